From an optimization exercise on the open Yosys and OpenROAD flow, aimed at small area, a short achievable clock period and few clock cycles; shortcuts taken in it are not production practice. At most, simulation tests tie the RTL to the original design; equivalence was not proved. The runs stand in the order in which they began. Some may have run side by side, so a run need not build on the results above it, and the first need not be the original design. Not every run is shown, and edits may drop behaviour that the tests do not exercise. No functional check of the RTL was part of runs 1 to 10, 17, 18, 25 and 26. The clock cells of runs 20 to 22 come from the design's own scripts or RTL, not from TritonCTS. The clock input has no modelled driver; a real chip could not lean on it and would need a root buffer or a full tree. Power and IR drop assume default switching activity.

===== flow/config.mk =====
export PLATFORM = sky130hd
export DESIGN_NAME = systol_new1
export DESIGN_NICKNAME = systol_new1
export VERILOG_FILES = /design/flow/design.v
export SDC_FILE = /design/flow/constraint.sdc
export NUM_CORES = 4
export LEC_CHECK = 0
export CAP_MARGIN = 20
export CORE_MARGIN = 2
export CORE_UTILIZATION = 40
export SLEW_MARGIN = 20

===== flow/constraint.sdc =====
create_clock -name core_clock -period 7.0 [get_ports {clk}]
set_input_delay 1.4000 -clock core_clock [delete_from_list [all_inputs] [get_ports {clk}]]
set_output_delay 1.4000 -clock core_clock [all_outputs]
set_load 0.01 [all_outputs]

===== flow/design.v =====
`timescale 1ns / 1ns
module systol_new1(read_select, result, finish, start, read_data, clk, rst, we, ws);
input start, clk, rst;
input [7:0] read_data;
output reg [13:0] read_select;
output [7:0] result;
output finish;
output we;
output [13:0] ws;
localparam IDLE = 2'd0, CONV = 2'd1, BORD = 2'd2, DRAIN = 2'd3;
reg [1:0] state;
reg [13:0] base;                  
reg [5:0] pr, pc;                 
reg [1:0] dr, dc;                 
reg [5:0] br, bc;                 
reg [13:0] baddr;                 
reg v0, b0, last0;
reg [1:0] dr0, dc0;
reg [13:0] pa0;
reg v1, b1, last1;
reg [1:0] dr1, dc1;
reg [13:0] pa1, a1;
reg [7:0] d1, d2, d3;
reg cd;
reg [1:0] cdc;
reg [13:0] pa2;
reg [7:0] bd;
reg bw, blast2;
reg [13:0] ba2;
reg [7:0] w1, w2, w3, w4, w5, w6, w7, w8, w9;
reg [13:0] result_1;
reg [7:0] result_r;
reg [13:0] ws_r;
reg we_r, finish_r;
wire [13:0] l = base + {12'd0, dc};
wire [13:0] j = l + 14'd50;
wire [13:0] k = l + 14'd100;
always @(posedge clk)
begin
	if (rst)
	begin
		state <= IDLE;
		read_select <= 0;
		v0 <= 0;
		b0 <= 0;
		last0 <= 0;
		base <= 0;
		pr <= 1;
		pc <= 1;
		dr <= 0;
		dc <= 0;
		br <= 0;
		bc <= 0;
		baddr <= 0;
	end
	else
	begin
		v0 <= 0;
		b0 <= 0;
		last0 <= 0;
		case (state)
		IDLE:
			if (start)
			begin
				state <= CONV;
				base <= 0;
				pr <= 1;
				pc <= 1;
				dr <= 0;
				dc <= 0;
				br <= 0;
				bc <= 0;
				baddr <= 0;
			end
		CONV:
		begin
			read_select <= (dr == 2'd0) ? l : (dr == 2'd1) ? j : k;
			v0 <= 1;
			dr0 <= dr;
			dc0 <= dc;
			pa0 <= base + 14'd51;
			if (dr == 2'd2)
			begin
				dr <= 0;
				if (dc == 2'd2)
				begin
					dc <= 0;
					if (pc == 6'd48)
					begin
						pc <= 1;
						base <= base + 14'd3;
						if (pr == 6'd48)
							state <= BORD;
						else
							pr <= pr + 1'b1;
					end
					else
					begin
						pc <= pc + 1'b1;
						base <= base + 1'b1;
					end
				end
				else
					dc <= dc + 1'b1;
			end
			else
				dr <= dr + 1'b1;
		end
		BORD:
		begin
			read_select <= baddr;
			v0 <= 1;
			b0 <= 1;
			if (br == 6'd0 || br == 6'd49)
			begin
				if (bc == 6'd49)
				begin
					bc <= 0;
					br <= br + 1'b1;
					baddr <= baddr + 1'b1;
					if (br == 6'd49)
					begin
						last0 <= 1;
						state <= DRAIN;
					end
				end
				else
				begin
					bc <= bc + 1'b1;
					baddr <= baddr + 1'b1;
				end
			end
			else if (bc == 6'd0)
			begin
				bc <= 6'd49;
				baddr <= baddr + 14'd49;
			end
			else
			begin
				bc <= 0;
				br <= br + 1'b1;
				baddr <= baddr + 1'b1;
			end
		end
		DRAIN:
			if (bw && blast2)
				state <= IDLE;
		endcase
	end
end
always @(posedge clk)
begin
	if (rst)
	begin
		v1 <= 0;
		b1 <= 0;
		last1 <= 0;
	end
	else
	begin
		v1 <= v0;
		b1 <= b0;
		last1 <= last0;
	end
	dr1 <= dr0;
	dc1 <= dc0;
	pa1 <= pa0;
	a1 <= read_select;
end
always @(posedge clk)
begin
	if (rst)
	begin
		cd <= 0;
		bw <= 0;
		blast2 <= 0;
	end
	else
	begin
		cd <= 0;
		bw <= 0;
		blast2 <= 0;
		if (v1 && b1)
		begin
			bd <= read_data;
			bw <= 1;
			ba2 <= a1;
			blast2 <= last1;
		end
		else if (v1)
		begin
			if (dr1 == 2'd0)
				d1 <= read_data;
			else if (dr1 == 2'd1)
				d2 <= read_data;
			else
			begin
				d3 <= read_data;
				cd <= 1;
				cdc <= dc1;
				pa2 <= pa1;
			end
		end
	end
end
wire [7:0] wa = (cdc == 2'd0) ? w1 : (cdc == 2'd1) ? w2 : w3;
wire [7:0] wb = (cdc == 2'd0) ? w4 : (cdc == 2'd1) ? w5 : w6;
wire [7:0] wc = (cdc == 2'd0) ? w7 : (cdc == 2'd1) ? w8 : w9;
wire [15:0] mac = ((cdc == 2'd0) ? 16'd0 : {2'd0, result_1}) + wa*d1 + wb*d2 + wc*d3;
always @(posedge clk)
begin
	if (rst)
	begin
		w1 <= 1;
		w2 <= 2;
		w3 <= 1;
		w4 <= 2;
		w5 <= 4;
		w6 <= 2;
		w7 <= 1;
		w8 <= 2;
		w9 <= 1;
		result_1 <= 0;
		we_r <= 0;
		finish_r <= 0;
	end
	else
	begin
		we_r <= 0;
		finish_r <= 0;
		if (bw)
		begin
			result_r <= bd;
			ws_r <= ba2;
			we_r <= 1;
			finish_r <= blast2;
		end
		else if (cd)
		begin
			result_1 <= mac[13:0];
			if (cdc == 2'd2)
			begin
				result_r <= mac[11:4];
				ws_r <= pa2;
				we_r <= 1;
			end
		end
	end
end
assign result = result_r;
assign ws = ws_r;
assign we = we_r;
assign finish = finish_r;
endmodule

===== flow/run.sh =====
#!/bin/bash
# synth_recipe.tcl (not shown) runs the flow's synth.tcl, then flattens the netlist and writes it again
# the make line also repeats each setting of config.mk as NAME=value (left out here)
make -C /OpenROAD-flow-scripts/flow DESIGN_CONFIG=/design/flow/config.mk WORK_HOME=/design/flow/orfs CLKGATE_MAP_FILE= SYNTH_SCRIPT=/design/flow/synth_recipe.tcl finish

==> impl_results.md, run 1 <==
- Hold_sp: pa0[3]
- Initial Util: between 40% and 50%
- Power, Total: around 3.7 mW
- Largest cells by area after synthesis: edfxtp_1, dfxtp_1, fa_1, ha_1, nand2_1
- Synth Instances: roughly 1100
- R2r setup slk: between 1.5 and 2 ns
- R2r worst-path depth: 16
- Row count: slightly above 60
- Antenna-violating nets left: 0
- Via count: 7300
- Dpl cells: approximately 1400
- Drt first pass iters: 5
- Hold Slack: approximately 0.32 ns
- H-Tree Depth: 1
- Final Net Count: roughly 1200
- Dpl hpwl: roughly 16 mm
- Avg Inst Size Synth: ~11 µm²
- R2R Path End: result_r[5]
- GP Congestion: ~0.78
- Post-layout minimum cycle time: roughly 5.4 ns
- Worst Tran Pin Value: ~0.9 ns
- Cell Pwr Density: between 200 and 300 nW/µm²
- Residual DRC: 0
- First-pass GRT wire length: 37.6 mm
- CTS tree: built
- Die width: roughly 170 µm
- Status: complete, no violations
- Hold path endpoint: pa1[3]
- IO Pins: a little under 50
- Post-synth top flop: dfxtp_1
- Worst hold path class: flip-flop to flip-flop
- CP arrival: 5.65 ns
- Max cap viols: 0
- Post-synth EDFFs: about 100
- Synth warnings: 1
- FF-to-FF Start: cdc[1]
- Cts bufs inserted: 25
- Seq/Total Area, Yosys: between 50% and 60%
- Top cell type's share of synthesized area: about 28%
- Core Util, Final: between 40% and 50%
- Setup WS pre-CTS: roughly 1.6 ns
- Crit path kind: flip-flop to flip-flop
- FF+latch area: between 5000 and 6000 µm²
- CP required: around 7.3 ns
- Max-slew violations: 0
- Most common cell after layout, fill and taps aside: dfxtp_1
- Share of layout cells above drive strength 1: 7.37%
- Worst setup SP type: flip-flop
- Max VDD drop: 0.176 mV
- Library cells used by synthesis: 60
- Total grt overflow: 0
- Cell Area, Synth: approximately 11000 µm²
- Reg clk slew, reported paths: roughly 0.06 ns
- Postcts setup bufs: 0
- Sink Count: 229
- Largest net degree at the start of global routing: 60
- Initial antenna violation count: 0
- Fin crit share: approximately three quarters
- Core footprint: ~28000 µm²
- Clock root cell: clkbuf_16
- Overall Global Routing Usage: between 15 and 20%
- Slew headroom: 40.7%
- Synth area leader: edfxtp_1
- Final Worst Setup Slack: ~1.6 ns
- Dpl cell area: approximately 12000 µm²
- Die area: 29200 µm²
- Final instance area: ~13000 µm²
- Hold-critical path depth: 0
- Top cell by count, worst path: fa_1
- I/O Buffers: between 40 and 50
- Crit Path Max Fanout: 24
- Vias per cell: between 4 and 5
- Most frequent cells in the layout: dfxtp_1, edfxtp_1, nand2_1
- Ys async rst share: 0%
- Hold Fails Final Rpt: 0
- Clock Skew: around 0.031 ns
- Number of synthesized register bits: between 200 and 250
- Vias in the first global route: 7272
- DRT Wirelength: 22.6 mm
- Worst path slowest cell: nand2b_1
- Lkg Pwr: roughly 4.8 nW
- Area grow syn2layout: 15.8%
- Setup TNS: 0 ns
- Final setup violating endpoints: 0
- CP Launch Point: cdc[1]
- Clock Latency Late Sink: about 0.54 ns
- Crit-path cells: nand2b_1 -> and2_1 -> fa_1 -> fa_1 -> fa_1 -> inv_1 -> fa_1 -> inv_1 -> ha_1 -> a21o_1 -> a21oi_1 -> nor2b_1 -> o21ai_0 -> a21oi_1 -> xor2_1 -> mux2_2
- Fmax: between 0.15 and 0.2 GHz
- CP Capture Type: flip-flop
- Wire length per cell: roughly 15 µm
- Die Span Y: 171 µm
- Crit path largest cell delay: between 0.5 and 0.6 ns
- Cts repair resizes: 0
- Iteration-0 DRC Markers: roughly 480
- RSZ-0062 raised after global routing: no
- Multi-input gate area: ~5100 µm²
- Fin cells: about 1500
- Fill cells: between 2000 and 3000
- Maximum buffer depth of the clock tree: 3
- ANT cells: 0
- Hold Buf Count CTS: 0
[metal layers]
layer,track usage [%],share of wire [%]
met1,21.6,47
met2,27.1,47
met3,2.50,4.0
met4,4.20,2.1
met5,0,0
[critical path, delay by kind of cell (launching register included)]
family / cells / cell delay [ns]
adder cells (fa/ha/maj): 5 / 2.36
XOR/XNOR: 1 / 0.17
flip-flops: 1 / 0.41
AO/OA/AOI/OAI: 4 / 0.80
buffers and inverters: 2 / 0.12
multiplexers: 1 / 0.27
AND/OR/NAND/NOR: 3 / 0.99
[worst max path at each step]
stage	end	slack, ns	cells after the start
floorplan	result_r[6]	2.14	16
global placement	result_r[5]	1.64	16
detailed placement	result_r[5]	1.59	16
CTS	result_r[5]	1.58	16
global route	result_1[10]	1.22	17
finish	result_r[5]	1.61	16
[registers in the layout, indices dropped and copies added (netlist names), 8 cells and up]
signal       count
a1              14
ba2             14
baddr           14
base            14
bd               8
d1               8
d2               8
d3               8
pa0             14
pa1             14
pa2             14
read_select     14
result_1        12
result_r         8
ws_r            14
[cell type report]
type | count | share of cell area [%]
multi-input cells | 703 | 39.6
repair buffers | 59 | 4.33
flip-flops and latches | 229 | 43.5
clock buffers | 30 | 5.17
well taps | 378 | 3.67
inverters | 75 | 2.19
clock inverters | 16 | 1.54
[cell usage after synthesis, types with 34 or more instances]
library cell and number:
fa_1 40, nor2_1 90, inv_1 74, o21ai_0 47, nand2_1 92, xor2_1 34, a21oi_1 44, dfxtp_1 127
ha_1 49, xnor2_1 35, edfxtp_1 102, and2_1 46, clkbuf_1 35
[cell families after synthesis]
group	share of synthesized area, %
AND/OR/NAND/NOR	16.2
flip-flops	50.4
AO/OA/AOI/OAI	8.58
buffers and inverters	4.00
adder cells (fa/ha/maj)	12.7
XOR/XNOR	5.43
multiplexers	2.72
[where the power goes]
part | switching, mW | internal (mW) | total (mW)
combinational | 0.453 | 0.272 | 0.725
sequential | 0.0584 | 1.51 | 1.56
clock | 0.545 | 0.831 | 1.38
total | 1.06 | 2.61 | 3.67
==> run 2: changes to the inputs <==
==> flow/design.v (replaced) <==
`timescale 1ns / 1ns
module systol_new1(read_select, result, finish, start, read_data, clk, rst, we, ws);
input start, clk, rst;
input [7:0] read_data;
output reg [13:0] read_select;
output [7:0] result;
output finish;
output we;
output [13:0] ws;
localparam H  = 4;                
localparam D  = H + 2;            
localparam NS = 48 / H;           
localparam L  = 2 * D + 1;        
reg busy;
reg [2:0] k;                      
reg [5:0] c;                      
reg [3:0] s;                      
reg [7:0] sr [0:L-1];
reg [9:0] h0, h1, h2;
reg [7:0] result_r;
reg [13:0] ws_r;
reg we_r, finish_r;
wire last_k = (k == D - 1);
wire last_s = (s == NS - 1);
wire xstrip  = last_k && (c == 6'd49) && !last_s;
wire fin   = busy && (k == 3'd2) && (c == 6'd51);
always @(posedge clk)
begin
	if (rst)
	begin
		busy <= 0;
		k <= 0;
		c <= 0;
		s <= 0;
		read_select <= 0;
	end
	else if (fin)
	begin
		busy <= 0;
		k <= 0;
		c <= 0;
		s <= 0;
		read_select <= 0;
	end
	else if (busy || start)
	begin
		busy <= 1;
		if (last_k)
		begin
			k <= 0;
			if (xstrip)
			begin
				c <= 0;
				s <= s + 1'b1;
				read_select <= read_select - 14'd99;
			end
			else
			begin
				c <= c + 1'b1;
				read_select <= read_select - 14'd50 * (D - 1) + 14'd1;
			end
		end
		else
		begin
			k <= k + 1'b1;
			read_select <= read_select + 14'd50;
		end
	end
end
integer i;
always @(posedge clk)
begin
	sr[0] <= read_data;
	for (i = 1; i < L; i = i + 1)
		sr[i] <= sr[i-1];
	h0 <= {2'd0, sr[0]} + {1'b0, sr[D], 1'b0} + {2'd0, sr[2*D]};
	h1 <= h0;
	h2 <= h1;
end
wire [11:0] vsum = {2'd0, h2} + {1'b0, h1, 1'b0} + {2'd0, h0};
wire same_col = (k >= 3'd5);
wire c0 = (c == 6'd0);
wire c1 = (c == 6'd1);
wire c2 = (c == 6'd2);
wire s0 = (s == 4'd0);
wire cx0  = same_col ? c0 : c1;
wire cx1  = same_col ? c1 : c2;
wire cx50 = same_col ? (c == 6'd50) : (c == 6'd51);
wire copy = cx0 | cx1 | cx50;
wire slot_a = (k == 3'd3);
wire slot_b = (k == 3'd4);
wire wr_a = slot_a && s0 && (c <= 6'd49);
wire wr_b = slot_b && last_s && !c0 && (c <= 6'd50);
wire wr_i = !slot_a && !slot_b && (same_col ? !(c0 && s0) : !(s0 && (c0 || c1)));
reg [13:0] off;
always @*
begin
	if (slot_a)
		off = -14'd150;
	else if (slot_b)
		off = 14'd50 * (D - 5) - 14'd1;
	else if (same_col)
		off = cx0 ? -14'd201 + 14'd50 - 14'd50 * H : -14'd201;
	else if (c0)
		off = -14'd52;
	else
		off = cx0 ? 14'd50 * (D - 4) - 14'd2 + 14'd50 - 14'd50 * H : 14'd50 * (D - 4) - 14'd2;
end
always @(posedge clk)
begin
	if (rst)
	begin
		we_r <= 0;
		finish_r <= 0;
	end
	else
	begin
		we_r <= busy && (wr_a || wr_b || wr_i);
		finish_r <= fin;
	end
	ws_r <= read_select + off;
	if (slot_a)
		result_r <= sr[1];
	else if (slot_b)
		result_r <= sr[3];
	else if (copy)
		result_r <= sr[D+2];
	else
		result_r <= vsum[11:4];
end
assign result = result_r;
assign ws = ws_r;
assign we = we_r;
assign finish = finish_r;
endmodule
==> run 2 against run 1 <==
  * Largest power group unchanged
  * Sequential cell count down 43
  * Non-clock buffer count fell by 10
  * Design area fell by 36%
  * Register-to-register slack improved by 2.2 ns
  * Clock skew is 0.023 ns lower
==> impl_results.md, run 2 <==
- Worst hold path class: flip-flop to flip-flop (unchanged)
- Post-synth top flop: dfxtp_1 (unchanged)
- Synth area leader: dfxtp_1 (was edfxtp_1)
- Seq pwr share: 38.8% (was 42.7%)
- Number of synthesized register bits: 186 (was 229)
- Reg clk slew, reported paths: 0.07 ns (was 0.06 ns)
- Clock root cell: clkbuf_16 (unchanged)
- Setup TNS: 0 ns (unchanged)
- Clock power share: 28.2% (was 37.5%)
- Share of layout cells above drive strength 1: 6.55% (was 7.37%)
- Largest net degree at the start of global routing: 24 (was 60)
- Max VDD drop: 0.213 mV (was 0.176 mV)
- Crit path largest cell delay: 0.75 ns (was 0.54 ns)
- Initial antenna violation count: 0 (unchanged)
- Fmax: 0.309 GHz (was 0.186 GHz)
- CP Capture Type: flip-flop (unchanged)
- Wire length per cell: 14.6 µm (was 15.1 µm)
- Final instance area: 8210 µm² (was 12900 µm²)
- Worst Tran Pin Value: 0.981 ns (was 0.886 ns)
- Top reg by flops: sr
- Overall Global Routing Usage: 15.8% (was 16.1%)
- Max-slew violations: 0 (unchanged)
- Cell Pwr Density: 413 nW/µm² (was 285 nW/µm²)
- ANT cells: 0 (unchanged)
- CP arrival: 3.56 ns (was 5.65 ns)
- Final Net Count: 764 (was 1193)
- Hold Buf Count CTS: 0 (unchanged)
- Cts bufs inserted: 17 (was 25)
- Cell Area, Synth: 6940 µm² (was 11100 µm²)
- Avg Inst Size Synth: 10.9 µm² (was 10.6 µm²)
- Total grt overflow: 0 (unchanged)
- Fin cells: 927 (was 1490)
- Iteration-0 DRC Markers: 220 (was 478)
- Antenna-violating nets left: 0 (unchanged)
- Synth Instances: 639 (was 1050)
- Worst path slowest cell: nor2_1 (was nand2b_1)
- Buf/Inv on CP: 0 (was 2)
- Die Span Y: 136 µm (was 171 µm)
- Crit-path cells: or2_2 -> nor2_1 -> a21oi_1 -> or2_2 -> ha_1 -> o21ai_0 -> nor2_1 -> a211o_1 -> xor2_1 (was nand2b_1 -> and2_1 -> fa_1 -> fa_1 -> fa_1 -> inv_1 -> fa_1 -> inv_1 -> ha_1 -> a21o_1 -> a21oi_1 -> nor2b_1 -> o21ai_0 -> a21oi_1 -> xor2_1 -> mux2_2)
- First-pass GRT wire length: 22.7 mm (was 37.6 mm)
- Fin crit share: 46.2% (was 77.0%)
- I/O Buffers: 48 (unchanged)
- Dpl hpwl: 9.83 mm (was 16.1 mm)
- Worst setup SP type: flip-flop (unchanged)
- Core Util, Final: 48.0% (was 46.8%)
- Via count: 4631 (was 7300)
- CTS tree: built (unchanged)
- Int Power: 2.31 mW (was 2.61 mW)
- Synth cell count leaders: dfxtp_1, nor2_1, ha_1, a21oi_1, nand2_1 (was dfxtp_1, edfxtp_1, nand2_1, nor2_1, inv_1)
- Most frequent cells in the layout: dfxtp_1, nor2_1, clkdlybuf4s50_1 (was dfxtp_1, edfxtp_1, nand2_1)
- Max cap viols: 0 (unchanged)
- Largest cells by area after synthesis: dfxtp_1, ha_1, fa_1, nor2_1, xnor2_1 (was edfxtp_1, dfxtp_1, fa_1, ha_1, nand2_1)
- CP required: 7.32 ns (was 7.27 ns)
- Dpl cell area: 7620 µm² (was 12000 µm²)
- Crit path kind: flip-flop to flip-flop (unchanged)
- Initial Util: 40.5% (was 40.4%)
- Die width: 136 µm (was 171 µm)
- Largest regs: sr x104, read_select x14, ws_r x14
- Maximum buffer depth of the clock tree: 2 (was 3)
- Met3 Usage GRT: 3.89% (was 2.50%)
- Post-synth EDFFs: 0 (was 102)
- Worst path top cell family by delay: simple AND/OR/NAND/NOR gates (was adder cells)
- Synth warnings: 2 (was 1)
- GP Congestion: 0.860 (was 0.778)
- H-Tree Depth: 4 (was 1)
- Drt first pass iters: 4 (was 5)
- Comb pwr share: 33.0% (was 19.8%)
- Status: complete, no violations (unchanged)
- Dpl cells: 896 (was 1444)
- Most common cell after layout, fill and taps aside: dfxtp_1 (unchanged)
- Library cells used by synthesis: 63 (was 60)
- Crit Path Max Fanout: 11 (was 24)
- IO Pins: 49 (unchanged)
- Clock Skew: 0.00783 ns (was 0.0311 ns)
- DRT Wirelength: 13.5 mm (was 22.6 mm)
- Vias per cell: 5.00 (was 4.90)
- Final setup violating endpoints: 0 (unchanged)
- Core footprint: 17100 µm² (was 27600 µm²)
- Sw Pwr: 1.08 mW (was 1.06 mW)
- Grt met2 use: 25.4% (was 27.1%)
- Top-count cell post-synth: dfxtp_1 (unchanged)
- Postcts setup bufs: 0 (unchanged)
- Residual DRC: 0 (unchanged)
- Area grow syn2layout: 18.4% (was 15.8%)
- Fill cells: 1558 (was 2599)
- Seq/Total Area, Yosys: 53.7% (was 50.4%)
- Vias in the first global route: 4710 (was 7272)
- RSZ-0062 raised after global routing: no (unchanged)
- Top cell type's share of synthesized area: 53.7% (was 27.5%)
- Lkg Pwr: 3.38 nW (was 4.79 nW)
- Clock Latency Late Sink: 0.43 ns (was 0.54 ns)
- Ys async rst share: 0% (unchanged)
- Cts repair resizes: 0 (unchanged)
- Post-layout minimum cycle time: 3.24 ns (was 5.39 ns)
- Sink Count: 186 (was 229)
- Sw Share: 31.7% (was 28.8%)
- Die area: 18400 µm² (was 29200 µm²)
- Grt peak-use layer: met2 (unchanged)
- Hold Fails Final Rpt: 0 (unchanged)
- Max FFs per register: between 100 and 150
- Slew headroom: 34.4% (was 40.7%)
- M1 GR Usage: 20.0% (was 21.6%)
- Row count: 48 (was 61)
-- run 2: power groups by stage --
stage / registers [mW] / logic [mW] / clock network, mW
after floorplan: 1.34 / 0.752 / 0
after global placement: 1.34 / 1.11 / 0
after detailed placement: 1.34 / 1.12 / 0
after CTS: 1.32 / 1.14 / 0.982
after global routing: 1.34 / 1.25 / 1.02
final: 1.31 / 1.12 / 0.958
-- run 2: per-layer routing --
metal | part of all wire (%) | vias to the layer above
met4 | 2.3 | 0
met1 | 47 | 2202
li1 | - | 2327
met5 | 0 | -
met2 | 48 | 72
met3 | 3.4 | 30
-- run 2: worst reg2reg max path, stage by stage (launching register included) --
cell and delay, ns:
dfxtp_1 0.38, or2_2 0.35, nor2_1 0.75, a21oi_1 0.08, or2_2 0.38, ha_1 0.34, o21ai_0 0.31, nor2_1 0.09
a211o_1 0.31, xor2_1 0.14
-- run 2: area by class of cell --
class	instances	area (µm²)	share of cell area [%]
Sequential cell	186	3720	45.3
Multi-Input combinational cell	410	3030	36.9
Timing Repair Buffer	49	488	5.94
Clock buffer	18	429	5.23
Tap cell	225	282	3.43
Clock inverter	13	163	1.98
Inverter	26	97.6	1.19
-- run 2: path summary, 6_finish.rpt --
kind / start / end / slack (ns) / cells after the start
setup / recovery: k[0] / ws_r[12] / 3.76 / 9
hold / removal: sr[9][7] / sr[10][7] / 0.32 / 0
setup reg to reg: k[0] / ws_r[12] / 3.76 / 9
hold reg to reg: sr[9][7] / sr[10][7] / 0.32 / 0
-- run 2: through the flow --
stage | setup slack [ns] | hold slack (ns) | total power, mW
detailed placement | 3.48 | 0.312 | 2.46
floorplan | 4.28 | 0.310 | 2.10
finish | 3.76 | 0.322 | 3.39
global route | 3.51 | 0.322 | 3.61
CTS | 3.74 | 0.322 | 3.44
global placement | 3.53 | 0.310 | 2.45
-- run 2: kinds of logic (layout without fill, tap and decap cells) --
group	after synthesis	in the layout	share of synthesized area, %
mux	8	8	1.17
simple gates	173	173	12.6
buf+inv	43	106	2.62
compound gates	125	125	11.5
flops	186	186	53.7
xor+xnor	41	41	5.18
fa+ha+maj	63	63	13.3
==> run 3: changes to the inputs <==
--- a/flow/config.mk
+++ b/flow/config.mk
@@ -10,2 +10,3 @@
 export CORE_UTILIZATION = 40
+export CTS_BUF_LIST = sky130_fd_sc_hd__clkbuf_4 sky130_fd_sc_hd__clkbuf_8
 export SLEW_MARGIN = 20
==> run 3 against run 2 <==
  * Still clean
  * Design area is 2.3% lower
  * Clock skew is 0.0027 ns higher
  * Count of clock-buffer cells in the layout stayed put
  * Non-clock buffer count stayed put
  * Combinational power hardly changed
  * Routed wire length is 0.55% lower
  * Die area stayed put
  * Register-to-register slack worse by 0.04 ns
  * First-iteration DRC count is 16% higher
  * Sequential cell count stayed put
==> impl_results.md, run 3 <==
- Via count: 4610 (was 4631)
- Worst Tran Pin Value: 0.981 ns (about the same)
- Multi-input gate area: 3030 µm² (unchanged)
- Most common cell after layout, fill and taps aside: dfxtp_1 (unchanged)
- Sink Count: 186 (unchanged)
- Final setup violating endpoints: 0 (unchanged)
- Synth cell count leaders: dfxtp_1, nor2_1, ha_1, a21oi_1, nand2_1 (unchanged)
- Synth warnings: 2 (unchanged)
- First-pass GRT wire length: 22.7 mm (about the same)
- GP Congestion: 0.860 (unchanged)
- Iteration-0 DRC Markers: 255 (was 220)
- Clock power share: 23.0% (was 28.2%)
- Fin crit share: 46.7% (was 46.2%)
- Initial antenna violation count: 0 (unchanged)
- Reg clk slew, reported paths: 0.09 ns (was 0.07 ns)
- Setup TNS: 0 ns (unchanged)
- Largest net degree at the start of global routing: 24 (unchanged)
- Hold_sp: sr[7][6] (was sr[9][7])
- Seq pwr share: 41.6% (was 38.8%)
- Cell Pwr Density: 393 nW/µm² (was 413 nW/µm²)
- Top cell type's share of synthesized area: 53.7% (unchanged)
- Postcts setup bufs: 0 (unchanged)
- Fmax: 0.306 GHz (was 0.309 GHz)
- Largest regs: sr x104, read_select x14, ws_r x14 (unchanged)
- CP arrival: 3.63 ns (was 3.56 ns)
- Initial Util: 40.5% (unchanged)
- Wire length per cell: 14.5 µm (was 14.6 µm)
- Sw Share: 33.2% (was 31.7%)
- Top reg by flops: sr (unchanged)
- Die width: 136 µm (unchanged)
- Die Span Y: 136 µm (unchanged)
- Antenna-violating nets left: 0 (unchanged)
- Library cells used by synthesis: 63 (unchanged)
- Overall Global Routing Usage: 15.8% (about the same)
- RSZ-0062 raised after global routing: no (unchanged)
- Post-synth EDFFs: 0 (unchanged)
- CP required: 7.36 ns (was 7.32 ns)
- Vias in the first global route: 4699 (was 4710)
- Total grt overflow: 0 (unchanged)
- CTS tree: built (unchanged)
- Clock Skew: 0.0105 ns (was 0.00783 ns)
- Hold Buf Count CTS: 0 (unchanged)
- Max cap viols: 0 (unchanged)
- Dpl hpwl: 9.83 mm (unchanged)
- DRT Wirelength: 13.4 mm (was 13.5 mm)
- Die area: 18400 µm² (unchanged)
- I/O Buffers: 48 (unchanged)
- Vias per cell: 4.97 (was 5.00)
- ANT cells: 0 (unchanged)
- FF+latch area: 3720 µm² (unchanged)
- Slew headroom: 34.3% (was 34.4%)
- H-Tree Depth: 4 (unchanged)
- Crit path kind: flip-flop to flip-flop (unchanged)
- CP Launch Point: k[0] (unchanged)
- Share of layout cells above drive strength 1: 6.70% (was 6.55%)
- Synth Instances: 639 (unchanged)
- Cts bufs inserted: 17 (unchanged)
- Comb pwr share: 35.4% (was 33.0%)
- Lkg Pwr: 3.29 nW (was 3.38 nW)
- Post-synth top flop: dfxtp_1 (unchanged)
- Number of synthesized register bits: 186 (unchanged)
- Hold Fails Final Rpt: 0 (unchanged)
- Cell Area, Synth: 6940 µm² (unchanged)
- Most frequent cells in the layout: dfxtp_1, nor2_1, clkdlybuf4s50_1 (unchanged)
- Core footprint: 17100 µm² (unchanged)
- FF-to-FF Start: k[0] (unchanged)
- Clock Latency Late Sink: 0.46 ns (was 0.43 ns)
- Worst setup SP type: flip-flop (unchanged)
- Post-layout minimum cycle time: 3.27 ns (was 3.24 ns)
- Avg Inst Size Synth: 10.9 µm² (unchanged)
- Max-slew violations: 0 (unchanged)
- Synth area leader: dfxtp_1 (unchanged)
- Status: complete, no violations (unchanged)
- Fill cells: 1572 (was 1558)
- CP Capture Type: flip-flop (unchanged)
- Maximum buffer depth of the clock tree: 2 (unchanged)
- Worst hold path class: flip-flop to flip-flop (unchanged)
- Power, Total: 3.16 mW (was 3.39 mW)
- Top-count cell post-synth: dfxtp_1 (unchanged)
- Dpl cells: 896 (unchanged)
- Crit Path Max Fanout: 11 (unchanged)
- Int Power: 2.11 mW (was 2.31 mW)
- Largest cells by area after synthesis: dfxtp_1, ha_1, fa_1, nor2_1, xnor2_1 (unchanged)
- Residual DRC: 0 (unchanged)
- Max VDD drop: 0.166 mV (was 0.213 mV)
- Seq/Total Area, Yosys: 53.7% (unchanged)
- Drt first pass iters: 4 (unchanged)
- Ys async rst share: 0% (unchanged)
- Sw Pwr: 1.05 mW (was 1.08 mW)
- Area grow syn2layout: 15.7% (was 18.4%)
- Clock root cell: clkbuf_8 (was clkbuf_16)
- Max FFs per register: 104 (unchanged)
- Cts repair resizes: 0 (unchanged)
- Fin cells: 927 (unchanged)
- Row count: 48 (unchanged)
- Final Net Count: 764 (unchanged)
- IO Pins: 49 (unchanged)
-- run 3: power by group through the flow --
stage / logic, mW / clock network (mW) / registers [mW]
after floorplan: 0.752 / 0 / 1.34
after global placement: 1.11 / 0 / 1.34
after detailed placement: 1.12 / 0 / 1.34
after CTS: 1.14 / 0.745 / 1.32
after global routing: 1.25 / 0.790 / 1.34
final: 1.12 / 0.725 / 1.31
-- run 3: routing by layer --
layer | wire (µm) | vias to the layer above | track usage (%)
met1 | 6290 | 2178 | 20.1
met2 | 6400 | 79 | 25.1
li1 | - | 2325 | -
met3 | 482 | 28 | 4.60
met5 | 0 | - | 0
met4 | 250 | 0 | 6.60
-- run 3: kinds of logic after synthesis --
kind of cell / count (synthesis) / share of synthesized area (%)
DFF: 186 / 53.7
and+or+nand+nor: 173 / 12.6
AOI/OAI and AO/OA: 125 / 11.5
adders and majority gates: 63 / 13.3
buffers and inverters: 43 / 2.62
xor gates and xnor gates: 41 / 5.18
muxes: 8 / 1.17
-- run 3: through the flow --
step	cell area (µm²)	setup slack (ns)	util (%)	hold slack, ns
after floorplan	6940	4.28	-	0.310
after global placement	7620	3.53	44.5	0.310
after detailed placement	7620	3.48	44.5	0.312
after CTS	8030	3.70	46.9	0.325
after global routing	8030	3.50	46.9	0.324
final	8030	3.73	46.9	0.324
-- run 3: worst paths after layout --
check	end	cells after the start	slack (ns)
setup / recovery	ws_r[12]	9	3.73
hold / removal	sr[8][6]	0	0.32
setup reg to reg	ws_r[12]	9	3.73
hold reg to reg	sr[8][6]	0	0.32
-- run 3: area by class of cell --
class	count	area share (%)
Multi-Input combinational cell	410	37.8
Inverter	26	1.22
Sequential cell	186	46.4
Timing Repair Buffer	49	6.08
Tap cell	225	3.51
Clock inverter	13	2.03
Clock buffer	18	3.01
-- run 3: worst max-delay path, stage by stage, from the launching register on --
cell and delay, ns:
dfxtp_1 0.39, or2_2 0.35, nor2_1 0.75, a21oi_1 0.10, or2_2 0.38, ha_1 0.34
o21ai_0 0.31, nor2_1 0.09, a211o_1 0.31, xor2_1 0.14
==> run 4: changes to the inputs <==
--- a/flow/config.mk
+++ b/flow/config.mk
@@ -11,2 +11,3 @@
 export CTS_BUF_LIST = sky130_fd_sc_hd__clkbuf_4 sky130_fd_sc_hd__clkbuf_8
+export SETUP_SLACK_MARGIN = 4.3
 export SLEW_MARGIN = 20
==> run 4 against run 3 <==
  * Critical path depth is 2 higher
  * Synthesized cell count stayed put
  * Highest routed layer unchanged
  * Via count is 3.1% higher
  * Global-route usage is 0.14 points higher
  * Power is 0.32% higher
  * Cell count is 1.7% higher
  * Maximum frequency is 23% higher
  * Sequential cell count stayed put
  * Hold slack hardly changed
  * Design area is 3.6% higher
  * Die area stayed put
  * Still clean
==> impl_results.md, run 4 <==
- Avg Inst Size Synth: 10.9 µm² (unchanged)
- Vias per cell: 5.04 (was 4.97)
- Core Util, Final: 48.6% (was 46.9%)
- Synth area leader: dfxtp_1 (unchanged)
- CTS tree: built (unchanged)
- Hold Fails Final Rpt: 0 (unchanged)
- RSZ-0062 raised after global routing: yes (was no)
- Residual DRC: 0 (unchanged)
- Max FFs per register: 104 (unchanged)
- Dpl hpwl: 9.78 mm (was 9.83 mm)
- Hold-critical path depth: 0 (unchanged)
- Clock Skew: 0.0163 ns (was 0.0105 ns)
- Total grt overflow: 0 (unchanged)
- Iteration-0 DRC Markers: 227 (was 255)
- Initial antenna violation count: 0 (unchanged)
- Post-synth top flop: dfxtp_1 (unchanged)
- Wire length per cell: 14.9 µm (was 14.5 µm)
- GP Congestion: 0.864 (was 0.860)
- Critical path depth: 11 (was 9)
- Worst hold path class: flip-flop to flip-flop (unchanged)
- Final Worst Setup Slack: 4.34 ns (was 3.73 ns)
- Slew headroom: 50.1% (was 34.3%)
- Worst path slowest cell: dfxtp_2 (was nor2_1)
- Top cell type's share of synthesized area: 53.7% (unchanged)
- Max VDD drop: 0.197 mV (was 0.166 mV)
- DRT Wirelength: 14.1 mm (was 13.4 mm)
- Hold_sp: sr[5][2] (was sr[7][6])
- Vias in the first global route: 4713 (was 4699)
- Cell Pwr Density: 381 nW/µm² (was 393 nW/µm²)
- I/O Buffers: 48 (unchanged)
- Via count: 4752 (was 4610)
- Ys async rst share: 0% (unchanged)
- Crit-path cells: or2_2 -> or2_4 -> a21o_1 -> inv_1 -> fa_2 -> nor2b_2 -> o31a_1 -> nor3_2 -> o21ai_2 -> a211o_1 -> xor2_1 (was or2_2 -> nor2_1 -> a21oi_1 -> or2_2 -> ha_1 -> o21ai_0 -> nor2_1 -> a211o_1 -> xor2_1)
- Most common cell after layout, fill and taps aside: dfxtp_1 (unchanged)
- Synth cell count leaders: dfxtp_1, nor2_1, ha_1, a21oi_1, nand2_1 (unchanged)
- Max-slew violations: 0 (unchanged)
- Multi-input gate area: 3190 µm² (was 3030 µm²)
- Setup WS pre-CTS: 3.47 ns (was 3.48 ns)
- Status: complete, no violations (unchanged)
- First-pass GRT wire length: 22.7 mm (about the same)
- Power, Total: 3.17 mW (was 3.16 mW)
- Core footprint: 17100 µm² (unchanged)
- Final setup violating endpoints: 0 (unchanged)
- Max cap viols: 0 (unchanged)
- Antenna-violating nets left: 0 (unchanged)
- Top reg by flops: sr (unchanged)
- Most frequent cells in the layout: dfxtp_1, nor2_1, ha_1 (was dfxtp_1, nor2_1, clkdlybuf4s50_1)
- Worst setup SP type: flip-flop (unchanged)
- Fmax: 0.376 GHz (was 0.306 GHz)
- Clock root cell: clkbuf_8 (unchanged)
- FF+latch area: 3790 µm² (was 3720 µm²)
- Hold Buf Count CTS: 0 (unchanged)
- Synth Instances: 639 (unchanged)
- Clock Latency Late Sink: 0.47 ns (was 0.46 ns)
- Crit path kind: flip-flop to flip-flop (unchanged)
- Crit Path Max Fanout: 12 (was 11)
- H-Tree Depth: 4 (unchanged)
- Drt first pass iters: 5 (was 4)
- Post-synth EDFFs: 0 (unchanged)
- Die Span Y: 136 µm (unchanged)
- Worst Tran Pin Value: 0.748 ns (was 0.981 ns)
- Row count: 48 (unchanged)
- CP arrival: 3.02 ns (was 3.63 ns)
- Reg clk slew, reported paths: 0.10 ns (was 0.09 ns)
- R2r worst-path depth: 11 (was 9)
- Cell Area, Synth: 6940 µm² (unchanged)
- Cts bufs inserted: 17 (unchanged)
- Maximum buffer depth of the clock tree: 2 (unchanged)
- Share of layout cells above drive strength 1: 15.9% (was 6.70%)
- Number of synthesized register bits: 186 (unchanged)
- Top-count cell post-synth: dfxtp_1 (unchanged)
- Seq/Total Area, Yosys: 53.7% (unchanged)
- Hold Slack: 0.323 ns (was 0.324 ns)
- Largest net degree at the start of global routing: 24 (unchanged)
- Sink Count: 186 (unchanged)
- FF-to-FF Start: k[0] (unchanged)
- ANT cells: 0 (unchanged)
- Final Net Count: 779 (was 764)
- Fill cells: 1529 (was 1572)
- Initial Util: 40.5% (unchanged)
- Overall Global Routing Usage: 15.9% (was 15.8%)
- Hold path endpoint: sr[6][2] (was sr[8][6])
- Crit path largest cell delay: 0.37 ns (was 0.75 ns)
- Largest cells by area after synthesis: dfxtp_1, ha_1, fa_1, nor2_1, xnor2_1 (unchanged)
- IO Pins: 49 (unchanged)
- Largest regs: sr x104, read_select x14, ws_r x14 (unchanged)
- Worst path top cell family by delay: simple AND/OR/NAND/NOR gates (unchanged)
- R2R Path End: ws_r[12] (unchanged)
- CP Capture Type: flip-flop (unchanged)
- Fin crit share: 37.9% (was 46.7%)
- R2r setup slk: 4.34 ns (was 3.73 ns)
- Area grow syn2layout: 19.9% (was 15.7%)
- Post-layout minimum cycle time: 2.66 ns (was 3.27 ns)
- CP required: 7.36 ns (about the same)
- Die width: 136 µm (unchanged)
- Library cells used by synthesis: 63 (unchanged)
- Buf/Inv on CP: 1 (was 0)
- Synth warnings: 2 (unchanged)
- Die area: 18400 µm² (unchanged)
- Lkg Pwr: 3.49 nW (was 3.29 nW)
- Setup TNS: 0 ns (unchanged)
-- run 4: how the worst max path moves through the flow --
stage / startpoint / endpoint
after detailed placement: start / read_select[5]
after CTS: c[4] / ws_r[12]
after global routing: c[5] / ws_r[12]
after floorplan: k[2] / ws_r[12]
after global placement: start / read_select[5]
final: k[0] / ws_r[12]
-- run 4: final cells by class --
| cell class | count | share of cell area, % |
|---|---|---|
| Clock buffer | 18 | 2.98 |
| Clock inverter | 14 | 1.84 |
| Inverter | 26 | 1.22 |
| Multi-Input combinational cell | 410 | 38.4 |
| Sequential cell | 186 | 45.5 |
| Tap cell | 225 | 3.38 |
| Timing Repair Buffer | 64 | 6.69 |
-- run 4: logic make-up (layout without fill, tap and decap cells) --
family,Yosys count,after routing,synth area share [%]
AOI/OAI and AO/OA,125,125,11.5
xor gates and xnor gates,41,41,5.18
adders and majority gates,63,63,13.3
buffers and inverters,43,122,2.62
DFF,186,186,53.7
muxes,8,8,1.17
and+or+nand+nor,173,173,12.6
-- run 4: stage by stage --
stage,instance area (µm²),cells
6_report,8320,943
5_1_grt,8320,943
4_1_cts,8180,937
3_5_place_dp,7630,896
3_3_place_gp,7630,896
2_1_floorplan,6950,639
-- run 4: per-layer routing --
metal | vias to the layer above | global-route usage [%] | part of all wire, %
met5 | - | 0 | 0
met4 | 0 | 5.84 | 1.8
met3 | 25 | 4.94 | 3.7
met2 | 92 | 25.7 | 48
met1 | 2281 | 20.1 | 46
li1 | 2354 | - | -
-- run 4: where the power goes --
group          internal [mW]  switching [mW]  total [mW]
Clock                  0.277           0.416       0.693
Combinational          0.547           0.617        1.16
Sequential              1.23          0.0826        1.31
Total                   2.05            1.12        3.17
-- run 4: timing repair --
item,CTS,global route
setup buffers,9,6
setup endpoints to repair,54,14
pin swaps,3,11
resized for setup,90,25
==> run 5: changes to the inputs <==
==> flow/design.v (replaced) <==
`timescale 1ns / 1ns
module systol_new1(read_select, result, finish, start, read_data, clk, rst, we, ws);
input start, clk, rst;
input [7:0] read_data;
output [13:0] read_select;
output [7:0] result;
output finish;
output we;
output [13:0] ws;
localparam H  = 6;                
localparam D  = H + 2;            
localparam NS = 48 / H;           
localparam L  = 2 * D + 1;        
localparam [11:0] OFF_ROW0 = -12'd150;                        
localparam [11:0] OFF_ROW49 = 12'd50 * (D - 5) - 12'd1;       
localparam [11:0] OFF_SAME = -12'd201;                        
localparam [11:0] OFF_NEXT = 12'd50 * (D - 4) - 12'd2;        
localparam [11:0] OFF_XS = -12'd52;                           
localparam [11:0] OFF_SAME49 = -12'd201 + 12'd50 - 12'd50 * H;  
reg busy;
reg [2:0] k;                      
reg [5:0] c;                      
reg [3:0] s;                      
reg [11:0] ra;                    
reg [7:0] sr [0:L-1];
reg [9:0] h0, h1;
reg [11:0] u;
reg [7:0] result_r;
reg [11:0] ws_r;
reg we_r, finish_r;
wire last_k = (k == D - 1);
wire last_s = (s == NS - 1);
wire fin    = busy && (k == 3'd2) && (c == 6'd51);
reg busy_nx;
reg [2:0] k_nx;
reg [5:0] c_nx;
reg [3:0] s_nx;
reg [11:0] ra_nx;
always @*
begin
	busy_nx = 0;
	k_nx = 0;
	c_nx = 0;
	s_nx = 0;
	ra_nx = 0;
	if (busy && !fin)
	begin
		busy_nx = 1;
		s_nx = s;
		if (last_k)
		begin
			if ((c == 6'd49) && !last_s)
			begin
				s_nx = s + 1'b1;
				ra_nx = ra - 12'd99;
			end
			else
			begin
				c_nx = c + 1'b1;
				ra_nx = ra - 12'd50 * (D - 1) + 12'd1;
			end
		end
		else
		begin
			k_nx = k + 1'b1;
			c_nx = c;
			ra_nx = ra + 12'd50;
		end
	end
	else if (!busy && start)
	begin
		busy_nx = 1;
		k_nx = 1;
		ra_nx = 12'd50;
	end
end
always @(posedge clk)
begin
	if (rst)
	begin
		busy <= 0;
		k <= 0;
		c <= 0;
		s <= 0;
		ra <= 0;
	end
	else
	begin
		busy <= busy_nx;
		k <= k_nx;
		c <= c_nx;
		s <= s_nx;
		ra <= ra_nx;
	end
end
wire same_col = (k_nx >= 3'd5);
wire nc0 = (c_nx == 6'd0);
wire nc1 = (c_nx == 6'd1);
wire ns0 = (s_nx == 4'd0);
wire cx0  = same_col ? nc0 : nc1;
wire cx1  = same_col ? nc1 : (c_nx == 6'd2);
wire cx50 = same_col ? (c_nx == 6'd50) : (c_nx == 6'd51);
wire slot_a = (k_nx == 3'd3);
wire slot_b = (k_nx == 3'd4);
wire wr_a = slot_a && ns0 && (c_nx <= 6'd49);
wire wr_b = slot_b && (s_nx == NS - 1) && !nc0 && (c_nx <= 6'd50);
wire wr_i = !slot_a && !slot_b && (same_col ? !(nc0 && ns0) : !(ns0 && (nc0 || nc1)));
reg wen_q, fin_q;
reg [1:0] rsel_q;                 
reg [2:0] osel_q;
always @(posedge clk)
begin
	if (rst)
	begin
		wen_q <= 0;
		fin_q <= 0;
	end
	else
	begin
		wen_q <= busy_nx && (wr_a || wr_b || wr_i);
		fin_q <= busy_nx && (k_nx == 3'd2) && (c_nx == 6'd51);
	end
	rsel_q <= slot_a ? 2'd1 : slot_b ? 2'd2 : (cx0 | cx1 | cx50) ? 2'd3 : 2'd0;
	osel_q <= slot_a ? 3'd0 : slot_b ? 3'd1 :
	          same_col ? (cx0 ? 3'd2 : 3'd3) :
	          nc0 ? 3'd4 : cx0 ? 3'd4 : 3'd5;
end
reg [11:0] off;
always @*
	case (osel_q)
	3'd0: off = OFF_ROW0;
	3'd1: off = OFF_ROW49;
	3'd2: off = OFF_SAME49;
	3'd3: off = OFF_SAME;
	3'd4: off = OFF_XS;
	default: off = OFF_NEXT;
	endcase
integer i;
always @(posedge clk)
begin
	sr[0] <= read_data;
	for (i = 1; i < L; i = i + 1)
		sr[i] <= sr[i-1];
	h0 <= {2'd0, sr[0]} + {1'b0, sr[D], 1'b0} + {2'd0, sr[2*D]};
	h1 <= h0;
	u <= {2'b0, h1} + {1'b0, h0, 1'b0};
end
wire [11:0] vsum = u + {2'd0, h0};
always @(posedge clk)
begin
	if (rst)
	begin
		we_r <= 0;
		finish_r <= 0;
	end
	else
	begin
		we_r <= wen_q;
		finish_r <= fin_q;
	end
	ws_r <= ra + off;
	case (rsel_q)
	2'd0: result_r <= vsum[11:4];
	2'd1: result_r <= sr[1];
	2'd2: result_r <= sr[3];
	default: result_r <= sr[D+2];
	endcase
end
assign read_select = {2'b00, ra};
assign result = result_r;
assign ws = {2'b00, ws_r};
assign we = we_r;
assign finish = finish_r;
endmodule
--- a/flow/config.mk
+++ b/flow/config.mk
@@ -11,3 +11,3 @@
 export CTS_BUF_LIST = sky130_fd_sc_hd__clkbuf_4 sky130_fd_sc_hd__clkbuf_8
-export SETUP_SLACK_MARGIN = 4.3
+export SETUP_SLACK_MARGIN = 4.7
 export SLEW_MARGIN = 20
==> run 5 against run 4 <==
  * Clock skew is 0.0085 ns higher
  * Maximum frequency is 9.8% higher
  * Critical endpoint is now ws_r[11]
  * Largest cell class unchanged
  * Die area is 12% higher
  * Still clean on timing, DRC and antenna
  * Via count is 9.1% higher
  * Sequential cell count is 37 higher
  * Routed wire length is 13% higher
  * First-iteration DRC count is 2.6% higher
  * Area after synthesis is 13% higher
  * Power is 11% higher
  * Highest routed layer unchanged
==> impl_results.md, run 5 <==
- IO Pins: 49 (unchanged)
- Lkg Pwr: 4.13 nW (was 3.49 nW)
- Synth area leader: dfxtp_1 (unchanged)
- Cts bufs inserted: 37 (was 17)
- Ys async rst share: 0% (unchanged)
- GP Congestion: 0.835 (was 0.864)
- Post-layout minimum cycle time: 2.42 ns (was 2.66 ns)
- Max VDD drop: 0.131 mV (was 0.197 mV)
- Library cells used by synthesis: 71 (was 63)
- Power, Total: 3.52 mW (was 3.17 mW)
- H-Tree Depth: 2 (was 4)
- Final Worst Setup Slack: 4.58 ns (was 4.34 ns)
- Top cell type's share of synthesized area: 57.2% (was 53.7%)
- Sw Pwr: 0.976 mW (was 1.12 mW)
- Die Span Y: 144 µm (was 136 µm)
- Core footprint: 19300 µm² (was 17100 µm²)
- Max-slew violations: 0 (unchanged)
- Crit path largest cell delay: 0.37 ns (about the same)
- Via count: 5186 (was 4752)
- Final Net Count: 868 (was 779)
- Met1 WL: 7.08 mm (was 6.50 mm)
- Clock root cell: clkbuf_8 (unchanged)
- Vias per cell: 4.78 (was 5.04)
- Number of synthesized register bits: 223 (was 186)
- Sw Share: 27.7% (was 35.3%)
- Wire length per cell: 14.6 µm (was 14.9 µm)
- Worst Tran Pin Value: 0.829 ns (was 0.748 ns)
- Status: complete, no violations (unchanged)
- Fin crit share: 34.6% (was 37.9%)
- Slew headroom: 44.6% (was 50.1%)
- Initial Util: 40.4% (was 40.5%)
- Worst setup SP type: flip-flop (unchanged)
- Max cap viols: 0 (unchanged)
- Most common cell after layout, fill and taps aside: dfxtp_1 (unchanged)
- Post-synth EDFFs: 0 (unchanged)
- CTS tree: built (unchanged)
- Dpl hpwl: 9.79 mm (was 9.78 mm)
- Row count: 51 (was 48)
- Worst hold path class: flip-flop to flip-flop (unchanged)
- Crit-path cells: xor2_1 -> o21ai_2 -> ha_1 -> a21oi_2 -> o211ai_1 -> a31oi_1 -> nor2b_1 -> o21a_1 -> o41ai_2 -> xnor2_1 (was or2_2 -> or2_4 -> a21o_1 -> inv_1 -> fa_2 -> nor2b_2 -> o31a_1 -> nor3_2 -> o21ai_2 -> a211o_1 -> xor2_1)
- Iteration-0 DRC Markers: 233 (was 227)
- Area grow syn2layout: 29.1% (was 19.9%)
- Final setup violating endpoints: 0 (unchanged)
- Vias in the first global route: 5277 (was 4713)
- Maximum buffer depth of the clock tree: 3 (was 2)
- RSZ-0062 raised after global routing: yes (unchanged)
- Worst path top cell family by delay: compound AO/OA/AOI/OAI gates (was simple AND/OR/NAND/NOR gates)
- First-pass GRT wire length: 25.4 mm (was 22.7 mm)
- DRT Wirelength: 15.9 mm (was 14.1 mm)
- Cell Area, Synth: 7810 µm² (was 6940 µm²)
- CP Capture Type: flip-flop (unchanged)
- Hold Fails Final Rpt: 0 (unchanged)
- Comb pwr share: 24.7% (was 36.8%)
- Most frequent cells in the layout: dfxtp_1, nor2_1, buf_4 (was dfxtp_1, nor2_1, ha_1)
- Antenna-violating nets left: 0 (unchanged)
- CP arrival: 2.86 ns (was 3.02 ns)
- Cell Pwr Density: 349 nW/µm² (was 381 nW/µm²)
- Synth cell count leaders: dfxtp_1, nor2_1, ha_1, a21oi_1, inv_1 (was dfxtp_1, nor2_1, ha_1, a21oi_1, nand2_1)
- Die width: 144 µm (was 136 µm)
- Int Power: 2.55 mW (was 2.05 mW)
- Top reg by flops: sr (unchanged)
- Reg clk slew, reported paths: 0.06 ns (was 0.10 ns)
- Core Util, Final: 52.1% (was 48.6%)
- Avg Inst Size Synth: 11.5 µm² (was 10.9 µm²)
- Top-count cell post-synth: dfxtp_1 (unchanged)
- Largest net degree at the start of global routing: 15 (was 24)
- Hold Buf Count CTS: 0 (unchanged)
- Clock power share: 32.4% (was 21.9%)
- Buf/Inv on CP: 0 (was 1)
- Max FFs per register: 136 (was 104)
- Post-synth top flop: dfxtp_1 (unchanged)
- ANT cells: 0 (unchanged)
- Crit path kind: flip-flop to flip-flop (unchanged)
- WL met3: 688 µm (was 519 µm)
- Total length of routed met2 wires: 7.78 mm (was 6.81 mm)
- Share of layout cells above drive strength 1: 31.6% (was 15.9%)
- Fmax: 0.413 GHz (was 0.376 GHz)
- Largest cells by area after synthesis: dfxtp_1, ha_1, xnor2_1, nor2_1, fa_1 (was dfxtp_1, ha_1, fa_1, nor2_1, xnor2_1)
- Die area: 20700 µm² (was 18400 µm²)
- Setup TNS: 0 ns (unchanged)
- Initial antenna violation count: 0 (unchanged)
- Clock Latency Late Sink: 0.52 ns (was 0.47 ns)
- Overall Global Routing Usage: 15.5% (was 15.9%)
- Sink Count: 223 (was 186)
- Total grt overflow: 0 (unchanged)
- Drt first pass iters: 4 (was 5)
- Setup WS pre-CTS: 3.71 ns (was 3.47 ns)
- Worst path slowest cell: dfxtp_4 (was dfxtp_2)
- Top layer in use: met4 (unchanged)
- Seq/Total Area, Yosys: 57.2% (was 53.7%)
- CP required: 7.44 ns (was 7.36 ns)
- Seq pwr share: 42.9% (was 41.3%)
- Synth warnings: 2 (unchanged)
- Clock Skew: 0.0248 ns (was 0.0163 ns)
- Synth Instances: 681 (was 639)
- I/O Buffers: 44 (was 48)
- Residual DRC: 0 (unchanged)
- Crit Path Max Fanout: 8 (was 12)
## run 5: cell types whose count changed in the layout (fill, tap and decap cells not counted), moves of 9 or more
cell,delta
dlygate4sd2_1,-36
buf_4,+33
clkbuf_8,+26
dfxtp_1,+22
buf_6,+19
buf_2,+14
dfxtp_2,+12
fa_1,-9
## run 5: worst paths after layout
kind                  start         to  slack [ns]  cells past startpoint
setup reg to reg  osel_q[2]   ws_r[11]        4.58                     10
hold reg to reg   sr[11][3]  sr[12][3]        0.31                      0
hold / removal    sr[11][3]  sr[12][3]        0.31                      0
setup / recovery  osel_q[2]   ws_r[11]        4.58                     10
## run 5: per-layer routing
| metal | GRT usage (%) | vias up |
|---|---|---|
| met4 | 5.31 | 0 |
| met2 | 26.0 | 90 |
| met5 | 0 | - |
| met1 | 19.2 | 2494 |
| li1 | - | 2578 |
| met3 | 4.37 | 24 |
## run 5: what timing repair did
action	in CTS	in global routing
buffers inserted	38	10
cloned	1	1
endpoints found under the setup margin	54	52
pin swaps	15	20
resized for setup	225	67
## run 5: cell type report
cell class | count | area, µm²
well taps | 265 | 332
clock inverters | 9 | 82.6
fillers | 1724 | 9260
flip-flops and latches | 223 | 4550
inverters | 33 | 130
clock buffers | 52 | 666
repair buffers | 95 | 831
multi-input cells | 408 | 3480
## run 5: power groups by stage
stage	Sequential (mW)	Clock (mW)	Combinational, mW
after global routing	1.53	1.25	0.968
after global placement	1.53	0	0.747
after CTS	1.51	1.18	0.843
after detailed placement	1.53	0	0.761
final	1.51	1.14	0.871
after floorplan	1.52	0	0.558
## run 5: cell families (layout without fill, tap and decap cells)
kind of cell    Yosys count  after routing  synth area share, %
buf+inv                  53            189                 2.82
fa+ha+maj                59             59                 10.4
flops                   223            223                 57.2
xor+xnor                 49             49                 5.50
mux                      14             14                 2.93
compound gates          120            120                 10.1
simple gates            162            162                 11.0
other cells               1              4               0.0480
## run 5: through the flow
stage | std cells | instance area [µm²] | hold slack [ns]
global placement | 974 | 8520 | 0.310
detailed placement | 974 | 8520 | 0.312
floorplan | 684 | 7840 | 0.310
CTS | 1074 | 9740 | 0.301
finish | 1085 | 10100 | 0.306
global route | 1085 | 10100 | 0.318
## run 5: worst register-to-register path, delay by kind of cell, from the launching register on
family          cells  cell delay [ns]
flops               1             0.37
xor+xnor            2             0.34
compound gates      6             1.29
simple gates        1             0.07
fa+ha+maj           1             0.27
==> run 6: changes to the inputs <==
--- a/flow/config.mk
+++ b/flow/config.mk
@@ -11,3 +11,3 @@
 export CTS_BUF_LIST = sky130_fd_sc_hd__clkbuf_4 sky130_fd_sc_hd__clkbuf_8
-export SETUP_SLACK_MARGIN = 4.7
+export SETUP_SLACK_MARGIN = 4.4
 export SLEW_MARGIN = 20
==> run 6 against run 5 <==
  * Register-to-register slack got worse by 0.12 ns
  * Highest routed layer unchanged
  * Hold slack improved by 0.0045 ns
  * Core utilization decreased by 2.5 points
  * Design area decreased by 4.8%
  * Sequential power about the same
  * Critical path type is now flip-flop to output port
  * Count of clock-buffer cells in the layout increased by 4
  * Die area unchanged
  * Clock skew decreased by 0.0091 ns
  * Maximum frequency decreased by 5.7%
  * First-iteration DRC count increased by 14%
  * Routed wire length decreased by 7.7%
  * Power decreased by 0.11%
==> impl_results.md, run 6 <==
- Worst path top cell family by delay: flip-flops (was compound AO/OA/AOI/OAI gates)
- Vias in the first global route: 5016 (was 5277)
- Library cells used by synthesis: 71 (unchanged)
- Comb pwr share: 21.6% (was 24.7%)
- IO Pins: 49 (unchanged)
- Critical path depth: 1 (was 10)
- Seq/Total Area, Yosys: 57.2% (unchanged)
- Setup TNS: 0 ns (unchanged)
- Max cap viols: 0 (unchanged)
- Wire length per cell: 13.9 µm (was 14.6 µm)
- H-Tree Depth: 2 (unchanged)
- Dpl hpwl: 9.59 mm (was 9.79 mm)
- RSZ-0062 raised after global routing: yes (unchanged)
- Largest cells by area after synthesis: dfxtp_1, ha_1, xnor2_1, nor2_1, fa_1 (unchanged)
- CP arrival: 1.16 ns (was 2.86 ns)
- Max FFs per register: 136 (unchanged)
- Sw Pwr: 0.949 mW (was 0.976 mW)
- Crit path largest cell delay: 0.35 ns (was 0.37 ns)
- Worst Setup EP: read_select[0] (was ws_r[11])
- Reg clk slew, reported paths: 0.06 ns (about the same)
- Int Power: 2.57 mW (was 2.55 mW)
- Die area: 20700 µm² (unchanged)
- Slew headroom: 47.5% (was 44.6%)
- Most frequent cells in the layout: dfxtp_1, nor2_1, ha_1 (was dfxtp_1, nor2_1, buf_4)
- Clock Skew: 0.0156 ns (was 0.0248 ns)
- Drt first pass iters: 4 (unchanged)
- Largest net degree at the start of global routing: 28 (was 15)
- Synth area leader: dfxtp_1 (unchanged)
- Synth cell count leaders: dfxtp_1, nor2_1, ha_1, a21oi_1, inv_1 (unchanged)
- Final setup violating endpoints: 0 (unchanged)
- Clock power share: 35.9% (was 32.4%)
- Hold_sp: sr[7][2] (was sr[11][3])
- Hold Buf Count CTS: 0 (unchanged)
- DRT Wirelength: 14.6 mm (was 15.9 mm)
- Top-count cell post-synth: dfxtp_1 (unchanged)
- Vias per cell: 4.76 (was 4.78)
- Buf/Inv on CP: 1 (was 0)
- GP Congestion: 0.829 (was 0.835)
- Die Span Y: 144 µm (unchanged)
- Multi-input gate area: 3240 µm² (was 3480 µm²)
- Via count: 5025 (was 5186)
- Number of synthesized register bits: 223 (unchanged)
- Maximum buffer depth of the clock tree: 3 (unchanged)
- Share of layout cells above drive strength 1: 18.2% (was 31.6%)
- R2r setup slk: 4.46 ns (was 4.58 ns)
- Worst Tran Pin Value: 0.787 ns (was 0.829 ns)
- Lkg Pwr: 3.98 nW (was 4.13 nW)
- Fill cells: 1731 (was 1724)
- Most common cell after layout, fill and taps aside: dfxtp_1 (unchanged)
- First-pass GRT wire length: 24.4 mm (was 25.4 mm)
- Synth warnings: 2 (unchanged)
- Setup WS pre-CTS: 3.74 ns (was 3.71 ns)
- Crit path kind: flip-flop to output port (was flip-flop to flip-flop)
- Max-slew violations: 0 (unchanged)
- Clock root cell: clkbuf_8 (unchanged)
- Worst setup SP type: flip-flop (unchanged)
- Post-synth top flop: dfxtp_1 (unchanged)
- Seq pwr share: 42.5% (was 42.9%)
- Iteration-0 DRC Markers: 265 (was 233)
- Cell Pwr Density: 367 nW/µm² (was 349 nW/µm²)
- Antenna-violating nets left: 0 (unchanged)
- Top cell type's share of synthesized area: 57.2% (unchanged)
- Total grt overflow: 0 (unchanged)
- Post-layout minimum cycle time: 2.56 ns (was 2.42 ns)
- Avg Inst Size Synth: 11.5 µm² (unchanged)
- CP Capture Type: output port (was flip-flop)
- Hold-critical path depth: 0 (unchanged)
- Top reg by flops: sr (unchanged)
- FF+latch area: 4520 µm² (was 4550 µm²)
- Initial Util: 40.4% (unchanged)
- Fin crit share: 36.6% (was 34.6%)
- Crit-path cells: dlygate4sd2_1 (was xor2_1 -> o21ai_2 -> ha_1 -> a21oi_2 -> o211ai_1 -> a31oi_1 -> nor2b_1 -> o21a_1 -> o41ai_2 -> xnor2_1)
- CP required: 5.60 ns (was 7.44 ns)
- Die width: 144 µm (unchanged)
- Overall Global Routing Usage: 14.7% (was 15.5%)
- Status: complete, no violations (unchanged)
- Area grow syn2layout: 23.0% (was 29.1%)
- Clock Latency Late Sink: 0.54 ns (was 0.52 ns)
- CTS tree: built (unchanged)
- Fmax: 0.390 GHz (was 0.413 GHz)
- CP Launch Point: ra[0] (was osel_q[2])
- R2r worst-path depth: 12 (was 10)
- FF-to-FF Start: osel_q[0] (was osel_q[2])
- Final Net Count: 834 (was 868)
- Initial antenna violation count: 0 (unchanged)
- ANT cells: 0 (unchanged)
- Sw Share: 27.0% (was 27.7%)
- Ys async rst share: 0% (unchanged)
- Cell Area, Synth: 7810 µm² (unchanged)
- Hold Slack: 0.310 ns (was 0.306 ns)
- Sink Count: 223 (unchanged)
- R2R Path End: ws_r[10] (was ws_r[11])
- Worst path slowest cell: dfxtp_4 (unchanged)
- Max VDD drop: 0.228 mV (was 0.131 mV)
- Synth Instances: 681 (unchanged)
- Hold Fails Final Rpt: 0 (unchanged)
- Post-synth EDFFs: 0 (unchanged)
- Worst hold path class: flip-flop to flip-flop (unchanged)
- Core footprint: 19300 µm² (unchanged)
- Cts bufs inserted: 37 (unchanged)
- Crit Path Max Fanout: 3 (was 8)
- Row count: 51 (unchanged)
- Final Worst Setup Slack: 4.44 ns (was 4.58 ns)
- I/O Buffers: 44 (unchanged)
- Residual DRC: 0 (unchanged)
## run 6: cell counts after synthesis
Identical to the previous run, type by type.
## run 6: layer usage
layer  GRT usage (%)  vias to the layer above  share of wire (%)
met5               0                        -                  0
li1                -                     2520                  -
met2            23.3                      108                 46
met4            6.09                        0                2.8
met3            3.87                       39                5.0
met1            19.1                     2358                 46
## run 6: logic make-up (layout without fill, tap and decap cells)
kind of cell             after synthesis  after routing  synth area share [%]
buffers and inverters                 53            159                  2.82
AND/OR/NAND/NOR                      162            162                  11.0
adder cells (fa/ha/maj)               59             59                  10.4
XOR/XNOR                              49             49                  5.50
flip-flops                           223            223                  57.2
other                                  1              4                0.0480
multiplexers                          14             14                  2.93
AO/OA/AOI/OAI                        120            120                  10.1
## run 6: area by class of cell
| cell class | count | area share (%) |
|---|---|---|
| Sequential cell | 223 | 47.0 |
| Multi-Input combinational cell | 408 | 33.7 |
| Clock buffer | 56 | 7.31 |
| Timing Repair Buffer | 61 | 5.72 |
| Tap cell | 265 | 3.45 |
| Clock inverter | 9 | 1.47 |
| Inverter | 33 | 1.30 |
## run 6: worst min path at each step
stage	to	slack, ns
global route	sr[8][2]	0.31
finish	sr[8][2]	0.31
detailed placement	sr[5][6]	0.31
global placement	sr[12][5]	0.31
CTS	sr[8][2]	0.30
floorplan	sr[10][0]	0.31
## run 6: repair_timing
| item | 4_1_cts | 5_1_grt |
|---|---|---|
| pin swaps | 2 | 9 |
| buffers inserted | 7 | 10 |
| gates resized for setup | 85 | 23 |
| cloned | 0 | 0 |
| endpoints found under the setup margin | 44 | 17 |
## run 6: power groups by stage
stage	clock network, mW	logic (mW)	registers [mW]
after floorplan	0	0.558	1.52
after global placement	0	0.751	1.53
after detailed placement	0	0.766	1.53
after CTS	1.31	0.760	1.50
final	1.26	0.760	1.49
after global routing	1.37	0.847	1.51
## run 6: per-stage QoR
step / utilization (%) / total power [mW] / cell area (µm²) / std cells
3_3_place_gp: 44.0 / 2.28 / 8500 / 973
5_1_grt: 49.7 / 3.73 / 9600 / 1055
6_report: 49.7 / 3.52 / 9600 / 1055
2_1_floorplan: - / 2.08 / 7830 / 684
3_5_place_dp: 44.0 / 2.30 / 8500 / 973
4_1_cts: 48.8 / 3.57 / 9440 / 1045
==> run 7: changes to the inputs <==
--- a/flow/config.mk
+++ b/flow/config.mk
@@ -10,3 +10,5 @@
 export CORE_UTILIZATION = 40
-export CTS_BUF_LIST = sky130_fd_sc_hd__clkbuf_4 sky130_fd_sc_hd__clkbuf_8
+export CTS_BUF_LIST = sky130_fd_sc_hd__clkbuf_8
+export CTS_CLUSTER_DIAMETER = 300
+export CTS_CLUSTER_SIZE = 18
 export SETUP_SLACK_MARGIN = 4.4
==> run 7 against run 6 <==
  * Sequential cell count stayed put
  * Setup slack better by 0.023 ns
  * Sequential power hardly changed
==> impl_results.md, run 7 <==
- Worst path top cell family by delay: flip-flops (unchanged)
- R2r worst-path depth: 12 (unchanged)
- Fin crit share: 36.3% (was 36.6%)
- Worst path slowest cell: dfxtp_4 (unchanged)
- Seq/Total Area, Yosys: 57.2% (unchanged)
- Number of synthesized register bits: 223 (unchanged)
- Synth cell count leaders: dfxtp_1, nor2_1, ha_1, a21oi_1, inv_1 (unchanged)
- Max-slew violations: 0 (unchanged)
- Setup TNS: 0 ns (unchanged)
- Row count: 51 (unchanged)
- Die area: 20700 µm² (unchanged)
- Ys async rst share: 0% (unchanged)
- Worst Tran Pin Value: 0.788 ns (was 0.787 ns)
- Total grt overflow: 0 (unchanged)
- Critical path depth: 1 (unchanged)
- Slew headroom: 47.4% (was 47.5%)
- Synth warnings: 2 (unchanged)
- Cts bufs inserted: 16 (was 37)
- Residual DRC: 0 (unchanged)
- Initial Util: 40.4% (unchanged)
- Hold-critical path depth: 0 (unchanged)
- Most common cell after layout, fill and taps aside: dfxtp_1 (unchanged)
- IO Pins: 49 (unchanged)
- CTS tree: built (unchanged)
- RSZ-0062 raised after global routing: yes (unchanged)
- Crit-path cells: clkdlybuf4s15_1 (was dlygate4sd2_1)
- Largest cells by area after synthesis: dfxtp_1, ha_1, xnor2_1, nor2_1, fa_1 (unchanged)
- Core footprint: 19300 µm² (unchanged)
- H-Tree Depth: 1 (was 2)
- Cell Area, Synth: 7810 µm² (unchanged)
- Hold Fails Final Rpt: 0 (unchanged)
- Max FFs per register: 136 (unchanged)
- CP Capture Type: output port (unchanged)
- Final Net Count: 817 (was 834)
- Hold_sp: sr[13][5] (was sr[7][2])
- Top-count cell post-synth: dfxtp_1 (unchanged)
- Die Span Y: 144 µm (unchanged)
- Fmax: 0.393 GHz (was 0.390 GHz)
- First-pass GRT wire length: 23.0 mm (was 24.4 mm)
- Clock Skew: 0.0128 ns (was 0.0156 ns)
- FF+latch area: 4520 µm² (unchanged)
- Wire length per cell: 13.8 µm (was 13.9 µm)
- Vias per cell: 4.82 (was 4.76)
- Post-synth EDFFs: 0 (unchanged)
- Sink Count: 223 (unchanged)
- CP required: 5.60 ns (about the same)
- Dpl hpwl: 9.59 mm (unchanged)
- Worst setup SP type: flip-flop (unchanged)
- Reg clk slew, reported paths: 0.11 ns (was 0.06 ns)
- Crit Path Max Fanout: 7 (was 3)
- Largest net degree at the start of global routing: 28 (unchanged)
- Hold Buf Count CTS: 0 (unchanged)
- Top cell type's share of synthesized area: 57.2% (unchanged)
- ANT cells: 0 (unchanged)
- Core Util, Final: 46.5% (was 49.7%)
- Final setup violating endpoints: 0 (unchanged)
- Most frequent cells in the layout: dfxtp_1, nor2_1, ha_1 (unchanged)
- CP arrival: 1.14 ns (was 1.16 ns)
- Area grow syn2layout: 15.1% (was 23.0%)
- Avg Inst Size Synth: 11.5 µm² (unchanged)
- Cell Pwr Density: 317 nW/µm² (was 367 nW/µm²)
- Crit path largest cell delay: 0.40 ns (was 0.35 ns)
- Maximum buffer depth of the clock tree: 3 (unchanged)
- Post-layout minimum cycle time: 2.54 ns (was 2.56 ns)
- Vias in the first global route: 4718 (was 5016)
- Initial antenna violation count: 0 (unchanged)
- DRT Wirelength: 14.0 mm (was 14.6 mm)
- Die width: 144 µm (unchanged)
- Worst hold path class: flip-flop to flip-flop (unchanged)
- Library cells used by synthesis: 71 (unchanged)
- Via count: 4882 (was 5025)
- Crit path kind: flip-flop to output port (unchanged)
- Clock Latency Late Sink: 0.49 ns (was 0.54 ns)
- R2r setup slk: 4.47 ns (was 4.46 ns)
- Multi-input gate area: 3210 µm² (was 3240 µm²)
- FF-to-FF Start: osel_q[0] (unchanged)
- GP Congestion: 0.829 (unchanged)
- Fill cells: 1786 (was 1731)
- Drt first pass iters: 5 (was 4)
- Synth area leader: dfxtp_1 (unchanged)
- Overall Global Routing Usage: 13.7% (was 14.7%)
- Synth Instances: 681 (unchanged)
- Antenna-violating nets left: 0 (unchanged)
- Lkg Pwr: 3.72 nW (was 3.98 nW)
- R2R Path End: ws_r[10] (unchanged)
- Post-synth top flop: dfxtp_1 (unchanged)
- Max VDD drop: 0.148 mV (was 0.228 mV)
- Hold path endpoint: sr[14][5] (was sr[8][2])
- Top reg by flops: sr (unchanged)
- Share of layout cells above drive strength 1: 12.3% (was 18.2%)
- Iteration-0 DRC Markers: 287 (was 265)
- I/O Buffers: 44 (unchanged)
- Clock root cell: clkbuf_8 (unchanged)
- Dpl cell area: 8500 µm² (unchanged)
- Buf/Inv on CP: 1 (unchanged)
- Max cap viols: 0 (unchanged)
- Final instance area: 8990 µm² (was 9600 µm²)
- Status: complete, no violations (unchanged)
- Hold Slack: 0.333 ns (was 0.310 ns)
-- run 7: cell count changes in the layout (fill, tap and decap cells not counted), sizes merged --
cell,previous run,this run
dlygate4sd2,23,28
clkdlybuf4s15,10,3
bufinv,3,0
inv,34,32
dlymetal6s2s,0,1
clkbuf,56,20
clkinv,5,2
buf,18,20
-- run 7: worst max path at each step --
stage	start	end	slack (ns)
detailed placement	rst	wen_q	3.74
floorplan	osel_q[1]	ws_r[10]	4.41
CTS	ra[0]	read_select[0]	4.18
global placement	rst	wen_q	3.83
finish	ra[9]	read_select[9]	4.46
global route	osel_q[2]	ws_r[11]	4.19
-- run 7: layer usage --
metal / GRT usage, % / routed length, µm / vias up
met1: 18.9 / 6830 / 2307
li1: - / - / 2464
met3: 2.30 / 528 / 18
met2: 22.4 / 6470 / 93
met5: 0 / 0 / -
met4: 3.15 / 173 / 0
-- run 7: metrics by stage --
step / power (mW) / worst slack, ns / instances
2_1_floorplan: 2.08 / 4.41 / 684
3_3_place_gp: 2.28 / 3.83 / 973
3_5_place_dp: 2.30 / 3.74 / 973
4_1_cts: 2.88 / 4.18 / 996
5_1_grt: 3.03 / 4.19 / 1012
6_report: 2.85 / 4.46 / 1012
-- run 7: cells by family after synthesis --
family	share of synthesized area, %
buffers and inverters	2.82
multiplexers	2.93
adder cells (fa/ha/maj)	10.4
AO/OA/AOI/OAI	10.1
flip-flops	57.2
other	0.0480
XOR/XNOR	5.50
AND/OR/NAND/NOR	11.0
-- run 7: final cells by class --
cell class	instances	share of cell area, %
Clock inverter	1	0.181
Sequential cell	223	50.2
Tap cell	265	3.69
Clock buffer	17	2.60
Inverter	33	1.39
Multi-Input combinational cell	408	35.7
Timing Repair Buffer	65	6.18
-- run 7: power breakdown --
group	leakage, nW	total (mW)	internal [mW]	switching, mW
Combinational	1.71	0.759	0.385	0.375
Clock	0.129	0.598	0.224	0.374
Sequential	1.88	1.49	1.42	0.0673
Total	3.72	2.85	2.03	0.816
-- run 7: what timing repair did --
| item | CTS | global route |
|---|---|---|
| setup endpoints to repair | 45 | 18 |
| pin swaps | 2 | 8 |
| setup buffers | 5 | 16 |
| gates resized for setup | 73 | 17 |
| gates cloned | 0 | 0 |
==> run 8: changes to the inputs <==
--- a/flow/config.mk
+++ b/flow/config.mk
@@ -10,5 +10,5 @@
 export CORE_UTILIZATION = 40
-export CTS_BUF_LIST = sky130_fd_sc_hd__clkbuf_8
+export CTS_BUF_LIST = sky130_fd_sc_hd__clkbuf_16
 export CTS_CLUSTER_DIAMETER = 300
-export CTS_CLUSTER_SIZE = 18
+export CTS_CLUSTER_SIZE = 28
 export SETUP_SLACK_MARGIN = 4.4
==> run 8 against run 7 <==
  * First-iteration DRC count increased by 1.7%
  * Power increased by 1.6%
  * Sequential cell count unchanged
  * Sequential power about the same
  * Routed wire length decreased by 1.4%
  * Maximum frequency decreased by 0.27%
  * Combinational power decreased by 0.8%
  * Global-route usage increased by 0.056 points
  * Die area unchanged
==> impl_results.md, run 8 <==
- Status: complete, no violations (unchanged)
- Clock Skew: 0.0145 ns (was 0.0128 ns)
- R2R Path End: ws_r[10] (unchanged)
- Iteration-0 DRC Markers: 292 (was 287)
- Final setup violating endpoints: 0 (unchanged)
- Power, Total: 2.90 mW (was 2.85 mW)
- RSZ-0062 raised after global routing: yes (unchanged)
- CP arrival: 1.15 ns (was 1.14 ns)
- Overall Global Routing Usage: 13.7% (about the same)
- Most frequent cells in the layout: dfxtp_1, nor2_1, ha_1 (unchanged)
- Fmax: 0.392 GHz (was 0.393 GHz)
- Antenna-violating nets left: 0 (unchanged)
- Largest net degree at the start of global routing: 29 (was 28)
- Slew headroom: 46.8% (was 47.4%)
- Comb pwr share: 26.0% (was 26.6%)
- Most common cell after layout, fill and taps aside: dfxtp_1 (unchanged)
- Clock power share: 22.4% (was 21.0%)
- First-pass GRT wire length: 23.0 mm (about the same)
- Ys async rst share: 0% (unchanged)
- Buf/Inv on CP: 1 (unchanged)
- Worst Tran Pin Value: 0.796 ns (was 0.788 ns)
- Hold-critical path depth: 0 (unchanged)
- Die area: 20700 µm² (unchanged)
- R2r setup slk: 4.49 ns (was 4.47 ns)
- Hold_sp: sr[4][3] (was sr[13][5])
- Seq/Total Area, Yosys: 57.2% (unchanged)
- Clock Latency Late Sink: 0.46 ns (was 0.49 ns)
- Hold Fails Final Rpt: 0 (unchanged)
- Via count: 4849 (was 4882)
- WL met3: 516 µm (was 528 µm)
- Vias per cell: 4.86 (was 4.82)
- Synth area leader: dfxtp_1 (unchanged)
- Cell Pwr Density: 323 nW/µm² (was 317 nW/µm²)
- Hold path endpoint: sr[5][3] (was sr[14][5])
- Max FFs per register: 136 (unchanged)
- Post-layout minimum cycle time: 2.55 ns (was 2.54 ns)
- ANT cells: 0 (unchanged)
- Crit path largest cell delay: 0.41 ns (was 0.40 ns)
- Wire length per cell: 13.8 µm (about the same)
- FF+latch area: 4520 µm² (unchanged)
- Crit path kind: flip-flop to output port (unchanged)
- Maximum buffer depth of the clock tree: 3 (unchanged)
- Synth Instances: 681 (unchanged)
- Drt first pass iters: 5 (unchanged)
- Top layer in use: met4 (unchanged)
- Setup TNS: 0 ns (unchanged)
- IO Pins: 49 (unchanged)
- Met1 WL: 6.71 mm (was 6.83 mm)
- Avg Inst Size Synth: 11.5 µm² (unchanged)
- Worst hold path class: flip-flop to flip-flop (unchanged)
- Share of layout cells above drive strength 1: 10.5% (was 12.3%)
- Sink Count: 223 (unchanged)
- Largest cells by area after synthesis: dfxtp_1, ha_1, xnor2_1, nor2_1, fa_1 (unchanged)
- I/O Buffers: 44 (unchanged)
- Worst setup SP type: flip-flop (unchanged)
- Final Net Count: 804 (was 817)
- Dpl cells: 973 (unchanged)
- Dpl hpwl: 9.59 mm (unchanged)
- Library cells used by synthesis: 71 (unchanged)
- Int Power: 2.09 mW (was 2.03 mW)
- Row count: 51 (unchanged)
- Seq pwr share: 51.6% (was 52.4%)
- Core footprint: 19300 µm² (unchanged)
- Post-synth EDFFs: 0 (unchanged)
- Multi-input gate area: 3220 µm² (was 3210 µm²)
- Initial antenna violation count: 0 (unchanged)
- Worst path slowest cell: dfxtp_4 (unchanged)
- Reg clk slew, reported paths: 0.11 ns (about the same)
- Cts bufs inserted: 11 (was 16)
- Synth cell count leaders: dfxtp_1, nor2_1, ha_1, a21oi_1, inv_1 (unchanged)
- Die width: 144 µm (unchanged)
- Max-slew violations: 0 (unchanged)
- Max cap viols: 0 (unchanged)
- Sw Share: 27.8% (was 28.6%)
- FF-to-FF Start: osel_q[0] (unchanged)
- Number of synthesized register bits: 223 (unchanged)
- Max VDD drop: 0.149 mV (was 0.148 mV)
- Lkg Pwr: 3.68 nW (was 3.72 nW)
- Residual DRC: 0 (unchanged)
- Worst path top cell family by delay: flip-flops (unchanged)
- Top-count cell post-synth: dfxtp_1 (unchanged)
- Cell Area, Synth: 7810 µm² (unchanged)
- Total length of routed met2 wires: 6.37 mm (was 6.47 mm)
- Synth warnings: 2 (unchanged)
- R2r worst-path depth: 12 (unchanged)
- Initial Util: 40.4% (unchanged)
- Top cell type's share of synthesized area: 57.2% (unchanged)
- Clock root cell: clkbuf_16 (was clkbuf_8)
- Crit Path Max Fanout: 9 (was 7)
- Fill cells: 1790 (was 1786)
- Post-synth top flop: dfxtp_1 (unchanged)
- Sw Pwr: 0.805 mW (was 0.816 mW)
- Fin cells: 998 (was 1012)
- H-Tree Depth: 1 (unchanged)
- GP Congestion: 0.829 (unchanged)
- Total grt overflow: 0 (unchanged)
- CP Capture Type: output port (unchanged)
- Die Span Y: 144 µm (unchanged)
- Fin crit share: 36.4% (was 36.3%)
- Crit-path cells: dlygate4sd2_1 (was clkdlybuf4s15_1)
- Vias in the first global route: 4723 (was 4718)
- DRT Wirelength: 13.8 mm (was 14.0 mm)
- Top reg by flops: sr (unchanged)
- Hold Buf Count CTS: 0 (unchanged)
- CP required: 5.60 ns (about the same)
- Area grow syn2layout: 14.8% (was 15.1%)
- CTS tree: built (unchanged)
[run 8: cell families after synthesis]
family                   count (synthesis)  synth area share [%]
flip-flops                             223                  57.2
AND/OR/NAND/NOR                        162                  11.0
AO/OA/AOI/OAI                          120                  10.1
adder cells (fa/ha/maj)                 59                  10.4
buffers and inverters                   53                  2.82
XOR/XNOR                                49                  5.50
multiplexers                            14                  2.93
other                                    1                0.0480
[run 8: worst max-delay path by stage]
stage | start | endpoint | slack [ns] | cells past startpoint
4_1_cts | ra[8] | read_select[8] | 4.40 | 1
5_1_grt | osel_q[2] | ws_r[11] | 4.28 | 10
6_report | ra[6] | read_select[6] | 4.45 | 1
2_1_floorplan | osel_q[1] | ws_r[10] | 4.41 | 13
3_5_place_dp | rst | wen_q | 3.74 | 6
3_3_place_gp | rst | wen_q | 3.83 | 6
[run 8: cell type report]
type | instances | area share [%]
clock buffers | 11 | 3.07
well taps | 265 | 3.70
clock inverters | 1 | 0.0419
flip-flops and latches | 223 | 50.4
multi-input cells | 408 | 35.9
inverters | 33 | 1.40
repair buffers | 57 | 5.51
[run 8: power by group through the flow]
| stage | clock (mW) | combinational, mW | sequential [mW] |
|---|---|---|---|
| 2_1_floorplan | 0 | 0.558 | 1.52 |
| 3_3_place_gp | 0 | 0.751 | 1.53 |
| 3_5_place_dp | 0 | 0.766 | 1.53 |
| 4_1_cts | 0.678 | 0.753 | 1.50 |
| 5_1_grt | 0.729 | 0.842 | 1.51 |
| 6_report | 0.649 | 0.753 | 1.49 |
[run 8: metrics by stage]
stage                     hold WS (ns)  utilization (%)  setup WS, ns  area [µm²]
after detailed placement         0.312             44.0          3.74        8500
final                            0.332             46.4          4.45        8960
after floorplan                  0.310                -          4.41        7830
after global routing             0.339             46.4          4.28        8960
after CTS                        0.334             45.6          4.40        8820
after global placement           0.311             44.0          3.83        8500
[run 8: routing by layer]
| layer | global-route usage [%] | up-vias |
|---|---|---|
| met2 | 22.6 | 89 |
| met1 | 18.9 | 2300 |
| li1 | - | 2439 |
| met4 | 3.15 | 0 |
| met3 | 2.27 | 21 |
| met5 | 0 | - |
[run 8: what timing repair did]
item                                    CTS  global route
endpoints found under the setup margin   45            16
pin swaps                                 2             8
gates resized for setup                  68            20
cloned                                    0             0
buffers inserted                          2            11
==> run 9: changes to the inputs <==
--- a/flow/design.v
+++ b/flow/design.v
@@ -19,2 +19,5 @@
 localparam [11:0] OFF_SAME49 = -12'd201 + 12'd50 - 12'd50 * H;  
+localparam [11:0] K_ROW = 12'd50;                             
+localparam [11:0] K_COL = -12'd50 * (D - 1) + 12'd1;          
+localparam [11:0] K_STRIP = -12'd99;                          
 reg busy;
@@ -22,3 +25,3 @@
 reg [5:0] c;                      
-reg [3:0] s;                      
+reg [2:0] s;                      
 reg [11:0] ra;                    
@@ -30,5 +33,80 @@
 reg we_r, finish_r;
-wire last_k = (k == D - 1);
-wire last_s = (s == NS - 1);
-wire fin    = busy && (k == 3'd2) && (c == 6'd51);
+reg last_k;                       
+reg strip_end;                    
+reg fin_q;                        
+wire fin = fin_q;
+wire [11:0] kra = !last_k ? K_ROW : strip_end ? K_STRIP : K_COL;
+	wire ar_p0 = ra[0] ^ kra[0];
+	wire ar_g0 = ra[0] & kra[0];
+	wire ar_p1 = ra[1] ^ kra[1];
+	wire ar_g1 = ra[1] & kra[1];
+	wire ar_p2 = ra[2] ^ kra[2];
+	wire ar_g2 = ra[2] & kra[2];
+	wire ar_p3 = ra[3] ^ kra[3];
+	wire ar_g3 = ra[3] & kra[3];
+	wire ar_p4 = ra[4] ^ kra[4];
+	wire ar_g4 = ra[4] & kra[4];
+	wire ar_p5 = ra[5] ^ kra[5];
+	wire ar_g5 = ra[5] & kra[5];
+	wire ar_p6 = ra[6] ^ kra[6];
+	wire ar_g6 = ra[6] & kra[6];
+	wire ar_p7 = ra[7] ^ kra[7];
+	wire ar_g7 = ra[7] & kra[7];
+	wire ar_p8 = ra[8] ^ kra[8];
+	wire ar_g8 = ra[8] & kra[8];
+	wire ar_p9 = ra[9] ^ kra[9];
+	wire ar_g9 = ra[9] & kra[9];
+	wire ar_p10 = ra[10] ^ kra[10];
+	wire ar_g10 = ra[10] & kra[10];
+	wire ar_p11 = ra[11] ^ kra[11];
+	wire ar_g11 = ra[11] & kra[11];
+	wire ar_G0 = ar_g1 | (ar_p1 & ar_g0);
+	wire ar_P0 = ar_p1 & ar_p0;
+	wire ar_G1 = ar_g3 | (ar_p3 & ar_g2);
+	wire ar_P1 = ar_p3 & ar_p2;
+	wire ar_G2 = ar_g5 | (ar_p5 & ar_g4);
+	wire ar_P2 = ar_p5 & ar_p4;
+	wire ar_G3 = ar_g7 | (ar_p7 & ar_g6);
+	wire ar_P3 = ar_p7 & ar_p6;
+	wire ar_G4 = ar_g9 | (ar_p9 & ar_g8);
+	wire ar_P4 = ar_p9 & ar_p8;
+	wire ar_G5 = ar_g11 | (ar_p11 & ar_g10);
+	wire ar_P5 = ar_p11 & ar_p10;
+	wire ar_G6 = ar_G1 | (ar_P1 & ar_G0);
+	wire ar_P6 = ar_P1 & ar_P0;
+	wire ar_G7 = ar_G3 | (ar_P3 & ar_G2);
+	wire ar_P7 = ar_P3 & ar_P2;
+	wire ar_G8 = ar_G5 | (ar_P5 & ar_G4);
+	wire ar_P8 = ar_P5 & ar_P4;
+	wire ar_G9 = ar_G7 | (ar_P7 & ar_G6);
+	wire ar_P9 = ar_P7 & ar_P6;
+	wire ar_G10 = ar_G8 | (ar_P8 & ar_G9);
+	wire ar_P10 = ar_P8 & ar_P9;
+	wire ar_G11 = ar_G2 | (ar_P2 & ar_G6);
+	wire ar_P11 = ar_P2 & ar_P6;
+	wire ar_G12 = ar_G4 | (ar_P4 & ar_G9);
+	wire ar_P12 = ar_P4 & ar_P9;
+	wire ar_G13 = ar_g2 | (ar_p2 & ar_G0);
+	wire ar_P13 = ar_p2 & ar_P0;
+	wire ar_G14 = ar_g4 | (ar_p4 & ar_G6);
+	wire ar_P14 = ar_p4 & ar_P6;
+	wire ar_G15 = ar_g6 | (ar_p6 & ar_G11);
+	wire ar_P15 = ar_p6 & ar_P11;
+	wire ar_G16 = ar_g8 | (ar_p8 & ar_G9);
+	wire ar_P16 = ar_p8 & ar_P9;
+	wire ar_G17 = ar_g10 | (ar_p10 & ar_G12);
+	wire ar_P17 = ar_p10 & ar_P12;
+	wire [11:0] ra_sum;
+	assign ra_sum[0] = ar_p0;
+	assign ra_sum[1] = ar_p1 ^ ar_g0;
+	assign ra_sum[2] = ar_p2 ^ ar_G0;
+	assign ra_sum[3] = ar_p3 ^ ar_G13;
+	assign ra_sum[4] = ar_p4 ^ ar_G6;
+	assign ra_sum[5] = ar_p5 ^ ar_G14;
+	assign ra_sum[6] = ar_p6 ^ ar_G11;
+	assign ra_sum[7] = ar_p7 ^ ar_G15;
+	assign ra_sum[8] = ar_p8 ^ ar_G9;
+	assign ra_sum[9] = ar_p9 ^ ar_G16;
+	assign ra_sum[10] = ar_p10 ^ ar_G12;
+	assign ra_sum[11] = ar_p11 ^ ar_G17;
 reg busy_nx;
@@ -36,3 +114,3 @@
 reg [5:0] c_nx;
-reg [3:0] s_nx;
+reg [2:0] s_nx;
 reg [11:0] ra_nx;
@@ -49,14 +127,9 @@
 		s_nx = s;
+		ra_nx = ra_sum;
 		if (last_k)
 		begin
-			if ((c == 6'd49) && !last_s)
-			begin
+			if (strip_end)
 				s_nx = s + 1'b1;
-				ra_nx = ra - 12'd99;
-			end
 			else
-			begin
 				c_nx = c + 1'b1;
-				ra_nx = ra - 12'd50 * (D - 1) + 12'd1;
-			end
 		end
@@ -66,3 +139,2 @@
 			c_nx = c;
-			ra_nx = ra + 12'd50;
 		end
@@ -73,3 +145,3 @@
 		k_nx = 1;
-		ra_nx = 12'd50;
+		ra_nx = K_ROW;
 	end
@@ -98,3 +170,3 @@
 wire nc1 = (c_nx == 6'd1);
-wire ns0 = (s_nx == 4'd0);
+wire ns0 = (s_nx == 3'd0);
 wire cx0  = same_col ? nc0 : nc1;
@@ -107,3 +179,3 @@
 wire wr_i = !slot_a && !slot_b && (same_col ? !(nc0 && ns0) : !(ns0 && (nc0 || nc1)));
-reg wen_q, fin_q;
+reg wen_q;
 reg [1:0] rsel_q;                 
@@ -116,2 +188,4 @@
 		fin_q <= 0;
+		last_k <= 0;
+		strip_end <= 0;
 	end
@@ -121,2 +195,4 @@
 		fin_q <= busy_nx && (k_nx == 3'd2) && (c_nx == 6'd51);
+		last_k <= (k_nx == D - 1);
+		strip_end <= (k_nx == D - 1) && (c_nx == 6'd49) && (s_nx != NS - 1);
 	end
@@ -137,2 +213,285 @@
 	endcase
+	wire aw_p0 = ra[0] ^ off[0];
+	wire aw_g0 = ra[0] & off[0];
+	wire aw_p1 = ra[1] ^ off[1];
+	wire aw_g1 = ra[1] & off[1];
+	wire aw_p2 = ra[2] ^ off[2];
+	wire aw_g2 = ra[2] & off[2];
+	wire aw_p3 = ra[3] ^ off[3];
+	wire aw_g3 = ra[3] & off[3];
+	wire aw_p4 = ra[4] ^ off[4];
+	wire aw_g4 = ra[4] & off[4];
+	wire aw_p5 = ra[5] ^ off[5];
+	wire aw_g5 = ra[5] & off[5];
+	wire aw_p6 = ra[6] ^ off[6];
+	wire aw_g6 = ra[6] & off[6];
+	wire aw_p7 = ra[7] ^ off[7];
+	wire aw_g7 = ra[7] & off[7];
+	wire aw_p8 = ra[8] ^ off[8];
+	wire aw_g8 = ra[8] & off[8];
+	wire aw_p9 = ra[9] ^ off[9];
+	wire aw_g9 = ra[9] & off[9];
+	wire aw_p10 = ra[10] ^ off[10];
+	wire aw_g10 = ra[10] & off[10];
+	wire aw_p11 = ra[11] ^ off[11];
+	wire aw_g11 = ra[11] & off[11];
+	wire aw_G0 = aw_g1 | (aw_p1 & aw_g0);
+	wire aw_P0 = aw_p1 & aw_p0;
+	wire aw_G1 = aw_g3 | (aw_p3 & aw_g2);
+	wire aw_P1 = aw_p3 & aw_p2;
+	wire aw_G2 = aw_g5 | (aw_p5 & aw_g4);
+	wire aw_P2 = aw_p5 & aw_p4;
+	wire aw_G3 = aw_g7 | (aw_p7 & aw_g6);
+	wire aw_P3 = aw_p7 & aw_p6;
+	wire aw_G4 = aw_g9 | (aw_p9 & aw_g8);
+	wire aw_P4 = aw_p9 & aw_p8;
+	wire aw_G5 = aw_g11 | (aw_p11 & aw_g10);
+	wire aw_P5 = aw_p11 & aw_p10;
+	wire aw_G6 = aw_G1 | (aw_P1 & aw_G0);
+	wire aw_P6 = aw_P1 & aw_P0;
+	wire aw_G7 = aw_G3 | (aw_P3 & aw_G2);
+	wire aw_P7 = aw_P3 & aw_P2;
+	wire aw_G8 = aw_G5 | (aw_P5 & aw_G4);
+	wire aw_P8 = aw_P5 & aw_P4;
+	wire aw_G9 = aw_G7 | (aw_P7 & aw_G6);
+	wire aw_P9 = aw_P7 & aw_P6;
+	wire aw_G10 = aw_G8 | (aw_P8 & aw_G9);
+	wire aw_P10 = aw_P8 & aw_P9;
+	wire aw_G11 = aw_G2 | (aw_P2 & aw_G6);
+	wire aw_P11 = aw_P2 & aw_P6;
+	wire aw_G12 = aw_G4 | (aw_P4 & aw_G9);
+	wire aw_P12 = aw_P4 & aw_P9;
+	wire aw_G13 = aw_g2 | (aw_p2 & aw_G0);
+	wire aw_P13 = aw_p2 & aw_P0;
+	wire aw_G14 = aw_g4 | (aw_p4 & aw_G6);
+	wire aw_P14 = aw_p4 & aw_P6;
+	wire aw_G15 = aw_g6 | (aw_p6 & aw_G11);
+	wire aw_P15 = aw_p6 & aw_P11;
+	wire aw_G16 = aw_g8 | (aw_p8 & aw_G9);
+	wire aw_P16 = aw_p8 & aw_P9;
+	wire aw_G17 = aw_g10 | (aw_p10 & aw_G12);
+	wire aw_P17 = aw_p10 & aw_P12;
+	wire [11:0] ws_sum;
+	assign ws_sum[0] = aw_p0;
+	assign ws_sum[1] = aw_p1 ^ aw_g0;
+	assign ws_sum[2] = aw_p2 ^ aw_G0;
+	assign ws_sum[3] = aw_p3 ^ aw_G13;
+	assign ws_sum[4] = aw_p4 ^ aw_G6;
+	assign ws_sum[5] = aw_p5 ^ aw_G14;
+	assign ws_sum[6] = aw_p6 ^ aw_G11;
+	assign ws_sum[7] = aw_p7 ^ aw_G15;
+	assign ws_sum[8] = aw_p8 ^ aw_G9;
+	assign ws_sum[9] = aw_p9 ^ aw_G16;
+	assign ws_sum[10] = aw_p10 ^ aw_G12;
+	assign ws_sum[11] = aw_p11 ^ aw_G17;
+wire [7:0] hp = sr[0];
+wire [7:0] hq = sr[D];
+wire [7:0] hr = sr[2*D];
+wire [8:0] hs = {hq[7], hp[7:1] ^ hq[6:0] ^ hr[7:1], hp[0] ^ hr[0]};
+wire [7:0] hc = {(hp[7:1] & hq[6:0]) | (hp[7:1] & hr[7:1]) | (hq[6:0] & hr[7:1]), hp[0] & hr[0]};
+	wire ah_p0 = hs[0] ^ 1'b0;
+	wire ah_g0 = hs[0] & 1'b0;
+	wire ah_p1 = hs[1] ^ hc[0];
+	wire ah_g1 = hs[1] & hc[0];
+	wire ah_p2 = hs[2] ^ hc[1];
+	wire ah_g2 = hs[2] & hc[1];
+	wire ah_p3 = hs[3] ^ hc[2];
+	wire ah_g3 = hs[3] & hc[2];
+	wire ah_p4 = hs[4] ^ hc[3];
+	wire ah_g4 = hs[4] & hc[3];
+	wire ah_p5 = hs[5] ^ hc[4];
+	wire ah_g5 = hs[5] & hc[4];
+	wire ah_p6 = hs[6] ^ hc[5];
+	wire ah_g6 = hs[6] & hc[5];
+	wire ah_p7 = hs[7] ^ hc[6];
+	wire ah_g7 = hs[7] & hc[6];
+	wire ah_p8 = hs[8] ^ hc[7];
+	wire ah_g8 = hs[8] & hc[7];
+	wire ah_p9 = 1'b0 ^ 1'b0;
+	wire ah_g9 = 1'b0 & 1'b0;
+	wire ah_G0 = ah_g1 | (ah_p1 & ah_g0);
+	wire ah_P0 = ah_p1 & ah_p0;
+	wire ah_G1 = ah_g3 | (ah_p3 & ah_g2);
+	wire ah_P1 = ah_p3 & ah_p2;
+	wire ah_G2 = ah_g5 | (ah_p5 & ah_g4);
+	wire ah_P2 = ah_p5 & ah_p4;
+	wire ah_G3 = ah_g7 | (ah_p7 & ah_g6);
+	wire ah_P3 = ah_p7 & ah_p6;
+	wire ah_G4 = ah_g9 | (ah_p9 & ah_g8);
+	wire ah_P4 = ah_p9 & ah_p8;
+	wire ah_G5 = ah_G1 | (ah_P1 & ah_G0);
+	wire ah_P5 = ah_P1 & ah_P0;
+	wire ah_G6 = ah_G3 | (ah_P3 & ah_G2);
+	wire ah_P6 = ah_P3 & ah_P2;
+	wire ah_G7 = ah_G6 | (ah_P6 & ah_G5);
+	wire ah_P7 = ah_P6 & ah_P5;
+	wire ah_G8 = ah_G2 | (ah_P2 & ah_G5);
+	wire ah_P8 = ah_P2 & ah_P5;
+	wire ah_G9 = ah_G4 | (ah_P4 & ah_G7);
+	wire ah_P9 = ah_P4 & ah_P7;
+	wire ah_G10 = ah_g2 | (ah_p2 & ah_G0);
+	wire ah_P10 = ah_p2 & ah_P0;
+	wire ah_G11 = ah_g4 | (ah_p4 & ah_G5);
+	wire ah_P11 = ah_p4 & ah_P5;
+	wire ah_G12 = ah_g6 | (ah_p6 & ah_G8);
+	wire ah_P12 = ah_p6 & ah_P8;
+	wire ah_G13 = ah_g8 | (ah_p8 & ah_G7);
+	wire ah_P13 = ah_p8 & ah_P7;
+	wire [9:0] h_sum;
+	assign h_sum[0] = ah_p0;
+	assign h_sum[1] = ah_p1 ^ ah_g0;
+	assign h_sum[2] = ah_p2 ^ ah_G0;
+	assign h_sum[3] = ah_p3 ^ ah_G10;
+	assign h_sum[4] = ah_p4 ^ ah_G5;
+	assign h_sum[5] = ah_p5 ^ ah_G11;
+	assign h_sum[6] = ah_p6 ^ ah_G8;
+	assign h_sum[7] = ah_p7 ^ ah_G12;
+	assign h_sum[8] = ah_p8 ^ ah_G7;
+	assign h_sum[9] = ah_p9 ^ ah_G13;
+	wire au_p0 = h1[0] ^ 1'b0;
+	wire au_g0 = h1[0] & 1'b0;
+	wire au_p1 = h1[1] ^ h0[0];
+	wire au_g1 = h1[1] & h0[0];
+	wire au_p2 = h1[2] ^ h0[1];
+	wire au_g2 = h1[2] & h0[1];
+	wire au_p3 = h1[3] ^ h0[2];
+	wire au_g3 = h1[3] & h0[2];
+	wire au_p4 = h1[4] ^ h0[3];
+	wire au_g4 = h1[4] & h0[3];
+	wire au_p5 = h1[5] ^ h0[4];
+	wire au_g5 = h1[5] & h0[4];
+	wire au_p6 = h1[6] ^ h0[5];
+	wire au_g6 = h1[6] & h0[5];
+	wire au_p7 = h1[7] ^ h0[6];
+	wire au_g7 = h1[7] & h0[6];
+	wire au_p8 = h1[8] ^ h0[7];
+	wire au_g8 = h1[8] & h0[7];
+	wire au_p9 = h1[9] ^ h0[8];
+	wire au_g9 = h1[9] & h0[8];
+	wire au_p10 = 1'b0 ^ h0[9];
+	wire au_g10 = 1'b0 & h0[9];
+	wire au_p11 = 1'b0 ^ 1'b0;
+	wire au_g11 = 1'b0 & 1'b0;
+	wire au_G0 = au_g1 | (au_p1 & au_g0);
+	wire au_P0 = au_p1 & au_p0;
+	wire au_G1 = au_g3 | (au_p3 & au_g2);
+	wire au_P1 = au_p3 & au_p2;
+	wire au_G2 = au_g5 | (au_p5 & au_g4);
+	wire au_P2 = au_p5 & au_p4;
+	wire au_G3 = au_g7 | (au_p7 & au_g6);
+	wire au_P3 = au_p7 & au_p6;
+	wire au_G4 = au_g9 | (au_p9 & au_g8);
+	wire au_P4 = au_p9 & au_p8;
+	wire au_G5 = au_g11 | (au_p11 & au_g10);
+	wire au_P5 = au_p11 & au_p10;
+	wire au_G6 = au_G1 | (au_P1 & au_G0);
+	wire au_P6 = au_P1 & au_P0;
+	wire au_G7 = au_G3 | (au_P3 & au_G2);
+	wire au_P7 = au_P3 & au_P2;
+	wire au_G8 = au_G5 | (au_P5 & au_G4);
+	wire au_P8 = au_P5 & au_P4;
+	wire au_G9 = au_G7 | (au_P7 & au_G6);
+	wire au_P9 = au_P7 & au_P6;
+	wire au_G10 = au_G8 | (au_P8 & au_G9);
+	wire au_P10 = au_P8 & au_P9;
+	wire au_G11 = au_G2 | (au_P2 & au_G6);
+	wire au_P11 = au_P2 & au_P6;
+	wire au_G12 = au_G4 | (au_P4 & au_G9);
+	wire au_P12 = au_P4 & au_P9;
+	wire au_G13 = au_g2 | (au_p2 & au_G0);
+	wire au_P13 = au_p2 & au_P0;
+	wire au_G14 = au_g4 | (au_p4 & au_G6);
+	wire au_P14 = au_p4 & au_P6;
+	wire au_G15 = au_g6 | (au_p6 & au_G11);
+	wire au_P15 = au_p6 & au_P11;
+	wire au_G16 = au_g8 | (au_p8 & au_G9);
+	wire au_P16 = au_p8 & au_P9;
+	wire au_G17 = au_g10 | (au_p10 & au_G12);
+	wire au_P17 = au_p10 & au_P12;
+	wire [11:0] u_sum;
+	assign u_sum[0] = au_p0;
+	assign u_sum[1] = au_p1 ^ au_g0;
+	assign u_sum[2] = au_p2 ^ au_G0;
+	assign u_sum[3] = au_p3 ^ au_G13;
+	assign u_sum[4] = au_p4 ^ au_G6;
+	assign u_sum[5] = au_p5 ^ au_G14;
+	assign u_sum[6] = au_p6 ^ au_G11;
+	assign u_sum[7] = au_p7 ^ au_G15;
+	assign u_sum[8] = au_p8 ^ au_G9;
+	assign u_sum[9] = au_p9 ^ au_G16;
+	assign u_sum[10] = au_p10 ^ au_G12;
+	assign u_sum[11] = au_p11 ^ au_G17;
+	wire av_p0 = u[0] ^ h0[0];
+	wire av_g0 = u[0] & h0[0];
+	wire av_p1 = u[1] ^ h0[1];
+	wire av_g1 = u[1] & h0[1];
+	wire av_p2 = u[2] ^ h0[2];
+	wire av_g2 = u[2] & h0[2];
+	wire av_p3 = u[3] ^ h0[3];
+	wire av_g3 = u[3] & h0[3];
+	wire av_p4 = u[4] ^ h0[4];
+	wire av_g4 = u[4] & h0[4];
+	wire av_p5 = u[5] ^ h0[5];
+	wire av_g5 = u[5] & h0[5];
+	wire av_p6 = u[6] ^ h0[6];
+	wire av_g6 = u[6] & h0[6];
+	wire av_p7 = u[7] ^ h0[7];
+	wire av_g7 = u[7] & h0[7];
+	wire av_p8 = u[8] ^ h0[8];
+	wire av_g8 = u[8] & h0[8];
+	wire av_p9 = u[9] ^ h0[9];
+	wire av_g9 = u[9] & h0[9];
+	wire av_p10 = u[10] ^ 1'b0;
+	wire av_g10 = u[10] & 1'b0;
+	wire av_p11 = u[11] ^ 1'b0;
+	wire av_g11 = u[11] & 1'b0;
+	wire av_G0 = av_g1 | (av_p1 & av_g0);
+	wire av_P0 = av_p1 & av_p0;
+	wire av_G1 = av_g3 | (av_p3 & av_g2);
+	wire av_P1 = av_p3 & av_p2;
+	wire av_G2 = av_g5 | (av_p5 & av_g4);
+	wire av_P2 = av_p5 & av_p4;
+	wire av_G3 = av_g7 | (av_p7 & av_g6);
+	wire av_P3 = av_p7 & av_p6;
+	wire av_G4 = av_g9 | (av_p9 & av_g8);
+	wire av_P4 = av_p9 & av_p8;
+	wire av_G5 = av_g11 | (av_p11 & av_g10);
+	wire av_P5 = av_p11 & av_p10;
+	wire av_G6 = av_G1 | (av_P1 & av_G0);
+	wire av_P6 = av_P1 & av_P0;
+	wire av_G7 = av_G3 | (av_P3 & av_G2);
+	wire av_P7 = av_P3 & av_P2;
+	wire av_G8 = av_G5 | (av_P5 & av_G4);
+	wire av_P8 = av_P5 & av_P4;
+	wire av_G9 = av_G7 | (av_P7 & av_G6);
+	wire av_P9 = av_P7 & av_P6;
+	wire av_G10 = av_G8 | (av_P8 & av_G9);
+	wire av_P10 = av_P8 & av_P9;
+	wire av_G11 = av_G2 | (av_P2 & av_G6);
+	wire av_P11 = av_P2 & av_P6;
+	wire av_G12 = av_G4 | (av_P4 & av_G9);
+	wire av_P12 = av_P4 & av_P9;
+	wire av_G13 = av_g2 | (av_p2 & av_G0);
+	wire av_P13 = av_p2 & av_P0;
+	wire av_G14 = av_g4 | (av_p4 & av_G6);
+	wire av_P14 = av_p4 & av_P6;
+	wire av_G15 = av_g6 | (av_p6 & av_G11);
+	wire av_P15 = av_p6 & av_P11;
+	wire av_G16 = av_g8 | (av_p8 & av_G9);
+	wire av_P16 = av_p8 & av_P9;
+	wire av_G17 = av_g10 | (av_p10 & av_G12);
+	wire av_P17 = av_p10 & av_P12;
+	wire [11:0] vsum;
+	assign vsum[0] = av_p0;
+	assign vsum[1] = av_p1 ^ av_g0;
+	assign vsum[2] = av_p2 ^ av_G0;
+	assign vsum[3] = av_p3 ^ av_G13;
+	assign vsum[4] = av_p4 ^ av_G6;
+	assign vsum[5] = av_p5 ^ av_G14;
+	assign vsum[6] = av_p6 ^ av_G11;
+	assign vsum[7] = av_p7 ^ av_G15;
+	assign vsum[8] = av_p8 ^ av_G9;
+	assign vsum[9] = av_p9 ^ av_G16;
+	assign vsum[10] = av_p10 ^ av_G12;
+	assign vsum[11] = av_p11 ^ av_G17;
 integer i;
@@ -143,7 +502,6 @@
 		sr[i] <= sr[i-1];
-	h0 <= {2'd0, sr[0]} + {1'b0, sr[D], 1'b0} + {2'd0, sr[2*D]};
+	h0 <= h_sum;
 	h1 <= h0;
-	u <= {2'b0, h1} + {1'b0, h0, 1'b0};
+	u <= u_sum;
 end
-wire [11:0] vsum = u + {2'd0, h0};
 always @(posedge clk)
@@ -160,3 +518,3 @@
 	end
-	ws_r <= ra + off;
+	ws_r <= ws_sum;
 	case (rsel_q)
==> run 9 against run 8 <==
  * Still clean
  * Die area is 5.1% lower
  * Critical path depth is 11 higher
  * Routed wire length is 10% lower
  * Power fell by 2.5%
  * Global-route usage decreased by 0.72 points
  * Synthesized cell count is 18% lower
  * Design area shrank 2.9%
  * Area after synthesis is 5.2% lower
  * Clock skew rose by 0.0090 ns
  * Maximum frequency shrank 9.9%
  * Count of clock-buffer cells in the layout unchanged
  * Clock power up 0.8%
  * Critical path type is now flip-flop to flip-flop
  * Critical endpoint is now ra[11]
  * Highest routed layer unchanged
==> impl_results.md, run 9 <==
- GP Congestion: 0.782 (was 0.829)
- Final instance area: 8700 µm² (was 8960 µm²)
- Seq/Total Area, Yosys: 60.6% (was 57.2%)
- CP Launch Point: last_k (was ra[6])
- Crit path kind: flip-flop to flip-flop (was flip-flop to output port)
- Multiplexer area fraction after synthesis: 2.57% (was 2.93%)
- DRT Wirelength: 12.4 mm (was 13.8 mm)
- Clock Latency Late Sink: 0.47 ns (was 0.46 ns)
- Die area: 19600 µm² (was 20700 µm²)
- Vias per cell: 4.71 (was 4.86)
- Xor and xnor area share after synthesis: 3.91% (was 5.50%)
- Synth area leader: dfxtp_1 (unchanged)
- CP required: 7.36 ns (was 5.60 ns)
- Vias in the first global route: 4161 (was 4723)
- First-pass GRT wire length: 21.0 mm (was 23.0 mm)
- Max FFs per register: 136 (unchanged)
- Fin crit share: 40.4% (was 36.4%)
- Final Worst Setup Slack: 4.17 ns (was 4.45 ns)
- Comb pwr share: 23.0% (was 26.0%)
- Clock power share: 23.2% (was 22.4%)
- Initial Util: 40.9% (was 40.4%)
- Avg Inst Size Synth: 13.2 µm² (was 11.5 µm²)
- Worst path slowest cell: dfxtp_4 (unchanged)
- Worst hold path class: flip-flop to flip-flop (unchanged)
- Max VDD drop: 0.176 mV (was 0.149 mV)
- CTS tree: built (unchanged)
- Die Span Y: 140 µm (was 144 µm)
- Core footprint: 18100 µm² (was 19300 µm²)
- Post-layout minimum cycle time: 2.83 ns (was 2.55 ns)
- Cts bufs inserted: 11 (unchanged)
- Synth Instances: 560 (was 681)
- Largest cells by area after synthesis: dfxtp_1, ha_1, fa_1, mux4_2, xor2_1 (was dfxtp_1, ha_1, xnor2_1, nor2_1, fa_1)
- Hold Fails Final Rpt: 0 (unchanged)
- Residual DRC: 0 (unchanged)
- Synth warnings: 2 (unchanged)
- Clock Skew: 0.0234 ns (was 0.0145 ns)
- Multi-input gate area: 2920 µm² (was 3220 µm²)
- Power, Total: 2.82 mW (was 2.90 mW)
- CP arrival: 3.19 ns (was 1.15 ns)
- Post-synth top flop: dfxtp_1 (unchanged)
- Crit Path Max Fanout: 4 (was 9)
- FF-to-FF Start: last_k (was osel_q[0])
- Dpl hpwl: 8.74 mm (was 9.59 mm)
- Share of layout cells above drive strength 1: 16.9% (was 10.5%)
- Top reg by flops: sr (unchanged)
- Reg clk slew, reported paths: 0.12 ns (was 0.11 ns)
- Worst Tran Pin Value: 0.647 ns (was 0.796 ns)
- Fmax: 0.353 GHz (was 0.392 GHz)
- Fill cells: 1591 (was 1790)
- Antenna-violating nets left: 0 (unchanged)
- Sink Count: 224 (was 223)
- Seq pwr share: 53.8% (was 51.6%)
- Final Net Count: 718 (was 804)
- Overall Global Routing Usage: 13.0% (was 13.7%)
- CP Capture Type: flip-flop (was output port)
- Largest net degree at the start of global routing: 30 (was 29)
- I/O Buffers: 44 (unchanged)
- Crit-path cells: ha_2 -> fa_2 -> a21o_1 -> a21oi_2 -> nor2b_2 -> o41a_1 -> a21o_1 -> a21o_1 -> fa_2 -> xor2_1 -> xnor2_1 -> nor2_1 (was dlygate4sd2_1)
- H-Tree Depth: 1 (unchanged)
- Wire length per cell: 14.5 µm (was 13.8 µm)
- Top cell by count, worst path: a21o_1
- Top-count cell post-synth: dfxtp_1 (unchanged)
- Slew headroom: 56.8% (was 46.8%)
- Core Util, Final: 48.1% (was 46.4%)
- Total grt overflow: 0 (unchanged)
- Synth cell count leaders: dfxtp_1, ha_1, inv_1, fa_1, nor2_1 (was dfxtp_1, nor2_1, ha_1, a21oi_1, inv_1)
- Worst setup SP type: flip-flop (unchanged)
- Die width: 140 µm (was 144 µm)
- Hold Buf Count CTS: 0 (unchanged)
- Sw Share: 26.7% (was 27.8%)
- Post-synthesis adder-cell area fraction: 16.1% (was 10.4%)
- IO Pins: 49 (unchanged)
- Dpl cell area: 8130 µm² (was 8500 µm²)
- Maximum buffer depth of the clock tree: 3 (unchanged)
- FF+latch area: 4530 µm² (was 4520 µm²)
- Lkg Pwr: 3.83 nW (was 3.68 nW)
- ANT cells: 0 (unchanged)
- Crit path largest cell delay: 0.39 ns (was 0.41 ns)
- Drt first pass iters: 6 (was 5)
- Iteration-0 DRC Markers: 171 (was 292)
- Setup WS pre-CTS: 3.89 ns (was 3.74 ns)
- Row count: 49 (was 51)
- Clock root cell: clkbuf_16 (unchanged)
- Int Power: 2.07 mW (was 2.09 mW)
- Initial antenna violation count: 0 (unchanged)
- Post-synthesis simple-gate area fraction: 7.73% (was 11.0%)
- Ys async rst share: 0% (unchanged)
- RSZ-0062 raised after global routing: yes (unchanged)
- Most common cell after layout, fill and taps aside: dfxtp_1 (unchanged)
- Setup TNS: 0 ns (unchanged)
- Via count: 4040 (was 4849)
- Cell Area, Synth: 7400 µm² (was 7810 µm²)
- Largest family of logic cells by synthesized area: adder cells (was simple AND/OR/NAND/NOR gates)
- Status: complete, no violations (unchanged)
- Max cap viols: 0 (unchanged)
- Number of synthesized register bits: 224 (was 223)
- Top cell type's share of synthesized area: 60.6% (was 57.2%)
- Area grow syn2layout: 17.6% (was 14.8%)
- Final setup violating endpoints: 0 (unchanged)
- Post-synth EDFFs: 0 (unchanged)
- Post-synthesis compound-gate area fraction: 6.54% (was 10.1%)
- Library cells used by synthesis: 55 (was 71)
- Most frequent cells in the layout: dfxtp_1, ha_1, dlygate4sd2_1 (was dfxtp_1, nor2_1, ha_1)
- Cell Pwr Density: 324 nW/µm² (was 323 nW/µm²)
- Hold_sp: sr[5][5] (was sr[4][3])
- Max-slew violations: 0 (unchanged)
- Sw Pwr: 0.755 mW (was 0.805 mW)
[run 9: changes by cell type in the layout (fill, tap and decap cells not counted), moves of 7 or more]
cell     delta
dfxtp_2     +9
nand3_1    -11
nor2_1     -34
nand2_1    -16
fa_1       +14
xnor2_1    -15
a21oi_1    -23
o21ai_0    -12
and2_1      +9
buf_4       +7
a31oi_1     -9
a21o_1      +8
[run 9: cells by family after synthesis]
family,after synthesis
adders and majority gates,78
DFF,224
muxes,9
other,1
and+or+nand+nor,104
buffers and inverters,42
AOI/OAI and AO/OA,69
xor gates and xnor gates,33
[run 9: final cells by class]
cell class | count | area share (%)
sequential | 224 | 52.1
multi-input combinational | 297 | 33.5
timing repair buffer | 65 | 6.51
tap | 229 | 3.29
clock buffer | 11 | 3.16
inverter | 30 | 1.32
clock inverter | 2 | 0.0863
[run 9: path summary, 6_finish.rpt]
kind              endpoint  slack (ns)  cells past startpoint
hold reg to reg   sr[6][5]        0.33                      0
hold / removal    sr[6][5]        0.33                      0
setup reg to reg    ra[11]        4.17                     12
setup / recovery    ra[11]        4.17                     12
[run 9: layer usage]
metal  up-vias  GRT usage (%)  routed length, µm
li1       2000              -                  -
met4         0           2.71                193
met3        16           2.19                313
met1      1980           18.2               6000
met2        44           21.4               5890
met5         -              0                  0
[run 9: worst max-delay path, delay by kind of cell (launching register included)]
kind	cells	cell delay (ns)
compound gates	5	1.06
xor+xnor	2	0.30
fa+ha+maj	3	0.86
flops	1	0.39
simple gates	2	0.12
[run 9: repair_timing]
action | in CTS | in global routing
gates resized for setup | 63 | 24
pin swaps | 17 | 20
endpoints found under the setup margin | 47 | 18
setup buffers | 11 | 10
[run 9: power groups by stage]
| stage | clock, mW | combinational [mW] | sequential (mW) |
|---|---|---|---|
| CTS | 0.683 | 0.643 | 1.52 |
| finish | 0.654 | 0.650 | 1.52 |
| global route | 0.728 | 0.745 | 1.54 |
| floorplan | 0 | 0.432 | 1.54 |
| detailed placement | 0 | 0.641 | 1.55 |
| global placement | 0 | 0.622 | 1.55 |
[run 9: through the flow]
step | std cells | hold WS [ns]
global route | 858 | 0.333
global placement | 824 | 0.310
floorplan | 563 | 0.310
CTS | 848 | 0.325
finish | 858 | 0.328
detailed placement | 824 | 0.312
==> run 10: changes to the inputs <==
==> flow/design.v: back to that of run 5 <==
==> flow/flow/run.sh (new file) <==
#!/bin/bash
# Layout flow: the standard flow (standard synthesis unchanged), with
#  - port buffers made from buf_1 cells instead of the default delay buffers,
#  - clock tree from clkbuf_16 in clusters of up to 28 sinks, without
#    dummy loads.
# Each tool's full output stays in the ORFS logs folder; the make output is
# kept in flow_make.log here.
set -euo pipefail
bash standard.sh \
  "BUFFER_PORTS_ARGS=-buffer_cell sky130_fd_sc_hd__buf_1" \
  "CTS_ARGS=-sink_clustering_enable -repair_clock_nets -buf_list sky130_fd_sc_hd__clkbuf_16 -sink_clustering_size 28 -sink_clustering_max_diameter 300 -dont_use_dummy_load" \
  finish > flow_make.log 2>&1
==> flow/standard.sh (new file) <==
#!/bin/bash
# synth_recipe.tcl (not shown) runs the flow's synth.tcl, then flattens the netlist and writes it again
# the make line also repeats each setting of config.mk as NAME=value (left out here)
make -C /OpenROAD-flow-scripts/flow DESIGN_CONFIG=/design/flow/config.mk WORK_HOME=/design/flow/orfs CLKGATE_MAP_FILE= SYNTH_SCRIPT=/design/flow/synth_recipe.tcl "${@:-finish}"
--- a/flow/config.mk
+++ b/flow/config.mk
@@ -10,5 +10,2 @@
 export CORE_UTILIZATION = 40
-export CTS_BUF_LIST = sky130_fd_sc_hd__clkbuf_16
-export CTS_CLUSTER_DIAMETER = 300
-export CTS_CLUSTER_SIZE = 28
 export SETUP_SLACK_MARGIN = 4.4
removed: flow/run.sh
==> run 10 against run 9 <==
  * Sequential power about the same
  * Sequential share of layout area fell by 0.47 points
  * Critical path type unchanged
  * Critical endpoint is now ws_r[8]
  * Count of clock-buffer cells in the layout unchanged
==> impl_results.md, run 10 <==
- CTS tree: built (unchanged)
- I/O Buffers: 44 (unchanged)
- Crit path largest cell delay: 0.39 ns (about the same)
- CP required: 7.36 ns (about the same)
- Fin crit share: 36.8% (was 40.4%)
- Largest family of logic cells by synthesized area: simple AND/OR/NAND/NOR gates (was adder cells)
- Total grt overflow: 0 (unchanged)
- Multiplexer area fraction after synthesis: 2.93% (was 2.57%)
- Worst Tran Pin Value: 0.762 ns (was 0.647 ns)
- Antenna-violating nets left: 0 (unchanged)
- Max cap viols: 0 (unchanged)
- Crit-path cells: nor2_4 -> or2_4 -> inv_4 -> ha_4 -> fa_2 -> a21o_1 -> a21oi_2 -> o21bai_2 -> a2111oi_4 -> buf_4 -> buf_6 -> nor2_2 -> xnor2_1 (was ha_2 -> fa_2 -> a21o_1 -> a21oi_2 -> nor2b_2 -> o41a_1 -> a21o_1 -> a21o_1 -> fa_2 -> xor2_1 -> xnor2_1 -> nor2_1)
- Largest net degree at the start of global routing: 29 (was 30)
- GP Congestion: 0.857 (was 0.782)
- Hold-critical path depth: 0 (unchanged)
- Lkg Pwr: 3.47 nW (was 3.83 nW)
- DRT Wirelength: 13.9 mm (was 12.4 mm)
- IO Pins: 49 (unchanged)
- Largest cells by area after synthesis: dfxtp_1, ha_1, xnor2_1, nor2_1, fa_1 (was dfxtp_1, ha_1, fa_1, mux4_2, xor2_1)
- Initial Util: 40.4% (was 40.9%)
- Setup WS pre-CTS: 3.88 ns (was 3.89 ns)
- Hold Buf Count CTS: 0 (unchanged)
- Residual DRC: 0 (unchanged)
- Synth cell count leaders: dfxtp_1, nor2_1, ha_1, a21oi_1, inv_1 (was dfxtp_1, ha_1, inv_1, fa_1, nor2_1)
- ANT cells: 0 (unchanged)
- Hold Fails Final Rpt: 0 (unchanged)
- Iteration-0 DRC Markers: 249 (was 171)
- Wire length per cell: 14.0 µm (was 14.5 µm)
- Crit path kind: flip-flop to flip-flop (unchanged)
- Vias per cell: 4.86 (was 4.71)
- H-Tree Depth: 1 (unchanged)
- Core footprint: 19300 µm² (was 18100 µm²)
- Worst hold path class: flip-flop to flip-flop (unchanged)
- Max VDD drop: 0.163 mV (was 0.176 mV)
- Post-synth top flop: dfxtp_1 (unchanged)
- Top cell type's share of synthesized area: 57.2% (was 60.6%)
- RSZ-0062 raised after global routing: yes (unchanged)
- Area grow syn2layout: 11.3% (was 17.6%)
- Final Worst Setup Slack: 4.42 ns (was 4.17 ns)
- Clock root cell: clkbuf_16 (unchanged)
- Synth warnings: 2 (unchanged)
- Core Util, Final: 44.9% (was 48.1%)
- Final Net Count: 799 (was 718)
- Die width: 144 µm (was 140 µm)
- Clock Skew: 0.0195 ns (was 0.0234 ns)
- Fmax: 0.388 GHz (was 0.353 GHz)
- CP Capture Type: flip-flop (unchanged)
- Status: complete, no violations (unchanged)
- Drt first pass iters: 4 (was 6)
- Cell Area, Synth: 7810 µm² (was 7400 µm²)
- Avg Inst Size Synth: 11.5 µm² (was 13.2 µm²)
- Initial antenna violation count: 0 (unchanged)
- Worst path slowest cell: dfxtp_4 (unchanged)
- R2r worst-path depth: 13 (was 12)
- Buf/Inv on CP: 3 (was 0)
- Synth area leader: dfxtp_1 (unchanged)
- CP arrival: 2.94 ns (was 3.19 ns)
- Worst path top cell family by delay: compound AO/OA/AOI/OAI gates (unchanged)
- Die Span Y: 144 µm (was 140 µm)
- Vias in the first global route: 4673 (was 4161)
- Post-synth EDFFs: 0 (unchanged)
- Ys async rst share: 0% (unchanged)
- Xor and xnor area share after synthesis: 5.50% (was 3.91%)
- Most common cell after layout, fill and taps aside: dfxtp_1 (unchanged)
- Cell Pwr Density: 329 nW/µm² (was 324 nW/µm²)
- Power, Total: 2.86 mW (was 2.82 mW)
- Via count: 4820 (was 4040)
- Post-synthesis adder-cell area fraction: 10.4% (was 16.1%)
- Worst setup SP type: flip-flop (unchanged)
- First-pass GRT wire length: 22.6 mm (was 21.0 mm)
- Cts bufs inserted: 11 (unchanged)
- Row count: 51 (was 49)
- Top-count cell post-synth: dfxtp_1 (unchanged)
- Most frequent cells in the layout: dfxtp_1, nor2_1, ha_1 (was dfxtp_1, ha_1, dlygate4sd2_1)
- Post-layout minimum cycle time: 2.58 ns (was 2.83 ns)
- Clock Latency Late Sink: 0.46 ns (was 0.47 ns)
- Setup TNS: 0 ns (unchanged)
- Die area: 20700 µm² (was 19600 µm²)
- Synth Instances: 681 (was 560)
- Crit Path Max Fanout: 8 (was 4)
- Dpl hpwl: 9.68 mm (was 8.74 mm)
- Overall Global Routing Usage: 13.6% (was 13.0%)
- Reg clk slew, reported paths: 0.11 ns (was 0.12 ns)
- Max FFs per register: 136 (unchanged)
- Hold Slack: 0.328 ns (about the same)
- Post-synthesis compound-gate area fraction: 10.1% (was 6.54%)
- Share of layout cells above drive strength 1: 9.90% (was 16.9%)
- Post-synthesis simple-gate area fraction: 11.0% (was 7.73%)
- Slew headroom: 49.1% (was 56.8%)
- Critical path depth: 13 (was 12)
- Number of synthesized register bits: 223 (was 224)
- Maximum buffer depth of the clock tree: 3 (unchanged)
- Seq/Total Area, Yosys: 57.2% (was 60.6%)
- Library cells used by synthesis: 71 (was 55)
- Final setup violating endpoints: 0 (unchanged)
- Sink Count: 223 (was 224)
- Top reg by flops: sr (unchanged)
- Max-slew violations: 0 (unchanged)
## run 10: cell types whose count changed in the layout (fill, tap and decap cells not counted), moves of 15 or more
cell	change
a21oi_1	+23
buf_1	+44
dlygate4sd2_1	-33
fa_1	-15
nand2_1	+16
nor2_1	+33
xnor2_1	+15
## run 10: where the power goes
| part | total (mW) | internal, mW | switching, mW |
|---|---|---|---|
| Clock | 0.643 | 0.284 | 0.359 |
| Sequential | 1.50 | 1.43 | 0.0708 |
| Combinational | 0.721 | 0.359 | 0.361 |
## run 10: metrics by stage
step | instances | cell area [µm²]
after floorplan | 684 | 7830
after global placement | 973 | 8230
after detailed placement | 973 | 8230
after CTS | 985 | 8560
after global routing | 992 | 8690
final | 992 | 8690
## run 10: cells by family after synthesis
group,Yosys count
adder cells (fa/ha/maj),59
multiplexers,14
AO/OA/AOI/OAI,120
flip-flops,223
other,1
buffers and inverters,53
XOR/XNOR,49
AND/OR/NAND/NOR,162
## run 10: final timing paths
kind / start / end / slack, ns
min reg2reg: sr[14][0] / sr[15][0] / 0.33
max: osel_q[0] / ws_r[8] / 4.42
max reg2reg: osel_q[0] / ws_r[8] / 4.42
min: sr[14][0] / sr[15][0] / 0.33
## run 10: timing repair
item,CTS,global route
endpoints found under the setup margin,20,14
pin swaps,2,11
gates resized for setup,19,24
setup buffers,1,7
## run 10: worst register-to-register path, cell delays in order (launching register included)
cell and delay, ns:
dfxtp_4 0.39, nor2_4 0.08, or2_4 0.13, inv_4 0.04
ha_4 0.15, fa_2 0.36, a21o_1 0.20, a21oi_2 0.19
o21bai_2 0.13, a2111oi_4 0.39, buf_4 0.17, buf_6 0.08
nor2_2 0.03, xnor2_1 0.12
## run 10: metal layers
metal  global-route usage, %  share of wire, %  vias to the layer above
met4                    3.82               1.7                        0
met5                       0                 0                        -
li1                        -                 -                     2424
met2                    22.7                47                       79
met3                    2.20               3.7                       17
met1                    18.3                47                     2300
## run 10: area by class of cell
type	count	area [µm²]
Sequential cell	223	4490
Fill cell	1832	10600
Timing Repair Buffer	52	238
Inverter	33	128
Tap cell	265	332
Clock buffer	11	275
Multi-Input combinational cell	408	3230
==> run 11: changes to the inputs <==
--- a/flow/design.v
+++ b/flow/design.v
@@ -19,2 +19,5 @@
 localparam [11:0] OFF_SAME49 = -12'd201 + 12'd50 - 12'd50 * H;  
+localparam [11:0] K_ROW = 12'd50;                             
+localparam [11:0] K_COL = -12'd50 * (D - 1) + 12'd1;          
+localparam [11:0] K_STRIP = -12'd99;                          
 reg busy;
@@ -22,3 +25,3 @@
 reg [5:0] c;                      
-reg [3:0] s;                      
+reg [2:0] s;                      
 reg [11:0] ra;                    
@@ -30,5 +33,110 @@
 reg we_r, finish_r;
-wire last_k = (k == D - 1);
-wire last_s = (s == NS - 1);
-wire fin    = busy && (k == 3'd2) && (c == 6'd51);
+reg last_k;                       
+reg strip_end;                    
+reg fin_q;                        
+wire fin = fin_q;
+wire [11:0] kra = !last_k ? K_ROW : strip_end ? K_STRIP : K_COL;
+	wire ar_p0 = ra[0] ^ kra[0];
+	wire ar_g0 = ra[0] & kra[0];
+	wire ar_p1 = ra[1] ^ kra[1];
+	wire ar_g1 = ra[1] & kra[1];
+	wire ar_p2 = ra[2] ^ kra[2];
+	wire ar_g2 = ra[2] & kra[2];
+	wire ar_p3 = ra[3] ^ kra[3];
+	wire ar_g3 = ra[3] & kra[3];
+	wire ar_p4 = ra[4] ^ kra[4];
+	wire ar_g4 = ra[4] & kra[4];
+	wire ar_p5 = ra[5] ^ kra[5];
+	wire ar_g5 = ra[5] & kra[5];
+	wire ar_p6 = ra[6] ^ kra[6];
+	wire ar_g6 = ra[6] & kra[6];
+	wire ar_p7 = ra[7] ^ kra[7];
+	wire ar_g7 = ra[7] & kra[7];
+	wire ar_p8 = ra[8] ^ kra[8];
+	wire ar_g8 = ra[8] & kra[8];
+	wire ar_p9 = ra[9] ^ kra[9];
+	wire ar_g9 = ra[9] & kra[9];
+	wire ar_p10 = ra[10] ^ kra[10];
+	wire ar_g10 = ra[10] & kra[10];
+	wire ar_p11 = ra[11] ^ kra[11];
+	wire ar_g11 = ra[11] & kra[11];
+	wire ar_G0 = ar_g1 | (ar_p1 & ar_g0);
+	wire ar_P0 = ar_p1 & ar_p0;
+	wire ar_G1 = ar_g2 | (ar_p2 & ar_g1);
+	wire ar_P1 = ar_p2 & ar_p1;
+	wire ar_G2 = ar_g3 | (ar_p3 & ar_g2);
+	wire ar_P2 = ar_p3 & ar_p2;
+	wire ar_G3 = ar_g4 | (ar_p4 & ar_g3);
+	wire ar_P3 = ar_p4 & ar_p3;
+	wire ar_G4 = ar_g5 | (ar_p5 & ar_g4);
+	wire ar_P4 = ar_p5 & ar_p4;
+	wire ar_G5 = ar_g6 | (ar_p6 & ar_g5);
+	wire ar_P5 = ar_p6 & ar_p5;
+	wire ar_G6 = ar_g7 | (ar_p7 & ar_g6);
+	wire ar_P6 = ar_p7 & ar_p6;
+	wire ar_G7 = ar_g8 | (ar_p8 & ar_g7);
+	wire ar_P7 = ar_p8 & ar_p7;
+	wire ar_G8 = ar_g9 | (ar_p9 & ar_g8);
+	wire ar_P8 = ar_p9 & ar_p8;
+	wire ar_G9 = ar_g10 | (ar_p10 & ar_g9);
+	wire ar_P9 = ar_p10 & ar_p9;
+	wire ar_G10 = ar_g11 | (ar_p11 & ar_g10);
+	wire ar_P10 = ar_p11 & ar_p10;
+	wire ar_G11 = ar_G1 | (ar_P1 & ar_g0);
+	wire ar_P11 = ar_P1 & ar_p0;
+	wire ar_G12 = ar_G2 | (ar_P2 & ar_G0);
+	wire ar_P12 = ar_P2 & ar_P0;
+	wire ar_G13 = ar_G3 | (ar_P3 & ar_G1);
+	wire ar_P13 = ar_P3 & ar_P1;
+	wire ar_G14 = ar_G4 | (ar_P4 & ar_G2);
+	wire ar_P14 = ar_P4 & ar_P2;
+	wire ar_G15 = ar_G5 | (ar_P5 & ar_G3);
+	wire ar_P15 = ar_P5 & ar_P3;
+	wire ar_G16 = ar_G6 | (ar_P6 & ar_G4);
+	wire ar_P16 = ar_P6 & ar_P4;
+	wire ar_G17 = ar_G7 | (ar_P7 & ar_G5);
+	wire ar_P17 = ar_P7 & ar_P5;
+	wire ar_G18 = ar_G8 | (ar_P8 & ar_G6);
+	wire ar_P18 = ar_P8 & ar_P6;
+	wire ar_G19 = ar_G9 | (ar_P9 & ar_G7);
+	wire ar_P19 = ar_P9 & ar_P7;
+	wire ar_G20 = ar_G10 | (ar_P10 & ar_G8);
+	wire ar_P20 = ar_P10 & ar_P8;
+	wire ar_G21 = ar_G13 | (ar_P13 & ar_g0);
+	wire ar_P21 = ar_P13 & ar_p0;
+	wire ar_G22 = ar_G14 | (ar_P14 & ar_G0);
+	wire ar_P22 = ar_P14 & ar_P0;
+	wire ar_G23 = ar_G15 | (ar_P15 & ar_G11);
+	wire ar_P23 = ar_P15 & ar_P11;
+	wire ar_G24 = ar_G16 | (ar_P16 & ar_G12);
+	wire ar_P24 = ar_P16 & ar_P12;
+	wire ar_G25 = ar_G17 | (ar_P17 & ar_G13);
+	wire ar_P25 = ar_P17 & ar_P13;
+	wire ar_G26 = ar_G18 | (ar_P18 & ar_G14);
+	wire ar_P26 = ar_P18 & ar_P14;
+	wire ar_G27 = ar_G19 | (ar_P19 & ar_G15);
+	wire ar_P27 = ar_P19 & ar_P15;
+	wire ar_G28 = ar_G20 | (ar_P20 & ar_G16);
+	wire ar_P28 = ar_P20 & ar_P16;
+	wire ar_G29 = ar_G25 | (ar_P25 & ar_g0);
+	wire ar_P29 = ar_P25 & ar_p0;
+	wire ar_G30 = ar_G26 | (ar_P26 & ar_G0);
+	wire ar_P30 = ar_P26 & ar_P0;
+	wire ar_G31 = ar_G27 | (ar_P27 & ar_G11);
+	wire ar_P31 = ar_P27 & ar_P11;
+	wire ar_G32 = ar_G28 | (ar_P28 & ar_G12);
+	wire ar_P32 = ar_P28 & ar_P12;
+	wire [11:0] ra_sum;
+	assign ra_sum[0] = ar_p0;
+	assign ra_sum[1] = ar_p1 ^ ar_g0;
+	assign ra_sum[2] = ar_p2 ^ ar_G0;
+	assign ra_sum[3] = ar_p3 ^ ar_G11;
+	assign ra_sum[4] = ar_p4 ^ ar_G12;
+	assign ra_sum[5] = ar_p5 ^ ar_G21;
+	assign ra_sum[6] = ar_p6 ^ ar_G22;
+	assign ra_sum[7] = ar_p7 ^ ar_G23;
+	assign ra_sum[8] = ar_p8 ^ ar_G24;
+	assign ra_sum[9] = ar_p9 ^ ar_G29;
+	assign ra_sum[10] = ar_p10 ^ ar_G30;
+	assign ra_sum[11] = ar_p11 ^ ar_G31;
 reg busy_nx;
@@ -36,3 +144,3 @@
 reg [5:0] c_nx;
-reg [3:0] s_nx;
+reg [2:0] s_nx;
 reg [11:0] ra_nx;
@@ -49,14 +157,9 @@
 		s_nx = s;
+		ra_nx = ra_sum;
 		if (last_k)
 		begin
-			if ((c == 6'd49) && !last_s)
-			begin
+			if (strip_end)
 				s_nx = s + 1'b1;
-				ra_nx = ra - 12'd99;
-			end
 			else
-			begin
 				c_nx = c + 1'b1;
-				ra_nx = ra - 12'd50 * (D - 1) + 12'd1;
-			end
 		end
@@ -66,3 +169,2 @@
 			c_nx = c;
-			ra_nx = ra + 12'd50;
 		end
@@ -73,3 +175,3 @@
 		k_nx = 1;
-		ra_nx = 12'd50;
+		ra_nx = K_ROW;
 	end
@@ -98,3 +200,3 @@
 wire nc1 = (c_nx == 6'd1);
-wire ns0 = (s_nx == 4'd0);
+wire ns0 = (s_nx == 3'd0);
 wire cx0  = same_col ? nc0 : nc1;
@@ -107,3 +209,3 @@
 wire wr_i = !slot_a && !slot_b && (same_col ? !(nc0 && ns0) : !(ns0 && (nc0 || nc1)));
-reg wen_q, fin_q;
+reg wen_q;
 reg [1:0] rsel_q;                 
@@ -116,2 +218,4 @@
 		fin_q <= 0;
+		last_k <= 0;
+		strip_end <= 0;
 	end
@@ -121,2 +225,4 @@
 		fin_q <= busy_nx && (k_nx == 3'd2) && (c_nx == 6'd51);
+		last_k <= (k_nx == D - 1);
+		strip_end <= (k_nx == D - 1) && (c_nx == 6'd49) && (s_nx != NS - 1);
 	end
@@ -137,2 +243,315 @@
 	endcase
+	wire aw_p0 = ra[0] ^ off[0];
+	wire aw_g0 = ra[0] & off[0];
+	wire aw_p1 = ra[1] ^ off[1];
+	wire aw_g1 = ra[1] & off[1];
+	wire aw_p2 = ra[2] ^ off[2];
+	wire aw_g2 = ra[2] & off[2];
+	wire aw_p3 = ra[3] ^ off[3];
+	wire aw_g3 = ra[3] & off[3];
+	wire aw_p4 = ra[4] ^ off[4];
+	wire aw_g4 = ra[4] & off[4];
+	wire aw_p5 = ra[5] ^ off[5];
+	wire aw_g5 = ra[5] & off[5];
+	wire aw_p6 = ra[6] ^ off[6];
+	wire aw_g6 = ra[6] & off[6];
+	wire aw_p7 = ra[7] ^ off[7];
+	wire aw_g7 = ra[7] & off[7];
+	wire aw_p8 = ra[8] ^ off[8];
+	wire aw_g8 = ra[8] & off[8];
+	wire aw_p9 = ra[9] ^ off[9];
+	wire aw_g9 = ra[9] & off[9];
+	wire aw_p10 = ra[10] ^ off[10];
+	wire aw_g10 = ra[10] & off[10];
+	wire aw_p11 = ra[11] ^ off[11];
+	wire aw_g11 = ra[11] & off[11];
+	wire aw_G0 = aw_g1 | (aw_p1 & aw_g0);
+	wire aw_P0 = aw_p1 & aw_p0;
+	wire aw_G1 = aw_g2 | (aw_p2 & aw_g1);
+	wire aw_P1 = aw_p2 & aw_p1;
+	wire aw_G2 = aw_g3 | (aw_p3 & aw_g2);
+	wire aw_P2 = aw_p3 & aw_p2;
+	wire aw_G3 = aw_g4 | (aw_p4 & aw_g3);
+	wire aw_P3 = aw_p4 & aw_p3;
+	wire aw_G4 = aw_g5 | (aw_p5 & aw_g4);
+	wire aw_P4 = aw_p5 & aw_p4;
+	wire aw_G5 = aw_g6 | (aw_p6 & aw_g5);
+	wire aw_P5 = aw_p6 & aw_p5;
+	wire aw_G6 = aw_g7 | (aw_p7 & aw_g6);
+	wire aw_P6 = aw_p7 & aw_p6;
+	wire aw_G7 = aw_g8 | (aw_p8 & aw_g7);
+	wire aw_P7 = aw_p8 & aw_p7;
+	wire aw_G8 = aw_g9 | (aw_p9 & aw_g8);
+	wire aw_P8 = aw_p9 & aw_p8;
+	wire aw_G9 = aw_g10 | (aw_p10 & aw_g9);
+	wire aw_P9 = aw_p10 & aw_p9;
+	wire aw_G10 = aw_g11 | (aw_p11 & aw_g10);
+	wire aw_P10 = aw_p11 & aw_p10;
+	wire aw_G11 = aw_G1 | (aw_P1 & aw_g0);
+	wire aw_P11 = aw_P1 & aw_p0;
+	wire aw_G12 = aw_G2 | (aw_P2 & aw_G0);
+	wire aw_P12 = aw_P2 & aw_P0;
+	wire aw_G13 = aw_G3 | (aw_P3 & aw_G1);
+	wire aw_P13 = aw_P3 & aw_P1;
+	wire aw_G14 = aw_G4 | (aw_P4 & aw_G2);
+	wire aw_P14 = aw_P4 & aw_P2;
+	wire aw_G15 = aw_G5 | (aw_P5 & aw_G3);
+	wire aw_P15 = aw_P5 & aw_P3;
+	wire aw_G16 = aw_G6 | (aw_P6 & aw_G4);
+	wire aw_P16 = aw_P6 & aw_P4;
+	wire aw_G17 = aw_G7 | (aw_P7 & aw_G5);
+	wire aw_P17 = aw_P7 & aw_P5;
+	wire aw_G18 = aw_G8 | (aw_P8 & aw_G6);
+	wire aw_P18 = aw_P8 & aw_P6;
+	wire aw_G19 = aw_G9 | (aw_P9 & aw_G7);
+	wire aw_P19 = aw_P9 & aw_P7;
+	wire aw_G20 = aw_G10 | (aw_P10 & aw_G8);
+	wire aw_P20 = aw_P10 & aw_P8;
+	wire aw_G21 = aw_G13 | (aw_P13 & aw_g0);
+	wire aw_P21 = aw_P13 & aw_p0;
+	wire aw_G22 = aw_G14 | (aw_P14 & aw_G0);
+	wire aw_P22 = aw_P14 & aw_P0;
+	wire aw_G23 = aw_G15 | (aw_P15 & aw_G11);
+	wire aw_P23 = aw_P15 & aw_P11;
+	wire aw_G24 = aw_G16 | (aw_P16 & aw_G12);
+	wire aw_P24 = aw_P16 & aw_P12;
+	wire aw_G25 = aw_G17 | (aw_P17 & aw_G13);
+	wire aw_P25 = aw_P17 & aw_P13;
+	wire aw_G26 = aw_G18 | (aw_P18 & aw_G14);
+	wire aw_P26 = aw_P18 & aw_P14;
+	wire aw_G27 = aw_G19 | (aw_P19 & aw_G15);
+	wire aw_P27 = aw_P19 & aw_P15;
+	wire aw_G28 = aw_G20 | (aw_P20 & aw_G16);
+	wire aw_P28 = aw_P20 & aw_P16;
+	wire aw_G29 = aw_G25 | (aw_P25 & aw_g0);
+	wire aw_P29 = aw_P25 & aw_p0;
+	wire aw_G30 = aw_G26 | (aw_P26 & aw_G0);
+	wire aw_P30 = aw_P26 & aw_P0;
+	wire aw_G31 = aw_G27 | (aw_P27 & aw_G11);
+	wire aw_P31 = aw_P27 & aw_P11;
+	wire aw_G32 = aw_G28 | (aw_P28 & aw_G12);
+	wire aw_P32 = aw_P28 & aw_P12;
+	wire [11:0] ws_sum;
+	assign ws_sum[0] = aw_p0;
+	assign ws_sum[1] = aw_p1 ^ aw_g0;
+	assign ws_sum[2] = aw_p2 ^ aw_G0;
+	assign ws_sum[3] = aw_p3 ^ aw_G11;
+	assign ws_sum[4] = aw_p4 ^ aw_G12;
+	assign ws_sum[5] = aw_p5 ^ aw_G21;
+	assign ws_sum[6] = aw_p6 ^ aw_G22;
+	assign ws_sum[7] = aw_p7 ^ aw_G23;
+	assign ws_sum[8] = aw_p8 ^ aw_G24;
+	assign ws_sum[9] = aw_p9 ^ aw_G29;
+	assign ws_sum[10] = aw_p10 ^ aw_G30;
+	assign ws_sum[11] = aw_p11 ^ aw_G31;
+wire [7:0] hp = sr[0];
+wire [7:0] hq = sr[D];
+wire [7:0] hr = sr[2*D];
+wire [8:0] hs = {hq[7], hp[7:1] ^ hq[6:0] ^ hr[7:1], hp[0] ^ hr[0]};
+wire [7:0] hc = {(hp[7:1] & hq[6:0]) | (hp[7:1] & hr[7:1]) | (hq[6:0] & hr[7:1]), hp[0] & hr[0]};
+	wire ah_p0 = hs[0] ^ 1'b0;
+	wire ah_g0 = hs[0] & 1'b0;
+	wire ah_p1 = hs[1] ^ hc[0];
+	wire ah_g1 = hs[1] & hc[0];
+	wire ah_p2 = hs[2] ^ hc[1];
+	wire ah_g2 = hs[2] & hc[1];
+	wire ah_p3 = hs[3] ^ hc[2];
+	wire ah_g3 = hs[3] & hc[2];
+	wire ah_p4 = hs[4] ^ hc[3];
+	wire ah_g4 = hs[4] & hc[3];
+	wire ah_p5 = hs[5] ^ hc[4];
+	wire ah_g5 = hs[5] & hc[4];
+	wire ah_p6 = hs[6] ^ hc[5];
+	wire ah_g6 = hs[6] & hc[5];
+	wire ah_p7 = hs[7] ^ hc[6];
+	wire ah_g7 = hs[7] & hc[6];
+	wire ah_p8 = hs[8] ^ hc[7];
+	wire ah_g8 = hs[8] & hc[7];
+	wire ah_p9 = 1'b0 ^ 1'b0;
+	wire ah_g9 = 1'b0 & 1'b0;
+	wire ah_G0 = ah_g1 | (ah_p1 & ah_g0);
+	wire ah_P0 = ah_p1 & ah_p0;
+	wire ah_G1 = ah_g3 | (ah_p3 & ah_g2);
+	wire ah_P1 = ah_p3 & ah_p2;
+	wire ah_G2 = ah_g5 | (ah_p5 & ah_g4);
+	wire ah_P2 = ah_p5 & ah_p4;
+	wire ah_G3 = ah_g7 | (ah_p7 & ah_g6);
+	wire ah_P3 = ah_p7 & ah_p6;
+	wire ah_G4 = ah_g9 | (ah_p9 & ah_g8);
+	wire ah_P4 = ah_p9 & ah_p8;
+	wire ah_G5 = ah_G1 | (ah_P1 & ah_G0);
+	wire ah_P5 = ah_P1 & ah_P0;
+	wire ah_G6 = ah_G3 | (ah_P3 & ah_G2);
+	wire ah_P6 = ah_P3 & ah_P2;
+	wire ah_G7 = ah_G6 | (ah_P6 & ah_G5);
+	wire ah_P7 = ah_P6 & ah_P5;
+	wire ah_G8 = ah_G2 | (ah_P2 & ah_G5);
+	wire ah_P8 = ah_P2 & ah_P5;
+	wire ah_G9 = ah_G4 | (ah_P4 & ah_G7);
+	wire ah_P9 = ah_P4 & ah_P7;
+	wire ah_G10 = ah_g2 | (ah_p2 & ah_G0);
+	wire ah_P10 = ah_p2 & ah_P0;
+	wire ah_G11 = ah_g4 | (ah_p4 & ah_G5);
+	wire ah_P11 = ah_p4 & ah_P5;
+	wire ah_G12 = ah_g6 | (ah_p6 & ah_G8);
+	wire ah_P12 = ah_p6 & ah_P8;
+	wire ah_G13 = ah_g8 | (ah_p8 & ah_G7);
+	wire ah_P13 = ah_p8 & ah_P7;
+	wire [9:0] h_sum;
+	assign h_sum[0] = ah_p0;
+	assign h_sum[1] = ah_p1 ^ ah_g0;
+	assign h_sum[2] = ah_p2 ^ ah_G0;
+	assign h_sum[3] = ah_p3 ^ ah_G10;
+	assign h_sum[4] = ah_p4 ^ ah_G5;
+	assign h_sum[5] = ah_p5 ^ ah_G11;
+	assign h_sum[6] = ah_p6 ^ ah_G8;
+	assign h_sum[7] = ah_p7 ^ ah_G12;
+	assign h_sum[8] = ah_p8 ^ ah_G7;
+	assign h_sum[9] = ah_p9 ^ ah_G13;
+	wire au_p0 = h1[0] ^ 1'b0;
+	wire au_g0 = h1[0] & 1'b0;
+	wire au_p1 = h1[1] ^ h0[0];
+	wire au_g1 = h1[1] & h0[0];
+	wire au_p2 = h1[2] ^ h0[1];
+	wire au_g2 = h1[2] & h0[1];
+	wire au_p3 = h1[3] ^ h0[2];
+	wire au_g3 = h1[3] & h0[2];
+	wire au_p4 = h1[4] ^ h0[3];
+	wire au_g4 = h1[4] & h0[3];
+	wire au_p5 = h1[5] ^ h0[4];
+	wire au_g5 = h1[5] & h0[4];
+	wire au_p6 = h1[6] ^ h0[5];
+	wire au_g6 = h1[6] & h0[5];
+	wire au_p7 = h1[7] ^ h0[6];
+	wire au_g7 = h1[7] & h0[6];
+	wire au_p8 = h1[8] ^ h0[7];
+	wire au_g8 = h1[8] & h0[7];
+	wire au_p9 = h1[9] ^ h0[8];
+	wire au_g9 = h1[9] & h0[8];
+	wire au_p10 = 1'b0 ^ h0[9];
+	wire au_g10 = 1'b0 & h0[9];
+	wire au_p11 = 1'b0 ^ 1'b0;
+	wire au_g11 = 1'b0 & 1'b0;
+	wire au_G0 = au_g1 | (au_p1 & au_g0);
+	wire au_P0 = au_p1 & au_p0;
+	wire au_G1 = au_g3 | (au_p3 & au_g2);
+	wire au_P1 = au_p3 & au_p2;
+	wire au_G2 = au_g5 | (au_p5 & au_g4);
+	wire au_P2 = au_p5 & au_p4;
+	wire au_G3 = au_g7 | (au_p7 & au_g6);
+	wire au_P3 = au_p7 & au_p6;
+	wire au_G4 = au_g9 | (au_p9 & au_g8);
+	wire au_P4 = au_p9 & au_p8;
+	wire au_G5 = au_g11 | (au_p11 & au_g10);
+	wire au_P5 = au_p11 & au_p10;
+	wire au_G6 = au_G1 | (au_P1 & au_G0);
+	wire au_P6 = au_P1 & au_P0;
+	wire au_G7 = au_G3 | (au_P3 & au_G2);
+	wire au_P7 = au_P3 & au_P2;
+	wire au_G8 = au_G5 | (au_P5 & au_G4);
+	wire au_P8 = au_P5 & au_P4;
+	wire au_G9 = au_G7 | (au_P7 & au_G6);
+	wire au_P9 = au_P7 & au_P6;
+	wire au_G10 = au_G8 | (au_P8 & au_G9);
+	wire au_P10 = au_P8 & au_P9;
+	wire au_G11 = au_G2 | (au_P2 & au_G6);
+	wire au_P11 = au_P2 & au_P6;
+	wire au_G12 = au_G4 | (au_P4 & au_G9);
+	wire au_P12 = au_P4 & au_P9;
+	wire au_G13 = au_g2 | (au_p2 & au_G0);
+	wire au_P13 = au_p2 & au_P0;
+	wire au_G14 = au_g4 | (au_p4 & au_G6);
+	wire au_P14 = au_p4 & au_P6;
+	wire au_G15 = au_g6 | (au_p6 & au_G11);
+	wire au_P15 = au_p6 & au_P11;
+	wire au_G16 = au_g8 | (au_p8 & au_G9);
+	wire au_P16 = au_p8 & au_P9;
+	wire au_G17 = au_g10 | (au_p10 & au_G12);
+	wire au_P17 = au_p10 & au_P12;
+	wire [11:0] u_sum;
+	assign u_sum[0] = au_p0;
+	assign u_sum[1] = au_p1 ^ au_g0;
+	assign u_sum[2] = au_p2 ^ au_G0;
+	assign u_sum[3] = au_p3 ^ au_G13;
+	assign u_sum[4] = au_p4 ^ au_G6;
+	assign u_sum[5] = au_p5 ^ au_G14;
+	assign u_sum[6] = au_p6 ^ au_G11;
+	assign u_sum[7] = au_p7 ^ au_G15;
+	assign u_sum[8] = au_p8 ^ au_G9;
+	assign u_sum[9] = au_p9 ^ au_G16;
+	assign u_sum[10] = au_p10 ^ au_G12;
+	assign u_sum[11] = au_p11 ^ au_G17;
+	wire av_p0 = u[0] ^ h0[0];
+	wire av_g0 = u[0] & h0[0];
+	wire av_p1 = u[1] ^ h0[1];
+	wire av_g1 = u[1] & h0[1];
+	wire av_p2 = u[2] ^ h0[2];
+	wire av_g2 = u[2] & h0[2];
+	wire av_p3 = u[3] ^ h0[3];
+	wire av_g3 = u[3] & h0[3];
+	wire av_p4 = u[4] ^ h0[4];
+	wire av_g4 = u[4] & h0[4];
+	wire av_p5 = u[5] ^ h0[5];
+	wire av_g5 = u[5] & h0[5];
+	wire av_p6 = u[6] ^ h0[6];
+	wire av_g6 = u[6] & h0[6];
+	wire av_p7 = u[7] ^ h0[7];
+	wire av_g7 = u[7] & h0[7];
+	wire av_p8 = u[8] ^ h0[8];
+	wire av_g8 = u[8] & h0[8];
+	wire av_p9 = u[9] ^ h0[9];
+	wire av_g9 = u[9] & h0[9];
+	wire av_p10 = u[10] ^ 1'b0;
+	wire av_g10 = u[10] & 1'b0;
+	wire av_p11 = u[11] ^ 1'b0;
+	wire av_g11 = u[11] & 1'b0;
+	wire av_G0 = av_g1 | (av_p1 & av_g0);
+	wire av_P0 = av_p1 & av_p0;
+	wire av_G1 = av_g3 | (av_p3 & av_g2);
+	wire av_P1 = av_p3 & av_p2;
+	wire av_G2 = av_g5 | (av_p5 & av_g4);
+	wire av_P2 = av_p5 & av_p4;
+	wire av_G3 = av_g7 | (av_p7 & av_g6);
+	wire av_P3 = av_p7 & av_p6;
+	wire av_G4 = av_g9 | (av_p9 & av_g8);
+	wire av_P4 = av_p9 & av_p8;
+	wire av_G5 = av_g11 | (av_p11 & av_g10);
+	wire av_P5 = av_p11 & av_p10;
+	wire av_G6 = av_G1 | (av_P1 & av_G0);
+	wire av_P6 = av_P1 & av_P0;
+	wire av_G7 = av_G3 | (av_P3 & av_G2);
+	wire av_P7 = av_P3 & av_P2;
+	wire av_G8 = av_G5 | (av_P5 & av_G4);
+	wire av_P8 = av_P5 & av_P4;
+	wire av_G9 = av_G7 | (av_P7 & av_G6);
+	wire av_P9 = av_P7 & av_P6;
+	wire av_G10 = av_G8 | (av_P8 & av_G9);
+	wire av_P10 = av_P8 & av_P9;
+	wire av_G11 = av_G2 | (av_P2 & av_G6);
+	wire av_P11 = av_P2 & av_P6;
+	wire av_G12 = av_G4 | (av_P4 & av_G9);
+	wire av_P12 = av_P4 & av_P9;
+	wire av_G13 = av_g2 | (av_p2 & av_G0);
+	wire av_P13 = av_p2 & av_P0;
+	wire av_G14 = av_g4 | (av_p4 & av_G6);
+	wire av_P14 = av_p4 & av_P6;
+	wire av_G15 = av_g6 | (av_p6 & av_G11);
+	wire av_P15 = av_p6 & av_P11;
+	wire av_G16 = av_g8 | (av_p8 & av_G9);
+	wire av_P16 = av_p8 & av_P9;
+	wire av_G17 = av_g10 | (av_p10 & av_G12);
+	wire av_P17 = av_p10 & av_P12;
+	wire [11:0] vsum;
+	assign vsum[0] = av_p0;
+	assign vsum[1] = av_p1 ^ av_g0;
+	assign vsum[2] = av_p2 ^ av_G0;
+	assign vsum[3] = av_p3 ^ av_G13;
+	assign vsum[4] = av_p4 ^ av_G6;
+	assign vsum[5] = av_p5 ^ av_G14;
+	assign vsum[6] = av_p6 ^ av_G11;
+	assign vsum[7] = av_p7 ^ av_G15;
+	assign vsum[8] = av_p8 ^ av_G9;
+	assign vsum[9] = av_p9 ^ av_G16;
+	assign vsum[10] = av_p10 ^ av_G12;
+	assign vsum[11] = av_p11 ^ av_G17;
 integer i;
@@ -143,7 +562,6 @@
 		sr[i] <= sr[i-1];
-	h0 <= {2'd0, sr[0]} + {1'b0, sr[D], 1'b0} + {2'd0, sr[2*D]};
+	h0 <= h_sum;
 	h1 <= h0;
-	u <= {2'b0, h1} + {1'b0, h0, 1'b0};
+	u <= u_sum;
 end
-wire [11:0] vsum = u + {2'd0, h0};
 always @(posedge clk)
@@ -160,3 +578,3 @@
 	end
-	ws_r <= ra + off;
+	ws_r <= ws_sum;
 	case (rsel_q)
==> flow/run.sh (new file) <==
#!/bin/bash
# synth_recipe.tcl (not shown) runs the flow's synth.tcl, then flattens the netlist and writes it again
# the make line also repeats each setting of config.mk as NAME=value (left out here)
make -C /OpenROAD-flow-scripts/flow DESIGN_CONFIG=/design/flow/config.mk WORK_HOME=/design/flow/orfs CLKGATE_MAP_FILE= SYNTH_SCRIPT=/design/flow/synth_recipe.tcl finish
--- a/flow/config.mk
+++ b/flow/config.mk
@@ -10,2 +10,5 @@
 export CORE_UTILIZATION = 40
+export CTS_BUF_LIST = sky130_fd_sc_hd__clkbuf_16
+export CTS_CLUSTER_DIAMETER = 300
+export CTS_CLUSTER_SIZE = 28
 export SETUP_SLACK_MARGIN = 4.4
removed: flow/flow/run.sh
removed: flow/standard.sh
==> run 11 against run 10 <==
  * Still clean
  * Hold slack improved by 0.0032 ns
  * Core utilization rose by 2.2 points
  * Non-clock buffer count rose by 9
  * Die area fell by 3.0%
  * Critical path type unchanged
  * Largest power group unchanged
==> impl_results.md, run 11 <==
- Area grow syn2layout: 16.0% (was 11.3%)
- Residual DRC: 0 (unchanged)
- Drt first pass iters: 4 (unchanged)
- Cell Area, Synth: 7570 µm² (was 7810 µm²)
- First-pass GRT wire length: 21.7 mm (was 22.6 mm)
- Dpl hpwl: 9.31 mm (was 9.68 mm)
- Final instance area: 8780 µm² (was 8690 µm²)
- ANT cells: 0 (unchanged)
- Worst hold path class: flip-flop to flip-flop (unchanged)
- Hold Fails Final Rpt: 0 (unchanged)
- R2R Path End: ws_r[11] (was ws_r[8])
- Initial Util: 40.6% (was 40.4%)
- Setup WS pre-CTS: 3.58 ns (was 3.88 ns)
- Fin crit share: 36.6% (was 36.8%)
- Clock Skew: 0.0197 ns (was 0.0195 ns)
- Hold Slack: 0.331 ns (was 0.328 ns)
- Clock root cell: clkbuf_16 (unchanged)
- Die width: 142 µm (was 144 µm)
- Max-slew violations: 0 (unchanged)
- FF-to-FF Start: osel_q[1] (was osel_q[0])
- Dpl cell area: 8250 µm² (was 8230 µm²)
- Synth cell count leaders: dfxtp_1, ha_1, nand2_1, nor2_1, inv_1 (was dfxtp_1, nor2_1, ha_1, a21oi_1, inv_1)
- Post-synth top flop: dfxtp_1 (unchanged)
- I/O Buffers: 44 (unchanged)
- Most frequent cells in the layout: dfxtp_1, ha_1, dlygate4sd2_1 (was dfxtp_1, nor2_1, ha_1)
- Hold-critical path depth: 0 (unchanged)
- Number of synthesized register bits: 224 (was 223)
- Status: complete, no violations (unchanged)
- IO Pins: 49 (unchanged)
- Via count: 4419 (was 4820)
- Most common cell after layout, fill and taps aside: dfxtp_1 (unchanged)
- Crit path kind: flip-flop to flip-flop (unchanged)
- Synth Instances: 605 (was 681)
- Avg Inst Size Synth: 12.5 µm² (was 11.5 µm²)
- Lkg Pwr: 3.75 nW (was 3.47 nW)
- Vias in the first global route: 4467 (was 4673)
- CP arrival: 2.93 ns (was 2.94 ns)
- Vias per cell: 4.89 (was 4.86)
- Iteration-0 DRC Markers: 240 (was 249)
- Hold_sp: sr[4][0] (was sr[14][0])
- Die Span Y: 142 µm (was 144 µm)
- Antenna-violating nets left: 0 (unchanged)
- Largest cells by area after synthesis: dfxtp_1, ha_1, fa_1, mux4_2, xnor2_1 (was dfxtp_1, ha_1, xnor2_1, nor2_1, fa_1)
- Hold Buf Count CTS: 0 (unchanged)
- CTS tree: built (unchanged)
- Sink Count: 224 (was 223)
- Max cap viols: 0 (unchanged)
- Maximum buffer depth of the clock tree: 3 (unchanged)
- CP required: 7.37 ns (was 7.36 ns)
- Initial antenna violation count: 0 (unchanged)
- Wire length per cell: 14.7 µm (was 14.0 µm)
- Library cells used by synthesis: 58 (was 71)
- Dpl cells: 875 (was 973)
- Setup TNS: 0 ns (unchanged)
- Die area: 20000 µm² (was 20700 µm²)
- Reg clk slew, reported paths: 0.11 ns (about the same)
- Fmax: 0.390 GHz (was 0.388 GHz)
- Final setup violating endpoints: 0 (unchanged)
- Crit Path Max Fanout: 6 (was 8)
- Power, Total: 2.84 mW (was 2.86 mW)
- Share of layout cells above drive strength 1: 13.6% (was 9.90%)
- Slew headroom: 53.4% (was 49.1%)
- Cts bufs inserted: 11 (unchanged)
- GP Congestion: 0.845 (was 0.857)
- Overall Global Routing Usage: 13.3% (was 13.6%)
- Cell Pwr Density: 324 nW/µm² (was 329 nW/µm²)
- DRT Wirelength: 13.2 mm (was 13.9 mm)
- Max VDD drop: 0.135 mV (was 0.163 mV)
- R2r setup slk: 4.44 ns (was 4.42 ns)
- Seq/Total Area, Yosys: 59.3% (was 57.2%)
- Final Worst Setup Slack: 4.44 ns (was 4.42 ns)
- Post-synth EDFFs: 0 (unchanged)
- Synth area leader: dfxtp_1 (unchanged)
- Largest net degree at the start of global routing: 29 (unchanged)
- Final Net Count: 754 (was 799)
- Top-count cell post-synth: dfxtp_1 (unchanged)
- Core footprint: 18600 µm² (was 19300 µm²)
- Post-layout minimum cycle time: 2.56 ns (was 2.58 ns)
- Top reg by flops: sr (unchanged)
- Hold path endpoint: sr[5][0] (was sr[15][0])
- Clock Latency Late Sink: 0.46 ns (about the same)
- RSZ-0062 raised after global routing: yes (unchanged)
- Synth warnings: 2 (unchanged)
- R2r worst-path depth: 10 (was 13)
- Ys async rst share: 0% (unchanged)
- Max FFs per register: 136 (unchanged)
- H-Tree Depth: 1 (unchanged)
- Worst Tran Pin Value: 0.699 ns (was 0.762 ns)
- Core Util, Final: 47.1% (was 44.9%)
- Row count: 50 (was 51)
- Total grt overflow: 0 (unchanged)
- Top cell type's share of synthesized area: 59.3% (was 57.2%)
- CP Capture Type: flip-flop (unchanged)
- Fin cells: 903 (was 992)
- Worst setup SP type: flip-flop (unchanged)
run 11: worst max-delay path by stage:
| stage | from | end | slack (ns) | cells past startpoint |
|---|---|---|---|---|
| after floorplan | start | rsel_q[0] | 4.34 | 5 |
| after global placement | rst | ra[11] | 3.61 | 6 |
| after detailed placement | rst | ra[11] | 3.58 | 6 |
| after CTS | osel_q[1] | ws_r[10] | 4.40 | 11 |
| after global routing | osel_q[1] | ws_r[11] | 4.34 | 10 |
| final | osel_q[1] | ws_r[11] | 4.44 | 10 |
run 11: per-layer routing:
layer  global-route usage (%)  share of wire [%]  wire length [µm]
met3                     2.23                3.1               412
met2                     22.0                 47              6220
met5                        0                  0                 0
met4                     2.79                1.9               251
met1                     18.6                 48              6360
run 11: what timing repair did:
| action | CTS | global route |
|---|---|---|
| hold endpoints to repair | 0 | 0 |
| buffers inserted | 9 | 8 |
| pin swaps | 19 | 19 |
| resized for setup | 81 | 14 |
| endpoints found under the setup margin | 56 | 13 |
| cloned | 0 | 0 |
run 11: layout make-up:
| cell class | instances | area [µm²] |
|---|---|---|
| Clock buffer | 11 | 275 |
| Fill cell | 1709 | 9860 |
| Inverter | 26 | 97.6 |
| Multi-Input combinational cell | 347 | 3070 |
| Sequential cell | 224 | 4530 |
| Tap cell | 234 | 293 |
| Timing Repair Buffer | 61 | 519 |
run 11: critical path, stage by stage, from the launching register on:
cell and delay (ns):
dfxtp_4 0.35, buf_4 0.15, xor2_1 0.16, o21ai_2 0.18
ha_4 0.24, a211oi_4 0.26, nor2_2 0.07, or4_4 0.55
a211oi_4 0.29, a21oi_2 0.10, xnor2_1 0.12
run 11: cells by family after synthesis:
logic type      count (synthesis)  share of synthesized area, %
compound gates                 96                          8.67
xor+xnor                       36                          4.17
fa+ha+maj                      72                          13.9
buf+inv                        37                          2.20
flops                         224                          59.3
mux                            12                          2.96
other cells                     1                        0.0496
simple gates                  127                          8.80
run 11: where the power goes:
| group | internal [mW] | switching (mW) |
|---|---|---|
| registers | 1.44 | 0.0845 |
| logic | 0.368 | 0.302 |
| clock network | 0.284 | 0.368 |
| total | 2.09 | 0.755 |
Testbench counts for the RTL of run 11, summed over its fixed seeds: cycles 77,088.
==> run 12: changes to the inputs <==
==> flow/flow/run.sh (new file) <==
#!/bin/bash
# Layout flow: the standard flow (standard synthesis unchanged), with
#  - port buffers made from buf_1 cells instead of the default delay buffers,
#  - clock tree from clkbuf_16 in clusters of up to 28 sinks, without
#    dummy loads.
# Each tool's full output stays in the ORFS logs folder; the make output is
# kept in flow_make.log here.
set -euo pipefail
bash standard.sh \
  "BUFFER_PORTS_ARGS=-buffer_cell sky130_fd_sc_hd__buf_1" \
  "CTS_ARGS=-sink_clustering_enable -repair_clock_nets -buf_list sky130_fd_sc_hd__clkbuf_16 -sink_clustering_size 28 -sink_clustering_max_diameter 300 -dont_use_dummy_load" \
  finish > flow_make.log 2>&1
==> flow/standard.sh (new file) <==
#!/bin/bash
# synth_recipe.tcl (not shown) runs the flow's synth.tcl, then flattens the netlist and writes it again
# the make line also repeats each setting of config.mk as NAME=value (left out here)
make -C /OpenROAD-flow-scripts/flow DESIGN_CONFIG=/design/flow/config.mk WORK_HOME=/design/flow/orfs CLKGATE_MAP_FILE= SYNTH_SCRIPT=/design/flow/synth_recipe.tcl "${@:-finish}"
--- a/flow/config.mk
+++ b/flow/config.mk
@@ -10,5 +10,2 @@
 export CORE_UTILIZATION = 40
-export CTS_BUF_LIST = sky130_fd_sc_hd__clkbuf_16
-export CTS_CLUSTER_DIAMETER = 300
-export CTS_CLUSTER_SIZE = 28
 export SETUP_SLACK_MARGIN = 4.4
removed: flow/run.sh
==> run 12 against run 11 <==
  * Register-to-register slack barely moved
  * Die area unchanged
  * Critical path depth shrank 1
  * Core utilization is 1.6 points lower
  * Hold slack worse by 0.0091 ns
  * Combinational power is 3.4% lower
  * Maximum frequency is 0.23% lower
  * Global-route usage is 0.22 points lower
  * Non-clock buffer count fell by 4
  * Synthesized cell count did not move
  * Sequential cell count unchanged
  * Sequential share of layout area up 1.5 points
  * Highest routed layer unchanged
==> impl_results.md, run 12 <==
- Status: complete, no violations (unchanged)
- Cell Pwr Density: 332 nW/µm² (was 324 nW/µm²)
- GP Congestion: 0.860 (was 0.845)
- WL met3: 476 µm (was 412 µm)
- Crit-path cells: buf_4 -> or3_1 -> ha_1 -> o21ai_1 -> nor2_2 -> or4_4 -> a211oi_4 -> buf_4 -> xnor2_1 (was buf_4 -> xor2_1 -> o21ai_2 -> ha_4 -> a211oi_4 -> nor2_2 -> or4_4 -> a211oi_4 -> a21oi_2 -> xnor2_1)
- IO Pins: 49 (unchanged)
- Most frequent cells in the layout: dfxtp_1, ha_1, buf_1 (was dfxtp_1, ha_1, dlygate4sd2_1)
- Synth warnings: 2 (unchanged)
- Initial antenna violation count: 0 (unchanged)
- Largest net degree at the start of global routing: 29 (unchanged)
- Lkg Pwr: 3.53 nW (was 3.75 nW)
- Post-layout minimum cycle time: 2.57 ns (was 2.56 ns)
- Top-count cell post-synth: dfxtp_1 (unchanged)
- Crit Path Max Fanout: 5 (was 6)
- Hold Fails Final Rpt: 0 (unchanged)
- DRT Wirelength: 13.1 mm (was 13.2 mm)
- Crit path largest cell delay: 0.45 ns (was 0.55 ns)
- H-Tree Depth: 1 (unchanged)
- Synth area leader: dfxtp_1 (unchanged)
- Die area: 20000 µm² (unchanged)
- Ys async rst share: 0% (unchanged)
- Setup TNS: 0 ns (unchanged)
- Total length of routed met2 wires: 6.01 mm (was 6.22 mm)
- Cts bufs inserted: 11 (unchanged)
- Antenna-violating nets left: 0 (unchanged)
- Fin cells: 899 (was 903)
- Top cell by count, worst path: buf_4 (was a211oi_4)
- Fin crit share: 36.7% (was 36.6%)
- Iteration-0 DRC Markers: 209 (was 240)
- CP Capture Type: flip-flop (unchanged)
- CTS tree: built (unchanged)
- Multi-input gate area: 3050 µm² (was 3070 µm²)
- Vias per cell: 4.87 (was 4.89)
- Initial Util: 40.6% (unchanged)
- Share of layout cells above drive strength 1: 11.0% (was 13.6%)
- Fmax: 0.389 GHz (was 0.390 GHz)
- Worst setup SP type: flip-flop (unchanged)
- Max cap viols: 0 (unchanged)
- Clock Skew: 0.0156 ns (was 0.0197 ns)
- Seq/Total Area, Yosys: 59.3% (unchanged)
- Largest cells by area after synthesis: dfxtp_1, ha_1, fa_1, mux4_2, xnor2_1 (unchanged)
- Dpl cells: 875 (unchanged)
- Via count: 4378 (was 4419)
- RSZ-0062 raised after global routing: yes (unchanged)
- Wire length per cell: 14.6 µm (was 14.7 µm)
- Final Net Count: 750 (was 754)
- I/O Buffers: 44 (unchanged)
- Residual DRC: 0 (unchanged)
- Met1 WL: 6.43 mm (was 6.36 mm)
- Reg clk slew, reported paths: 0.11 ns (about the same)
- Clock root cell: clkbuf_16 (unchanged)
- Library cells used by synthesis: 58 (unchanged)
- Max VDD drop: 0.150 mV (was 0.135 mV)
- CP required: 7.39 ns (was 7.37 ns)
- Slew headroom: 53.2% (was 53.4%)
- Sink Count: 224 (unchanged)
- Fill cells: 1712 (was 1709)
- Avg Inst Size Synth: 12.5 µm² (unchanged)
- First-pass GRT wire length: 21.5 mm (was 21.7 mm)
- Overall Global Routing Usage: 13.1% (was 13.3%)
- Worst hold path class: flip-flop to flip-flop (unchanged)
- Vias in the first global route: 4456 (was 4467)
- Total grt overflow: 0 (unchanged)
- Worst path slowest cell: or4_4 (unchanged)
- Post-synth EDFFs: 0 (unchanged)
- Synth cell count leaders: dfxtp_1, ha_1, nand2_1, nor2_1, inv_1 (unchanged)
- Synth Instances: 605 (unchanged)
- CP arrival: 2.96 ns (was 2.93 ns)
- Most common cell after layout, fill and taps aside: dfxtp_1 (unchanged)
- Cell Area, Synth: 7570 µm² (unchanged)
- Row count: 50 (unchanged)
- Worst Tran Pin Value: 0.701 ns (was 0.699 ns)
- Max-slew violations: 0 (unchanged)
- FF+latch area: 4500 µm² (was 4530 µm²)
- Core footprint: 18600 µm² (unchanged)
- Die width: 142 µm (unchanged)
- Post-synth top flop: dfxtp_1 (unchanged)
- Top reg by flops: sr (unchanged)
- Maximum buffer depth of the clock tree: 3 (unchanged)
- Area grow syn2layout: 12.1% (was 16.0%)
- Final setup violating endpoints: 0 (unchanged)
- Number of synthesized register bits: 224 (unchanged)
- Top cell type's share of synthesized area: 59.3% (unchanged)
- Crit path kind: flip-flop to flip-flop (unchanged)
- Clock Latency Late Sink: 0.46 ns (about the same)
- Dpl hpwl: 9.25 mm (was 9.31 mm)
- Max FFs per register: 136 (unchanged)
- R2r setup slk: 4.43 ns (was 4.44 ns)
- Top layer in use: met4 (unchanged)
- Die Span Y: 142 µm (unchanged)
- Drt first pass iters: 6 (was 4)
- ANT cells: 0 (unchanged)
==> run 12: changes by cell type in the layout (fill, tap and decap cells not counted), moves of 3 or more <==
cell	before	now
buf_1	0	43
dlygate4sd2_1	35	0
dfxtp_1	206	215
clkdlybuf4s50_1	8	0
dfxtp_4	9	2
buf_4	17	13
o21ai_1	0	3
o21ai_2	4	1
==> run 12: routing by layer <==
layer / GRT usage (%) / up-vias
met1: 18.2 / 2106
met4: 3.21 / 0
met2: 21.5 / 70
met5: 0 / -
met3: 2.29 / 19
li1: - / 2183
==> run 12: kinds of logic (layout without fill, tap and decap cells) <==
family / Yosys count / after routing / share of synthesized area, %
AOI/OAI and AO/OA: 96 / 96 / 8.67
xor gates and xnor gates: 36 / 36 / 4.17
adders and majority gates: 72 / 72 / 13.9
buffers and inverters: 37 / 94 / 2.20
DFF: 224 / 224 / 59.3
muxes: 12 / 12 / 2.96
other: 1 / 4 / 0.0496
and+or+nand+nor: 127 / 127 / 8.80
==> run 12: path summary, 6_finish.rpt <==
| kind | endpoint | start | cells after the start |
|---|---|---|---|
| max | ws_r[9] | osel_q[1] | 9 |
| min | sr[6][1] | sr[5][1] | 0 |
| max reg2reg | ws_r[9] | osel_q[1] | 9 |
| min reg2reg | sr[6][1] | sr[5][1] | 0 |
==> run 12: stage by stage <==
| step | util (%) | area [µm²] | setup slack (ns) | total power [mW] | hold WS, ns |
|---|---|---|---|---|---|
| 2_1_floorplan | - | 7590 | 4.34 | 1.99 | 0.310 |
| 3_3_place_gp | 42.8 | 7980 | 4.01 | 2.14 | 0.310 |
| 3_5_place_dp | 42.8 | 7980 | 3.84 | 2.17 | 0.312 |
| 4_1_cts | 44.8 | 8360 | 4.36 | 2.85 | 0.325 |
| 5_1_grt | 45.5 | 8480 | 4.36 | 3.00 | 0.329 |
| 6_report | 45.5 | 8480 | 4.43 | 2.82 | 0.322 |
==> run 12: critical path: cells and delay by family, from the launching register on <==
| kind | cells | cell delay (ns) |
|---|---|---|
| simple gates | 3 | 0.87 |
| compound gates | 2 | 0.51 |
| flops | 1 | 0.36 |
| fa+ha+maj | 1 | 0.35 |
| buf+inv | 2 | 0.30 |
| xor+xnor | 1 | 0.11 |
==> run 12: power by group <==
| group | total (mW) | leakage (nW) | internal [mW] | switching [mW] |
|---|---|---|---|---|
| combinational | 0.647 | 1.51 | 0.341 | 0.305 |
| sequential | 1.52 | 1.88 | 1.44 | 0.0846 |
| clock | 0.650 | 0.136 | 0.284 | 0.366 |
==> run 12: final cells by class <==
class	instances	area share [%]
clock buffer	11	3.25
tap	234	3.45
timing repair buffer	57	3.11
sequential	224	53.1
multi-input combinational	347	36.0
inverter	26	1.15
==> run 12: repair_timing <==
action | CTS | global route
resized for setup | 20 | 19
hold buffers | 0 | 0
gates cloned | 0 | 0
endpoints found under the setup margin | 20 | 11
endpoints found under the hold margin | 0 | 0
buffers inserted | 6 | 7
pin swaps | 13 | 16
==> run 13: changes to the inputs <==
--- a/flow/design.v
+++ b/flow/design.v
@@ -141,39 +141,11 @@
 	assign ra_sum[11] = ar_p11 ^ ar_G31;
-reg busy_nx;
-reg [2:0] k_nx;
-reg [5:0] c_nx;
-reg [2:0] s_nx;
-reg [11:0] ra_nx;
-always @*
-begin
-	busy_nx = 0;
-	k_nx = 0;
-	c_nx = 0;
-	s_nx = 0;
-	ra_nx = 0;
-	if (busy && !fin)
-	begin
-		busy_nx = 1;
-		s_nx = s;
-		ra_nx = ra_sum;
-		if (last_k)
-		begin
-			if (strip_end)
-				s_nx = s + 1'b1;
-			else
-				c_nx = c + 1'b1;
-		end
-		else
-		begin
-			k_nx = k + 1'b1;
-			c_nx = c;
-		end
-	end
-	else if (!busy && start)
-	begin
-		busy_nx = 1;
-		k_nx = 1;
-		ra_nx = K_ROW;
-	end
-end
+wire run = (busy || start) && !fin;
+wire [2:0] k_adv = last_k ? 3'd0 : k + 1'b1;
+wire [5:0] c_adv = !last_k ? c : strip_end ? 6'd0 : c + 1'b1;
+wire [2:0] s_adv = strip_end ? s + 1'b1 : s;
+wire busy_nx = run;
+wire [2:0] k_nx = run ? k_adv : 3'd0;
+wire [5:0] c_nx = run ? c_adv : 6'd0;
+wire [2:0] s_nx = run ? s_adv : 3'd0;
+wire [11:0] ra_nx = run ? ra_sum : 12'd0;
 always @(posedge clk)
@@ -197,13 +169,13 @@
 end
-wire same_col = (k_nx >= 3'd5);
-wire nc0 = (c_nx == 6'd0);
-wire nc1 = (c_nx == 6'd1);
-wire ns0 = (s_nx == 3'd0);
+wire same_col = (k_adv >= 3'd5);
+wire nc0 = (c_adv == 6'd0);
+wire nc1 = (c_adv == 6'd1);
+wire ns0 = (s_adv == 3'd0);
 wire cx0  = same_col ? nc0 : nc1;
-wire cx1  = same_col ? nc1 : (c_nx == 6'd2);
-wire cx50 = same_col ? (c_nx == 6'd50) : (c_nx == 6'd51);
-wire slot_a = (k_nx == 3'd3);
-wire slot_b = (k_nx == 3'd4);
-wire wr_a = slot_a && ns0 && (c_nx <= 6'd49);
-wire wr_b = slot_b && (s_nx == NS - 1) && !nc0 && (c_nx <= 6'd50);
+wire cx1  = same_col ? nc1 : (c_adv == 6'd2);
+wire cx50 = same_col ? (c_adv == 6'd50) : (c_adv == 6'd51);
+wire slot_a = (k_adv == 3'd3);
+wire slot_b = (k_adv == 3'd4);
+wire wr_a = slot_a && ns0 && (c_adv <= 6'd49);
+wire wr_b = slot_b && (s_adv == NS - 1) && !nc0 && (c_adv <= 6'd50);
 wire wr_i = !slot_a && !slot_b && (same_col ? !(nc0 && ns0) : !(ns0 && (nc0 || nc1)));
@@ -223,6 +195,6 @@
 	begin
-		wen_q <= busy_nx && (wr_a || wr_b || wr_i);
-		fin_q <= busy_nx && (k_nx == 3'd2) && (c_nx == 6'd51);
-		last_k <= (k_nx == D - 1);
-		strip_end <= (k_nx == D - 1) && (c_nx == 6'd49) && (s_nx != NS - 1);
+		wen_q <= busy && !fin && (wr_a || wr_b || wr_i);
+		fin_q <= busy && !fin && (k_adv == 3'd2) && (c_adv == 6'd51);
+		last_k <= run && (k_adv == D - 1);
+		strip_end <= run && (k_adv == D - 1) && (c_adv == 6'd49) && (s_adv != NS - 1);
 	end
@@ -556,2 +528,3 @@
 	assign vsum[11] = av_p11 ^ av_G17;
+wire [7:0] pix = (rsel_q == 2'd1) ? sr[1] : (rsel_q == 2'd2) ? sr[3] : sr[D+2];
 integer i;
@@ -579,8 +552,3 @@
 	ws_r <= ws_sum;
-	case (rsel_q)
-	2'd0: result_r <= vsum[11:4];
-	2'd1: result_r <= sr[1];
-	2'd2: result_r <= sr[3];
-	default: result_r <= sr[D+2];
-	endcase
+	result_r <= (rsel_q == 2'd0) ? vsum[11:4] : pix;
 end
--- a/flow/config.mk
+++ b/flow/config.mk
@@ -10,3 +10,3 @@
 export CORE_UTILIZATION = 40
-export SETUP_SLACK_MARGIN = 4.4
+export SETUP_SLACK_MARGIN = 4.6
 export SLEW_MARGIN = 20
==> run 13 against run 12 <==
  * Sequential share of layout area is 0.74 points lower
  * Non-clock buffer count up 11
  * Synthesized cell count rose by 0.17%
  * Design area rose by 2.2%
  * Clock power is essentially flat
  * Largest power group unchanged
==> impl_results.md, run 13 <==
- Initial Util: 40.4% (was 40.6%)
- CP required: 7.33 ns (was 7.39 ns)
- Iteration-0 DRC Markers: 207 (was 209)
- Die Span Y: 141 µm (was 142 µm)
- Ys async rst share: 0% (unchanged)
- R2R Path End: result_r[7] (was ws_r[9])
- Top cell type's share of synthesized area: 59.8% (was 59.3%)
- CP arrival: 2.84 ns (was 2.96 ns)
- Final setup violating endpoints: 0 (unchanged)
- Hold path endpoint: sr[5][7] (was sr[6][1])
- Via count: 4421 (was 4378)
- Top-count cell post-synth: dfxtp_1 (unchanged)
- Wire length per cell: 14.5 µm (was 14.6 µm)
- R2r worst-path depth: 10 (was 9)
- Crit Path Max Fanout: 2 (was 5)
- Fill cells: 1672 (was 1712)
- Most frequent cells in the layout: dfxtp_1, ha_1, nor2_1 (was dfxtp_1, ha_1, buf_1)
- DRT Wirelength: 13.2 mm (was 13.1 mm)
- Post-synth top flop: dfxtp_1 (unchanged)
- FF+latch area: 4530 µm² (was 4500 µm²)
- Setup WS pre-CTS: 4.16 ns (was 3.84 ns)
- Cell Area, Synth: 7500 µm² (was 7570 µm²)
- IO Pins: 49 (unchanged)
- Post-synth EDFFs: 0 (unchanged)
- Dpl hpwl: 9.25 mm (about the same)
- Post-layout minimum cycle time: 2.51 ns (was 2.57 ns)
- Hold Fails Final Rpt: 0 (unchanged)
- ANT cells: 0 (unchanged)
- Max VDD drop: 0.122 mV (was 0.150 mV)
- Library cells used by synthesis: 53 (was 58)
- Grt peak-use layer: met2 (unchanged)
- Number of synthesized register bits: 224 (unchanged)
- Reg clk slew, reported paths: 0.11 ns (about the same)
- Status: complete, no violations (unchanged)
- Slew headroom: 57.4% (was 53.2%)
- Clock Latency Late Sink: 0.46 ns (about the same)
- Top reg by flops: sr (unchanged)
- Total grt overflow: 0 (unchanged)
- Crit path kind: flip-flop to flip-flop (unchanged)
- Worst setup SP type: flip-flop (unchanged)
- Avg Inst Size Synth: 12.4 µm² (was 12.5 µm²)
- Sink Count: 224 (unchanged)
- Die area: 19900 µm² (was 20000 µm²)
- Met3 Usage GRT: 2.31% (was 2.29%)
- Area grow syn2layout: 15.5% (was 12.1%)
- Most common cell after layout, fill and taps aside: dfxtp_1 (unchanged)
- R2r setup slk: 4.49 ns (was 4.43 ns)
- Worst hold path class: flip-flop to flip-flop (unchanged)
- Hold-critical path depth: 0 (unchanged)
- Maximum buffer depth of the clock tree: 3 (unchanged)
- Largest cells by area after synthesis: dfxtp_1, ha_1, fa_1, mux4_2, xor2_1 (was dfxtp_1, ha_1, fa_1, mux4_2, xnor2_1)
- CTS tree: built (unchanged)
- Residual DRC: 0 (unchanged)
- I/O Buffers: 44 (unchanged)
- Max cap viols: 0 (unchanged)
- Drt first pass iters: 4 (was 6)
- Max FFs per register: 136 (unchanged)
- Worst Tran Pin Value: 0.635 ns (was 0.701 ns)
- Multi-input gate area: 3080 µm² (was 3050 µm²)
- Hold_sp: sr[4][7] (was sr[5][1])
- Final Net Count: 760 (was 750)
- CP Capture Type: flip-flop (unchanged)
- Lkg Pwr: 3.67 nW (was 3.53 nW)
- Vias per cell: 4.86 (was 4.87)
- Synth area leader: dfxtp_1 (unchanged)
- Share of layout cells above drive strength 1: 19.3% (was 11.0%)
- Cell Pwr Density: 342 nW/µm² (was 332 nW/µm²)
- Synth warnings: 2 (unchanged)
- Final Worst Setup Slack: 4.49 ns (was 4.43 ns)
- Grt met2 use: 21.7% (was 21.5%)
- Clock root cell: clkbuf_16 (unchanged)
- Antenna-violating nets left: 0 (unchanged)
- Setup TNS: 0 ns (unchanged)
- GP Congestion: 0.849 (was 0.860)
- Max-slew violations: 0 (unchanged)
- RSZ-0062 raised after global routing: yes (unchanged)
- Fmax: 0.399 GHz (was 0.389 GHz)
- Initial antenna violation count: 0 (unchanged)
- Synth Instances: 606 (was 605)
- Cts bufs inserted: 11 (unchanged)
- Core footprint: 18600 µm² (about the same)
- Largest net degree at the start of global routing: 29 (unchanged)
- H-Tree Depth: 1 (unchanged)
- Overall Global Routing Usage: 13.1% (about the same)
- Vias in the first global route: 4373 (was 4456)
- Row count: 50 (unchanged)
- Synth cell count leaders: dfxtp_1, ha_1, nor2_1, inv_1, a21oi_1 (was dfxtp_1, ha_1, nand2_1, nor2_1, inv_1)
- Power, Total: 2.96 mW (was 2.82 mW)
- Core Util, Final: 46.6% (was 45.5%)
- Hold Buf Count CTS: 0 (unchanged)
- M1 GR Usage: 17.7% (was 18.2%)
- First-pass GRT wire length: 21.3 mm (was 21.5 mm)
- Die width: 141 µm (was 142 µm)
- Seq/Total Area, Yosys: 59.8% (was 59.3%)
- Fin crit share: 35.8% (was 36.7%)
- FF-to-FF Start: u[1] (was osel_q[1])
- Clock Skew: 0.0171 ns (was 0.0156 ns)
[run 13: cell types whose count changed in the layout (fill, tap and decap cells not counted), sizes merged, moves of 4 or more]
| cell | before | now |
|---|---|---|
| nor2b | 12 | 7 |
| nor2 | 28 | 35 |
| buf | 56 | 66 |
| nand2 | 29 | 18 |
| a31oi | 6 | 2 |
| nor4 | 3 | 7 |
| nor3 | 9 | 20 |
| inv | 26 | 30 |
| a211oi | 8 | 4 |
| o21ai | 11 | 19 |
| nand2b | 9 | 4 |
[run 13: where the power goes]
group | total, mW | switching, mW | internal [mW] | leakage [nW]
clock network | 0.653 | 0.368 | 0.285 | 0.136
registers | 1.55 | 0.0995 | 1.45 | 1.89
logic | 0.757 | 0.362 | 0.395 | 1.64
total | 2.96 | 0.829 | 2.13 | 3.67
[run 13: logic make-up after synthesis]
logic type               share of synthesized area, %
flip-flops                                       59.8
multiplexers                                     2.55
AO/OA/AOI/OAI                                    8.06
AND/OR/NAND/NOR                                  8.91
other                                          0.0500
XOR/XNOR                                         4.09
buffers and inverters                            2.57
adder cells (fa/ha/maj)                          14.0
[run 13: cell type report]
cell class	count	area share, %
Clock buffer	11	3.18
Multi-Input combinational cell	342	35.5
Sequential cell	224	52.3
Timing Repair Buffer	68	4.22
Tap cell	234	3.38
Inverter	30	1.33
[run 13: metal layers]
layer  up-vias  wire length, µm
li1       2212                -
met1      2118             6130
met2        68             6300
met3        23              481
met4         0              265
met5         -                0
[run 13: worst max path at each step]
stage / start / to / slack, ns
2_1_floorplan: h0[1] / result_r[7] / 4.55
3_3_place_gp: last_k / ra[10] / 4.22
3_5_place_dp: last_k / ra[10] / 4.16
4_1_cts: u[1] / result_r[7] / 4.46
5_1_grt: u[1] / result_r[7] / 4.38
6_report: u[1] / result_r[7] / 4.49
[run 13: critical path, stage by stage (launching register included)]
cell	delay (ns)
dfxtp_2	0.34
ha_4	0.23
a31o_4	0.24
a21oi_4	0.13
o21ai_2	0.08
nor4_2	0.25
nor3_2	0.09
a31o_2	0.26
ha_4	0.16
xor2_2	0.14
mux4_2	0.45
[run 13: stage by stage]
step	hold slack, ns	area [µm²]	std cells
finish	0.320	8660	909
global route	0.332	8660	909
CTS	0.314	8420	900
detailed placement	0.312	7910	875
global placement	0.310	7910	875
floorplan	0.310	7520	609
[run 13: what timing repair did]
item,4_1_cts,5_1_grt
resized for setup,56,41
setup buffers,14,9
pin swaps,15,23
endpoints found under the setup margin,37,29
Testbench counts for the RTL of run 13, summed over its fixed seeds: cycles 77,088.
==> run 14: changes to the inputs <==
--- a/flow/config.mk
+++ b/flow/config.mk
@@ -10,3 +10,3 @@
 export CORE_UTILIZATION = 40
-export SETUP_SLACK_MARGIN = 4.6
+export SETUP_SLACK_MARGIN = 4.8
 export SLEW_MARGIN = 20
==> run 14 against run 13 <==
  * Still clean on timing, DRC and antenna
  * Sequential share of layout area down 2.4 points
  * Die area unchanged
  * Combinational power up 7.7%
  * Clock skew down 0.0048 ns
  * Area after synthesis unchanged
  * Clock power down 1%
  * Cell count up 2.1%
  * Sequential power about the same
  * Critical path type unchanged
==> impl_results.md, run 14 <==
- Residual DRC: 0 (unchanged)
- I/O Buffers: 44 (unchanged)
- Largest family of logic cells by synthesized area: adder cells (unchanged)
- Fin crit share: 35.0% (was 35.8%)
- First-pass GRT wire length: 22.1 mm (was 21.3 mm)
- Status: complete, no violations (unchanged)
- Core footprint: 18600 µm² (unchanged)
- Power, Total: 3.02 mW (was 2.96 mW)
- Clock root cell: clkbuf_16 (unchanged)
- Post-layout minimum cycle time: 2.45 ns (was 2.51 ns)
- Most frequent cells in the layout: dfxtp_1, ha_1, buf_4 (was dfxtp_1, ha_1, nor2_1)
- Die Span Y: 141 µm (unchanged)
- Crit-path cells: fa_1 -> ha_1 -> a21o_1 -> a21oi_2 -> o21bai_1 -> a21o_1 -> nand3_1 -> nand2_1 -> fa_1 (was ha_4 -> a31o_4 -> a21oi_4 -> o21ai_2 -> nor4_2 -> nor3_2 -> a31o_2 -> ha_4 -> xor2_2 -> mux4_2)
- Top-count cell post-synth: dfxtp_1 (unchanged)
- Lkg Pwr: 3.85 nW (was 3.67 nW)
- Max VDD drop: 0.143 mV (was 0.122 mV)
- Hold Fails Final Rpt: 0 (unchanged)
- Clock Latency Late Sink: 0.45 ns (was 0.46 ns)
- Setup TNS: 0 ns (unchanged)
- Final setup violating endpoints: 0 (unchanged)
- Seq pwr share: 51.7% (was 52.4%)
- Number of synthesized register bits: 224 (unchanged)
- Area grow syn2layout: 21.7% (was 15.5%)
- Die width: 141 µm (unchanged)
- CTS tree: built (unchanged)
- Post-synthesis adder-cell area fraction: 14.0% (unchanged)
- Clock Skew: 0.0123 ns (was 0.0171 ns)
- Reg clk slew, reported paths: 0.10 ns (was 0.11 ns)
- Hold Slack: 0.329 ns (was 0.320 ns)
- Multiplexer area fraction after synthesis: 2.55% (unchanged)
- Seq/Total Area, Yosys: 59.8% (unchanged)
- Crit Path Max Fanout: 2 (unchanged)
- Overall Global Routing Usage: 13.7% (was 13.1%)
- Max-slew violations: 0 (unchanged)
- Initial Util: 40.4% (unchanged)
- Comb pwr share: 27.0% (was 25.6%)
- Synth warnings: 2 (unchanged)
- Worst Tran Pin Value: 0.734 ns (was 0.635 ns)
- Top cell type's share of synthesized area: 59.8% (unchanged)
- Post-synthesis compound-gate area fraction: 8.06% (unchanged)
- Largest cells by area after synthesis: dfxtp_1, ha_1, fa_1, mux4_2, xor2_1 (unchanged)
- Post-synthesis simple-gate area fraction: 8.91% (unchanged)
- Iteration-0 DRC Markers: 133 (was 207)
- CP arrival: 2.78 ns (was 2.84 ns)
- Hold Buf Count CTS: 0 (unchanged)
- Core Util, Final: 49.1% (was 46.6%)
- Vias per cell: 4.81 (was 4.86)
- Vias in the first global route: 4595 (was 4373)
- Cell Pwr Density: 331 nW/µm² (was 342 nW/µm²)
- Sw Share: 27.6% (was 28.0%)
- Fmax: 0.408 GHz (was 0.399 GHz)
- Maximum buffer depth of the clock tree: 3 (unchanged)
- IO Pins: 49 (unchanged)
- Worst hold path class: flip-flop to flip-flop (unchanged)
- Max cap viols: 0 (unchanged)
- Setup WS pre-CTS: 4.16 ns (about the same)
- Buf/Inv on CP: 0 (unchanged)
- Xor and xnor area share after synthesis: 4.09% (unchanged)
- Post-synth EDFFs: 0 (unchanged)
- Synth area leader: dfxtp_1 (unchanged)
- Sink Count: 224 (unchanged)
- ANT cells: 0 (unchanged)
- Sw Pwr: 0.832 mW (was 0.829 mW)
- Crit path largest cell delay: 0.55 ns (was 0.45 ns)
- Library cells used by synthesis: 53 (unchanged)
- Max FFs per register: 136 (unchanged)
- GP Congestion: 0.866 (was 0.849)
- Int Power: 2.19 mW (was 2.13 mW)
- Largest net degree at the start of global routing: 29 (unchanged)
- Synth cell count leaders: dfxtp_1, ha_1, nor2_1, inv_1, a21oi_1 (unchanged)
- DRT Wirelength: 13.7 mm (was 13.2 mm)
- Worst setup SP type: flip-flop (unchanged)
- Synth Instances: 606 (unchanged)
- Via count: 4465 (was 4421)
- Worst path top cell family by delay: adder cells (was compound AO/OA/AOI/OAI gates)
- CP Capture Type: flip-flop (unchanged)
- Cts bufs inserted: 11 (unchanged)
- Cell Area, Synth: 7500 µm² (unchanged)
- Wire length per cell: 14.8 µm (was 14.5 µm)
- Most common cell after layout, fill and taps aside: dfxtp_1 (unchanged)
- Die area: 19900 µm² (unchanged)
- Crit path kind: flip-flop to flip-flop (unchanged)
- Post-synth top flop: dfxtp_1 (unchanged)
- Worst path slowest cell: fa_1 (was mux4_2)
- Ys async rst share: 0% (unchanged)
- Antenna-violating nets left: 0 (unchanged)
- Drt first pass iters: 4 (unchanged)
- Total grt overflow: 0 (unchanged)
- Top reg by flops: sr (unchanged)
- RSZ-0062 raised after global routing: yes (unchanged)
- Fill cells: 1611 (was 1672)
- Final Worst Setup Slack: 4.55 ns (was 4.49 ns)
- Row count: 50 (unchanged)
- Slew headroom: 50.7% (was 57.4%)
- Initial antenna violation count: 0 (unchanged)
- H-Tree Depth: 1 (unchanged)
- Final Net Count: 779 (was 760)
- Dpl hpwl: 9.16 mm (was 9.25 mm)
- Avg Inst Size Synth: 12.4 µm² (unchanged)
- Clock power share: 21.3% (was 22.0%)
- Share of layout cells above drive strength 1: 28.8% (was 19.3%)
- CP required: 7.33 ns (about the same)
==> run 14: cell counts after synthesis <==
Identical to the previous run, type by type.
==> run 14: metrics by stage <==
stage | instance area [µm²] | std cells
after global routing | 9130 | 928
after detailed placement | 8000 | 874
after CTS | 8810 | 911
after floorplan | 7620 | 609
after global placement | 8000 | 874
final | 9130 | 928
==> run 14: worst paths after layout <==
check	cells after the start	end	slack, ns	startpoint
min reg2reg	0	sr[10][3]	0.33	sr[9][3]
max	9	h0[8]	4.55	sr[0][2]
max reg2reg	9	h0[8]	4.55	sr[0][2]
min	0	sr[10][3]	0.33	sr[9][3]
==> run 14: routing by layer <==
layer	GRT usage (%)	part of all wire, %
met1	17.5	45
met3	1.87	2.5
met5	0	0
met2	24.4	51
met4	3.53	1.6
==> run 14: worst register-to-register path, cell delays in order (launching register included) <==
cell      delay [ns]
dfxtp_2         0.34
fa_1            0.55
ha_1            0.23
a21o_1          0.16
a21oi_2         0.17
o21bai_1        0.09
a21o_1          0.20
nand3_1         0.09
nand2_1         0.06
fa_1            0.43
==> run 14: layout make-up <==
cell class                      count  area (µm²)  share of cell area, %
Clock buffer                       11         275                   3.02
Sequential cell                   224        4560                   49.9
Multi-Input combinational cell    343        3220                   35.3
Tap cell                          234         293                   3.21
Timing Repair Buffer               86         671                   7.35
Inverter                           30         115                   1.26
==> run 14: what timing repair did <==
action                                 4_1_cts  5_1_grt
gates resized for setup                    118       43
setup endpoints to repair                   63       65
buffers inserted                            25       17
endpoints found under the hold margin        0        0
gates cloned                                 1        0
pin swaps                                   19       23
==> run 14: cell families (layout without fill, tap and decap cells) <==
group	Yosys count	after routing
AO/OA/AOI/OAI	92	93
XOR/XNOR	35	35
adder cells (fa/ha/maj)	72	72
buffers and inverters	43	127
flip-flops	224	224
multiplexers	9	9
other	1	4
AND/OR/NAND/NOR	130	130
==> run 14: power groups by stage <==
| stage | registers [mW] | logic [mW] | clock network, mW |
|---|---|---|---|
| finish | 1.56 | 0.815 | 0.644 |
| global route | 1.58 | 0.909 | 0.716 |
| CTS | 1.56 | 0.787 | 0.677 |
| detailed placement | 1.59 | 0.677 | 0 |
| global placement | 1.58 | 0.662 | 0 |
| floorplan | 1.57 | 0.502 | 0 |
==> run 15: changes to the inputs <==
--- a/flow/config.mk
+++ b/flow/config.mk
@@ -10,3 +10,3 @@
 export CORE_UTILIZATION = 40
-export SETUP_SLACK_MARGIN = 4.8
+export SETUP_SLACK_MARGIN = 4.0
 export SLEW_MARGIN = 20
==> run 15 against run 14 <==
  * Sequential share of layout area grew 5.0 points
  * Largest power group unchanged
  * Non-clock buffer count shrank 41
  * Count of clock-buffer cells in the layout is the same
==> impl_results.md, run 15 <==
- Status: complete, no violations (unchanged)
- Sw Share: 27.2% (was 27.6%)
- Area grow syn2layout: 8.97% (was 21.7%)
- CP arrival: 3.02 ns (was 2.78 ns)
- CP required: 7.34 ns (was 7.33 ns)
- Initial Util: 40.4% (unchanged)
- Int Power: 2.07 mW (was 2.19 mW)
- Synth cell count leaders: dfxtp_1, ha_1, nor2_1, inv_1, a21oi_1 (unchanged)
- Dpl hpwl: 9.02 mm (was 9.16 mm)
- Max FFs per register: 136 (unchanged)
- Final setup violating endpoints: 0 (unchanged)
- Top reg by flops: sr (unchanged)
- Post-layout minimum cycle time: 2.69 ns (was 2.45 ns)
- Sink Count: 224 (unchanged)
- Crit Path Max Fanout: 4 (was 2)
- Sw Pwr: 0.771 mW (was 0.832 mW)
- Worst Tran Pin Value: 0.653 ns (was 0.734 ns)
- Clock root cell: clkbuf_16 (unchanged)
- Top cell type's share of synthesized area: 59.8% (unchanged)
- CTS tree: built (unchanged)
- Via count: 4241 (was 4465)
- Comb pwr share: 22.7% (was 27.0%)
- Crit path kind: flip-flop to flip-flop (unchanged)
- R2r worst-path depth: 10 (was 9)
- Antenna-violating nets left: 0 (unchanged)
- Top-count cell post-synth: dfxtp_1 (unchanged)
- Slew headroom: 56.1% (was 50.7%)
- Die Span Y: 141 µm (unchanged)
- Max VDD drop: 0.128 mV (was 0.143 mV)
- Worst path slowest cell: mux4_2 (was fa_1)
- Number of synthesized register bits: 224 (unchanged)
- Avg Inst Size Synth: 12.4 µm² (unchanged)
- Worst setup SP type: flip-flop (unchanged)
- Synth Instances: 606 (unchanged)
- Hold-critical path depth: 0 (unchanged)
- Cts repair resizes: 0 (was 118)
- I/O Buffers: 44 (unchanged)
- Most frequent cells in the layout: dfxtp_1, ha_1, buf_1 (was dfxtp_1, ha_1, buf_4)
- Post-synth EDFFs: 0 (unchanged)
- Cts bufs inserted: 11 (unchanged)
- Max-slew violations: 0 (unchanged)
- Reg clk slew, reported paths: 0.10 ns (about the same)
- Worst hold path class: flip-flop to flip-flop (unchanged)
- Hold Fails Final Rpt: 0 (unchanged)
- Max cap viols: 0 (unchanged)
- Clock power share: 23.0% (was 21.3%)
- Cell Pwr Density: 348 nW/µm² (was 331 nW/µm²)
- Drt first pass iters: 4 (unchanged)
- FF-to-FF Start: h0[1] (was sr[0][2])
- Crit path largest cell delay: 0.44 ns (was 0.55 ns)
- Worst path top cell family by delay: compound AO/OA/AOI/OAI gates (was adder cells)
- Residual DRC: 0 (unchanged)
- Fin cells: 886 (was 928)
- R2R Path End: result_r[7] (was h0[8])
- Initial antenna violation count: 0 (unchanged)
- Maximum buffer depth of the clock tree: 3 (unchanged)
- First-pass GRT wire length: 20.5 mm (was 22.1 mm)
- Hold_sp: sr[7][7] (was sr[9][3])
- Seq/Total Area, Yosys: 59.8% (unchanged)
- Final Net Count: 737 (was 779)
- Fmax: 0.372 GHz (was 0.408 GHz)
- Clock Latency Late Sink: 0.45 ns (about the same)
- Row count: 50 (unchanged)
- Die area: 19900 µm² (unchanged)
- ANT cells: 0 (unchanged)
- Final instance area: 8180 µm² (was 9130 µm²)
- Share of layout cells above drive strength 1: 4.91% (was 28.8%)
- Die width: 141 µm (unchanged)
- CP Capture Type: flip-flop (unchanged)
- Overall Global Routing Usage: 12.6% (was 13.7%)
- Setup TNS: 0 ns (unchanged)
- Buf/Inv on CP: 0 (unchanged)
- Most common cell after layout, fill and taps aside: dfxtp_1 (unchanged)
- Crit-path cells: ha_1 -> a31o_2 -> a21oi_1 -> o21ai_0 -> nor4_1 -> nor3_1 -> a31o_2 -> ha_1 -> xor2_1 -> mux4_2 (was fa_1 -> ha_1 -> a21o_1 -> a21oi_2 -> o21bai_1 -> a21o_1 -> nand3_1 -> nand2_1 -> fa_1)
- Cell Area, Synth: 7500 µm² (unchanged)
- Fin crit share: 38.4% (was 35.0%)
- Postcts setup bufs: 0 (was 25)
- Wire length per cell: 13.9 µm (was 14.8 µm)
- DRT Wirelength: 12.3 mm (was 13.7 mm)
- H-Tree Depth: 1 (unchanged)
- Dpl cells: 875 (was 874)
- Vias in the first global route: 4264 (was 4595)
- GP Congestion: 0.870 (was 0.866)
- Lkg Pwr: 3.44 nW (was 3.85 nW)
- RSZ-0062 raised after global routing: no (was yes)
- Post-synth top flop: dfxtp_1 (unchanged)
- R2r setup slk: 4.31 ns (was 4.55 ns)
- Clock Skew: 0.0118 ns (was 0.0123 ns)
- Seq pwr share: 54.3% (was 51.7%)
- Ys async rst share: 0% (unchanged)
- Synth area leader: dfxtp_1 (unchanged)
- Hold path endpoint: sr[8][7] (was sr[10][3])
- Largest net degree at the start of global routing: 29 (unchanged)
- IO Pins: 49 (unchanged)
- Dpl cell area: 7900 µm² (was 8000 µm²)
- Iteration-0 DRC Markers: 170 (was 133)
- Core footprint: 18600 µm² (unchanged)
- Total grt overflow: 0 (unchanged)
- Library cells used by synthesis: 53 (unchanged)
- Hold Buf Count CTS: 0 (unchanged)
- Synth warnings: 2 (unchanged)
- Vias per cell: 4.79 (was 4.81)
- Largest cells by area after synthesis: dfxtp_1, ha_1, fa_1, mux4_2, xor2_1 (unchanged)
-- run 15: cell types whose count changed in the layout (fill, tap and decap cells not counted), moves of 10 or more --
| cell | change |
|---|---|
| buf_1 | +34 |
| buf_2 | -13 |
| buf_4 | -39 |
| buf_6 | -22 |
| dfxtp_1 | +32 |
| dfxtp_2 | -20 |
| dfxtp_4 | -12 |
| ha_1 | +10 |
-- run 15: layout make-up --
type,count,area (µm²)
Fill cell,1660,10400
Sequential cell,224,4490
Multi-Input combinational cell,342,2840
Tap cell,234,293
Clock buffer,11,275
Timing Repair Buffer,45,173
Inverter,30,113
-- run 15: cells by family (layout without fill, tap and decap cells) --
family / after synthesis / count (layout) / share of synthesized area [%]
XOR/XNOR: 35 / 35 / 4.09
multiplexers: 9 / 9 / 2.55
adder cells (fa/ha/maj): 72 / 72 / 14.0
flip-flops: 224 / 224 / 59.8
AND/OR/NAND/NOR: 130 / 130 / 8.91
other: 1 / 4 / 0.0500
AO/OA/AOI/OAI: 92 / 92 / 8.06
buffers and inverters: 43 / 86 / 2.57
-- run 15: how the worst max path moves through the flow --
| stage | start | endpoint | slack, ns | cells after the start |
|---|---|---|---|---|
| floorplan | h0[1] | result_r[7] | 4.50 | 10 |
| global placement | rst | ra[11] | 4.22 | 9 |
| detailed placement | last_k | ra[10] | 4.14 | 8 |
| CTS | last_k | ra[10] | 4.13 | 8 |
| global route | h0[1] | result_r[7] | 4.08 | 10 |
| finish | h0[1] | result_r[7] | 4.31 | 10 |
-- run 15: routing by layer --
layer / part of all wire (%) / wire (µm) / global-route usage [%]
met1: 48 / 5910 / 17.3
met2: 46 / 5690 / 21.1
met3: 4.5 / 552 / 2.34
met4: 1.1 / 130 / 2.58
met5: 0 / 0 / 0
-- run 15: through the flow --
step           worst slack [ns]  util, %  power, mW  hold WS (ns)
2_1_floorplan              4.50        -       2.05         0.310
3_3_place_gp               4.22     42.5       2.21         0.310
3_5_place_dp               4.14     42.5       2.23         0.312
4_1_cts                    4.13     44.0       2.89         0.327
5_1_grt                    4.08     44.0       3.04         0.332
6_report                   4.31     44.0       2.84         0.327
-- run 15: power by group through the flow --
stage / clock network (mW) / logic [mW] / registers (mW)
floorplan: 0 / 0.486 / 1.57
global placement: 0 / 0.637 / 1.57
detailed placement: 0 / 0.656 / 1.58
CTS: 0.678 / 0.659 / 1.55
global route: 0.723 / 0.749 / 1.57
finish: 0.652 / 0.645 / 1.54
==> run 16: changes to the inputs <==
--- a/flow/config.mk
+++ b/flow/config.mk
@@ -10,3 +10,3 @@
 export CORE_UTILIZATION = 40
-export SETUP_SLACK_MARGIN = 4.0
+export SETUP_SLACK_MARGIN = 4.2
 export SLEW_MARGIN = 20
==> run 16 against run 15 <==
  * Still clean on timing, DRC and antenna
  * Combinational power up 0.9%
  * Setup slack better by 0.029 ns
  * Maximum frequency up 1.1%
  * Sequential power about the same
  * Hold slack better by 0.0015 ns
  * Critical path type unchanged
  * Largest power group unchanged
  * Highest routed layer unchanged
==> impl_results.md, run 16 <==
- Final Net Count: 737 (unchanged)
- First-pass GRT wire length: 20.5 mm (unchanged)
- Avg Inst Size Synth: 12.4 µm² (unchanged)
- Status: complete, no violations (unchanged)
- RSZ-0062 raised after global routing: yes (was no)
- Cell Area, Synth: 7500 µm² (unchanged)
- Synth cell count leaders: dfxtp_1, ha_1, nor2_1, inv_1, a21oi_1 (unchanged)
- Post-layout minimum cycle time: 2.66 ns (was 2.69 ns)
- Share of layout cells above drive strength 1: 5.52% (was 4.91%)
- Wire length per cell: 14.0 µm (was 13.9 µm)
- Via count: 4274 (was 4241)
- ANT cells: 0 (unchanged)
- Grt met2 use: 21.1% (unchanged)
- Cell Pwr Density: 348 nW/µm² (about the same)
- Overall Global Routing Usage: 12.6% (unchanged)
- Clock root cell: clkbuf_16 (unchanged)
- IO Pins: 49 (unchanged)
- Iteration-0 DRC Markers: 157 (was 170)
- Top reg by flops: sr (unchanged)
- CTS tree: built (unchanged)
- I/O Buffers: 44 (unchanged)
- Largest cells by area after synthesis: dfxtp_1, ha_1, fa_1, mux4_2, xor2_1 (unchanged)
- Most frequent cells in the layout: dfxtp_1, ha_1, buf_1 (unchanged)
- Final setup violating endpoints: 0 (unchanged)
- Cts repair resizes: 1 (was 0)
- Worst path slowest cell: mux4_2 (unchanged)
- Post-synth top flop: dfxtp_1 (unchanged)
- Total grt overflow: 0 (unchanged)
- DRT Wirelength: 12.4 mm (was 12.3 mm)
- Slew headroom: 56.4% (was 56.1%)
- Number of synthesized register bits: 224 (unchanged)
- Top-count cell post-synth: dfxtp_1 (unchanged)
- Grt peak-use layer: met2 (unchanged)
- M1 GR Usage: 17.3% (unchanged)
- Most common cell after layout, fill and taps aside: dfxtp_1 (unchanged)
- Cts bufs inserted: 11 (unchanged)
- Clock Skew: 0.0126 ns (was 0.0118 ns)
- Met3 Usage GRT: 2.34% (unchanged)
- Crit Path Max Fanout: 4 (unchanged)
- Worst Tran Pin Value: 0.649 ns (was 0.653 ns)
- Crit path kind: flip-flop to flip-flop (unchanged)
- Synth area leader: dfxtp_1 (unchanged)
- Vias in the first global route: 4264 (unchanged)
- Worst path top cell family by delay: compound AO/OA/AOI/OAI gates (unchanged)
- Reg clk slew, reported paths: 0.10 ns (about the same)
- Core footprint: 18600 µm² (unchanged)
- Initial antenna violation count: 0 (unchanged)
- Die area: 19900 µm² (unchanged)
- Dpl hpwl: 9.02 mm (unchanged)
- Post-synth EDFFs: 0 (unchanged)
- Crit path largest cell delay: 0.44 ns (about the same)
- Hold Fails Final Rpt: 0 (unchanged)
- Clock Latency Late Sink: 0.45 ns (about the same)
- Initial Util: 40.4% (unchanged)
- Sink Count: 224 (unchanged)
- Dpl cells: 875 (unchanged)
- Buf/Inv on CP: 0 (unchanged)
- Maximum buffer depth of the clock tree: 3 (unchanged)
- CP Capture Type: flip-flop (unchanged)
- Max FFs per register: 136 (unchanged)
- Largest net degree at the start of global routing: 29 (unchanged)
- Row count: 50 (unchanged)
- Lkg Pwr: 3.44 nW (about the same)
- Max cap viols: 0 (unchanged)
- Fmax: 0.376 GHz (was 0.372 GHz)
- Max-slew violations: 0 (unchanged)
- Fill cells: 1661 (was 1660)
- Vias per cell: 4.82 (was 4.79)
- Seq/Total Area, Yosys: 59.8% (unchanged)
- Library cells used by synthesis: 53 (unchanged)
- Core Util, Final: 44.1% (was 44.0%)
- Top cell type's share of synthesized area: 59.8% (unchanged)
- Setup TNS: 0 ns (unchanged)
- CP arrival: 2.99 ns (was 3.02 ns)
- Dpl cell area: 7900 µm² (unchanged)
- Die Span Y: 141 µm (unchanged)
- Hold Buf Count CTS: 0 (unchanged)
- GP Congestion: 0.870 (unchanged)
- H-Tree Depth: 1 (unchanged)
- Synth warnings: 2 (unchanged)
- Area grow syn2layout: 9.14% (was 8.97%)
- Residual DRC: 0 (unchanged)
- Max VDD drop: 0.129 mV (was 0.128 mV)
- Synth Instances: 606 (unchanged)
- Postcts setup bufs: 0 (unchanged)
- Fin cells: 886 (unchanged)
- Worst setup SP type: flip-flop (unchanged)
- Antenna-violating nets left: 0 (unchanged)
- Die width: 141 µm (unchanged)
- Ys async rst share: 0% (unchanged)
- CP required: 7.33 ns (was 7.34 ns)
- Drt first pass iters: 4 (unchanged)
- Worst hold path class: flip-flop to flip-flop (unchanged)
- Fin crit share: 38.0% (was 38.4%)
- Final instance area: 8190 µm² (was 8180 µm²)
- Crit-path cells: ha_1 -> a31o_2 -> a21oi_2 -> o21ai_0 -> nor4_1 -> nor3_1 -> a31o_2 -> ha_1 -> xor2_1 -> mux4_2 (was ha_1 -> a31o_2 -> a21oi_1 -> o21ai_0 -> nor4_1 -> nor3_1 -> a31o_2 -> ha_1 -> xor2_1 -> mux4_2)
[run 16: cell counts after synthesis]
No cell type changed its count.
[run 16: worst paths after layout]
check | startpoint | to | slack (ns) | cells after the start
min | sr[5][0] | sr[6][0] | 0.33 | 0
max reg2reg | h0[1] | result_r[7] | 4.34 | 10
max | h0[1] | result_r[7] | 4.34 | 10
min reg2reg | sr[5][0] | sr[6][0] | 0.33 | 0
[run 16: kinds of logic after synthesis]
family / after synthesis / synth area share (%)
adders and majority gates: 72 / 14.0
and+or+nand+nor: 130 / 8.91
muxes: 9 / 2.55
buffers and inverters: 43 / 2.57
DFF: 224 / 59.8
xor gates and xnor gates: 35 / 4.09
other: 1 / 0.0500
AOI/OAI and AO/OA: 92 / 8.06
[run 16: final cells by class]
cell class	count	area (µm²)	share of cell area, %
multi-input combinational	342	2850	34.8
clock buffer	11	275	3.36
inverter	30	113	1.38
tap	234	293	3.58
timing repair buffer	45	173	2.11
sequential	224	4490	54.8
[run 16: metrics by stage]
step | setup WS [ns] | power (mW) | hold WS, ns
CTS | 4.28 | 2.89 | 0.327
global placement | 4.22 | 2.21 | 0.310
floorplan | 4.50 | 2.05 | 0.310
detailed placement | 4.14 | 2.23 | 0.312
global route | 4.19 | 3.04 | 0.332
finish | 4.34 | 2.85 | 0.328
[run 16: worst register-to-register path: cells and delay by family (launching register included)]
kind	cells	cell delay (ns)
flip-flops	1	0.35
AO/OA/AOI/OAI	4	0.84
adder cells (fa/ha/maj)	2	0.48
AND/OR/NAND/NOR	2	0.31
XOR/XNOR	1	0.16
multiplexers	1	0.44
[run 16: per-layer routing]
layer,routed length (µm),vias to the layer above,share of wire (%)
met2,5720,89,46
li1,-,2160,-
met3,583,12,4.7
met4,130,0,1.1
met1,5930,2013,48
met5,0,-,0
[run 16: where the power goes]
part           switching [mW]  total [mW]  internal, mW  leakage [nW]
Combinational           0.313       0.651         0.338          1.43
Sequential             0.0939        1.54          1.45          1.88
Clock                   0.369       0.653         0.285         0.136
Total                   0.776        2.85          2.07          3.44
==> run 17: changes to the inputs <==
--- a/flow/design.v
+++ b/flow/design.v
@@ -33,3 +33,3 @@
 reg we_r, finish_r;
-reg last_k;                       
+wire last_k = (k == D - 1);
 reg strip_end;                    
@@ -190,3 +190,2 @@
 		fin_q <= 0;
-		last_k <= 0;
 		strip_end <= 0;
@@ -197,3 +196,2 @@
 		fin_q <= busy && !fin && (k_adv == 3'd2) && (c_adv == 6'd51);
-		last_k <= run && (k_adv == D - 1);
 		strip_end <= run && (k_adv == D - 1) && (c_adv == 6'd49) && (s_adv != NS - 1);
--- a/flow/config.mk
+++ b/flow/config.mk
@@ -10,3 +10,3 @@
 export CORE_UTILIZATION = 40
-export SETUP_SLACK_MARGIN = 4.2
+export SETUP_SLACK_MARGIN = 4.4
 export SLEW_MARGIN = 20
==> run 17 against run 16 <==
  * Routed wire length grew 6.2%
  * Design area increased by 3.5%
  * Maximum frequency up 1.7%
  * Hold slack better by 0.0055 ns
  * Setup slack improved by 0.043 ns
  * Critical endpoint is now h0[8]
  * Largest power group unchanged
  * Clock skew decreased by 0.0010 ns
  * Still clean on timing, DRC and antenna
==> impl_results.md, run 17 <==
- Status: complete, no violations (unchanged)
- Largest cells by area after synthesis: dfxtp_1, ha_1, fa_1, mux4_2, xor2_1 (unchanged)
- First-pass GRT wire length: 21.9 mm (was 20.5 mm)
- Worst hold path class: flip-flop to flip-flop (unchanged)
- Final setup violating endpoints: 0 (unchanged)
- Wire length per cell: 14.5 µm (was 14.0 µm)
- Dpl cell area: 7940 µm² (was 7900 µm²)
- Synth warnings: 2 (unchanged)
- Synth cell count leaders: dfxtp_1, ha_1, inv_1, nor2_1, a21oi_1 (was dfxtp_1, ha_1, nor2_1, inv_1, a21oi_1)
- Vias per cell: 4.94 (was 4.82)
- Residual DRC: 0 (unchanged)
- Post-layout minimum cycle time: 2.61 ns (was 2.66 ns)
- Die area: 20000 µm² (was 19900 µm²)
- Crit path kind: flip-flop to flip-flop (unchanged)
- Row count: 50 (unchanged)
- Hold Buf Count CTS: 0 (unchanged)
- Setup WS pre-CTS: 3.59 ns (was 4.14 ns)
- Drt first pass iters: 4 (unchanged)
- Clock root cell: clkbuf_16 (unchanged)
- Post-synthesis simple-gate area fraction: 8.76% (was 8.91%)
- Initial Util: 40.6% (was 40.4%)
- Final Worst Setup Slack: 4.39 ns (was 4.34 ns)
- Lkg Pwr: 3.57 nW (was 3.44 nW)
- GP Congestion: 0.879 (was 0.870)
- Cts bufs inserted: 11 (unchanged)
- Die Span Y: 141 µm (about the same)
- Core footprint: 18600 µm² (unchanged)
- Antenna-violating nets left: 0 (unchanged)
- CP Capture Type: flip-flop (unchanged)
- Top-count cell post-synth: dfxtp_1 (unchanged)
- Post-synth top flop: dfxtp_1 (unchanged)
- Xor and xnor area share after synthesis: 3.14% (was 4.09%)
- Clock power share: 22.6% (was 22.9%)
- Number of synthesized register bits: 223 (was 224)
- H-Tree Depth: 1 (unchanged)
- Iteration-0 DRC Markers: 196 (was 157)
- Top reg by flops: sr (unchanged)
- Sw Pwr: 0.776 mW (about the same)
- Sw Share: 27.2% (about the same)
- Slew headroom: 52.7% (was 56.4%)
- Sink Count: 223 (was 224)
- Max-slew violations: 0 (unchanged)
- Maximum buffer depth of the clock tree: 3 (unchanged)
- RSZ-0062 raised after global routing: yes (unchanged)
- Dpl hpwl: 9.45 mm (was 9.02 mm)
- Final Net Count: 759 (was 737)
- Vias in the first global route: 4555 (was 4264)
- Max cap viols: 0 (unchanged)
- Reg clk slew, reported paths: 0.10 ns (about the same)
- Cell Pwr Density: 336 nW/µm² (was 348 nW/µm²)
- Avg Inst Size Synth: 12.3 µm² (was 12.4 µm²)
- Max FFs per register: 136 (unchanged)
- CP required: 7.33 ns (about the same)
- Setup TNS: 0 ns (unchanged)
- Worst setup SP type: flip-flop (unchanged)
- Share of layout cells above drive strength 1: 11.3% (was 5.52%)
- Clock Skew: 0.0116 ns (was 0.0126 ns)
- Most common cell after layout, fill and taps aside: dfxtp_1 (unchanged)
- Largest net degree at the start of global routing: 29 (unchanged)
- Clock Latency Late Sink: 0.46 ns (was 0.45 ns)
- Via count: 4477 (was 4274)
- Final instance area: 8470 µm² (was 8190 µm²)
- Most frequent cells in the layout: dfxtp_1, ha_1, buf_1 (unchanged)
- Comb pwr share: 23.6% (was 22.9%)
- Largest family of logic cells by synthesized area: adder cells (unchanged)
- Hold Slack: 0.334 ns (was 0.328 ns)
- DRT Wirelength: 13.1 mm (was 12.4 mm)
- Synth Instances: 612 (was 606)
- Fin crit share: 37.4% (was 38.0%)
- Die width: 141 µm (about the same)
- ANT cells: 0 (unchanged)
- Worst Tran Pin Value: 0.709 ns (was 0.649 ns)
- Top cell type's share of synthesized area: 59.2% (was 59.8%)
- Post-synth EDFFs: 0 (unchanged)
- Multiplexer area fraction after synthesis: 2.66% (was 2.55%)
- Post-synthesis adder-cell area fraction: 14.1% (was 14.0%)
- Library cells used by synthesis: 61 (was 53)
- Overall Global Routing Usage: 13.4% (was 12.6%)
- Crit Path Max Fanout: 2 (was 4)
- Hold Fails Final Rpt: 0 (unchanged)
- Ys async rst share: 0% (unchanged)
- CP arrival: 2.95 ns (was 2.99 ns)
- Int Power: 2.08 mW (was 2.07 mW)
- Cell Area, Synth: 7540 µm² (was 7500 µm²)
- I/O Buffers: 44 (unchanged)
- Area grow syn2layout: 12.4% (was 9.14%)
- Seq pwr share: 53.8% (was 54.2%)
- Post-synthesis compound-gate area fraction: 9.38% (was 8.06%)
- Fmax: 0.382 GHz (was 0.376 GHz)
- CTS tree: built (unchanged)
- Synth area leader: dfxtp_1 (unchanged)
- Total grt overflow: 0 (unchanged)
- Max VDD drop: 0.147 mV (was 0.129 mV)
- Initial antenna violation count: 0 (unchanged)
- IO Pins: 49 (unchanged)
- Seq/Total Area, Yosys: 59.2% (was 59.8%)
run 17: changes by cell type in the layout (fill, tap and decap cells not counted), moves of 6 or more:
cell     delta
dfxtp_1     -8
buf_4      +17
xnor2_1     -8
nor3_1      -6
run 17: critical path: stages (launching register included):
cell      delay [ns]
dfxtp_2         0.34
fa_1            0.56
ha_1            0.23
a21o_1          0.17
a21oi_2         0.18
o21bai_1        0.08
a21o_1          0.20
a21o_1          0.16
a21o_1          0.16
fa_1            0.42
run 17: layout make-up:
type                    count  area (µm²)
inverters                  32         123
fillers                  1655       10100
multi-input cells         345        3000
clock buffers              11         275
well taps                 234         293
repair buffers             62         300
flip-flops and latches    223        4480
run 17: per-stage QoR:
stage                     power [mW]  instances  utilization (%)
after floorplan                 2.00        615                -
after global placement          2.16        879             42.7
after detailed placement        2.19        879             42.7
after CTS                       2.88        896             44.7
after global routing            3.04        907             45.6
final                           2.85        907             45.6
run 17: final timing paths:
path / startpoint / end / slack (ns) / cells after the start
max: sr[8][1] / h0[8] / 4.39 / 9
min: sr[14][5] / sr[15][5] / 0.33 / 0
min reg2reg: sr[14][5] / sr[15][5] / 0.33 / 0
max reg2reg: sr[8][1] / h0[8] / 4.39 / 9
run 17: cell families after synthesis:
logic type      count (synthesis)
mux                            10
fa+ha+maj                      73
flops                         223
other cells                     1
buf+inv                        47
compound gates                105
xor+xnor                       27
simple gates                  126
run 17: what timing repair did:
item	CTS	global route
pin swaps	16	23
setup endpoints to repair	26	20
setup buffers	6	11
cloned	0	0
resized for setup	19	26
run 17: power groups by stage:
stage / clock (mW) / combinational, mW / sequential, mW
final: 0.646 / 0.673 / 1.53
after global routing: 0.720 / 0.771 / 1.55
after CTS: 0.678 / 0.661 / 1.54
after detailed placement: 0 / 0.626 / 1.57
after global placement: 0 / 0.598 / 1.56
after floorplan: 0 / 0.450 / 1.55
run 17: routing by layer:
metal	GRT usage, %	up-vias	wire [µm]
li1	-	2221	-
met1	18.0	2161	6120
met2	22.6	69	6240
met3	2.26	26	471
met4	3.68	0	297
met5	0	-	0
==> run 18: changes to the inputs <==
--- a/flow/config.mk
+++ b/flow/config.mk
@@ -9,3 +9,3 @@
 export CORE_MARGIN = 2
-export CORE_UTILIZATION = 40
+export CORE_UTILIZATION = 55
 export SETUP_SLACK_MARGIN = 4.4
==> run 18 against run 17 <==
  * Still clean on timing, DRC and antenna
  * Setup slack better by 0.023 ns
  * Die area down 27%
  * Clock skew rose by 0.0017 ns
  * Cell count is 6.1% lower
  * Core utilization grew 18 points
  * Maximum frequency is 0.88% higher
==> impl_results.md, run 18 <==
- Status: complete, no violations (unchanged)
- Top-count cell post-synth: dfxtp_1 (unchanged)
- Residual DRC: 0 (unchanged)
- Clock root cell: clkbuf_16 (unchanged)
- First-pass GRT wire length: 20.6 mm (was 21.9 mm)
- Hold_sp: sr[9][2] (was sr[14][5])
- Dpl cell area: 7860 µm² (was 7940 µm²)
- ANT cells: 0 (unchanged)
- Slew headroom: 58.0% (was 52.7%)
- Most frequent cells in the layout: dfxtp_1, ha_1, buf_1 (unchanged)
- Worst path slowest cell: fa_1 (unchanged)
- Hold Fails Final Rpt: 0 (unchanged)
- Clock Latency Late Sink: 0.45 ns (was 0.46 ns)
- Cell Area, Synth: 7540 µm² (unchanged)
- Library cells used by synthesis: 61 (unchanged)
- Setup TNS: 0 ns (unchanged)
- Hold Slack: 0.325 ns (was 0.334 ns)
- Post-layout minimum cycle time: 2.59 ns (was 2.61 ns)
- Largest net degree at the start of global routing: 29 (unchanged)
- Vias in the first global route: 4220 (was 4555)
- Max VDD drop: 0.151 mV (was 0.147 mV)
- Top cell type's share of synthesized area: 59.2% (unchanged)
- Area grow syn2layout: 11.5% (was 12.4%)
- I/O Buffers: 44 (unchanged)
- Dpl hpwl: 8.88 mm (was 9.45 mm)
- CTS tree: built (unchanged)
- Share of layout cells above drive strength 1: 11.4% (was 11.3%)
- CP Capture Type: flip-flop (unchanged)
- Final setup violating endpoints: 0 (unchanged)
- Overall Global Routing Usage: 17.5% (was 13.4%)
- Initial antenna violation count: 0 (unchanged)
- Avg Inst Size Synth: 12.3 µm² (unchanged)
- Final instance area: 8400 µm² (was 8470 µm²)
- Worst setup SP type: flip-flop (unchanged)
- R2r worst-path depth: 9 (unchanged)
- CP required: 7.33 ns (about the same)
- Hold-critical path depth: 0 (unchanged)
- FF-to-FF Start: sr[16][2] (was sr[8][1])
- Die width: 121 µm (was 141 µm)
- Cts bufs inserted: 11 (unchanged)
- Clock Skew: 0.0133 ns (was 0.0116 ns)
- Worst Tran Pin Value: 0.629 ns (was 0.709 ns)
- Maximum buffer depth of the clock tree: 3 (unchanged)
- Post-synth EDFFs: 0 (unchanged)
- Worst hold path class: flip-flop to flip-flop (unchanged)
- Most common cell after layout, fill and taps aside: dfxtp_1 (unchanged)
- Iteration-0 DRC Markers: 201 (was 196)
- Seq/Total Area, Yosys: 59.2% (unchanged)
- Number of synthesized register bits: 223 (unchanged)
- Vias per cell: 5.17 (was 4.94)
- Drt first pass iters: 5 (was 4)
- CP arrival: 2.92 ns (was 2.95 ns)
- Synth cell count leaders: dfxtp_1, ha_1, inv_1, nor2_1, a21oi_1 (unchanged)
- Final Net Count: 762 (was 759)
- DRT Wirelength: 12.5 mm (was 13.1 mm)
- IO Pins: 49 (unchanged)
- Max cap viols: 0 (unchanged)
- Initial Util: 56.7% (was 40.6%)
- Top cell by count, worst path: a21o_1 (unchanged)
- Synth Instances: 612 (unchanged)
- Fin crit share: 37.0% (was 37.4%)
- H-Tree Depth: 1 (unchanged)
- Post-synth top flop: dfxtp_1 (unchanged)
- Via count: 4405 (was 4477)
- Critical path depth: 9 (unchanged)
- CP Launch Point: sr[16][2] (was sr[8][1])
- Worst path top cell family by delay: adder cells (unchanged)
- Crit Path Max Fanout: 2 (unchanged)
- Max FFs per register: 136 (unchanged)
- Core footprint: 13300 µm² (was 18600 µm²)
- Buf/Inv on CP: 0 (unchanged)
- RSZ-0062 raised after global routing: yes (unchanged)
- Fmax: 0.386 GHz (was 0.382 GHz)
- Largest cells by area after synthesis: dfxtp_1, ha_1, fa_1, mux4_2, xor2_1 (unchanged)
- Ys async rst share: 0% (unchanged)
- Die area: 14700 µm² (was 20000 µm²)
- Crit path largest cell delay: 0.56 ns (about the same)
- Synth warnings: 2 (unchanged)
- Sink Count: 223 (unchanged)
- Max-slew violations: 0 (unchanged)
- Crit path kind: flip-flop to flip-flop (unchanged)
- Antenna-violating nets left: 0 (unchanged)
- Reg clk slew, reported paths: 0.10 ns (about the same)
- Top reg by flops: sr (unchanged)
- Crit-path cells: fa_1 -> ha_1 -> a21o_1 -> a21oi_2 -> o21bai_1 -> a21o_1 -> a21o_1 -> a21o_1 -> fa_1 (unchanged)
- Wire length per cell: 14.7 µm (was 14.5 µm)
- GP Congestion: 0.934 (was 0.879)
- Die Span Y: 121 µm (was 141 µm)
- Total grt overflow: 0 (unchanged)
- Cell Pwr Density: 338 nW/µm² (was 336 nW/µm²)
- Row count: 42 (was 50)
- Lkg Pwr: 3.58 nW (was 3.57 nW)
- Hold Buf Count CTS: 0 (unchanged)
- Synth area leader: dfxtp_1 (unchanged)
==> run 18: cell type report <==
class	count	area (µm²)
tap	176	220
fill	1065	4890
sequential	223	4480
multi-input combinational	345	2990
inverter	32	120
clock buffer	11	275
timing repair buffer	65	323
==> run 18: timing repair <==
action,in CTS,in global routing
buffers inserted,12,8
resized for setup,21,19
setup endpoints to repair,27,16
cloned,0,0
pin swaps,20,11
==> run 18: kinds of logic after synthesis <==
logic type,after synthesis,share of synthesized area [%]
DFF,223,59.2
AOI/OAI and AO/OA,105,9.38
other,1,0.0498
buffers and inverters,47,2.67
adders and majority gates,73,14.1
and+or+nand+nor,126,8.77
muxes,10,2.66
xor gates and xnor gates,27,3.14
==> run 18: final timing paths <==
path	end	slack (ns)
worst max-delay path	h0[8]	4.41
worst max register to register	h0[8]	4.41
worst min-delay path	sr[10][2]	0.33
worst min register to register	sr[10][2]	0.33
==> run 18: worst register-to-register path, cell delays in order, from the launching register on <==
cell	delay [ns]
dfxtp_2	0.33
fa_1	0.56
ha_1	0.24
a21o_1	0.17
a21oi_2	0.15
o21bai_1	0.10
a21o_1	0.18
a21o_1	0.17
a21o_1	0.17
fa_1	0.42
==> run 18: power breakdown <==
part	switching [mW]	leakage [nW]	total, mW	internal, mW
Sequential	0.0917	1.87	1.53	1.44
Clock	0.354	0.136	0.638	0.284
Combinational	0.317	1.58	0.675	0.358
Total	0.763	3.58	2.84	2.08
==> run 18: per-stage QoR <==
| step | instances | setup WS [ns] | power (mW) | util, % |
|---|---|---|---|---|
| after floorplan | 615 | 4.40 | 2.00 | - |
| after global placement | 821 | 3.74 | 2.15 | 59.1 |
| after detailed placement | 821 | 3.61 | 2.18 | 59.1 |
| after CTS | 844 | 4.39 | 2.87 | 62.4 |
| after global routing | 852 | 4.32 | 3.04 | 63.2 |
| final | 852 | 4.41 | 2.84 | 63.2 |
==> run 18: per-layer routing <==
| layer | up-vias | global-route usage (%) | routed length, µm |
|---|---|---|---|
| met5 | - | 0 | 0 |
| met2 | 61 | 30.5 | 6250 |
| li1 | 2226 | - | - |
| met3 | 13 | 2.58 | 364 |
| met4 | 0 | 3.34 | 136 |
| met1 | 2105 | 23.4 | 5770 |
==> run 19: changes to the inputs <==
--- a/flow/design.v
+++ b/flow/design.v
@@ -33,3 +33,3 @@
 reg we_r, finish_r;
-wire last_k = (k == D - 1);
+reg last_k;                       
 reg strip_end;                    
@@ -190,2 +190,3 @@
 		fin_q <= 0;
+		last_k <= 0;
 		strip_end <= 0;
@@ -196,2 +197,3 @@
 		fin_q <= busy && !fin && (k_adv == 3'd2) && (c_adv == 6'd51);
+		last_k <= run && (k_adv == D - 1);
 		strip_end <= run && (k_adv == D - 1) && (c_adv == 6'd49) && (s_adv != NS - 1);
--- a/flow/config.mk
+++ b/flow/config.mk
@@ -9,3 +9,3 @@
 export CORE_MARGIN = 2
-export CORE_UTILIZATION = 55
+export CORE_UTILIZATION = 40
 export SETUP_SLACK_MARGIN = 4.4
==> run 19 against run 18 <==
  * Still clean on timing, DRC and antenna
  * Sequential share of layout area up 0.97 points
  * Clock skew down 0.0030 ns
  * Power up 1.3%
  * Die area up 36%
  * Core utilization down 19 points
  * Design area down 1.3%
  * Synthesized cell count down 0.98%
  * Routed wire length about the same
  * Critical endpoint is now read_select[11]
==> impl_results.md, run 19 <==
- Status: complete, no violations (unchanged)
- H-Tree Depth: 1 (unchanged)
- RSZ-0062 raised after global routing: yes (unchanged)
- First-pass GRT wire length: 20.6 mm (about the same)
- Top cell type's share of synthesized area: 59.8% (was 59.2%)
- I/O Buffers: 44 (unchanged)
- Top-count cell post-synth: dfxtp_1 (unchanged)
- R2R Path End: result_r[7] (was h0[8])
- Fmax: 0.405 GHz (was 0.386 GHz)
- Post-synth EDFFs: 0 (unchanged)
- Clock Latency Late Sink: 0.46 ns (was 0.45 ns)
- CP Capture Type: output port (was flip-flop)
- CP required: 5.60 ns (was 7.33 ns)
- Seq/Total Area, Yosys: 59.8% (was 59.2%)
- Worst path slowest cell: dfxtp_1 (was fa_1)
- Sink Count: 224 (was 223)
- Die width: 141 µm (was 121 µm)
- Worst setup SP type: flip-flop (unchanged)
- Setup TNS: 0 ns (unchanged)
- Max FFs per register: 136 (unchanged)
- Wire length per cell: 14.1 µm (was 14.7 µm)
- Cell Area, Synth: 7500 µm² (was 7540 µm²)
- CP Launch Point: ra[11] (was sr[16][2])
- Worst Tran Pin Value: 0.641 ns (was 0.629 ns)
- Hold_sp: sr[5][0] (was sr[9][2])
- FF-to-FF Start: h0[1] (was sr[16][2])
- GP Congestion: 0.870 (was 0.934)
- Number of synthesized register bits: 224 (was 223)
- Fin cells: 889 (was 852)
- Worst hold path class: flip-flop to flip-flop (unchanged)
- Crit-path cells: buf_1 (was fa_1 -> ha_1 -> a21o_1 -> a21oi_2 -> o21bai_1 -> a21o_1 -> a21o_1 -> a21o_1 -> fa_1)
- Overall Global Routing Usage: 12.7% (was 17.5%)
- Avg Inst Size Synth: 12.4 µm² (was 12.3 µm²)
- Final setup violating endpoints: 0 (unchanged)
- Maximum buffer depth of the clock tree: 3 (unchanged)
- Synth Instances: 606 (was 612)
- Vias in the first global route: 4291 (was 4220)
- Fin crit share: 35.3% (was 37.0%)
- Hold Slack: 0.330 ns (was 0.325 ns)
- Post-layout minimum cycle time: 2.47 ns (was 2.59 ns)
- Ys async rst share: 0% (unchanged)
- Most frequent cells in the layout: dfxtp_1, ha_1, buf_1 (unchanged)
- Setup WS pre-CTS: 4.14 ns (was 3.61 ns)
- ANT cells: 0 (unchanged)
- Final Net Count: 740 (was 762)
- Via count: 4292 (was 4405)
- Reg clk slew, reported paths: 0.11 ns (was 0.10 ns)
- Iteration-0 DRC Markers: 159 (was 201)
- Area grow syn2layout: 10.6% (was 11.5%)
- Slew headroom: 57.0% (was 58.0%)
- Total length of routed met2 wires: 5.91 mm (was 6.25 mm)
- R2r setup slk: 4.54 ns (was 4.41 ns)
- Clock Skew: 0.0103 ns (was 0.0133 ns)
- Initial antenna violation count: 0 (unchanged)
- Largest cells by area after synthesis: dfxtp_1, ha_1, fa_1, mux4_2, xor2_1 (unchanged)
- IO Pins: 49 (unchanged)
- Buf/Inv on CP: 1 (was 0)
- Row count: 50 (was 42)
- Synth warnings: 2 (unchanged)
- Post-synth top flop: dfxtp_1 (unchanged)
- Largest net degree at the start of global routing: 29 (unchanged)
- Antenna-violating nets left: 0 (unchanged)
- Hold Fails Final Rpt: 0 (unchanged)
- Max cap viols: 0 (unchanged)
- Hold Buf Count CTS: 0 (unchanged)
- Synth area leader: dfxtp_1 (unchanged)
- Final Worst Setup Slack: 4.53 ns (was 4.41 ns)
- Total grt overflow: 0 (unchanged)
- Library cells used by synthesis: 53 (was 61)
- Dpl hpwl: 9.02 mm (was 8.88 mm)
- Crit path kind: flip-flop to output port (was flip-flop to flip-flop)
- Die area: 19900 µm² (was 14700 µm²)
- Max VDD drop: 0.122 mV (was 0.151 mV)
- Dpl cells: 875 (was 821)
- Lkg Pwr: 3.47 nW (was 3.58 nW)
- Die Span Y: 141 µm (was 121 µm)
- Hold-critical path depth: 0 (unchanged)
- Synth cell count leaders: dfxtp_1, ha_1, nor2_1, inv_1, a21oi_1 (was dfxtp_1, ha_1, inv_1, nor2_1, a21oi_1)
- Hold path endpoint: sr[6][0] (was sr[10][2])
- Clock root cell: clkbuf_16 (unchanged)
- Top reg by flops: sr (unchanged)
- CTS tree: built (unchanged)
- Worst path top cell family by delay: flip-flops (was adder cells)
- DRT Wirelength: 12.5 mm (about the same)
- CP arrival: 1.07 ns (was 2.92 ns)
- Top layer in use: met4 (unchanged)
- Initial Util: 40.4% (was 56.7%)
- Cell Pwr Density: 347 nW/µm² (was 338 nW/µm²)
- Cts bufs inserted: 11 (unchanged)
- Crit path largest cell delay: 0.43 ns (was 0.56 ns)
- Met1 WL: 5.91 mm (was 5.77 mm)
- Share of layout cells above drive strength 1: 8.24% (was 11.4%)
- WL met3: 580 µm (was 364 µm)
- Core footprint: 18600 µm² (was 13300 µm²)
- Vias per cell: 4.83 (was 5.17)
- Max-slew violations: 0 (unchanged)
- Residual DRC: 0 (unchanged)
- Drt first pass iters: 4 (was 5)
- R2r worst-path depth: 10 (was 9)
- Crit Path Max Fanout: 3 (was 2)
- Most common cell after layout, fill and taps aside: dfxtp_1 (unchanged)
run 19: metrics by stage:
step | util [%] | power [mW] | cell area [µm²]
final | 44.7 | 2.88 | 8300
after global routing | 44.7 | 3.08 | 8300
after detailed placement | 42.5 | 2.23 | 7900
after floorplan | - | 2.05 | 7510
after global placement | 42.5 | 2.21 | 7900
after CTS | 44.2 | 2.91 | 8210
run 19: how the worst max path moves through the flow:
| stage | to | slack [ns] | depth (start not counted) |
|---|---|---|---|
| after global placement | ra[11] | 4.22 | 9 |
| final | read_select[11] | 4.53 | 1 |
| after detailed placement | ra[10] | 4.14 | 8 |
| after floorplan | result_r[7] | 4.50 | 10 |
| after global routing | ws_r[10] | 4.37 | 12 |
| after CTS | result_r[7] | 4.41 | 10 |
run 19: cells by family after synthesis:
kind of cell,after synthesis,share of synthesized area (%)
DFF,224,59.8
and+or+nand+nor,130,8.91
AOI/OAI and AO/OA,92,8.06
adders and majority gates,72,14.0
buffers and inverters,43,2.57
xor gates and xnor gates,35,4.09
muxes,9,2.55
other,1,0.0500
run 19: layer usage:
layer  GRT usage [%]  vias to the layer above
li1                -                     2166
met1            17.3                     2030
met2            21.3                       84
met3            2.34                       12
met4            2.58                        0
met5               0                        -
run 19: cell type report:
class	instances	area, µm²
Fill cell	1652	10300
Sequential cell	224	4500
Multi-Input combinational cell	342	2920
Tap cell	234	293
Clock buffer	11	275
Timing Repair Buffer	48	195
Inverter	30	113
run 19: report_power, final:
part	total (mW)	internal, mW	switching [mW]	leakage (nW)
logic	0.688	0.357	0.331	1.45
clock network	0.648	0.284	0.363	0.136
registers	1.55	1.45	0.0954	1.88
run 19: repair_timing:
| item | in CTS | in global routing |
|---|---|---|
| pin swaps | 5 | 12 |
| resized for setup | 10 | 18 |
| buffers inserted | 1 | 2 |
| endpoints found under the setup margin | 15 | 15 |
run 19: worst reg2reg max path, delay by kind of cell (launching register included):
| family | cells | cell delay [ns] |
|---|---|---|
| AO/OA/AOI/OAI | 4 | 0.74 |
| XOR/XNOR | 1 | 0.15 |
| adder cells (fa/ha/maj) | 2 | 0.40 |
| flip-flops | 1 | 0.35 |
| multiplexers | 1 | 0.44 |
| AND/OR/NAND/NOR | 2 | 0.27 |
Testbench counts for the RTL of run 19, summed over its fixed seeds: cycles 77,088.
==> run 20: changes to the inputs <==
--- a/flow/flow/run.sh
+++ b/flow/flow/run.sh
@@ -3,4 +3,6 @@
 #  - port buffers made from buf_1 cells instead of the default delay buffers,
-#  - clock tree from clkbuf_16 in clusters of up to 28 sinks, without
-#    dummy loads.
+#  - the clock tree rebuilt after CTS (flow/manual_cts.tcl, run as ORFS's
+#    POST_CTS_TCL hook) as two balanced levels: the clock port drives four
+#    clkbuf_16, each driving three clkbuf_8 leaf buffers, each driving a
+#    compact group of flip-flops.
 # Each tool's full output stays in the ORFS logs folder; the make output is
@@ -11,2 +13,3 @@
   "CTS_ARGS=-sink_clustering_enable -repair_clock_nets -buf_list sky130_fd_sc_hd__clkbuf_16 -sink_clustering_size 28 -sink_clustering_max_diameter 300 -dont_use_dummy_load" \
+  "POST_CTS_TCL=$(pwd)/flow/manual_cts.tcl" \
   finish > flow_make.log 2>&1
==> flow/flow/manual_cts.tcl (new file) <==
# Two-level clock tree: the clock port drives NTOP clkbuf_16 buffers; each
# drives the leaf clkbuf buffers of its region; each leaf buffer drives a
# compact group of flip-flops.  Groups come from balanced k-means on the
# flip-flop positions; buffers sit at their group's centroid.
proc kmeans_groups { pts nb } {
  # pts: list of {id x y}; returns list of groups (lists of indices) and centres
  set n [llength $pts]
  set xs {}; set ys {}
  foreach s $pts { lappend xs [lindex $s 1]; lappend ys [lindex $s 2] }
  set xs [lsort -integer $xs]; set ys [lsort -integer $ys]
  set g [expr {int(ceil(sqrt($nb)))}]
  set gy [expr {int(ceil(double($nb) / $g))}]
  set cx {}; set cy {}
  for {set i 0} {$i < $nb} {incr i} {
    set ix [expr {$i % $g}]; set iy [expr {$i / $g}]
    lappend cx [lindex $xs [expr {int(($ix + 0.5) * $n / $g)}]]
    lappend cy [lindex $ys [expr {min($n - 1, int(($iy + 0.5) * $n / $gy))}]]
  }
  set cap [expr {int(ceil(double($n) / $nb))}]
  for {set round 0} {$round < 12} {incr round} {
    set pairs {}
    for {set i 0} {$i < $n} {incr i} {
      set s [lindex $pts $i]
      for {set c 0} {$c < $nb} {incr c} {
        set d [expr {abs([lindex $s 1] - [lindex $cx $c]) + abs([lindex $s 2] - [lindex $cy $c])}]
        lappend pairs [list $d $i $c]
      }
    }
    set pairs [lsort -integer -index 0 $pairs]
    array unset asg; array unset cnt
    for {set c 0} {$c < $nb} {incr c} { set cnt($c) 0; set sx($c) 0; set sy($c) 0 }
    foreach p $pairs {
      lassign $p d i c
      if {[info exists asg($i)] || $cnt($c) >= $cap} continue
      set asg($i) $c; incr cnt($c)
    }
    for {set i 0} {$i < $n} {incr i} {
      set c $asg($i); set s [lindex $pts $i]
      set sx($c) [expr {$sx($c) + [lindex $s 1]}]; set sy($c) [expr {$sy($c) + [lindex $s 2]}]
    }
    set ncx {}; set ncy {}
    for {set c 0} {$c < $nb} {incr c} {
      lappend ncx [expr {$cnt($c) ? $sx($c) / $cnt($c) : [lindex $cx $c]}]
      lappend ncy [expr {$cnt($c) ? $sy($c) / $cnt($c) : [lindex $cy $c]}]
    }
    set cx $ncx; set cy $ncy
  }
  set groups {}
  for {set c 0} {$c < $nb} {incr c} { set grp($c) {} }
  for {set i 0} {$i < $n} {incr i} { lappend grp($asg($i)) $i }
  for {set c 0} {$c < $nb} {incr c} { lappend groups [list $grp($c) [lindex $cx $c] [lindex $cy $c]] }
  return $groups
}

proc add_buf { block master name in_net x y } {
  set inst [odb::dbInst_create $block $master $name]
  set net [odb::dbNet_create $block "${name}_net"]
  $net setSigType CLOCK
  [$inst findITerm A] connect $in_net
  [$inst findITerm X] connect $net
  $inst setLocation [expr {int($x)}] [expr {int($y)}]
  $inst setPlacementStatus PLACED
  return $net
}

proc manual_clock_tree2 { ntop nleaf leafcell } {
  set block [ord::get_db_block]
  set clk_net [$block findNet clk]
  set topm [[ord::get_db] findMaster sky130_fd_sc_hd__clkbuf_16]
  set leafm [[ord::get_db] findMaster $leafcell]
  set pts {}
  set its {}
  set i 0
  foreach it [$clk_net getITerms] {
    lassign [[$it getInst] getLocation] x y
    lappend pts [list $i $x $y]; lappend its $it; incr i
  }
  # leaf groups
  set leaves [kmeans_groups $pts $nleaf]
  set lpts {}
  set li 0
  foreach l $leaves { lappend lpts [list $li [lindex $l 1] [lindex $l 2]]; incr li }
  set tops [kmeans_groups $lpts $ntop]
  set ti 0
  foreach t $tops {
    lassign $t members tx ty
    set tnet [add_buf $block $topm "clkbuf_top_$ti" $clk_net $tx $ty]
    foreach m $members {
      lassign [lindex $leaves $m] sinks lx ly
      set lnet [add_buf $block $leafm "clkbuf_leaf_$m" $tnet $lx $ly]
      foreach s $sinks {
        set it [lindex $its $s]
        $it disconnect
        $it connect $lnet
      }
      puts "manual clock tree: top $ti leaf $m drives [llength $sinks] sinks"
    }
    incr ti
  }
}

# ---- replace the tree clock_tree_synthesis built ----
proc rebuild_clock_tree { ntop nleaf leafcell } {
  set block [ord::get_db_block]
  set clk_net [$block findNet clk]
  # walk the clock network from the port, collecting buffers and sinks
  set bufs {}
  set sinks {}
  set todo [list $clk_net]
  while {[llength $todo]} {
    set net [lindex $todo 0]; set todo [lrange $todo 1 end]
    foreach it [$net getITerms] {
      if {![$it isInputSignal]} continue
      set inst [$it getInst]
      set m [[$inst getMaster] getName]
      if {[string match "sky130_fd_sc_hd__clkbuf_*" $m]} {
        lappend bufs $inst
        lappend todo [[$inst findITerm X] getNet]
      } else {
        lappend sinks $it
      }
    }
  }
  puts "rebuild_clock_tree: removing [llength $bufs] clock buffers, [llength $sinks] sinks"
  foreach it $sinks { $it disconnect; $it connect $clk_net }
  foreach inst $bufs {
    set onet [[$inst findITerm X] getNet]
    odb::dbInst_destroy $inst
    if {$onet ne "NULL" && $onet ne ""} { odb::dbNet_destroy $onet }
  }
  manual_clock_tree2 $ntop $nleaf $leafcell
}
rebuild_clock_tree 4 12 sky130_fd_sc_hd__clkbuf_8
detailed_placement
check_placement -verbose
estimate_parasitics -placement
report_clock_skew
==> run 20 against run 19 <==
  * Routed wire length grew 1.1%
  * Critical path depth increased by 9
  * Sequential cell count unchanged
  * Hold slack got worse by 0.025 ns
  * Core utilization about the same
  * Still clean on timing, DRC and antenna
  * Register-to-register slack lost 0.03 ns
  * Clock skew is 0.024 ns higher
  * Sequential power about the same
  * Sequential share of layout area down 0.094 points
  * Area after synthesis is the same
  * Via count is 1.1% higher
  * Design area about the same
==> impl_results.md, run 20 <==
- Die area: 19900 µm² (unchanged)
- Avg Inst Size Synth: 12.4 µm² (unchanged)
- I/O Buffers: 44 (unchanged)
- Slew headroom: 52.0% (was 57.0%)
- Final Net Count: 745 (was 740)
- Iteration-0 DRC Markers: 155 (was 159)
- R2r setup slk: 4.51 ns (was 4.54 ns)
- Hold-critical path depth: 0 (unchanged)
- Die Span Y: 141 µm (unchanged)
- Reg clk slew, reported paths: 0.12 ns (was 0.11 ns)
- Final Worst Setup Slack: 4.51 ns (was 4.53 ns)
- Core footprint: 18600 µm² (unchanged)
- CP Launch Point: h0[1] (was ra[11])
- IO Pins: 49 (unchanged)
- Dpl hpwl: 9.02 mm (unchanged)
- Ys async rst share: 0% (unchanged)
- Max cap viols: 0 (unchanged)
- Fmax: 0.402 GHz (was 0.405 GHz)
- Crit Path Max Fanout: 2 (was 3)
- First-pass GRT wire length: 20.8 mm (was 20.6 mm)
- Area grow syn2layout: 10.7% (was 10.6%)
- Dpl cells: 875 (unchanged)
- FF-to-FF Start: h0[1] (unchanged)
- Hold path endpoint: sr[10][1] (was sr[6][0])
- Overall Global Routing Usage: 13.0% (was 12.7%)
- Antenna-violating nets left: 0 (unchanged)
- Max-slew violations: 0 (unchanged)
- Seq/Total Area, Yosys: 59.8% (unchanged)
- DRT Wirelength: 12.7 mm (was 12.5 mm)
- Core Util, Final: 44.7% (about the same)
- Setup TNS: 0 ns (unchanged)
- R2R Path End: result_r[7] (unchanged)
- GP Congestion: 0.870 (unchanged)
- Synth cell count leaders: dfxtp_1, ha_1, nor2_1, inv_1, a21oi_1 (unchanged)
- Max FFs per register: 136 (unchanged)
- Die width: 141 µm (unchanged)
- Library cells used by synthesis: 53 (unchanged)
- Top-count cell post-synth: dfxtp_1 (unchanged)
- Cell Area, Synth: 7500 µm² (unchanged)
- Final setup violating endpoints: 0 (unchanged)
- Number of synthesized register bits: 224 (unchanged)
- Status: complete, no violations (unchanged)
- Via count: 4339 (was 4292)
- Worst setup SP type: flip-flop (unchanged)
- Largest net degree at the start of global routing: 25 (was 29)
- Vias per cell: 4.85 (was 4.83)
- Synth Instances: 606 (unchanged)
- Top reg by flops: sr (unchanged)
- Total grt overflow: 0 (unchanged)
- Initial Util: 40.4% (unchanged)
- Worst hold path class: flip-flop to flip-flop (unchanged)
- Vias in the first global route: 4315 (was 4291)
- Fin cells: 894 (was 889)
- Cell Pwr Density: 344 nW/µm² (was 347 nW/µm²)
- Most frequent cells in the layout: dfxtp_1, ha_1, buf_1 (unchanged)
- CP arrival: 2.65 ns (was 1.07 ns)
- Synth area leader: dfxtp_1 (unchanged)
- Worst Tran Pin Value: 0.715 ns (was 0.641 ns)
- Setup WS pre-CTS: 4.14 ns (unchanged)
- Crit path kind: flip-flop to flip-flop (was flip-flop to output port)
- Synth warnings: 2 (unchanged)
- R2r worst-path depth: 10 (unchanged)
- Post-layout minimum cycle time: 2.49 ns (was 2.47 ns)
- Post-synth EDFFs: 0 (unchanged)
- Residual DRC: 0 (unchanged)
- Post-synth top flop: dfxtp_1 (unchanged)
- Most common cell after layout, fill and taps aside: dfxtp_1 (unchanged)
- Hold_sp: sr[9][1] (was sr[5][0])
- CP Capture Type: flip-flop (was output port)
- RSZ-0062 raised after global routing: yes (unchanged)
- Wire length per cell: 14.2 µm (was 14.1 µm)
- Lkg Pwr: 3.47 nW (about the same)
- Max VDD drop: 0.153 mV (was 0.122 mV)
- Hold Fails Final Rpt: 0 (unchanged)
- Clock Skew: 0.0343 ns (was 0.0103 ns)
- ANT cells: 0 (unchanged)
- CP required: 7.17 ns (was 5.60 ns)
- Top cell type's share of synthesized area: 59.8% (unchanged)
- Fin crit share: 35.5% (was 35.3%)
- Sink Count: 224 (unchanged)
- Largest cells by area after synthesis: dfxtp_1, ha_1, fa_1, mux4_2, xor2_1 (unchanged)
- Share of layout cells above drive strength 1: 9.09% (was 8.24%)
- Clock Latency Late Sink: 0.31 ns (was 0.46 ns)
- Drt first pass iters: 4 (unchanged)
- Row count: 50 (unchanged)
- Initial antenna violation count: 0 (unchanged)
run 20: cell counts after synthesis:
Identical to the previous run, type by type.
run 20: power by group:
part           leakage, nW  internal, mW  switching [mW]
clock                0.136         0.259           0.353
sequential            1.88          1.45          0.0968
combinational         1.45         0.361           0.336
total                 3.47          2.07           0.786
run 20: worst max path at each step:
stage	to
2_1_floorplan	result_r[7]
3_3_place_gp	ra[11]
3_5_place_dp	ra[10]
5_1_grt	ws_r[10]
6_report	result_r[7]
run 20: cell type report:
cell class	count	area [µm²]
Fill cell	1658	10300
Sequential cell	224	4500
Multi-Input combinational cell	342	2940
Tap cell	234	293
Buffer	16	265
Timing Repair Buffer	48	199
Inverter	30	113
run 20: critical path, stage by stage (launching register included):
cell and delay (ns):
dfxtp_2 0.38, ha_4 0.20, a31o_4 0.22, a21oi_4 0.16
o21ai_2 0.09, nor4_2 0.17, nor3_2 0.11, a31o_2 0.28
ha_4 0.16, xor2_1 0.15, mux4_2 0.44
run 20: cell families (layout without fill, tap and decap cells):
family          after synthesis  after routing  synth area share, %
compound gates               92             92                 8.06
xor+xnor                     35             35                 4.09
flops                       224            224                 59.8
fa+ha+maj                    72             72                 14.0
mux                           9              9                 2.55
buf+inv                      43             94                 2.57
other cells                   1              4               0.0500
simple gates                130            130                 8.91
run 20: per-layer routing:
metal	wire [µm]	share of wire, %	vias up	GRT usage [%]
met5	0	0	-	0
met3	538	4.2	21	3.13
met2	5920	47	83	21.2
li1	-	-	2177	-
met4	261	2.1	0	3.89
met1	5940	47	2058	17.3
run 20: through the flow:
step                instance area [µm²]  hold slack, ns  total power, mW
global route                       8310           0.310             3.05
global placement                   7900           0.310             2.21
floorplan                          7510           0.310             2.05
detailed placement                 7900           0.312             2.23
finish                             8310           0.304             2.86
==> run 21: changes to the inputs <==
--- a/flow/config.mk
+++ b/flow/config.mk
@@ -10,3 +10,3 @@
 export CORE_UTILIZATION = 40
-export SETUP_SLACK_MARGIN = 4.4
+export SETUP_SLACK_MARGIN = 4.6
 export SLEW_MARGIN = 20
==> run 21 against run 20 <==
  * Global-route usage up 0.28 points
  * Power up 2.3%
  * First-iteration DRC count is 3.2% higher
  * Clock skew barely moved
  * Hold slack gained 0.019 ns
  * Synthesized cell count stayed put
  * Maximum frequency decreased by 1.6%
  * Design area increased by 4.0%
==> impl_results.md, run 21 <==
- Max VDD drop: 0.124 mV (was 0.153 mV)
- Core footprint: 18600 µm² (unchanged)
- Vias in the first global route: 4402 (was 4315)
- Lkg Pwr: 3.65 nW (was 3.47 nW)
- Max FFs per register: 136 (unchanged)
- R2r worst-path depth: 10 (unchanged)
- Worst Setup EP: result_r[7] (unchanged)
- Crit path kind: flip-flop to flip-flop (unchanged)
- Worst Tran Pin Value: 0.653 ns (was 0.715 ns)
- Synth area leader: dfxtp_1 (unchanged)
- Drt first pass iters: 4 (unchanged)
- RSZ-0062 raised after global routing: yes (unchanged)
- Die area: 19900 µm² (unchanged)
- Fin crit share: 36.1% (was 35.5%)
- Final Worst Setup Slack: 4.47 ns (was 4.51 ns)
- Hold Fails Final Rpt: 0 (unchanged)
- Xor and xnor area share after synthesis: 4.09% (unchanged)
- Share of layout cells above drive strength 1: 19.6% (was 9.09%)
- Library cells used by synthesis: 53 (unchanged)
- Int Power: 2.10 mW (was 2.07 mW)
- ANT cells: 0 (unchanged)
- Comb pwr share: 26.0% (was 24.4%)
- GP Congestion: 0.849 (was 0.870)
- Largest family of logic cells by synthesized area: adder cells (unchanged)
- Clock Skew: 0.0345 ns (was 0.0343 ns)
- Max-slew violations: 0 (unchanged)
- Initial Util: 40.4% (unchanged)
- Fin cells: 911 (was 894)
- Residual DRC: 0 (unchanged)
- Seq pwr share: 53.1% (was 54.2%)
- Crit Path Max Fanout: 2 (unchanged)
- Area grow syn2layout: 15.2% (was 10.7%)
- Final setup violating endpoints: 0 (unchanged)
- Die width: 141 µm (unchanged)
- Cell Pwr Density: 338 nW/µm² (was 344 nW/µm²)
- Synth cell count leaders: dfxtp_1, ha_1, nor2_1, inv_1, a21oi_1 (unchanged)
- Worst path slowest cell: mux4_2 (unchanged)
- FF-to-FF Start: u[1] (was h0[1])
- Post-synthesis compound-gate area fraction: 8.06% (unchanged)
- Fmax: 0.395 GHz (was 0.402 GHz)
- Dpl hpwl: 9.25 mm (was 9.02 mm)
- CP Launch Point: u[1] (was h0[1])
- Largest net degree at the start of global routing: 24 (was 25)
- Multiplexer area fraction after synthesis: 2.55% (unchanged)
- Largest cells by area after synthesis: dfxtp_1, ha_1, fa_1, mux4_2, xor2_1 (unchanged)
- Hold Slack: 0.323 ns (was 0.304 ns)
- Core Util, Final: 46.5% (was 44.7%)
- Row count: 50 (unchanged)
- Via count: 4417 (was 4339)
- Buf/Inv on CP: 0 (unchanged)
- Worst path top cell family by delay: compound AO/OA/AOI/OAI gates (unchanged)
- Post-synth EDFFs: 0 (unchanged)
- R2r setup slk: 4.47 ns (was 4.51 ns)
- Vias per cell: 4.85 (about the same)
- Final instance area: 8640 µm² (was 8310 µm²)
- Clock power share: 20.8% (was 21.4%)
- Total grt overflow: 0 (unchanged)
- Worst hold path class: flip-flop to flip-flop (unchanged)
- Sw Pwr: 0.815 mW (was 0.786 mW)
- Most frequent cells in the layout: dfxtp_1, ha_1, nor2_1 (was dfxtp_1, ha_1, buf_1)
- Ys async rst share: 0% (unchanged)
- Post-synthesis adder-cell area fraction: 14.0% (unchanged)
- Post-layout minimum cycle time: 2.53 ns (was 2.49 ns)
- R2R Path End: result_r[7] (unchanged)
- Status: complete, no violations (unchanged)
- Cell Area, Synth: 7500 µm² (unchanged)
- Critical path depth: 10 (unchanged)
- Setup WS pre-CTS: 4.16 ns (was 4.14 ns)
- CP arrival: 2.69 ns (was 2.65 ns)
- Seq/Total Area, Yosys: 59.8% (unchanged)
- CP required: 7.16 ns (was 7.17 ns)
- Sw Share: 27.9% (was 27.5%)
- First-pass GRT wire length: 21.3 mm (was 20.8 mm)
- Fill cells: 1669 (was 1658)
- Dpl cell area: 7910 µm² (was 7900 µm²)
- Clock Latency Late Sink: 0.31 ns (about the same)
- Number of synthesized register bits: 224 (unchanged)
- Post-synth top flop: dfxtp_1 (unchanged)
- Final Net Count: 762 (was 745)
- Top-count cell post-synth: dfxtp_1 (unchanged)
- Worst setup SP type: flip-flop (unchanged)
- Iteration-0 DRC Markers: 160 (was 155)
- Power, Total: 2.92 mW (was 2.86 mW)
- Sink Count: 224 (unchanged)
- Synth warnings: 2 (unchanged)
- Crit path largest cell delay: 0.45 ns (was 0.44 ns)
- Max cap viols: 0 (unchanged)
- Dpl cells: 875 (unchanged)
- Most common cell after layout, fill and taps aside: dfxtp_1 (unchanged)
- CP Capture Type: flip-flop (unchanged)
- Top reg by flops: sr (unchanged)
- Initial antenna violation count: 0 (unchanged)
- Top cell by count, worst path: ha_4 (unchanged)
- Reg clk slew, reported paths: 0.11 ns (was 0.12 ns)
- Crit-path cells: ha_4 -> a31o_4 -> a21oi_4 -> o21ai_2 -> nor4_2 -> nor3_2 -> a31o_2 -> ha_4 -> xor2_2 -> mux4_2 (was ha_4 -> a31o_4 -> a21oi_4 -> o21ai_2 -> nor4_2 -> nor3_2 -> a31o_2 -> ha_4 -> xor2_1 -> mux4_2)
- Slew headroom: 56.4% (was 52.0%)
- Overall Global Routing Usage: 13.3% (was 13.0%)
- DRT Wirelength: 13.2 mm (was 12.7 mm)
- Wire length per cell: 14.5 µm (was 14.2 µm)
- Die Span Y: 141 µm (unchanged)
- Post-synthesis simple-gate area fraction: 8.91% (unchanged)
- I/O Buffers: 44 (unchanged)
- Avg Inst Size Synth: 12.4 µm² (unchanged)
- Setup TNS: 0 ns (unchanged)
- Top cell type's share of synthesized area: 59.8% (unchanged)
- Antenna-violating nets left: 0 (unchanged)
- IO Pins: 49 (unchanged)
- Synth Instances: 606 (unchanged)
## run 21: cell counts after synthesis
No cell type changed its count.
## run 21: how the worst min path moves through the flow
stage               cells after the start  slack, ns   endpoint      start
finish                                  0       0.32  sr[13][4]  sr[12][4]
global route                            0       0.33  sr[13][6]  sr[12][6]
detailed placement                      0       0.31  sr[13][7]  sr[12][7]
global placement                        0       0.31  sr[13][6]  sr[12][6]
floorplan                               0       0.31  sr[10][0]   sr[9][0]
## run 21: area by class of cell
class | instances | area (µm²) | share of cell area [%]
inverter | 30 | 115 | 1.33
tap | 234 | 293 | 3.39
timing repair buffer | 65 | 340 | 3.94
buffer | 16 | 265 | 3.07
sequential | 224 | 4530 | 52.5
multi-input combinational | 342 | 3090 | 35.8
## run 21: cell families after synthesis
logic type / after synthesis
flops: 224
simple gates: 130
compound gates: 92
fa+ha+maj: 72
buf+inv: 43
xor+xnor: 35
mux: 9
other cells: 1
## run 21: power groups by stage
| stage | sequential, mW | clock (mW) | combinational [mW] |
|---|---|---|---|
| 2_1_floorplan | 1.57 | 0 | 0.492 |
| 3_3_place_gp | 1.57 | 0 | 0.654 |
| 3_5_place_dp | 1.58 | 0 | 0.688 |
| 5_1_grt | 1.57 | 0.682 | 0.858 |
| 6_report | 1.55 | 0.608 | 0.761 |
## run 21: metal layers
metal / part of all wire, % / vias up / global-route usage [%] / wire length (µm)
met5: 0 / - / 0 / 0
met4: 2.4 / 0 / 4.26 / 318
met2: 48 / 57 / 21.6 / 6300
met3: 3.7 / 27 / 3.53 / 496
li1: - / 2215 / - / -
met1: 46 / 2118 / 17.4 / 6120
==> run 22: changes to the inputs <==
--- a/flow/config.mk
+++ b/flow/config.mk
@@ -10,3 +10,3 @@
 export CORE_UTILIZATION = 40
-export SETUP_SLACK_MARGIN = 4.6
+export SETUP_SLACK_MARGIN = 4.7
 export SLEW_MARGIN = 20
==> run 22 against run 21 <==
  * Hold slack worse by 0.00094 ns
  * Register-to-register slack better by 0.08 ns
  * Via count up 1.4%
  * Synthesized cell count unchanged
  * First-iteration DRC count up 30%
  * Die area unchanged
  * Area after synthesis unchanged
  * Critical endpoint is now h0[8]
==> impl_results.md, run 22 <==
- Xor and xnor area share after synthesis: 4.09% (unchanged)
- Max VDD drop: 0.140 mV (was 0.124 mV)
- Largest net degree at the start of global routing: 22 (was 24)
- Die Span Y: 141 µm (unchanged)
- Cell Pwr Density: 332 nW/µm² (was 338 nW/µm²)
- Worst path top cell family by delay: adder cells (was compound AO/OA/AOI/OAI gates)
- Library cells used by synthesis: 53 (unchanged)
- Top cell type's share of synthesized area: 59.8% (unchanged)
- Max cap viols: 0 (unchanged)
- Most common cell after layout, fill and taps aside: dfxtp_1 (unchanged)
- Slew headroom: 56.4% (about the same)
- R2R Path End: h0[8] (was result_r[7])
- Via count: 4478 (was 4417)
- Die width: 141 µm (unchanged)
- Residual DRC: 0 (unchanged)
- RSZ-0062 raised after global routing: yes (unchanged)
- Max FFs per register: 136 (unchanged)
- Post-synth EDFFs: 0 (unchanged)
- Die area: 19900 µm² (unchanged)
- First-pass GRT wire length: 22.0 mm (was 21.3 mm)
- Top-count cell post-synth: dfxtp_1 (unchanged)
- IO Pins: 49 (unchanged)
- Final setup violating endpoints: 0 (unchanged)
- CP required: 7.24 ns (was 7.16 ns)
- Hold-critical path depth: 0 (unchanged)
- Post-synthesis compound-gate area fraction: 8.06% (unchanged)
- Dpl hpwl: 9.29 mm (was 9.25 mm)
- Post-synth top flop: dfxtp_1 (unchanged)
- Total grt overflow: 0 (unchanged)
- Cell Area, Synth: 7500 µm² (unchanged)
- Largest family of logic cells by synthesized area: adder cells (unchanged)
- Crit-path cells: fa_1 -> ha_1 -> a21o_1 -> a21oi_2 -> o21bai_1 -> a21o_1 -> nand3_2 -> nand2_2 -> fa_2 (was ha_4 -> a31o_4 -> a21oi_4 -> o21ai_2 -> nor4_2 -> nor3_2 -> a31o_2 -> ha_4 -> xor2_2 -> mux4_2)
- R2r setup slk: 4.55 ns (was 4.47 ns)
- Antenna-violating nets left: 0 (unchanged)
- Synth area leader: dfxtp_1 (unchanged)
- Synth cell count leaders: dfxtp_1, ha_1, nor2_1, inv_1, a21oi_1 (unchanged)
- Lkg Pwr: 3.78 nW (was 3.65 nW)
- Fill cells: 1614 (was 1669)
- ANT cells: 0 (unchanged)
- Post-layout minimum cycle time: 2.45 ns (was 2.53 ns)
- I/O Buffers: 44 (unchanged)
- Vias per cell: 4.85 (about the same)
- Worst Tran Pin Value: 0.654 ns (was 0.653 ns)
- Fmax: 0.409 GHz (was 0.395 GHz)
- Crit path kind: flip-flop to flip-flop (unchanged)
- Vias in the first global route: 4501 (was 4402)
- Top reg by flops: sr (unchanged)
- Multi-input gate area: 3140 µm² (was 3090 µm²)
- Post-synthesis adder-cell area fraction: 14.0% (unchanged)
- Hold path endpoint: sr[8][2] (was sr[13][4])
- Core footprint: 18600 µm² (unchanged)
- Initial Util: 40.4% (unchanged)
- Worst setup SP type: flip-flop (unchanged)
- Reg clk slew, reported paths: 0.11 ns (about the same)
- Row count: 50 (unchanged)
- Worst hold path class: flip-flop to flip-flop (unchanged)
- DRT Wirelength: 13.7 mm (was 13.2 mm)
- Max-slew violations: 0 (unchanged)
- Clock Skew: 0.0230 ns (was 0.0345 ns)
- Crit path largest cell delay: 0.55 ns (was 0.45 ns)
- Buf/Inv on CP: 0 (unchanged)
- CP Capture Type: flip-flop (unchanged)
- Most frequent cells in the layout: dfxtp_1, ha_1, nor2_1 (unchanged)
- Largest cells by area after synthesis: dfxtp_1, ha_1, fa_1, mux4_2, xor2_1 (unchanged)
- Iteration-0 DRC Markers: 208 (was 160)
- Ys async rst share: 0% (unchanged)
- Critical path depth: 9 (was 10)
- Post-synthesis simple-gate area fraction: 8.91% (unchanged)
- Number of synthesized register bits: 224 (unchanged)
- Fin crit share: 35.0% (was 36.1%)
- Area grow syn2layout: 19.3% (was 15.2%)
- Worst path slowest cell: fa_1 (was mux4_2)
- Top cell by count, worst path: a21o_1 (was ha_4)
- Wire length per cell: 14.9 µm (was 14.5 µm)
- FF+latch area: 4550 µm² (was 4530 µm²)
- Crit Path Max Fanout: 2 (unchanged)
- FF-to-FF Start: sr[16][2] (was u[1])
- CP arrival: 2.69 ns (about the same)
- Drt first pass iters: 4 (unchanged)
- Final Net Count: 774 (was 762)
- Multiplexer area fraction after synthesis: 2.55% (unchanged)
- R2r worst-path depth: 9 (was 10)
- Hold_sp: sr[7][2] (was sr[12][4])
- Clock Latency Late Sink: 0.30 ns (was 0.31 ns)
- Power, Total: 2.97 mW (was 2.92 mW)
- Synth Instances: 606 (unchanged)
- Setup TNS: 0 ns (unchanged)
- Seq/Total Area, Yosys: 59.8% (unchanged)
- Initial antenna violation count: 0 (unchanged)
- Synth warnings: 2 (unchanged)
- Share of layout cells above drive strength 1: 26.6% (was 19.6%)
- GP Congestion: 0.808 (was 0.849)
- Sink Count: 224 (unchanged)
- Overall Global Routing Usage: 13.8% (was 13.3%)
- Hold Fails Final Rpt: 0 (unchanged)
- Avg Inst Size Synth: 12.4 µm² (unchanged)
- Status: complete, no violations (unchanged)
==> run 22: cell counts after synthesis <==
No cell type changed its count.
==> run 22: cell type report <==
type / instances / share of cell area, %
Sequential cell: 224 / 50.8
Multi-Input combinational cell: 343 / 35.1
Timing Repair Buffer: 76 / 6.54
Tap cell: 234 / 3.27
Buffer: 16 / 2.96
Inverter: 30 / 1.29
==> run 22: worst register-to-register path, delay by kind of cell (launching register included) <==
kind            cells  cell delay, ns
flops               1            0.33
fa+ha+maj           3            1.29
compound gates      4            0.66
simple gates        2            0.14
==> run 22: metrics by stage <==
step | instances | hold WS (ns) | worst slack (ns) | util (%) | area [µm²]
global placement | 874 | 0.310 | 4.15 | 42.8 | 7960
floorplan | 609 | 0.310 | 4.66 | - | 7580
global route | 923 | 0.337 | 4.42 | 48.2 | 8950
finish | 923 | 0.322 | 4.55 | 48.2 | 8950
detailed placement | 874 | 0.312 | 4.09 | 42.8 | 7960
==> run 22: worst max-delay path by stage <==
stage,from,endpoint,slack [ns]
after floorplan,u[1],result_r[7],4.66
after global placement,start,ra[11],4.15
after detailed placement,start,ra[11],4.09
after global routing,h0[1],result_r[7],4.42
final,sr[16][2],h0[8],4.55
==> run 22: kinds of logic after synthesis <==
group,after synthesis
AOI/OAI and AO/OA,92
adders and majority gates,72
xor gates and xnor gates,35
other,1
buffers and inverters,43
and+or+nand+nor,130
DFF,224
muxes,9
==> run 22: where the power goes <==
| part | leakage [nW] | switching [mW] | internal [mW] |
|---|---|---|---|
| clock | 0.136 | 0.344 | 0.258 |
| sequential | 1.89 | 0.104 | 1.45 |
| combinational | 1.76 | 0.376 | 0.437 |
==> run 22: metal layers <==
metal / wire length (µm) / GRT usage (%)
met1: 6210 / 17.4
met2: 6860 / 23.9
met3: 480 / 2.82
met4: 203 / 4.74
met5: 0 / 0
==> run 23: changes to the inputs <==
==> flow/flow/run.sh (replaced) <==
#!/bin/bash
# Layout flow: the standard flow (standard synthesis unchanged), with
#  - port buffers made from buf_1 cells instead of the default delay buffers,
#  - clock tree from clkbuf_8 in clusters of up to 20 sinks, without
#    dummy loads.
# Each tool's full output stays in the ORFS logs folder; the make output is
# kept in flow_make.log here.
set -euo pipefail
bash standard.sh \
  "BUFFER_PORTS_ARGS=-buffer_cell sky130_fd_sc_hd__buf_1" \
  "CTS_ARGS=-sink_clustering_enable -repair_clock_nets -buf_list sky130_fd_sc_hd__clkbuf_8 -sink_clustering_size 20 -sink_clustering_max_diameter 300 -dont_use_dummy_load" \
  finish > flow_make.log 2>&1
--- a/flow/config.mk
+++ b/flow/config.mk
@@ -10,3 +10,3 @@
 export CORE_UTILIZATION = 40
-export SETUP_SLACK_MARGIN = 4.7
+export SETUP_SLACK_MARGIN = 4.4
 export SLEW_MARGIN = 20
removed: flow/flow/manual_cts.tcl
==> run 23 against run 22 <==
  * Setup slack lost 0.039 ns
  * Sequential share of layout area increased by 4.0 points
  * Largest cell class unchanged
  * Combinational power down 15%
  * Sequential cell count did not move
  * Maximum frequency down 1.6%
  * Clock skew rose by 0.051 ns
  * Die area unchanged
  * Clock power down 7.5%
  * Area after synthesis stayed put
==> impl_results.md, run 23 <==
- Residual DRC: 0 (unchanged)
- Top cell type's share of synthesized area: 59.8% (unchanged)
- CP Capture Type: output port (was flip-flop)
- Core footprint: 18600 µm² (unchanged)
- Max-slew violations: 0 (unchanged)
- Post-synth EDFFs: 0 (unchanged)
- Die width: 141 µm (unchanged)
- Sw Pwr: 0.787 mW (was 0.824 mW)
- Post-synthesis simple-gate area fraction: 8.91% (unchanged)
- Critical path depth: 1 (was 9)
- Most frequent cells in the layout: dfxtp_1, ha_1, buf_1 (was dfxtp_1, ha_1, nor2_1)
- Cell Pwr Density: 340 nW/µm² (was 332 nW/µm²)
- Setup TNS: 0 ns (unchanged)
- Ys async rst share: 0% (unchanged)
- Clock root cell: clkbuf_8
- Final setup violating endpoints: 0 (unchanged)
- Clock power share: 20.0% (was 20.3%)
- Total grt overflow: 0 (unchanged)
- Sw Share: 28.2% (was 27.7%)
- Crit path largest cell delay: 0.43 ns (was 0.55 ns)
- Int Power: 2.00 mW (was 2.15 mW)
- Fmax: 0.402 GHz (was 0.409 GHz)
- Vias per cell: 4.85 (about the same)
- Dpl hpwl: 9.02 mm (was 9.29 mm)
- Comb pwr share: 24.6% (was 27.3%)
- R2r worst-path depth: 8 (was 9)
- Post-synthesis adder-cell area fraction: 14.0% (unchanged)
- Hold-critical path depth: 0 (unchanged)
- Maximum buffer depth of the clock tree: 3
- Library cells used by synthesis: 53 (unchanged)
- H-Tree Depth: 1
- Synth cell count leaders: dfxtp_1, ha_1, nor2_1, inv_1, a21oi_1 (unchanged)
- Share of layout cells above drive strength 1: 8.51% (was 26.6%)
- Seq/Total Area, Yosys: 59.8% (unchanged)
- Lkg Pwr: 3.44 nW (was 3.78 nW)
- Antenna-violating nets left: 0 (unchanged)
- Drt first pass iters: 4 (unchanged)
- Overall Global Routing Usage: 12.8% (was 13.8%)
- Row count: 50 (unchanged)
- Worst path slowest cell: dfxtp_1 (was fa_1)
- Seq pwr share: 55.4% (was 52.4%)
- Crit-path cells: buf_1 (was fa_1 -> ha_1 -> a21o_1 -> a21oi_2 -> o21bai_1 -> a21o_1 -> nand3_2 -> nand2_2 -> fa_2)
- Reg clk slew, reported paths: 0.12 ns (was 0.11 ns)
- GP Congestion: 0.870 (was 0.808)
- CTS tree: built
- Synth area leader: dfxtp_1 (unchanged)
- Max VDD drop: 0.125 mV (was 0.140 mV)
- Die area: 19900 µm² (unchanged)
- Top reg by flops: sr (unchanged)
- DRT Wirelength: 12.5 mm (was 13.7 mm)
- Status: complete, no violations (unchanged)
- Buf/Inv on CP: 1 (was 0)
- Hold Fails Final Rpt: 0 (unchanged)
- Max cap viols: 0 (unchanged)
- Most common cell after layout, fill and taps aside: dfxtp_1 (unchanged)
- Worst path top cell family by delay: flip-flops (was adder cells)
- Worst setup SP type: flip-flop (unchanged)
- Cell Area, Synth: 7500 µm² (unchanged)
- Crit path kind: flip-flop to output port (was flip-flop to flip-flop)
- Sink Count: 224 (unchanged)
- I/O Buffers: 44 (unchanged)
- Top-count cell post-synth: dfxtp_1 (unchanged)
- CP arrival: 1.09 ns (was 2.69 ns)
- Xor and xnor area share after synthesis: 4.09% (unchanged)
- Clock Skew: 0.0742 ns (was 0.0230 ns)
- Worst Tran Pin Value: 0.652 ns (was 0.654 ns)
- RSZ-0062 raised after global routing: yes (unchanged)
- Largest cells by area after synthesis: dfxtp_1, ha_1, fa_1, mux4_2, xor2_1 (unchanged)
- Initial Util: 40.4% (unchanged)
- Largest net degree at the start of global routing: 25 (was 22)
- Worst hold path class: flip-flop to flip-flop (unchanged)
- Cts bufs inserted: 15
- Clock Latency Late Sink: 0.49 ns (was 0.30 ns)
- Max FFs per register: 136 (unchanged)
- Multiplexer area fraction after synthesis: 2.55% (unchanged)
- CP required: 5.60 ns (was 7.24 ns)
- Initial antenna violation count: 0 (unchanged)
- Slew headroom: 56.2% (was 56.4%)
- Number of synthesized register bits: 224 (unchanged)
- Post-synth top flop: dfxtp_1 (unchanged)
- IO Pins: 49 (unchanged)
- Hold Buf Count CTS: 0
- Post-layout minimum cycle time: 2.49 ns (was 2.45 ns)
- Synth Instances: 606 (unchanged)
- Vias in the first global route: 4297 (was 4501)
- Crit Path Max Fanout: 3 (was 2)
- Fin crit share: 35.5% (was 35.0%)
- Final Net Count: 743 (was 774)
- Avg Inst Size Synth: 12.4 µm² (unchanged)
- Wire length per cell: 14.0 µm (was 14.9 µm)
- Area grow syn2layout: 9.42% (was 19.3%)
- Via count: 4325 (was 4478)
- Iteration-0 DRC Markers: 189 (was 208)
- First-pass GRT wire length: 20.8 mm (was 22.0 mm)
- Synth warnings: 2 (unchanged)
- Largest family of logic cells by synthesized area: adder cells (unchanged)
- Die Span Y: 141 µm (unchanged)
- ANT cells: 0 (unchanged)
- Post-synthesis compound-gate area fraction: 8.06% (unchanged)
- Power, Total: 2.79 mW (was 2.97 mW)
==> run 23: cell counts after synthesis <==
No cell type changed its count.
==> run 23: metrics by stage <==
| step | hold slack [ns] | std cells | utilization [%] | worst slack (ns) | instance area, µm² |
|---|---|---|---|---|---|
| 2_1_floorplan | 0.310 | 609 | - | 4.50 | 7510 |
| 3_3_place_gp | 0.310 | 875 | 42.5 | 4.22 | 7900 |
| 3_5_place_dp | 0.312 | 875 | 42.5 | 4.14 | 7900 |
| 4_1_cts | 0.320 | 891 | 43.8 | 4.40 | 8140 |
| 5_1_grt | 0.323 | 892 | 44.2 | 4.39 | 8210 |
| 6_report | 0.312 | 892 | 44.2 | 4.51 | 8210 |
==> run 23: area by class of cell <==
type | count | area, µm²
multi-input cells | 342 | 2910
clock buffers | 15 | 206
flip-flops and latches | 224 | 4500
inverters | 30 | 113
repair buffers | 47 | 188
fillers | 1665 | 10400
well taps | 234 | 293
==> run 23: power groups by stage <==
stage               clock network, mW  registers [mW]  logic (mW)
global route                    0.636            1.57       0.787
global placement                    0            1.57       0.637
detailed placement                  0            1.58       0.656
floorplan                           0            1.57       0.486
CTS                             0.588            1.55       0.681
finish                          0.557            1.55       0.687
==> run 23: final timing paths <==
kind | startpoint | to | slack (ns)
worst min register to register | sr[15][6] | sr[16][6] | 0.31
worst min-delay path | sr[15][6] | sr[16][6] | 0.31
worst max register to register | h0[1] | result_r[3] | 4.52
worst max-delay path | ra[9] | read_select[9] | 4.51
==> run 23: kinds of logic (layout without fill, tap and decap cells) <==
group	count (synthesis)	count (layout)
multiplexers	9	9
adder cells (fa/ha/maj)	72	72
AND/OR/NAND/NOR	130	130
flip-flops	224	224
AO/OA/AOI/OAI	92	92
other	1	4
XOR/XNOR	35	35
buffers and inverters	43	92
==> run 23: metal layers <==
metal / GRT usage [%] / part of all wire [%] / routed length [µm]
met5: 0 / 0 / 0
met2: 21.0 / 46 / 5780
met1: 17.5 / 48 / 5950
met4: 3.16 / 1.9 / 231
met3: 2.65 / 4.1 / 505
==> run 23: repair_timing <==
action	4_1_cts	5_1_grt
endpoints found under the setup margin	15	15
pin swaps	4	11
resized for setup	10	14
buffers inserted	1	1
==> run 24: changes to the inputs <==
--- a/flow/config.mk
+++ b/flow/config.mk
@@ -10,2 +10,3 @@
 export CORE_UTILIZATION = 40
+export PLACE_DENSITY = 0.8
 export SETUP_SLACK_MARGIN = 4.4
==> run 24 against run 23 <==
  * Routed wire length is 0.29% higher
  * Hold slack better by 0.017 ns
  * Count of clock-buffer cells in the layout stayed put
  * Global-route usage is 0.054 points higher
  * Sequential cell count stayed put
  * Design area is 0.23% higher
  * Largest cell class unchanged
  * Highest routed layer unchanged
==> impl_results.md, run 24 <==
- Fmax: 0.402 GHz (about the same)
- Die area: 19900 µm² (unchanged)
- Setup TNS: 0 ns (unchanged)
- Core footprint: 18600 µm² (unchanged)
- Largest cells by area after synthesis: dfxtp_1, ha_1, fa_1, mux4_2, xor2_1 (unchanged)
- Synth Instances: 606 (unchanged)
- Wire length per cell: 14.0 µm (about the same)
- Comb pwr share: 25.2% (was 24.6%)
- Die Span Y: 141 µm (unchanged)
- Residual DRC: 0 (unchanged)
- R2r worst-path depth: 9 (was 8)
- R2R Path End: h0[8] (was result_r[3])
- Top reg by flops: sr (unchanged)
- Dpl cells: 875 (unchanged)
- Synth warnings: 2 (unchanged)
- Clock Latency Late Sink: 0.50 ns (was 0.49 ns)
- Largest net degree at the start of global routing: 25 (unchanged)
- Top-count cell post-synth: dfxtp_1 (unchanged)
- Row count: 50 (unchanged)
- Clock root cell: clkbuf_8 (unchanged)
- Worst path slowest cell: dfxtp_1 (unchanged)
- Hold Slack: 0.329 ns (was 0.312 ns)
- Cts bufs inserted: 15 (unchanged)
- FF-to-FF Start: sr[16][2] (was h0[1])
- FF+latch area: 4500 µm² (about the same)
- Sink Count: 224 (unchanged)
- Int Power: 2.01 mW (was 2.00 mW)
- Crit path kind: flip-flop to output port (unchanged)
- Post-layout minimum cycle time: 2.49 ns (about the same)
- Worst hold path class: flip-flop to flip-flop (unchanged)
- Max VDD drop: 0.132 mV (was 0.125 mV)
- Setup WS pre-CTS: 4.17 ns (was 4.14 ns)
- Max cap viols: 0 (unchanged)
- Initial Util: 40.4% (unchanged)
- Final Worst Setup Slack: 4.51 ns (about the same)
- Vias per cell: 4.88 (was 4.85)
- Crit-path cells: buf_1 (unchanged)
- IO Pins: 49 (unchanged)
- CP Capture Type: output port (unchanged)
- Final Net Count: 744 (was 743)
- H-Tree Depth: 1 (unchanged)
- Fill cells: 1668 (was 1665)
- Drt first pass iters: 4 (unchanged)
- Avg Inst Size Synth: 12.4 µm² (unchanged)
- Status: complete, no violations (unchanged)
- Hold Buf Count CTS: 0 (unchanged)
- First-pass GRT wire length: 21.0 mm (was 20.8 mm)
- Maximum buffer depth of the clock tree: 3 (unchanged)
- Post-synth top flop: dfxtp_1 (unchanged)
- Slew headroom: 52.1% (was 56.2%)
- Seq pwr share: 55.0% (was 55.4%)
- Multi-input gate area: 2920 µm² (was 2910 µm²)
- Antenna-violating nets left: 0 (unchanged)
- Die width: 141 µm (unchanged)
- CP arrival: 1.09 ns (about the same)
- Reg clk slew, reported paths: 0.12 ns (about the same)
- Fin cells: 893 (was 892)
- Hold-critical path depth: 0 (unchanged)
- Max FFs per register: 136 (unchanged)
- Synth area leader: dfxtp_1 (unchanged)
- RSZ-0062 raised after global routing: yes (unchanged)
- I/O Buffers: 44 (unchanged)
- Post-synth EDFFs: 0 (unchanged)
- Seq/Total Area, Yosys: 59.8% (unchanged)
- GP Congestion: 0.858 (was 0.870)
- Worst setup SP type: flip-flop (unchanged)
- Crit Path Max Fanout: 3 (unchanged)
- Area grow syn2layout: 9.67% (was 9.42%)
- Sw Share: 28.6% (was 28.2%)
- Top cell type's share of synthesized area: 59.8% (unchanged)
- Ys async rst share: 0% (unchanged)
- Hold_sp: sr[14][3] (was sr[15][6])
- Crit path largest cell delay: 0.44 ns (was 0.43 ns)
- Via count: 4362 (was 4325)
- Vias in the first global route: 4315 (was 4297)
- Final setup violating endpoints: 0 (unchanged)
- Buf/Inv on CP: 1 (unchanged)
- Most common cell after layout, fill and taps aside: dfxtp_1 (unchanged)
- Library cells used by synthesis: 53 (unchanged)
- Worst Tran Pin Value: 0.719 ns (was 0.652 ns)
- Share of layout cells above drive strength 1: 8.80% (was 8.51%)
- Clock power share: 19.8% (was 20.0%)
- Hold path endpoint: sr[15][3] (was sr[16][6])
- Clock Skew: 0.0903 ns (was 0.0742 ns)
- Initial antenna violation count: 0 (unchanged)
- Overall Global Routing Usage: 12.9% (was 12.8%)
- Worst path top cell family by delay: flip-flops (unchanged)
- CTS tree: built (unchanged)
- Cell Pwr Density: 342 nW/µm² (was 340 nW/µm²)
- Fin crit share: 35.6% (was 35.5%)
- Number of synthesized register bits: 224 (unchanged)
- Max-slew violations: 0 (unchanged)
- Synth cell count leaders: dfxtp_1, ha_1, nor2_1, inv_1, a21oi_1 (unchanged)
- Most frequent cells in the layout: dfxtp_1, ha_1, buf_1 (unchanged)
- Total grt overflow: 0 (unchanged)
- ANT cells: 0 (unchanged)
- Core Util, Final: 44.3% (was 44.2%)
- Iteration-0 DRC Markers: 201 (was 189)
- Cell Area, Synth: 7500 µm² (unchanged)
- CP required: 5.60 ns (about the same)
- Lkg Pwr: 3.44 nW (about the same)
- DRT Wirelength: 12.5 mm (about the same)
- R2r setup slk: 4.52 ns (about the same)
- Hold Fails Final Rpt: 0 (unchanged)
- Sw Pwr: 0.805 mW (was 0.787 mW)
- Dpl hpwl: 8.75 mm (was 9.02 mm)
==> run 24: cell count changes in the layout (fill, tap and decap cells not counted) <==
cell / previous run / this run
dfxtp_1: 213 / 216
ha_2: 0 / 2
dfxtp_2: 10 / 6
a211oi_1: 4 / 3
a211oi_2: 0 / 1
fa_2: 0 / 1
o21ai_1: 2 / 3
ha_1: 51 / 49
fa_1: 20 / 19
clkbuf_4: 0 / 1
dfxtp_4: 1 / 2
o21ai_0: 16 / 15
==> run 24: cells by family (layout without fill, tap and decap cells) <==
family                     after synthesis  in the layout  synth area share, %
AOI/OAI and AO/OA                       92             92                 8.06
xor gates and xnor gates                35             35                 4.09
adders and majority gates               72             72                 14.0
buffers and inverters                   43             93                 2.57
DFF                                    224            224                 59.8
muxes                                    9              9                 2.55
other                                    1              4               0.0500
and+or+nand+nor                        130            130                 8.91
==> run 24: timing repair <==
item | CTS | global route
buffers inserted | 1 | 2
pin swaps | 4 | 7
resized for setup | 9 | 18
endpoints found under the setup margin | 12 | 16
==> run 24: per-stage QoR <==
step / power, mW / instance area [µm²]
final: 2.82 / 8230
after global routing: 3.01 / 8230
after CTS: 2.83 / 8140
after detailed placement: 2.23 / 7900
after global placement: 2.20 / 7900
after floorplan: 2.05 / 7510
==> run 24: power groups by stage <==
stage | Combinational [mW] | Clock (mW) | Sequential (mW)
after floorplan | 0.486 | 0 | 1.57
after global placement | 0.628 | 0 | 1.57
after detailed placement | 0.655 | 0 | 1.58
after CTS | 0.700 | 0.581 | 1.55
after global routing | 0.802 | 0.632 | 1.57
final | 0.710 | 0.557 | 1.55
==> run 24: final cells by class <==
| cell class | instances | share of cell area, % |
|---|---|---|
| Sequential cell | 224 | 54.7 |
| Multi-Input combinational cell | 342 | 35.5 |
| Tap cell | 234 | 3.56 |
| Clock buffer | 15 | 2.51 |
| Timing Repair Buffer | 48 | 2.37 |
| Inverter | 30 | 1.37 |
==> run 24: how the worst max path moves through the flow <==
stage / startpoint / to / slack [ns] / cells after the start
after floorplan: h0[1] / result_r[7] / 4.50 / 10
after global placement: rst / ra[11] / 4.20 / 9
after detailed placement: rst / ra[11] / 4.17 / 9
after CTS: h0[1] / result_r[7] / 4.40 / 10
after global routing: osel_q[0] / ws_r[11] / 4.37 / 10
final: ra[11] / read_select[11] / 4.51 / 1
==> run 24: metal layers <==
layer  vias to the layer above  global-route usage (%)  part of all wire, %
met1                      2081                    17.5                   46
met4                         0                    3.26                  1.6
met3                        21                    2.31                  4.6
met5                         -                       0                    0
li1                       2177                       -                    -
met2                        83                    21.5                   48
==> run 25: changes to the inputs <==
--- a/flow/design.v
+++ b/flow/design.v
@@ -13,4 +13,4 @@
 localparam L  = 2 * D + 1;        
-localparam [11:0] OFF_ROW0 = -12'd150;                        
-localparam [11:0] OFF_ROW49 = 12'd50 * (D - 5) - 12'd1;       
+localparam [11:0] OFF_ROW0 = -12'd200;                        
+localparam [11:0] OFF_ROW49 = 12'd50 * (D - 4) - 12'd1;       
 localparam [11:0] OFF_SAME = -12'd201;                        
@@ -176,6 +176,6 @@
 wire cx50 = same_col ? (c_adv == 6'd50) : (c_adv == 6'd51);
-wire slot_a = (k_adv == 3'd3);
-wire slot_b = (k_adv == 3'd4);
-wire wr_a = slot_a && ns0 && (c_adv <= 6'd49);
-wire wr_b = slot_b && (s_adv == NS - 1) && !nc0 && (c_adv <= 6'd50);
+wire slot_a = (k_adv == 3'd4);   
+wire slot_b = (k_adv == 3'd3);   
+wire wr_a = slot_a && ns0;
+wire wr_b = slot_b && (s_adv == NS - 1) && !nc0;
 wire wr_i = !slot_a && !slot_b && (same_col ? !(nc0 && ns0) : !(ns0 && (nc0 || nc1)));
@@ -200,3 +200,3 @@
 	end
-	rsel_q <= slot_a ? 2'd1 : slot_b ? 2'd2 : (cx0 | cx1 | cx50) ? 2'd3 : 2'd0;
+	rsel_q <= (slot_a | slot_b) ? 2'd1 : (cx0 | cx1 | cx50) ? 2'd3 : 2'd0;
 	osel_q <= slot_a ? 3'd0 : slot_b ? 3'd1 :
@@ -528,3 +528,3 @@
 	assign vsum[11] = av_p11 ^ av_G17;
-wire [7:0] pix = (rsel_q == 2'd1) ? sr[1] : (rsel_q == 2'd2) ? sr[3] : sr[D+2];
+wire [7:0] pix = rsel_q[1] ? sr[D+2] : sr[2];
 integer i;
--- a/flow/config.mk
+++ b/flow/config.mk
@@ -10,3 +10,2 @@
 export CORE_UTILIZATION = 40
-export PLACE_DENSITY = 0.8
 export SETUP_SLACK_MARGIN = 4.4
==> run 25 against run 24 <==
  * Still clean
  * Sequential share of layout area up 0.11 points
  * Clock skew grew 0.0068 ns
  * Design area shrank 0.30%
  * Via count increased by 2.2%
  * Global-route usage increased by 0.21 points
  * Register-to-register slack worse by 0.07 ns
  * Largest power group unchanged
  * Highest routed layer unchanged
==> impl_results.md, run 25 <==
- Share of layout cells above drive strength 1: 6.77% (was 8.80%)
- Library cells used by synthesis: 66 (was 53)
- Fin crit share: 36.4% (was 35.6%)
- DRT Wirelength: 13.0 mm (was 12.5 mm)
- CTS tree: built (unchanged)
- Clock Skew: 0.0971 ns (was 0.0903 ns)
- Core footprint: 18600 µm² (about the same)
- Vias in the first global route: 4467 (was 4315)
- Antenna-violating nets left: 0 (unchanged)
- Dpl cells: 896 (was 875)
- Met3 Usage GRT: 2.43% (was 2.31%)
- Grt peak-use layer: met2 (unchanged)
- I/O Buffers: 44 (unchanged)
- FF+latch area: 4490 µm² (was 4500 µm²)
- Clock power share: 19.3% (was 19.8%)
- Seq pwr share: 54.5% (was 55.0%)
- Core Util, Final: 44.0% (was 44.3%)
- Multi-input gate area: 2930 µm² (was 2920 µm²)
- Sw Pwr: 0.870 mW (was 0.805 mW)
- Clock root cell: clkbuf_8 (unchanged)
- Die Span Y: 141 µm (about the same)
- Via count: 4460 (was 4362)
- Wire length per cell: 14.2 µm (was 14.0 µm)
- Clock Latency Late Sink: 0.51 ns (was 0.50 ns)
- Die area: 20000 µm² (was 19900 µm²)
- Largest cells by area after synthesis: dfxtp_1, ha_1, fa_1, xnor2_1, a21oi_1 (was dfxtp_1, ha_1, fa_1, mux4_2, xor2_1)
- Post-synth EDFFs: 0 (unchanged)
- Vias per cell: 4.88 (about the same)
- Worst path slowest cell: o41ai_1 (was dfxtp_1)
- Sink Count: 224 (unchanged)
- Buf/Inv on CP: 0 (was 1)
- Drt first pass iters: 5 (was 4)
- Initial Util: 40.5% (was 40.4%)
- Top cell type's share of synthesized area: 59.3% (was 59.8%)
- Final Net Count: 762 (was 744)
- Number of synthesized register bits: 224 (unchanged)
- Total grt overflow: 0 (unchanged)
- Sw Share: 30.3% (was 28.6%)
- Lkg Pwr: 3.36 nW (was 3.44 nW)
- Fill cells: 1729 (was 1668)
- Worst hold path class: flip-flop to flip-flop (unchanged)
- Comb pwr share: 26.2% (was 25.2%)
- Cell Area, Synth: 7560 µm² (was 7500 µm²)
- Synth warnings: 2 (unchanged)
- Ys async rst share: 0% (unchanged)
- Top-count cell post-synth: dfxtp_1 (unchanged)
- Fmax: 0.392 GHz (was 0.402 GHz)
- Largest net degree at the start of global routing: 25 (unchanged)
- Post-layout minimum cycle time: 2.55 ns (was 2.49 ns)
- Cell Pwr Density: 350 nW/µm² (was 342 nW/µm²)
- Crit Path Max Fanout: 7 (was 3)
- M1 GR Usage: 17.3% (was 17.5%)
- Iteration-0 DRC Markers: 186 (was 201)
- Worst setup SP type: flip-flop (unchanged)
- Slew headroom: 59.5% (was 52.1%)
- Reg clk slew, reported paths: 0.12 ns (about the same)
- CP Capture Type: flip-flop (was output port)
- Most frequent cells in the layout: dfxtp_1, ha_1, buf_1 (unchanged)
- Maximum buffer depth of the clock tree: 3 (unchanged)
- GP Congestion: 0.833 (was 0.858)
- Worst path top cell family by delay: compound AO/OA/AOI/OAI gates (was flip-flops)
- H-Tree Depth: 1 (unchanged)
- Hold Fails Final Rpt: 0 (unchanged)
- Max FFs per register: 136 (unchanged)
- Power, Total: 2.87 mW (was 2.82 mW)
- Hold Buf Count CTS: 0 (unchanged)
- Top reg by flops: sr (unchanged)
- Crit-path cells: nor2b_2 -> or2_2 -> ha_1 -> nand2_1 -> o41ai_1 -> a311oi_1 -> o21bai_1 -> xor2_1 (was buf_1)
- Row count: 50 (unchanged)
- Area grow syn2layout: 8.53% (was 9.67%)
- Synth area leader: dfxtp_1 (unchanged)
- Max-slew violations: 0 (unchanged)
- CP required: 7.40 ns (was 5.60 ns)
- Initial antenna violation count: 0 (unchanged)
- Synth Instances: 630 (was 606)
- Post-synth top flop: dfxtp_1 (unchanged)
- First-pass GRT wire length: 21.3 mm (was 21.0 mm)
- Die width: 141 µm (about the same)
- Final setup violating endpoints: 0 (unchanged)
- Grt met2 use: 21.8% (was 21.5%)
- Overall Global Routing Usage: 13.1% (was 12.9%)
- Max VDD drop: 0.137 mV (was 0.132 mV)
- Max cap viols: 0 (unchanged)
- Avg Inst Size Synth: 12.0 µm² (was 12.4 µm²)
- ANT cells: 0 (unchanged)
- Setup TNS: 0 ns (unchanged)
- Fin cells: 913 (was 893)
- Int Power: 2.00 mW (was 2.01 mW)
- Synth cell count leaders: dfxtp_1, ha_1, nor2_1, a21oi_1, nand2_1 (was dfxtp_1, ha_1, nor2_1, inv_1, a21oi_1)
- Status: complete, no violations (unchanged)
- Crit path largest cell delay: 0.49 ns (was 0.44 ns)
- Most common cell after layout, fill and taps aside: dfxtp_1 (unchanged)
- Seq/Total Area, Yosys: 59.3% (was 59.8%)
- IO Pins: 49 (unchanged)
- CP arrival: 2.95 ns (was 1.09 ns)
- Cts bufs inserted: 15 (unchanged)
- Dpl hpwl: 9.29 mm (was 8.75 mm)
- Worst Tran Pin Value: 0.607 ns (was 0.719 ns)
- Residual DRC: 0 (unchanged)
- Crit path kind: flip-flop to flip-flop (was flip-flop to output port)
- RSZ-0062 raised after global routing: yes (unchanged)
run 25: changes by cell type in the layout (fill, tap and decap cells not counted), sizes merged, moves of 5 or more:
cell    before  now
nand2       18   28
mux4         8    0
o21ai       19   27
a211oi       4   11
xor2        18   11
nand2b       4   10
and3         5    0
inv         30   25
mux2i        0    5
o21a         4    9
run 25: cell families (layout without fill, tap and decap cells):
family                   after synthesis  in the layout  share of synthesized area, %
AO/OA/AOI/OAI                        116            116                          10.5
multiplexers                           7              7                         0.960
flip-flops                           224            224                          59.3
AND/OR/NAND/NOR                      142            142                          9.63
other                                  1              4                        0.0496
XOR/XNOR                              29             29                          3.46
buffers and inverters                 41             87                          2.47
adder cells (fa/ha/maj)               70             70                          13.6
run 25: area by class of cell:
type,instances,area share [%]
sequential,224,54.8
multi-input combinational,368,35.7
tap,234,3.57
clock buffer,15,2.52
timing repair buffer,47,2.29
inverter,25,1.14
run 25: path summary, 6_finish.rpt:
check | startpoint | end | slack (ns) | cells after the start
setup reg to reg | osel_q[1] | ws_r[9] | 4.45 | 8
setup / recovery | osel_q[1] | ws_r[9] | 4.45 | 8
hold reg to reg | sr[15][7] | sr[16][7] | 0.30 | 0
hold / removal | sr[15][7] | sr[16][7] | 0.30 | 0
run 25: metrics by stage:
stage	hold WS (ns)	instance area, µm²	setup slack (ns)
after floorplan	0.310	7570	4.53
after global placement	0.310	7940	4.22
after detailed placement	0.312	7940	4.21
after CTS	0.306	8160	4.41
after global routing	0.304	8200	4.33
final	0.301	8200	4.45
run 25: per-layer routing:
layer / vias to the layer above / wire, µm
met5: - / 0
met4: 0 / 329
met3: 24 / 417
met2: 57 / 5910
met1: 2119 / 6300
li1: 2260 / -
run 25: power groups by stage:
stage | sequential, mW | combinational [mW] | clock [mW]
6_report | 1.57 | 0.752 | 0.556
5_1_grt | 1.59 | 0.865 | 0.629
3_3_place_gp | 1.59 | 0.709 | 0
3_5_place_dp | 1.60 | 0.737 | 0
2_1_floorplan | 1.59 | 0.526 | 0
4_1_cts | 1.57 | 0.747 | 0.583
run 25: worst register-to-register path, delay by kind of cell (launching register included):
family	cells	cell delay, ns
xor gates and xnor gates	1	0.23
and+or+nand+nor	3	0.55
DFF	1	0.48
AOI/OAI and AO/OA	3	0.80
adders and majority gates	1	0.41
run 25: timing repair:
item,4_1_cts,5_1_grt
gates resized for setup,6,11
endpoints found under the setup margin,10,11
cloned,0,0
buffers inserted,0,2
pin swaps,0,4
==> run 26: changes to the inputs <==
--- a/flow/design.v
+++ b/flow/design.v
@@ -13,4 +13,4 @@
 localparam L  = 2 * D + 1;        
-localparam [11:0] OFF_ROW0 = -12'd200;                        
-localparam [11:0] OFF_ROW49 = 12'd50 * (D - 4) - 12'd1;       
+localparam [11:0] OFF_ROW0 = -12'd150;                        
+localparam [11:0] OFF_ROW49 = 12'd50 * (D - 5) - 12'd1;       
 localparam [11:0] OFF_SAME = -12'd201;                        
@@ -176,6 +176,6 @@
 wire cx50 = same_col ? (c_adv == 6'd50) : (c_adv == 6'd51);
-wire slot_a = (k_adv == 3'd4);   
-wire slot_b = (k_adv == 3'd3);   
-wire wr_a = slot_a && ns0;
-wire wr_b = slot_b && (s_adv == NS - 1) && !nc0;
+wire slot_a = (k_adv == 3'd3);
+wire slot_b = (k_adv == 3'd4);
+wire wr_a = slot_a && ns0 && (c_adv <= 6'd49);
+wire wr_b = slot_b && (s_adv == NS - 1) && !nc0 && (c_adv <= 6'd50);
 wire wr_i = !slot_a && !slot_b && (same_col ? !(nc0 && ns0) : !(ns0 && (nc0 || nc1)));
@@ -200,3 +200,3 @@
 	end
-	rsel_q <= (slot_a | slot_b) ? 2'd1 : (cx0 | cx1 | cx50) ? 2'd3 : 2'd0;
+	rsel_q <= slot_a ? 2'd1 : slot_b ? 2'd2 : (cx0 | cx1 | cx50) ? 2'd3 : 2'd0;
 	osel_q <= slot_a ? 3'd0 : slot_b ? 3'd1 :
@@ -345,28 +345,50 @@
 	wire ah_P0 = ah_p1 & ah_p0;
-	wire ah_G1 = ah_g3 | (ah_p3 & ah_g2);
-	wire ah_P1 = ah_p3 & ah_p2;
-	wire ah_G2 = ah_g5 | (ah_p5 & ah_g4);
-	wire ah_P2 = ah_p5 & ah_p4;
-	wire ah_G3 = ah_g7 | (ah_p7 & ah_g6);
-	wire ah_P3 = ah_p7 & ah_p6;
-	wire ah_G4 = ah_g9 | (ah_p9 & ah_g8);
-	wire ah_P4 = ah_p9 & ah_p8;
-	wire ah_G5 = ah_G1 | (ah_P1 & ah_G0);
-	wire ah_P5 = ah_P1 & ah_P0;
-	wire ah_G6 = ah_G3 | (ah_P3 & ah_G2);
-	wire ah_P6 = ah_P3 & ah_P2;
-	wire ah_G7 = ah_G6 | (ah_P6 & ah_G5);
-	wire ah_P7 = ah_P6 & ah_P5;
-	wire ah_G8 = ah_G2 | (ah_P2 & ah_G5);
-	wire ah_P8 = ah_P2 & ah_P5;
-	wire ah_G9 = ah_G4 | (ah_P4 & ah_G7);
-	wire ah_P9 = ah_P4 & ah_P7;
-	wire ah_G10 = ah_g2 | (ah_p2 & ah_G0);
-	wire ah_P10 = ah_p2 & ah_P0;
-	wire ah_G11 = ah_g4 | (ah_p4 & ah_G5);
-	wire ah_P11 = ah_p4 & ah_P5;
-	wire ah_G12 = ah_g6 | (ah_p6 & ah_G8);
-	wire ah_P12 = ah_p6 & ah_P8;
-	wire ah_G13 = ah_g8 | (ah_p8 & ah_G7);
-	wire ah_P13 = ah_p8 & ah_P7;
+	wire ah_G1 = ah_g2 | (ah_p2 & ah_g1);
+	wire ah_P1 = ah_p2 & ah_p1;
+	wire ah_G2 = ah_g3 | (ah_p3 & ah_g2);
+	wire ah_P2 = ah_p3 & ah_p2;
+	wire ah_G3 = ah_g4 | (ah_p4 & ah_g3);
+	wire ah_P3 = ah_p4 & ah_p3;
+	wire ah_G4 = ah_g5 | (ah_p5 & ah_g4);
+	wire ah_P4 = ah_p5 & ah_p4;
+	wire ah_G5 = ah_g6 | (ah_p6 & ah_g5);
+	wire ah_P5 = ah_p6 & ah_p5;
+	wire ah_G6 = ah_g7 | (ah_p7 & ah_g6);
+	wire ah_P6 = ah_p7 & ah_p6;
+	wire ah_G7 = ah_g8 | (ah_p8 & ah_g7);
+	wire ah_P7 = ah_p8 & ah_p7;
+	wire ah_G8 = ah_g9 | (ah_p9 & ah_g8);
+	wire ah_P8 = ah_p9 & ah_p8;
+	wire ah_G9 = ah_G1 | (ah_P1 & ah_g0);
+	wire ah_P9 = ah_P1 & ah_p0;
+	wire ah_G10 = ah_G2 | (ah_P2 & ah_G0);
+	wire ah_P10 = ah_P2 & ah_P0;
+	wire ah_G11 = ah_G3 | (ah_P3 & ah_G1);
+	wire ah_P11 = ah_P3 & ah_P1;
+	wire ah_G12 = ah_G4 | (ah_P4 & ah_G2);
+	wire ah_P12 = ah_P4 & ah_P2;
+	wire ah_G13 = ah_G5 | (ah_P5 & ah_G3);
+	wire ah_P13 = ah_P5 & ah_P3;
+	wire ah_G14 = ah_G6 | (ah_P6 & ah_G4);
+	wire ah_P14 = ah_P6 & ah_P4;
+	wire ah_G15 = ah_G7 | (ah_P7 & ah_G5);
+	wire ah_P15 = ah_P7 & ah_P5;
+	wire ah_G16 = ah_G8 | (ah_P8 & ah_G6);
+	wire ah_P16 = ah_P8 & ah_P6;
+	wire ah_G17 = ah_G11 | (ah_P11 & ah_g0);
+	wire ah_P17 = ah_P11 & ah_p0;
+	wire ah_G18 = ah_G12 | (ah_P12 & ah_G0);
+	wire ah_P18 = ah_P12 & ah_P0;
+	wire ah_G19 = ah_G13 | (ah_P13 & ah_G9);
+	wire ah_P19 = ah_P13 & ah_P9;
+	wire ah_G20 = ah_G14 | (ah_P14 & ah_G10);
+	wire ah_P20 = ah_P14 & ah_P10;
+	wire ah_G21 = ah_G15 | (ah_P15 & ah_G11);
+	wire ah_P21 = ah_P15 & ah_P11;
+	wire ah_G22 = ah_G16 | (ah_P16 & ah_G12);
+	wire ah_P22 = ah_P16 & ah_P12;
+	wire ah_G23 = ah_G21 | (ah_P21 & ah_g0);
+	wire ah_P23 = ah_P21 & ah_p0;
+	wire ah_G24 = ah_G22 | (ah_P22 & ah_G0);
+	wire ah_P24 = ah_P22 & ah_P0;
 	wire [9:0] h_sum;
@@ -375,9 +397,9 @@
 	assign h_sum[2] = ah_p2 ^ ah_G0;
-	assign h_sum[3] = ah_p3 ^ ah_G10;
-	assign h_sum[4] = ah_p4 ^ ah_G5;
-	assign h_sum[5] = ah_p5 ^ ah_G11;
-	assign h_sum[6] = ah_p6 ^ ah_G8;
-	assign h_sum[7] = ah_p7 ^ ah_G12;
-	assign h_sum[8] = ah_p8 ^ ah_G7;
-	assign h_sum[9] = ah_p9 ^ ah_G13;
+	assign h_sum[3] = ah_p3 ^ ah_G9;
+	assign h_sum[4] = ah_p4 ^ ah_G10;
+	assign h_sum[5] = ah_p5 ^ ah_G17;
+	assign h_sum[6] = ah_p6 ^ ah_G18;
+	assign h_sum[7] = ah_p7 ^ ah_G19;
+	assign h_sum[8] = ah_p8 ^ ah_G20;
+	assign h_sum[9] = ah_p9 ^ ah_G23;
 	wire au_p0 = h1[0] ^ 1'b0;
@@ -408,36 +430,66 @@
 	wire au_P0 = au_p1 & au_p0;
-	wire au_G1 = au_g3 | (au_p3 & au_g2);
-	wire au_P1 = au_p3 & au_p2;
-	wire au_G2 = au_g5 | (au_p5 & au_g4);
-	wire au_P2 = au_p5 & au_p4;
-	wire au_G3 = au_g7 | (au_p7 & au_g6);
-	wire au_P3 = au_p7 & au_p6;
-	wire au_G4 = au_g9 | (au_p9 & au_g8);
-	wire au_P4 = au_p9 & au_p8;
-	wire au_G5 = au_g11 | (au_p11 & au_g10);
-	wire au_P5 = au_p11 & au_p10;
-	wire au_G6 = au_G1 | (au_P1 & au_G0);
-	wire au_P6 = au_P1 & au_P0;
-	wire au_G7 = au_G3 | (au_P3 & au_G2);
-	wire au_P7 = au_P3 & au_P2;
-	wire au_G8 = au_G5 | (au_P5 & au_G4);
-	wire au_P8 = au_P5 & au_P4;
-	wire au_G9 = au_G7 | (au_P7 & au_G6);
-	wire au_P9 = au_P7 & au_P6;
-	wire au_G10 = au_G8 | (au_P8 & au_G9);
-	wire au_P10 = au_P8 & au_P9;
-	wire au_G11 = au_G2 | (au_P2 & au_G6);
-	wire au_P11 = au_P2 & au_P6;
-	wire au_G12 = au_G4 | (au_P4 & au_G9);
-	wire au_P12 = au_P4 & au_P9;
-	wire au_G13 = au_g2 | (au_p2 & au_G0);
-	wire au_P13 = au_p2 & au_P0;
-	wire au_G14 = au_g4 | (au_p4 & au_G6);
-	wire au_P14 = au_p4 & au_P6;
-	wire au_G15 = au_g6 | (au_p6 & au_G11);
-	wire au_P15 = au_p6 & au_P11;
-	wire au_G16 = au_g8 | (au_p8 & au_G9);
-	wire au_P16 = au_p8 & au_P9;
-	wire au_G17 = au_g10 | (au_p10 & au_G12);
-	wire au_P17 = au_p10 & au_P12;
+	wire au_G1 = au_g2 | (au_p2 & au_g1);
+	wire au_P1 = au_p2 & au_p1;
+	wire au_G2 = au_g3 | (au_p3 & au_g2);
+	wire au_P2 = au_p3 & au_p2;
+	wire au_G3 = au_g4 | (au_p4 & au_g3);
+	wire au_P3 = au_p4 & au_p3;
+	wire au_G4 = au_g5 | (au_p5 & au_g4);
+	wire au_P4 = au_p5 & au_p4;
+	wire au_G5 = au_g6 | (au_p6 & au_g5);
+	wire au_P5 = au_p6 & au_p5;
+	wire au_G6 = au_g7 | (au_p7 & au_g6);
+	wire au_P6 = au_p7 & au_p6;
+	wire au_G7 = au_g8 | (au_p8 & au_g7);
+	wire au_P7 = au_p8 & au_p7;
+	wire au_G8 = au_g9 | (au_p9 & au_g8);
+	wire au_P8 = au_p9 & au_p8;
+	wire au_G9 = au_g10 | (au_p10 & au_g9);
+	wire au_P9 = au_p10 & au_p9;
+	wire au_G10 = au_g11 | (au_p11 & au_g10);
+	wire au_P10 = au_p11 & au_p10;
+	wire au_G11 = au_G1 | (au_P1 & au_g0);
+	wire au_P11 = au_P1 & au_p0;
+	wire au_G12 = au_G2 | (au_P2 & au_G0);
+	wire au_P12 = au_P2 & au_P0;
+	wire au_G13 = au_G3 | (au_P3 & au_G1);
+	wire au_P13 = au_P3 & au_P1;
+	wire au_G14 = au_G4 | (au_P4 & au_G2);
+	wire au_P14 = au_P4 & au_P2;
+	wire au_G15 = au_G5 | (au_P5 & au_G3);
+	wire au_P15 = au_P5 & au_P3;
+	wire au_G16 = au_G6 | (au_P6 & au_G4);
+	wire au_P16 = au_P6 & au_P4;
+	wire au_G17 = au_G7 | (au_P7 & au_G5);
+	wire au_P17 = au_P7 & au_P5;
+	wire au_G18 = au_G8 | (au_P8 & au_G6);
+	wire au_P18 = au_P8 & au_P6;
+	wire au_G19 = au_G9 | (au_P9 & au_G7);
+	wire au_P19 = au_P9 & au_P7;
+	wire au_G20 = au_G10 | (au_P10 & au_G8);
+	wire au_P20 = au_P10 & au_P8;
+	wire au_G21 = au_G13 | (au_P13 & au_g0);
+	wire au_P21 = au_P13 & au_p0;
+	wire au_G22 = au_G14 | (au_P14 & au_G0);
+	wire au_P22 = au_P14 & au_P0;
+	wire au_G23 = au_G15 | (au_P15 & au_G11);
+	wire au_P23 = au_P15 & au_P11;
+	wire au_G24 = au_G16 | (au_P16 & au_G12);
+	wire au_P24 = au_P16 & au_P12;
+	wire au_G25 = au_G17 | (au_P17 & au_G13);
+	wire au_P25 = au_P17 & au_P13;
+	wire au_G26 = au_G18 | (au_P18 & au_G14);
+	wire au_P26 = au_P18 & au_P14;
+	wire au_G27 = au_G19 | (au_P19 & au_G15);
+	wire au_P27 = au_P19 & au_P15;
+	wire au_G28 = au_G20 | (au_P20 & au_G16);
+	wire au_P28 = au_P20 & au_P16;
+	wire au_G29 = au_G25 | (au_P25 & au_g0);
+	wire au_P29 = au_P25 & au_p0;
+	wire au_G30 = au_G26 | (au_P26 & au_G0);
+	wire au_P30 = au_P26 & au_P0;
+	wire au_G31 = au_G27 | (au_P27 & au_G11);
+	wire au_P31 = au_P27 & au_P11;
+	wire au_G32 = au_G28 | (au_P28 & au_G12);
+	wire au_P32 = au_P28 & au_P12;
 	wire [11:0] u_sum;
@@ -446,11 +498,11 @@
 	assign u_sum[2] = au_p2 ^ au_G0;
-	assign u_sum[3] = au_p3 ^ au_G13;
-	assign u_sum[4] = au_p4 ^ au_G6;
-	assign u_sum[5] = au_p5 ^ au_G14;
-	assign u_sum[6] = au_p6 ^ au_G11;
-	assign u_sum[7] = au_p7 ^ au_G15;
-	assign u_sum[8] = au_p8 ^ au_G9;
-	assign u_sum[9] = au_p9 ^ au_G16;
-	assign u_sum[10] = au_p10 ^ au_G12;
-	assign u_sum[11] = au_p11 ^ au_G17;
+	assign u_sum[3] = au_p3 ^ au_G11;
+	assign u_sum[4] = au_p4 ^ au_G12;
+	assign u_sum[5] = au_p5 ^ au_G21;
+	assign u_sum[6] = au_p6 ^ au_G22;
+	assign u_sum[7] = au_p7 ^ au_G23;
+	assign u_sum[8] = au_p8 ^ au_G24;
+	assign u_sum[9] = au_p9 ^ au_G29;
+	assign u_sum[10] = au_p10 ^ au_G30;
+	assign u_sum[11] = au_p11 ^ au_G31;
 	wire av_p0 = u[0] ^ h0[0];
@@ -481,36 +533,66 @@
 	wire av_P0 = av_p1 & av_p0;
-	wire av_G1 = av_g3 | (av_p3 & av_g2);
-	wire av_P1 = av_p3 & av_p2;
-	wire av_G2 = av_g5 | (av_p5 & av_g4);
-	wire av_P2 = av_p5 & av_p4;
-	wire av_G3 = av_g7 | (av_p7 & av_g6);
-	wire av_P3 = av_p7 & av_p6;
-	wire av_G4 = av_g9 | (av_p9 & av_g8);
-	wire av_P4 = av_p9 & av_p8;
-	wire av_G5 = av_g11 | (av_p11 & av_g10);
-	wire av_P5 = av_p11 & av_p10;
-	wire av_G6 = av_G1 | (av_P1 & av_G0);
-	wire av_P6 = av_P1 & av_P0;
-	wire av_G7 = av_G3 | (av_P3 & av_G2);
-	wire av_P7 = av_P3 & av_P2;
-	wire av_G8 = av_G5 | (av_P5 & av_G4);
-	wire av_P8 = av_P5 & av_P4;
-	wire av_G9 = av_G7 | (av_P7 & av_G6);
-	wire av_P9 = av_P7 & av_P6;
-	wire av_G10 = av_G8 | (av_P8 & av_G9);
-	wire av_P10 = av_P8 & av_P9;
-	wire av_G11 = av_G2 | (av_P2 & av_G6);
-	wire av_P11 = av_P2 & av_P6;
-	wire av_G12 = av_G4 | (av_P4 & av_G9);
-	wire av_P12 = av_P4 & av_P9;
-	wire av_G13 = av_g2 | (av_p2 & av_G0);
-	wire av_P13 = av_p2 & av_P0;
-	wire av_G14 = av_g4 | (av_p4 & av_G6);
-	wire av_P14 = av_p4 & av_P6;
-	wire av_G15 = av_g6 | (av_p6 & av_G11);
-	wire av_P15 = av_p6 & av_P11;
-	wire av_G16 = av_g8 | (av_p8 & av_G9);
-	wire av_P16 = av_p8 & av_P9;
-	wire av_G17 = av_g10 | (av_p10 & av_G12);
-	wire av_P17 = av_p10 & av_P12;
+	wire av_G1 = av_g2 | (av_p2 & av_g1);
+	wire av_P1 = av_p2 & av_p1;
+	wire av_G2 = av_g3 | (av_p3 & av_g2);
+	wire av_P2 = av_p3 & av_p2;
+	wire av_G3 = av_g4 | (av_p4 & av_g3);
+	wire av_P3 = av_p4 & av_p3;
+	wire av_G4 = av_g5 | (av_p5 & av_g4);
+	wire av_P4 = av_p5 & av_p4;
+	wire av_G5 = av_g6 | (av_p6 & av_g5);
+	wire av_P5 = av_p6 & av_p5;
+	wire av_G6 = av_g7 | (av_p7 & av_g6);
+	wire av_P6 = av_p7 & av_p6;
+	wire av_G7 = av_g8 | (av_p8 & av_g7);
+	wire av_P7 = av_p8 & av_p7;
+	wire av_G8 = av_g9 | (av_p9 & av_g8);
+	wire av_P8 = av_p9 & av_p8;
+	wire av_G9 = av_g10 | (av_p10 & av_g9);
+	wire av_P9 = av_p10 & av_p9;
+	wire av_G10 = av_g11 | (av_p11 & av_g10);
+	wire av_P10 = av_p11 & av_p10;
+	wire av_G11 = av_G1 | (av_P1 & av_g0);
+	wire av_P11 = av_P1 & av_p0;
+	wire av_G12 = av_G2 | (av_P2 & av_G0);
+	wire av_P12 = av_P2 & av_P0;
+	wire av_G13 = av_G3 | (av_P3 & av_G1);
+	wire av_P13 = av_P3 & av_P1;
+	wire av_G14 = av_G4 | (av_P4 & av_G2);
+	wire av_P14 = av_P4 & av_P2;
+	wire av_G15 = av_G5 | (av_P5 & av_G3);
+	wire av_P15 = av_P5 & av_P3;
+	wire av_G16 = av_G6 | (av_P6 & av_G4);
+	wire av_P16 = av_P6 & av_P4;
+	wire av_G17 = av_G7 | (av_P7 & av_G5);
+	wire av_P17 = av_P7 & av_P5;
+	wire av_G18 = av_G8 | (av_P8 & av_G6);
+	wire av_P18 = av_P8 & av_P6;
+	wire av_G19 = av_G9 | (av_P9 & av_G7);
+	wire av_P19 = av_P9 & av_P7;
+	wire av_G20 = av_G10 | (av_P10 & av_G8);
+	wire av_P20 = av_P10 & av_P8;
+	wire av_G21 = av_G13 | (av_P13 & av_g0);
+	wire av_P21 = av_P13 & av_p0;
+	wire av_G22 = av_G14 | (av_P14 & av_G0);
+	wire av_P22 = av_P14 & av_P0;
+	wire av_G23 = av_G15 | (av_P15 & av_G11);
+	wire av_P23 = av_P15 & av_P11;
+	wire av_G24 = av_G16 | (av_P16 & av_G12);
+	wire av_P24 = av_P16 & av_P12;
+	wire av_G25 = av_G17 | (av_P17 & av_G13);
+	wire av_P25 = av_P17 & av_P13;
+	wire av_G26 = av_G18 | (av_P18 & av_G14);
+	wire av_P26 = av_P18 & av_P14;
+	wire av_G27 = av_G19 | (av_P19 & av_G15);
+	wire av_P27 = av_P19 & av_P15;
+	wire av_G28 = av_G20 | (av_P20 & av_G16);
+	wire av_P28 = av_P20 & av_P16;
+	wire av_G29 = av_G25 | (av_P25 & av_g0);
+	wire av_P29 = av_P25 & av_p0;
+	wire av_G30 = av_G26 | (av_P26 & av_G0);
+	wire av_P30 = av_P26 & av_P0;
+	wire av_G31 = av_G27 | (av_P27 & av_G11);
+	wire av_P31 = av_P27 & av_P11;
+	wire av_G32 = av_G28 | (av_P28 & av_G12);
+	wire av_P32 = av_P28 & av_P12;
 	wire [11:0] vsum;
@@ -519,12 +601,12 @@
 	assign vsum[2] = av_p2 ^ av_G0;
-	assign vsum[3] = av_p3 ^ av_G13;
-	assign vsum[4] = av_p4 ^ av_G6;
-	assign vsum[5] = av_p5 ^ av_G14;
-	assign vsum[6] = av_p6 ^ av_G11;
-	assign vsum[7] = av_p7 ^ av_G15;
-	assign vsum[8] = av_p8 ^ av_G9;
-	assign vsum[9] = av_p9 ^ av_G16;
-	assign vsum[10] = av_p10 ^ av_G12;
-	assign vsum[11] = av_p11 ^ av_G17;
-wire [7:0] pix = rsel_q[1] ? sr[D+2] : sr[2];
+	assign vsum[3] = av_p3 ^ av_G11;
+	assign vsum[4] = av_p4 ^ av_G12;
+	assign vsum[5] = av_p5 ^ av_G21;
+	assign vsum[6] = av_p6 ^ av_G22;
+	assign vsum[7] = av_p7 ^ av_G23;
+	assign vsum[8] = av_p8 ^ av_G24;
+	assign vsum[9] = av_p9 ^ av_G29;
+	assign vsum[10] = av_p10 ^ av_G30;
+	assign vsum[11] = av_p11 ^ av_G31;
+wire [7:0] pix = (rsel_q == 2'd1) ? sr[1] : (rsel_q == 2'd2) ? sr[3] : sr[D+2];
 integer i;
==> run 26 against run 25 <==
  * Critical path type is now flip-flop to output port
  * Die area rose by 0.80%
  * Sequential power fell by 3%
  * Largest cell class unchanged
  * Cell count rose by 2.4%
  * Highest routed layer unchanged
==> impl_results.md, run 26 <==
- Top-count cell post-synth: dfxtp_1 (unchanged)
- Maximum buffer depth of the clock tree: 3 (unchanged)
- Residual DRC: 0 (unchanged)
- Dpl hpwl: 9.74 mm (was 9.29 mm)
- Worst setup SP type: flip-flop (unchanged)
- Core footprint: 18700 µm² (was 18600 µm²)
- RSZ-0062 raised after global routing: yes (unchanged)
- Initial Util: 40.7% (was 40.5%)
- CP required: 5.60 ns (was 7.40 ns)
- Max VDD drop: 0.172 mV (was 0.137 mV)
- Clock Skew: 0.0908 ns (was 0.0971 ns)
- Worst path top cell family by delay: flip-flops (was compound AO/OA/AOI/OAI gates)
- Vias in the first global route: 4658 (was 4467)
- Sink Count: 224 (unchanged)
- Post-synth EDFFs: 0 (unchanged)
- Crit-path cells: buf_1 (was nor2b_2 -> or2_2 -> ha_1 -> nand2_1 -> o41ai_1 -> a311oi_1 -> o21bai_1 -> xor2_1)
- First-pass GRT wire length: 22.4 mm (was 21.3 mm)
- Hold Buf Count CTS: 0 (unchanged)
- Seq/Total Area, Yosys: 58.8% (was 59.3%)
- Synth Instances: 651 (was 630)
- CTS tree: built (unchanged)
- Wire length per cell: 14.3 µm (was 14.2 µm)
- Final instance area: 8250 µm² (was 8200 µm²)
- Max FFs per register: 136 (unchanged)
- Total grt overflow: 0 (unchanged)
- Final Net Count: 776 (was 762)
- Die area: 20200 µm² (was 20000 µm²)
- Overall Global Routing Usage: 13.5% (was 13.1%)
- CP Capture Type: output port (was flip-flop)
- Share of layout cells above drive strength 1: 6.28% (was 6.77%)
- Crit path kind: flip-flop to output port (was flip-flop to flip-flop)
- Dpl cells: 920 (was 896)
- Fin crit share: 35.6% (was 36.4%)
- Max-slew violations: 0 (unchanged)
- Row count: 50 (unchanged)
- I/O Buffers: 44 (unchanged)
- Clock root cell: clkbuf_8 (unchanged)
- Top cell type's share of synthesized area: 58.8% (was 59.3%)
- Fin cells: 935 (was 913)
- Largest net degree at the start of global routing: 23 (was 25)
- Final setup violating endpoints: 0 (unchanged)
- Slew headroom: 52.7% (was 59.5%)
- Hold Slack: 0.305 ns (was 0.301 ns)
- Power, Total: 2.86 mW (was 2.87 mW)
- Dpl cell area: 8020 µm² (was 7940 µm²)
- IO Pins: 49 (unchanged)
- GP Congestion: 0.875 (was 0.833)
- Number of synthesized register bits: 224 (unchanged)
- Hold Fails Final Rpt: 0 (unchanged)
- Synth warnings: 2 (unchanged)
- Area grow syn2layout: 8.23% (was 8.53%)
- Setup TNS: 0 ns (unchanged)
- Synth cell count leaders: dfxtp_1, ha_1, nor2_1, a21oi_1, xnor2_1 (was dfxtp_1, ha_1, nor2_1, a21oi_1, nand2_1)
- Avg Inst Size Synth: 11.7 µm² (was 12.0 µm²)
- Crit path largest cell delay: 0.44 ns (was 0.49 ns)
- Die width: 142 µm (was 141 µm)
- CP arrival: 1.09 ns (was 2.95 ns)
- Post-layout minimum cycle time: 2.49 ns (was 2.55 ns)
- Cell Area, Synth: 7620 µm² (was 7560 µm²)
- Fmax: 0.402 GHz (was 0.392 GHz)
- Cts bufs inserted: 15 (unchanged)
- Core Util, Final: 44.1% (was 44.0%)
- Library cells used by synthesis: 60 (was 66)
- Postcts setup bufs: 0 (unchanged)
- Most common cell after layout, fill and taps aside: dfxtp_1 (unchanged)
- Crit Path Max Fanout: 3 (was 7)
- Vias per cell: 4.95 (was 4.88)
- Final Worst Setup Slack: 4.51 ns (was 4.45 ns)
- H-Tree Depth: 1 (unchanged)
- Synth area leader: dfxtp_1 (unchanged)
- Reg clk slew, reported paths: 0.12 ns (about the same)
- Die Span Y: 142 µm (was 141 µm)
- Initial antenna violation count: 0 (unchanged)
- Largest cells by area after synthesis: dfxtp_1, ha_1, xnor2_1, fa_1, a21oi_1 (was dfxtp_1, ha_1, fa_1, xnor2_1, a21oi_1)
- ANT cells: 0 (unchanged)
- Most frequent cells in the layout: dfxtp_1, ha_1, buf_1 (unchanged)
- Ys async rst share: 0% (unchanged)
- DRT Wirelength: 13.4 mm (was 13.0 mm)
- Clock Latency Late Sink: 0.50 ns (was 0.51 ns)
- Iteration-0 DRC Markers: 183 (was 186)
- Worst path slowest cell: dfxtp_1 (was o41ai_1)
- Worst Tran Pin Value: 0.709 ns (was 0.607 ns)
- Antenna-violating nets left: 0 (unchanged)
- Cell Pwr Density: 347 nW/µm² (was 350 nW/µm²)
- Drt first pass iters: 4 (was 5)
- Worst hold path class: flip-flop to flip-flop (unchanged)
- Setup WS pre-CTS: 4.30 ns (was 4.21 ns)
- Lkg Pwr: 3.42 nW (was 3.36 nW)
- Max cap viols: 0 (unchanged)
- Status: complete, no violations (unchanged)
- Via count: 4630 (was 4460)
- Cts repair resizes: 2 (was 6)
- Buf/Inv on CP: 1 (was 0)
- Post-synth top flop: dfxtp_1 (unchanged)
- Top reg by flops: sr (unchanged)
[run 26: area by class of cell]
| cell class | count | area, µm² |
|---|---|---|
| clock buffers | 15 | 206 |
| multi-input cells | 388 | 2970 |
| flip-flops and latches | 224 | 4490 |
| inverters | 29 | 109 |
| well taps | 234 | 293 |
| repair buffers | 45 | 173 |
| fillers | 1764 | 10500 |
[run 26: worst paths after layout]
path	startpoint	endpoint	slack, ns	cells after the start
setup / recovery	ra[3]	read_select[3]	4.51	1
hold / removal	sr[9][2]	sr[10][2]	0.30	0
setup reg to reg	osel_q[1]	ws_r[10]	4.52	11
hold reg to reg	sr[9][2]	sr[10][2]	0.30	0
[run 26: layer usage]
layer | global-route usage [%] | vias to the layer above | share of wire (%)
met5 | 0 | - | 0
met4 | 3.00 | 0 | 1.8
met3 | 2.56 | 19 | 3.3
met2 | 22.8 | 70 | 47
met1 | 18.2 | 2189 | 48
li1 | - | 2352 | -
[run 26: kinds of logic after synthesis]
kind of cell,after synthesis,share of synthesized area (%)
adder cells (fa/ha/maj),62,11.3
other,1,0.0492
AO/OA/AOI/OAI,120,10.2
XOR/XNOR,41,4.71
multiplexers,9,2.18
flip-flops,224,58.8
AND/OR/NAND/NOR,152,10.3
buffers and inverters,42,2.43
[run 26: report_power, final]
group	switching, mW	total, mW	internal (mW)
clock network	0.360	0.555	0.195
logic	0.402	0.772	0.370
registers	0.0851	1.53	1.45
total	0.846	2.86	2.02

==> static timing again, ports no longer ideal <==
The results above use ideal ports. As a check the final layouts listed here were re-extracted and re-timed, cells and wires unchanged. Step 1 assumes that a clkbuf_16 drives the clock port and a buf_2 every other input. Step 2 moves the port delays by t, midway between the first and last clock arrival at a register: inputs arrive t later, outputs are due t later. That takes back most of the time a late clock gives input paths. Three values: no drivers, after step 1, after step 2; two values: the first two.
run	shift t [ns]	setup WS [ns]	worst register clock-pin slew, ns	worst data-port slew with drivers (ns)
run 1	0.577	1.613 / 1.613 / 1.613	0.07 / 0.07	0.04
run 2	0.469	3.764 / 3.764 / 3.449	0.07 / 0.07	0.03
run 3	0.494	3.728 / 3.728 / 3.452	0.10 / 0.10	0.03
run 4	0.502	4.344 / 4.344 / 3.893	0.11 / 0.11	0.03
run 5	0.544	4.581 / 4.571 / 4.356	0.06 / 0.06	0.04
run 6	0.573	4.435 / 4.397 / 3.978	0.07 / 0.07	0.03
run 7	0.522	4.458 / 4.420 / 4.003	0.11 / 0.11	0.03
run 8	0.495	4.451 / 4.404 / 4.055	0.11 / 0.11	0.03
run 9	0.494	4.171 / 4.171 / 3.995	0.12 / 0.12	0.03
run 10	0.502	4.425 / 4.413 / 4.176	0.11 / 0.11	0.03
run 11	0.495	4.436 / 4.412 / 3.979	0.11 / 0.11	0.03
run 12	0.495	4.430 / 4.430 / 4.079	0.11 / 0.11	0.04
run 13	0.495	4.493 / 4.493 / 4.280	0.11 / 0.11	0.06
run 14	0.489	4.550 / 4.550 / 4.432	0.11 / 0.11	0.05
run 15	0.490	4.313 / 4.313 / 4.206	0.11 / 0.11	0.03
run 16	0.491	4.342 / 4.342 / 4.203	0.11 / 0.11	0.03
run 17	0.490	4.385 / 4.385 / 4.378	0.11 / 0.11	0.03
run 18	0.485	4.408 / 4.408 / 4.249	0.11 / 0.11	0.03
run 19	0.489	4.528 / 4.486 / 4.204	0.11 / 0.11	0.03
run 20	0.383	4.513 / 4.495 / 4.264	0.12 / 0.12	0.03
run 21	0.381	4.471 / 4.471 / 4.422	0.12 / 0.12	0.06
run 22	0.384	4.553 / 4.553 / 4.395	0.12 / 0.12	0.05
run 23	0.489	4.513 / 4.477 / 4.220	0.12 / 0.12	0.03
run 24	0.488	4.509 / 4.472 / 4.191	0.12 / 0.12	0.03
run 25	0.504	4.450 / 4.446 / 4.133	0.12 / 0.12	0.04
run 26	0.492	4.510 / 4.475 / 4.414	0.12 / 0.12	0.03
After both steps setup and hold are still met in every run listed.
